This is an optimization exercise on Yosys and OpenROAD, whose aim is small area, a short achievable clock period and few clock cycles per item, not a production implementation. RTL that was checked went through simulation tests only; none was proved equivalent to the original. The runs stand in the order in which they began. Some may have run side by side, so a run need not build on the results above it, and the first need not be the original design. The series may have gaps, and a smaller design here may also do less where the tests do not look. No functional check of the RTL was part of runs 3 to 5 and 14. Power and IR drop assume default switching activity.

==> design/flow/design.v <==
module MatrixMultiplication (
    input clk,
    input reset,
    input start,
    input [71:0] A_flat,   
    input [71:0] B_flat,   
    output reg [71:0] C_flat,  
    output reg done
);
    reg [7:0] A [2:0][2:0];
    reg [7:0] B [2:0][2:0];
    reg [7:0] C [2:0][2:0];
    reg [1:0] i, j, k;
    reg [15:0] sum;  
    reg [1:0] state;
    localparam IDLE = 0,
               MULT = 1,
               DONE = 2;
    integer m, n;
    always @(*) begin
        for (m = 0; m < 3; m = m + 1) begin
            for (n = 0; n < 3; n = n + 1) begin
                A[m][n] = A_flat[(m * 3 + n) * 8 +: 8];
                B[m][n] = B_flat[(m * 3 + n) * 8 +: 8];
            end
        end
    end
    always @(*) begin
        for (m = 0; m < 3; m = m + 1) begin
            for (n = 0; n < 3; n = n + 1) begin
                C_flat[(m * 3 + n) * 8 +: 8] = C[m][n];
            end
        end
    end
    always @(posedge clk or posedge reset) begin
        if (reset) begin
            state <= IDLE;
            done <= 0;
            i <= 0;
            j <= 0;
            k <= 0;
            sum <= 0;
            for (m = 0; m < 3; m = m + 1) begin
                for (n = 0; n < 3; n = n + 1) begin
                    C[m][n] <= 0;
                end
            end
        end else begin
            case (state)
                IDLE: begin
                    if (start) begin
                        state <= MULT;
                        i <= 0;
                        j <= 0;
                        k <= 0;
                        sum <= 0;
                        done <= 0;
                    end
                end
                MULT: begin
                    if (k == 0) begin
                        sum <= A[i][k] * B[k][j];
                        k <= k + 1;
                    end
                    else if (k < 3) begin
                        sum <= sum + (A[i][k] * B[k][j]);
                        k <= k + 1;
                    end else begin
                        C[i][j] <= sum[7:0];   
                        sum <= 0;
                        k <= 0;
                        if (j < 2) begin
                            j <= j + 1;
                        end else if (i < 2) begin
                            j <= 0;
                            i <= i + 1;
                        end else begin
                            state <= DONE;
                        end
                    end
                end
                DONE: begin
                    done <= 1;
                    state <= IDLE;
                end
            endcase
        end
    end
endmodule
==> design/flow/run.sh <==
#!/bin/bash
# synth_recipe.tcl (not shown) runs the flow's synth.tcl, then flattens the netlist and writes it again
# the make line also repeats each setting of config.mk as NAME=value (left out here)
make -C /OpenROAD-flow-scripts/flow DESIGN_CONFIG=/design/flow/config.mk WORK_HOME=/design/flow/orfs CLKGATE_MAP_FILE= SYNTH_SCRIPT=/design/flow/synth_recipe.tcl finish
==> design/flow/config.mk <==
export PLATFORM = sky130hd
export DESIGN_NAME = MatrixMultiplication
export DESIGN_NICKNAME = MatrixMultiplication
export VERILOG_FILES = /design/flow/design.v
export SDC_FILE = /design/flow/constraint.sdc
export NUM_CORES = 4
export LEC_CHECK = 0
export CAP_MARGIN = 20
export CORE_MARGIN = 2
export CORE_UTILIZATION = 40
export SLEW_MARGIN = 20
==> design/flow/constraint.sdc <==
create_clock -name core_clock -period 10.0 [get_ports {clk}]
set_input_delay 2.0000 -clock core_clock [delete_from_list [all_inputs] [get_ports {clk}]]
set_output_delay 2.0000 -clock core_clock [all_outputs]
set_load 0.01 [all_outputs]
==> results of run 1 <==
==> stage by stage <==
step           cells  worst slack [ps]  instance area [µm²]
3_5_place_dp    1165              1420                 9470
2_1_floorplan    750              2010                 7090
3_3_place_gp    1165              1690                 9470
4_1_cts         1181              1410                 9790
5_1_grt         1181               762                 9810
6_report        1181              1400                 9810
==> registers in the layout, summed over array words and instances, names as in the netlist <==
register and count:
k 2, C 72, done 1, j 2, sum 8, i 2
state 2
==> metal layers <==
metal / global-route usage / part of all wire / up-vias
met5: 0 / 0 / -
met4: 0.0584 / 0.023 / 0
met3: 0.0463 / 0.044 / 36
met2: 0.387 / 0.49 / 179
met1: 0.311 / 0.44 / 3033
li1: - / - / 3000
==> worst paths after layout <==
kind / depth (start not counted) / to / startpoint / slack [ps]
min reg2reg: 2 / C[6][5] / C[6][5] / 480
max in group asynchronous: 3 / C[3][2] / reset / 7240
min in group asynchronous: 2 / C[4][3] / reset / 1830
min: 2 / C[6][5] / C[6][5] / 480
max reg2reg: 30 / sum[7] / k[0] / 1400
max: 30 / sum[7] / k[0] / 1400
==> layout by cell type (no fill, tap or decap), types with 4 or more instances in the layout <==
cell and instances:
mux2_2 53, nand2b_1 5, a221oi_1 4, o22ai_1 11, a22oi_1 4, and2_1 14, xnor2_1 24, nor3_1 14
buf_4 6, clkbuf_16 9, clkdlybuf4s50_1 219, mux4_2 4, o21ai_0 64, o22a_1 4, a21oi_1 34, inv_1 72
dfrtp_1 89, a21o_1 7, nor2_1 26, fa_1 29, mux2i_1 16, nand3_1 17, ha_1 52, nand2_1 95
==> layout make-up <==
| type | count | area (µm²) | share of cell area |
|---|---|---|---|
| clock buffers | 10 | 229 | 0.0233 |
| inverters | 74 | 279 | 0.0284 |
| multi-input cells | 551 | 4460 | 0.454 |
| clock inverters | 6 | 91.3 | 0.00931 |
| well taps | 225 | 282 | 0.0287 |
| flip-flops and latches | 89 | 2230 | 0.227 |
| repair buffers | 226 | 2250 | 0.229 |
==> cell families after synthesis <==
group / after synthesis / share of synthesized area
simple gates: 195 / 0.129
flops: 89 / 0.314
xor+xnor: 35 / 0.0551
compound gates: 166 / 0.148
fa+ha+maj: 82 / 0.175
buf+inv: 110 / 0.0591
mux: 73 / 0.120
==> critical path: cells and delay by family, from the launching register on <==
family,cells,cell delay (ps)
flip-flops,1,550
XOR/XNOR,6,1330
AO/OA/AOI/OAI,6,1120
buffers and inverters,6,430
adder cells (fa/ha/maj),9,4180
AND/OR/NAND/NOR,3,850
==> summary.txt, run 1 <==
Clocking
  – CTS root buf: clkbuf_16
  – Reg clk slew, reported paths: 60 ps
  – H-tree Lvls: 3
  – Clock Latency Late Sink: 340 ps
  – CTS tree: yes
  – Sink Count: 89
  – Hold buffer count at cts: 0
  – Cts repair resizes: 0
  – Postcts setup bufs: 0
  – Clk buf depth: 2
  – Num CTS Buffers: 9

Detailed routing
  – Via Count: 6248
  – Routed vias/inst: 5.29
  – DR pass1 iterations: 5
  – Routed Antenna Nets: 0
  – WL final: 21000 µm
  – Initial DRC count: 403
  – Routed len/inst: 17.8 µm
  – Residual DRC: 0

Logic synthesis
  – Top cell type's share of synthesized area: 0.314
  – Sequential area share after synthesis: 0.314
  – Net Count, Synth: 978
  – Largest cells by area after synthesis: dfrtp_1 31%, ha_1 9.2%, mux2_2 8.4%
  – Top post-synthesis cells by count: 95 x nand2_1, 89 x dfrtp_1, 73 x inv_1, 64 x o21ai_0, 53 x mux2_2
  – Post-synth EDFFs: 0
  – Synth Cell Area: 7090 µm²
  – Synth warnings: 4
  – Synth cell types: 71
  – Most frequent cell after synthesis: nand2_1
  – Syn Inst Count: 750
  – Flops & latches, synth: 89
  – Top cell type by total area after synthesis: dfrtp_1
  – Async S/R FF share, synth: 1.00
  – Syn Area/Cell: 9.45 µm²
  – Post-synth top flop: dfrtp_1

Die
  – Initial core utilization: 0.410
  – Row Count: 48
  – Die height: 137 µm
  – Die area: 18800 µm²
  – Io pins: 220
  – Core ar.: 17300 µm²
  – Chip width: 137 µm

Place
  – GPL Wtd Cong: 0.941
  – IO buf count: 219
  – HPWL Detailed: 17200 µm

STA
  – Hold Vio Cnt, Final: 0
  – Final setup viols: 0
  – RSZ-0062 raised after global routing: no
  – Worst slew pin tran: 944 ps
  – Relative slew slack: 0.353
  – Fmax: 0.116 GHz
  – Setup TNS: 0 ps
  – Final min period: 8600 ps
  – Part of the cycle the worst path needs: 0.860
  – Hold slack: 478 ps
  – Skew final: 6.20 ps
  – Pins Over Slew Limit: 0

Worst setup path
  – CP Launch Type: register
  – Most used cell, CP: inv_1
  – Crit-path slowest cell: fa_1
  – Setup Crit Path Kind: register to register
  – Worst EP arrival: 8820 ps
  – Max Fanout on Critical Path: 25
  – Endpoint type of the worst setup path: register
  – Critical Path RT: 10220 ps
  – Crit-path max cell delay: 1110 ps

Status
  – Status: no timing/DRC/antenna violations

Job
  – Max cap viols: 0

Cells and area
  – Nets: 1179
  – Final core utilization: 0.567
  – Share of layout cells above drive strength 1: 0.0994
  – Antenna diode count: 0
  – Synth-to-Final Area Change: 38.5%
  – Filler Cell Count: 1519

Global route
  – Initial antenna violation count: 0
  – Grt total ovfl: 0
  – Vias in the first global route: 6542
  – Pin count of the biggest net entering global routing: 88
  – Global-route wire length before repair: 34100 µm
  – Aggregate global-route resource usage: 0.233

Worst hold path
  – Hold Crit Class: register to register
Testbench counts, summed over its fixed seeds: cycles 36,480, items 960.
Power of run 1 is left out: the tool's default activity adds up to more than one toggle a clock period on the data nets, which glitch-free logic cannot reach.
==> run 2, diff against run 1 <==
==> design/flow/design.v (replaced) <==
module MatrixMultiplication (
    input clk,
    input reset,
    input start,
    input [71:0] A_flat,   
    input [71:0] B_flat,   
    output [71:0] C_flat,  
    output reg done
);
    reg s1, s2;                   
    wire idle = ~s1 & ~s2;
    wire go = idle & start;       
    wire [7:0] As [0:2];
    wire [7:0] Bs [0:2];
    genvar g;
    generate
        for (g = 0; g < 3; g = g + 1) begin : sel
            assign As[g] = ({8{go}} & A_flat[(g*3+0)*8 +: 8])
                         | ({8{s1}} & A_flat[(g*3+1)*8 +: 8])
                         | ({8{s2}} & A_flat[(g*3+2)*8 +: 8]);
            assign Bs[g] = s1 ? B_flat[(3+g)*8 +: 8]
                         : s2 ? B_flat[(6+g)*8 +: 8]
                         : B_flat[g*8 +: 8];
        end
    endgenerate
    generate
        for (g = 0; g < 9; g = g + 1) begin : mac
            reg [7:0] c;
            always @(posedge clk)
                c <= (go ? 8'd0 : c) + As[g/3] * Bs[g%3];
            assign C_flat[g*8 +: 8] = c;
        end
    endgenerate
    always @(posedge clk or posedge reset) begin
        if (reset) begin
            s1 <= 1'b0;
            s2 <= 1'b0;
            done <= 1'b0;
        end else begin
            s1 <= go;
            s2 <= s1;
            if (go) done <= 1'b0;
            else if (s2) done <= 1'b1;
        end
    end
endmodule
==> run 2 against run 1 <==
- die area increased by 71%
- final area rose by 55%
- first-iteration DRC count increased by 65%
- count of clock-buffer cells in the layout grew 1
- register-to-register slack improved by 2200 ps
- global-route usage increased by 0.41 points
- cell count up 75%
- flip-flop and latch count is 14 lower
- via count grew 63%
- largest cell class unchanged
- highest routed layer is now met5
==> summary.txt, run 2 <==
Status
  – Status: no timing/DRC/antenna violations

Cells and area
  – Final core utilization: 0.501 (-0.0659)
  – Nets: 2123 (+80%)
  – Most frequent cells in the layout: 289 x inv_1, 270 x nand2_1, 219 x clkdlybuf4s50_1
  – Share of layout cells above drive strength 1: 0.0432 (-0.0562)
  – Synth-to-Final Area Change: 23.8%
  – Cell area after layout: 15300 µm² (+55%)
  – Commonest non-fill, non-tap cell in the layout: inv_1
  – Top reg by flops: mac.c
  – Max reg flops: 72 (unchanged)

Worst setup path
  – Levels on crit path: 17 (-43%)
  – Crit-path max cell delay: 730 ps (-380 ps)
  – Setup Crit Path Kind: input pin to register
  – RR Endpoint: mac[5].c[7]
  – CP Launch Type: input pin
  – CP delay by family, top: adder cells
  – RR Startpoint: s1
  – CP endpoint: mac[5].c[7]
  – CP Buf/Inv Count: 4 (-2)
  – CP Launch Point: start
  – Crit-path slowest cell: or3b_4
  – Reg2Reg Setup Slack: 3600 ps (+2200 ps)
  – Worst-case reg-to-reg path depth: 17 (-43%)
  – Worst EP arrival: 7770 ps (-1050 ps)
  – Most used cell, CP: fa_1
  – CP cell instances: clkdlybuf4s50_1 > or3b_4 > clkinv_4 > a21oi_2 > nor2_1 > fa_1 > fa_1 > ha_1 > inv_1 > fa_1 > inv_1 > ha_1 > a21o_1 > a21oi_1 > xnor2_1 > xnor2_1 > xnor3_1
  – Critical Path RT: 10240 ps (+20 ps)
  – Max Fanout on Critical Path: 45 (+80%)
  – Endpoint type of the worst setup path: register

STA
  – Setup TNS: 0 ps (unchanged)
  – Relative slew slack: 0.255 (-0.0971)
  – RSZ-0062 raised after global routing: no
  – Part of the cycle the worst path needs: 0.753 (-0.108)
  – Hold Vio Cnt, Final: 0 (unchanged)
  – Pins Over Slew Limit: 0 (unchanged)
  – Final min period: 7530 ps (-1080 ps)
  – Worst slew pin tran: 1120 ps (+173 ps)
  – Skew final: 11.5 ps (+5.28 ps)
  – Final setup viols: 0 (unchanged)
  – Fmax: 0.133 GHz (+14%)

Clocking
  – Postcts setup bufs: 0 (unchanged)
  – H-tree Lvls: 3 (unchanged)
  – Num CTS Buffers: 9 (unchanged)
  – Reg clk slew, reported paths: 70 ps (about the same)
  – Clock Latency Late Sink: 360 ps (+20 ps)
  – CTS tree: yes
  – Sink Count: 75 (-16%)
  – Hold buffer count at cts: 0 (unchanged)
  – Cts repair resizes: 0 (unchanged)
  – CTS root buf: clkbuf_16
  – Clk buf depth: 2 (unchanged)

Die
  – Initial core utilization: 0.405 (-0.00486)
  – Row Count: 64 (+33%)
  – Die height: 180 µm (+31%)
  – Core ar.: 30400 µm² (+76%)
  – Io pins: 220 (unchanged)
  – Chip width: 180 µm (+31%)
  – Die area: 32200 µm² (+71%)

Global route
  – Pin count of the biggest net entering global routing: 81 (-8.0%)
  – Global-route wire length before repair: 59200 µm (+74%)
  – Initial antenna violation count: 3 (+3)
  – Vias in the first global route: 10700 (+64%)
  – Grt total ovfl: 0 (unchanged)
  – Aggregate global-route resource usage: 0.237 (+0.00407)

Logic synthesis
  – Top cell type's share of synthesized area: 0.263 (-0.0510)
  – Top cell type by total area after synthesis: fa_1
  – Most frequent cell after synthesis: inv_1
  – Top post-synthesis cells by count: 289 x inv_1, 270 x nand2_1, 162 x fa_1, 153 x ha_1, 125 x xnor2_1
  – Post-synth EDFFs: 0 (unchanged)
  – Flops & latches, synth: 75 (-16%)
  – Post-synth top flop: dfxtp_1
  – Synth Cell Area: 12300 µm² (+74%)
  – Sequential area share after synthesis: 0.123 (-0.191)
  – Synth cell types: 37 (-48%)
  – Syn Inst Count: 1458 (+94%)
  – Net Count, Synth: 1920 (+96%)
  – Async S/R FF share, synth: 0.0400 (-0.960)
  – Synth warnings: 1 (-3)
  – Largest cells by area after synthesis: fa_1 26%, ha_1 16%, dfxtp_1 12%
  – Syn Area/Cell: 8.45 µm² (-11%)

Detailed routing
  – DR pass1 iterations: 5 (unchanged)
  – Via Count: 10200 (+63%)
  – Routed len/inst: 18.2 µm (+2.2%)
  – Initial DRC count: 664 (+65%)
  – Residual DRC: 0 (unchanged)
  – Routed vias/inst: 4.94 (-6.7%)
  – Routed Antenna Nets: 0 (unchanged)
  – WL final: 37500 µm (+79%)

Pwr
  – P_leak: 7.56 nW
  – Switch share: 0.450
  – VDD IR-drop max: 0.000118 V
  – Total power: 0.00457 W
  – Clock share of power: 0.076
  – Sequential share of power: 0.133
  – PD cells: 300 nW/µm²
  – NetSw: 0.00206 W
  – Gate power share: 0.791
  – P_int: 0.00251 W

Place
  – GPL Wtd Cong: 0.856 (-9.0%)
  – HPWL Detailed: 29200 µm (+70%)
  – Placed cell area: 15000 µm² (+58%)
  – IO buf count: 219 (unchanged)

Worst hold path
  – Hold Crit Class: register to register

Job
  – Max cap viols: 0 (unchanged)
-- run 2: cell types whose count changed after synthesis, sizes merged, moves of 93 or more --
cell   delta
nor2     +93
nand2   +175
ha      +101
inv     +216
fa      +133
xnor2    +99
-- run 2: kinds of logic (layout without fill, tap and decap cells) --
group	Yosys count	after routing	share of synthesized area
other	0	1	0
DFF	75	75	0.123
adders and majority gates	315	315	0.419
xor gates and xnor gates	153	153	0.119
AOI/OAI and AO/OA	112	112	0.0615
buffers and inverters	344	552	0.111
and+or+nand+nor	424	424	0.137
muxes	35	35	0.0295
-- run 2: worst min-delay path by stage --
stage | startpoint | end | depth (start not counted)
finish | done | done | 2
global route | done | done | 2
CTS | done | done | 2
detailed placement | done | done | 2
global placement | done | done | 2
floorplan | s1 | s2 | 0
-- run 2: stage by stage --
step                setup WS, ps  cells  hold slack (ps)
finish                      2470   2063              508
global route                2240   2062              570
CTS                         2550   2062              515
global placement            2280   2046              484
detailed placement          2170   2046              496
floorplan                   3410   1458              349
-- run 2: per-layer routing --
layer | GRT usage | vias to the layer above | wire, µm
met3 | 0.0334 | 54 | 2070
met5 | 0 | - | 13
li1 | - | 4813 | -
met4 | 0.0660 | 2 | 912
met2 | 0.412 | 313 | 18400
met1 | 0.307 | 5005 | 16200
-- run 2: area by class of cell --
type                       instances  area [µm²]
antenna                            1        2.50
fill                            2935       15200
tap                              396         495
timing repair buffer             246        2390
multi-input combinational       1039        9460
clock buffer                      11         233
clock inverter                     5        62.6
inverter                         290        1090
sequential                        75        1520
-- run 2: worst reg2reg max path, delay by kind of cell, from the launching register on --
family	cells	cell delay, ps
simple gates	2	920
flops	1	340
buf+inv	4	1110
fa+ha+maj	5	1990
xor+xnor	3	730
compound gates	3	1190
-- run 2: power groups by stage --
stage | sequential (W) | combinational, W | clock (W)
finish | 0.000610 | 0.00362 | 0.000347
detailed placement | 0.000616 | 0.00363 | 0
floorplan | 0.000658 | 0.00255 | 0
CTS | 0.000612 | 0.00366 | 0.000352
global route | 0.000627 | 0.00411 | 0.000362
global placement | 0.000621 | 0.00351 | 0
Testbench counts for the RTL of run 2, summed over its fixed seeds: cycles 2,880, items 960.
==> run 3, diff against run 2 <==
==> design/flow/design.v (replaced) <==
module MatrixMultiplication (
    input clk,
    input reset,
    input start,
    input [71:0] A_flat,   
    input [71:0] B_flat,   
    output [71:0] C_flat,  
    output reg done
);
    reg s1, s2;                   
    wire busy = s1 | s2;
    wire go = ~busy & start;      
    wire [7:0] As0 = ({8{go}} & A_flat[0 +: 8]) | ({8{s1}} & A_flat[8 +: 8]) | ({8{s2}} & A_flat[16 +: 8]);
    wire [7:0] As1 = ({8{go}} & A_flat[24 +: 8]) | ({8{s1}} & A_flat[32 +: 8]) | ({8{s2}} & A_flat[40 +: 8]);
    wire [7:0] As2 = ({8{go}} & A_flat[48 +: 8]) | ({8{s1}} & A_flat[56 +: 8]) | ({8{s2}} & A_flat[64 +: 8]);
    wire [7:0] Bs0 = s1 ? B_flat[24 +: 8] : s2 ? B_flat[48 +: 8] : B_flat[0 +: 8];
    wire [7:0] Bs1 = s1 ? B_flat[32 +: 8] : s2 ? B_flat[56 +: 8] : B_flat[8 +: 8];
    wire [7:0] Bs2 = s1 ? B_flat[40 +: 8] : s2 ? B_flat[64 +: 8] : B_flat[16 +: 8];
    reg [7:0] c0;
    wire [7:0] gs0 = {8{~go}} & c0;
    wire e0_s0 = gs0[5] ^ (As0[0] & Bs0[5]);
    wire e0_c0 = gs0[5] & (As0[0] & Bs0[5]);
    wire e0_s1 = gs0[6] ^ (As0[0] & Bs0[6]) ^ (As0[1] & Bs0[5]);
    wire e0_c1 = (gs0[6] & (As0[0] & Bs0[6])) | (gs0[6] & (As0[1] & Bs0[5])) | ((As0[0] & Bs0[6]) & (As0[1] & Bs0[5]));
    wire e0_s2 = (As0[2] & Bs0[4]) ^ (As0[3] & Bs0[3]);
    wire e0_c2 = (As0[2] & Bs0[4]) & (As0[3] & Bs0[3]);
    wire e0_s3 = gs0[7] ^ (As0[0] & Bs0[7]) ^ (As0[1] & Bs0[6]);
    wire e0_c3 = (gs0[7] & (As0[0] & Bs0[7])) | (gs0[7] & (As0[1] & Bs0[6])) | ((As0[0] & Bs0[7]) & (As0[1] & Bs0[6]));
    wire e0_s4 = (As0[2] & Bs0[5]) ^ (As0[3] & Bs0[4]) ^ (As0[4] & Bs0[3]);
    wire e0_c4 = ((As0[2] & Bs0[5]) & (As0[3] & Bs0[4])) | ((As0[2] & Bs0[5]) & (As0[4] & Bs0[3])) | ((As0[3] & Bs0[4]) & (As0[4] & Bs0[3]));
    wire e0_s5 = (As0[5] & Bs0[2]) ^ (As0[6] & Bs0[1]);
    wire e0_c5 = (As0[5] & Bs0[2]) & (As0[6] & Bs0[1]);
    wire e0_s6 = gs0[3] ^ (As0[0] & Bs0[3]);
    wire e0_c6 = gs0[3] & (As0[0] & Bs0[3]);
    wire e0_s7 = gs0[4] ^ (As0[0] & Bs0[4]) ^ (As0[1] & Bs0[3]);
    wire e0_c7 = (gs0[4] & (As0[0] & Bs0[4])) | (gs0[4] & (As0[1] & Bs0[3])) | ((As0[0] & Bs0[4]) & (As0[1] & Bs0[3]));
    wire e0_s8 = (As0[2] & Bs0[2]) ^ (As0[3] & Bs0[1]);
    wire e0_c8 = (As0[2] & Bs0[2]) & (As0[3] & Bs0[1]);
    wire e0_s9 = (As0[1] & Bs0[4]) ^ (As0[2] & Bs0[3]) ^ (As0[3] & Bs0[2]);
    wire e0_c9 = ((As0[1] & Bs0[4]) & (As0[2] & Bs0[3])) | ((As0[1] & Bs0[4]) & (As0[3] & Bs0[2])) | ((As0[2] & Bs0[3]) & (As0[3] & Bs0[2]));
    wire e0_s10 = (As0[4] & Bs0[1]) ^ (As0[5] & Bs0[0]) ^ e0_s0;
    wire e0_c10 = ((As0[4] & Bs0[1]) & (As0[5] & Bs0[0])) | ((As0[4] & Bs0[1]) & e0_s0) | ((As0[5] & Bs0[0]) & e0_s0);
    wire e0_s11 = (As0[4] & Bs0[2]) ^ (As0[5] & Bs0[1]) ^ (As0[6] & Bs0[0]);
    wire e0_c11 = ((As0[4] & Bs0[2]) & (As0[5] & Bs0[1])) | ((As0[4] & Bs0[2]) & (As0[6] & Bs0[0])) | ((As0[5] & Bs0[1]) & (As0[6] & Bs0[0]));
    wire e0_s12 = e0_c0 ^ e0_s2 ^ e0_s1;
    wire e0_c12 = (e0_c0 & e0_s2) | (e0_c0 & e0_s1) | (e0_s2 & e0_s1);
    wire e0_s13 = (As0[7] & Bs0[0]) ^ e0_c2 ^ e0_s5;
    wire e0_c13 = ((As0[7] & Bs0[0]) & e0_c2) | ((As0[7] & Bs0[0]) & e0_s5) | (e0_c2 & e0_s5);
    wire e0_s14 = e0_c1 ^ e0_s3 ^ e0_s4;
    wire e0_c14 = (e0_c1 & e0_s3) | (e0_c1 & e0_s4) | (e0_s3 & e0_s4);
    wire e0_s15 = gs0[2] ^ (As0[0] & Bs0[2]);
    wire e0_c15 = gs0[2] & (As0[0] & Bs0[2]);
    wire e0_s16 = (As0[1] & Bs0[2]) ^ (As0[2] & Bs0[1]) ^ (As0[3] & Bs0[0]);
    wire e0_c16 = ((As0[1] & Bs0[2]) & (As0[2] & Bs0[1])) | ((As0[1] & Bs0[2]) & (As0[3] & Bs0[0])) | ((As0[2] & Bs0[1]) & (As0[3] & Bs0[0]));
    wire e0_s17 = (As0[4] & Bs0[0]) ^ e0_c6 ^ e0_s8;
    wire e0_c17 = ((As0[4] & Bs0[0]) & e0_c6) | ((As0[4] & Bs0[0]) & e0_s8) | (e0_c6 & e0_s8);
    wire e0_s18 = e0_c8 ^ e0_c7 ^ e0_s9;
    wire e0_c18 = (e0_c8 & e0_c7) | (e0_c8 & e0_s9) | (e0_c7 & e0_s9);
    wire e0_s19 = e0_c9 ^ e0_s11 ^ e0_c10;
    wire e0_c19 = (e0_c9 & e0_s11) | (e0_c9 & e0_c10) | (e0_s11 & e0_c10);
    wire e0_s20 = e0_c11 ^ e0_s13 ^ e0_c12;
    wire e0_c20 = (e0_c11 & e0_s13) | (e0_c11 & e0_c12) | (e0_s13 & e0_c12);
    wire e0_s21 = gs0[1] ^ (As0[0] & Bs0[1]);
    wire e0_c21 = gs0[1] & (As0[0] & Bs0[1]);
    wire e0_s22 = (As0[1] & Bs0[1]) ^ (As0[2] & Bs0[0]) ^ e0_s15;
    wire e0_c22 = ((As0[1] & Bs0[1]) & (As0[2] & Bs0[0])) | ((As0[1] & Bs0[1]) & e0_s15) | ((As0[2] & Bs0[0]) & e0_s15);
    wire e0_s23 = e0_c15 ^ e0_s6 ^ e0_s16;
    wire e0_c23 = (e0_c15 & e0_s6) | (e0_c15 & e0_s16) | (e0_s6 & e0_s16);
    wire e0_s24 = e0_c16 ^ e0_s7 ^ e0_s17;
    wire e0_c24 = (e0_c16 & e0_s7) | (e0_c16 & e0_s17) | (e0_s7 & e0_s17);
    wire e0_s25 = e0_c17 ^ e0_s10 ^ e0_s18;
    wire e0_c25 = (e0_c17 & e0_s10) | (e0_c17 & e0_s18) | (e0_s10 & e0_s18);
    wire e0_s26 = e0_c18 ^ e0_s12 ^ e0_s19;
    wire e0_c26 = (e0_c18 & e0_s12) | (e0_c18 & e0_s19) | (e0_s12 & e0_s19);
    wire e0_s27 = e0_s14 ^ e0_c19 ^ e0_s20;
    wire e0_c27 = (e0_s14 & e0_c19) | (e0_s14 & e0_s20) | (e0_c19 & e0_s20);
    wire [7:0] n0 = {e0_s27, e0_s26, e0_s25, e0_s24, e0_s23, e0_s22, e0_s21, gs0[0]} + {e0_c26, e0_c25, e0_c24, e0_c23, e0_c22, e0_c21, (As0[1] & Bs0[0]), (As0[0] & Bs0[0])};
    always @(posedge clk)
        if (1'b1) c0 <= n0;
    assign C_flat[0 +: 8] = c0;
    reg [7:0] c1;
    wire [7:0] gs1 = {8{~go}} & c1;
    wire e1_s0 = gs1[5] ^ (As0[0] & Bs1[5]);
    wire e1_c0 = gs1[5] & (As0[0] & Bs1[5]);
    wire e1_s1 = gs1[6] ^ (As0[0] & Bs1[6]) ^ (As0[1] & Bs1[5]);
    wire e1_c1 = (gs1[6] & (As0[0] & Bs1[6])) | (gs1[6] & (As0[1] & Bs1[5])) | ((As0[0] & Bs1[6]) & (As0[1] & Bs1[5]));
    wire e1_s2 = (As0[2] & Bs1[4]) ^ (As0[3] & Bs1[3]);
    wire e1_c2 = (As0[2] & Bs1[4]) & (As0[3] & Bs1[3]);
    wire e1_s3 = gs1[7] ^ (As0[0] & Bs1[7]) ^ (As0[1] & Bs1[6]);
    wire e1_c3 = (gs1[7] & (As0[0] & Bs1[7])) | (gs1[7] & (As0[1] & Bs1[6])) | ((As0[0] & Bs1[7]) & (As0[1] & Bs1[6]));
    wire e1_s4 = (As0[2] & Bs1[5]) ^ (As0[3] & Bs1[4]) ^ (As0[4] & Bs1[3]);
    wire e1_c4 = ((As0[2] & Bs1[5]) & (As0[3] & Bs1[4])) | ((As0[2] & Bs1[5]) & (As0[4] & Bs1[3])) | ((As0[3] & Bs1[4]) & (As0[4] & Bs1[3]));
    wire e1_s5 = (As0[5] & Bs1[2]) ^ (As0[6] & Bs1[1]);
    wire e1_c5 = (As0[5] & Bs1[2]) & (As0[6] & Bs1[1]);
    wire e1_s6 = gs1[3] ^ (As0[0] & Bs1[3]);
    wire e1_c6 = gs1[3] & (As0[0] & Bs1[3]);
    wire e1_s7 = gs1[4] ^ (As0[0] & Bs1[4]) ^ (As0[1] & Bs1[3]);
    wire e1_c7 = (gs1[4] & (As0[0] & Bs1[4])) | (gs1[4] & (As0[1] & Bs1[3])) | ((As0[0] & Bs1[4]) & (As0[1] & Bs1[3]));
    wire e1_s8 = (As0[2] & Bs1[2]) ^ (As0[3] & Bs1[1]);
    wire e1_c8 = (As0[2] & Bs1[2]) & (As0[3] & Bs1[1]);
    wire e1_s9 = (As0[1] & Bs1[4]) ^ (As0[2] & Bs1[3]) ^ (As0[3] & Bs1[2]);
    wire e1_c9 = ((As0[1] & Bs1[4]) & (As0[2] & Bs1[3])) | ((As0[1] & Bs1[4]) & (As0[3] & Bs1[2])) | ((As0[2] & Bs1[3]) & (As0[3] & Bs1[2]));
    wire e1_s10 = (As0[4] & Bs1[1]) ^ (As0[5] & Bs1[0]) ^ e1_s0;
    wire e1_c10 = ((As0[4] & Bs1[1]) & (As0[5] & Bs1[0])) | ((As0[4] & Bs1[1]) & e1_s0) | ((As0[5] & Bs1[0]) & e1_s0);
    wire e1_s11 = (As0[4] & Bs1[2]) ^ (As0[5] & Bs1[1]) ^ (As0[6] & Bs1[0]);
    wire e1_c11 = ((As0[4] & Bs1[2]) & (As0[5] & Bs1[1])) | ((As0[4] & Bs1[2]) & (As0[6] & Bs1[0])) | ((As0[5] & Bs1[1]) & (As0[6] & Bs1[0]));
    wire e1_s12 = e1_c0 ^ e1_s2 ^ e1_s1;
    wire e1_c12 = (e1_c0 & e1_s2) | (e1_c0 & e1_s1) | (e1_s2 & e1_s1);
    wire e1_s13 = (As0[7] & Bs1[0]) ^ e1_c2 ^ e1_s5;
    wire e1_c13 = ((As0[7] & Bs1[0]) & e1_c2) | ((As0[7] & Bs1[0]) & e1_s5) | (e1_c2 & e1_s5);
    wire e1_s14 = e1_c1 ^ e1_s3 ^ e1_s4;
    wire e1_c14 = (e1_c1 & e1_s3) | (e1_c1 & e1_s4) | (e1_s3 & e1_s4);
    wire e1_s15 = gs1[2] ^ (As0[0] & Bs1[2]);
    wire e1_c15 = gs1[2] & (As0[0] & Bs1[2]);
    wire e1_s16 = (As0[1] & Bs1[2]) ^ (As0[2] & Bs1[1]) ^ (As0[3] & Bs1[0]);
    wire e1_c16 = ((As0[1] & Bs1[2]) & (As0[2] & Bs1[1])) | ((As0[1] & Bs1[2]) & (As0[3] & Bs1[0])) | ((As0[2] & Bs1[1]) & (As0[3] & Bs1[0]));
    wire e1_s17 = (As0[4] & Bs1[0]) ^ e1_c6 ^ e1_s8;
    wire e1_c17 = ((As0[4] & Bs1[0]) & e1_c6) | ((As0[4] & Bs1[0]) & e1_s8) | (e1_c6 & e1_s8);
    wire e1_s18 = e1_c8 ^ e1_c7 ^ e1_s9;
    wire e1_c18 = (e1_c8 & e1_c7) | (e1_c8 & e1_s9) | (e1_c7 & e1_s9);
    wire e1_s19 = e1_c9 ^ e1_s11 ^ e1_c10;
    wire e1_c19 = (e1_c9 & e1_s11) | (e1_c9 & e1_c10) | (e1_s11 & e1_c10);
    wire e1_s20 = e1_c11 ^ e1_s13 ^ e1_c12;
    wire e1_c20 = (e1_c11 & e1_s13) | (e1_c11 & e1_c12) | (e1_s13 & e1_c12);
    wire e1_s21 = gs1[1] ^ (As0[0] & Bs1[1]);
    wire e1_c21 = gs1[1] & (As0[0] & Bs1[1]);
    wire e1_s22 = (As0[1] & Bs1[1]) ^ (As0[2] & Bs1[0]) ^ e1_s15;
    wire e1_c22 = ((As0[1] & Bs1[1]) & (As0[2] & Bs1[0])) | ((As0[1] & Bs1[1]) & e1_s15) | ((As0[2] & Bs1[0]) & e1_s15);
    wire e1_s23 = e1_c15 ^ e1_s6 ^ e1_s16;
    wire e1_c23 = (e1_c15 & e1_s6) | (e1_c15 & e1_s16) | (e1_s6 & e1_s16);
    wire e1_s24 = e1_c16 ^ e1_s7 ^ e1_s17;
    wire e1_c24 = (e1_c16 & e1_s7) | (e1_c16 & e1_s17) | (e1_s7 & e1_s17);
    wire e1_s25 = e1_c17 ^ e1_s10 ^ e1_s18;
    wire e1_c25 = (e1_c17 & e1_s10) | (e1_c17 & e1_s18) | (e1_s10 & e1_s18);
    wire e1_s26 = e1_c18 ^ e1_s12 ^ e1_s19;
    wire e1_c26 = (e1_c18 & e1_s12) | (e1_c18 & e1_s19) | (e1_s12 & e1_s19);
    wire e1_s27 = e1_s14 ^ e1_c19 ^ e1_s20;
    wire e1_c27 = (e1_s14 & e1_c19) | (e1_s14 & e1_s20) | (e1_c19 & e1_s20);
    wire [7:0] n1 = {e1_s27, e1_s26, e1_s25, e1_s24, e1_s23, e1_s22, e1_s21, gs1[0]} + {e1_c26, e1_c25, e1_c24, e1_c23, e1_c22, e1_c21, (As0[1] & Bs1[0]), (As0[0] & Bs1[0])};
    always @(posedge clk)
        if (1'b1) c1 <= n1;
    assign C_flat[8 +: 8] = c1;
    reg [7:0] c2;
    wire [7:0] gs2 = {8{~go}} & c2;
    wire e2_s0 = gs2[5] ^ (As0[0] & Bs2[5]);
    wire e2_c0 = gs2[5] & (As0[0] & Bs2[5]);
    wire e2_s1 = gs2[6] ^ (As0[0] & Bs2[6]) ^ (As0[1] & Bs2[5]);
    wire e2_c1 = (gs2[6] & (As0[0] & Bs2[6])) | (gs2[6] & (As0[1] & Bs2[5])) | ((As0[0] & Bs2[6]) & (As0[1] & Bs2[5]));
    wire e2_s2 = (As0[2] & Bs2[4]) ^ (As0[3] & Bs2[3]);
    wire e2_c2 = (As0[2] & Bs2[4]) & (As0[3] & Bs2[3]);
    wire e2_s3 = gs2[7] ^ (As0[0] & Bs2[7]) ^ (As0[1] & Bs2[6]);
    wire e2_c3 = (gs2[7] & (As0[0] & Bs2[7])) | (gs2[7] & (As0[1] & Bs2[6])) | ((As0[0] & Bs2[7]) & (As0[1] & Bs2[6]));
    wire e2_s4 = (As0[2] & Bs2[5]) ^ (As0[3] & Bs2[4]) ^ (As0[4] & Bs2[3]);
    wire e2_c4 = ((As0[2] & Bs2[5]) & (As0[3] & Bs2[4])) | ((As0[2] & Bs2[5]) & (As0[4] & Bs2[3])) | ((As0[3] & Bs2[4]) & (As0[4] & Bs2[3]));
    wire e2_s5 = (As0[5] & Bs2[2]) ^ (As0[6] & Bs2[1]);
    wire e2_c5 = (As0[5] & Bs2[2]) & (As0[6] & Bs2[1]);
    wire e2_s6 = gs2[3] ^ (As0[0] & Bs2[3]);
    wire e2_c6 = gs2[3] & (As0[0] & Bs2[3]);
    wire e2_s7 = gs2[4] ^ (As0[0] & Bs2[4]) ^ (As0[1] & Bs2[3]);
    wire e2_c7 = (gs2[4] & (As0[0] & Bs2[4])) | (gs2[4] & (As0[1] & Bs2[3])) | ((As0[0] & Bs2[4]) & (As0[1] & Bs2[3]));
    wire e2_s8 = (As0[2] & Bs2[2]) ^ (As0[3] & Bs2[1]);
    wire e2_c8 = (As0[2] & Bs2[2]) & (As0[3] & Bs2[1]);
    wire e2_s9 = (As0[1] & Bs2[4]) ^ (As0[2] & Bs2[3]) ^ (As0[3] & Bs2[2]);
    wire e2_c9 = ((As0[1] & Bs2[4]) & (As0[2] & Bs2[3])) | ((As0[1] & Bs2[4]) & (As0[3] & Bs2[2])) | ((As0[2] & Bs2[3]) & (As0[3] & Bs2[2]));
    wire e2_s10 = (As0[4] & Bs2[1]) ^ (As0[5] & Bs2[0]) ^ e2_s0;
    wire e2_c10 = ((As0[4] & Bs2[1]) & (As0[5] & Bs2[0])) | ((As0[4] & Bs2[1]) & e2_s0) | ((As0[5] & Bs2[0]) & e2_s0);
    wire e2_s11 = (As0[4] & Bs2[2]) ^ (As0[5] & Bs2[1]) ^ (As0[6] & Bs2[0]);
    wire e2_c11 = ((As0[4] & Bs2[2]) & (As0[5] & Bs2[1])) | ((As0[4] & Bs2[2]) & (As0[6] & Bs2[0])) | ((As0[5] & Bs2[1]) & (As0[6] & Bs2[0]));
    wire e2_s12 = e2_c0 ^ e2_s2 ^ e2_s1;
    wire e2_c12 = (e2_c0 & e2_s2) | (e2_c0 & e2_s1) | (e2_s2 & e2_s1);
    wire e2_s13 = (As0[7] & Bs2[0]) ^ e2_c2 ^ e2_s5;
    wire e2_c13 = ((As0[7] & Bs2[0]) & e2_c2) | ((As0[7] & Bs2[0]) & e2_s5) | (e2_c2 & e2_s5);
    wire e2_s14 = e2_c1 ^ e2_s3 ^ e2_s4;
    wire e2_c14 = (e2_c1 & e2_s3) | (e2_c1 & e2_s4) | (e2_s3 & e2_s4);
    wire e2_s15 = gs2[2] ^ (As0[0] & Bs2[2]);
    wire e2_c15 = gs2[2] & (As0[0] & Bs2[2]);
    wire e2_s16 = (As0[1] & Bs2[2]) ^ (As0[2] & Bs2[1]) ^ (As0[3] & Bs2[0]);
    wire e2_c16 = ((As0[1] & Bs2[2]) & (As0[2] & Bs2[1])) | ((As0[1] & Bs2[2]) & (As0[3] & Bs2[0])) | ((As0[2] & Bs2[1]) & (As0[3] & Bs2[0]));
    wire e2_s17 = (As0[4] & Bs2[0]) ^ e2_c6 ^ e2_s8;
    wire e2_c17 = ((As0[4] & Bs2[0]) & e2_c6) | ((As0[4] & Bs2[0]) & e2_s8) | (e2_c6 & e2_s8);
    wire e2_s18 = e2_c8 ^ e2_c7 ^ e2_s9;
    wire e2_c18 = (e2_c8 & e2_c7) | (e2_c8 & e2_s9) | (e2_c7 & e2_s9);
    wire e2_s19 = e2_c9 ^ e2_s11 ^ e2_c10;
    wire e2_c19 = (e2_c9 & e2_s11) | (e2_c9 & e2_c10) | (e2_s11 & e2_c10);
    wire e2_s20 = e2_c11 ^ e2_s13 ^ e2_c12;
    wire e2_c20 = (e2_c11 & e2_s13) | (e2_c11 & e2_c12) | (e2_s13 & e2_c12);
    wire e2_s21 = gs2[1] ^ (As0[0] & Bs2[1]);
    wire e2_c21 = gs2[1] & (As0[0] & Bs2[1]);
    wire e2_s22 = (As0[1] & Bs2[1]) ^ (As0[2] & Bs2[0]) ^ e2_s15;
    wire e2_c22 = ((As0[1] & Bs2[1]) & (As0[2] & Bs2[0])) | ((As0[1] & Bs2[1]) & e2_s15) | ((As0[2] & Bs2[0]) & e2_s15);
    wire e2_s23 = e2_c15 ^ e2_s6 ^ e2_s16;
    wire e2_c23 = (e2_c15 & e2_s6) | (e2_c15 & e2_s16) | (e2_s6 & e2_s16);
    wire e2_s24 = e2_c16 ^ e2_s7 ^ e2_s17;
    wire e2_c24 = (e2_c16 & e2_s7) | (e2_c16 & e2_s17) | (e2_s7 & e2_s17);
    wire e2_s25 = e2_c17 ^ e2_s10 ^ e2_s18;
    wire e2_c25 = (e2_c17 & e2_s10) | (e2_c17 & e2_s18) | (e2_s10 & e2_s18);
    wire e2_s26 = e2_c18 ^ e2_s12 ^ e2_s19;
    wire e2_c26 = (e2_c18 & e2_s12) | (e2_c18 & e2_s19) | (e2_s12 & e2_s19);
    wire e2_s27 = e2_s14 ^ e2_c19 ^ e2_s20;
    wire e2_c27 = (e2_s14 & e2_c19) | (e2_s14 & e2_s20) | (e2_c19 & e2_s20);
    wire [7:0] n2 = {e2_s27, e2_s26, e2_s25, e2_s24, e2_s23, e2_s22, e2_s21, gs2[0]} + {e2_c26, e2_c25, e2_c24, e2_c23, e2_c22, e2_c21, (As0[1] & Bs2[0]), (As0[0] & Bs2[0])};
    always @(posedge clk)
        if (1'b1) c2 <= n2;
    assign C_flat[16 +: 8] = c2;
    reg [7:0] c3;
    wire [7:0] gs3 = {8{~go}} & c3;
    wire e3_s0 = gs3[5] ^ (As1[0] & Bs0[5]);
    wire e3_c0 = gs3[5] & (As1[0] & Bs0[5]);
    wire e3_s1 = gs3[6] ^ (As1[0] & Bs0[6]) ^ (As1[1] & Bs0[5]);
    wire e3_c1 = (gs3[6] & (As1[0] & Bs0[6])) | (gs3[6] & (As1[1] & Bs0[5])) | ((As1[0] & Bs0[6]) & (As1[1] & Bs0[5]));
    wire e3_s2 = (As1[2] & Bs0[4]) ^ (As1[3] & Bs0[3]);
    wire e3_c2 = (As1[2] & Bs0[4]) & (As1[3] & Bs0[3]);
    wire e3_s3 = gs3[7] ^ (As1[0] & Bs0[7]) ^ (As1[1] & Bs0[6]);
    wire e3_c3 = (gs3[7] & (As1[0] & Bs0[7])) | (gs3[7] & (As1[1] & Bs0[6])) | ((As1[0] & Bs0[7]) & (As1[1] & Bs0[6]));
    wire e3_s4 = (As1[2] & Bs0[5]) ^ (As1[3] & Bs0[4]) ^ (As1[4] & Bs0[3]);
    wire e3_c4 = ((As1[2] & Bs0[5]) & (As1[3] & Bs0[4])) | ((As1[2] & Bs0[5]) & (As1[4] & Bs0[3])) | ((As1[3] & Bs0[4]) & (As1[4] & Bs0[3]));
    wire e3_s5 = (As1[5] & Bs0[2]) ^ (As1[6] & Bs0[1]);
    wire e3_c5 = (As1[5] & Bs0[2]) & (As1[6] & Bs0[1]);
    wire e3_s6 = gs3[3] ^ (As1[0] & Bs0[3]);
    wire e3_c6 = gs3[3] & (As1[0] & Bs0[3]);
    wire e3_s7 = gs3[4] ^ (As1[0] & Bs0[4]) ^ (As1[1] & Bs0[3]);
    wire e3_c7 = (gs3[4] & (As1[0] & Bs0[4])) | (gs3[4] & (As1[1] & Bs0[3])) | ((As1[0] & Bs0[4]) & (As1[1] & Bs0[3]));
    wire e3_s8 = (As1[2] & Bs0[2]) ^ (As1[3] & Bs0[1]);
    wire e3_c8 = (As1[2] & Bs0[2]) & (As1[3] & Bs0[1]);
    wire e3_s9 = (As1[1] & Bs0[4]) ^ (As1[2] & Bs0[3]) ^ (As1[3] & Bs0[2]);
    wire e3_c9 = ((As1[1] & Bs0[4]) & (As1[2] & Bs0[3])) | ((As1[1] & Bs0[4]) & (As1[3] & Bs0[2])) | ((As1[2] & Bs0[3]) & (As1[3] & Bs0[2]));
    wire e3_s10 = (As1[4] & Bs0[1]) ^ (As1[5] & Bs0[0]) ^ e3_s0;
    wire e3_c10 = ((As1[4] & Bs0[1]) & (As1[5] & Bs0[0])) | ((As1[4] & Bs0[1]) & e3_s0) | ((As1[5] & Bs0[0]) & e3_s0);
    wire e3_s11 = (As1[4] & Bs0[2]) ^ (As1[5] & Bs0[1]) ^ (As1[6] & Bs0[0]);
    wire e3_c11 = ((As1[4] & Bs0[2]) & (As1[5] & Bs0[1])) | ((As1[4] & Bs0[2]) & (As1[6] & Bs0[0])) | ((As1[5] & Bs0[1]) & (As1[6] & Bs0[0]));
    wire e3_s12 = e3_c0 ^ e3_s2 ^ e3_s1;
    wire e3_c12 = (e3_c0 & e3_s2) | (e3_c0 & e3_s1) | (e3_s2 & e3_s1);
    wire e3_s13 = (As1[7] & Bs0[0]) ^ e3_c2 ^ e3_s5;
    wire e3_c13 = ((As1[7] & Bs0[0]) & e3_c2) | ((As1[7] & Bs0[0]) & e3_s5) | (e3_c2 & e3_s5);
    wire e3_s14 = e3_c1 ^ e3_s3 ^ e3_s4;
    wire e3_c14 = (e3_c1 & e3_s3) | (e3_c1 & e3_s4) | (e3_s3 & e3_s4);
    wire e3_s15 = gs3[2] ^ (As1[0] & Bs0[2]);
    wire e3_c15 = gs3[2] & (As1[0] & Bs0[2]);
    wire e3_s16 = (As1[1] & Bs0[2]) ^ (As1[2] & Bs0[1]) ^ (As1[3] & Bs0[0]);
    wire e3_c16 = ((As1[1] & Bs0[2]) & (As1[2] & Bs0[1])) | ((As1[1] & Bs0[2]) & (As1[3] & Bs0[0])) | ((As1[2] & Bs0[1]) & (As1[3] & Bs0[0]));
    wire e3_s17 = (As1[4] & Bs0[0]) ^ e3_c6 ^ e3_s8;
    wire e3_c17 = ((As1[4] & Bs0[0]) & e3_c6) | ((As1[4] & Bs0[0]) & e3_s8) | (e3_c6 & e3_s8);
    wire e3_s18 = e3_c8 ^ e3_c7 ^ e3_s9;
    wire e3_c18 = (e3_c8 & e3_c7) | (e3_c8 & e3_s9) | (e3_c7 & e3_s9);
    wire e3_s19 = e3_c9 ^ e3_s11 ^ e3_c10;
    wire e3_c19 = (e3_c9 & e3_s11) | (e3_c9 & e3_c10) | (e3_s11 & e3_c10);
    wire e3_s20 = e3_c11 ^ e3_s13 ^ e3_c12;
    wire e3_c20 = (e3_c11 & e3_s13) | (e3_c11 & e3_c12) | (e3_s13 & e3_c12);
    wire e3_s21 = gs3[1] ^ (As1[0] & Bs0[1]);
    wire e3_c21 = gs3[1] & (As1[0] & Bs0[1]);
    wire e3_s22 = (As1[1] & Bs0[1]) ^ (As1[2] & Bs0[0]) ^ e3_s15;
    wire e3_c22 = ((As1[1] & Bs0[1]) & (As1[2] & Bs0[0])) | ((As1[1] & Bs0[1]) & e3_s15) | ((As1[2] & Bs0[0]) & e3_s15);
    wire e3_s23 = e3_c15 ^ e3_s6 ^ e3_s16;
    wire e3_c23 = (e3_c15 & e3_s6) | (e3_c15 & e3_s16) | (e3_s6 & e3_s16);
    wire e3_s24 = e3_c16 ^ e3_s7 ^ e3_s17;
    wire e3_c24 = (e3_c16 & e3_s7) | (e3_c16 & e3_s17) | (e3_s7 & e3_s17);
    wire e3_s25 = e3_c17 ^ e3_s10 ^ e3_s18;
    wire e3_c25 = (e3_c17 & e3_s10) | (e3_c17 & e3_s18) | (e3_s10 & e3_s18);
    wire e3_s26 = e3_c18 ^ e3_s12 ^ e3_s19;
    wire e3_c26 = (e3_c18 & e3_s12) | (e3_c18 & e3_s19) | (e3_s12 & e3_s19);
    wire e3_s27 = e3_s14 ^ e3_c19 ^ e3_s20;
    wire e3_c27 = (e3_s14 & e3_c19) | (e3_s14 & e3_s20) | (e3_c19 & e3_s20);
    wire [7:0] n3 = {e3_s27, e3_s26, e3_s25, e3_s24, e3_s23, e3_s22, e3_s21, gs3[0]} + {e3_c26, e3_c25, e3_c24, e3_c23, e3_c22, e3_c21, (As1[1] & Bs0[0]), (As1[0] & Bs0[0])};
    always @(posedge clk)
        if (1'b1) c3 <= n3;
    assign C_flat[24 +: 8] = c3;
    reg [7:0] c4;
    wire [7:0] gs4 = {8{~go}} & c4;
    wire e4_s0 = gs4[5] ^ (As1[0] & Bs1[5]);
    wire e4_c0 = gs4[5] & (As1[0] & Bs1[5]);
    wire e4_s1 = gs4[6] ^ (As1[0] & Bs1[6]) ^ (As1[1] & Bs1[5]);
    wire e4_c1 = (gs4[6] & (As1[0] & Bs1[6])) | (gs4[6] & (As1[1] & Bs1[5])) | ((As1[0] & Bs1[6]) & (As1[1] & Bs1[5]));
    wire e4_s2 = (As1[2] & Bs1[4]) ^ (As1[3] & Bs1[3]);
    wire e4_c2 = (As1[2] & Bs1[4]) & (As1[3] & Bs1[3]);
    wire e4_s3 = gs4[7] ^ (As1[0] & Bs1[7]) ^ (As1[1] & Bs1[6]);
    wire e4_c3 = (gs4[7] & (As1[0] & Bs1[7])) | (gs4[7] & (As1[1] & Bs1[6])) | ((As1[0] & Bs1[7]) & (As1[1] & Bs1[6]));
    wire e4_s4 = (As1[2] & Bs1[5]) ^ (As1[3] & Bs1[4]) ^ (As1[4] & Bs1[3]);
    wire e4_c4 = ((As1[2] & Bs1[5]) & (As1[3] & Bs1[4])) | ((As1[2] & Bs1[5]) & (As1[4] & Bs1[3])) | ((As1[3] & Bs1[4]) & (As1[4] & Bs1[3]));
    wire e4_s5 = (As1[5] & Bs1[2]) ^ (As1[6] & Bs1[1]);
    wire e4_c5 = (As1[5] & Bs1[2]) & (As1[6] & Bs1[1]);
    wire e4_s6 = gs4[3] ^ (As1[0] & Bs1[3]);
    wire e4_c6 = gs4[3] & (As1[0] & Bs1[3]);
    wire e4_s7 = gs4[4] ^ (As1[0] & Bs1[4]) ^ (As1[1] & Bs1[3]);
    wire e4_c7 = (gs4[4] & (As1[0] & Bs1[4])) | (gs4[4] & (As1[1] & Bs1[3])) | ((As1[0] & Bs1[4]) & (As1[1] & Bs1[3]));
    wire e4_s8 = (As1[2] & Bs1[2]) ^ (As1[3] & Bs1[1]);
    wire e4_c8 = (As1[2] & Bs1[2]) & (As1[3] & Bs1[1]);
    wire e4_s9 = (As1[1] & Bs1[4]) ^ (As1[2] & Bs1[3]) ^ (As1[3] & Bs1[2]);
    wire e4_c9 = ((As1[1] & Bs1[4]) & (As1[2] & Bs1[3])) | ((As1[1] & Bs1[4]) & (As1[3] & Bs1[2])) | ((As1[2] & Bs1[3]) & (As1[3] & Bs1[2]));
    wire e4_s10 = (As1[4] & Bs1[1]) ^ (As1[5] & Bs1[0]) ^ e4_s0;
    wire e4_c10 = ((As1[4] & Bs1[1]) & (As1[5] & Bs1[0])) | ((As1[4] & Bs1[1]) & e4_s0) | ((As1[5] & Bs1[0]) & e4_s0);
    wire e4_s11 = (As1[4] & Bs1[2]) ^ (As1[5] & Bs1[1]) ^ (As1[6] & Bs1[0]);
    wire e4_c11 = ((As1[4] & Bs1[2]) & (As1[5] & Bs1[1])) | ((As1[4] & Bs1[2]) & (As1[6] & Bs1[0])) | ((As1[5] & Bs1[1]) & (As1[6] & Bs1[0]));
    wire e4_s12 = e4_c0 ^ e4_s2 ^ e4_s1;
    wire e4_c12 = (e4_c0 & e4_s2) | (e4_c0 & e4_s1) | (e4_s2 & e4_s1);
    wire e4_s13 = (As1[7] & Bs1[0]) ^ e4_c2 ^ e4_s5;
    wire e4_c13 = ((As1[7] & Bs1[0]) & e4_c2) | ((As1[7] & Bs1[0]) & e4_s5) | (e4_c2 & e4_s5);
    wire e4_s14 = e4_c1 ^ e4_s3 ^ e4_s4;
    wire e4_c14 = (e4_c1 & e4_s3) | (e4_c1 & e4_s4) | (e4_s3 & e4_s4);
    wire e4_s15 = gs4[2] ^ (As1[0] & Bs1[2]);
    wire e4_c15 = gs4[2] & (As1[0] & Bs1[2]);
    wire e4_s16 = (As1[1] & Bs1[2]) ^ (As1[2] & Bs1[1]) ^ (As1[3] & Bs1[0]);
    wire e4_c16 = ((As1[1] & Bs1[2]) & (As1[2] & Bs1[1])) | ((As1[1] & Bs1[2]) & (As1[3] & Bs1[0])) | ((As1[2] & Bs1[1]) & (As1[3] & Bs1[0]));
    wire e4_s17 = (As1[4] & Bs1[0]) ^ e4_c6 ^ e4_s8;
    wire e4_c17 = ((As1[4] & Bs1[0]) & e4_c6) | ((As1[4] & Bs1[0]) & e4_s8) | (e4_c6 & e4_s8);
    wire e4_s18 = e4_c8 ^ e4_c7 ^ e4_s9;
    wire e4_c18 = (e4_c8 & e4_c7) | (e4_c8 & e4_s9) | (e4_c7 & e4_s9);
    wire e4_s19 = e4_c9 ^ e4_s11 ^ e4_c10;
    wire e4_c19 = (e4_c9 & e4_s11) | (e4_c9 & e4_c10) | (e4_s11 & e4_c10);
    wire e4_s20 = e4_c11 ^ e4_s13 ^ e4_c12;
    wire e4_c20 = (e4_c11 & e4_s13) | (e4_c11 & e4_c12) | (e4_s13 & e4_c12);
    wire e4_s21 = gs4[1] ^ (As1[0] & Bs1[1]);
    wire e4_c21 = gs4[1] & (As1[0] & Bs1[1]);
    wire e4_s22 = (As1[1] & Bs1[1]) ^ (As1[2] & Bs1[0]) ^ e4_s15;
    wire e4_c22 = ((As1[1] & Bs1[1]) & (As1[2] & Bs1[0])) | ((As1[1] & Bs1[1]) & e4_s15) | ((As1[2] & Bs1[0]) & e4_s15);
    wire e4_s23 = e4_c15 ^ e4_s6 ^ e4_s16;
    wire e4_c23 = (e4_c15 & e4_s6) | (e4_c15 & e4_s16) | (e4_s6 & e4_s16);
    wire e4_s24 = e4_c16 ^ e4_s7 ^ e4_s17;
    wire e4_c24 = (e4_c16 & e4_s7) | (e4_c16 & e4_s17) | (e4_s7 & e4_s17);
    wire e4_s25 = e4_c17 ^ e4_s10 ^ e4_s18;
    wire e4_c25 = (e4_c17 & e4_s10) | (e4_c17 & e4_s18) | (e4_s10 & e4_s18);
    wire e4_s26 = e4_c18 ^ e4_s12 ^ e4_s19;
    wire e4_c26 = (e4_c18 & e4_s12) | (e4_c18 & e4_s19) | (e4_s12 & e4_s19);
    wire e4_s27 = e4_s14 ^ e4_c19 ^ e4_s20;
    wire e4_c27 = (e4_s14 & e4_c19) | (e4_s14 & e4_s20) | (e4_c19 & e4_s20);
    wire [7:0] n4 = {e4_s27, e4_s26, e4_s25, e4_s24, e4_s23, e4_s22, e4_s21, gs4[0]} + {e4_c26, e4_c25, e4_c24, e4_c23, e4_c22, e4_c21, (As1[1] & Bs1[0]), (As1[0] & Bs1[0])};
    always @(posedge clk)
        if (1'b1) c4 <= n4;
    assign C_flat[32 +: 8] = c4;
    reg [7:0] c5;
    wire [7:0] gs5 = {8{~go}} & c5;
    wire e5_s0 = gs5[5] ^ (As1[0] & Bs2[5]);
    wire e5_c0 = gs5[5] & (As1[0] & Bs2[5]);
    wire e5_s1 = gs5[6] ^ (As1[0] & Bs2[6]) ^ (As1[1] & Bs2[5]);
    wire e5_c1 = (gs5[6] & (As1[0] & Bs2[6])) | (gs5[6] & (As1[1] & Bs2[5])) | ((As1[0] & Bs2[6]) & (As1[1] & Bs2[5]));
    wire e5_s2 = (As1[2] & Bs2[4]) ^ (As1[3] & Bs2[3]);
    wire e5_c2 = (As1[2] & Bs2[4]) & (As1[3] & Bs2[3]);
    wire e5_s3 = gs5[7] ^ (As1[0] & Bs2[7]) ^ (As1[1] & Bs2[6]);
    wire e5_c3 = (gs5[7] & (As1[0] & Bs2[7])) | (gs5[7] & (As1[1] & Bs2[6])) | ((As1[0] & Bs2[7]) & (As1[1] & Bs2[6]));
    wire e5_s4 = (As1[2] & Bs2[5]) ^ (As1[3] & Bs2[4]) ^ (As1[4] & Bs2[3]);
    wire e5_c4 = ((As1[2] & Bs2[5]) & (As1[3] & Bs2[4])) | ((As1[2] & Bs2[5]) & (As1[4] & Bs2[3])) | ((As1[3] & Bs2[4]) & (As1[4] & Bs2[3]));
    wire e5_s5 = (As1[5] & Bs2[2]) ^ (As1[6] & Bs2[1]);
    wire e5_c5 = (As1[5] & Bs2[2]) & (As1[6] & Bs2[1]);
    wire e5_s6 = gs5[3] ^ (As1[0] & Bs2[3]);
    wire e5_c6 = gs5[3] & (As1[0] & Bs2[3]);
    wire e5_s7 = gs5[4] ^ (As1[0] & Bs2[4]) ^ (As1[1] & Bs2[3]);
    wire e5_c7 = (gs5[4] & (As1[0] & Bs2[4])) | (gs5[4] & (As1[1] & Bs2[3])) | ((As1[0] & Bs2[4]) & (As1[1] & Bs2[3]));
    wire e5_s8 = (As1[2] & Bs2[2]) ^ (As1[3] & Bs2[1]);
    wire e5_c8 = (As1[2] & Bs2[2]) & (As1[3] & Bs2[1]);
    wire e5_s9 = (As1[1] & Bs2[4]) ^ (As1[2] & Bs2[3]) ^ (As1[3] & Bs2[2]);
    wire e5_c9 = ((As1[1] & Bs2[4]) & (As1[2] & Bs2[3])) | ((As1[1] & Bs2[4]) & (As1[3] & Bs2[2])) | ((As1[2] & Bs2[3]) & (As1[3] & Bs2[2]));
    wire e5_s10 = (As1[4] & Bs2[1]) ^ (As1[5] & Bs2[0]) ^ e5_s0;
    wire e5_c10 = ((As1[4] & Bs2[1]) & (As1[5] & Bs2[0])) | ((As1[4] & Bs2[1]) & e5_s0) | ((As1[5] & Bs2[0]) & e5_s0);
    wire e5_s11 = (As1[4] & Bs2[2]) ^ (As1[5] & Bs2[1]) ^ (As1[6] & Bs2[0]);
    wire e5_c11 = ((As1[4] & Bs2[2]) & (As1[5] & Bs2[1])) | ((As1[4] & Bs2[2]) & (As1[6] & Bs2[0])) | ((As1[5] & Bs2[1]) & (As1[6] & Bs2[0]));
    wire e5_s12 = e5_c0 ^ e5_s2 ^ e5_s1;
    wire e5_c12 = (e5_c0 & e5_s2) | (e5_c0 & e5_s1) | (e5_s2 & e5_s1);
    wire e5_s13 = (As1[7] & Bs2[0]) ^ e5_c2 ^ e5_s5;
    wire e5_c13 = ((As1[7] & Bs2[0]) & e5_c2) | ((As1[7] & Bs2[0]) & e5_s5) | (e5_c2 & e5_s5);
    wire e5_s14 = e5_c1 ^ e5_s3 ^ e5_s4;
    wire e5_c14 = (e5_c1 & e5_s3) | (e5_c1 & e5_s4) | (e5_s3 & e5_s4);
    wire e5_s15 = gs5[2] ^ (As1[0] & Bs2[2]);
    wire e5_c15 = gs5[2] & (As1[0] & Bs2[2]);
    wire e5_s16 = (As1[1] & Bs2[2]) ^ (As1[2] & Bs2[1]) ^ (As1[3] & Bs2[0]);
    wire e5_c16 = ((As1[1] & Bs2[2]) & (As1[2] & Bs2[1])) | ((As1[1] & Bs2[2]) & (As1[3] & Bs2[0])) | ((As1[2] & Bs2[1]) & (As1[3] & Bs2[0]));
    wire e5_s17 = (As1[4] & Bs2[0]) ^ e5_c6 ^ e5_s8;
    wire e5_c17 = ((As1[4] & Bs2[0]) & e5_c6) | ((As1[4] & Bs2[0]) & e5_s8) | (e5_c6 & e5_s8);
    wire e5_s18 = e5_c8 ^ e5_c7 ^ e5_s9;
    wire e5_c18 = (e5_c8 & e5_c7) | (e5_c8 & e5_s9) | (e5_c7 & e5_s9);
    wire e5_s19 = e5_c9 ^ e5_s11 ^ e5_c10;
    wire e5_c19 = (e5_c9 & e5_s11) | (e5_c9 & e5_c10) | (e5_s11 & e5_c10);
    wire e5_s20 = e5_c11 ^ e5_s13 ^ e5_c12;
    wire e5_c20 = (e5_c11 & e5_s13) | (e5_c11 & e5_c12) | (e5_s13 & e5_c12);
    wire e5_s21 = gs5[1] ^ (As1[0] & Bs2[1]);
    wire e5_c21 = gs5[1] & (As1[0] & Bs2[1]);
    wire e5_s22 = (As1[1] & Bs2[1]) ^ (As1[2] & Bs2[0]) ^ e5_s15;
    wire e5_c22 = ((As1[1] & Bs2[1]) & (As1[2] & Bs2[0])) | ((As1[1] & Bs2[1]) & e5_s15) | ((As1[2] & Bs2[0]) & e5_s15);
    wire e5_s23 = e5_c15 ^ e5_s6 ^ e5_s16;
    wire e5_c23 = (e5_c15 & e5_s6) | (e5_c15 & e5_s16) | (e5_s6 & e5_s16);
    wire e5_s24 = e5_c16 ^ e5_s7 ^ e5_s17;
    wire e5_c24 = (e5_c16 & e5_s7) | (e5_c16 & e5_s17) | (e5_s7 & e5_s17);
    wire e5_s25 = e5_c17 ^ e5_s10 ^ e5_s18;
    wire e5_c25 = (e5_c17 & e5_s10) | (e5_c17 & e5_s18) | (e5_s10 & e5_s18);
    wire e5_s26 = e5_c18 ^ e5_s12 ^ e5_s19;
    wire e5_c26 = (e5_c18 & e5_s12) | (e5_c18 & e5_s19) | (e5_s12 & e5_s19);
    wire e5_s27 = e5_s14 ^ e5_c19 ^ e5_s20;
    wire e5_c27 = (e5_s14 & e5_c19) | (e5_s14 & e5_s20) | (e5_c19 & e5_s20);
    wire [7:0] n5 = {e5_s27, e5_s26, e5_s25, e5_s24, e5_s23, e5_s22, e5_s21, gs5[0]} + {e5_c26, e5_c25, e5_c24, e5_c23, e5_c22, e5_c21, (As1[1] & Bs2[0]), (As1[0] & Bs2[0])};
    always @(posedge clk)
        if (1'b1) c5 <= n5;
    assign C_flat[40 +: 8] = c5;
    reg [7:0] c6;
    wire [7:0] gs6 = {8{~go}} & c6;
    wire e6_s0 = gs6[5] ^ (As2[0] & Bs0[5]);
    wire e6_c0 = gs6[5] & (As2[0] & Bs0[5]);
    wire e6_s1 = gs6[6] ^ (As2[0] & Bs0[6]) ^ (As2[1] & Bs0[5]);
    wire e6_c1 = (gs6[6] & (As2[0] & Bs0[6])) | (gs6[6] & (As2[1] & Bs0[5])) | ((As2[0] & Bs0[6]) & (As2[1] & Bs0[5]));
    wire e6_s2 = (As2[2] & Bs0[4]) ^ (As2[3] & Bs0[3]);
    wire e6_c2 = (As2[2] & Bs0[4]) & (As2[3] & Bs0[3]);
    wire e6_s3 = gs6[7] ^ (As2[0] & Bs0[7]) ^ (As2[1] & Bs0[6]);
    wire e6_c3 = (gs6[7] & (As2[0] & Bs0[7])) | (gs6[7] & (As2[1] & Bs0[6])) | ((As2[0] & Bs0[7]) & (As2[1] & Bs0[6]));
    wire e6_s4 = (As2[2] & Bs0[5]) ^ (As2[3] & Bs0[4]) ^ (As2[4] & Bs0[3]);
    wire e6_c4 = ((As2[2] & Bs0[5]) & (As2[3] & Bs0[4])) | ((As2[2] & Bs0[5]) & (As2[4] & Bs0[3])) | ((As2[3] & Bs0[4]) & (As2[4] & Bs0[3]));
    wire e6_s5 = (As2[5] & Bs0[2]) ^ (As2[6] & Bs0[1]);
    wire e6_c5 = (As2[5] & Bs0[2]) & (As2[6] & Bs0[1]);
    wire e6_s6 = gs6[3] ^ (As2[0] & Bs0[3]);
    wire e6_c6 = gs6[3] & (As2[0] & Bs0[3]);
    wire e6_s7 = gs6[4] ^ (As2[0] & Bs0[4]) ^ (As2[1] & Bs0[3]);
    wire e6_c7 = (gs6[4] & (As2[0] & Bs0[4])) | (gs6[4] & (As2[1] & Bs0[3])) | ((As2[0] & Bs0[4]) & (As2[1] & Bs0[3]));
    wire e6_s8 = (As2[2] & Bs0[2]) ^ (As2[3] & Bs0[1]);
    wire e6_c8 = (As2[2] & Bs0[2]) & (As2[3] & Bs0[1]);
    wire e6_s9 = (As2[1] & Bs0[4]) ^ (As2[2] & Bs0[3]) ^ (As2[3] & Bs0[2]);
    wire e6_c9 = ((As2[1] & Bs0[4]) & (As2[2] & Bs0[3])) | ((As2[1] & Bs0[4]) & (As2[3] & Bs0[2])) | ((As2[2] & Bs0[3]) & (As2[3] & Bs0[2]));
    wire e6_s10 = (As2[4] & Bs0[1]) ^ (As2[5] & Bs0[0]) ^ e6_s0;
    wire e6_c10 = ((As2[4] & Bs0[1]) & (As2[5] & Bs0[0])) | ((As2[4] & Bs0[1]) & e6_s0) | ((As2[5] & Bs0[0]) & e6_s0);
    wire e6_s11 = (As2[4] & Bs0[2]) ^ (As2[5] & Bs0[1]) ^ (As2[6] & Bs0[0]);
    wire e6_c11 = ((As2[4] & Bs0[2]) & (As2[5] & Bs0[1])) | ((As2[4] & Bs0[2]) & (As2[6] & Bs0[0])) | ((As2[5] & Bs0[1]) & (As2[6] & Bs0[0]));
    wire e6_s12 = e6_c0 ^ e6_s2 ^ e6_s1;
    wire e6_c12 = (e6_c0 & e6_s2) | (e6_c0 & e6_s1) | (e6_s2 & e6_s1);
    wire e6_s13 = (As2[7] & Bs0[0]) ^ e6_c2 ^ e6_s5;
    wire e6_c13 = ((As2[7] & Bs0[0]) & e6_c2) | ((As2[7] & Bs0[0]) & e6_s5) | (e6_c2 & e6_s5);
    wire e6_s14 = e6_c1 ^ e6_s3 ^ e6_s4;
    wire e6_c14 = (e6_c1 & e6_s3) | (e6_c1 & e6_s4) | (e6_s3 & e6_s4);
    wire e6_s15 = gs6[2] ^ (As2[0] & Bs0[2]);
    wire e6_c15 = gs6[2] & (As2[0] & Bs0[2]);
    wire e6_s16 = (As2[1] & Bs0[2]) ^ (As2[2] & Bs0[1]) ^ (As2[3] & Bs0[0]);
    wire e6_c16 = ((As2[1] & Bs0[2]) & (As2[2] & Bs0[1])) | ((As2[1] & Bs0[2]) & (As2[3] & Bs0[0])) | ((As2[2] & Bs0[1]) & (As2[3] & Bs0[0]));
    wire e6_s17 = (As2[4] & Bs0[0]) ^ e6_c6 ^ e6_s8;
    wire e6_c17 = ((As2[4] & Bs0[0]) & e6_c6) | ((As2[4] & Bs0[0]) & e6_s8) | (e6_c6 & e6_s8);
    wire e6_s18 = e6_c8 ^ e6_c7 ^ e6_s9;
    wire e6_c18 = (e6_c8 & e6_c7) | (e6_c8 & e6_s9) | (e6_c7 & e6_s9);
    wire e6_s19 = e6_c9 ^ e6_s11 ^ e6_c10;
    wire e6_c19 = (e6_c9 & e6_s11) | (e6_c9 & e6_c10) | (e6_s11 & e6_c10);
    wire e6_s20 = e6_c11 ^ e6_s13 ^ e6_c12;
    wire e6_c20 = (e6_c11 & e6_s13) | (e6_c11 & e6_c12) | (e6_s13 & e6_c12);
    wire e6_s21 = gs6[1] ^ (As2[0] & Bs0[1]);
    wire e6_c21 = gs6[1] & (As2[0] & Bs0[1]);
    wire e6_s22 = (As2[1] & Bs0[1]) ^ (As2[2] & Bs0[0]) ^ e6_s15;
    wire e6_c22 = ((As2[1] & Bs0[1]) & (As2[2] & Bs0[0])) | ((As2[1] & Bs0[1]) & e6_s15) | ((As2[2] & Bs0[0]) & e6_s15);
    wire e6_s23 = e6_c15 ^ e6_s6 ^ e6_s16;
    wire e6_c23 = (e6_c15 & e6_s6) | (e6_c15 & e6_s16) | (e6_s6 & e6_s16);
    wire e6_s24 = e6_c16 ^ e6_s7 ^ e6_s17;
    wire e6_c24 = (e6_c16 & e6_s7) | (e6_c16 & e6_s17) | (e6_s7 & e6_s17);
    wire e6_s25 = e6_c17 ^ e6_s10 ^ e6_s18;
    wire e6_c25 = (e6_c17 & e6_s10) | (e6_c17 & e6_s18) | (e6_s10 & e6_s18);
    wire e6_s26 = e6_c18 ^ e6_s12 ^ e6_s19;
    wire e6_c26 = (e6_c18 & e6_s12) | (e6_c18 & e6_s19) | (e6_s12 & e6_s19);
    wire e6_s27 = e6_s14 ^ e6_c19 ^ e6_s20;
    wire e6_c27 = (e6_s14 & e6_c19) | (e6_s14 & e6_s20) | (e6_c19 & e6_s20);
    wire [7:0] n6 = {e6_s27, e6_s26, e6_s25, e6_s24, e6_s23, e6_s22, e6_s21, gs6[0]} + {e6_c26, e6_c25, e6_c24, e6_c23, e6_c22, e6_c21, (As2[1] & Bs0[0]), (As2[0] & Bs0[0])};
    always @(posedge clk)
        if (1'b1) c6 <= n6;
    assign C_flat[48 +: 8] = c6;
    reg [7:0] c7;
    wire [7:0] gs7 = {8{~go}} & c7;
    wire e7_s0 = gs7[5] ^ (As2[0] & Bs1[5]);
    wire e7_c0 = gs7[5] & (As2[0] & Bs1[5]);
    wire e7_s1 = gs7[6] ^ (As2[0] & Bs1[6]) ^ (As2[1] & Bs1[5]);
    wire e7_c1 = (gs7[6] & (As2[0] & Bs1[6])) | (gs7[6] & (As2[1] & Bs1[5])) | ((As2[0] & Bs1[6]) & (As2[1] & Bs1[5]));
    wire e7_s2 = (As2[2] & Bs1[4]) ^ (As2[3] & Bs1[3]);
    wire e7_c2 = (As2[2] & Bs1[4]) & (As2[3] & Bs1[3]);
    wire e7_s3 = gs7[7] ^ (As2[0] & Bs1[7]) ^ (As2[1] & Bs1[6]);
    wire e7_c3 = (gs7[7] & (As2[0] & Bs1[7])) | (gs7[7] & (As2[1] & Bs1[6])) | ((As2[0] & Bs1[7]) & (As2[1] & Bs1[6]));
    wire e7_s4 = (As2[2] & Bs1[5]) ^ (As2[3] & Bs1[4]) ^ (As2[4] & Bs1[3]);
    wire e7_c4 = ((As2[2] & Bs1[5]) & (As2[3] & Bs1[4])) | ((As2[2] & Bs1[5]) & (As2[4] & Bs1[3])) | ((As2[3] & Bs1[4]) & (As2[4] & Bs1[3]));
    wire e7_s5 = (As2[5] & Bs1[2]) ^ (As2[6] & Bs1[1]);
    wire e7_c5 = (As2[5] & Bs1[2]) & (As2[6] & Bs1[1]);
    wire e7_s6 = gs7[3] ^ (As2[0] & Bs1[3]);
    wire e7_c6 = gs7[3] & (As2[0] & Bs1[3]);
    wire e7_s7 = gs7[4] ^ (As2[0] & Bs1[4]) ^ (As2[1] & Bs1[3]);
    wire e7_c7 = (gs7[4] & (As2[0] & Bs1[4])) | (gs7[4] & (As2[1] & Bs1[3])) | ((As2[0] & Bs1[4]) & (As2[1] & Bs1[3]));
    wire e7_s8 = (As2[2] & Bs1[2]) ^ (As2[3] & Bs1[1]);
    wire e7_c8 = (As2[2] & Bs1[2]) & (As2[3] & Bs1[1]);
    wire e7_s9 = (As2[1] & Bs1[4]) ^ (As2[2] & Bs1[3]) ^ (As2[3] & Bs1[2]);
    wire e7_c9 = ((As2[1] & Bs1[4]) & (As2[2] & Bs1[3])) | ((As2[1] & Bs1[4]) & (As2[3] & Bs1[2])) | ((As2[2] & Bs1[3]) & (As2[3] & Bs1[2]));
    wire e7_s10 = (As2[4] & Bs1[1]) ^ (As2[5] & Bs1[0]) ^ e7_s0;
    wire e7_c10 = ((As2[4] & Bs1[1]) & (As2[5] & Bs1[0])) | ((As2[4] & Bs1[1]) & e7_s0) | ((As2[5] & Bs1[0]) & e7_s0);
    wire e7_s11 = (As2[4] & Bs1[2]) ^ (As2[5] & Bs1[1]) ^ (As2[6] & Bs1[0]);
    wire e7_c11 = ((As2[4] & Bs1[2]) & (As2[5] & Bs1[1])) | ((As2[4] & Bs1[2]) & (As2[6] & Bs1[0])) | ((As2[5] & Bs1[1]) & (As2[6] & Bs1[0]));
    wire e7_s12 = e7_c0 ^ e7_s2 ^ e7_s1;
    wire e7_c12 = (e7_c0 & e7_s2) | (e7_c0 & e7_s1) | (e7_s2 & e7_s1);
    wire e7_s13 = (As2[7] & Bs1[0]) ^ e7_c2 ^ e7_s5;
    wire e7_c13 = ((As2[7] & Bs1[0]) & e7_c2) | ((As2[7] & Bs1[0]) & e7_s5) | (e7_c2 & e7_s5);
    wire e7_s14 = e7_c1 ^ e7_s3 ^ e7_s4;
    wire e7_c14 = (e7_c1 & e7_s3) | (e7_c1 & e7_s4) | (e7_s3 & e7_s4);
    wire e7_s15 = gs7[2] ^ (As2[0] & Bs1[2]);
    wire e7_c15 = gs7[2] & (As2[0] & Bs1[2]);
    wire e7_s16 = (As2[1] & Bs1[2]) ^ (As2[2] & Bs1[1]) ^ (As2[3] & Bs1[0]);
    wire e7_c16 = ((As2[1] & Bs1[2]) & (As2[2] & Bs1[1])) | ((As2[1] & Bs1[2]) & (As2[3] & Bs1[0])) | ((As2[2] & Bs1[1]) & (As2[3] & Bs1[0]));
    wire e7_s17 = (As2[4] & Bs1[0]) ^ e7_c6 ^ e7_s8;
    wire e7_c17 = ((As2[4] & Bs1[0]) & e7_c6) | ((As2[4] & Bs1[0]) & e7_s8) | (e7_c6 & e7_s8);
    wire e7_s18 = e7_c8 ^ e7_c7 ^ e7_s9;
    wire e7_c18 = (e7_c8 & e7_c7) | (e7_c8 & e7_s9) | (e7_c7 & e7_s9);
    wire e7_s19 = e7_c9 ^ e7_s11 ^ e7_c10;
    wire e7_c19 = (e7_c9 & e7_s11) | (e7_c9 & e7_c10) | (e7_s11 & e7_c10);
    wire e7_s20 = e7_c11 ^ e7_s13 ^ e7_c12;
    wire e7_c20 = (e7_c11 & e7_s13) | (e7_c11 & e7_c12) | (e7_s13 & e7_c12);
    wire e7_s21 = gs7[1] ^ (As2[0] & Bs1[1]);
    wire e7_c21 = gs7[1] & (As2[0] & Bs1[1]);
    wire e7_s22 = (As2[1] & Bs1[1]) ^ (As2[2] & Bs1[0]) ^ e7_s15;
    wire e7_c22 = ((As2[1] & Bs1[1]) & (As2[2] & Bs1[0])) | ((As2[1] & Bs1[1]) & e7_s15) | ((As2[2] & Bs1[0]) & e7_s15);
    wire e7_s23 = e7_c15 ^ e7_s6 ^ e7_s16;
    wire e7_c23 = (e7_c15 & e7_s6) | (e7_c15 & e7_s16) | (e7_s6 & e7_s16);
    wire e7_s24 = e7_c16 ^ e7_s7 ^ e7_s17;
    wire e7_c24 = (e7_c16 & e7_s7) | (e7_c16 & e7_s17) | (e7_s7 & e7_s17);
    wire e7_s25 = e7_c17 ^ e7_s10 ^ e7_s18;
    wire e7_c25 = (e7_c17 & e7_s10) | (e7_c17 & e7_s18) | (e7_s10 & e7_s18);
    wire e7_s26 = e7_c18 ^ e7_s12 ^ e7_s19;
    wire e7_c26 = (e7_c18 & e7_s12) | (e7_c18 & e7_s19) | (e7_s12 & e7_s19);
    wire e7_s27 = e7_s14 ^ e7_c19 ^ e7_s20;
    wire e7_c27 = (e7_s14 & e7_c19) | (e7_s14 & e7_s20) | (e7_c19 & e7_s20);
    wire [7:0] n7 = {e7_s27, e7_s26, e7_s25, e7_s24, e7_s23, e7_s22, e7_s21, gs7[0]} + {e7_c26, e7_c25, e7_c24, e7_c23, e7_c22, e7_c21, (As2[1] & Bs1[0]), (As2[0] & Bs1[0])};
    always @(posedge clk)
        if (1'b1) c7 <= n7;
    assign C_flat[56 +: 8] = c7;
    reg [7:0] c8;
    wire [7:0] gs8 = {8{~go}} & c8;
    wire e8_s0 = gs8[5] ^ (As2[0] & Bs2[5]);
    wire e8_c0 = gs8[5] & (As2[0] & Bs2[5]);
    wire e8_s1 = gs8[6] ^ (As2[0] & Bs2[6]) ^ (As2[1] & Bs2[5]);
    wire e8_c1 = (gs8[6] & (As2[0] & Bs2[6])) | (gs8[6] & (As2[1] & Bs2[5])) | ((As2[0] & Bs2[6]) & (As2[1] & Bs2[5]));
    wire e8_s2 = (As2[2] & Bs2[4]) ^ (As2[3] & Bs2[3]);
    wire e8_c2 = (As2[2] & Bs2[4]) & (As2[3] & Bs2[3]);
    wire e8_s3 = gs8[7] ^ (As2[0] & Bs2[7]) ^ (As2[1] & Bs2[6]);
    wire e8_c3 = (gs8[7] & (As2[0] & Bs2[7])) | (gs8[7] & (As2[1] & Bs2[6])) | ((As2[0] & Bs2[7]) & (As2[1] & Bs2[6]));
    wire e8_s4 = (As2[2] & Bs2[5]) ^ (As2[3] & Bs2[4]) ^ (As2[4] & Bs2[3]);
    wire e8_c4 = ((As2[2] & Bs2[5]) & (As2[3] & Bs2[4])) | ((As2[2] & Bs2[5]) & (As2[4] & Bs2[3])) | ((As2[3] & Bs2[4]) & (As2[4] & Bs2[3]));
    wire e8_s5 = (As2[5] & Bs2[2]) ^ (As2[6] & Bs2[1]);
    wire e8_c5 = (As2[5] & Bs2[2]) & (As2[6] & Bs2[1]);
    wire e8_s6 = gs8[3] ^ (As2[0] & Bs2[3]);
    wire e8_c6 = gs8[3] & (As2[0] & Bs2[3]);
    wire e8_s7 = gs8[4] ^ (As2[0] & Bs2[4]) ^ (As2[1] & Bs2[3]);
    wire e8_c7 = (gs8[4] & (As2[0] & Bs2[4])) | (gs8[4] & (As2[1] & Bs2[3])) | ((As2[0] & Bs2[4]) & (As2[1] & Bs2[3]));
    wire e8_s8 = (As2[2] & Bs2[2]) ^ (As2[3] & Bs2[1]);
    wire e8_c8 = (As2[2] & Bs2[2]) & (As2[3] & Bs2[1]);
    wire e8_s9 = (As2[1] & Bs2[4]) ^ (As2[2] & Bs2[3]) ^ (As2[3] & Bs2[2]);
    wire e8_c9 = ((As2[1] & Bs2[4]) & (As2[2] & Bs2[3])) | ((As2[1] & Bs2[4]) & (As2[3] & Bs2[2])) | ((As2[2] & Bs2[3]) & (As2[3] & Bs2[2]));
    wire e8_s10 = (As2[4] & Bs2[1]) ^ (As2[5] & Bs2[0]) ^ e8_s0;
    wire e8_c10 = ((As2[4] & Bs2[1]) & (As2[5] & Bs2[0])) | ((As2[4] & Bs2[1]) & e8_s0) | ((As2[5] & Bs2[0]) & e8_s0);
    wire e8_s11 = (As2[4] & Bs2[2]) ^ (As2[5] & Bs2[1]) ^ (As2[6] & Bs2[0]);
    wire e8_c11 = ((As2[4] & Bs2[2]) & (As2[5] & Bs2[1])) | ((As2[4] & Bs2[2]) & (As2[6] & Bs2[0])) | ((As2[5] & Bs2[1]) & (As2[6] & Bs2[0]));
    wire e8_s12 = e8_c0 ^ e8_s2 ^ e8_s1;
    wire e8_c12 = (e8_c0 & e8_s2) | (e8_c0 & e8_s1) | (e8_s2 & e8_s1);
    wire e8_s13 = (As2[7] & Bs2[0]) ^ e8_c2 ^ e8_s5;
    wire e8_c13 = ((As2[7] & Bs2[0]) & e8_c2) | ((As2[7] & Bs2[0]) & e8_s5) | (e8_c2 & e8_s5);
    wire e8_s14 = e8_c1 ^ e8_s3 ^ e8_s4;
    wire e8_c14 = (e8_c1 & e8_s3) | (e8_c1 & e8_s4) | (e8_s3 & e8_s4);
    wire e8_s15 = gs8[2] ^ (As2[0] & Bs2[2]);
    wire e8_c15 = gs8[2] & (As2[0] & Bs2[2]);
    wire e8_s16 = (As2[1] & Bs2[2]) ^ (As2[2] & Bs2[1]) ^ (As2[3] & Bs2[0]);
    wire e8_c16 = ((As2[1] & Bs2[2]) & (As2[2] & Bs2[1])) | ((As2[1] & Bs2[2]) & (As2[3] & Bs2[0])) | ((As2[2] & Bs2[1]) & (As2[3] & Bs2[0]));
    wire e8_s17 = (As2[4] & Bs2[0]) ^ e8_c6 ^ e8_s8;
    wire e8_c17 = ((As2[4] & Bs2[0]) & e8_c6) | ((As2[4] & Bs2[0]) & e8_s8) | (e8_c6 & e8_s8);
    wire e8_s18 = e8_c8 ^ e8_c7 ^ e8_s9;
    wire e8_c18 = (e8_c8 & e8_c7) | (e8_c8 & e8_s9) | (e8_c7 & e8_s9);
    wire e8_s19 = e8_c9 ^ e8_s11 ^ e8_c10;
    wire e8_c19 = (e8_c9 & e8_s11) | (e8_c9 & e8_c10) | (e8_s11 & e8_c10);
    wire e8_s20 = e8_c11 ^ e8_s13 ^ e8_c12;
    wire e8_c20 = (e8_c11 & e8_s13) | (e8_c11 & e8_c12) | (e8_s13 & e8_c12);
    wire e8_s21 = gs8[1] ^ (As2[0] & Bs2[1]);
    wire e8_c21 = gs8[1] & (As2[0] & Bs2[1]);
    wire e8_s22 = (As2[1] & Bs2[1]) ^ (As2[2] & Bs2[0]) ^ e8_s15;
    wire e8_c22 = ((As2[1] & Bs2[1]) & (As2[2] & Bs2[0])) | ((As2[1] & Bs2[1]) & e8_s15) | ((As2[2] & Bs2[0]) & e8_s15);
    wire e8_s23 = e8_c15 ^ e8_s6 ^ e8_s16;
    wire e8_c23 = (e8_c15 & e8_s6) | (e8_c15 & e8_s16) | (e8_s6 & e8_s16);
    wire e8_s24 = e8_c16 ^ e8_s7 ^ e8_s17;
    wire e8_c24 = (e8_c16 & e8_s7) | (e8_c16 & e8_s17) | (e8_s7 & e8_s17);
    wire e8_s25 = e8_c17 ^ e8_s10 ^ e8_s18;
    wire e8_c25 = (e8_c17 & e8_s10) | (e8_c17 & e8_s18) | (e8_s10 & e8_s18);
    wire e8_s26 = e8_c18 ^ e8_s12 ^ e8_s19;
    wire e8_c26 = (e8_c18 & e8_s12) | (e8_c18 & e8_s19) | (e8_s12 & e8_s19);
    wire e8_s27 = e8_s14 ^ e8_c19 ^ e8_s20;
    wire e8_c27 = (e8_s14 & e8_c19) | (e8_s14 & e8_s20) | (e8_c19 & e8_s20);
    wire [7:0] n8 = {e8_s27, e8_s26, e8_s25, e8_s24, e8_s23, e8_s22, e8_s21, gs8[0]} + {e8_c26, e8_c25, e8_c24, e8_c23, e8_c22, e8_c21, (As2[1] & Bs2[0]), (As2[0] & Bs2[0])};
    always @(posedge clk)
        if (1'b1) c8 <= n8;
    assign C_flat[64 +: 8] = c8;
    always @(posedge clk or posedge reset) begin
        if (reset) begin
            s1 <= 1'b0;
            s2 <= 1'b0;
            done <= 1'b0;
        end else begin
            s1 <= go;
            s2 <= s1;
            if (go) done <= 1'b0;
            else if (s2) done <= 1'b1;
        end
    end
endmodule
==> design/flow/flow/run.sh (new file) <==
#!/bin/bash
# Standard layout, except that the port buffers are the smallest buffer cell
# instead of the cell buffer_ports picks by default (clkdlybuf4s50_1).
set -euo pipefail
export BUFFER_PORTS_ARGS="-buffer_cell sky130_fd_sc_hd__buf_1"
bash standard.sh finish > standard_make.log 2>&1
==> design/flow/standard.sh (new file) <==
#!/bin/bash
# synth_recipe.tcl (not shown) runs the flow's synth.tcl, then flattens the netlist and writes it again
# the make line also repeats each setting of config.mk as NAME=value (left out here)
make -C /OpenROAD-flow-scripts/flow DESIGN_CONFIG=/design/flow/config.mk WORK_HOME=/design/flow/orfs CLKGATE_MAP_FILE= SYNTH_SCRIPT=/design/flow/synth_recipe.tcl "${@:-finish}"
removed: design/flow/run.sh
==> run 3 against run 2 <==
- cell count decreased by 1.3%
- count of clock-buffer cells in the layout decreased by 1
- synthesized cell count decreased by 0.55%
- via count increased by 0.62%
- register-to-register slack improved by 870 ps
- total power decreased by 6.9%
- sequential power about the same
- largest cell class unchanged
- largest power group unchanged
- highest routed layer is now met4
==> summary.txt, run 3 <==
Detailed routing
  – Initial DRC count: 607 (-8.6%)
  – Routed Antenna Nets: 0 (unchanged)
  – Residual DRC: 0 (unchanged)
  – WL final: 37400 µm (-0.38%)
  – Routed vias/inst: 5.03 (+2.0%)
  – DR pass1 iterations: 7 (+2)
  – Routed len/inst: 18.4 µm (+0.94%)
  – Via Count: 10300 (+0.62%)

Die
  – Chip width: 178 µm (-0.72%)
  – Core ar.: 29800 µm² (-2.1%)
  – Row Count: 63 (-1.6%)
  – Die height: 178 µm (-0.72%)
  – Die area: 31800 µm² (-1.4%)
  – Initial core utilization: 0.407 (+0.00256)
  – Io pins: 220 (unchanged)

Pwr
  – NetSw: 0.00198 W (-4.0%)
  – VDD IR-drop max: 0.000148 V (+26%)
  – PD cells: 314 nW/µm² (+4.7%)
  – P_int: 0.00228 W (-9.3%)
  – P_leak: 6.55 nW (-13%)
  – Switch share: 0.465 (+0.0141)
  – Clock share of power: 0.078 (+0.002)
  – Gate power share: 0.779 (-0.012)
  – Sequential share of power: 0.143 (+0.010)

Logic synthesis
  – Largest family of logic cells by synthesized area: adder cells
  – Syn Inst Count: 1450 (-0.55%)
  – Synth Cell Area: 12100 µm² (-1.5%)
  – Synth cell types: 48 (+30%)
  – Multiplexer share of the synthesized area: 0.0213 (-0.00822)
  – Syn Area/Cell: 8.37 µm² (-0.92%)
  – Most frequent cell after synthesis: inv_1
  – Largest cells by area after synthesis: fa_1 24%, ha_1 12%, dfxtp_1 12%
  – Sequential area share after synthesis: 0.125 (+0.00183)
  – Adder-Cell Fraction of Synth Area: 0.358 (-0.0606)
  – Flops & latches, synth: 75 (unchanged)
  – Top post-synthesis cells by count: 234 x inv_1, 225 x nand2_1, 146 x nor2_1, 144 x fa_1, 117 x ha_1
  – Synth warnings: 1 (unchanged)
  – Post-synth EDFFs: 0 (unchanged)
  – Post-synth top flop: dfxtp_1
  – Top cell type's share of synthesized area: 0.237 (-0.0258)
  – Top cell type by total area after synthesis: fa_1
  – Async S/R FF share, synth: 0.0400 (unchanged)
  – Post-Synth XOR/XNOR Area: 0.137 (+0.0178)
  – Net Count, Synth: 1858 (-3.2%)
  – Simple-gate share of the synthesized area: 0.153 (+0.0154)
  – Synth Area in Compound Gates: 0.109 (+0.0476)

Worst setup path
  – CP cell instances: buf_1 > or3b_2 > buf_4 > o21ai_1 > nand2_1 > fa_1 > inv_1 > fa_1 > fa_1 > ha_1 > nor2b_1 > a311oi_1 > xnor3_1
  – Crit-path slowest cell: o21ai_1
  – Most used cell, CP: fa_1
  – RR Endpoint: c6[7]
  – RR Startpoint: s1
  – Critical Path RT: 10240 ps (about the same)
  – CP Launch Type: input pin
  – Setup Crit Path Kind: input pin to register
  – Endpoint type of the worst setup path: register
  – Max Fanout on Critical Path: 35 (-22%)
  – Crit-path max cell delay: 860 ps (+130 ps)
  – Worst-case reg-to-reg path depth: 12 (-5)
  – Worst EP arrival: 6950 ps (-820 ps)
  – Reg2Reg Setup Slack: 4470 ps (+870 ps)

Clocking
  – Hold buffer count at cts: 0 (unchanged)
  – Sink Count: 75 (unchanged)
  – Num CTS Buffers: 9 (unchanged)
  – Clk buf depth: 2 (unchanged)
  – H-tree Lvls: 3 (unchanged)
  – CTS root buf: clkbuf_16
  – Postcts setup bufs: 0 (unchanged)
  – Clock Latency Late Sink: 360 ps (about the same)
  – CTS tree: yes
  – Reg clk slew, reported paths: 70 ps (about the same)
  – Cts repair resizes: 0 (unchanged)

Global route
  – Met3 Use GR: 0.0332 (-0.000180)
  – Initial antenna violation count: 0 (-3)
  – Layer with the highest usage: met2
  – Grt total ovfl: 0 (unchanged)
  – Vias in the first global route: 10300 (-3.8%)
  – Met2 usage: 0.394 (-0.0180)
  – Global-route wire length before repair: 57300 µm (-3.2%)
  – Aggregate global-route resource usage: 0.240 (+0.00328)
  – Pin count of the biggest net entering global routing: 56 (-31%)
  – Met1 GRT Util: 0.327 (+0.0202)

Place
  – GPL Wtd Cong: 0.891 (+4.1%)
  – IO buf count: 219 (unchanged)
  – HPWL Detailed: 29100 µm (-0.42%)

Cells and area
  – Most frequent cells in the layout: 234 x inv_1, 225 x nand2_1, 219 x buf_1
  – Synth-to-Final Area Change: 11.7%
  – Share of layout cells above drive strength 1: 0.0383 (-0.00494)
  – Antenna diode count: 0 (-1)
  – Commonest non-fill, non-tap cell in the layout: inv_1
  – Nets: 2049 (-3.5%)

Worst hold path
  – Hold_sp: done
  – Hold EP: done
  – Hold Crit Class: register to register
  – Hold path cells: 2 (unchanged)

STA
  – Fmax: 0.149 GHz (+12%)
  – Relative slew slack: 0.228 (-0.0270)
  – Setup TNS: 0 ps (unchanged)
  – Pins Over Slew Limit: 0 (unchanged)
  – RSZ-0062 raised after global routing: no
  – Part of the cycle the worst path needs: 0.671 (-0.0816)
  – Skew final: 10.2 ps (-1.27 ps)
  – Hold Vio Cnt, Final: 0 (unchanged)
  – Hold slack: 507 ps (-1.76 ps)
  – Final setup viols: 0 (unchanged)
  – Final min period: 6710 ps (-816 ps)
  – Worst slew pin tran: 1160 ps (+40.6 ps)

Status
  – Status: no timing/DRC/antenna violations

Job
  – Max cap viols: 0 (unchanged)
## run 3: cell count changes in the layout (fill, tap and decap cells not counted), sizes merged, moves of 15 or more
cell / change
a21o: +15
buf: +208
fa: -18
xor2: +16
clkdlybuf4s50: -219
ha: -36
nor2: +27
and2: +23
inv: -55
nand2: -45
a21oi: +19
## run 3: power by group through the flow
| stage | Sequential, W | Combinational, W | Clock (W) |
|---|---|---|---|
| 2_1_floorplan | 0.000655 | 0.00255 | 0 |
| 3_3_place_gp | 0.000622 | 0.00324 | 0 |
| 3_5_place_dp | 0.000618 | 0.00331 | 0 |
| 4_1_cts | 0.000614 | 0.00334 | 0.000339 |
| 5_1_grt | 0.000632 | 0.00375 | 0.000350 |
| 6_report | 0.000610 | 0.00332 | 0.000332 |
## run 3: critical path, delay by kind of cell
family,cells,cell delay (ps)
adders and majority gates,4,1910
buffers and inverters,3,630
and+or+nand+nor,3,860
AOI/OAI and AO/OA,2,1100
xor gates and xnor gates,1,420
## run 3: layout make-up
type                    instances  area [µm²]
fillers                      3056       16200
flip-flops and latches         75        1520
well taps                     390         488
inverters                     235         885
repair buffers                235         942
clock buffers                  10         239
multi-input cells            1085        9450
clock inverters                 6        41.3
## run 3: cells by family after synthesis
kind of cell,Yosys count
buf+inv,290
xor+xnor,165
simple gates,444
compound gates,190
fa+ha+maj,261
mux,25
flops,75
## run 3: worst max path at each step
stage / slack, ps / start / cells past startpoint / end
floorplan: 3930 / start / 16 / c5[7]
global placement: 3090 / start / 13 / c5[7]
detailed placement: 2960 / start / 13 / c6[7]
CTS: 3320 / start / 13 / c6[7]
global route: 3090 / start / 13 / c6[7]
finish: 3290 / start / 13 / c6[7]
## run 3: routing by layer
metal,up-vias,part of all wire
li1,4893,-
met3,49,0.076
met2,359,0.47
met4,0,0.029
met5,-,0
met1,4949,0.43
## run 3: per-stage QoR
| step | instance area (µm²) | cells | utilization | power, W | setup slack [ps] |
|---|---|---|---|---|---|
| floorplan | 12100 | 1450 | - | 0.00320 | 3930 |
| global placement | 13300 | 2020 | 0.446 | 0.00387 | 3090 |
| detailed placement | 13300 | 2020 | 0.446 | 0.00392 | 2960 |
| CTS | 13600 | 2036 | 0.455 | 0.00429 | 3320 |
| global route | 13600 | 2036 | 0.455 | 0.00473 | 3090 |
| finish | 13600 | 2036 | 0.455 | 0.00426 | 3290 |
==> run 4, diff against run 3 <==
--- a/design/flow/design.v
+++ b/design/flow/design.v
@@ -10,14 +10,14 @@
     reg s1, s2;                   
     wire busy = s1 | s2;
     wire go = ~busy & start;      
-    wire [7:0] As0 = ({8{go}} & A_flat[0 +: 8]) | ({8{s1}} & A_flat[8 +: 8]) | ({8{s2}} & A_flat[16 +: 8]);
-    wire [7:0] As1 = ({8{go}} & A_flat[24 +: 8]) | ({8{s1}} & A_flat[32 +: 8]) | ({8{s2}} & A_flat[40 +: 8]);
-    wire [7:0] As2 = ({8{go}} & A_flat[48 +: 8]) | ({8{s1}} & A_flat[56 +: 8]) | ({8{s2}} & A_flat[64 +: 8]);
+    wire [7:0] As0 = s1 ? A_flat[8 +: 8] : s2 ? A_flat[16 +: 8] : A_flat[0 +: 8];
+    wire [7:0] As1 = s1 ? A_flat[32 +: 8] : s2 ? A_flat[40 +: 8] : A_flat[24 +: 8];
+    wire [7:0] As2 = s1 ? A_flat[56 +: 8] : s2 ? A_flat[64 +: 8] : A_flat[48 +: 8];
     wire [7:0] Bs0 = s1 ? B_flat[24 +: 8] : s2 ? B_flat[48 +: 8] : B_flat[0 +: 8];
     wire [7:0] Bs1 = s1 ? B_flat[32 +: 8] : s2 ? B_flat[56 +: 8] : B_flat[8 +: 8];
     wire [7:0] Bs2 = s1 ? B_flat[40 +: 8] : s2 ? B_flat[64 +: 8] : B_flat[16 +: 8];
     reg [7:0] c0;
-    wire [7:0] gs0 = {8{~go}} & c0;
+    wire [7:0] gs0 = {8{busy}} & c0;
     wire e0_s0 = gs0[5] ^ (As0[0] & Bs0[5]);
     wire e0_c0 = gs0[5] & (As0[0] & Bs0[5]);
     wire e0_s1 = gs0[6] ^ (As0[0] & Bs0[6]) ^ (As0[1] & Bs0[5]);
@@ -76,10 +76,10 @@
     wire e0_c27 = (e0_s14 & e0_c19) | (e0_s14 & e0_s20) | (e0_c19 & e0_s20);
     wire [7:0] n0 = {e0_s27, e0_s26, e0_s25, e0_s24, e0_s23, e0_s22, e0_s21, gs0[0]} + {e0_c26, e0_c25, e0_c24, e0_c23, e0_c22, e0_c21, (As0[1] & Bs0[0]), (As0[0] & Bs0[0])};
     always @(posedge clk)
-        if (1'b1) c0 <= n0;
+        if (go | busy) c0 <= n0;
     assign C_flat[0 +: 8] = c0;
     reg [7:0] c1;
-    wire [7:0] gs1 = {8{~go}} & c1;
+    wire [7:0] gs1 = {8{busy}} & c1;
     wire e1_s0 = gs1[5] ^ (As0[0] & Bs1[5]);
     wire e1_c0 = gs1[5] & (As0[0] & Bs1[5]);
     wire e1_s1 = gs1[6] ^ (As0[0] & Bs1[6]) ^ (As0[1] & Bs1[5]);
@@ -138,10 +138,10 @@
     wire e1_c27 = (e1_s14 & e1_c19) | (e1_s14 & e1_s20) | (e1_c19 & e1_s20);
     wire [7:0] n1 = {e1_s27, e1_s26, e1_s25, e1_s24, e1_s23, e1_s22, e1_s21, gs1[0]} + {e1_c26, e1_c25, e1_c24, e1_c23, e1_c22, e1_c21, (As0[1] & Bs1[0]), (As0[0] & Bs1[0])};
     always @(posedge clk)
-        if (1'b1) c1 <= n1;
+        if (go | busy) c1 <= n1;
     assign C_flat[8 +: 8] = c1;
     reg [7:0] c2;
-    wire [7:0] gs2 = {8{~go}} & c2;
+    wire [7:0] gs2 = {8{busy}} & c2;
     wire e2_s0 = gs2[5] ^ (As0[0] & Bs2[5]);
     wire e2_c0 = gs2[5] & (As0[0] & Bs2[5]);
     wire e2_s1 = gs2[6] ^ (As0[0] & Bs2[6]) ^ (As0[1] & Bs2[5]);
@@ -200,10 +200,10 @@
     wire e2_c27 = (e2_s14 & e2_c19) | (e2_s14 & e2_s20) | (e2_c19 & e2_s20);
     wire [7:0] n2 = {e2_s27, e2_s26, e2_s25, e2_s24, e2_s23, e2_s22, e2_s21, gs2[0]} + {e2_c26, e2_c25, e2_c24, e2_c23, e2_c22, e2_c21, (As0[1] & Bs2[0]), (As0[0] & Bs2[0])};
     always @(posedge clk)
-        if (1'b1) c2 <= n2;
+        if (go | busy) c2 <= n2;
     assign C_flat[16 +: 8] = c2;
     reg [7:0] c3;
-    wire [7:0] gs3 = {8{~go}} & c3;
+    wire [7:0] gs3 = {8{busy}} & c3;
     wire e3_s0 = gs3[5] ^ (As1[0] & Bs0[5]);
     wire e3_c0 = gs3[5] & (As1[0] & Bs0[5]);
     wire e3_s1 = gs3[6] ^ (As1[0] & Bs0[6]) ^ (As1[1] & Bs0[5]);
@@ -262,10 +262,10 @@
     wire e3_c27 = (e3_s14 & e3_c19) | (e3_s14 & e3_s20) | (e3_c19 & e3_s20);
     wire [7:0] n3 = {e3_s27, e3_s26, e3_s25, e3_s24, e3_s23, e3_s22, e3_s21, gs3[0]} + {e3_c26, e3_c25, e3_c24, e3_c23, e3_c22, e3_c21, (As1[1] & Bs0[0]), (As1[0] & Bs0[0])};
     always @(posedge clk)
-        if (1'b1) c3 <= n3;
+        if (go | busy) c3 <= n3;
     assign C_flat[24 +: 8] = c3;
     reg [7:0] c4;
-    wire [7:0] gs4 = {8{~go}} & c4;
+    wire [7:0] gs4 = {8{busy}} & c4;
     wire e4_s0 = gs4[5] ^ (As1[0] & Bs1[5]);
     wire e4_c0 = gs4[5] & (As1[0] & Bs1[5]);
     wire e4_s1 = gs4[6] ^ (As1[0] & Bs1[6]) ^ (As1[1] & Bs1[5]);
@@ -324,10 +324,10 @@
     wire e4_c27 = (e4_s14 & e4_c19) | (e4_s14 & e4_s20) | (e4_c19 & e4_s20);
     wire [7:0] n4 = {e4_s27, e4_s26, e4_s25, e4_s24, e4_s23, e4_s22, e4_s21, gs4[0]} + {e4_c26, e4_c25, e4_c24, e4_c23, e4_c22, e4_c21, (As1[1] & Bs1[0]), (As1[0] & Bs1[0])};
     always @(posedge clk)
-        if (1'b1) c4 <= n4;
+        if (go | busy) c4 <= n4;
     assign C_flat[32 +: 8] = c4;
     reg [7:0] c5;
-    wire [7:0] gs5 = {8{~go}} & c5;
+    wire [7:0] gs5 = {8{busy}} & c5;
     wire e5_s0 = gs5[5] ^ (As1[0] & Bs2[5]);
     wire e5_c0 = gs5[5] & (As1[0] & Bs2[5]);
     wire e5_s1 = gs5[6] ^ (As1[0] & Bs2[6]) ^ (As1[1] & Bs2[5]);
@@ -386,10 +386,10 @@
     wire e5_c27 = (e5_s14 & e5_c19) | (e5_s14 & e5_s20) | (e5_c19 & e5_s20);
     wire [7:0] n5 = {e5_s27, e5_s26, e5_s25, e5_s24, e5_s23, e5_s22, e5_s21, gs5[0]} + {e5_c26, e5_c25, e5_c24, e5_c23, e5_c22, e5_c21, (As1[1] & Bs2[0]), (As1[0] & Bs2[0])};
     always @(posedge clk)
-        if (1'b1) c5 <= n5;
+        if (go | busy) c5 <= n5;
     assign C_flat[40 +: 8] = c5;
     reg [7:0] c6;
-    wire [7:0] gs6 = {8{~go}} & c6;
+    wire [7:0] gs6 = {8{busy}} & c6;
     wire e6_s0 = gs6[5] ^ (As2[0] & Bs0[5]);
     wire e6_c0 = gs6[5] & (As2[0] & Bs0[5]);
     wire e6_s1 = gs6[6] ^ (As2[0] & Bs0[6]) ^ (As2[1] & Bs0[5]);
@@ -448,10 +448,10 @@
     wire e6_c27 = (e6_s14 & e6_c19) | (e6_s14 & e6_s20) | (e6_c19 & e6_s20);
     wire [7:0] n6 = {e6_s27, e6_s26, e6_s25, e6_s24, e6_s23, e6_s22, e6_s21, gs6[0]} + {e6_c26, e6_c25, e6_c24, e6_c23, e6_c22, e6_c21, (As2[1] & Bs0[0]), (As2[0] & Bs0[0])};
     always @(posedge clk)
-        if (1'b1) c6 <= n6;
+        if (go | busy) c6 <= n6;
     assign C_flat[48 +: 8] = c6;
     reg [7:0] c7;
-    wire [7:0] gs7 = {8{~go}} & c7;
+    wire [7:0] gs7 = {8{busy}} & c7;
     wire e7_s0 = gs7[5] ^ (As2[0] & Bs1[5]);
     wire e7_c0 = gs7[5] & (As2[0] & Bs1[5]);
     wire e7_s1 = gs7[6] ^ (As2[0] & Bs1[6]) ^ (As2[1] & Bs1[5]);
@@ -510,10 +510,10 @@
     wire e7_c27 = (e7_s14 & e7_c19) | (e7_s14 & e7_s20) | (e7_c19 & e7_s20);
     wire [7:0] n7 = {e7_s27, e7_s26, e7_s25, e7_s24, e7_s23, e7_s22, e7_s21, gs7[0]} + {e7_c26, e7_c25, e7_c24, e7_c23, e7_c22, e7_c21, (As2[1] & Bs1[0]), (As2[0] & Bs1[0])};
     always @(posedge clk)
-        if (1'b1) c7 <= n7;
+        if (go | busy) c7 <= n7;
     assign C_flat[56 +: 8] = c7;
     reg [7:0] c8;
-    wire [7:0] gs8 = {8{~go}} & c8;
+    wire [7:0] gs8 = {8{busy}} & c8;
     wire e8_s0 = gs8[5] ^ (As2[0] & Bs2[5]);
     wire e8_c0 = gs8[5] & (As2[0] & Bs2[5]);
     wire e8_s1 = gs8[6] ^ (As2[0] & Bs2[6]) ^ (As2[1] & Bs2[5]);
@@ -572,7 +572,7 @@
     wire e8_c27 = (e8_s14 & e8_c19) | (e8_s14 & e8_s20) | (e8_c19 & e8_s20);
     wire [7:0] n8 = {e8_s27, e8_s26, e8_s25, e8_s24, e8_s23, e8_s22, e8_s21, gs8[0]} + {e8_c26, e8_c25, e8_c24, e8_c23, e8_c22, e8_c21, (As2[1] & Bs2[0]), (As2[0] & Bs2[0])};
     always @(posedge clk)
-        if (1'b1) c8 <= n8;
+        if (go | busy) c8 <= n8;
     assign C_flat[64 +: 8] = c8;
     always @(posedge clk or posedge reset) begin
         if (reset) begin
==> run 4 against run 3 <==
- still clean
- count of clock-buffer cells in the layout unchanged
- synthesized cell count decreased by 0.21%
- flip-flop and latch count stayed put
- sequential power grew about 30%
- clock skew up 0.52 ps
- wire length is 0.59% lower
- via count up 0.71%
- die area is 8.7% higher
- critical path depth increased by 3
- fmax grew 11%
- global-route usage down 1.6 points
- clock power shrank 6.3%
- critical path type unchanged
- largest power group unchanged
- highest routed layer unchanged
==> summary.txt, run 4 <==
Detailed routing
  – Routed len/inst: 17.8 µm (-2.8%)
  – Via Count: 10300 (+0.71%)
  – DR pass1 iterations: 5 (-2)
  – Routed Antenna Nets: 0 (unchanged)
  – Routed vias/inst: 4.96 (-1.6%)
  – Initial DRC count: 556 (-8.4%)
  – Residual DRC: 0 (unchanged)
  – WL final: 37200 µm (-0.59%)

Cells and area
  – Commonest non-fill, non-tap cell in the layout: inv_1
  – Most frequent cells in the layout: 235 x inv_1, 219 x buf_1, 186 x nor2_1
  – Share of layout cells above drive strength 1: 0.0603 (+0.0221)
  – Antenna diode count: 0 (unchanged)
  – Cell Count, Final, Fillers Out: 2083 (+2.3%)
  – Nets: 2045 (-0.20%)
  – Synth-to-Final Area Change: 10.8%

Global route
  – Vias in the first global route: 10800 (+4.8%)
  – Aggregate global-route resource usage: 0.224 (-0.0164)
  – Initial antenna violation count: 0 (unchanged)
  – Global-route wire length before repair: 58400 µm (+1.9%)
  – Pin count of the biggest net entering global routing: 73 (+30%)
  – Grt total ovfl: 0 (unchanged)

Worst setup path
  – Worst EP arrival: 6160 ps (-790 ps)
  – Max Fanout on Critical Path: 24 (-31%)
  – Endpoint type of the worst setup path: register
  – Setup Crit Path Kind: input pin to register
  – Critical Path RT: 10100 ps (-140 ps)
  – CP Launch Type: input pin

Clocking
  – H-tree Lvls: 3 (unchanged)
  – Hold buffer count at cts: 0 (unchanged)
  – Num CTS Buffers: 9 (unchanged)
  – Clk buf depth: 2 (unchanged)
  – Clock Latency Late Sink: 360 ps (about the same)
  – Sink Count: 75 (unchanged)
  – CTS tree: yes
  – Reg clk slew, reported paths: 60 ps (about the same)
  – CTS root buf: clkbuf_16
  – Cts repair resizes: 0 (unchanged)
  – Postcts setup bufs: 0 (unchanged)

Logic synthesis
  – Flops & latches, synth: 75 (unchanged)
  – Top cell type by total area after synthesis: fa_1
  – Syn Inst Count: 1447 (-0.21%)
  – Syn Area/Cell: 9.14 µm² (+9.1%)
  – Async S/R FF share, synth: 0.0400 (unchanged)
  – Sequential area share after synthesis: 0.169 (+0.0443)
  – Net Count, Synth: 1855 (-0.16%)
  – Synth cell types: 37 (-23%)
  – Most frequent cell after synthesis: inv_1
  – Post-synth EDFFs: 72 (+72)
  – Synth warnings: 1 (unchanged)
  – Top cell type's share of synthesized area: 0.218 (-0.0194)
  – Synth Cell Area: 13200 µm² (+8.9%)
  – Post-synth top flop: edfxtp_1
  – Largest cells by area after synthesis: fa_1 22%, edfxtp_1 16%, ha_1 11%
  – Top post-synthesis cells by count: 235 x inv_1, 186 x nor2_1, 161 x nand2_1, 144 x fa_1, 117 x ha_1

Place
  – HPWL Detailed: 28200 µm (-3.2%)
  – Dpl cells: 2068 (+2.4%)
  – GPL Wtd Cong: 0.861 (-3.3%)
  – IO buf count: 219 (unchanged)

Pwr
  – PD cells: 309 nW/µm² (-1.6%)
  – VDD IR-drop max: 0.000144 V (-2.9%)
  – P_leak: 6.94 nW (+5.9%)

STA
  – Worst slew pin tran: 1090 ps (-64.8 ps)
  – Part of the cycle the worst path needs: 0.606 (-0.0655)
  – Setup TNS: 0 ps (unchanged)
  – Final setup viols: 0 (unchanged)
  – Fmax: 0.165 GHz (+11%)
  – Final min period: 6060 ps (-655 ps)
  – Hold Vio Cnt, Final: 0 (unchanged)
  – Skew final: 10.7 ps (+0.519 ps)
  – Relative slew slack: 0.272 (+0.0432)
  – Pins Over Slew Limit: 0 (unchanged)
  – RSZ-0062 raised after global routing: no

Die
  – Io pins: 220 (unchanged)
  – Initial core utilization: 0.406 (-0.00109)
  – Chip width: 186 µm (+4.3%)
  – Core ar.: 32500 µm² (+9.2%)
  – Die area: 34500 µm² (+8.7%)
  – Row Count: 66 (+4.8%)
  – Die height: 186 µm (+4.3%)

Status
  – Status: no timing/DRC/antenna violations

Job
  – Max cap viols: 0 (unchanged)

Worst hold path
  – Hold Crit Class: register to register
==> run 4: metrics by stage <==
stage	total power, W	hold slack [ps]	utilization	setup slack, ps	area [µm²]
floorplan	0.00348	355	-	4060	13200
global placement	0.00414	481	0.443	3710	14400
detailed placement	0.00421	499	0.443	3570	14400
CTS	0.00457	511	0.450	3950	14700
global route	0.00500	597	0.450	3750	14700
finish	0.00453	505	0.450	3940	14700
==> run 4: logic make-up (layout without fill, tap and decap cells) <==
| logic type | Yosys count | after routing | share of synthesized area |
|---|---|---|---|
| AND/OR/NAND/NOR | 432 | 432 | 0.138 |
| buffers and inverters | 295 | 489 | 0.0942 |
| adder cells (fa/ha/maj) | 261 | 261 | 0.329 |
| XOR/XNOR | 162 | 162 | 0.129 |
| AO/OA/AOI/OAI | 155 | 155 | 0.0781 |
| flip-flops | 75 | 75 | 0.169 |
| multiplexers | 67 | 67 | 0.0630 |
==> run 4: path summary, 6_finish.rpt <==
path	start	endpoint	slack [ps]	depth (start not counted)
max	A_flat[40]	c5[7]	3940	16
min	done	done	510	2
max reg2reg	s1	c5[7]	4210	16
min reg2reg	done	done	510	2
max in group asynchronous	reset	s2	8380	2
min in group asynchronous	reset	done	1470	2
==> run 4: where the power goes <==
part,switching (W),leakage (nW),internal [W]
clock,0.000147,0.125,0.000164
combinational,0.00180,6.04,0.00161
sequential,0.0000990,0.775,0.000697
total,0.00205,6.94,0.00247
==> run 4: area by class of cell <==
cell class              count  area [µm²]
fillers                  3282       17900
multi-input cells        1077        9750
flip-flops and latches     75        2240
repair buffers            239         972
inverters                 235         882
well taps                 442         553
clock buffers              10         229
clock inverters             5        21.3
==> run 4: routing by layer <==
layer | wire length (µm) | global-route usage | vias to the layer above
met5 | 0 | 0 | -
li1 | - | - | 4904
met1 | 15900 | 0.279 | 5062
met4 | 709 | 0.0595 | 0
met2 | 18700 | 0.410 | 312
met3 | 1860 | 0.0233 | 45
==> run 4: worst max-delay path: stages <==
cell and delay [ps]:
buf_1 70, mux2_2 280, mux2i_4 730, nor2_1 120, ha_1 320, inv_1 50, fa_1 410, inv_1 90
fa_1 430, fa_1 450, xor2_1 160, xnor2_1 180, xnor2_1 140, xnor3_1 450, xnor2_1 150, xnor2_1 120
==> run 5, diff against run 4 <==
--- a/design/flow/config.mk
+++ b/design/flow/config.mk
@@ -8,4 +8,5 @@
 export CAP_MARGIN = 20
 export CORE_MARGIN = 2
 export CORE_UTILIZATION = 40
+export SETUP_SLACK_MARGIN = 3
 export SLEW_MARGIN = 20
==> run 5 against run 4 <==
- critical path type unchanged
- area after synthesis unchanged
- clock skew unchanged
- fmax unchanged
- synthesized cell count unchanged
- critical endpoint unchanged
- highest routed layer unchanged
==> summary.txt, run 5 <==
Logic synthesis
  – Top cell type's share of synthesized area: 0.218 (unchanged)
  – Net Count, Synth: 1855 (unchanged)
  – Post-synth top flop: edfxtp_1
  – Flops & latches, synth: 75 (unchanged)
  – Syn Inst Count: 1447 (unchanged)
  – Top cell type by total area after synthesis: fa_1
  – Async S/R FF share, synth: 0.0400 (unchanged)
  – Top post-synthesis cells by count: 235 x inv_1, 186 x nor2_1, 161 x nand2_1, 144 x fa_1, 117 x ha_1
  – Most frequent cell after synthesis: inv_1
  – Synth Cell Area: 13200 µm² (unchanged)
  – Post-synth EDFFs: 72 (unchanged)
  – Synth cell types: 37 (unchanged)
  – Syn Area/Cell: 9.14 µm² (unchanged)
  – Sequential area share after synthesis: 0.169 (unchanged)
  – Largest cells by area after synthesis: fa_1 22%, edfxtp_1 16%, ha_1 11%
  – Synth warnings: 1 (unchanged)

STA
  – Skew final: 10.7 ps (unchanged)
  – Worst slew pin tran: 1090 ps (unchanged)
  – Part of the cycle the worst path needs: 0.606 (unchanged)
  – Pins Over Slew Limit: 0 (unchanged)
  – Fmax: 0.165 GHz (unchanged)
  – RSZ-0062 raised after global routing: no
  – Final min period: 6060 ps (unchanged)
  – Final setup viols: 0 (unchanged)
  – Hold Vio Cnt, Final: 0 (unchanged)
  – Relative slew slack: 0.272 (unchanged)
  – Setup TNS: 0 ps (unchanged)

Cells and area
  – Most frequent cells in the layout: 235 x inv_1, 219 x buf_1, 186 x nor2_1
  – Share of layout cells above drive strength 1: 0.0603 (unchanged)
  – Synth-to-Final Area Change: 10.8% (unchanged)
  – Nets: 2045 (unchanged)
  – Filler Cell Count: 3282 (unchanged)
  – Commonest non-fill, non-tap cell in the layout: inv_1
  – Antenna diode count: 0 (unchanged)

Pwr
  – Total power: 0.00453 W (unchanged)
  – PD cells: 309 nW/µm² (unchanged)
  – VDD IR-drop max: 0.000144 V (unchanged)
  – P_leak: 6.94 nW (unchanged)

Global route
  – Met1 GRT Util: 0.279 (unchanged)
  – Layer with the highest usage: met2
  – Grt total ovfl: 0 (unchanged)
  – Pin count of the biggest net entering global routing: 73 (unchanged)
  – Met3 Use GR: 0.0233 (unchanged)
  – Vias in the first global route: 10800 (unchanged)
  – Met2 usage: 0.410 (unchanged)
  – Initial antenna violation count: 0 (unchanged)
  – Global-route wire length before repair: 58400 µm (unchanged)
  – Aggregate global-route resource usage: 0.224 (unchanged)

Die
  – Die area: 34500 µm² (unchanged)
  – Io pins: 220 (unchanged)
  – Die height: 186 µm (unchanged)
  – Initial core utilization: 0.406 (unchanged)
  – Chip width: 186 µm (unchanged)
  – Row Count: 66 (unchanged)
  – Core ar.: 32500 µm² (unchanged)

Worst setup path
  – Worst EP arrival: 6160 ps (about the same)
  – Endpoint type of the worst setup path: register
  – CP Launch Type: input pin
  – Setup Crit Path Kind: input pin to register
  – Critical Path RT: 10100 ps (about the same)
  – Max Fanout on Critical Path: 24 (unchanged)

Detailed routing
  – WL final: 37200 µm (unchanged)
  – Residual DRC: 0 (unchanged)
  – DR pass1 iterations: 5 (unchanged)
  – Routed vias/inst: 4.96 (unchanged)
  – Via Count: 10300 (unchanged)
  – Routed Antenna Nets: 0 (unchanged)
  – Initial DRC count: 556 (unchanged)
  – Routed len/inst: 17.8 µm (unchanged)

Place
  – HPWL Detailed: 28200 µm (unchanged)
  – IO buf count: 219 (unchanged)
  – GPL Wtd Cong: 0.861 (unchanged)

Clocking
  – Sink Count: 75 (unchanged)
  – Hold buffer count at cts: 0 (unchanged)
  – CTS tree: yes
  – Reg clk slew, reported paths: 60 ps (about the same)
  – CTS root buf: clkbuf_16
  – Cts repair resizes: 0 (unchanged)
  – H-tree Lvls: 3 (unchanged)
  – Clk buf depth: 2 (unchanged)
  – Num CTS Buffers: 9 (unchanged)
  – Clock Latency Late Sink: 360 ps (about the same)
  – Postcts setup bufs: 0 (unchanged)

Worst hold path
  – Hold Crit Class: register to register

Status
  – Status: no timing/DRC/antenna violations

Job
  – Max cap viols: 0 (unchanged)
[run 5: cell counts in the layout (fill, tap and decap cells not counted)]
No cell type changed its count.
[run 5: routing by layer]
layer  wire, µm  share of wire
met5          0              0
met4        709          0.019
met3       1860          0.050
met2      18700           0.50
met1      15900           0.43
[run 5: kinds of logic after synthesis]
group,Yosys count,synth area share
buffers and inverters,295,0.0942
adders and majority gates,261,0.329
and+or+nand+nor,432,0.138
muxes,67,0.0630
AOI/OAI and AO/OA,155,0.0781
xor gates and xnor gates,162,0.129
DFF,75,0.169
[run 5: metrics by stage]
stage	setup WS, ps	std cells	cell area, µm²	utilization	hold slack, ps
4_1_cts	3950	2083	14700	0.450	511
3_3_place_gp	3710	2068	14400	0.443	481
2_1_floorplan	4060	1447	13200	-	355
5_1_grt	3750	2083	14700	0.450	597
6_report	3940	2083	14700	0.450	505
3_5_place_dp	3570	2068	14400	0.443	499
[run 5: power by group]
| group | leakage [nW] | switching [W] | total (W) | internal, W |
|---|---|---|---|---|
| clock network | 0.125 | 0.000147 | 0.000311 | 0.000164 |
| logic | 6.04 | 0.00180 | 0.00342 | 0.00161 |
| registers | 0.775 | 0.0000990 | 0.000796 | 0.000697 |
| total | 6.94 | 0.00205 | 0.00453 | 0.00247 |
[run 5: final cells by class]
type | count | area, µm² | area share
sequential | 75 | 2240 | 0.153
timing repair buffer | 239 | 972 | 0.0663
tap | 442 | 553 | 0.0377
clock inverter | 5 | 21.3 | 0.00145
multi-input combinational | 1077 | 9750 | 0.665
clock buffer | 10 | 229 | 0.0156
inverter | 235 | 882 | 0.0602
[run 5: critical path, cell delays in order]
cell and delay, ps:
buf_1 70, mux2_2 280, mux2i_4 730, nor2_1 120, ha_1 320, inv_1 50, fa_1 410, inv_1 90
fa_1 430, fa_1 450, xor2_1 160, xnor2_1 180, xnor2_1 140, xnor3_1 450, xnor2_1 150, xnor2_1 120
[run 5: path summary, 6_finish.rpt]
check,startpoint,to,slack [ps],depth (start not counted)
min in group asynchronous,reset,done,1470,2
setup reg to reg,s1,c5[7],4210,16
max in group asynchronous,reset,s2,8380,2
setup / recovery,A_flat[40],c5[7],3940,16
hold reg to reg,done,done,510,2
hold / removal,done,done,510,2
## Run 6: large edit since run 5, in outline
design/flow/design.v: 589 -> 855 lines; modules unchanged: 0
  MatrixMultiplication: edited, 589 -> 855 lines, shown in part
==> module MatrixMultiplication, changes in run 6, first 31 of 1403 lines <==
@@ -7,583 +7,849 @@
     output [71:0] C_flat,  
     output reg done
 );
-    reg s1, s2;                   
-    wire busy = s1 | s2;
-    wire go = ~busy & start;      
-    wire [7:0] As0 = s1 ? A_flat[8 +: 8] : s2 ? A_flat[16 +: 8] : A_flat[0 +: 8];
-    wire [7:0] As1 = s1 ? A_flat[32 +: 8] : s2 ? A_flat[40 +: 8] : A_flat[24 +: 8];
-    wire [7:0] As2 = s1 ? A_flat[56 +: 8] : s2 ? A_flat[64 +: 8] : A_flat[48 +: 8];
-    wire [7:0] Bs0 = s1 ? B_flat[24 +: 8] : s2 ? B_flat[48 +: 8] : B_flat[0 +: 8];
-    wire [7:0] Bs1 = s1 ? B_flat[32 +: 8] : s2 ? B_flat[56 +: 8] : B_flat[8 +: 8];
-    wire [7:0] Bs2 = s1 ? B_flat[40 +: 8] : s2 ? B_flat[64 +: 8] : B_flat[16 +: 8];
+    reg s1;
+    wire go = ~s1 & start;
+    wire [7:0] Ar0 = s1 ? A_flat[48 +: 8] : A_flat[0 +: 8];
+    wire [7:0] Bc0 = s1 ? B_flat[16 +: 8] : B_flat[0 +: 8];
+    wire [7:0] Ar1 = s1 ? A_flat[56 +: 8] : A_flat[8 +: 8];
+    wire [7:0] Bc1 = s1 ? B_flat[40 +: 8] : B_flat[24 +: 8];
+    wire [7:0] Ar2 = s1 ? A_flat[64 +: 8] : A_flat[16 +: 8];
+    wire [7:0] Bc2 = s1 ? B_flat[64 +: 8] : B_flat[48 +: 8];
+    wire [7:0] x0_0 = Ar0;
+    wire [7:0] y0_0 = B_flat[0 +: 8];
+    wire [7:0] x0_1 = Ar1;
+    wire [7:0] y0_1 = B_flat[24 +: 8];
+    wire [7:0] x0_2 = Ar2;
+    wire [7:0] y0_2 = B_flat[48 +: 8];
+    wire p0_s0 = (x0_0[0] & y0_0[6]) ^ (x0_0[1] & y0_0[5]) ^ (x0_0[2] & y0_0[4]);
+    wire p0_c0 = ((x0_0[0] & y0_0[6]) & (x0_0[1] & y0_0[5])) | ((x0_0[0] & y0_0[6]) & (x0_0[2] & y0_0[4])) | ((x0_0[1] & y0_0[5]) & (x0_0[2] & y0_0[4]));
+    wire p0_s1 = (x0_0[0] & y0_0[7]) ^ (x0_0[1] & y0_0[6]) ^ (x0_0[2] & y0_0[5]);
+    wire p0_c1 = ((x0_0[0] & y0_0[7]) & (x0_0[1] & y0_0[6])) | ((x0_0[0] & y0_0[7]) & (x0_0[2] & y0_0[5])) | ((x0_0[1] & y0_0[6]) & (x0_0[2] & y0_0[5]));
--- a/design/flow/config.mk
+++ b/design/flow/config.mk
@@ -8,5 +8,4 @@
 export CAP_MARGIN = 20
 export CORE_MARGIN = 2
 export CORE_UTILIZATION = 40
-export SETUP_SLACK_MARGIN = 3
 export SLEW_MARGIN = 20
==> run 6 against run 5 <==
- still clean on timing, DRC and antenna
- sequential power grew 12%
- hold slack lost 12 ps
- core utilization shrank 0.64 points
- area after synthesis grew 14%
- register-to-register slack lost 1200 ps
- critical path depth grew 3
- largest power group unchanged
- highest routed layer unchanged
==> summary.txt, run 6 <==
Cells and area
  – Multi-input gate area: 11700 µm² (+20%)
  – Cell area after layout: 16600 µm² (+13%)
  – Most frequent cells in the layout: 259 x nand2_1, 254 x fa_1, 231 x inv_1
  – Storage cell area: 2220 µm² (-1.3%)
  – Antenna diode count: 0 (unchanged)
  – Final core utilization: 0.444 (-0.00638)
  – Synth-to-Final Area Change: 10.3%
  – Filler Cell Count: 3675 (+12%)
  – Commonest non-fill, non-tap cell in the layout: nand2_1
  – Share of layout cells above drive strength 1: 0.0446 (-0.0158)
  – Nets: 2199 (+7.5%)

STA
  – Part of the cycle the worst path needs: 0.710 (+0.105)
  – RSZ-0062 raised after global routing: no
  – Hold Vio Cnt, Final: 0 (unchanged)
  – Worst slew pin tran: 984 ps (-109 ps)
  – Skew final: 21.9 ps (+11.2 ps)
  – Final setup viols: 0 (unchanged)
  – Pins Over Slew Limit: 0 (unchanged)
  – Relative slew slack: 0.344 (+0.0726)
  – Final min period: 7100 ps (+1050 ps)
  – Final WS setup: 2900 ps (-1050 ps)
  – Hold slack: 493 ps (-12.0 ps)
  – Fmax: 0.141 GHz (-15%)
  – Setup TNS: 0 ps (unchanged)

Die
  – Core ar.: 37400 µm² (+15%)
  – Chip width: 198 µm (+6.6%)
  – Die height: 198 µm (+6.6%)
  – Initial core utilization: 0.403 (-0.00384)
  – Die area: 39200 µm² (+14%)
  – Io pins: 220 (unchanged)
  – Row Count: 71 (+7.6%)

Global route
  – Pin count of the biggest net entering global routing: 63 (-14%)
  – Grt total ovfl: 0 (unchanged)
  – Initial antenna violation count: 0 (unchanged)
  – Global-route wire length before repair: 73600 µm (+26%)
  – Aggregate global-route resource usage: 0.259 (+0.0348)
  – Vias in the first global route: 12000 (+11%)

Clocking
  – CTS tree: yes
  – Clock Latency Late Sink: 380 ps (+20 ps)
  – Num CTS Buffers: 9 (unchanged)
  – Cts repair resizes: 0 (unchanged)
  – CTS root buf: clkbuf_16
  – H-tree Lvls: 3 (unchanged)
  – Reg clk slew, reported paths: 80 ps (+20 ps)
  – Postcts setup bufs: 0 (unchanged)
  – Sink Count: 74 (-1.3%)
  – Clk buf depth: 2 (unchanged)
  – Hold buffer count at cts: 0 (unchanged)

Logic synthesis
  – Flops & latches, synth: 74 (-1.3%)
  – Synth Cell Area: 15100 µm² (+14%)
  – Async S/R FF share, synth: 0.0270 (-0.0130)
  – Synth cell types: 41 (+11%)
  – Top post-synthesis cells by count: 259 x nand2_1, 254 x fa_1, 231 x inv_1, 192 x and2_1, 147 x xnor2_1
  – Synth warnings: 1 (unchanged)
  – Simple-gate share of the synthesized area: 0.168 (+0.0299)
  – Sequential area share after synthesis: 0.147 (-0.0223)
  – Adder-Cell Fraction of Synth Area: 0.400 (+0.0713)
  – Top cell type's share of synthesized area: 0.338 (+0.120)
  – Most frequent cell after synthesis: nand2_1
  – Net Count, Synth: 2012 (+8.5%)
  – Largest family of logic cells by synthesized area: adder cells
  – Multiplexer share of the synthesized area: 0.0362 (-0.0269)
  – Post-synth EDFFs: 72 (unchanged)
  – Post-Synth XOR/XNOR Area: 0.131 (+0.00251)
  – Syn Area/Cell: 9.80 µm² (+7.3%)
  – Top cell type by total area after synthesis: fa_1
  – Largest cells by area after synthesis: fa_1 34%, edfxtp_1 14%, xnor2_1 8.6%
  – Synth Area in Compound Gates: 0.0408 (-0.0373)
  – Syn Inst Count: 1536 (+6.2%)
  – Post-synth top flop: edfxtp_1

Place
  – GPL Wtd Cong: 0.984 (+14%)
  – Pre-CTS WS: 2580 ps (-998 ps)
  – Placed cell area: 16300 µm² (+13%)
  – IO buf count: 219 (unchanged)
  – HPWL Detailed: 38100 µm (+35%)

Worst setup path
  – Critical Path RT: 10120 ps (+20 ps)
  – Endpoint type of the worst setup path: register
  – Worst EP arrival: 7220 ps (+1060 ps)
  – CP Buf/Inv Count: 5 (+2)
  – Most used cell, CP: fa_1
  – CP cell instances: buf_1 > mux2i_1 > nor2b_1 > fa_1 > inv_1 > fa_1 > inv_1 > fa_1 > inv_1 > fa_1 > inv_1 > fa_1 > xor2_1 > xnor2_1 > xnor2_1 > xnor2_1 > xnor3_1 > xnor3_1 > xor2_1
  – CP delay by family, top: adder cells
  – RR Startpoint: s1
  – Crit-path max cell delay: 740 ps (about the same)
  – Setup Crit Path Kind: input pin to register
  – CP Launch Point: B_flat[17]
  – Crit-path slowest cell: mux2i_1
  – CP Launch Type: input pin
  – Max Fanout on Critical Path: 8 (-67%)

Detailed routing
  – DR pass1 iterations: 6 (+1)
  – Residual DRC: 0 (unchanged)
  – Routed vias/inst: 5.12 (+3.4%)
  – Via Count: 11500 (+11%)
  – Initial DRC count: 900 (+62%)
  – Routed len/inst: 21.7 µm (+21%)
  – Routed Antenna Nets: 0 (unchanged)
  – WL final: 48500 µm (+30%)

Worst hold path
  – Hold Crit Class: register to register
  – Hold_sp: done

Status
  – Status: no timing/DRC/antenna violations

Pwr
  – PD cells: 314 nW/µm² (+1.7%)
  – P_leak: 6.97 nW (+0.39%)
  – VDD IR-drop max: 0.000227 V (+58%)

Job
  – Max cap viols: 0 (unchanged)
[run 6: cell count changes after synthesis, sizes merged, moves of 15 or more]
cell	before	now
nor2	186	5
and2	54	193
fa	144	254
nand2	162	261
xnor2	94	147
ha	117	75
mux2i	48	6
o21ai	45	8
nor2b	0	35
a21o	36	9
mux2	19	42
o21a	20	0
buf	28	13
[run 6: layer usage]
metal | GRT usage | part of all wire
met1 | 0.351 | 0.43
met2 | 0.417 | 0.46
met3 | 0.0397 | 0.070
met4 | 0.102 | 0.038
met5 | 0 | 0
[run 6: logic make-up (layout without fill, tap and decap cells)]
family	Yosys count	in the layout
simple gates	508	508
compound gates	86	86
mux	48	48
flops	74	74
fa+ha+maj	329	329
xor+xnor	203	203
buf+inv	288	480
[run 6: cell type report]
cell class / count / area share
Inverter: 231 / 0.0522
Multi-Input combinational cell: 1174 / 0.704
Clock inverter: 6 / 0.00203
Sequential cell: 74 / 0.133
Tap cell: 511 / 0.0385
Timing Repair Buffer: 233 / 0.0558
Clock buffer: 10 / 0.0138
[run 6: path summary, 6_finish.rpt]
kind,endpoint,slack [ps],cells past startpoint
min in group asynchronous,s1,1430,2
worst min register to register,done,490,1
worst max register to register,c0[7],3060,19
max in group asynchronous,s1,8450,2
worst max-delay path,c5[7],2900,19
worst min-delay path,done,490,1
[run 6: stage by stage]
step / instances / power [W]
after floorplan: 1536 / 0.00401
after detailed placement: 2223 / 0.00489
after global placement: 2223 / 0.00481
after CTS: 2239 / 0.00525
final: 2239 / 0.00522
after global routing: 2239 / 0.00575
[run 6: report_power, final]
group          total (W)  switching [W]  internal, W  leakage, nW
Clock           0.000315       0.000149     0.000166        0.127
Combinational    0.00401        0.00206      0.00195         6.13
Sequential      0.000888      0.0000462     0.000842        0.714
Testbench counts for the RTL of run 6, summed over its fixed seeds: cycles 1,920, items 960.
==> run 7, diff against run 6 <==
==> design/flow/flow/run.sh (replaced) <==
#!/bin/bash
# Standard layout with two changes: Yosys's synth skips its early generic ABC pass
# (-noabc; the final ABC mapping still runs), so the full and half adders it finds
# keep their polarity, and the port buffers are the smallest buffer cell.
set -euo pipefail
export SYNTH_ARGS="-noabc"
export BUFFER_PORTS_ARGS="-buffer_cell sky130_fd_sc_hd__buf_1"
bash standard.sh finish > standard_make.log 2>&1
==> run 7 against run 6 <==
- die area is 1.5% lower
- hold slack worse by 6.6 ps
- wire length is 3.7% lower
==> summary.txt, run 7 <==
Global route
  – Grt total ovfl: 0 (unchanged)
  – Initial antenna violation count: 1 (+1)
  – Pin count of the biggest net entering global routing: 53 (-16%)
  – Met1 GRT Util: 0.351 (about the same)
  – Vias in the first global route: 11200 (-6.4%)
  – Global-route wire length before repair: 70600 µm (-4.1%)
  – Met3 Use GR: 0.0510 (+0.0113)
  – Layer with the highest usage: met2
  – Met2 usage: 0.388 (-0.0288)
  – Aggregate global-route resource usage: 0.251 (-0.00795)

Detailed routing
  – WL final: 46700 µm (-3.7%)
  – Initial DRC count: 807 (-10%)
  – Routed Antenna Nets: 0 (unchanged)
  – DR pass1 iterations: 5 (-1)
  – Routed len/inst: 23.5 µm (+8.5%)
  – Via Count: 10500 (-8.4%)
  – Routed vias/inst: 5.29 (+3.2%)
  – Residual DRC: 0 (unchanged)

Worst setup path
  – CP delay by family, top: adder cells
  – Crit-path max cell delay: 730 ps (about the same)
  – Worst-case reg-to-reg path depth: 16 (-3)
  – Worst EP arrival: 7140 ps (-80 ps)
  – Crit-path slowest cell: mux2i_1
  – RR Endpoint: c3[7]
  – CP Launch Type: input pin
  – Reg2Reg Setup Slack: 3200 ps (+140 ps)
  – Critical Path RT: 10090 ps (-30 ps)
  – CP Buf/Inv Count: 2 (-3)
  – Setup Crit Path Kind: input pin to register
  – RR Startpoint: s1
  – Max Fanout on Critical Path: 13 (+5)
  – Endpoint type of the worst setup path: register
  – CP cell instances: buf_1 > mux2i_1 > buf_4 > nor2b_1 > fa_1 > fa_1 > fa_1 > fa_1 > fa_1 > xnor2_1 > xnor2_1 > xnor2_1 > xnor2_1 > xnor3_1 > xnor3_1 > xnor2_1

Worst hold path
  – Hold path cells: 1 (unchanged)
  – Hold EP: done
  – Hold_sp: done
  – Hold Crit Class: register to register

Cells and area
  – Multi-input gate area: 12300 µm² (+5.2%)
  – Synth-to-Final Area Change: 10.9%
  – Most frequent cells in the layout: 325 x nor2b_1, 254 x fa_1, 219 x buf_1
  – Filler Cell Count: 3517 (-4.3%)
  – Commonest non-fill, non-tap cell in the layout: nor2b_1
  – Cell Count, Final, Fillers Out: 1988 (-11%)
  – Final core utilization: 0.450 (+0.00587)
  – Share of layout cells above drive strength 1: 0.0481 (+0.00350)
  – Nets: 1991 (-9.5%)
  – Storage cell area: 2220 µm² (unchanged)

Die
  – Die area: 38600 µm² (-1.5%)
  – Core ar.: 36500 µm² (-2.3%)
  – Initial core utilization: 0.406 (+0.00319)
  – Die height: 196 µm (-0.77%)
  – Chip width: 196 µm (-0.77%)
  – Io pins: 220 (unchanged)
  – Row Count: 70 (-1.4%)

Logic synthesis
  – Most frequent cell after synthesis: nor2b_1
  – Synth cell types: 40 (-2.4%)
  – Top cell type's share of synthesized area: 0.343 (+0.00539)
  – Largest cells by area after synthesis: fa_1 34%, edfxtp_1 15%, nor2b_1 14%
  – Top cell type by total area after synthesis: fa_1
  – Syn Inst Count: 1309 (-15%)
  – Synth warnings: 1 (unchanged)
  – Sequential area share after synthesis: 0.149 (+0.00234)
  – Post-Synth XOR/XNOR Area: 0.133 (+0.00210)
  – Largest family of logic cells by synthesized area: adder cells
  – Synth Area in Compound Gates: 0.0424 (+0.00158)
  – Flops & latches, synth: 74 (unchanged)
  – Adder-Cell Fraction of Synth Area: 0.406 (+0.00638)
  – Multiplexer share of the synthesized area: 0.0366 (+0.000408)
  – Net Count, Synth: 1785 (-11%)
  – Syn Area/Cell: 11.3 µm² (+15%)
  – Top post-synthesis cells by count: 325 x nor2b_1, 254 x fa_1, 164 x xnor2_1, 75 x ha_1, 72 x edfxtp_1
  – Simple-gate share of the synthesized area: 0.209 (+0.0414)
  – Post-synth top flop: edfxtp_1
  – Post-synth EDFFs: 72 (unchanged)
  – Synth Cell Area: 14800 µm² (-1.6%)
  – Async S/R FF share, synth: 0.0270 (unchanged)

Pwr
  – Gate power share: 0.771 (+0.002)
  – P_int: 0.00301 W (+1.9%)
  – VDD IR-drop max: 0.000207 V (-9.0%)
  – PD cells: 316 nW/µm² (+0.46%)
  – Switch share: 0.419 (-0.0144)
  – Sequential share of power: 0.171 (about the same)
  – P_leak: 6.69 nW (-4.0%)
  – Clock share of power: 0.058 (-0.002)
  – NetSw: 0.00217 W (-3.9%)

Clocking
  – CTS root buf: clkbuf_16
  – CTS tree: yes
  – Hold buffer count at cts: 0 (unchanged)
  – Clk buf depth: 2 (unchanged)
  – H-tree Lvls: 3 (unchanged)
  – Cts repair resizes: 0 (unchanged)
  – Num CTS Buffers: 9 (unchanged)
  – Sink Count: 74 (unchanged)
  – Reg clk slew, reported paths: 70 ps (about the same)
  – Clock Latency Late Sink: 370 ps (about the same)
  – Postcts setup bufs: 0 (unchanged)

Place
  – GPL Wtd Cong: 0.933 (-5.2%)
  – HPWL Detailed: 37400 µm (-1.9%)
  – IO buf count: 219 (unchanged)
  – Dpl cells: 1972 (-11%)

STA
  – RSZ-0062 raised after global routing: no
  – Skew final: 18.0 ps (-3.97 ps)
  – Part of the cycle the worst path needs: 0.704 (-0.00568)
  – Relative slew slack: 0.350 (+0.00578)
  – Fmax: 0.142 GHz (+0.81%)
  – Final min period: 7040 ps (-56.8 ps)
  – Pins Over Slew Limit: 0 (unchanged)
  – Setup TNS: 0 ps (unchanged)
  – Hold slack: 487 ps (-6.62 ps)
  – Worst slew pin tran: 948 ps (-35.8 ps)
  – Final setup viols: 0 (unchanged)
  – Hold Vio Cnt, Final: 0 (unchanged)

Job
  – Max cap viols: 0 (unchanged)

Status
  – Status: no timing/DRC/antenna violations
## run 7: cell types whose count changed after synthesis, sizes merged, moves of 5 or more
cell,before,now
nor2b,35,326
inv,231,13
nand2,261,50
and2,193,65
and2b,2,44
mux2,42,15
mux2i,6,33
xnor2,147,165
xor2,42,24
a22o,8,18
clkbuf,44,34
nand2b,5,11
a32oi,9,4
## run 7: metal layers
metal | routed length [µm] | up-vias
li1 | - | 4648
met1 | 20400 | 5312
met2 | 21200 | 474
met3 | 3820 | 73
met4 | 1290 | 0
met5 | 0 | -
## run 7: metrics by stage
stage               setup WS, ps  area [µm²]  power, W
detailed placement          2650       16200   0.00492
global route                2770       16400   0.00569
finish                      2960       16400   0.00519
CTS                         3040       16400   0.00525
global placement            2710       16200   0.00483
floorplan                   3090       14800   0.00399
## run 7: cell families after synthesis
family                     after synthesis
muxes                                   48
DFF                                     74
buffers and inverters                   62
xor gates and xnor gates               203
AOI/OAI and AO/OA                       86
adders and majority gates              329
and+or+nand+nor                        507
## run 7: final cells by class
class,count,share of cell area
Antenna cell,1,0.000152
Clock buffer,12,0.0144
Inverter,13,0.00297
Timing Repair Buffer,244,0.0622
Sequential cell,74,0.135
Multi-Input combinational cell,1173,0.749
Tap cell,468,0.0356
Clock inverter,3,0.00107
## run 7: how the worst max path moves through the flow
stage          cells past startpoint  startpoint     to
2_1_floorplan                     16  A_flat[49]  c0[7]
3_3_place_gp                      15  B_flat[16]  c3[7]
3_5_place_dp                      16  A_flat[58]  c0[7]
4_1_cts                           16  A_flat[58]  c6[7]
5_1_grt                           15  B_flat[16]  c3[7]
6_report                          16  A_flat[58]  c6[7]
## run 7: worst reg2reg max path: stages (launching register included)
cell     delay [ps]
dfrtp_4         930
buf_4           660
mux2i_1         740
nor2b_1         170
fa_1            460
ha_1            330
fa_1            470
fa_1            400
fa_1            490
fa_1            390
xnor2_1         140
xnor2_1         190
xnor2_1         150
xnor2_1         160
xnor3_1         330
xnor3_1         380
xnor2_1         150
## run 7: power groups by stage
stage | Combinational [W] | Clock (W) | Sequential, W
2_1_floorplan | 0.00304 | 0 | 0.000954
3_3_place_gp | 0.00393 | 0 | 0.000897
3_5_place_dp | 0.00402 | 0 | 0.000897
4_1_cts | 0.00404 | 0.000315 | 0.000891
5_1_grt | 0.00446 | 0.000324 | 0.000902
6_report | 0.00400 | 0.000302 | 0.000888
==> run 8, diff against run 7 <==
==> design/flow/flow/run.sh (replaced) <==
#!/bin/bash
# Standard layout, except that the port buffers are the smallest buffer cell
# instead of the cell buffer_ports picks by default (clkdlybuf4s50_1).
set -euo pipefail
export BUFFER_PORTS_ARGS="-buffer_cell sky130_fd_sc_hd__buf_1"
bash standard.sh finish > standard_make.log 2>&1
--- a/design/flow/config.mk
+++ b/design/flow/config.mk
@@ -8,4 +8,6 @@
 export CAP_MARGIN = 20
 export CORE_MARGIN = 2
 export CORE_UTILIZATION = 40
+export SETUP_SLACK_MARGIN = 5
 export SLEW_MARGIN = 20
+export TNS_END_PERCENT = 0
==> run 8 against run 7 <==
- still clean
- total power is 0.12% higher
- synthesized cell count is 17% higher
- global-route usage is 1.8 points higher
- via count is 12% higher
- worst setup slack better by 520 ps
- fmax is 8.1% higher
- core utilization is 0.97 points higher
- first-iteration DRC count is 18% higher
- clock power is 26% higher
- critical path depth is 1 lower
- combinational power is 2% lower
- critical endpoint is now c7[7]
- largest cell class unchanged
- largest power group unchanged
==> summary.txt, run 8 <==
Status
  – Status: no timing/DRC/antenna violations

Logic synthesis
  – Simple-gate share of the synthesized area: 0.168 (-0.0414)
  – Post-synth top flop: edfxtp_1
  – Multiplexer share of the synthesized area: 0.0362 (-0.000408)
  – Flops & latches, synth: 74 (unchanged)
  – Synth cell types: 41 (+2.5%)
  – Synth Cell Area: 15100 µm² (+1.6%)
  – Post-Synth XOR/XNOR Area: 0.131 (-0.00210)
  – Synth warnings: 1 (unchanged)
  – Largest family of logic cells by synthesized area: adder cells
  – Syn Inst Count: 1536 (+17%)
  – Net Count, Synth: 2012 (+13%)
  – Async S/R FF share, synth: 0.0270 (unchanged)
  – Top cell type's share of synthesized area: 0.338 (-0.00539)
  – Sequential area share after synthesis: 0.147 (-0.00234)
  – Syn Area/Cell: 9.80 µm² (-13%)
  – Top post-synthesis cells by count: 259 x nand2_1, 254 x fa_1, 231 x inv_1, 192 x and2_1, 147 x xnor2_1
  – Top cell type by total area after synthesis: fa_1
  – Largest cells by area after synthesis: fa_1 34%, edfxtp_1 14%, xnor2_1 8.6%
  – Synth Area in Compound Gates: 0.0408 (-0.00158)
  – Adder-Cell Fraction of Synth Area: 0.400 (-0.00638)
  – Most frequent cell after synthesis: nand2_1
  – Post-synth EDFFs: 72 (unchanged)

STA
  – Part of the cycle the worst path needs: 0.652 (-0.0525)
  – Pins Over Slew Limit: 0 (unchanged)
  – Setup TNS: 0 ps (unchanged)
  – Final min period: 6520 ps (-525 ps)
  – RSZ-0062 raised after global routing: yes
  – Final setup viols: 0 (unchanged)
  – Relative slew slack: 0.412 (+0.0619)
  – Worst slew pin tran: 882 ps (-65.7 ps)
  – Skew final: 25.8 ps (+7.84 ps)
  – Hold Vio Cnt, Final: 0 (unchanged)
  – Fmax: 0.153 GHz (+8.1%)

Global route
  – Global-route wire length before repair: 76200 µm (+7.9%)
  – Grt total ovfl: 0 (unchanged)
  – Vias in the first global route: 12600 (+12%)
  – Initial antenna violation count: 3 (+2)
  – Aggregate global-route resource usage: 0.268 (+0.0176)
  – Pin count of the biggest net entering global routing: 140 (+160%)

Cells and area
  – Filler Cell Count: 3650 (+3.8%)
  – Synth-to-Final Area Change: 14.2%
  – Share of layout cells above drive strength 1: 0.0897 (+0.0416)
  – Antenna diode count: 0 (-1)
  – Commonest non-fill, non-tap cell in the layout: nand2_1
  – Nets: 2233 (+12%)
  – Most frequent cells in the layout: 258 x nand2_1, 249 x fa_1, 226 x inv_1

Worst setup path
  – Critical Path RT: 10130 ps (+40 ps)
  – Reg2Reg Setup Slack: 3950 ps (+750 ps)
  – CP Launch Type: input pin
  – Max Fanout on Critical Path: 12 (-1)
  – Worst EP arrival: 6650 ps (-490 ps)
  – Setup Crit Path Kind: input pin to register
  – Endpoint type of the worst setup path: register

Die
  – Die height: 198 µm (+0.78%)
  – Die area: 39200 µm² (+1.6%)
  – Chip width: 198 µm (+0.78%)
  – Io pins: 220 (unchanged)
  – Initial core utilization: 0.403 (-0.00319)
  – Core ar.: 37400 µm² (+2.4%)
  – Row Count: 71 (+1.4%)

Detailed routing
  – Routed len/inst: 22.2 µm (-5.6%)
  – Max Used Layer: met4
  – Residual DRC: 0 (unchanged)
  – Via Count: 11800 (+12%)
  – Initial DRC count: 950 (+18%)
  – Routed Antenna Nets: 0 (unchanged)
  – DR pass1 iterations: 5 (unchanged)
  – Wire length on met1: 20600 µm (+1.0%)
  – Met3 wire length: 3970 µm (+3.9%)
  – Routed vias/inst: 5.18 (-2.0%)
  – WL final: 50400 µm (+8.0%)
  – Metal2 WL: 23200 µm (+9.3%)

Clocking
  – H-tree Lvls: 3 (unchanged)
  – CTS root buf: clkbuf_16
  – Num CTS Buffers: 9 (unchanged)
  – Clock Latency Late Sink: 380 ps (about the same)
  – Clk buf depth: 2 (unchanged)
  – Reg clk slew, reported paths: 90 ps (+20 ps)
  – Hold buffer count at cts: 0 (unchanged)
  – Sink Count: 74 (unchanged)
  – CTS tree: yes

Place
  – IO buf count: 219 (unchanged)
  – HPWL Detailed: 37900 µm (+1.3%)
  – GPL Wtd Cong: 0.916 (-1.9%)

Pwr
  – P_int: 0.00288 W (-4.4%)
  – PD cells: 302 nW/µm² (-4.3%)
  – NetSw: 0.00231 W (+6.4%)
  – Total power: 0.00519 W (+0.12%)
  – P_leak: 7.33 nW (+9.6%)
  – VDD IR-drop max: 0.000175 V (-15%)
  – Clock share of power: 0.073 (+0.015)
  – Gate power share: 0.757 (-0.014)
  – Switch share: 0.445 (+0.0265)
  – Sequential share of power: 0.170 (about the same)

Worst hold path
  – Hold Crit Class: register to register

Job
  – Max cap viols: 0 (unchanged)
[run 8: cell count changes after synthesis, sizes merged, moves of 27 or more]
cell and delta:
nor2b -291, inv +218, nand2 +211, and2 +128, and2b -42, mux2 +27
mux2i -27
[run 8: logic make-up (layout without fill, tap and decap cells)]
logic type                 count (synthesis)  in the layout
xor gates and xnor gates                 203            203
muxes                                     48             51
and+or+nand+nor                          508            508
DFF                                       74             74
adders and majority gates                329            329
AOI/OAI and AO/OA                         86             86
buffers and inverters                    288            511
[run 8: final timing paths]
path	cells past startpoint	end	startpoint
worst max-delay path	15	c7[7]	B_flat[34]
worst min-delay path	1	done	done
worst max register to register	19	c7[7]	s1
worst min register to register	1	done	done
max in group asynchronous	2	s1	reset
min in group asynchronous	2	s1	reset
[run 8: metal layers]
| layer | vias up | track usage |
|---|---|---|
| met5 | - | 0 |
| met2 | 568 | 0.436 |
| met1 | 5921 | 0.348 |
| met4 | 0 | 0.139 |
| met3 | 139 | 0.0404 |
| li1 | 5146 | - |
[run 8: timing repair]
| action | CTS | global route |
|---|---|---|
| setup endpoints to repair | 47 | 47 |
| setup buffers | 27 | 7 |
| pin swaps | 18 | 13 |
| gates resized for setup | 43 | 19 |
| cloned | 3 | 0 |
[run 8: power by group through the flow]
stage                     clock network (W)  logic (W)  registers, W
after global placement                    0    0.00377      0.000892
after floorplan                           0    0.00289      0.000954
after detailed placement                  0    0.00386      0.000893
after global routing               0.000404    0.00443      0.000897
after CTS                          0.000390    0.00395      0.000886
final                              0.000380    0.00393      0.000882
[run 8: cell type report]
cell class,instances,area [µm²],share of cell area
repair buffers,264,1260,0.0732
inverters,231,867,0.0504
well taps,511,639,0.0372
flip-flops and latches,74,2220,0.129
clock buffers,9,225,0.0131
multi-input cells,1177,11900,0.691
clock inverters,7,101,0.00590
[run 8: worst max-delay path: stages]
cell,delay (ps)
buf_1,640
nand2_1,210
fa_1,560
fa_1,470
fa_1,510
inv_1,50
fa_1,470
fa_2,370
xnor2_2,150
xnor2_1,140
xnor2_1,140
xnor2_1,210
xnor3_1,250
xnor3_2,280
xor2_1,190
[run 8: through the flow]
| stage | util | instances | hold WS, ps | worst slack (ps) | instance area [µm²] |
|---|---|---|---|---|---|
| after floorplan | - | 1536 | 518 | 3400 | 15100 |
| after global placement | 0.438 | 2220 | 462 | 2990 | 16400 |
| after detailed placement | 0.438 | 2220 | 472 | 2940 | 16400 |
| after CTS | 0.456 | 2266 | 499 | 3520 | 17100 |
| after global routing | 0.460 | 2273 | 510 | 3370 | 17200 |
| final | 0.460 | 2273 | 497 | 3480 | 17200 |
==> run 9, diff against run 8 <==
==> design/flow/flow/run.sh (replaced) <==
#!/bin/bash
# Standard layout with two changes: Yosys's synth skips its early generic ABC pass
# (-noabc; the final ABC mapping still runs), so the full and half adders it finds
# keep their polarity, and the port buffers are the smallest buffer cell.
set -euo pipefail
export SYNTH_ARGS="-noabc"
export BUFFER_PORTS_ARGS="-buffer_cell sky130_fd_sc_hd__buf_2"
bash standard.sh finish > standard_make.log 2>&1
==> run 9 against run 8 <==
- critical path depth is 2 higher
- highest routed layer unchanged
- global-route usage decreased by 1.4 points
- count of clock-buffer cells in the layout grew 1
- first-iteration DRC count shrank 9.7%
- largest power group unchanged
- cell count is 11% lower
- core utilization up 1.4 points
- area after synthesis decreased by 1.6%
- still clean
- flip-flop and latch count unchanged
- sequential power grew 0.5%
- final area grew 0.57%
==> summary.txt, run 9 <==
Status
  – Status: no timing/DRC/antenna violations

Die
  – Core ar.: 36500 µm² (-2.3%)
  – Initial core utilization: 0.406 (+0.00319)
  – Row Count: 70 (-1.4%)
  – Die height: 196 µm (-0.77%)
  – Io pins: 220 (unchanged)
  – Chip width: 196 µm (-0.77%)
  – Die area: 38600 µm² (-1.5%)

STA
  – Hold Vio Cnt, Final: 0 (unchanged)
  – Final setup viols: 0 (unchanged)
  – Final WS setup: 3560 ps (+81.8 ps)
  – Final min period: 6440 ps (-81.8 ps)
  – Setup TNS: 0 ps (unchanged)
  – Skew final: 11.2 ps (-14.6 ps)
  – Fmax: 0.155 GHz (+1.3%)
  – Pins Over Slew Limit: 0 (unchanged)
  – Relative slew slack: 0.239 (-0.173)
  – Part of the cycle the worst path needs: 0.644 (-0.00818)
  – RSZ-0062 raised after global routing: yes
  – Worst slew pin tran: 1120 ps (+237 ps)

Clocking
  – Clk buf depth: 2 (unchanged)
  – Hold buffer count at cts: 0 (unchanged)
  – CTS root buf: clkbuf_16
  – Reg clk slew, reported paths: 60 ps (-30 ps)
  – H-tree Lvls: 3 (unchanged)
  – CTS tree: yes
  – Sink Count: 74 (unchanged)
  – Num CTS Buffers: 9 (unchanged)
  – Clock Latency Late Sink: 370 ps (about the same)

Detailed routing
  – DR pass1 iterations: 7 (+2)
  – Routed Antenna Nets: 0 (unchanged)
  – Routed len/inst: 23.8 µm (+7.1%)
  – Residual DRC: 0 (unchanged)
  – Via Count: 10700 (-9.0%)
  – Routed vias/inst: 5.31 (+2.4%)
  – WL final: 48000 µm (-4.8%)
  – Initial DRC count: 858 (-9.7%)

Worst setup path
  – Critical Path RT: 10100 ps (-30 ps)
  – Worst EP arrival: 6540 ps (-110 ps)
  – Setup Crit Path Kind: input pin to register
  – Endpoint type of the worst setup path: register
  – CP Launch Type: input pin
  – Max Fanout on Critical Path: 5 (-7)

Logic synthesis
  – Synth cell types: 40 (-2.4%)
  – Net Count, Synth: 1785 (-11%)
  – Top cell type's share of synthesized area: 0.343 (+0.00539)
  – Synth warnings: 1 (unchanged)
  – Synth Cell Area: 14800 µm² (-1.6%)
  – Top cell type by total area after synthesis: fa_1
  – Async S/R FF share, synth: 0.0270 (unchanged)
  – Post-synth top flop: edfxtp_1
  – Syn Area/Cell: 11.3 µm² (+15%)
  – Largest cells by area after synthesis: fa_1 34%, edfxtp_1 15%, nor2b_1 14%
  – Sequential area share after synthesis: 0.149 (+0.00234)
  – Post-synth EDFFs: 72 (unchanged)
  – Most frequent cell after synthesis: nor2b_1
  – Syn Inst Count: 1309 (-15%)
  – Flops & latches, synth: 74 (unchanged)
  – Top post-synthesis cells by count: 325 x nor2b_1, 254 x fa_1, 164 x xnor2_1, 75 x ha_1, 72 x edfxtp_1

Cells and area
  – Share of layout cells above drive strength 1: 0.224 (+0.135)
  – Commonest non-fill, non-tap cell in the layout: nor2b_1
  – Synth-to-Final Area Change: 16.6%
  – Multi-input gate area: 12600 µm² (+5.7%)
  – Filler Cell Count: 3433 (-5.9%)
  – Most frequent cells in the layout: 324 x nor2b_1, 251 x fa_1, 219 x buf_2
  – Nets: 2022 (-9.4%)
  – Final core utilization: 0.473 (+0.0137)
  – Storage cell area: 2220 µm² (unchanged)

Place
  – IO buf count: 219 (unchanged)
  – GPL Wtd Cong: 0.926 (+1.1%)
  – HPWL Detailed: 37000 µm (-2.4%)
  – Pre-CTS WS: 2730 ps (-204 ps)

Pwr
  – PD cells: 305 nW/µm² (+1.1%)
  – VDD IR-drop max: 0.000234 V (+34%)
  – P_leak: 7.49 nW (+2.2%)

Global route
  – Grt total ovfl: 0 (unchanged)
  – Pin count of the biggest net entering global routing: 46 (-67%)
  – Global-route wire length before repair: 70800 µm (-7.1%)
  – Aggregate global-route resource usage: 0.254 (-0.0142)
  – Vias in the first global route: 11400 (-9.5%)
  – Initial antenna violation count: 2 (-1)

Job
  – Max cap viols: 0 (unchanged)

Worst hold path
  – Hold Crit Class: register to register
[run 9: final timing paths]
check                           cells after the start  slack [ps]       from  endpoint
worst min-delay path                                1         480       done      done
max in group asynchronous                           2        8410      reset        s1
min in group asynchronous                           2        1460      reset      done
worst max-delay path                               17        3560  A_flat[0]     c6[7]
worst min register to register                      1         480       done      done
worst max register to register                     17        3680         s1     c6[7]
[run 9: kinds of logic (layout without fill, tap and decap cells)]
kind of cell	after synthesis	after routing	share of synthesized area
simple gates	507	507	0.209
fa+ha+maj	329	329	0.406
xor+xnor	203	203	0.133
compound gates	86	86	0.0424
flops	74	74	0.149
buf+inv	62	303	0.0226
mux	48	49	0.0366
other cells	0	1	0
[run 9: metal layers]
metal	vias up	GRT usage	wire, µm	share of wire
met5	-	0	0	0
met4	0	0.0651	932	0.019
met3	58	0.0573	3950	0.082
met2	478	0.397	21800	0.45
met1	5470	0.358	21400	0.44
li1	4712	-	-	-
[run 9: worst max-delay path, stage by stage]
cell and delay (ps):
clkbuf_4 170, mux2i_4 330, buf_6 160, nor2b_1 60
fa_1 560, ha_4 210, fa_1 500, fa_2 360
fa_1 470, fa_2 400, xnor2_2 150, xnor2_1 200
xnor2_1 150, xnor2_1 140, xnor3_1 240, xnor3_2 280
xnor2_2 160
[run 9: metrics by stage]
| step | instances | hold WS (ps) | power, W | instance area (µm²) |
|---|---|---|---|---|
| CTS | 2006 | 490 | 0.00525 | 17100 |
| finish | 2020 | 482 | 0.00528 | 17300 |
| global placement | 1963 | 458 | 0.00481 | 16400 |
| detailed placement | 1963 | 474 | 0.00486 | 16400 |
| floorplan | 1309 | 518 | 0.00391 | 14900 |
| global route | 2020 | 521 | 0.00575 | 17300 |
[run 9: repair_timing]
item / in CTS / in global routing
gates resized for setup: 29 / 7
pin swaps: 1 / 10
setup buffers: 25 / 13
endpoints found under the setup margin: 50 / 50
gates cloned: 2 / 0
[run 9: cell type report]
cell class              instances  share of cell area
diodes                          1            0.000145
repair buffers                274              0.0929
multi-input cells            1174               0.727
flip-flops and latches         74               0.128
inverters                      13             0.00282
clock inverters                 6             0.00195
well taps                     468              0.0339
clock buffers                  10              0.0132
[run 9: report_power, final]
group | internal (W) | total [W] | switching (W)
clock network | 0.000166 | 0.000304 | 0.000138
registers | 0.000842 | 0.000886 | 0.0000446
logic | 0.00204 | 0.00409 | 0.00206
==> run 10, diff against run 9 <==
--- a/design/flow/flow/run.sh
+++ b/design/flow/flow/run.sh
@@ -4,5 +4,5 @@
 # keep their polarity, and the port buffers are the smallest buffer cell.
 set -euo pipefail
 export SYNTH_ARGS="-noabc"
-export BUFFER_PORTS_ARGS="-buffer_cell sky130_fd_sc_hd__buf_2"
+export BUFFER_PORTS_ARGS="-buffer_cell sky130_fd_sc_hd__buf_1"
 bash standard.sh finish > standard_make.log 2>&1
==> run 10 against run 9 <==
- non-clock buffer count down 4
- synthesized cell count unchanged
- via count up 0.17%
- fmax up 2.4%
- final area down 1.5%
- total power down 1.1%
- largest power group unchanged
- sequential power about the same
==> summary.txt, run 10 <==
Pwr
  – P_leak: 6.98 nW (-6.9%)
  – VDD IR-drop max: 0.000236 V (+0.78%)
  – PD cells: 307 nW/µm² (+0.45%)

Status
  – Status: no timing/DRC/antenna violations

Worst setup path
  – Reg2Reg Setup Slack: 3780 ps (+100 ps)
  – Most used cell, CP: fa_1
  – Crit-path slowest cell: fa_1
  – Endpoint type of the worst setup path: register
  – Crit-path max cell delay: 550 ps (about the same)
  – Max Fanout on Critical Path: 9 (+4)
  – CP Launch Type: input pin
  – RR Startpoint: s1
  – Worst-case reg-to-reg path depth: 16 (-1)
  – CP cell instances: buf_1 > mux2i_4 > nor2b_1 > fa_1 > fa_1 > fa_1 > fa_1 > fa_2 > xnor2_2 > xnor2_1 > xnor2_1 > xnor2_1 > xnor3_1 > xnor3_1 > xnor2_2
  – Critical Path RT: 10120 ps (+20 ps)
  – Setup Crit Path Kind: input pin to register
  – RR Endpoint: c5[7]
  – Worst EP arrival: 6400 ps (-140 ps)

Place
  – GPL Wtd Cong: 0.923 (-0.30%)
  – Dpl cells: 1970 (+0.36%)
  – IO buf count: 219 (unchanged)
  – HPWL Detailed: 36800 µm (-0.39%)
  – Pre-CTS WS: 2700 ps (-36.4 ps)

Clocking
  – CTS tree: yes
  – Num CTS Buffers: 9 (unchanged)
  – Sink Count: 74 (unchanged)
  – Clk buf depth: 2 (unchanged)
  – H-tree Lvls: 3 (unchanged)
  – CTS root buf: clkbuf_16
  – Reg clk slew, reported paths: 70 ps (about the same)
  – Clock Latency Late Sink: 370 ps (about the same)

STA
  – Skew final: 10.7 ps (-0.488 ps)
  – Part of the cycle the worst path needs: 0.629 (-0.0149)
  – Final min period: 6290 ps (-149 ps)
  – Hold Vio Cnt, Final: 0 (unchanged)
  – Worst slew pin tran: 1040 ps (-82.7 ps)
  – Final setup viols: 0 (unchanged)
  – Relative slew slack: 0.295 (+0.0562)
  – Setup TNS: 0 ps (unchanged)
  – RSZ-0062 raised after global routing: yes
  – Fmax: 0.159 GHz (+2.4%)
  – Pins Over Slew Limit: 0 (unchanged)
  – Final WS setup: 3710 ps (+149 ps)

Worst hold path
  – Hold path cells: 1 (unchanged)
  – Hold_sp: done
  – Hold Crit Class: register to register
  – Hold EP: done

Cells and area
  – Final core utilization: 0.466 (-0.00726)
  – Nets: 2018 (-0.20%)
  – Commonest non-fill, non-tap cell in the layout: nor2b_1
  – Synth-to-Final Area Change: 14.9%
  – Most frequent cells in the layout: 320 x nor2b_1, 250 x fa_1, 186 x buf_1
  – Share of layout cells above drive strength 1: 0.107 (-0.118)
  – Cell Count, Final, Fillers Out: 2015 (-0.25%)
  – Filler Cell Count: 3463 (+0.87%)
  – Antenna diode count: 0 (-1)

Global route
  – Met3 Use GR: 0.0650 (+0.00770)
  – Initial antenna violation count: 1 (-1)
  – Layer with the highest usage: met2
  – Met2 usage: 0.392 (-0.00486)
  – Met1 GRT Util: 0.355 (-0.00300)
  – Aggregate global-route resource usage: 0.256 (+0.00216)
  – Vias in the first global route: 11600 (+2.5%)
  – Pin count of the biggest net entering global routing: 45 (-2.2%)
  – Global-route wire length before repair: 71800 µm (+1.4%)
  – Grt total ovfl: 0 (unchanged)

Detailed routing
  – Via Count: 10700 (+0.17%)
  – Routed len/inst: 23.8 µm (about the same)
  – Residual DRC: 0 (unchanged)
  – WL final: 47900 µm (-0.30%)
  – Initial DRC count: 813 (-5.2%)
  – Routed Antenna Nets: 0 (unchanged)
  – Routed vias/inst: 5.33 (+0.42%)
  – DR pass1 iterations: 5 (-2)

Logic synthesis
  – Async S/R FF share, synth: 0.0270 (unchanged)
  – Top post-synthesis cells by count: 325 x nor2b_1, 254 x fa_1, 164 x xnor2_1, 75 x ha_1, 72 x edfxtp_1
  – Sequential area share after synthesis: 0.149 (unchanged)
  – Syn Area/Cell: 11.3 µm² (unchanged)
  – Post-synth top flop: edfxtp_1
  – Synth cell types: 40 (unchanged)
  – Net Count, Synth: 1785 (unchanged)
  – Post-synth EDFFs: 72 (unchanged)
  – Most frequent cell after synthesis: nor2b_1
  – Largest cells by area after synthesis: fa_1 34%, edfxtp_1 15%, nor2b_1 14%
  – Flops & latches, synth: 74 (unchanged)
  – Top cell type by total area after synthesis: fa_1
  – Synth Cell Area: 14800 µm² (unchanged)
  – Synth warnings: 1 (unchanged)
  – Top cell type's share of synthesized area: 0.343 (unchanged)
  – Syn Inst Count: 1309 (unchanged)

Die
  – Die area: 38600 µm² (unchanged)
  – Die height: 196 µm (unchanged)
  – Initial core utilization: 0.406 (unchanged)
  – Core ar.: 36500 µm² (unchanged)
  – Io pins: 220 (unchanged)
  – Row Count: 70 (unchanged)
  – Chip width: 196 µm (unchanged)

Job
  – Max cap viols: 0 (unchanged)
[run 10: cell type report]
cell class / instances / area, µm² / area share
clock buffer: 10 / 229 / 0.0135
clock inverter: 6 / 33.8 / 0.00198
inverter: 13 / 48.8 / 0.00287
multi-input combinational: 1174 / 12600 / 0.740
sequential: 74 / 2220 / 0.130
tap: 468 / 586 / 0.0344
timing repair buffer: 270 / 1310 / 0.0769
[run 10: timing repair]
item                       in CTS  in global routing
pin swaps                       4                  1
hold buffers                    0                  0
buffers inserted               25                  2
setup endpoints to repair      46                 53
gates cloned                    2                  0
resized for setup              70                 13
[run 10: worst max path at each step]
stage	from	end	slack, ps
after floorplan	A_flat[49]	c0[7]	3680
after global placement	A_flat[57]	c1[7]	2700
after detailed placement	A_flat[0]	c1[7]	2700
after CTS	A_flat[0]	c0[7]	3750
after global routing	A_flat[33]	c5[7]	3580
final	B_flat[16]	c5[7]	3710
[run 10: kinds of logic after synthesis]
logic type	Yosys count	share of synthesized area
compound gates	86	0.0424
flops	74	0.149
simple gates	507	0.209
xor+xnor	203	0.133
buf+inv	62	0.0226
mux	48	0.0366
fa+ha+maj	329	0.406
[run 10: through the flow]
step	hold WS [ps]	total power [W]	cell area [µm²]
after global placement	469	0.00479	16200
after detailed placement	481	0.00485	16200
after CTS	505	0.00522	17000
final	497	0.00522	17000
after global routing	533	0.00573	17000
after floorplan	518	0.00391	14900
[run 10: critical path, delay by kind of cell]
family / cells / cell delay (ps)
xor+xnor: 7 / 1260
fa+ha+maj: 5 / 2300
buf+inv: 1 / 410
mux: 1 / 240
simple gates: 1 / 190
[run 10: layer usage]
layer  wire (µm)  up-vias
met2       21400      499
met4        1300        2
met1       21100     5456
met5          11        -
li1            -     4705
met3        4040       74
[run 10: report_power, final]
group	switching (W)	internal, W	total, W
clock	0.000137	0.000166	0.000302
combinational	0.00208	0.00195	0.00403
sequential	0.0000450	0.000842	0.000887
total	0.00226	0.00296	0.00522
==> run 11, diff against run 10 <==
--- a/design/flow/config.mk
+++ b/design/flow/config.mk
@@ -7,7 +7,7 @@
 export LEC_CHECK = 0
 export CAP_MARGIN = 20
 export CORE_MARGIN = 2
-export CORE_UTILIZATION = 40
+export CORE_UTILIZATION = 65
 export SETUP_SLACK_MARGIN = 5
 export SLEW_MARGIN = 20
 export TNS_END_PERCENT = 0
==> run 11 against run 10 <==
- non-clock buffer count rose by 3
- count of clock-buffer cells in the layout fell by 1
- sequential power shrank 0.9%
- cell count is 8.9% lower
- die area down 38%
- still clean on timing, DRC and antenna
- final area is 1.2% lower
- area after synthesis is the same
- critical path depth rose by 1
- highest routed layer is now met4
- global-route usage rose by 13 points
==> summary.txt, run 11 <==
Worst setup path
  – CP cell instances: buf_1 > mux2i_2 > buf_4 > nor2b_1 > fa_1 > fa_1 > fa_1 > fa_1 > fa_2 > xnor2_2 > xnor2_1 > xnor2_1 > xnor2_1 > xnor3_1 > xnor3_2 > xnor2_1
  – CP delay by family, top: adder cells
  – Worst EP arrival: 6460 ps (+60 ps)
  – RR Endpoint: c6[7]
  – CP Launch Type: input pin
  – Reg2Reg Setup Slack: 3830 ps (+50 ps)
  – RR Startpoint: s1
  – Crit-path slowest cell: fa_1
  – Max Fanout on Critical Path: 24 (+15)
  – Worst-case reg-to-reg path depth: 16 (unchanged)
  – Setup Crit Path Kind: input pin to register
  – Crit-path max cell delay: 540 ps (about the same)
  – Critical Path RT: 10090 ps (-30 ps)
  – Endpoint type of the worst setup path: register
  – CP Buf/Inv Count: 2 (+1)

Cells and area
  – Most frequent cells in the layout: 323 x nor2b_1, 252 x fa_1, 192 x buf_1
  – Cell Count, Final, Fillers Out: 1835 (-8.9%)
  – Synth-to-Final Area Change: 13.5%
  – Final core utilization: 0.747 (+0.281)
  – Multi-input gate area: 12500 µm² (-0.43%)
  – Share of layout cells above drive strength 1: 0.100 (-0.00659)
  – Commonest non-fill, non-tap cell in the layout: nor2b_1
  – Storage cell area: 2220 µm² (unchanged)
  – Nets: 2021 (+0.15%)
  – Filler Cell Count: 1598 (-54%)

Detailed routing
  – Routed len/inst: 24.3 µm (+2.5%)
  – DR pass1 iterations: 7 (+2)
  – Initial DRC count: 943 (+16%)
  – WL final: 44700 µm (-6.7%)
  – Routed vias/inst: 6.10 (+14%)
  – Routed Antenna Nets: 0 (unchanged)
  – Via Count: 11200 (+4.2%)
  – Residual DRC: 0 (unchanged)

Pwr
  – P_leak: 6.97 nW (about the same)
  – PD cells: 311 nW/µm² (+1.3%)
  – VDD IR-drop max: 0.000487 V (+110%)

Clocking
  – Num CTS Buffers: 9 (unchanged)
  – CTS root buf: clkbuf_16
  – Clk buf depth: 2 (unchanged)
  – Clock Latency Late Sink: 350 ps (-20 ps)
  – Hold buffer count at cts: 0 (unchanged)
  – Sink Count: 74 (unchanged)
  – H-tree Lvls: 3 (unchanged)
  – Reg clk slew, reported paths: 70 ps (about the same)
  – CTS tree: yes

Logic synthesis
  – Net Count, Synth: 1785 (unchanged)
  – Sequential area share after synthesis: 0.149 (unchanged)
  – Synth Cell Area: 14800 µm² (unchanged)
  – Largest cells by area after synthesis: fa_1 34%, edfxtp_1 15%, nor2b_1 14%
  – Flops & latches, synth: 74 (unchanged)
  – Top cell type by total area after synthesis: fa_1
  – Syn Inst Count: 1309 (unchanged)
  – Post-synth EDFFs: 72 (unchanged)
  – Synth cell types: 40 (unchanged)
  – Syn Area/Cell: 11.3 µm² (unchanged)
  – Async S/R FF share, synth: 0.0270 (unchanged)
  – Top cell type's share of synthesized area: 0.343 (unchanged)
  – Most frequent cell after synthesis: nor2b_1
  – Synth warnings: 1 (unchanged)
  – Top post-synthesis cells by count: 325 x nor2b_1, 254 x fa_1, 164 x xnor2_1, 75 x ha_1, 72 x edfxtp_1
  – Post-synth top flop: edfxtp_1

Die
  – Initial core utilization: 0.659 (+0.253)
  – Die area: 24000 µm² (-38%)
  – Io pins: 220 (unchanged)
  – Row Count: 55 (-21%)
  – Core ar.: 22500 µm² (-38%)
  – Die height: 155 µm (-21%)
  – Chip width: 155 µm (-21%)

Place
  – Dpl cells: 1783 (-9.5%)
  – GPL Wtd Cong: 0.984 (+6.6%)
  – HPWL Detailed: 33400 µm (-9.3%)
  – IO buf count: 219 (unchanged)

Global route
  – Grt total ovfl: 0 (unchanged)
  – Met2 usage: 0.617 (+0.225)
  – Met1 GRT Util: 0.528 (+0.173)
  – Layer with the highest usage: met2
  – Aggregate global-route resource usage: 0.389 (+0.133)
  – Vias in the first global route: 12200 (+4.4%)
  – Initial antenna violation count: 0 (-1)
  – Pin count of the biggest net entering global routing: 75 (+67%)
  – Global-route wire length before repair: 69100 µm (-3.8%)
  – Met3 Use GR: 0.0972 (+0.0322)

STA
  – Final min period: 6370 ps (+81.2 ps)
  – Hold Vio Cnt, Final: 0 (unchanged)
  – Final setup viols: 0 (unchanged)
  – RSZ-0062 raised after global routing: yes
  – Skew final: 12.4 ps (+1.67 ps)
  – Pins Over Slew Limit: 0 (unchanged)
  – Relative slew slack: 0.290 (-0.00468)
  – Part of the cycle the worst path needs: 0.637 (+0.00812)
  – Hold slack: 494 ps (-3.44 ps)
  – Fmax: 0.157 GHz (-1.3%)
  – Setup TNS: 0 ps (unchanged)
  – Worst slew pin tran: 1040 ps (+6.88 ps)

Worst hold path
  – Hold_sp: done
  – Hold Crit Class: register to register
  – Hold path cells: 1 (unchanged)
  – Hold EP: done

Status
  – Status: no timing/DRC/antenna violations

Job
  – Max cap viols: 0 (unchanged)
-- run 11: cell counts after synthesis --
Identical to the previous run, type by type.
-- run 11: worst register-to-register path, cell delays in order (launching register included) --
cell,delay [ps]
dfrtp_4,780
buf_6,580
mux2i_2,300
buf_4,400
nor2b_1,140
fa_1,530
fa_1,450
fa_1,540
fa_1,450
fa_2,430
xnor2_2,150
xnor2_1,180
xnor2_1,160
xnor2_1,150
xnor3_1,250
xnor3_2,270
xnor2_1,160
-- run 11: metrics by stage --
step | worst slack (ps) | power (W) | cell area (µm²)
2_1_floorplan | 3680 | 0.00391 | 14900
3_3_place_gp | 2930 | 0.00462 | 15900
6_report | 3630 | 0.00523 | 16800
3_5_place_dp | 2830 | 0.00475 | 15900
4_1_cts | 3720 | 0.00521 | 16800
5_1_grt | 3490 | 0.00567 | 16800
-- run 11: kinds of logic (layout without fill, tap and decap cells) --
kind of cell | after synthesis | count (layout) | synth area share
simple gates | 507 | 507 | 0.209
flops | 74 | 74 | 0.149
buf+inv | 62 | 301 | 0.0226
mux | 48 | 49 | 0.0366
fa+ha+maj | 329 | 329 | 0.406
compound gates | 86 | 86 | 0.0424
other cells | 0 | 1 | 0
xor+xnor | 203 | 203 | 0.133
-- run 11: how the worst max path moves through the flow --
stage,start,endpoint,cells after the start,slack [ps]
final,A_flat[64],c6[7],16,3630
after global routing,A_flat[1],c0[7],17,3490
after CTS,A_flat[1],c0[7],17,3720
after detailed placement,A_flat[0],c7[7],14,2830
after global placement,A_flat[0],c1[7],14,2930
after floorplan,A_flat[49],c0[7],16,3680
-- run 11: cell type report --
type	instances	share of cell area
Antenna cell	1	0.000149
Inverter	13	0.00290
Sequential cell	74	0.132
Timing Repair Buffer	273	0.0792
Clock inverter	6	0.00536
Tap cell	285	0.0212
Clock buffer	9	0.0134
Multi-Input combinational cell	1174	0.746
-- run 11: per-layer routing --
layer  vias to the layer above  wire [µm]
met5                         -          0
met4                         0       1520
met3                       117       5140
met2                       755      20600
met1                      5605      17400
li1                       4710          -
-- run 11: power breakdown --
part | internal, W | leakage (nW) | switching [W]
clock | 0.000218 | 0.152 | 0.000139
sequential | 0.000841 | 0.714 | 0.0000387
combinational | 0.00197 | 6.11 | 0.00202
total | 0.00303 | 6.97 | 0.00219
-- run 11: repair_timing --
action / in CTS / in global routing
pin swaps: 2 / 2
setup buffers: 34 / 0
gates resized for setup: 55 / 5
setup endpoints to repair: 46 / 51
gates cloned: 2 / 0
==> run 12, diff against run 11 <==
==> design/flow/design.v (replaced) <==
module MatrixMultiplication (
    input clk,
    input reset,
    input start,
    input [71:0] A_flat,   
    input [71:0] B_flat,   
    output [71:0] C_flat,  
    output reg done
);
    reg s1;
    wire go = ~s1 & start;
    wire [7:0] Ar0 = s1 ? A_flat[48 +: 8] : A_flat[0 +: 8];
    wire [7:0] Bc0 = s1 ? B_flat[16 +: 8] : B_flat[0 +: 8];
    wire [7:0] Ar1 = s1 ? A_flat[56 +: 8] : A_flat[8 +: 8];
    wire [7:0] Bc1 = s1 ? B_flat[40 +: 8] : B_flat[24 +: 8];
    wire [7:0] Ar2 = s1 ? A_flat[64 +: 8] : A_flat[16 +: 8];
    wire [7:0] Bc2 = s1 ? B_flat[64 +: 8] : B_flat[48 +: 8];
    wire [7:0] x0_0 = Ar0;
    wire [7:0] y0_0 = B_flat[0 +: 8];
    wire [7:0] x0_1 = Ar1;
    wire [7:0] y0_1 = B_flat[24 +: 8];
    wire [7:0] x0_2 = Ar2;
    wire [7:0] y0_2 = B_flat[48 +: 8];
    wire p0_s0 = (x0_0[0] & y0_0[6]) ^ (x0_0[1] & y0_0[5]) ^ (x0_0[2] & y0_0[4]);
    wire p0_c0 = ((x0_0[0] & y0_0[6]) & (x0_0[1] & y0_0[5])) | ((x0_0[0] & y0_0[6]) & (x0_0[2] & y0_0[4])) | ((x0_0[1] & y0_0[5]) & (x0_0[2] & y0_0[4]));
    wire p0_s1 = (x0_0[0] & y0_0[4]) ^ (x0_0[1] & y0_0[3]) ^ (x0_0[2] & y0_0[2]);
    wire p0_c1 = ((x0_0[0] & y0_0[4]) & (x0_0[1] & y0_0[3])) | ((x0_0[0] & y0_0[4]) & (x0_0[2] & y0_0[2])) | ((x0_0[1] & y0_0[3]) & (x0_0[2] & y0_0[2]));
    wire p0_s2 = (x0_0[0] & y0_0[5]) ^ (x0_0[1] & y0_0[4]) ^ (x0_0[2] & y0_0[3]);
    wire p0_c2 = ((x0_0[0] & y0_0[5]) & (x0_0[1] & y0_0[4])) | ((x0_0[0] & y0_0[5]) & (x0_0[2] & y0_0[3])) | ((x0_0[1] & y0_0[4]) & (x0_0[2] & y0_0[3]));
    wire p0_s3 = (x0_0[3] & y0_0[2]) ^ (x0_0[4] & y0_0[1]) ^ (x0_0[5] & y0_0[0]);
    wire p0_c3 = ((x0_0[3] & y0_0[2]) & (x0_0[4] & y0_0[1])) | ((x0_0[3] & y0_0[2]) & (x0_0[5] & y0_0[0])) | ((x0_0[4] & y0_0[1]) & (x0_0[5] & y0_0[0]));
    wire p0_s4 = (x0_1[0] & y0_1[5]) ^ (x0_1[1] & y0_1[4]) ^ (x0_1[2] & y0_1[3]);
    wire p0_c4 = ((x0_1[0] & y0_1[5]) & (x0_1[1] & y0_1[4])) | ((x0_1[0] & y0_1[5]) & (x0_1[2] & y0_1[3])) | ((x0_1[1] & y0_1[4]) & (x0_1[2] & y0_1[3]));
    wire p0_s5 = (x0_0[3] & y0_0[3]) ^ (x0_0[4] & y0_0[2]) ^ (x0_0[5] & y0_0[1]);
    wire p0_c5 = ((x0_0[3] & y0_0[3]) & (x0_0[4] & y0_0[2])) | ((x0_0[3] & y0_0[3]) & (x0_0[5] & y0_0[1])) | ((x0_0[4] & y0_0[2]) & (x0_0[5] & y0_0[1]));
    wire p0_s6 = (x0_0[6] & y0_0[0]) ^ (x0_1[0] & y0_1[6]) ^ (x0_1[1] & y0_1[5]);
    wire p0_c6 = ((x0_0[6] & y0_0[0]) & (x0_1[0] & y0_1[6])) | ((x0_0[6] & y0_0[0]) & (x0_1[1] & y0_1[5])) | ((x0_1[0] & y0_1[6]) & (x0_1[1] & y0_1[5]));
    wire p0_s7 = (x0_1[2] & y0_1[4]) ^ (x0_1[3] & y0_1[3]) ^ (x0_1[4] & y0_1[2]);
    wire p0_c7 = ((x0_1[2] & y0_1[4]) & (x0_1[3] & y0_1[3])) | ((x0_1[2] & y0_1[4]) & (x0_1[4] & y0_1[2])) | ((x0_1[3] & y0_1[3]) & (x0_1[4] & y0_1[2]));
    wire p0_s8 = (x0_1[5] & y0_1[1]) ^ (x0_1[6] & y0_1[0]) ^ (x0_2[0] & y0_2[6]);
    wire p0_c8 = ((x0_1[5] & y0_1[1]) & (x0_1[6] & y0_1[0])) | ((x0_1[5] & y0_1[1]) & (x0_2[0] & y0_2[6])) | ((x0_1[6] & y0_1[0]) & (x0_2[0] & y0_2[6]));
    wire p0_s9 = (x0_2[1] & y0_2[5]) ^ (x0_2[2] & y0_2[4]);
    wire p0_c9 = (x0_2[1] & y0_2[5]) & (x0_2[2] & y0_2[4]);
    wire p0_s10 = (x0_0[0] & y0_0[3]) ^ (x0_0[1] & y0_0[2]) ^ (x0_0[2] & y0_0[1]);
    wire p0_c10 = ((x0_0[0] & y0_0[3]) & (x0_0[1] & y0_0[2])) | ((x0_0[0] & y0_0[3]) & (x0_0[2] & y0_0[1])) | ((x0_0[1] & y0_0[2]) & (x0_0[2] & y0_0[1]));
    wire p0_s11 = (x0_0[3] & y0_0[0]) ^ (x0_1[0] & y0_1[3]);
    wire p0_c11 = (x0_0[3] & y0_0[0]) & (x0_1[0] & y0_1[3]);
    wire p0_s12 = (x0_0[3] & y0_0[1]) ^ (x0_0[4] & y0_0[0]) ^ (x0_1[0] & y0_1[4]);
    wire p0_c12 = ((x0_0[3] & y0_0[1]) & (x0_0[4] & y0_0[0])) | ((x0_0[3] & y0_0[1]) & (x0_1[0] & y0_1[4])) | ((x0_0[4] & y0_0[0]) & (x0_1[0] & y0_1[4]));
    wire p0_s13 = (x0_1[1] & y0_1[3]) ^ (x0_1[2] & y0_1[2]) ^ (x0_1[3] & y0_1[1]);
    wire p0_c13 = ((x0_1[1] & y0_1[3]) & (x0_1[2] & y0_1[2])) | ((x0_1[1] & y0_1[3]) & (x0_1[3] & y0_1[1])) | ((x0_1[2] & y0_1[2]) & (x0_1[3] & y0_1[1]));
    wire p0_s14 = (x0_1[4] & y0_1[0]) ^ (x0_2[0] & y0_2[4]) ^ (x0_2[1] & y0_2[3]);
    wire p0_c14 = ((x0_1[4] & y0_1[0]) & (x0_2[0] & y0_2[4])) | ((x0_1[4] & y0_1[0]) & (x0_2[1] & y0_2[3])) | ((x0_2[0] & y0_2[4]) & (x0_2[1] & y0_2[3]));
    wire p0_s15 = (x0_1[3] & y0_1[2]) ^ (x0_1[4] & y0_1[1]) ^ (x0_1[5] & y0_1[0]);
    wire p0_c15 = ((x0_1[3] & y0_1[2]) & (x0_1[4] & y0_1[1])) | ((x0_1[3] & y0_1[2]) & (x0_1[5] & y0_1[0])) | ((x0_1[4] & y0_1[1]) & (x0_1[5] & y0_1[0]));
    wire p0_s16 = (x0_2[0] & y0_2[5]) ^ (x0_2[1] & y0_2[4]) ^ (x0_2[2] & y0_2[3]);
    wire p0_c16 = ((x0_2[0] & y0_2[5]) & (x0_2[1] & y0_2[4])) | ((x0_2[0] & y0_2[5]) & (x0_2[2] & y0_2[3])) | ((x0_2[1] & y0_2[4]) & (x0_2[2] & y0_2[3]));
    wire p0_s17 = (x0_2[3] & y0_2[2]) ^ (x0_2[4] & y0_2[1]) ^ (x0_2[5] & y0_2[0]);
    wire p0_c17 = ((x0_2[3] & y0_2[2]) & (x0_2[4] & y0_2[1])) | ((x0_2[3] & y0_2[2]) & (x0_2[5] & y0_2[0])) | ((x0_2[4] & y0_2[1]) & (x0_2[5] & y0_2[0]));
    wire p0_s18 = p0_c1 ^ p0_s2;
    wire p0_c18 = p0_c1 & p0_s2;
    wire p0_s19 = (x0_2[3] & y0_2[3]) ^ (x0_2[4] & y0_2[2]) ^ (x0_2[5] & y0_2[1]);
    wire p0_c19 = ((x0_2[3] & y0_2[3]) & (x0_2[4] & y0_2[2])) | ((x0_2[3] & y0_2[3]) & (x0_2[5] & y0_2[1])) | ((x0_2[4] & y0_2[2]) & (x0_2[5] & y0_2[1]));
    wire p0_s20 = (x0_2[6] & y0_2[0]) ^ p0_s9 ^ p0_c2;
    wire p0_c20 = ((x0_2[6] & y0_2[0]) & p0_s9) | ((x0_2[6] & y0_2[0]) & p0_c2) | (p0_s9 & p0_c2);
    wire p0_s21 = p0_c3 ^ p0_c4 ^ p0_s0;
    wire p0_c21 = (p0_c3 & p0_c4) | (p0_c3 & p0_s0) | (p0_c4 & p0_s0);
    wire p0_s22 = p0_s5 ^ p0_s6 ^ p0_s7;
    wire p0_c22 = (p0_s5 & p0_s6) | (p0_s5 & p0_s7) | (p0_s6 & p0_s7);
    wire p0_s23 = (x0_0[0] & y0_0[2]) ^ (x0_0[1] & y0_0[1]) ^ (x0_0[2] & y0_0[0]);
    wire p0_c23 = ((x0_0[0] & y0_0[2]) & (x0_0[1] & y0_0[1])) | ((x0_0[0] & y0_0[2]) & (x0_0[2] & y0_0[0])) | ((x0_0[1] & y0_0[1]) & (x0_0[2] & y0_0[0]));
    wire p0_s24 = (x0_1[0] & y0_1[2]) ^ (x0_1[1] & y0_1[1]);
    wire p0_c24 = (x0_1[0] & y0_1[2]) & (x0_1[1] & y0_1[1]);
    wire p0_s25 = (x0_1[1] & y0_1[2]) ^ (x0_1[2] & y0_1[1]) ^ (x0_1[3] & y0_1[0]);
    wire p0_c25 = ((x0_1[1] & y0_1[2]) & (x0_1[2] & y0_1[1])) | ((x0_1[1] & y0_1[2]) & (x0_1[3] & y0_1[0])) | ((x0_1[2] & y0_1[1]) & (x0_1[3] & y0_1[0]));
    wire p0_s26 = (x0_2[0] & y0_2[3]) ^ (x0_2[1] & y0_2[2]) ^ (x0_2[2] & y0_2[1]);
    wire p0_c26 = ((x0_2[0] & y0_2[3]) & (x0_2[1] & y0_2[2])) | ((x0_2[0] & y0_2[3]) & (x0_2[2] & y0_2[1])) | ((x0_2[1] & y0_2[2]) & (x0_2[2] & y0_2[1]));
    wire p0_s27 = (x0_2[3] & y0_2[0]) ^ p0_s11;
    wire p0_c27 = (x0_2[3] & y0_2[0]) & p0_s11;
    wire p0_s28 = (x0_2[2] & y0_2[2]) ^ (x0_2[3] & y0_2[1]) ^ (x0_2[4] & y0_2[0]);
    wire p0_c28 = ((x0_2[2] & y0_2[2]) & (x0_2[3] & y0_2[1])) | ((x0_2[2] & y0_2[2]) & (x0_2[4] & y0_2[0])) | ((x0_2[3] & y0_2[1]) & (x0_2[4] & y0_2[0]));
    wire p0_s29 = p0_c11 ^ p0_c10 ^ p0_s1;
    wire p0_c29 = (p0_c11 & p0_c10) | (p0_c11 & p0_s1) | (p0_c10 & p0_s1);
    wire p0_s30 = p0_s12 ^ p0_s13 ^ p0_s14;
    wire p0_c30 = (p0_s12 & p0_s13) | (p0_s12 & p0_s14) | (p0_s13 & p0_s14);
    wire p0_s31 = p0_c12 ^ p0_c13 ^ p0_c14;
    wire p0_c31 = (p0_c12 & p0_c13) | (p0_c12 & p0_c14) | (p0_c13 & p0_c14);
    wire p0_s32 = p0_s15 ^ p0_s16 ^ p0_s17;
    wire p0_c32 = (p0_s15 & p0_s16) | (p0_s15 & p0_s17) | (p0_s16 & p0_s17);
    wire p0_s33 = p0_s3 ^ p0_s4 ^ p0_s18;
    wire p0_c33 = (p0_s3 & p0_s4) | (p0_s3 & p0_s18) | (p0_s4 & p0_s18);
    wire p0_s34 = p0_c15 ^ p0_c16 ^ p0_c17;
    wire p0_c34 = (p0_c15 & p0_c16) | (p0_c15 & p0_c17) | (p0_c16 & p0_c17);
    wire p0_s35 = p0_s19 ^ p0_s8 ^ p0_c18;
    wire p0_c35 = (p0_s19 & p0_s8) | (p0_s19 & p0_c18) | (p0_s8 & p0_c18);
    wire p0_s36 = p0_s20 ^ p0_s21 ^ p0_s22;
    wire p0_c36 = (p0_s20 & p0_s21) | (p0_s20 & p0_s22) | (p0_s21 & p0_s22);
    wire p0_s37 = (x0_0[0] & y0_0[1]) ^ (x0_0[1] & y0_0[0]) ^ (x0_1[0] & y0_1[1]);
    wire p0_c37 = ((x0_0[0] & y0_0[1]) & (x0_0[1] & y0_0[0])) | ((x0_0[0] & y0_0[1]) & (x0_1[0] & y0_1[1])) | ((x0_0[1] & y0_0[0]) & (x0_1[0] & y0_1[1]));
    wire p0_s38 = (x0_1[2] & y0_1[0]) ^ (x0_2[0] & y0_2[2]) ^ (x0_2[1] & y0_2[1]);
    wire p0_c38 = ((x0_1[2] & y0_1[0]) & (x0_2[0] & y0_2[2])) | ((x0_1[2] & y0_1[0]) & (x0_2[1] & y0_2[1])) | ((x0_2[0] & y0_2[2]) & (x0_2[1] & y0_2[1]));
    wire p0_s39 = (x0_2[2] & y0_2[0]) ^ p0_s24;
    wire p0_c39 = (x0_2[2] & y0_2[0]) & p0_s24;
    wire p0_s40 = p0_c24 ^ p0_c23 ^ p0_s10;
    wire p0_c40 = (p0_c24 & p0_c23) | (p0_c24 & p0_s10) | (p0_c23 & p0_s10);
    wire p0_s41 = p0_s25 ^ p0_s26 ^ p0_s27;
    wire p0_c41 = (p0_s25 & p0_s26) | (p0_s25 & p0_s27) | (p0_s26 & p0_s27);
    wire p0_s42 = p0_c25 ^ p0_c26 ^ p0_c27;
    wire p0_c42 = (p0_c25 & p0_c26) | (p0_c25 & p0_c27) | (p0_c26 & p0_c27);
    wire p0_s43 = p0_s28 ^ p0_s29 ^ p0_s30;
    wire p0_c43 = (p0_s28 & p0_s29) | (p0_s28 & p0_s30) | (p0_s29 & p0_s30);
    wire p0_s44 = p0_c28 ^ p0_c29 ^ p0_c30;
    wire p0_c44 = (p0_c28 & p0_c29) | (p0_c28 & p0_c30) | (p0_c29 & p0_c30);
    wire p0_s45 = p0_s31 ^ p0_s32 ^ p0_s33;
    wire p0_c45 = (p0_s31 & p0_s32) | (p0_s31 & p0_s33) | (p0_s32 & p0_s33);
    wire p0_s46 = p0_c31 ^ p0_c32 ^ p0_s34;
    wire p0_c46 = (p0_c31 & p0_c32) | (p0_c31 & p0_s34) | (p0_c32 & p0_s34);
    wire p0_s47 = p0_c33 ^ p0_s35 ^ p0_s36;
    wire p0_c47 = (p0_c33 & p0_s35) | (p0_c33 & p0_s36) | (p0_s35 & p0_s36);
    wire p0_s48 = (x0_1[1] & y0_1[0]) ^ (x0_2[0] & y0_2[1]);
    wire p0_c48 = (x0_1[1] & y0_1[0]) & (x0_2[0] & y0_2[1]);
    wire p0_s49 = p0_c37 ^ p0_s23 ^ p0_s38;
    wire p0_c49 = (p0_c37 & p0_s23) | (p0_c37 & p0_s38) | (p0_s23 & p0_s38);
    wire p0_s50 = p0_c38 ^ p0_c39 ^ p0_s40;
    wire p0_c50 = (p0_c38 & p0_c39) | (p0_c38 & p0_s40) | (p0_c39 & p0_s40);
    wire p0_s51 = p0_c40 ^ p0_c41 ^ p0_s42;
    wire p0_c51 = (p0_c40 & p0_c41) | (p0_c40 & p0_s42) | (p0_c41 & p0_s42);
    wire p0_s52 = p0_c42 ^ p0_s44 ^ p0_c43;
    wire p0_c52 = (p0_c42 & p0_s44) | (p0_c42 & p0_c43) | (p0_s44 & p0_c43);
    wire p0_s53 = p0_c44 ^ p0_s46 ^ p0_c45;
    wire p0_c53 = (p0_c44 & p0_s46) | (p0_c44 & p0_c45) | (p0_s46 & p0_c45);
    wire p0_s54 = (x0_0[0] & y0_0[0]) ^ (x0_1[0] & y0_1[0]);
    wire p0_c54 = (x0_0[0] & y0_0[0]) & (x0_1[0] & y0_1[0]);
    wire p0_s55 = (x0_2[1] & y0_2[0]) ^ p0_s48 ^ p0_s37;
    wire p0_c55 = ((x0_2[1] & y0_2[0]) & p0_s48) | ((x0_2[1] & y0_2[0]) & p0_s37) | (p0_s48 & p0_s37);
    wire p0_s56 = p0_c48 ^ p0_s39 ^ p0_s49;
    wire p0_c56 = (p0_c48 & p0_s39) | (p0_c48 & p0_s49) | (p0_s39 & p0_s49);
    wire p0_s57 = p0_c49 ^ p0_s41 ^ p0_s50;
    wire p0_c57 = (p0_c49 & p0_s41) | (p0_c49 & p0_s50) | (p0_s41 & p0_s50);
    wire p0_s58 = p0_c50 ^ p0_s51 ^ p0_s43;
    wire p0_c58 = (p0_c50 & p0_s51) | (p0_c50 & p0_s43) | (p0_s51 & p0_s43);
    wire p0_s59 = p0_c51 ^ p0_s45 ^ p0_s52;
    wire p0_c59 = (p0_c51 & p0_s45) | (p0_c51 & p0_s52) | (p0_s45 & p0_s52);
    wire p0_s60 = p0_c52 ^ p0_s47 ^ p0_s53;
    wire p0_c60 = (p0_c52 & p0_s47) | (p0_c52 & p0_s53) | (p0_s47 & p0_s53);
    wire p0_x61 = (x0_0[0] & y0_0[7]) ^ (x0_0[1] & y0_0[6]);
    wire p0_x62 = (x0_0[2] & y0_0[5]) ^ (x0_0[3] & y0_0[4]);
    wire p0_x63 = (x0_0[4] & y0_0[3]) ^ (x0_0[5] & y0_0[2]);
    wire p0_x64 = (x0_0[6] & y0_0[1]) ^ (x0_0[7] & y0_0[0]);
    wire p0_x65 = (x0_1[0] & y0_1[7]) ^ (x0_1[1] & y0_1[6]);
    wire p0_x66 = (x0_1[2] & y0_1[5]) ^ (x0_1[3] & y0_1[4]);
    wire p0_x67 = (x0_1[4] & y0_1[3]) ^ (x0_1[5] & y0_1[2]);
    wire p0_x68 = (x0_1[6] & y0_1[1]) ^ (x0_1[7] & y0_1[0]);
    wire p0_x69 = (x0_2[0] & y0_2[7]) ^ (x0_2[1] & y0_2[6]);
    wire p0_x70 = (x0_2[2] & y0_2[5]) ^ (x0_2[3] & y0_2[4]);
    wire p0_x71 = (x0_2[4] & y0_2[3]) ^ (x0_2[5] & y0_2[2]);
    wire p0_x72 = (x0_2[6] & y0_2[1]) ^ (x0_2[7] & y0_2[0]);
    wire p0_x73 = p0_c9 ^ p0_x61;
    wire p0_x74 = p0_x62 ^ p0_x63;
    wire p0_x75 = p0_x64 ^ p0_x65;
    wire p0_x76 = p0_x66 ^ p0_x67;
    wire p0_x77 = p0_x68 ^ p0_x69;
    wire p0_x78 = p0_x70 ^ p0_x71;
    wire p0_x79 = p0_x72 ^ p0_c0;
    wire p0_x80 = p0_c19 ^ p0_c5;
    wire p0_x81 = p0_c6 ^ p0_c7;
    wire p0_x82 = p0_c8 ^ p0_x73;
    wire p0_x83 = p0_x74 ^ p0_x75;
    wire p0_x84 = p0_x76 ^ p0_x77;
    wire p0_x85 = p0_x78 ^ p0_x79;
    wire p0_x86 = p0_x80 ^ p0_x81;
    wire p0_x87 = p0_x82 ^ p0_x83;
    wire p0_x88 = p0_x84 ^ p0_c20;
    wire p0_x89 = p0_c34 ^ p0_x85;
    wire p0_x90 = p0_x86 ^ p0_x87;
    wire p0_x91 = p0_c21 ^ p0_c22;
    wire p0_x92 = p0_x88 ^ p0_x89;
    wire p0_x93 = p0_x90 ^ p0_c35;
    wire p0_x94 = p0_x91 ^ p0_x92;
    wire p0_x95 = p0_x93 ^ p0_c46;
    wire p0_x96 = p0_c36 ^ p0_x94;
    wire p0_x97 = p0_x95 ^ p0_x96;
    wire p0_x98 = p0_x97 ^ p0_c47;
    wire p0_x99 = p0_c53 ^ p0_x98;
    wire [7:0] d0 = {p0_c60, p0_s60, p0_s59, p0_s58, p0_s57, p0_s56, p0_s55, p0_s54} + {p0_x99, p0_c59, p0_c58, p0_c57, p0_c56, p0_c55, p0_c54, (x0_2[0] & y0_2[0])};
    wire [7:0] x1_0 = Ar0;
    wire [7:0] y1_0 = B_flat[8 +: 8];
    wire [7:0] x1_1 = Ar1;
    wire [7:0] y1_1 = B_flat[32 +: 8];
    wire [7:0] x1_2 = Ar2;
    wire [7:0] y1_2 = B_flat[56 +: 8];
    wire p1_s0 = (x1_0[0] & y1_0[6]) ^ (x1_0[1] & y1_0[5]) ^ (x1_0[2] & y1_0[4]);
    wire p1_c0 = ((x1_0[0] & y1_0[6]) & (x1_0[1] & y1_0[5])) | ((x1_0[0] & y1_0[6]) & (x1_0[2] & y1_0[4])) | ((x1_0[1] & y1_0[5]) & (x1_0[2] & y1_0[4]));
    wire p1_s1 = (x1_0[0] & y1_0[4]) ^ (x1_0[1] & y1_0[3]) ^ (x1_0[2] & y1_0[2]);
    wire p1_c1 = ((x1_0[0] & y1_0[4]) & (x1_0[1] & y1_0[3])) | ((x1_0[0] & y1_0[4]) & (x1_0[2] & y1_0[2])) | ((x1_0[1] & y1_0[3]) & (x1_0[2] & y1_0[2]));
    wire p1_s2 = (x1_0[0] & y1_0[5]) ^ (x1_0[1] & y1_0[4]) ^ (x1_0[2] & y1_0[3]);
    wire p1_c2 = ((x1_0[0] & y1_0[5]) & (x1_0[1] & y1_0[4])) | ((x1_0[0] & y1_0[5]) & (x1_0[2] & y1_0[3])) | ((x1_0[1] & y1_0[4]) & (x1_0[2] & y1_0[3]));
    wire p1_s3 = (x1_0[3] & y1_0[2]) ^ (x1_0[4] & y1_0[1]) ^ (x1_0[5] & y1_0[0]);
    wire p1_c3 = ((x1_0[3] & y1_0[2]) & (x1_0[4] & y1_0[1])) | ((x1_0[3] & y1_0[2]) & (x1_0[5] & y1_0[0])) | ((x1_0[4] & y1_0[1]) & (x1_0[5] & y1_0[0]));
    wire p1_s4 = (x1_1[0] & y1_1[5]) ^ (x1_1[1] & y1_1[4]) ^ (x1_1[2] & y1_1[3]);
    wire p1_c4 = ((x1_1[0] & y1_1[5]) & (x1_1[1] & y1_1[4])) | ((x1_1[0] & y1_1[5]) & (x1_1[2] & y1_1[3])) | ((x1_1[1] & y1_1[4]) & (x1_1[2] & y1_1[3]));
    wire p1_s5 = (x1_0[3] & y1_0[3]) ^ (x1_0[4] & y1_0[2]) ^ (x1_0[5] & y1_0[1]);
    wire p1_c5 = ((x1_0[3] & y1_0[3]) & (x1_0[4] & y1_0[2])) | ((x1_0[3] & y1_0[3]) & (x1_0[5] & y1_0[1])) | ((x1_0[4] & y1_0[2]) & (x1_0[5] & y1_0[1]));
    wire p1_s6 = (x1_0[6] & y1_0[0]) ^ (x1_1[0] & y1_1[6]) ^ (x1_1[1] & y1_1[5]);
    wire p1_c6 = ((x1_0[6] & y1_0[0]) & (x1_1[0] & y1_1[6])) | ((x1_0[6] & y1_0[0]) & (x1_1[1] & y1_1[5])) | ((x1_1[0] & y1_1[6]) & (x1_1[1] & y1_1[5]));
    wire p1_s7 = (x1_1[2] & y1_1[4]) ^ (x1_1[3] & y1_1[3]) ^ (x1_1[4] & y1_1[2]);
    wire p1_c7 = ((x1_1[2] & y1_1[4]) & (x1_1[3] & y1_1[3])) | ((x1_1[2] & y1_1[4]) & (x1_1[4] & y1_1[2])) | ((x1_1[3] & y1_1[3]) & (x1_1[4] & y1_1[2]));
    wire p1_s8 = (x1_1[5] & y1_1[1]) ^ (x1_1[6] & y1_1[0]) ^ (x1_2[0] & y1_2[6]);
    wire p1_c8 = ((x1_1[5] & y1_1[1]) & (x1_1[6] & y1_1[0])) | ((x1_1[5] & y1_1[1]) & (x1_2[0] & y1_2[6])) | ((x1_1[6] & y1_1[0]) & (x1_2[0] & y1_2[6]));
    wire p1_s9 = (x1_2[1] & y1_2[5]) ^ (x1_2[2] & y1_2[4]);
    wire p1_c9 = (x1_2[1] & y1_2[5]) & (x1_2[2] & y1_2[4]);
    wire p1_s10 = (x1_0[0] & y1_0[3]) ^ (x1_0[1] & y1_0[2]) ^ (x1_0[2] & y1_0[1]);
    wire p1_c10 = ((x1_0[0] & y1_0[3]) & (x1_0[1] & y1_0[2])) | ((x1_0[0] & y1_0[3]) & (x1_0[2] & y1_0[1])) | ((x1_0[1] & y1_0[2]) & (x1_0[2] & y1_0[1]));
    wire p1_s11 = (x1_0[3] & y1_0[0]) ^ (x1_1[0] & y1_1[3]);
    wire p1_c11 = (x1_0[3] & y1_0[0]) & (x1_1[0] & y1_1[3]);
    wire p1_s12 = (x1_0[3] & y1_0[1]) ^ (x1_0[4] & y1_0[0]) ^ (x1_1[0] & y1_1[4]);
    wire p1_c12 = ((x1_0[3] & y1_0[1]) & (x1_0[4] & y1_0[0])) | ((x1_0[3] & y1_0[1]) & (x1_1[0] & y1_1[4])) | ((x1_0[4] & y1_0[0]) & (x1_1[0] & y1_1[4]));
    wire p1_s13 = (x1_1[1] & y1_1[3]) ^ (x1_1[2] & y1_1[2]) ^ (x1_1[3] & y1_1[1]);
    wire p1_c13 = ((x1_1[1] & y1_1[3]) & (x1_1[2] & y1_1[2])) | ((x1_1[1] & y1_1[3]) & (x1_1[3] & y1_1[1])) | ((x1_1[2] & y1_1[2]) & (x1_1[3] & y1_1[1]));
    wire p1_s14 = (x1_1[4] & y1_1[0]) ^ (x1_2[0] & y1_2[4]) ^ (x1_2[1] & y1_2[3]);
    wire p1_c14 = ((x1_1[4] & y1_1[0]) & (x1_2[0] & y1_2[4])) | ((x1_1[4] & y1_1[0]) & (x1_2[1] & y1_2[3])) | ((x1_2[0] & y1_2[4]) & (x1_2[1] & y1_2[3]));
    wire p1_s15 = (x1_1[3] & y1_1[2]) ^ (x1_1[4] & y1_1[1]) ^ (x1_1[5] & y1_1[0]);
    wire p1_c15 = ((x1_1[3] & y1_1[2]) & (x1_1[4] & y1_1[1])) | ((x1_1[3] & y1_1[2]) & (x1_1[5] & y1_1[0])) | ((x1_1[4] & y1_1[1]) & (x1_1[5] & y1_1[0]));
    wire p1_s16 = (x1_2[0] & y1_2[5]) ^ (x1_2[1] & y1_2[4]) ^ (x1_2[2] & y1_2[3]);
    wire p1_c16 = ((x1_2[0] & y1_2[5]) & (x1_2[1] & y1_2[4])) | ((x1_2[0] & y1_2[5]) & (x1_2[2] & y1_2[3])) | ((x1_2[1] & y1_2[4]) & (x1_2[2] & y1_2[3]));
    wire p1_s17 = (x1_2[3] & y1_2[2]) ^ (x1_2[4] & y1_2[1]) ^ (x1_2[5] & y1_2[0]);
    wire p1_c17 = ((x1_2[3] & y1_2[2]) & (x1_2[4] & y1_2[1])) | ((x1_2[3] & y1_2[2]) & (x1_2[5] & y1_2[0])) | ((x1_2[4] & y1_2[1]) & (x1_2[5] & y1_2[0]));
    wire p1_s18 = p1_c1 ^ p1_s2;
    wire p1_c18 = p1_c1 & p1_s2;
    wire p1_s19 = (x1_2[3] & y1_2[3]) ^ (x1_2[4] & y1_2[2]) ^ (x1_2[5] & y1_2[1]);
    wire p1_c19 = ((x1_2[3] & y1_2[3]) & (x1_2[4] & y1_2[2])) | ((x1_2[3] & y1_2[3]) & (x1_2[5] & y1_2[1])) | ((x1_2[4] & y1_2[2]) & (x1_2[5] & y1_2[1]));
    wire p1_s20 = (x1_2[6] & y1_2[0]) ^ p1_s9 ^ p1_c2;
    wire p1_c20 = ((x1_2[6] & y1_2[0]) & p1_s9) | ((x1_2[6] & y1_2[0]) & p1_c2) | (p1_s9 & p1_c2);
    wire p1_s21 = p1_c3 ^ p1_c4 ^ p1_s0;
    wire p1_c21 = (p1_c3 & p1_c4) | (p1_c3 & p1_s0) | (p1_c4 & p1_s0);
    wire p1_s22 = p1_s5 ^ p1_s6 ^ p1_s7;
    wire p1_c22 = (p1_s5 & p1_s6) | (p1_s5 & p1_s7) | (p1_s6 & p1_s7);
    wire p1_s23 = (x1_0[0] & y1_0[2]) ^ (x1_0[1] & y1_0[1]) ^ (x1_0[2] & y1_0[0]);
    wire p1_c23 = ((x1_0[0] & y1_0[2]) & (x1_0[1] & y1_0[1])) | ((x1_0[0] & y1_0[2]) & (x1_0[2] & y1_0[0])) | ((x1_0[1] & y1_0[1]) & (x1_0[2] & y1_0[0]));
    wire p1_s24 = (x1_1[0] & y1_1[2]) ^ (x1_1[1] & y1_1[1]);
    wire p1_c24 = (x1_1[0] & y1_1[2]) & (x1_1[1] & y1_1[1]);
    wire p1_s25 = (x1_1[1] & y1_1[2]) ^ (x1_1[2] & y1_1[1]) ^ (x1_1[3] & y1_1[0]);
    wire p1_c25 = ((x1_1[1] & y1_1[2]) & (x1_1[2] & y1_1[1])) | ((x1_1[1] & y1_1[2]) & (x1_1[3] & y1_1[0])) | ((x1_1[2] & y1_1[1]) & (x1_1[3] & y1_1[0]));
    wire p1_s26 = (x1_2[0] & y1_2[3]) ^ (x1_2[1] & y1_2[2]) ^ (x1_2[2] & y1_2[1]);
    wire p1_c26 = ((x1_2[0] & y1_2[3]) & (x1_2[1] & y1_2[2])) | ((x1_2[0] & y1_2[3]) & (x1_2[2] & y1_2[1])) | ((x1_2[1] & y1_2[2]) & (x1_2[2] & y1_2[1]));
    wire p1_s27 = (x1_2[3] & y1_2[0]) ^ p1_s11;
    wire p1_c27 = (x1_2[3] & y1_2[0]) & p1_s11;
    wire p1_s28 = (x1_2[2] & y1_2[2]) ^ (x1_2[3] & y1_2[1]) ^ (x1_2[4] & y1_2[0]);
    wire p1_c28 = ((x1_2[2] & y1_2[2]) & (x1_2[3] & y1_2[1])) | ((x1_2[2] & y1_2[2]) & (x1_2[4] & y1_2[0])) | ((x1_2[3] & y1_2[1]) & (x1_2[4] & y1_2[0]));
    wire p1_s29 = p1_c11 ^ p1_c10 ^ p1_s1;
    wire p1_c29 = (p1_c11 & p1_c10) | (p1_c11 & p1_s1) | (p1_c10 & p1_s1);
    wire p1_s30 = p1_s12 ^ p1_s13 ^ p1_s14;
    wire p1_c30 = (p1_s12 & p1_s13) | (p1_s12 & p1_s14) | (p1_s13 & p1_s14);
    wire p1_s31 = p1_c12 ^ p1_c13 ^ p1_c14;
    wire p1_c31 = (p1_c12 & p1_c13) | (p1_c12 & p1_c14) | (p1_c13 & p1_c14);
    wire p1_s32 = p1_s15 ^ p1_s16 ^ p1_s17;
    wire p1_c32 = (p1_s15 & p1_s16) | (p1_s15 & p1_s17) | (p1_s16 & p1_s17);
    wire p1_s33 = p1_s3 ^ p1_s4 ^ p1_s18;
    wire p1_c33 = (p1_s3 & p1_s4) | (p1_s3 & p1_s18) | (p1_s4 & p1_s18);
    wire p1_s34 = p1_c15 ^ p1_c16 ^ p1_c17;
    wire p1_c34 = (p1_c15 & p1_c16) | (p1_c15 & p1_c17) | (p1_c16 & p1_c17);
    wire p1_s35 = p1_s19 ^ p1_s8 ^ p1_c18;
    wire p1_c35 = (p1_s19 & p1_s8) | (p1_s19 & p1_c18) | (p1_s8 & p1_c18);
    wire p1_s36 = p1_s20 ^ p1_s21 ^ p1_s22;
    wire p1_c36 = (p1_s20 & p1_s21) | (p1_s20 & p1_s22) | (p1_s21 & p1_s22);
    wire p1_s37 = (x1_0[0] & y1_0[1]) ^ (x1_0[1] & y1_0[0]) ^ (x1_1[0] & y1_1[1]);
    wire p1_c37 = ((x1_0[0] & y1_0[1]) & (x1_0[1] & y1_0[0])) | ((x1_0[0] & y1_0[1]) & (x1_1[0] & y1_1[1])) | ((x1_0[1] & y1_0[0]) & (x1_1[0] & y1_1[1]));
    wire p1_s38 = (x1_1[2] & y1_1[0]) ^ (x1_2[0] & y1_2[2]) ^ (x1_2[1] & y1_2[1]);
    wire p1_c38 = ((x1_1[2] & y1_1[0]) & (x1_2[0] & y1_2[2])) | ((x1_1[2] & y1_1[0]) & (x1_2[1] & y1_2[1])) | ((x1_2[0] & y1_2[2]) & (x1_2[1] & y1_2[1]));
    wire p1_s39 = (x1_2[2] & y1_2[0]) ^ p1_s24;
    wire p1_c39 = (x1_2[2] & y1_2[0]) & p1_s24;
    wire p1_s40 = p1_c24 ^ p1_c23 ^ p1_s10;
    wire p1_c40 = (p1_c24 & p1_c23) | (p1_c24 & p1_s10) | (p1_c23 & p1_s10);
    wire p1_s41 = p1_s25 ^ p1_s26 ^ p1_s27;
    wire p1_c41 = (p1_s25 & p1_s26) | (p1_s25 & p1_s27) | (p1_s26 & p1_s27);
    wire p1_s42 = p1_c25 ^ p1_c26 ^ p1_c27;
    wire p1_c42 = (p1_c25 & p1_c26) | (p1_c25 & p1_c27) | (p1_c26 & p1_c27);
    wire p1_s43 = p1_s28 ^ p1_s29 ^ p1_s30;
    wire p1_c43 = (p1_s28 & p1_s29) | (p1_s28 & p1_s30) | (p1_s29 & p1_s30);
    wire p1_s44 = p1_c28 ^ p1_c29 ^ p1_c30;
    wire p1_c44 = (p1_c28 & p1_c29) | (p1_c28 & p1_c30) | (p1_c29 & p1_c30);
    wire p1_s45 = p1_s31 ^ p1_s32 ^ p1_s33;
    wire p1_c45 = (p1_s31 & p1_s32) | (p1_s31 & p1_s33) | (p1_s32 & p1_s33);
    wire p1_s46 = p1_c31 ^ p1_c32 ^ p1_s34;
    wire p1_c46 = (p1_c31 & p1_c32) | (p1_c31 & p1_s34) | (p1_c32 & p1_s34);
    wire p1_s47 = p1_c33 ^ p1_s35 ^ p1_s36;
    wire p1_c47 = (p1_c33 & p1_s35) | (p1_c33 & p1_s36) | (p1_s35 & p1_s36);
    wire p1_s48 = (x1_1[1] & y1_1[0]) ^ (x1_2[0] & y1_2[1]);
    wire p1_c48 = (x1_1[1] & y1_1[0]) & (x1_2[0] & y1_2[1]);
    wire p1_s49 = p1_c37 ^ p1_s23 ^ p1_s38;
    wire p1_c49 = (p1_c37 & p1_s23) | (p1_c37 & p1_s38) | (p1_s23 & p1_s38);
    wire p1_s50 = p1_c38 ^ p1_c39 ^ p1_s40;
    wire p1_c50 = (p1_c38 & p1_c39) | (p1_c38 & p1_s40) | (p1_c39 & p1_s40);
    wire p1_s51 = p1_c40 ^ p1_c41 ^ p1_s42;
    wire p1_c51 = (p1_c40 & p1_c41) | (p1_c40 & p1_s42) | (p1_c41 & p1_s42);
    wire p1_s52 = p1_c42 ^ p1_s44 ^ p1_c43;
    wire p1_c52 = (p1_c42 & p1_s44) | (p1_c42 & p1_c43) | (p1_s44 & p1_c43);
    wire p1_s53 = p1_c44 ^ p1_s46 ^ p1_c45;
    wire p1_c53 = (p1_c44 & p1_s46) | (p1_c44 & p1_c45) | (p1_s46 & p1_c45);
    wire p1_s54 = (x1_0[0] & y1_0[0]) ^ (x1_1[0] & y1_1[0]);
    wire p1_c54 = (x1_0[0] & y1_0[0]) & (x1_1[0] & y1_1[0]);
    wire p1_s55 = (x1_2[1] & y1_2[0]) ^ p1_s48 ^ p1_s37;
    wire p1_c55 = ((x1_2[1] & y1_2[0]) & p1_s48) | ((x1_2[1] & y1_2[0]) & p1_s37) | (p1_s48 & p1_s37);
    wire p1_s56 = p1_c48 ^ p1_s39 ^ p1_s49;
    wire p1_c56 = (p1_c48 & p1_s39) | (p1_c48 & p1_s49) | (p1_s39 & p1_s49);
    wire p1_s57 = p1_c49 ^ p1_s41 ^ p1_s50;
    wire p1_c57 = (p1_c49 & p1_s41) | (p1_c49 & p1_s50) | (p1_s41 & p1_s50);
    wire p1_s58 = p1_c50 ^ p1_s51 ^ p1_s43;
    wire p1_c58 = (p1_c50 & p1_s51) | (p1_c50 & p1_s43) | (p1_s51 & p1_s43);
    wire p1_s59 = p1_c51 ^ p1_s45 ^ p1_s52;
    wire p1_c59 = (p1_c51 & p1_s45) | (p1_c51 & p1_s52) | (p1_s45 & p1_s52);
    wire p1_s60 = p1_c52 ^ p1_s47 ^ p1_s53;
    wire p1_c60 = (p1_c52 & p1_s47) | (p1_c52 & p1_s53) | (p1_s47 & p1_s53);
    wire p1_x61 = (x1_0[0] & y1_0[7]) ^ (x1_0[1] & y1_0[6]);
    wire p1_x62 = (x1_0[2] & y1_0[5]) ^ (x1_0[3] & y1_0[4]);
    wire p1_x63 = (x1_0[4] & y1_0[3]) ^ (x1_0[5] & y1_0[2]);
    wire p1_x64 = (x1_0[6] & y1_0[1]) ^ (x1_0[7] & y1_0[0]);
    wire p1_x65 = (x1_1[0] & y1_1[7]) ^ (x1_1[1] & y1_1[6]);
    wire p1_x66 = (x1_1[2] & y1_1[5]) ^ (x1_1[3] & y1_1[4]);
    wire p1_x67 = (x1_1[4] & y1_1[3]) ^ (x1_1[5] & y1_1[2]);
    wire p1_x68 = (x1_1[6] & y1_1[1]) ^ (x1_1[7] & y1_1[0]);
    wire p1_x69 = (x1_2[0] & y1_2[7]) ^ (x1_2[1] & y1_2[6]);
    wire p1_x70 = (x1_2[2] & y1_2[5]) ^ (x1_2[3] & y1_2[4]);
    wire p1_x71 = (x1_2[4] & y1_2[3]) ^ (x1_2[5] & y1_2[2]);
    wire p1_x72 = (x1_2[6] & y1_2[1]) ^ (x1_2[7] & y1_2[0]);
    wire p1_x73 = p1_c9 ^ p1_x61;
    wire p1_x74 = p1_x62 ^ p1_x63;
    wire p1_x75 = p1_x64 ^ p1_x65;
    wire p1_x76 = p1_x66 ^ p1_x67;
    wire p1_x77 = p1_x68 ^ p1_x69;
    wire p1_x78 = p1_x70 ^ p1_x71;
    wire p1_x79 = p1_x72 ^ p1_c0;
    wire p1_x80 = p1_c19 ^ p1_c5;
    wire p1_x81 = p1_c6 ^ p1_c7;
    wire p1_x82 = p1_c8 ^ p1_x73;
    wire p1_x83 = p1_x74 ^ p1_x75;
    wire p1_x84 = p1_x76 ^ p1_x77;
    wire p1_x85 = p1_x78 ^ p1_x79;
    wire p1_x86 = p1_x80 ^ p1_x81;
    wire p1_x87 = p1_x82 ^ p1_x83;
    wire p1_x88 = p1_x84 ^ p1_c20;
    wire p1_x89 = p1_c34 ^ p1_x85;
    wire p1_x90 = p1_x86 ^ p1_x87;
    wire p1_x91 = p1_c21 ^ p1_c22;
    wire p1_x92 = p1_x88 ^ p1_x89;
    wire p1_x93 = p1_x90 ^ p1_c35;
    wire p1_x94 = p1_x91 ^ p1_x92;
    wire p1_x95 = p1_x93 ^ p1_c46;
    wire p1_x96 = p1_c36 ^ p1_x94;
    wire p1_x97 = p1_x95 ^ p1_x96;
    wire p1_x98 = p1_x97 ^ p1_c47;
    wire p1_x99 = p1_c53 ^ p1_x98;
    wire [7:0] d1 = {p1_c60, p1_s60, p1_s59, p1_s58, p1_s57, p1_s56, p1_s55, p1_s54} + {p1_x99, p1_c59, p1_c58, p1_c57, p1_c56, p1_c55, p1_c54, (x1_2[0] & y1_2[0])};
    wire [7:0] x2_0 = Ar0;
    wire [7:0] y2_0 = B_flat[16 +: 8];
    wire [7:0] x2_1 = Ar1;
    wire [7:0] y2_1 = B_flat[40 +: 8];
    wire [7:0] x2_2 = Ar2;
    wire [7:0] y2_2 = B_flat[64 +: 8];
    wire p2_s0 = (x2_0[0] & y2_0[6]) ^ (x2_0[1] & y2_0[5]) ^ (x2_0[2] & y2_0[4]);
    wire p2_c0 = ((x2_0[0] & y2_0[6]) & (x2_0[1] & y2_0[5])) | ((x2_0[0] & y2_0[6]) & (x2_0[2] & y2_0[4])) | ((x2_0[1] & y2_0[5]) & (x2_0[2] & y2_0[4]));
    wire p2_s1 = (x2_0[0] & y2_0[4]) ^ (x2_0[1] & y2_0[3]) ^ (x2_0[2] & y2_0[2]);
    wire p2_c1 = ((x2_0[0] & y2_0[4]) & (x2_0[1] & y2_0[3])) | ((x2_0[0] & y2_0[4]) & (x2_0[2] & y2_0[2])) | ((x2_0[1] & y2_0[3]) & (x2_0[2] & y2_0[2]));
    wire p2_s2 = (x2_0[0] & y2_0[5]) ^ (x2_0[1] & y2_0[4]) ^ (x2_0[2] & y2_0[3]);
    wire p2_c2 = ((x2_0[0] & y2_0[5]) & (x2_0[1] & y2_0[4])) | ((x2_0[0] & y2_0[5]) & (x2_0[2] & y2_0[3])) | ((x2_0[1] & y2_0[4]) & (x2_0[2] & y2_0[3]));
    wire p2_s3 = (x2_0[3] & y2_0[2]) ^ (x2_0[4] & y2_0[1]) ^ (x2_0[5] & y2_0[0]);
    wire p2_c3 = ((x2_0[3] & y2_0[2]) & (x2_0[4] & y2_0[1])) | ((x2_0[3] & y2_0[2]) & (x2_0[5] & y2_0[0])) | ((x2_0[4] & y2_0[1]) & (x2_0[5] & y2_0[0]));
    wire p2_s4 = (x2_1[0] & y2_1[5]) ^ (x2_1[1] & y2_1[4]) ^ (x2_1[2] & y2_1[3]);
    wire p2_c4 = ((x2_1[0] & y2_1[5]) & (x2_1[1] & y2_1[4])) | ((x2_1[0] & y2_1[5]) & (x2_1[2] & y2_1[3])) | ((x2_1[1] & y2_1[4]) & (x2_1[2] & y2_1[3]));
    wire p2_s5 = (x2_0[3] & y2_0[3]) ^ (x2_0[4] & y2_0[2]) ^ (x2_0[5] & y2_0[1]);
    wire p2_c5 = ((x2_0[3] & y2_0[3]) & (x2_0[4] & y2_0[2])) | ((x2_0[3] & y2_0[3]) & (x2_0[5] & y2_0[1])) | ((x2_0[4] & y2_0[2]) & (x2_0[5] & y2_0[1]));
    wire p2_s6 = (x2_0[6] & y2_0[0]) ^ (x2_1[0] & y2_1[6]) ^ (x2_1[1] & y2_1[5]);
    wire p2_c6 = ((x2_0[6] & y2_0[0]) & (x2_1[0] & y2_1[6])) | ((x2_0[6] & y2_0[0]) & (x2_1[1] & y2_1[5])) | ((x2_1[0] & y2_1[6]) & (x2_1[1] & y2_1[5]));
    wire p2_s7 = (x2_1[2] & y2_1[4]) ^ (x2_1[3] & y2_1[3]) ^ (x2_1[4] & y2_1[2]);
    wire p2_c7 = ((x2_1[2] & y2_1[4]) & (x2_1[3] & y2_1[3])) | ((x2_1[2] & y2_1[4]) & (x2_1[4] & y2_1[2])) | ((x2_1[3] & y2_1[3]) & (x2_1[4] & y2_1[2]));
    wire p2_s8 = (x2_1[5] & y2_1[1]) ^ (x2_1[6] & y2_1[0]) ^ (x2_2[0] & y2_2[6]);
    wire p2_c8 = ((x2_1[5] & y2_1[1]) & (x2_1[6] & y2_1[0])) | ((x2_1[5] & y2_1[1]) & (x2_2[0] & y2_2[6])) | ((x2_1[6] & y2_1[0]) & (x2_2[0] & y2_2[6]));
    wire p2_s9 = (x2_2[1] & y2_2[5]) ^ (x2_2[2] & y2_2[4]);
    wire p2_c9 = (x2_2[1] & y2_2[5]) & (x2_2[2] & y2_2[4]);
    wire p2_s10 = (x2_0[0] & y2_0[3]) ^ (x2_0[1] & y2_0[2]) ^ (x2_0[2] & y2_0[1]);
    wire p2_c10 = ((x2_0[0] & y2_0[3]) & (x2_0[1] & y2_0[2])) | ((x2_0[0] & y2_0[3]) & (x2_0[2] & y2_0[1])) | ((x2_0[1] & y2_0[2]) & (x2_0[2] & y2_0[1]));
    wire p2_s11 = (x2_0[3] & y2_0[0]) ^ (x2_1[0] & y2_1[3]);
    wire p2_c11 = (x2_0[3] & y2_0[0]) & (x2_1[0] & y2_1[3]);
    wire p2_s12 = (x2_0[3] & y2_0[1]) ^ (x2_0[4] & y2_0[0]) ^ (x2_1[0] & y2_1[4]);
    wire p2_c12 = ((x2_0[3] & y2_0[1]) & (x2_0[4] & y2_0[0])) | ((x2_0[3] & y2_0[1]) & (x2_1[0] & y2_1[4])) | ((x2_0[4] & y2_0[0]) & (x2_1[0] & y2_1[4]));
    wire p2_s13 = (x2_1[1] & y2_1[3]) ^ (x2_1[2] & y2_1[2]) ^ (x2_1[3] & y2_1[1]);
    wire p2_c13 = ((x2_1[1] & y2_1[3]) & (x2_1[2] & y2_1[2])) | ((x2_1[1] & y2_1[3]) & (x2_1[3] & y2_1[1])) | ((x2_1[2] & y2_1[2]) & (x2_1[3] & y2_1[1]));
    wire p2_s14 = (x2_1[4] & y2_1[0]) ^ (x2_2[0] & y2_2[4]) ^ (x2_2[1] & y2_2[3]);
    wire p2_c14 = ((x2_1[4] & y2_1[0]) & (x2_2[0] & y2_2[4])) | ((x2_1[4] & y2_1[0]) & (x2_2[1] & y2_2[3])) | ((x2_2[0] & y2_2[4]) & (x2_2[1] & y2_2[3]));
    wire p2_s15 = (x2_1[3] & y2_1[2]) ^ (x2_1[4] & y2_1[1]) ^ (x2_1[5] & y2_1[0]);
    wire p2_c15 = ((x2_1[3] & y2_1[2]) & (x2_1[4] & y2_1[1])) | ((x2_1[3] & y2_1[2]) & (x2_1[5] & y2_1[0])) | ((x2_1[4] & y2_1[1]) & (x2_1[5] & y2_1[0]));
    wire p2_s16 = (x2_2[0] & y2_2[5]) ^ (x2_2[1] & y2_2[4]) ^ (x2_2[2] & y2_2[3]);
    wire p2_c16 = ((x2_2[0] & y2_2[5]) & (x2_2[1] & y2_2[4])) | ((x2_2[0] & y2_2[5]) & (x2_2[2] & y2_2[3])) | ((x2_2[1] & y2_2[4]) & (x2_2[2] & y2_2[3]));
    wire p2_s17 = (x2_2[3] & y2_2[2]) ^ (x2_2[4] & y2_2[1]) ^ (x2_2[5] & y2_2[0]);
    wire p2_c17 = ((x2_2[3] & y2_2[2]) & (x2_2[4] & y2_2[1])) | ((x2_2[3] & y2_2[2]) & (x2_2[5] & y2_2[0])) | ((x2_2[4] & y2_2[1]) & (x2_2[5] & y2_2[0]));
    wire p2_s18 = p2_c1 ^ p2_s2;
    wire p2_c18 = p2_c1 & p2_s2;
    wire p2_s19 = (x2_2[3] & y2_2[3]) ^ (x2_2[4] & y2_2[2]) ^ (x2_2[5] & y2_2[1]);
    wire p2_c19 = ((x2_2[3] & y2_2[3]) & (x2_2[4] & y2_2[2])) | ((x2_2[3] & y2_2[3]) & (x2_2[5] & y2_2[1])) | ((x2_2[4] & y2_2[2]) & (x2_2[5] & y2_2[1]));
    wire p2_s20 = (x2_2[6] & y2_2[0]) ^ p2_s9 ^ p2_c2;
    wire p2_c20 = ((x2_2[6] & y2_2[0]) & p2_s9) | ((x2_2[6] & y2_2[0]) & p2_c2) | (p2_s9 & p2_c2);
    wire p2_s21 = p2_c3 ^ p2_c4 ^ p2_s0;
    wire p2_c21 = (p2_c3 & p2_c4) | (p2_c3 & p2_s0) | (p2_c4 & p2_s0);
    wire p2_s22 = p2_s5 ^ p2_s6 ^ p2_s7;
    wire p2_c22 = (p2_s5 & p2_s6) | (p2_s5 & p2_s7) | (p2_s6 & p2_s7);
    wire p2_s23 = (x2_0[0] & y2_0[2]) ^ (x2_0[1] & y2_0[1]) ^ (x2_0[2] & y2_0[0]);
    wire p2_c23 = ((x2_0[0] & y2_0[2]) & (x2_0[1] & y2_0[1])) | ((x2_0[0] & y2_0[2]) & (x2_0[2] & y2_0[0])) | ((x2_0[1] & y2_0[1]) & (x2_0[2] & y2_0[0]));
    wire p2_s24 = (x2_1[0] & y2_1[2]) ^ (x2_1[1] & y2_1[1]);
    wire p2_c24 = (x2_1[0] & y2_1[2]) & (x2_1[1] & y2_1[1]);
    wire p2_s25 = (x2_1[1] & y2_1[2]) ^ (x2_1[2] & y2_1[1]) ^ (x2_1[3] & y2_1[0]);
    wire p2_c25 = ((x2_1[1] & y2_1[2]) & (x2_1[2] & y2_1[1])) | ((x2_1[1] & y2_1[2]) & (x2_1[3] & y2_1[0])) | ((x2_1[2] & y2_1[1]) & (x2_1[3] & y2_1[0]));
    wire p2_s26 = (x2_2[0] & y2_2[3]) ^ (x2_2[1] & y2_2[2]) ^ (x2_2[2] & y2_2[1]);
    wire p2_c26 = ((x2_2[0] & y2_2[3]) & (x2_2[1] & y2_2[2])) | ((x2_2[0] & y2_2[3]) & (x2_2[2] & y2_2[1])) | ((x2_2[1] & y2_2[2]) & (x2_2[2] & y2_2[1]));
    wire p2_s27 = (x2_2[3] & y2_2[0]) ^ p2_s11;
    wire p2_c27 = (x2_2[3] & y2_2[0]) & p2_s11;
    wire p2_s28 = (x2_2[2] & y2_2[2]) ^ (x2_2[3] & y2_2[1]) ^ (x2_2[4] & y2_2[0]);
    wire p2_c28 = ((x2_2[2] & y2_2[2]) & (x2_2[3] & y2_2[1])) | ((x2_2[2] & y2_2[2]) & (x2_2[4] & y2_2[0])) | ((x2_2[3] & y2_2[1]) & (x2_2[4] & y2_2[0]));
    wire p2_s29 = p2_c11 ^ p2_c10 ^ p2_s1;
    wire p2_c29 = (p2_c11 & p2_c10) | (p2_c11 & p2_s1) | (p2_c10 & p2_s1);
    wire p2_s30 = p2_s12 ^ p2_s13 ^ p2_s14;
    wire p2_c30 = (p2_s12 & p2_s13) | (p2_s12 & p2_s14) | (p2_s13 & p2_s14);
    wire p2_s31 = p2_c12 ^ p2_c13 ^ p2_c14;
    wire p2_c31 = (p2_c12 & p2_c13) | (p2_c12 & p2_c14) | (p2_c13 & p2_c14);
    wire p2_s32 = p2_s15 ^ p2_s16 ^ p2_s17;
    wire p2_c32 = (p2_s15 & p2_s16) | (p2_s15 & p2_s17) | (p2_s16 & p2_s17);
    wire p2_s33 = p2_s3 ^ p2_s4 ^ p2_s18;
    wire p2_c33 = (p2_s3 & p2_s4) | (p2_s3 & p2_s18) | (p2_s4 & p2_s18);
    wire p2_s34 = p2_c15 ^ p2_c16 ^ p2_c17;
    wire p2_c34 = (p2_c15 & p2_c16) | (p2_c15 & p2_c17) | (p2_c16 & p2_c17);
    wire p2_s35 = p2_s19 ^ p2_s8 ^ p2_c18;
    wire p2_c35 = (p2_s19 & p2_s8) | (p2_s19 & p2_c18) | (p2_s8 & p2_c18);
    wire p2_s36 = p2_s20 ^ p2_s21 ^ p2_s22;
    wire p2_c36 = (p2_s20 & p2_s21) | (p2_s20 & p2_s22) | (p2_s21 & p2_s22);
    wire p2_s37 = (x2_0[0] & y2_0[1]) ^ (x2_0[1] & y2_0[0]) ^ (x2_1[0] & y2_1[1]);
    wire p2_c37 = ((x2_0[0] & y2_0[1]) & (x2_0[1] & y2_0[0])) | ((x2_0[0] & y2_0[1]) & (x2_1[0] & y2_1[1])) | ((x2_0[1] & y2_0[0]) & (x2_1[0] & y2_1[1]));
    wire p2_s38 = (x2_1[2] & y2_1[0]) ^ (x2_2[0] & y2_2[2]) ^ (x2_2[1] & y2_2[1]);
    wire p2_c38 = ((x2_1[2] & y2_1[0]) & (x2_2[0] & y2_2[2])) | ((x2_1[2] & y2_1[0]) & (x2_2[1] & y2_2[1])) | ((x2_2[0] & y2_2[2]) & (x2_2[1] & y2_2[1]));
    wire p2_s39 = (x2_2[2] & y2_2[0]) ^ p2_s24;
    wire p2_c39 = (x2_2[2] & y2_2[0]) & p2_s24;
    wire p2_s40 = p2_c24 ^ p2_c23 ^ p2_s10;
    wire p2_c40 = (p2_c24 & p2_c23) | (p2_c24 & p2_s10) | (p2_c23 & p2_s10);
    wire p2_s41 = p2_s25 ^ p2_s26 ^ p2_s27;
    wire p2_c41 = (p2_s25 & p2_s26) | (p2_s25 & p2_s27) | (p2_s26 & p2_s27);
    wire p2_s42 = p2_c25 ^ p2_c26 ^ p2_c27;
    wire p2_c42 = (p2_c25 & p2_c26) | (p2_c25 & p2_c27) | (p2_c26 & p2_c27);
    wire p2_s43 = p2_s28 ^ p2_s29 ^ p2_s30;
    wire p2_c43 = (p2_s28 & p2_s29) | (p2_s28 & p2_s30) | (p2_s29 & p2_s30);
    wire p2_s44 = p2_c28 ^ p2_c29 ^ p2_c30;
    wire p2_c44 = (p2_c28 & p2_c29) | (p2_c28 & p2_c30) | (p2_c29 & p2_c30);
    wire p2_s45 = p2_s31 ^ p2_s32 ^ p2_s33;
    wire p2_c45 = (p2_s31 & p2_s32) | (p2_s31 & p2_s33) | (p2_s32 & p2_s33);
    wire p2_s46 = p2_c31 ^ p2_c32 ^ p2_s34;
    wire p2_c46 = (p2_c31 & p2_c32) | (p2_c31 & p2_s34) | (p2_c32 & p2_s34);
    wire p2_s47 = p2_c33 ^ p2_s35 ^ p2_s36;
    wire p2_c47 = (p2_c33 & p2_s35) | (p2_c33 & p2_s36) | (p2_s35 & p2_s36);
    wire p2_s48 = (x2_1[1] & y2_1[0]) ^ (x2_2[0] & y2_2[1]);
    wire p2_c48 = (x2_1[1] & y2_1[0]) & (x2_2[0] & y2_2[1]);
    wire p2_s49 = p2_c37 ^ p2_s23 ^ p2_s38;
    wire p2_c49 = (p2_c37 & p2_s23) | (p2_c37 & p2_s38) | (p2_s23 & p2_s38);
    wire p2_s50 = p2_c38 ^ p2_c39 ^ p2_s40;
    wire p2_c50 = (p2_c38 & p2_c39) | (p2_c38 & p2_s40) | (p2_c39 & p2_s40);
    wire p2_s51 = p2_c40 ^ p2_c41 ^ p2_s42;
    wire p2_c51 = (p2_c40 & p2_c41) | (p2_c40 & p2_s42) | (p2_c41 & p2_s42);
    wire p2_s52 = p2_c42 ^ p2_s44 ^ p2_c43;
    wire p2_c52 = (p2_c42 & p2_s44) | (p2_c42 & p2_c43) | (p2_s44 & p2_c43);
    wire p2_s53 = p2_c44 ^ p2_s46 ^ p2_c45;
    wire p2_c53 = (p2_c44 & p2_s46) | (p2_c44 & p2_c45) | (p2_s46 & p2_c45);
    wire p2_s54 = (x2_0[0] & y2_0[0]) ^ (x2_1[0] & y2_1[0]);
    wire p2_c54 = (x2_0[0] & y2_0[0]) & (x2_1[0] & y2_1[0]);
    wire p2_s55 = (x2_2[1] & y2_2[0]) ^ p2_s48 ^ p2_s37;
    wire p2_c55 = ((x2_2[1] & y2_2[0]) & p2_s48) | ((x2_2[1] & y2_2[0]) & p2_s37) | (p2_s48 & p2_s37);
    wire p2_s56 = p2_c48 ^ p2_s39 ^ p2_s49;
    wire p2_c56 = (p2_c48 & p2_s39) | (p2_c48 & p2_s49) | (p2_s39 & p2_s49);
    wire p2_s57 = p2_c49 ^ p2_s41 ^ p2_s50;
    wire p2_c57 = (p2_c49 & p2_s41) | (p2_c49 & p2_s50) | (p2_s41 & p2_s50);
    wire p2_s58 = p2_c50 ^ p2_s51 ^ p2_s43;
    wire p2_c58 = (p2_c50 & p2_s51) | (p2_c50 & p2_s43) | (p2_s51 & p2_s43);
    wire p2_s59 = p2_c51 ^ p2_s45 ^ p2_s52;
    wire p2_c59 = (p2_c51 & p2_s45) | (p2_c51 & p2_s52) | (p2_s45 & p2_s52);
    wire p2_s60 = p2_c52 ^ p2_s47 ^ p2_s53;
    wire p2_c60 = (p2_c52 & p2_s47) | (p2_c52 & p2_s53) | (p2_s47 & p2_s53);
    wire p2_x61 = (x2_0[0] & y2_0[7]) ^ (x2_0[1] & y2_0[6]);
    wire p2_x62 = (x2_0[2] & y2_0[5]) ^ (x2_0[3] & y2_0[4]);
    wire p2_x63 = (x2_0[4] & y2_0[3]) ^ (x2_0[5] & y2_0[2]);
    wire p2_x64 = (x2_0[6] & y2_0[1]) ^ (x2_0[7] & y2_0[0]);
    wire p2_x65 = (x2_1[0] & y2_1[7]) ^ (x2_1[1] & y2_1[6]);
    wire p2_x66 = (x2_1[2] & y2_1[5]) ^ (x2_1[3] & y2_1[4]);
    wire p2_x67 = (x2_1[4] & y2_1[3]) ^ (x2_1[5] & y2_1[2]);
    wire p2_x68 = (x2_1[6] & y2_1[1]) ^ (x2_1[7] & y2_1[0]);
    wire p2_x69 = (x2_2[0] & y2_2[7]) ^ (x2_2[1] & y2_2[6]);
    wire p2_x70 = (x2_2[2] & y2_2[5]) ^ (x2_2[3] & y2_2[4]);
    wire p2_x71 = (x2_2[4] & y2_2[3]) ^ (x2_2[5] & y2_2[2]);
    wire p2_x72 = (x2_2[6] & y2_2[1]) ^ (x2_2[7] & y2_2[0]);
    wire p2_x73 = p2_c9 ^ p2_x61;
    wire p2_x74 = p2_x62 ^ p2_x63;
    wire p2_x75 = p2_x64 ^ p2_x65;
    wire p2_x76 = p2_x66 ^ p2_x67;
    wire p2_x77 = p2_x68 ^ p2_x69;
    wire p2_x78 = p2_x70 ^ p2_x71;
    wire p2_x79 = p2_x72 ^ p2_c0;
    wire p2_x80 = p2_c19 ^ p2_c5;
    wire p2_x81 = p2_c6 ^ p2_c7;
    wire p2_x82 = p2_c8 ^ p2_x73;
    wire p2_x83 = p2_x74 ^ p2_x75;
    wire p2_x84 = p2_x76 ^ p2_x77;
    wire p2_x85 = p2_x78 ^ p2_x79;
    wire p2_x86 = p2_x80 ^ p2_x81;
    wire p2_x87 = p2_x82 ^ p2_x83;
    wire p2_x88 = p2_x84 ^ p2_c20;
    wire p2_x89 = p2_c34 ^ p2_x85;
    wire p2_x90 = p2_x86 ^ p2_x87;
    wire p2_x91 = p2_c21 ^ p2_c22;
    wire p2_x92 = p2_x88 ^ p2_x89;
    wire p2_x93 = p2_x90 ^ p2_c35;
    wire p2_x94 = p2_x91 ^ p2_x92;
    wire p2_x95 = p2_x93 ^ p2_c46;
    wire p2_x96 = p2_c36 ^ p2_x94;
    wire p2_x97 = p2_x95 ^ p2_x96;
    wire p2_x98 = p2_x97 ^ p2_c47;
    wire p2_x99 = p2_c53 ^ p2_x98;
    wire [7:0] d2 = {p2_c60, p2_s60, p2_s59, p2_s58, p2_s57, p2_s56, p2_s55, p2_s54} + {p2_x99, p2_c59, p2_c58, p2_c57, p2_c56, p2_c55, p2_c54, (x2_2[0] & y2_2[0])};
    wire [7:0] x3_0 = A_flat[24 +: 8];
    wire [7:0] y3_0 = Bc0;
    wire [7:0] x3_1 = A_flat[32 +: 8];
    wire [7:0] y3_1 = Bc1;
    wire [7:0] x3_2 = A_flat[40 +: 8];
    wire [7:0] y3_2 = Bc2;
    wire p3_s0 = (x3_0[0] & y3_0[6]) ^ (x3_0[1] & y3_0[5]) ^ (x3_0[2] & y3_0[4]);
    wire p3_c0 = ((x3_0[0] & y3_0[6]) & (x3_0[1] & y3_0[5])) | ((x3_0[0] & y3_0[6]) & (x3_0[2] & y3_0[4])) | ((x3_0[1] & y3_0[5]) & (x3_0[2] & y3_0[4]));
    wire p3_s1 = (x3_0[0] & y3_0[4]) ^ (x3_0[1] & y3_0[3]) ^ (x3_0[2] & y3_0[2]);
    wire p3_c1 = ((x3_0[0] & y3_0[4]) & (x3_0[1] & y3_0[3])) | ((x3_0[0] & y3_0[4]) & (x3_0[2] & y3_0[2])) | ((x3_0[1] & y3_0[3]) & (x3_0[2] & y3_0[2]));
    wire p3_s2 = (x3_0[0] & y3_0[5]) ^ (x3_0[1] & y3_0[4]) ^ (x3_0[2] & y3_0[3]);
    wire p3_c2 = ((x3_0[0] & y3_0[5]) & (x3_0[1] & y3_0[4])) | ((x3_0[0] & y3_0[5]) & (x3_0[2] & y3_0[3])) | ((x3_0[1] & y3_0[4]) & (x3_0[2] & y3_0[3]));
    wire p3_s3 = (x3_0[3] & y3_0[2]) ^ (x3_0[4] & y3_0[1]) ^ (x3_0[5] & y3_0[0]);
    wire p3_c3 = ((x3_0[3] & y3_0[2]) & (x3_0[4] & y3_0[1])) | ((x3_0[3] & y3_0[2]) & (x3_0[5] & y3_0[0])) | ((x3_0[4] & y3_0[1]) & (x3_0[5] & y3_0[0]));
    wire p3_s4 = (x3_1[0] & y3_1[5]) ^ (x3_1[1] & y3_1[4]) ^ (x3_1[2] & y3_1[3]);
    wire p3_c4 = ((x3_1[0] & y3_1[5]) & (x3_1[1] & y3_1[4])) | ((x3_1[0] & y3_1[5]) & (x3_1[2] & y3_1[3])) | ((x3_1[1] & y3_1[4]) & (x3_1[2] & y3_1[3]));
    wire p3_s5 = (x3_0[3] & y3_0[3]) ^ (x3_0[4] & y3_0[2]) ^ (x3_0[5] & y3_0[1]);
    wire p3_c5 = ((x3_0[3] & y3_0[3]) & (x3_0[4] & y3_0[2])) | ((x3_0[3] & y3_0[3]) & (x3_0[5] & y3_0[1])) | ((x3_0[4] & y3_0[2]) & (x3_0[5] & y3_0[1]));
    wire p3_s6 = (x3_0[6] & y3_0[0]) ^ (x3_1[0] & y3_1[6]) ^ (x3_1[1] & y3_1[5]);
    wire p3_c6 = ((x3_0[6] & y3_0[0]) & (x3_1[0] & y3_1[6])) | ((x3_0[6] & y3_0[0]) & (x3_1[1] & y3_1[5])) | ((x3_1[0] & y3_1[6]) & (x3_1[1] & y3_1[5]));
    wire p3_s7 = (x3_1[2] & y3_1[4]) ^ (x3_1[3] & y3_1[3]) ^ (x3_1[4] & y3_1[2]);
    wire p3_c7 = ((x3_1[2] & y3_1[4]) & (x3_1[3] & y3_1[3])) | ((x3_1[2] & y3_1[4]) & (x3_1[4] & y3_1[2])) | ((x3_1[3] & y3_1[3]) & (x3_1[4] & y3_1[2]));
    wire p3_s8 = (x3_1[5] & y3_1[1]) ^ (x3_1[6] & y3_1[0]) ^ (x3_2[0] & y3_2[6]);
    wire p3_c8 = ((x3_1[5] & y3_1[1]) & (x3_1[6] & y3_1[0])) | ((x3_1[5] & y3_1[1]) & (x3_2[0] & y3_2[6])) | ((x3_1[6] & y3_1[0]) & (x3_2[0] & y3_2[6]));
    wire p3_s9 = (x3_2[1] & y3_2[5]) ^ (x3_2[2] & y3_2[4]);
    wire p3_c9 = (x3_2[1] & y3_2[5]) & (x3_2[2] & y3_2[4]);
    wire p3_s10 = (x3_0[0] & y3_0[3]) ^ (x3_0[1] & y3_0[2]) ^ (x3_0[2] & y3_0[1]);
    wire p3_c10 = ((x3_0[0] & y3_0[3]) & (x3_0[1] & y3_0[2])) | ((x3_0[0] & y3_0[3]) & (x3_0[2] & y3_0[1])) | ((x3_0[1] & y3_0[2]) & (x3_0[2] & y3_0[1]));
    wire p3_s11 = (x3_0[3] & y3_0[0]) ^ (x3_1[0] & y3_1[3]);
    wire p3_c11 = (x3_0[3] & y3_0[0]) & (x3_1[0] & y3_1[3]);
    wire p3_s12 = (x3_0[3] & y3_0[1]) ^ (x3_0[4] & y3_0[0]) ^ (x3_1[0] & y3_1[4]);
    wire p3_c12 = ((x3_0[3] & y3_0[1]) & (x3_0[4] & y3_0[0])) | ((x3_0[3] & y3_0[1]) & (x3_1[0] & y3_1[4])) | ((x3_0[4] & y3_0[0]) & (x3_1[0] & y3_1[4]));
    wire p3_s13 = (x3_1[1] & y3_1[3]) ^ (x3_1[2] & y3_1[2]) ^ (x3_1[3] & y3_1[1]);
    wire p3_c13 = ((x3_1[1] & y3_1[3]) & (x3_1[2] & y3_1[2])) | ((x3_1[1] & y3_1[3]) & (x3_1[3] & y3_1[1])) | ((x3_1[2] & y3_1[2]) & (x3_1[3] & y3_1[1]));
    wire p3_s14 = (x3_1[4] & y3_1[0]) ^ (x3_2[0] & y3_2[4]) ^ (x3_2[1] & y3_2[3]);
    wire p3_c14 = ((x3_1[4] & y3_1[0]) & (x3_2[0] & y3_2[4])) | ((x3_1[4] & y3_1[0]) & (x3_2[1] & y3_2[3])) | ((x3_2[0] & y3_2[4]) & (x3_2[1] & y3_2[3]));
    wire p3_s15 = (x3_1[3] & y3_1[2]) ^ (x3_1[4] & y3_1[1]) ^ (x3_1[5] & y3_1[0]);
    wire p3_c15 = ((x3_1[3] & y3_1[2]) & (x3_1[4] & y3_1[1])) | ((x3_1[3] & y3_1[2]) & (x3_1[5] & y3_1[0])) | ((x3_1[4] & y3_1[1]) & (x3_1[5] & y3_1[0]));
    wire p3_s16 = (x3_2[0] & y3_2[5]) ^ (x3_2[1] & y3_2[4]) ^ (x3_2[2] & y3_2[3]);
    wire p3_c16 = ((x3_2[0] & y3_2[5]) & (x3_2[1] & y3_2[4])) | ((x3_2[0] & y3_2[5]) & (x3_2[2] & y3_2[3])) | ((x3_2[1] & y3_2[4]) & (x3_2[2] & y3_2[3]));
    wire p3_s17 = (x3_2[3] & y3_2[2]) ^ (x3_2[4] & y3_2[1]) ^ (x3_2[5] & y3_2[0]);
    wire p3_c17 = ((x3_2[3] & y3_2[2]) & (x3_2[4] & y3_2[1])) | ((x3_2[3] & y3_2[2]) & (x3_2[5] & y3_2[0])) | ((x3_2[4] & y3_2[1]) & (x3_2[5] & y3_2[0]));
    wire p3_s18 = p3_c1 ^ p3_s2;
    wire p3_c18 = p3_c1 & p3_s2;
    wire p3_s19 = (x3_2[3] & y3_2[3]) ^ (x3_2[4] & y3_2[2]) ^ (x3_2[5] & y3_2[1]);
    wire p3_c19 = ((x3_2[3] & y3_2[3]) & (x3_2[4] & y3_2[2])) | ((x3_2[3] & y3_2[3]) & (x3_2[5] & y3_2[1])) | ((x3_2[4] & y3_2[2]) & (x3_2[5] & y3_2[1]));
    wire p3_s20 = (x3_2[6] & y3_2[0]) ^ p3_s9 ^ p3_c2;
    wire p3_c20 = ((x3_2[6] & y3_2[0]) & p3_s9) | ((x3_2[6] & y3_2[0]) & p3_c2) | (p3_s9 & p3_c2);
    wire p3_s21 = p3_c3 ^ p3_c4 ^ p3_s0;
    wire p3_c21 = (p3_c3 & p3_c4) | (p3_c3 & p3_s0) | (p3_c4 & p3_s0);
    wire p3_s22 = p3_s5 ^ p3_s6 ^ p3_s7;
    wire p3_c22 = (p3_s5 & p3_s6) | (p3_s5 & p3_s7) | (p3_s6 & p3_s7);
    wire p3_s23 = (x3_0[0] & y3_0[2]) ^ (x3_0[1] & y3_0[1]) ^ (x3_0[2] & y3_0[0]);
    wire p3_c23 = ((x3_0[0] & y3_0[2]) & (x3_0[1] & y3_0[1])) | ((x3_0[0] & y3_0[2]) & (x3_0[2] & y3_0[0])) | ((x3_0[1] & y3_0[1]) & (x3_0[2] & y3_0[0]));
    wire p3_s24 = (x3_1[0] & y3_1[2]) ^ (x3_1[1] & y3_1[1]);
    wire p3_c24 = (x3_1[0] & y3_1[2]) & (x3_1[1] & y3_1[1]);
    wire p3_s25 = (x3_1[1] & y3_1[2]) ^ (x3_1[2] & y3_1[1]) ^ (x3_1[3] & y3_1[0]);
    wire p3_c25 = ((x3_1[1] & y3_1[2]) & (x3_1[2] & y3_1[1])) | ((x3_1[1] & y3_1[2]) & (x3_1[3] & y3_1[0])) | ((x3_1[2] & y3_1[1]) & (x3_1[3] & y3_1[0]));
    wire p3_s26 = (x3_2[0] & y3_2[3]) ^ (x3_2[1] & y3_2[2]) ^ (x3_2[2] & y3_2[1]);
    wire p3_c26 = ((x3_2[0] & y3_2[3]) & (x3_2[1] & y3_2[2])) | ((x3_2[0] & y3_2[3]) & (x3_2[2] & y3_2[1])) | ((x3_2[1] & y3_2[2]) & (x3_2[2] & y3_2[1]));
    wire p3_s27 = (x3_2[3] & y3_2[0]) ^ p3_s11;
    wire p3_c27 = (x3_2[3] & y3_2[0]) & p3_s11;
    wire p3_s28 = (x3_2[2] & y3_2[2]) ^ (x3_2[3] & y3_2[1]) ^ (x3_2[4] & y3_2[0]);
    wire p3_c28 = ((x3_2[2] & y3_2[2]) & (x3_2[3] & y3_2[1])) | ((x3_2[2] & y3_2[2]) & (x3_2[4] & y3_2[0])) | ((x3_2[3] & y3_2[1]) & (x3_2[4] & y3_2[0]));
    wire p3_s29 = p3_c11 ^ p3_c10 ^ p3_s1;
    wire p3_c29 = (p3_c11 & p3_c10) | (p3_c11 & p3_s1) | (p3_c10 & p3_s1);
    wire p3_s30 = p3_s12 ^ p3_s13 ^ p3_s14;
    wire p3_c30 = (p3_s12 & p3_s13) | (p3_s12 & p3_s14) | (p3_s13 & p3_s14);
    wire p3_s31 = p3_c12 ^ p3_c13 ^ p3_c14;
    wire p3_c31 = (p3_c12 & p3_c13) | (p3_c12 & p3_c14) | (p3_c13 & p3_c14);
    wire p3_s32 = p3_s15 ^ p3_s16 ^ p3_s17;
    wire p3_c32 = (p3_s15 & p3_s16) | (p3_s15 & p3_s17) | (p3_s16 & p3_s17);
    wire p3_s33 = p3_s3 ^ p3_s4 ^ p3_s18;
    wire p3_c33 = (p3_s3 & p3_s4) | (p3_s3 & p3_s18) | (p3_s4 & p3_s18);
    wire p3_s34 = p3_c15 ^ p3_c16 ^ p3_c17;
    wire p3_c34 = (p3_c15 & p3_c16) | (p3_c15 & p3_c17) | (p3_c16 & p3_c17);
    wire p3_s35 = p3_s19 ^ p3_s8 ^ p3_c18;
    wire p3_c35 = (p3_s19 & p3_s8) | (p3_s19 & p3_c18) | (p3_s8 & p3_c18);
    wire p3_s36 = p3_s20 ^ p3_s21 ^ p3_s22;
    wire p3_c36 = (p3_s20 & p3_s21) | (p3_s20 & p3_s22) | (p3_s21 & p3_s22);
    wire p3_s37 = (x3_0[0] & y3_0[1]) ^ (x3_0[1] & y3_0[0]) ^ (x3_1[0] & y3_1[1]);
    wire p3_c37 = ((x3_0[0] & y3_0[1]) & (x3_0[1] & y3_0[0])) | ((x3_0[0] & y3_0[1]) & (x3_1[0] & y3_1[1])) | ((x3_0[1] & y3_0[0]) & (x3_1[0] & y3_1[1]));
    wire p3_s38 = (x3_1[2] & y3_1[0]) ^ (x3_2[0] & y3_2[2]) ^ (x3_2[1] & y3_2[1]);
    wire p3_c38 = ((x3_1[2] & y3_1[0]) & (x3_2[0] & y3_2[2])) | ((x3_1[2] & y3_1[0]) & (x3_2[1] & y3_2[1])) | ((x3_2[0] & y3_2[2]) & (x3_2[1] & y3_2[1]));
    wire p3_s39 = (x3_2[2] & y3_2[0]) ^ p3_s24;
    wire p3_c39 = (x3_2[2] & y3_2[0]) & p3_s24;
    wire p3_s40 = p3_c24 ^ p3_c23 ^ p3_s10;
    wire p3_c40 = (p3_c24 & p3_c23) | (p3_c24 & p3_s10) | (p3_c23 & p3_s10);
    wire p3_s41 = p3_s25 ^ p3_s26 ^ p3_s27;
    wire p3_c41 = (p3_s25 & p3_s26) | (p3_s25 & p3_s27) | (p3_s26 & p3_s27);
    wire p3_s42 = p3_c25 ^ p3_c26 ^ p3_c27;
    wire p3_c42 = (p3_c25 & p3_c26) | (p3_c25 & p3_c27) | (p3_c26 & p3_c27);
    wire p3_s43 = p3_s28 ^ p3_s29 ^ p3_s30;
    wire p3_c43 = (p3_s28 & p3_s29) | (p3_s28 & p3_s30) | (p3_s29 & p3_s30);
    wire p3_s44 = p3_c28 ^ p3_c29 ^ p3_c30;
    wire p3_c44 = (p3_c28 & p3_c29) | (p3_c28 & p3_c30) | (p3_c29 & p3_c30);
    wire p3_s45 = p3_s31 ^ p3_s32 ^ p3_s33;
    wire p3_c45 = (p3_s31 & p3_s32) | (p3_s31 & p3_s33) | (p3_s32 & p3_s33);
    wire p3_s46 = p3_c31 ^ p3_c32 ^ p3_s34;
    wire p3_c46 = (p3_c31 & p3_c32) | (p3_c31 & p3_s34) | (p3_c32 & p3_s34);
    wire p3_s47 = p3_c33 ^ p3_s35 ^ p3_s36;
    wire p3_c47 = (p3_c33 & p3_s35) | (p3_c33 & p3_s36) | (p3_s35 & p3_s36);
    wire p3_s48 = (x3_1[1] & y3_1[0]) ^ (x3_2[0] & y3_2[1]);
    wire p3_c48 = (x3_1[1] & y3_1[0]) & (x3_2[0] & y3_2[1]);
    wire p3_s49 = p3_c37 ^ p3_s23 ^ p3_s38;
    wire p3_c49 = (p3_c37 & p3_s23) | (p3_c37 & p3_s38) | (p3_s23 & p3_s38);
    wire p3_s50 = p3_c38 ^ p3_c39 ^ p3_s40;
    wire p3_c50 = (p3_c38 & p3_c39) | (p3_c38 & p3_s40) | (p3_c39 & p3_s40);
    wire p3_s51 = p3_c40 ^ p3_c41 ^ p3_s42;
    wire p3_c51 = (p3_c40 & p3_c41) | (p3_c40 & p3_s42) | (p3_c41 & p3_s42);
    wire p3_s52 = p3_c42 ^ p3_s44 ^ p3_c43;
    wire p3_c52 = (p3_c42 & p3_s44) | (p3_c42 & p3_c43) | (p3_s44 & p3_c43);
    wire p3_s53 = p3_c44 ^ p3_s46 ^ p3_c45;
    wire p3_c53 = (p3_c44 & p3_s46) | (p3_c44 & p3_c45) | (p3_s46 & p3_c45);
    wire p3_s54 = (x3_0[0] & y3_0[0]) ^ (x3_1[0] & y3_1[0]);
    wire p3_c54 = (x3_0[0] & y3_0[0]) & (x3_1[0] & y3_1[0]);
    wire p3_s55 = (x3_2[1] & y3_2[0]) ^ p3_s48 ^ p3_s37;
    wire p3_c55 = ((x3_2[1] & y3_2[0]) & p3_s48) | ((x3_2[1] & y3_2[0]) & p3_s37) | (p3_s48 & p3_s37);
    wire p3_s56 = p3_c48 ^ p3_s39 ^ p3_s49;
    wire p3_c56 = (p3_c48 & p3_s39) | (p3_c48 & p3_s49) | (p3_s39 & p3_s49);
    wire p3_s57 = p3_c49 ^ p3_s41 ^ p3_s50;
    wire p3_c57 = (p3_c49 & p3_s41) | (p3_c49 & p3_s50) | (p3_s41 & p3_s50);
    wire p3_s58 = p3_c50 ^ p3_s51 ^ p3_s43;
    wire p3_c58 = (p3_c50 & p3_s51) | (p3_c50 & p3_s43) | (p3_s51 & p3_s43);
    wire p3_s59 = p3_c51 ^ p3_s45 ^ p3_s52;
    wire p3_c59 = (p3_c51 & p3_s45) | (p3_c51 & p3_s52) | (p3_s45 & p3_s52);
    wire p3_s60 = p3_c52 ^ p3_s47 ^ p3_s53;
    wire p3_c60 = (p3_c52 & p3_s47) | (p3_c52 & p3_s53) | (p3_s47 & p3_s53);
    wire p3_x61 = (x3_0[0] & y3_0[7]) ^ (x3_0[1] & y3_0[6]);
    wire p3_x62 = (x3_0[2] & y3_0[5]) ^ (x3_0[3] & y3_0[4]);
    wire p3_x63 = (x3_0[4] & y3_0[3]) ^ (x3_0[5] & y3_0[2]);
    wire p3_x64 = (x3_0[6] & y3_0[1]) ^ (x3_0[7] & y3_0[0]);
    wire p3_x65 = (x3_1[0] & y3_1[7]) ^ (x3_1[1] & y3_1[6]);
    wire p3_x66 = (x3_1[2] & y3_1[5]) ^ (x3_1[3] & y3_1[4]);
    wire p3_x67 = (x3_1[4] & y3_1[3]) ^ (x3_1[5] & y3_1[2]);
    wire p3_x68 = (x3_1[6] & y3_1[1]) ^ (x3_1[7] & y3_1[0]);
    wire p3_x69 = (x3_2[0] & y3_2[7]) ^ (x3_2[1] & y3_2[6]);
    wire p3_x70 = (x3_2[2] & y3_2[5]) ^ (x3_2[3] & y3_2[4]);
    wire p3_x71 = (x3_2[4] & y3_2[3]) ^ (x3_2[5] & y3_2[2]);
    wire p3_x72 = (x3_2[6] & y3_2[1]) ^ (x3_2[7] & y3_2[0]);
    wire p3_x73 = p3_c9 ^ p3_x61;
    wire p3_x74 = p3_x62 ^ p3_x63;
    wire p3_x75 = p3_x64 ^ p3_x65;
    wire p3_x76 = p3_x66 ^ p3_x67;
    wire p3_x77 = p3_x68 ^ p3_x69;
    wire p3_x78 = p3_x70 ^ p3_x71;
    wire p3_x79 = p3_x72 ^ p3_c0;
    wire p3_x80 = p3_c19 ^ p3_c5;
    wire p3_x81 = p3_c6 ^ p3_c7;
    wire p3_x82 = p3_c8 ^ p3_x73;
    wire p3_x83 = p3_x74 ^ p3_x75;
    wire p3_x84 = p3_x76 ^ p3_x77;
    wire p3_x85 = p3_x78 ^ p3_x79;
    wire p3_x86 = p3_x80 ^ p3_x81;
    wire p3_x87 = p3_x82 ^ p3_x83;
    wire p3_x88 = p3_x84 ^ p3_c20;
    wire p3_x89 = p3_c34 ^ p3_x85;
    wire p3_x90 = p3_x86 ^ p3_x87;
    wire p3_x91 = p3_c21 ^ p3_c22;
    wire p3_x92 = p3_x88 ^ p3_x89;
    wire p3_x93 = p3_x90 ^ p3_c35;
    wire p3_x94 = p3_x91 ^ p3_x92;
    wire p3_x95 = p3_x93 ^ p3_c46;
    wire p3_x96 = p3_c36 ^ p3_x94;
    wire p3_x97 = p3_x95 ^ p3_x96;
    wire p3_x98 = p3_x97 ^ p3_c47;
    wire p3_x99 = p3_c53 ^ p3_x98;
    wire [7:0] d3 = {p3_c60, p3_s60, p3_s59, p3_s58, p3_s57, p3_s56, p3_s55, p3_s54} + {p3_x99, p3_c59, p3_c58, p3_c57, p3_c56, p3_c55, p3_c54, (x3_2[0] & y3_2[0])};
    wire [7:0] x4_0 = s1 ? A_flat[40 +: 8] : A_flat[24 +: 8];
    wire [7:0] y4_0 = s1 ? B_flat[56 +: 8] : B_flat[8 +: 8];
    wire [7:0] x4_1 = {8{~s1}} & A_flat[32 +: 8];
    wire [7:0] y4_1 = B_flat[32 +: 8];
    reg [7:0] c4;
    wire [7:0] g4 = {8{s1}} & c4;
    wire p4_s0 = g4[6] ^ (x4_0[0] & y4_0[6]) ^ (x4_0[1] & y4_0[5]);
    wire p4_c0 = (g4[6] & (x4_0[0] & y4_0[6])) | (g4[6] & (x4_0[1] & y4_0[5])) | ((x4_0[0] & y4_0[6]) & (x4_0[1] & y4_0[5]));
    wire p4_s1 = g4[4] ^ (x4_0[0] & y4_0[4]) ^ (x4_0[1] & y4_0[3]);
    wire p4_c1 = (g4[4] & (x4_0[0] & y4_0[4])) | (g4[4] & (x4_0[1] & y4_0[3])) | ((x4_0[0] & y4_0[4]) & (x4_0[1] & y4_0[3]));
    wire p4_s2 = g4[5] ^ (x4_0[0] & y4_0[5]) ^ (x4_0[1] & y4_0[4]);
    wire p4_c2 = (g4[5] & (x4_0[0] & y4_0[5])) | (g4[5] & (x4_0[1] & y4_0[4])) | ((x4_0[0] & y4_0[5]) & (x4_0[1] & y4_0[4]));
    wire p4_s3 = (x4_0[2] & y4_0[3]) ^ (x4_0[3] & y4_0[2]) ^ (x4_0[4] & y4_0[1]);
    wire p4_c3 = ((x4_0[2] & y4_0[3]) & (x4_0[3] & y4_0[2])) | ((x4_0[2] & y4_0[3]) & (x4_0[4] & y4_0[1])) | ((x4_0[3] & y4_0[2]) & (x4_0[4] & y4_0[1]));
    wire p4_s4 = (x4_0[5] & y4_0[0]) ^ (x4_1[0] & y4_1[5]);
    wire p4_c4 = (x4_0[5] & y4_0[0]) & (x4_1[0] & y4_1[5]);
    wire p4_s5 = (x4_0[2] & y4_0[4]) ^ (x4_0[3] & y4_0[3]) ^ (x4_0[4] & y4_0[2]);
    wire p4_c5 = ((x4_0[2] & y4_0[4]) & (x4_0[3] & y4_0[3])) | ((x4_0[2] & y4_0[4]) & (x4_0[4] & y4_0[2])) | ((x4_0[3] & y4_0[3]) & (x4_0[4] & y4_0[2]));
    wire p4_s6 = (x4_0[5] & y4_0[1]) ^ (x4_0[6] & y4_0[0]) ^ (x4_1[0] & y4_1[6]);
    wire p4_c6 = ((x4_0[5] & y4_0[1]) & (x4_0[6] & y4_0[0])) | ((x4_0[5] & y4_0[1]) & (x4_1[0] & y4_1[6])) | ((x4_0[6] & y4_0[0]) & (x4_1[0] & y4_1[6]));
    wire p4_s7 = (x4_1[1] & y4_1[5]) ^ (x4_1[2] & y4_1[4]) ^ (x4_1[3] & y4_1[3]);
    wire p4_c7 = ((x4_1[1] & y4_1[5]) & (x4_1[2] & y4_1[4])) | ((x4_1[1] & y4_1[5]) & (x4_1[3] & y4_1[3])) | ((x4_1[2] & y4_1[4]) & (x4_1[3] & y4_1[3]));
    wire p4_s8 = (x4_1[4] & y4_1[2]) ^ (x4_1[5] & y4_1[1]);
    wire p4_c8 = (x4_1[4] & y4_1[2]) & (x4_1[5] & y4_1[1]);
    wire p4_s9 = g4[2] ^ (x4_0[0] & y4_0[2]);
    wire p4_c9 = g4[2] & (x4_0[0] & y4_0[2]);
    wire p4_s10 = g4[3] ^ (x4_0[0] & y4_0[3]) ^ (x4_0[1] & y4_0[2]);
    wire p4_c10 = (g4[3] & (x4_0[0] & y4_0[3])) | (g4[3] & (x4_0[1] & y4_0[2])) | ((x4_0[0] & y4_0[3]) & (x4_0[1] & y4_0[2]));
    wire p4_s11 = (x4_0[2] & y4_0[1]) ^ (x4_0[3] & y4_0[0]) ^ (x4_1[0] & y4_1[3]);
    wire p4_c11 = ((x4_0[2] & y4_0[1]) & (x4_0[3] & y4_0[0])) | ((x4_0[2] & y4_0[1]) & (x4_1[0] & y4_1[3])) | ((x4_0[3] & y4_0[0]) & (x4_1[0] & y4_1[3]));
    wire p4_s12 = (x4_0[2] & y4_0[2]) ^ (x4_0[3] & y4_0[1]) ^ (x4_0[4] & y4_0[0]);
    wire p4_c12 = ((x4_0[2] & y4_0[2]) & (x4_0[3] & y4_0[1])) | ((x4_0[2] & y4_0[2]) & (x4_0[4] & y4_0[0])) | ((x4_0[3] & y4_0[1]) & (x4_0[4] & y4_0[0]));
    wire p4_s13 = (x4_1[0] & y4_1[4]) ^ (x4_1[1] & y4_1[3]) ^ (x4_1[2] & y4_1[2]);
    wire p4_c13 = ((x4_1[0] & y4_1[4]) & (x4_1[1] & y4_1[3])) | ((x4_1[0] & y4_1[4]) & (x4_1[2] & y4_1[2])) | ((x4_1[1] & y4_1[3]) & (x4_1[2] & y4_1[2]));
    wire p4_s14 = (x4_1[3] & y4_1[1]) ^ (x4_1[4] & y4_1[0]);
    wire p4_c14 = (x4_1[3] & y4_1[1]) & (x4_1[4] & y4_1[0]);
    wire p4_s15 = (x4_1[1] & y4_1[4]) ^ (x4_1[2] & y4_1[3]) ^ (x4_1[3] & y4_1[2]);
    wire p4_c15 = ((x4_1[1] & y4_1[4]) & (x4_1[2] & y4_1[3])) | ((x4_1[1] & y4_1[4]) & (x4_1[3] & y4_1[2])) | ((x4_1[2] & y4_1[3]) & (x4_1[3] & y4_1[2]));
    wire p4_s16 = (x4_1[4] & y4_1[1]) ^ (x4_1[5] & y4_1[0]) ^ p4_s4;
    wire p4_c16 = ((x4_1[4] & y4_1[1]) & (x4_1[5] & y4_1[0])) | ((x4_1[4] & y4_1[1]) & p4_s4) | ((x4_1[5] & y4_1[0]) & p4_s4);
    wire p4_s17 = p4_c1 ^ p4_s2 ^ p4_s3;
    wire p4_c17 = (p4_c1 & p4_s2) | (p4_c1 & p4_s3) | (p4_s2 & p4_s3);
    wire p4_s18 = (x4_1[6] & y4_1[0]) ^ p4_c4 ^ p4_s8;
    wire p4_c18 = ((x4_1[6] & y4_1[0]) & p4_c4) | ((x4_1[6] & y4_1[0]) & p4_s8) | (p4_c4 & p4_s8);
    wire p4_s19 = p4_c2 ^ p4_c3 ^ p4_s0;
    wire p4_c19 = (p4_c2 & p4_c3) | (p4_c2 & p4_s0) | (p4_c3 & p4_s0);
    wire p4_s20 = p4_s5 ^ p4_s6 ^ p4_s7;
    wire p4_c20 = (p4_s5 & p4_s6) | (p4_s5 & p4_s7) | (p4_s6 & p4_s7);
    wire p4_s21 = g4[1] ^ (x4_0[0] & y4_0[1]);
    wire p4_c21 = g4[1] & (x4_0[0] & y4_0[1]);
    wire p4_s22 = (x4_0[1] & y4_0[1]) ^ (x4_0[2] & y4_0[0]) ^ (x4_1[0] & y4_1[2]);
    wire p4_c22 = ((x4_0[1] & y4_0[1]) & (x4_0[2] & y4_0[0])) | ((x4_0[1] & y4_0[1]) & (x4_1[0] & y4_1[2])) | ((x4_0[2] & y4_0[0]) & (x4_1[0] & y4_1[2]));
    wire p4_s23 = (x4_1[1] & y4_1[1]) ^ (x4_1[2] & y4_1[0]);
    wire p4_c23 = (x4_1[1] & y4_1[1]) & (x4_1[2] & y4_1[0]);
    wire p4_s24 = (x4_1[1] & y4_1[2]) ^ (x4_1[2] & y4_1[1]) ^ (x4_1[3] & y4_1[0]);
    wire p4_c24 = ((x4_1[1] & y4_1[2]) & (x4_1[2] & y4_1[1])) | ((x4_1[1] & y4_1[2]) & (x4_1[3] & y4_1[0])) | ((x4_1[2] & y4_1[1]) & (x4_1[3] & y4_1[0]));
    wire p4_s25 = p4_c9 ^ p4_s10 ^ p4_s11;
    wire p4_c25 = (p4_c9 & p4_s10) | (p4_c9 & p4_s11) | (p4_s10 & p4_s11);
    wire p4_s26 = p4_s14 ^ p4_c10 ^ p4_c11;
    wire p4_c26 = (p4_s14 & p4_c10) | (p4_s14 & p4_c11) | (p4_c10 & p4_c11);
    wire p4_s27 = p4_s1 ^ p4_s12 ^ p4_s13;
    wire p4_c27 = (p4_s1 & p4_s12) | (p4_s1 & p4_s13) | (p4_s12 & p4_s13);
    wire p4_s28 = p4_c14 ^ p4_c12 ^ p4_c13;
    wire p4_c28 = (p4_c14 & p4_c12) | (p4_c14 & p4_c13) | (p4_c12 & p4_c13);
    wire p4_s29 = p4_s15 ^ p4_s16 ^ p4_s17;
    wire p4_c29 = (p4_s15 & p4_s16) | (p4_s15 & p4_s17) | (p4_s16 & p4_s17);
    wire p4_s30 = p4_c15 ^ p4_c16 ^ p4_s18;
    wire p4_c30 = (p4_c15 & p4_c16) | (p4_c15 & p4_s18) | (p4_c16 & p4_s18);
    wire p4_s31 = p4_c17 ^ p4_s19 ^ p4_s20;
    wire p4_c31 = (p4_c17 & p4_s19) | (p4_c17 & p4_s20) | (p4_s19 & p4_s20);
    wire p4_s32 = (x4_0[1] & y4_0[0]) ^ (x4_1[0] & y4_1[1]);
    wire p4_c32 = (x4_0[1] & y4_0[0]) & (x4_1[0] & y4_1[1]);
    wire p4_s33 = p4_c21 ^ p4_s23 ^ p4_s9;
    wire p4_c33 = (p4_c21 & p4_s23) | (p4_c21 & p4_s9) | (p4_s23 & p4_s9);
    wire p4_s34 = p4_c23 ^ p4_c22 ^ p4_s24;
    wire p4_c34 = (p4_c23 & p4_c22) | (p4_c23 & p4_s24) | (p4_c22 & p4_s24);
    wire p4_s35 = p4_c24 ^ p4_c25 ^ p4_s26;
    wire p4_c35 = (p4_c24 & p4_c25) | (p4_c24 & p4_s26) | (p4_c25 & p4_s26);
    wire p4_s36 = p4_c26 ^ p4_c27 ^ p4_s28;
    wire p4_c36 = (p4_c26 & p4_c27) | (p4_c26 & p4_s28) | (p4_c27 & p4_s28);
    wire p4_s37 = p4_c28 ^ p4_s30 ^ p4_c29;
    wire p4_c37 = (p4_c28 & p4_s30) | (p4_c28 & p4_c29) | (p4_s30 & p4_c29);
    wire p4_s38 = g4[0] ^ (x4_0[0] & y4_0[0]);
    wire p4_c38 = g4[0] & (x4_0[0] & y4_0[0]);
    wire p4_s39 = (x4_1[1] & y4_1[0]) ^ p4_s21 ^ p4_s32;
    wire p4_c39 = ((x4_1[1] & y4_1[0]) & p4_s21) | ((x4_1[1] & y4_1[0]) & p4_s32) | (p4_s21 & p4_s32);
    wire p4_s40 = p4_c32 ^ p4_s22 ^ p4_s33;
    wire p4_c40 = (p4_c32 & p4_s22) | (p4_c32 & p4_s33) | (p4_s22 & p4_s33);
    wire p4_s41 = p4_c33 ^ p4_s25 ^ p4_s34;
    wire p4_c41 = (p4_c33 & p4_s25) | (p4_c33 & p4_s34) | (p4_s25 & p4_s34);
    wire p4_s42 = p4_c34 ^ p4_s27 ^ p4_s35;
    wire p4_c42 = (p4_c34 & p4_s27) | (p4_c34 & p4_s35) | (p4_s27 & p4_s35);
    wire p4_s43 = p4_c35 ^ p4_s36 ^ p4_s29;
    wire p4_c43 = (p4_c35 & p4_s36) | (p4_c35 & p4_s29) | (p4_s36 & p4_s29);
    wire p4_s44 = p4_c36 ^ p4_s31 ^ p4_s37;
    wire p4_c44 = (p4_c36 & p4_s31) | (p4_c36 & p4_s37) | (p4_s31 & p4_s37);
    wire p4_x45 = g4[7] ^ (x4_0[0] & y4_0[7]);
    wire p4_x46 = (x4_0[1] & y4_0[6]) ^ (x4_0[2] & y4_0[5]);
    wire p4_x47 = (x4_0[3] & y4_0[4]) ^ (x4_0[4] & y4_0[3]);
    wire p4_x48 = (x4_0[5] & y4_0[2]) ^ (x4_0[6] & y4_0[1]);
    wire p4_x49 = (x4_0[7] & y4_0[0]) ^ (x4_1[0] & y4_1[7]);
    wire p4_x50 = (x4_1[1] & y4_1[6]) ^ (x4_1[2] & y4_1[5]);
    wire p4_x51 = (x4_1[3] & y4_1[4]) ^ (x4_1[4] & y4_1[3]);
    wire p4_x52 = (x4_1[5] & y4_1[2]) ^ (x4_1[6] & y4_1[1]);
    wire p4_x53 = (x4_1[7] & y4_1[0]) ^ p4_c8;
    wire p4_x54 = p4_x45 ^ p4_x46;
    wire p4_x55 = p4_x47 ^ p4_x48;
    wire p4_x56 = p4_x49 ^ p4_x50;
    wire p4_x57 = p4_x51 ^ p4_x52;
    wire p4_x58 = p4_x53 ^ p4_c0;
    wire p4_x59 = p4_c5 ^ p4_c6;
    wire p4_x60 = p4_c7 ^ p4_x54;
    wire p4_x61 = p4_x55 ^ p4_x56;
    wire p4_x62 = p4_x57 ^ p4_x58;
    wire p4_x63 = p4_x59 ^ p4_x60;
    wire p4_x64 = p4_x61 ^ p4_c18;
    wire p4_x65 = p4_x62 ^ p4_x63;
    wire p4_x66 = p4_x64 ^ p4_c19;
    wire p4_x67 = p4_c20 ^ p4_x65;
    wire p4_x68 = p4_x66 ^ p4_c30;
    wire p4_x69 = p4_x67 ^ p4_x68;
    wire p4_x70 = p4_c31 ^ p4_x69;
    wire p4_x71 = p4_x70 ^ p4_c37;
    wire [7:0] d4 = {p4_c44, p4_s44, p4_s43, p4_s42, p4_s41, p4_s40, p4_s39, p4_s38} + {p4_x71, p4_c43, p4_c42, p4_c41, p4_c40, p4_c39, p4_c38, (x4_1[0] & y4_1[0])};
    always @(posedge clk) if (go | s1) c4 <= d4;
    reg [7:0] c0;
    always @(posedge clk) if (go) c0 <= d0;
    assign C_flat[0 +: 8] = c0;
    reg [7:0] c1;
    always @(posedge clk) if (go) c1 <= d1;
    assign C_flat[8 +: 8] = c1;
    reg [7:0] c2;
    always @(posedge clk) if (go) c2 <= d2;
    assign C_flat[16 +: 8] = c2;
    reg [7:0] c3;
    always @(posedge clk) if (go) c3 <= d3;
    assign C_flat[24 +: 8] = c3;
    assign C_flat[32 +: 8] = c4;
    reg [7:0] c5;
    always @(posedge clk) if (s1) c5 <= d3;
    assign C_flat[40 +: 8] = c5;
    reg [7:0] c6;
    always @(posedge clk) if (s1) c6 <= d0;
    assign C_flat[48 +: 8] = c6;
    reg [7:0] c7;
    always @(posedge clk) if (s1) c7 <= d1;
    assign C_flat[56 +: 8] = c7;
    reg [7:0] c8;
    always @(posedge clk) if (s1) c8 <= d2;
    assign C_flat[64 +: 8] = c8;
    always @(posedge clk or posedge reset) begin
        if (reset) begin
            s1 <= 1'b0;
            done <= 1'b0;
        end else begin
            s1 <= go;
            if (go) done <= 1'b0;
            else if (s1) done <= 1'b1;
        end
    end
endmodule
==> design/flow/flow/run.sh (replaced) <==
#!/bin/bash
# The standard layout (standard.sh) with three changes:
#  - Yosys's synth skips its early generic ABC pass (-noabc), so the full and
#    half adders that extract_fa finds keep the polarity the RTL gives them;
#  - the final ABC mapping runs flow/abc.script, an area-oriented mapping;
#  - the port buffers are the smallest buffer cell (buf_1) instead of the cell
#    buffer_ports picks by default (clkdlybuf4s50_1).
# Synthesis is otherwise synth_recipe.tcl unchanged (synth -nofsm -noshare,
# flatten, renames), so the registers and their names are the standard ones.
set -euo pipefail
here=$(pwd)
export SYNTH_ARGS="-noabc"
export BUFFER_PORTS_ARGS="-buffer_cell sky130_fd_sc_hd__buf_1"
{
  head -n 1 synth_recipe.tcl
  sed "s|@ABC_SCRIPT@|$here/flow/abc.script|" flow/abc_override.tcl
  tail -n +2 synth_recipe.tcl
} > my_synth.tcl
sed "s|SYNTH_SCRIPT=[^ ]*|SYNTH_SCRIPT=$here/my_synth.tcl|" standard.sh > my_standard.sh
grep -q "SYNTH_SCRIPT=$here/my_synth.tcl" my_standard.sh
bash my_standard.sh finish > standard_make.log 2>&1
==> design/flow/flow/abc.script (new file) <==
strash
dch -f
map -a
topo
stime -c
buffer -c
upsize -c
dnsize -c
==> design/flow/flow/abc_override.tcl (new file) <==
# Map with flow/abc.script (area-oriented mapping) in place of the script
# synth_preamble.tcl picks; everything else about the abc call stays as is.
proc abc {args} {
  set i [lsearch -exact $args -script]
  if { $i >= 0 } {
    lset args [expr { $i + 1 }] {@ABC_SCRIPT@}
  }
  yosys abc {*}$args
}
--- a/design/flow/config.mk
+++ b/design/flow/config.mk
@@ -7,7 +7,8 @@
 export LEC_CHECK = 0
 export CAP_MARGIN = 20
 export CORE_MARGIN = 2
-export CORE_UTILIZATION = 65
+export CORE_UTILIZATION = 40
+export CTS_BUF_LIST = sky130_fd_sc_hd__clkbuf_8
 export SETUP_SLACK_MARGIN = 5
 export SLEW_MARGIN = 20
 export TNS_END_PERCENT = 0
==> run 12 against run 11 <==
- still clean
- critical path type unchanged
- clock power shrank 38%
- critical endpoint is now c3[7]
- count of clock-buffer cells in the layout is the same
- hold slack lost 19 ps
- highest routed layer unchanged
==> summary.txt, run 12 <==
STA
  – Part of the cycle the worst path needs: 0.605 (-0.0320)
  – Worst slew pin tran: 681 ps (-363 ps)
  – Relative slew slack: 0.546 (+0.256)
  – Final WS setup: 3950 ps (+320 ps)
  – Final setup viols: 0 (unchanged)
  – Skew final: 24.4 ps (+12.1 ps)
  – RSZ-0062 raised after global routing: yes
  – Final min period: 6050 ps (-320 ps)
  – Setup TNS: 0 ps (unchanged)
  – Hold Vio Cnt, Final: 0 (unchanged)
  – Pins Over Slew Limit: 0 (unchanged)
  – Fmax: 0.165 GHz (+5.3%)

Pwr
  – PD cells: 308 nW/µm² (-0.76%)
  – P_int: 0.00266 W (-12%)
  – P_leak: 7.41 nW (+6.2%)
  – NetSw: 0.00241 W (+9.6%)
  – VDD IR-drop max: 0.000205 V (-58%)
  – Clock share of power: 0.044 (-0.024)
  – Gate power share: 0.772 (+0.009)
  – Switch share: 0.475 (+0.0549)
  – Total power: 0.00507 W (-3.1%)
  – Sequential share of power: 0.184 (+0.016)

Detailed routing
  – DR pass1 iterations: 6 (-1)
  – Via Count: 11800 (+5.4%)
  – Residual DRC: 0 (unchanged)
  – Routed len/inst: 21.2 µm (-13%)
  – Initial DRC count: 1040 (+10%)
  – Routed Antenna Nets: 0 (unchanged)
  – Routed vias/inst: 5.20 (-15%)
  – WL final: 48000 µm (+7.5%)

Clocking
  – H-tree Lvls: 3 (unchanged)
  – CTS tree: yes
  – Hold buffer count at cts: 0 (unchanged)
  – Reg clk slew, reported paths: 90 ps (+20 ps)
  – Num CTS Buffers: 9 (unchanged)
  – Sink Count: 74 (unchanged)
  – CTS root buf: clkbuf_8
  – Clk buf depth: 2 (unchanged)
  – Clock Latency Late Sink: 410 ps (+60 ps)

Cells and area
  – Nets: 2282 (+13%)
  – Storage cell area: 2220 µm² (unchanged)
  – Cell Count, Final, Fillers Out: 2267 (+24%)
  – Synth-to-Final Area Change: 18.1%
  – Multi-input gate area: 11400 µm² (-8.9%)
  – Filler Cell Count: 3386 (+110%)
  – Share of layout cells above drive strength 1: 0.134 (+0.0341)
  – Most frequent cells in the layout: 455 x nor2_1, 244 x fa_1, 192 x buf_1
  – Commonest non-fill, non-tap cell in the layout: nor2_1

Logic synthesis
  – Post-synth EDFFs: 72 (unchanged)
  – Most frequent cell after synthesis: nor2_1
  – Net Count, Synth: 2033 (+14%)
  – Top post-synthesis cells by count: 495 x nor2_1, 254 x fa_1, 156 x inv_1, 148 x nand2_1, 135 x xor2_1
  – Top cell type's share of synthesized area: 0.366 (+0.0224)
  – Synth warnings: 1 (unchanged)
  – Top cell type by total area after synthesis: fa_1
  – Async S/R FF share, synth: 0.0270 (unchanged)
  – Sequential area share after synthesis: 0.159 (+0.00976)
  – Syn Area/Cell: 8.93 µm² (-21%)
  – Synth cell types: 32 (-20%)
  – Largest cells by area after synthesis: fa_1 37%, edfxtp_1 16%, nor2_1 13%
  – Post-synth top flop: edfxtp_1
  – Synth Cell Area: 13900 µm² (-6.1%)
  – Syn Inst Count: 1557 (+19%)
  – Flops & latches, synth: 74 (unchanged)

Worst setup path
  – Setup Crit Path Kind: input pin to register
  – Crit-path max cell delay: 570 ps (+30 ps)
  – Worst-case reg-to-reg path depth: 16 (unchanged)
  – Worst EP arrival: 6190 ps (-270 ps)
  – CP cell instances: buf_2 > nor2_2 > a21oi_4 > inv_2 > nor2_1 > fa_1 > fa_1 > fa_1 > fa_1 > fa_2 > xor2_1 > xor2_1 > xor2_1 > xor2_1 > xor2_1 > xor2_1
  – CP Launch Type: input pin
  – Most used cell, CP: xor2_1
  – Max Fanout on Critical Path: 6 (-75%)
  – Crit-path slowest cell: fa_1
  – Critical Path RT: 10150 ps (+60 ps)
  – Endpoint type of the worst setup path: register

Global route
  – Initial antenna violation count: 1 (+1)
  – Vias in the first global route: 12300 (+1.2%)
  – Pin count of the biggest net entering global routing: 102 (+36%)
  – Grt total ovfl: 0 (unchanged)
  – Aggregate global-route resource usage: 0.272 (-0.117)
  – Global-route wire length before repair: 71900 µm (+4.1%)

Die
  – Initial core utilization: 0.405 (-0.254)
  – Io pins: 220 (unchanged)
  – Die height: 190 µm (+23%)
  – Core ar.: 34400 µm² (+53%)
  – Die area: 36300 µm² (+51%)
  – Chip width: 190 µm (+23%)
  – Row Count: 68 (+24%)

Place
  – HPWL Detailed: 38600 µm (+16%)
  – IO buf count: 219 (unchanged)
  – Dpl cells: 2204 (+24%)
  – GPL Wtd Cong: 0.945 (-4.0%)
  – Pre-CTS WS: 2850 ps (+23.2 ps)

Worst hold path
  – Hold path cells: 2 (+1)
  – Hold Crit Class: register to register

Job
  – Max cap viols: 0 (unchanged)

Status
  – Status: no timing/DRC/antenna violations
==> run 12: changes by cell type after synthesis, moves of 18 or more <==
cell,previous run,this run
a22o_1,18,0
and2_1,64,0
and2b_1,44,0
inv_1,13,156
mux2i_1,26,1
nand2_1,50,148
nor2_1,7,495
nor2b_1,325,0
o21ai_0,7,25
xnor2_1,164,81
xor2_1,24,135
==> run 12: critical path, delay by kind of cell <==
family | cells | cell delay [ps]
compound gates | 1 | 190
xor+xnor | 6 | 1160
fa+ha+maj | 5 | 2380
buf+inv | 2 | 230
simple gates | 2 | 210
==> run 12: layout make-up <==
cell class	count	area share
repair inverters	4	0.00152
clock buffers	9	0.00754
flip-flops and latches	74	0.135
inverters	168	0.0444
clock inverters	7	0.00282
well taps	455	0.0347
multi-input cells	1283	0.695
repair buffers	266	0.0786
diodes	1	0.000152
==> run 12: layer usage <==
layer,vias up,GRT usage,wire length [µm]
met5,-,0,0
met4,0,0.114,1950
met3,113,0.0692,4430
met2,596,0.426,22100
met1,5844,0.360,19500
li1,5241,-,-
==> run 12: power by group through the flow <==
| stage | sequential (W) | combinational, W | clock, W |
|---|---|---|---|
| floorplan | 0.00100 | 0.00286 | 0 |
| global placement | 0.000938 | 0.00373 | 0 |
| detailed placement | 0.000941 | 0.00382 | 0 |
| CTS | 0.000936 | 0.00391 | 0.000231 |
| global route | 0.000946 | 0.00439 | 0.000240 |
| finish | 0.000933 | 0.00391 | 0.000222 |
==> run 12: metrics by stage <==
stage                util  hold WS, ps  area, µm²
floorplan               -          507      14000
finish              0.478          475      16400
detailed placement  0.443          459      15200
global route        0.478          490      16400
CTS                 0.471          478      16200
global placement    0.443          452      15200
==> run 12: final timing paths <==
path | startpoint | endpoint | slack, ps
worst max register to register | s1 | c3[7] | 4170
max in group asynchronous | reset | s1 | 8460
worst max-delay path | B_flat[26] | c3[7] | 3950
min in group asynchronous | reset | s1 | 1420
worst min-delay path | done | done | 480
worst min register to register | done | done | 480
==> run 12: cell families after synthesis <==
kind of cell / Yosys count / share of synthesized area
AND/OR/NAND/NOR: 659 / 0.180
adder cells (fa/ha/maj): 329 / 0.433
XOR/XNOR: 217 / 0.137
buffers and inverters: 200 / 0.0594
AO/OA/AOI/OAI: 77 / 0.0308
flip-flops: 74 / 0.159
multiplexers: 1 / 0.000720
==> run 12: repair_timing <==
item,in CTS,in global routing
resized for setup,196,50
buffers inserted,34,8
pin swaps,26,21
cloned,4,0
endpoints found under the setup margin,51,45
Testbench counts for the RTL of run 12, summed over its fixed seeds: cycles 1,920, items 960.
==> run 13, diff against run 12 <==
--- a/design/flow/config.mk
+++ b/design/flow/config.mk
@@ -8,7 +8,4 @@
 export CAP_MARGIN = 20
 export CORE_MARGIN = 2
 export CORE_UTILIZATION = 40
-export CTS_BUF_LIST = sky130_fd_sc_hd__clkbuf_8
-export SETUP_SLACK_MARGIN = 5
 export SLEW_MARGIN = 20
-export TNS_END_PERCENT = 0
==> run 13 against run 12 <==
- die area unchanged
- clock skew down 7.4 ps
- flip-flop and latch count is the same
- sequential share of layout area up 0.81 points
- via count is 2.9% lower
- final area down 5.7%
- non-clock buffer count down 40
- wire length is 2.3% lower
- area after synthesis did not move
- fmax shrank 14%
- count of clock-buffer cells in the layout unchanged
- cell count fell by 2.1%
- highest routed layer unchanged
==> summary.txt, run 13 <==
Cells and area
  – Share of layout cells above drive strength 1: 0.0193 (-0.115)
  – Synth-to-Final Area Change: 11.4%
  – Most frequent cells in the layout: 494 x nor2_1, 254 x fa_1, 219 x buf_1
  – Filler Cell Count: 3512 (+3.7%)
  – Antenna diode count: 0 (-1)
  – Nets: 2238 (-1.9%)
  – Cell Count, Final, Fillers Out: 2220 (-2.1%)
  – Commonest non-fill, non-tap cell in the layout: nor2_1

Clocking
  – Clk buf depth: 2 (unchanged)
  – Cts repair resizes: 0 (-100%)
  – H-tree Lvls: 3 (unchanged)
  – Reg clk slew, reported paths: 70 ps (-20 ps)
  – Sink Count: 74 (unchanged)
  – Postcts setup bufs: 0 (-100%)
  – Num CTS Buffers: 9 (unchanged)
  – Clock Latency Late Sink: 370 ps (-40 ps)
  – Hold buffer count at cts: 0 (unchanged)
  – CTS tree: yes
  – CTS root buf: clkbuf_16

Place
  – HPWL Detailed: 39200 µm (+1.6%)
  – IO buf count: 219 (unchanged)
  – Dpl cells: 2206 (+0.091%)
  – Pre-CTS WS: 2660 ps (-196 ps)
  – GPL Wtd Cong: 0.974 (+3.1%)

Status
  – Status: no timing/DRC/antenna violations

Worst setup path
  – CP Launch Type: input pin
  – Critical Path RT: 10210 ps (+60 ps)
  – Crit-path slowest cell: clkinv_1
  – Setup Crit Path Kind: input pin to register
  – Max Fanout on Critical Path: 18 (+12)
  – Crit-path max cell delay: 850 ps (+280 ps)
  – Endpoint type of the worst setup path: register
  – Worst-case reg-to-reg path depth: 15 (-1)
  – Worst EP arrival: 7260 ps (+1070 ps)
  – CP cell instances: buf_1 > nor2_1 > nor2_1 > clkinv_1 > nor2_1 > fa_1 > fa_1 > fa_1 > fa_1 > fa_1 > ha_1 > a21oi_1 > xor2_1 > xor2_1
  – Most used cell, CP: fa_1
  – RR Startpoint: s1
  – Reg2Reg Setup Slack: 3390 ps (-780 ps)
  – RR Endpoint: c6[7]

Detailed routing
  – Metal2 WL: 21400 µm (-3.2%)
  – Initial DRC count: 836 (-20%)
  – Routed len/inst: 21.1 µm (-0.26%)
  – Max Used Layer: met4
  – Residual DRC: 0 (unchanged)
  – Via Count: 11500 (-2.9%)
  – Routed vias/inst: 5.16 (-0.83%)
  – Wire length on met1: 19800 µm (+1.3%)
  – Met3 wire length: 3960 µm (-10%)
  – DR pass1 iterations: 5 (-1)
  – Routed Antenna Nets: 0 (unchanged)
  – WL final: 46900 µm (-2.3%)

Die
  – Initial core utilization: 0.405 (unchanged)
  – Io pins: 220 (unchanged)
  – Chip width: 190 µm (unchanged)
  – Row Count: 68 (unchanged)
  – Core ar.: 34400 µm² (unchanged)
  – Die height: 190 µm (unchanged)
  – Die area: 36300 µm² (unchanged)

Global route
  – Vias in the first global route: 12300 (-0.38%)
  – Aggregate global-route resource usage: 0.270 (-0.00215)
  – Global-route wire length before repair: 71400 µm (-0.66%)
  – Pin count of the biggest net entering global routing: 74 (-27%)
  – Grt total ovfl: 0 (unchanged)
  – Initial antenna violation count: 0 (-1)

STA
  – Relative slew slack: 0.322 (-0.224)
  – Final setup viols: 0 (unchanged)
  – Fmax: 0.142 GHz (-14%)
  – Setup TNS: 0 ps (unchanged)
  – Skew final: 17.0 ps (-7.44 ps)
  – Pins Over Slew Limit: 0 (unchanged)
  – Hold slack: 466 ps (-9.68 ps)
  – Hold Vio Cnt, Final: 0 (unchanged)
  – RSZ-0062 raised after global routing: no
  – Final WS setup: 2950 ps (-1000 ps)
  – Part of the cycle the worst path needs: 0.705 (+0.100)
  – Final min period: 7050 ps (+1000 ps)
  – Worst slew pin tran: 1020 ps (+335 ps)

Logic synthesis
  – Largest cells by area after synthesis: fa_1 37%, edfxtp_1 16%, nor2_1 13%
  – Top post-synthesis cells by count: 495 x nor2_1, 254 x fa_1, 156 x inv_1, 148 x nand2_1, 135 x xor2_1
  – Synth warnings: 1 (unchanged)
  – Sequential area share after synthesis: 0.159 (unchanged)
  – Net Count, Synth: 2033 (unchanged)
  – Async S/R FF share, synth: 0.0270 (unchanged)
  – Flops & latches, synth: 74 (unchanged)
  – Top cell type's share of synthesized area: 0.366 (unchanged)
  – Most frequent cell after synthesis: nor2_1
  – Synth Cell Area: 13900 µm² (unchanged)
  – Syn Inst Count: 1557 (unchanged)
  – Synth cell types: 32 (unchanged)
  – Syn Area/Cell: 8.93 µm² (unchanged)
  – Top cell type by total area after synthesis: fa_1
  – Post-synth EDFFs: 72 (unchanged)
  – Post-synth top flop: edfxtp_1

Worst hold path
  – Hold_sp: done
  – Hold path cells: 2 (unchanged)
  – Hold Crit Class: register to register
  – Hold EP: done

Pwr
  – VDD IR-drop max: 0.000238 V (+16%)
  – P_leak: 7.15 nW (-3.4%)
  – PD cells: 317 nW/µm² (+2.8%)

Job
  – Max cap viols: 0 (unchanged)
==> run 13: cell counts after synthesis <==
No cell type changed its count.
==> run 13: worst max-delay path by stage <==
stage / from / to / slack [ps] / depth (start not counted)
4_1_cts: A_flat[49] / c6[7] / 3040 / 15
2_1_floorplan: A_flat[49] / c2[7] / 3650 / 15
3_5_place_dp: A_flat[49] / c6[7] / 2660 / 15
6_report: A_flat[9] / c6[7] / 2950 / 14
3_3_place_gp: A_flat[49] / c0[7] / 2680 / 15
5_1_grt: A_flat[49] / c8[7] / 2780 / 15
==> run 13: power breakdown <==
part	internal, W	switching, W
clock	0.000216	0.000139
sequential	0.000887	0.0000495
combinational	0.00152	0.00210
==> run 13: critical path, delay by kind of cell <==
family,cells,cell delay [ps]
compound gates,1,230
buf+inv,2,920
simple gates,3,890
fa+ha+maj,6,2830
xor+xnor,2,380
==> run 13: layout make-up <==
| class | count | area, µm² | area share |
|---|---|---|---|
| well taps | 455 | 569 | 0.0367 |
| multi-input cells | 1283 | 10900 | 0.702 |
| clock inverters | 5 | 81.3 | 0.00525 |
| inverters | 168 | 633 | 0.0409 |
| flip-flops and latches | 74 | 2220 | 0.143 |
| repair buffers | 226 | 887 | 0.0573 |
| clock buffers | 9 | 225 | 0.0145 |
==> run 13: through the flow <==
stage	power, W	utilization	instance area [µm²]
3_5_place_dp	0.00457	0.442	15200
3_3_place_gp	0.00448	0.441	15200
2_1_floorplan	0.00369	-	13900
6_report	0.00491	0.451	15500
4_1_cts	0.00495	0.451	15500
5_1_grt	0.00544	0.451	15500
==> run 13: metal layers <==
metal / vias to the layer above / track usage
met4: 0 / 0.106
met5: - / 0
met3: 94 / 0.0510
met1: 5668 / 0.368
li1: 5138 / -
met2: 554 / 0.426
==> run 13: cells by family (layout without fill, tap and decap cells) <==
logic type / count (synthesis) / after routing / synth area share
AO/OA/AOI/OAI: 77 / 77 / 0.0308
adder cells (fa/ha/maj): 329 / 329 / 0.433
XOR/XNOR: 217 / 217 / 0.137
buffers and inverters: 200 / 408 / 0.0594
flip-flops: 74 / 74 / 0.159
multiplexers: 1 / 1 / 0.000720
AND/OR/NAND/NOR: 659 / 659 / 0.180
==> run 14, diff against run 13 <==
--- a/design/flow/design.v
+++ b/design/flow/design.v
@@ -9,6 +9,9 @@
 );
     reg s1;
     wire go = ~s1 & start;
+    wire [7:0] A1_0 = A_flat[24 +: 8];
+    wire [7:0] A1_1 = A_flat[32 +: 8];
+    wire [7:0] A1_2 = A_flat[40 +: 8];
     wire [7:0] Ar0 = s1 ? A_flat[48 +: 8] : A_flat[0 +: 8];
     wire [7:0] Bc0 = s1 ? B_flat[16 +: 8] : B_flat[0 +: 8];
     wire [7:0] Ar1 = s1 ? A_flat[56 +: 8] : A_flat[8 +: 8];
@@ -115,18 +118,18 @@
     wire p0_c45 = (p0_s31 & p0_s32) | (p0_s31 & p0_s33) | (p0_s32 & p0_s33);
     wire p0_s46 = p0_c31 ^ p0_c32 ^ p0_s34;
     wire p0_c46 = (p0_c31 & p0_c32) | (p0_c31 & p0_s34) | (p0_c32 & p0_s34);
-    wire p0_s47 = p0_c33 ^ p0_s35 ^ p0_s36;
-    wire p0_c47 = (p0_c33 & p0_s35) | (p0_c33 & p0_s36) | (p0_s35 & p0_s36);
+    wire p0_s47 = p0_s35 ^ p0_c33 ^ p0_s36;
+    wire p0_c47 = (p0_s35 & p0_c33) | (p0_s35 & p0_s36) | (p0_c33 & p0_s36);
     wire p0_s48 = (x0_1[1] & y0_1[0]) ^ (x0_2[0] & y0_2[1]);
     wire p0_c48 = (x0_1[1] & y0_1[0]) & (x0_2[0] & y0_2[1]);
     wire p0_s49 = p0_c37 ^ p0_s23 ^ p0_s38;
     wire p0_c49 = (p0_c37 & p0_s23) | (p0_c37 & p0_s38) | (p0_s23 & p0_s38);
     wire p0_s50 = p0_c38 ^ p0_c39 ^ p0_s40;
     wire p0_c50 = (p0_c38 & p0_c39) | (p0_c38 & p0_s40) | (p0_c39 & p0_s40);
-    wire p0_s51 = p0_c40 ^ p0_c41 ^ p0_s42;
-    wire p0_c51 = (p0_c40 & p0_c41) | (p0_c40 & p0_s42) | (p0_c41 & p0_s42);
-    wire p0_s52 = p0_c42 ^ p0_s44 ^ p0_c43;
-    wire p0_c52 = (p0_c42 & p0_s44) | (p0_c42 & p0_c43) | (p0_s44 & p0_c43);
+    wire p0_s51 = p0_c40 ^ p0_s42 ^ p0_c41;
+    wire p0_c51 = (p0_c40 & p0_s42) | (p0_c40 & p0_c41) | (p0_s42 & p0_c41);
+    wire p0_s52 = p0_c42 ^ p0_c43 ^ p0_s44;
+    wire p0_c52 = (p0_c42 & p0_c43) | (p0_c42 & p0_s44) | (p0_c43 & p0_s44);
     wire p0_s53 = p0_c44 ^ p0_s46 ^ p0_c45;
     wire p0_c53 = (p0_c44 & p0_s46) | (p0_c44 & p0_c45) | (p0_s46 & p0_c45);
     wire p0_s54 = (x0_0[0] & y0_0[0]) ^ (x0_1[0] & y0_1[0]);
@@ -137,8 +140,8 @@
     wire p0_c56 = (p0_c48 & p0_s39) | (p0_c48 & p0_s49) | (p0_s39 & p0_s49);
     wire p0_s57 = p0_c49 ^ p0_s41 ^ p0_s50;
     wire p0_c57 = (p0_c49 & p0_s41) | (p0_c49 & p0_s50) | (p0_s41 & p0_s50);
-    wire p0_s58 = p0_c50 ^ p0_s51 ^ p0_s43;
-    wire p0_c58 = (p0_c50 & p0_s51) | (p0_c50 & p0_s43) | (p0_s51 & p0_s43);
+    wire p0_s58 = p0_c50 ^ p0_s43 ^ p0_s51;
+    wire p0_c58 = (p0_c50 & p0_s43) | (p0_c50 & p0_s51) | (p0_s43 & p0_s51);
     wire p0_s59 = p0_c51 ^ p0_s45 ^ p0_s52;
     wire p0_c59 = (p0_c51 & p0_s45) | (p0_c51 & p0_s52) | (p0_s45 & p0_s52);
     wire p0_s60 = p0_c52 ^ p0_s47 ^ p0_s53;
@@ -161,18 +164,18 @@
     wire p0_x76 = p0_x66 ^ p0_x67;
     wire p0_x77 = p0_x68 ^ p0_x69;
     wire p0_x78 = p0_x70 ^ p0_x71;
-    wire p0_x79 = p0_x72 ^ p0_c0;
-    wire p0_x80 = p0_c19 ^ p0_c5;
-    wire p0_x81 = p0_c6 ^ p0_c7;
-    wire p0_x82 = p0_c8 ^ p0_x73;
-    wire p0_x83 = p0_x74 ^ p0_x75;
-    wire p0_x84 = p0_x76 ^ p0_x77;
-    wire p0_x85 = p0_x78 ^ p0_x79;
+    wire p0_x79 = p0_x72 ^ p0_x73;
+    wire p0_x80 = p0_x74 ^ p0_x75;
+    wire p0_x81 = p0_x76 ^ p0_x77;
+    wire p0_x82 = p0_x78 ^ p0_c0;
+    wire p0_x83 = p0_c19 ^ p0_c5;
+    wire p0_x84 = p0_c6 ^ p0_c7;
+    wire p0_x85 = p0_c8 ^ p0_x79;
     wire p0_x86 = p0_x80 ^ p0_x81;
     wire p0_x87 = p0_x82 ^ p0_x83;
-    wire p0_x88 = p0_x84 ^ p0_c20;
-    wire p0_x89 = p0_c34 ^ p0_x85;
-    wire p0_x90 = p0_x86 ^ p0_x87;
+    wire p0_x88 = p0_x84 ^ p0_x85;
+    wire p0_x89 = p0_x86 ^ p0_x87;
+    wire p0_x90 = p0_c20 ^ p0_c34;
     wire p0_x91 = p0_c21 ^ p0_c22;
     wire p0_x92 = p0_x88 ^ p0_x89;
     wire p0_x93 = p0_x90 ^ p0_c35;
@@ -181,7 +184,7 @@
     wire p0_x96 = p0_c36 ^ p0_x94;
     wire p0_x97 = p0_x95 ^ p0_x96;
     wire p0_x98 = p0_x97 ^ p0_c47;
-    wire p0_x99 = p0_c53 ^ p0_x98;
+    wire p0_x99 = p0_x98 ^ p0_c53;
     wire [7:0] d0 = {p0_c60, p0_s60, p0_s59, p0_s58, p0_s57, p0_s56, p0_s55, p0_s54} + {p0_x99, p0_c59, p0_c58, p0_c57, p0_c56, p0_c55, p0_c54, (x0_2[0] & y0_2[0])};
     wire [7:0] x1_0 = Ar0;
     wire [7:0] y1_0 = B_flat[8 +: 8];
@@ -283,18 +286,18 @@
     wire p1_c45 = (p1_s31 & p1_s32) | (p1_s31 & p1_s33) | (p1_s32 & p1_s33);
     wire p1_s46 = p1_c31 ^ p1_c32 ^ p1_s34;
     wire p1_c46 = (p1_c31 & p1_c32) | (p1_c31 & p1_s34) | (p1_c32 & p1_s34);
-    wire p1_s47 = p1_c33 ^ p1_s35 ^ p1_s36;
-    wire p1_c47 = (p1_c33 & p1_s35) | (p1_c33 & p1_s36) | (p1_s35 & p1_s36);
+    wire p1_s47 = p1_s35 ^ p1_c33 ^ p1_s36;
+    wire p1_c47 = (p1_s35 & p1_c33) | (p1_s35 & p1_s36) | (p1_c33 & p1_s36);
     wire p1_s48 = (x1_1[1] & y1_1[0]) ^ (x1_2[0] & y1_2[1]);
     wire p1_c48 = (x1_1[1] & y1_1[0]) & (x1_2[0] & y1_2[1]);
     wire p1_s49 = p1_c37 ^ p1_s23 ^ p1_s38;
     wire p1_c49 = (p1_c37 & p1_s23) | (p1_c37 & p1_s38) | (p1_s23 & p1_s38);
     wire p1_s50 = p1_c38 ^ p1_c39 ^ p1_s40;
     wire p1_c50 = (p1_c38 & p1_c39) | (p1_c38 & p1_s40) | (p1_c39 & p1_s40);
-    wire p1_s51 = p1_c40 ^ p1_c41 ^ p1_s42;
-    wire p1_c51 = (p1_c40 & p1_c41) | (p1_c40 & p1_s42) | (p1_c41 & p1_s42);
-    wire p1_s52 = p1_c42 ^ p1_s44 ^ p1_c43;
-    wire p1_c52 = (p1_c42 & p1_s44) | (p1_c42 & p1_c43) | (p1_s44 & p1_c43);
+    wire p1_s51 = p1_c40 ^ p1_s42 ^ p1_c41;
+    wire p1_c51 = (p1_c40 & p1_s42) | (p1_c40 & p1_c41) | (p1_s42 & p1_c41);
+    wire p1_s52 = p1_c42 ^ p1_c43 ^ p1_s44;
+    wire p1_c52 = (p1_c42 & p1_c43) | (p1_c42 & p1_s44) | (p1_c43 & p1_s44);
     wire p1_s53 = p1_c44 ^ p1_s46 ^ p1_c45;
     wire p1_c53 = (p1_c44 & p1_s46) | (p1_c44 & p1_c45) | (p1_s46 & p1_c45);
     wire p1_s54 = (x1_0[0] & y1_0[0]) ^ (x1_1[0] & y1_1[0]);
@@ -305,8 +308,8 @@
     wire p1_c56 = (p1_c48 & p1_s39) | (p1_c48 & p1_s49) | (p1_s39 & p1_s49);
     wire p1_s57 = p1_c49 ^ p1_s41 ^ p1_s50;
     wire p1_c57 = (p1_c49 & p1_s41) | (p1_c49 & p1_s50) | (p1_s41 & p1_s50);
-    wire p1_s58 = p1_c50 ^ p1_s51 ^ p1_s43;
-    wire p1_c58 = (p1_c50 & p1_s51) | (p1_c50 & p1_s43) | (p1_s51 & p1_s43);
+    wire p1_s58 = p1_c50 ^ p1_s43 ^ p1_s51;
+    wire p1_c58 = (p1_c50 & p1_s43) | (p1_c50 & p1_s51) | (p1_s43 & p1_s51);
     wire p1_s59 = p1_c51 ^ p1_s45 ^ p1_s52;
     wire p1_c59 = (p1_c51 & p1_s45) | (p1_c51 & p1_s52) | (p1_s45 & p1_s52);
     wire p1_s60 = p1_c52 ^ p1_s47 ^ p1_s53;
@@ -329,18 +332,18 @@
     wire p1_x76 = p1_x66 ^ p1_x67;
     wire p1_x77 = p1_x68 ^ p1_x69;
     wire p1_x78 = p1_x70 ^ p1_x71;
-    wire p1_x79 = p1_x72 ^ p1_c0;
-    wire p1_x80 = p1_c19 ^ p1_c5;
-    wire p1_x81 = p1_c6 ^ p1_c7;
-    wire p1_x82 = p1_c8 ^ p1_x73;
-    wire p1_x83 = p1_x74 ^ p1_x75;
-    wire p1_x84 = p1_x76 ^ p1_x77;
-    wire p1_x85 = p1_x78 ^ p1_x79;
+    wire p1_x79 = p1_x72 ^ p1_x73;
+    wire p1_x80 = p1_x74 ^ p1_x75;
+    wire p1_x81 = p1_x76 ^ p1_x77;
+    wire p1_x82 = p1_x78 ^ p1_c0;
+    wire p1_x83 = p1_c19 ^ p1_c5;
+    wire p1_x84 = p1_c6 ^ p1_c7;
+    wire p1_x85 = p1_c8 ^ p1_x79;
     wire p1_x86 = p1_x80 ^ p1_x81;
     wire p1_x87 = p1_x82 ^ p1_x83;
-    wire p1_x88 = p1_x84 ^ p1_c20;
-    wire p1_x89 = p1_c34 ^ p1_x85;
-    wire p1_x90 = p1_x86 ^ p1_x87;
+    wire p1_x88 = p1_x84 ^ p1_x85;
+    wire p1_x89 = p1_x86 ^ p1_x87;
+    wire p1_x90 = p1_c20 ^ p1_c34;
     wire p1_x91 = p1_c21 ^ p1_c22;
     wire p1_x92 = p1_x88 ^ p1_x89;
     wire p1_x93 = p1_x90 ^ p1_c35;
@@ -349,7 +352,7 @@
     wire p1_x96 = p1_c36 ^ p1_x94;
     wire p1_x97 = p1_x95 ^ p1_x96;
     wire p1_x98 = p1_x97 ^ p1_c47;
-    wire p1_x99 = p1_c53 ^ p1_x98;
+    wire p1_x99 = p1_x98 ^ p1_c53;
     wire [7:0] d1 = {p1_c60, p1_s60, p1_s59, p1_s58, p1_s57, p1_s56, p1_s55, p1_s54} + {p1_x99, p1_c59, p1_c58, p1_c57, p1_c56, p1_c55, p1_c54, (x1_2[0] & y1_2[0])};
     wire [7:0] x2_0 = Ar0;
     wire [7:0] y2_0 = B_flat[16 +: 8];
@@ -451,18 +454,18 @@
     wire p2_c45 = (p2_s31 & p2_s32) | (p2_s31 & p2_s33) | (p2_s32 & p2_s33);
     wire p2_s46 = p2_c31 ^ p2_c32 ^ p2_s34;
     wire p2_c46 = (p2_c31 & p2_c32) | (p2_c31 & p2_s34) | (p2_c32 & p2_s34);
-    wire p2_s47 = p2_c33 ^ p2_s35 ^ p2_s36;
-    wire p2_c47 = (p2_c33 & p2_s35) | (p2_c33 & p2_s36) | (p2_s35 & p2_s36);
+    wire p2_s47 = p2_s35 ^ p2_c33 ^ p2_s36;
+    wire p2_c47 = (p2_s35 & p2_c33) | (p2_s35 & p2_s36) | (p2_c33 & p2_s36);
     wire p2_s48 = (x2_1[1] & y2_1[0]) ^ (x2_2[0] & y2_2[1]);
     wire p2_c48 = (x2_1[1] & y2_1[0]) & (x2_2[0] & y2_2[1]);
     wire p2_s49 = p2_c37 ^ p2_s23 ^ p2_s38;
     wire p2_c49 = (p2_c37 & p2_s23) | (p2_c37 & p2_s38) | (p2_s23 & p2_s38);
     wire p2_s50 = p2_c38 ^ p2_c39 ^ p2_s40;
     wire p2_c50 = (p2_c38 & p2_c39) | (p2_c38 & p2_s40) | (p2_c39 & p2_s40);
-    wire p2_s51 = p2_c40 ^ p2_c41 ^ p2_s42;
-    wire p2_c51 = (p2_c40 & p2_c41) | (p2_c40 & p2_s42) | (p2_c41 & p2_s42);
-    wire p2_s52 = p2_c42 ^ p2_s44 ^ p2_c43;
-    wire p2_c52 = (p2_c42 & p2_s44) | (p2_c42 & p2_c43) | (p2_s44 & p2_c43);
+    wire p2_s51 = p2_c40 ^ p2_s42 ^ p2_c41;
+    wire p2_c51 = (p2_c40 & p2_s42) | (p2_c40 & p2_c41) | (p2_s42 & p2_c41);
+    wire p2_s52 = p2_c42 ^ p2_c43 ^ p2_s44;
+    wire p2_c52 = (p2_c42 & p2_c43) | (p2_c42 & p2_s44) | (p2_c43 & p2_s44);
     wire p2_s53 = p2_c44 ^ p2_s46 ^ p2_c45;
     wire p2_c53 = (p2_c44 & p2_s46) | (p2_c44 & p2_c45) | (p2_s46 & p2_c45);
     wire p2_s54 = (x2_0[0] & y2_0[0]) ^ (x2_1[0] & y2_1[0]);
@@ -473,8 +476,8 @@
     wire p2_c56 = (p2_c48 & p2_s39) | (p2_c48 & p2_s49) | (p2_s39 & p2_s49);
     wire p2_s57 = p2_c49 ^ p2_s41 ^ p2_s50;
     wire p2_c57 = (p2_c49 & p2_s41) | (p2_c49 & p2_s50) | (p2_s41 & p2_s50);
-    wire p2_s58 = p2_c50 ^ p2_s51 ^ p2_s43;
-    wire p2_c58 = (p2_c50 & p2_s51) | (p2_c50 & p2_s43) | (p2_s51 & p2_s43);
+    wire p2_s58 = p2_c50 ^ p2_s43 ^ p2_s51;
+    wire p2_c58 = (p2_c50 & p2_s43) | (p2_c50 & p2_s51) | (p2_s43 & p2_s51);
     wire p2_s59 = p2_c51 ^ p2_s45 ^ p2_s52;
     wire p2_c59 = (p2_c51 & p2_s45) | (p2_c51 & p2_s52) | (p2_s45 & p2_s52);
     wire p2_s60 = p2_c52 ^ p2_s47 ^ p2_s53;
@@ -497,18 +500,18 @@
     wire p2_x76 = p2_x66 ^ p2_x67;
     wire p2_x77 = p2_x68 ^ p2_x69;
     wire p2_x78 = p2_x70 ^ p2_x71;
-    wire p2_x79 = p2_x72 ^ p2_c0;
-    wire p2_x80 = p2_c19 ^ p2_c5;
-    wire p2_x81 = p2_c6 ^ p2_c7;
-    wire p2_x82 = p2_c8 ^ p2_x73;
-    wire p2_x83 = p2_x74 ^ p2_x75;
-    wire p2_x84 = p2_x76 ^ p2_x77;
-    wire p2_x85 = p2_x78 ^ p2_x79;
+    wire p2_x79 = p2_x72 ^ p2_x73;
+    wire p2_x80 = p2_x74 ^ p2_x75;
+    wire p2_x81 = p2_x76 ^ p2_x77;
+    wire p2_x82 = p2_x78 ^ p2_c0;
+    wire p2_x83 = p2_c19 ^ p2_c5;
+    wire p2_x84 = p2_c6 ^ p2_c7;
+    wire p2_x85 = p2_c8 ^ p2_x79;
     wire p2_x86 = p2_x80 ^ p2_x81;
     wire p2_x87 = p2_x82 ^ p2_x83;
-    wire p2_x88 = p2_x84 ^ p2_c20;
-    wire p2_x89 = p2_c34 ^ p2_x85;
-    wire p2_x90 = p2_x86 ^ p2_x87;
+    wire p2_x88 = p2_x84 ^ p2_x85;
+    wire p2_x89 = p2_x86 ^ p2_x87;
+    wire p2_x90 = p2_c20 ^ p2_c34;
     wire p2_x91 = p2_c21 ^ p2_c22;
     wire p2_x92 = p2_x88 ^ p2_x89;
     wire p2_x93 = p2_x90 ^ p2_c35;
@@ -517,7 +520,7 @@
     wire p2_x96 = p2_c36 ^ p2_x94;
     wire p2_x97 = p2_x95 ^ p2_x96;
     wire p2_x98 = p2_x97 ^ p2_c47;
-    wire p2_x99 = p2_c53 ^ p2_x98;
+    wire p2_x99 = p2_x98 ^ p2_c53;
     wire [7:0] d2 = {p2_c60, p2_s60, p2_s59, p2_s58, p2_s57, p2_s56, p2_s55, p2_s54} + {p2_x99, p2_c59, p2_c58, p2_c57, p2_c56, p2_c55, p2_c54, (x2_2[0] & y2_2[0])};
     wire [7:0] x3_0 = A_flat[24 +: 8];
     wire [7:0] y3_0 = Bc0;
@@ -619,18 +622,18 @@
     wire p3_c45 = (p3_s31 & p3_s32) | (p3_s31 & p3_s33) | (p3_s32 & p3_s33);
     wire p3_s46 = p3_c31 ^ p3_c32 ^ p3_s34;
     wire p3_c46 = (p3_c31 & p3_c32) | (p3_c31 & p3_s34) | (p3_c32 & p3_s34);
-    wire p3_s47 = p3_c33 ^ p3_s35 ^ p3_s36;
-    wire p3_c47 = (p3_c33 & p3_s35) | (p3_c33 & p3_s36) | (p3_s35 & p3_s36);
+    wire p3_s47 = p3_s35 ^ p3_c33 ^ p3_s36;
+    wire p3_c47 = (p3_s35 & p3_c33) | (p3_s35 & p3_s36) | (p3_c33 & p3_s36);
     wire p3_s48 = (x3_1[1] & y3_1[0]) ^ (x3_2[0] & y3_2[1]);
     wire p3_c48 = (x3_1[1] & y3_1[0]) & (x3_2[0] & y3_2[1]);
     wire p3_s49 = p3_c37 ^ p3_s23 ^ p3_s38;
     wire p3_c49 = (p3_c37 & p3_s23) | (p3_c37 & p3_s38) | (p3_s23 & p3_s38);
     wire p3_s50 = p3_c38 ^ p3_c39 ^ p3_s40;
     wire p3_c50 = (p3_c38 & p3_c39) | (p3_c38 & p3_s40) | (p3_c39 & p3_s40);
-    wire p3_s51 = p3_c40 ^ p3_c41 ^ p3_s42;
-    wire p3_c51 = (p3_c40 & p3_c41) | (p3_c40 & p3_s42) | (p3_c41 & p3_s42);
-    wire p3_s52 = p3_c42 ^ p3_s44 ^ p3_c43;
-    wire p3_c52 = (p3_c42 & p3_s44) | (p3_c42 & p3_c43) | (p3_s44 & p3_c43);
+    wire p3_s51 = p3_c40 ^ p3_s42 ^ p3_c41;
+    wire p3_c51 = (p3_c40 & p3_s42) | (p3_c40 & p3_c41) | (p3_s42 & p3_c41);
+    wire p3_s52 = p3_c42 ^ p3_c43 ^ p3_s44;
+    wire p3_c52 = (p3_c42 & p3_c43) | (p3_c42 & p3_s44) | (p3_c43 & p3_s44);
     wire p3_s53 = p3_c44 ^ p3_s46 ^ p3_c45;
     wire p3_c53 = (p3_c44 & p3_s46) | (p3_c44 & p3_c45) | (p3_s46 & p3_c45);
     wire p3_s54 = (x3_0[0] & y3_0[0]) ^ (x3_1[0] & y3_1[0]);
@@ -641,8 +644,8 @@
     wire p3_c56 = (p3_c48 & p3_s39) | (p3_c48 & p3_s49) | (p3_s39 & p3_s49);
     wire p3_s57 = p3_c49 ^ p3_s41 ^ p3_s50;
     wire p3_c57 = (p3_c49 & p3_s41) | (p3_c49 & p3_s50) | (p3_s41 & p3_s50);
-    wire p3_s58 = p3_c50 ^ p3_s51 ^ p3_s43;
-    wire p3_c58 = (p3_c50 & p3_s51) | (p3_c50 & p3_s43) | (p3_s51 & p3_s43);
+    wire p3_s58 = p3_c50 ^ p3_s43 ^ p3_s51;
+    wire p3_c58 = (p3_c50 & p3_s43) | (p3_c50 & p3_s51) | (p3_s43 & p3_s51);
     wire p3_s59 = p3_c51 ^ p3_s45 ^ p3_s52;
     wire p3_c59 = (p3_c51 & p3_s45) | (p3_c51 & p3_s52) | (p3_s45 & p3_s52);
     wire p3_s60 = p3_c52 ^ p3_s47 ^ p3_s53;
@@ -665,18 +668,18 @@
     wire p3_x76 = p3_x66 ^ p3_x67;
     wire p3_x77 = p3_x68 ^ p3_x69;
     wire p3_x78 = p3_x70 ^ p3_x71;
-    wire p3_x79 = p3_x72 ^ p3_c0;
-    wire p3_x80 = p3_c19 ^ p3_c5;
-    wire p3_x81 = p3_c6 ^ p3_c7;
-    wire p3_x82 = p3_c8 ^ p3_x73;
-    wire p3_x83 = p3_x74 ^ p3_x75;
-    wire p3_x84 = p3_x76 ^ p3_x77;
-    wire p3_x85 = p3_x78 ^ p3_x79;
+    wire p3_x79 = p3_x72 ^ p3_x73;
+    wire p3_x80 = p3_x74 ^ p3_x75;
+    wire p3_x81 = p3_x76 ^ p3_x77;
+    wire p3_x82 = p3_x78 ^ p3_c0;
+    wire p3_x83 = p3_c19 ^ p3_c5;
+    wire p3_x84 = p3_c6 ^ p3_c7;
+    wire p3_x85 = p3_c8 ^ p3_x79;
     wire p3_x86 = p3_x80 ^ p3_x81;
     wire p3_x87 = p3_x82 ^ p3_x83;
-    wire p3_x88 = p3_x84 ^ p3_c20;
-    wire p3_x89 = p3_c34 ^ p3_x85;
-    wire p3_x90 = p3_x86 ^ p3_x87;
+    wire p3_x88 = p3_x84 ^ p3_x85;
+    wire p3_x89 = p3_x86 ^ p3_x87;
+    wire p3_x90 = p3_c20 ^ p3_c34;
     wire p3_x91 = p3_c21 ^ p3_c22;
     wire p3_x92 = p3_x88 ^ p3_x89;
     wire p3_x93 = p3_x90 ^ p3_c35;
@@ -685,133 +688,176 @@
     wire p3_x96 = p3_c36 ^ p3_x94;
     wire p3_x97 = p3_x95 ^ p3_x96;
     wire p3_x98 = p3_x97 ^ p3_c47;
-    wire p3_x99 = p3_c53 ^ p3_x98;
+    wire p3_x99 = p3_x98 ^ p3_c53;
     wire [7:0] d3 = {p3_c60, p3_s60, p3_s59, p3_s58, p3_s57, p3_s56, p3_s55, p3_s54} + {p3_x99, p3_c59, p3_c58, p3_c57, p3_c56, p3_c55, p3_c54, (x3_2[0] & y3_2[0])};
-    wire [7:0] x4_0 = s1 ? A_flat[40 +: 8] : A_flat[24 +: 8];
-    wire [7:0] y4_0 = s1 ? B_flat[56 +: 8] : B_flat[8 +: 8];
-    wire [7:0] x4_1 = {8{~s1}} & A_flat[32 +: 8];
+    wire [7:0] x4_0 = A_flat[24 +: 8];
+    wire [7:0] y4_0 = B_flat[8 +: 8];
+    wire [7:0] x4_1 = A_flat[32 +: 8];
     wire [7:0] y4_1 = B_flat[32 +: 8];
-    reg [7:0] c4;
-    wire [7:0] g4 = {8{s1}} & c4;
-    wire p4_s0 = g4[6] ^ (x4_0[0] & y4_0[6]) ^ (x4_0[1] & y4_0[5]);
-    wire p4_c0 = (g4[6] & (x4_0[0] & y4_0[6])) | (g4[6] & (x4_0[1] & y4_0[5])) | ((x4_0[0] & y4_0[6]) & (x4_0[1] & y4_0[5]));
-    wire p4_s1 = g4[4] ^ (x4_0[0] & y4_0[4]) ^ (x4_0[1] & y4_0[3]);
-    wire p4_c1 = (g4[4] & (x4_0[0] & y4_0[4])) | (g4[4] & (x4_0[1] & y4_0[3])) | ((x4_0[0] & y4_0[4]) & (x4_0[1] & y4_0[3]));
-    wire p4_s2 = g4[5] ^ (x4_0[0] & y4_0[5]) ^ (x4_0[1] & y4_0[4]);
-    wire p4_c2 = (g4[5] & (x4_0[0] & y4_0[5])) | (g4[5] & (x4_0[1] & y4_0[4])) | ((x4_0[0] & y4_0[5]) & (x4_0[1] & y4_0[4]));
-    wire p4_s3 = (x4_0[2] & y4_0[3]) ^ (x4_0[3] & y4_0[2]) ^ (x4_0[4] & y4_0[1]);
-    wire p4_c3 = ((x4_0[2] & y4_0[3]) & (x4_0[3] & y4_0[2])) | ((x4_0[2] & y4_0[3]) & (x4_0[4] & y4_0[1])) | ((x4_0[3] & y4_0[2]) & (x4_0[4] & y4_0[1]));
-    wire p4_s4 = (x4_0[5] & y4_0[0]) ^ (x4_1[0] & y4_1[5]);
-    wire p4_c4 = (x4_0[5] & y4_0[0]) & (x4_1[0] & y4_1[5]);
-    wire p4_s5 = (x4_0[2] & y4_0[4]) ^ (x4_0[3] & y4_0[3]) ^ (x4_0[4] & y4_0[2]);
-    wire p4_c5 = ((x4_0[2] & y4_0[4]) & (x4_0[3] & y4_0[3])) | ((x4_0[2] & y4_0[4]) & (x4_0[4] & y4_0[2])) | ((x4_0[3] & y4_0[3]) & (x4_0[4] & y4_0[2]));
-    wire p4_s6 = (x4_0[5] & y4_0[1]) ^ (x4_0[6] & y4_0[0]) ^ (x4_1[0] & y4_1[6]);
-    wire p4_c6 = ((x4_0[5] & y4_0[1]) & (x4_0[6] & y4_0[0])) | ((x4_0[5] & y4_0[1]) & (x4_1[0] & y4_1[6])) | ((x4_0[6] & y4_0[0]) & (x4_1[0] & y4_1[6]));
-    wire p4_s7 = (x4_1[1] & y4_1[5]) ^ (x4_1[2] & y4_1[4]) ^ (x4_1[3] & y4_1[3]);
-    wire p4_c7 = ((x4_1[1] & y4_1[5]) & (x4_1[2] & y4_1[4])) | ((x4_1[1] & y4_1[5]) & (x4_1[3] & y4_1[3])) | ((x4_1[2] & y4_1[4]) & (x4_1[3] & y4_1[3]));
-    wire p4_s8 = (x4_1[4] & y4_1[2]) ^ (x4_1[5] & y4_1[1]);
-    wire p4_c8 = (x4_1[4] & y4_1[2]) & (x4_1[5] & y4_1[1]);
-    wire p4_s9 = g4[2] ^ (x4_0[0] & y4_0[2]);
-    wire p4_c9 = g4[2] & (x4_0[0] & y4_0[2]);
-    wire p4_s10 = g4[3] ^ (x4_0[0] & y4_0[3]) ^ (x4_0[1] & y4_0[2]);
-    wire p4_c10 = (g4[3] & (x4_0[0] & y4_0[3])) | (g4[3] & (x4_0[1] & y4_0[2])) | ((x4_0[0] & y4_0[3]) & (x4_0[1] & y4_0[2]));
-    wire p4_s11 = (x4_0[2] & y4_0[1]) ^ (x4_0[3] & y4_0[0]) ^ (x4_1[0] & y4_1[3]);
-    wire p4_c11 = ((x4_0[2] & y4_0[1]) & (x4_0[3] & y4_0[0])) | ((x4_0[2] & y4_0[1]) & (x4_1[0] & y4_1[3])) | ((x4_0[3] & y4_0[0]) & (x4_1[0] & y4_1[3]));
-    wire p4_s12 = (x4_0[2] & y4_0[2]) ^ (x4_0[3] & y4_0[1]) ^ (x4_0[4] & y4_0[0]);
-    wire p4_c12 = ((x4_0[2] & y4_0[2]) & (x4_0[3] & y4_0[1])) | ((x4_0[2] & y4_0[2]) & (x4_0[4] & y4_0[0])) | ((x4_0[3] & y4_0[1]) & (x4_0[4] & y4_0[0]));
-    wire p4_s13 = (x4_1[0] & y4_1[4]) ^ (x4_1[1] & y4_1[3]) ^ (x4_1[2] & y4_1[2]);
-    wire p4_c13 = ((x4_1[0] & y4_1[4]) & (x4_1[1] & y4_1[3])) | ((x4_1[0] & y4_1[4]) & (x4_1[2] & y4_1[2])) | ((x4_1[1] & y4_1[3]) & (x4_1[2] & y4_1[2]));
-    wire p4_s14 = (x4_1[3] & y4_1[1]) ^ (x4_1[4] & y4_1[0]);
-    wire p4_c14 = (x4_1[3] & y4_1[1]) & (x4_1[4] & y4_1[0]);
-    wire p4_s15 = (x4_1[1] & y4_1[4]) ^ (x4_1[2] & y4_1[3]) ^ (x4_1[3] & y4_1[2]);
-    wire p4_c15 = ((x4_1[1] & y4_1[4]) & (x4_1[2] & y4_1[3])) | ((x4_1[1] & y4_1[4]) & (x4_1[3] & y4_1[2])) | ((x4_1[2] & y4_1[3]) & (x4_1[3] & y4_1[2]));
-    wire p4_s16 = (x4_1[4] & y4_1[1]) ^ (x4_1[5] & y4_1[0]) ^ p4_s4;
-    wire p4_c16 = ((x4_1[4] & y4_1[1]) & (x4_1[5] & y4_1[0])) | ((x4_1[4] & y4_1[1]) & p4_s4) | ((x4_1[5] & y4_1[0]) & p4_s4);
-    wire p4_s17 = p4_c1 ^ p4_s2 ^ p4_s3;
-    wire p4_c17 = (p4_c1 & p4_s2) | (p4_c1 & p4_s3) | (p4_s2 & p4_s3);
-    wire p4_s18 = (x4_1[6] & y4_1[0]) ^ p4_c4 ^ p4_s8;
-    wire p4_c18 = ((x4_1[6] & y4_1[0]) & p4_c4) | ((x4_1[6] & y4_1[0]) & p4_s8) | (p4_c4 & p4_s8);
-    wire p4_s19 = p4_c2 ^ p4_c3 ^ p4_s0;
-    wire p4_c19 = (p4_c2 & p4_c3) | (p4_c2 & p4_s0) | (p4_c3 & p4_s0);
-    wire p4_s20 = p4_s5 ^ p4_s6 ^ p4_s7;
-    wire p4_c20 = (p4_s5 & p4_s6) | (p4_s5 & p4_s7) | (p4_s6 & p4_s7);
-    wire p4_s21 = g4[1] ^ (x4_0[0] & y4_0[1]);
-    wire p4_c21 = g4[1] & (x4_0[0] & y4_0[1]);
-    wire p4_s22 = (x4_0[1] & y4_0[1]) ^ (x4_0[2] & y4_0[0]) ^ (x4_1[0] & y4_1[2]);
-    wire p4_c22 = ((x4_0[1] & y4_0[1]) & (x4_0[2] & y4_0[0])) | ((x4_0[1] & y4_0[1]) & (x4_1[0] & y4_1[2])) | ((x4_0[2] & y4_0[0]) & (x4_1[0] & y4_1[2]));
-    wire p4_s23 = (x4_1[1] & y4_1[1]) ^ (x4_1[2] & y4_1[0]);
-    wire p4_c23 = (x4_1[1] & y4_1[1]) & (x4_1[2] & y4_1[0]);
-    wire p4_s24 = (x4_1[1] & y4_1[2]) ^ (x4_1[2] & y4_1[1]) ^ (x4_1[3] & y4_1[0]);
-    wire p4_c24 = ((x4_1[1] & y4_1[2]) & (x4_1[2] & y4_1[1])) | ((x4_1[1] & y4_1[2]) & (x4_1[3] & y4_1[0])) | ((x4_1[2] & y4_1[1]) & (x4_1[3] & y4_1[0]));
-    wire p4_s25 = p4_c9 ^ p4_s10 ^ p4_s11;
-    wire p4_c25 = (p4_c9 & p4_s10) | (p4_c9 & p4_s11) | (p4_s10 & p4_s11);
-    wire p4_s26 = p4_s14 ^ p4_c10 ^ p4_c11;
-    wire p4_c26 = (p4_s14 & p4_c10) | (p4_s14 & p4_c11) | (p4_c10 & p4_c11);
-    wire p4_s27 = p4_s1 ^ p4_s12 ^ p4_s13;
-    wire p4_c27 = (p4_s1 & p4_s12) | (p4_s1 & p4_s13) | (p4_s12 & p4_s13);
-    wire p4_s28 = p4_c14 ^ p4_c12 ^ p4_c13;
-    wire p4_c28 = (p4_c14 & p4_c12) | (p4_c14 & p4_c13) | (p4_c12 & p4_c13);
-    wire p4_s29 = p4_s15 ^ p4_s16 ^ p4_s17;
-    wire p4_c29 = (p4_s15 & p4_s16) | (p4_s15 & p4_s17) | (p4_s16 & p4_s17);
-    wire p4_s30 = p4_c15 ^ p4_c16 ^ p4_s18;
-    wire p4_c30 = (p4_c15 & p4_c16) | (p4_c15 & p4_s18) | (p4_c16 & p4_s18);
-    wire p4_s31 = p4_c17 ^ p4_s19 ^ p4_s20;
-    wire p4_c31 = (p4_c17 & p4_s19) | (p4_c17 & p4_s20) | (p4_s19 & p4_s20);
-    wire p4_s32 = (x4_0[1] & y4_0[0]) ^ (x4_1[0] & y4_1[1]);
-    wire p4_c32 = (x4_0[1] & y4_0[0]) & (x4_1[0] & y4_1[1]);
-    wire p4_s33 = p4_c21 ^ p4_s23 ^ p4_s9;
-    wire p4_c33 = (p4_c21 & p4_s23) | (p4_c21 & p4_s9) | (p4_s23 & p4_s9);
-    wire p4_s34 = p4_c23 ^ p4_c22 ^ p4_s24;
-    wire p4_c34 = (p4_c23 & p4_c22) | (p4_c23 & p4_s24) | (p4_c22 & p4_s24);
-    wire p4_s35 = p4_c24 ^ p4_c25 ^ p4_s26;
-    wire p4_c35 = (p4_c24 & p4_c25) | (p4_c24 & p4_s26) | (p4_c25 & p4_s26);
-    wire p4_s36 = p4_c26 ^ p4_c27 ^ p4_s28;
-    wire p4_c36 = (p4_c26 & p4_c27) | (p4_c26 & p4_s28) | (p4_c27 & p4_s28);
-    wire p4_s37 = p4_c28 ^ p4_s30 ^ p4_c29;
-    wire p4_c37 = (p4_c28 & p4_s30) | (p4_c28 & p4_c29) | (p4_s30 & p4_c29);
-    wire p4_s38 = g4[0] ^ (x4_0[0] & y4_0[0]);
-    wire p4_c38 = g4[0] & (x4_0[0] & y4_0[0]);
-    wire p4_s39 = (x4_1[1] & y4_1[0]) ^ p4_s21 ^ p4_s32;
-    wire p4_c39 = ((x4_1[1] & y4_1[0]) & p4_s21) | ((x4_1[1] & y4_1[0]) & p4_s32) | (p4_s21 & p4_s32);
-    wire p4_s40 = p4_c32 ^ p4_s22 ^ p4_s33;
-    wire p4_c40 = (p4_c32 & p4_s22) | (p4_c32 & p4_s33) | (p4_s22 & p4_s33);
-    wire p4_s41 = p4_c33 ^ p4_s25 ^ p4_s34;
-    wire p4_c41 = (p4_c33 & p4_s25) | (p4_c33 & p4_s34) | (p4_s25 & p4_s34);
-    wire p4_s42 = p4_c34 ^ p4_s27 ^ p4_s35;
-    wire p4_c42 = (p4_c34 & p4_s27) | (p4_c34 & p4_s35) | (p4_s27 & p4_s35);
-    wire p4_s43 = p4_c35 ^ p4_s36 ^ p4_s29;
-    wire p4_c43 = (p4_c35 & p4_s36) | (p4_c35 & p4_s29) | (p4_s36 & p4_s29);
-    wire p4_s44 = p4_c36 ^ p4_s31 ^ p4_s37;
-    wire p4_c44 = (p4_c36 & p4_s31) | (p4_c36 & p4_s37) | (p4_s31 & p4_s37);
-    wire p4_x45 = g4[7] ^ (x4_0[0] & y4_0[7]);
-    wire p4_x46 = (x4_0[1] & y4_0[6]) ^ (x4_0[2] & y4_0[5]);
-    wire p4_x47 = (x4_0[3] & y4_0[4]) ^ (x4_0[4] & y4_0[3]);
-    wire p4_x48 = (x4_0[5] & y4_0[2]) ^ (x4_0[6] & y4_0[1]);
-    wire p4_x49 = (x4_0[7] & y4_0[0]) ^ (x4_1[0] & y4_1[7]);
-    wire p4_x50 = (x4_1[1] & y4_1[6]) ^ (x4_1[2] & y4_1[5]);
-    wire p4_x51 = (x4_1[3] & y4_1[4]) ^ (x4_1[4] & y4_1[3]);
-    wire p4_x52 = (x4_1[5] & y4_1[2]) ^ (x4_1[6] & y4_1[1]);
-    wire p4_x53 = (x4_1[7] & y4_1[0]) ^ p4_c8;
-    wire p4_x54 = p4_x45 ^ p4_x46;
-    wire p4_x55 = p4_x47 ^ p4_x48;
-    wire p4_x56 = p4_x49 ^ p4_x50;
-    wire p4_x57 = p4_x51 ^ p4_x52;
-    wire p4_x58 = p4_x53 ^ p4_c0;
-    wire p4_x59 = p4_c5 ^ p4_c6;
-    wire p4_x60 = p4_c7 ^ p4_x54;
-    wire p4_x61 = p4_x55 ^ p4_x56;
-    wire p4_x62 = p4_x57 ^ p4_x58;
-    wire p4_x63 = p4_x59 ^ p4_x60;
-    wire p4_x64 = p4_x61 ^ p4_c18;
-    wire p4_x65 = p4_x62 ^ p4_x63;
-    wire p4_x66 = p4_x64 ^ p4_c19;
-    wire p4_x67 = p4_c20 ^ p4_x65;
-    wire p4_x68 = p4_x66 ^ p4_c30;
-    wire p4_x69 = p4_x67 ^ p4_x68;
-    wire p4_x70 = p4_c31 ^ p4_x69;
-    wire p4_x71 = p4_x70 ^ p4_c37;
-    wire [7:0] d4 = {p4_c44, p4_s44, p4_s43, p4_s42, p4_s41, p4_s40, p4_s39, p4_s38} + {p4_x71, p4_c43, p4_c42, p4_c41, p4_c40, p4_c39, p4_c38, (x4_1[0] & y4_1[0])};
-    always @(posedge clk) if (go | s1) c4 <= d4;
+    wire [7:0] x4_2 = A_flat[40 +: 8];
+    wire [7:0] y4_2 = B_flat[56 +: 8];
+    wire p4_s0 = (x4_0[0] & y4_0[6]) ^ (x4_0[1] & y4_0[5]) ^ (x4_0[2] & y4_0[4]);
+    wire p4_c0 = ((x4_0[0] & y4_0[6]) & (x4_0[1] & y4_0[5])) | ((x4_0[0] & y4_0[6]) & (x4_0[2] & y4_0[4])) | ((x4_0[1] & y4_0[5]) & (x4_0[2] & y4_0[4]));
+    wire p4_s1 = (x4_0[0] & y4_0[4]) ^ (x4_0[1] & y4_0[3]) ^ (x4_0[2] & y4_0[2]);
+    wire p4_c1 = ((x4_0[0] & y4_0[4]) & (x4_0[1] & y4_0[3])) | ((x4_0[0] & y4_0[4]) & (x4_0[2] & y4_0[2])) | ((x4_0[1] & y4_0[3]) & (x4_0[2] & y4_0[2]));
+    wire p4_s2 = (x4_0[0] & y4_0[5]) ^ (x4_0[1] & y4_0[4]) ^ (x4_0[2] & y4_0[3]);
+    wire p4_c2 = ((x4_0[0] & y4_0[5]) & (x4_0[1] & y4_0[4])) | ((x4_0[0] & y4_0[5]) & (x4_0[2] & y4_0[3])) | ((x4_0[1] & y4_0[4]) & (x4_0[2] & y4_0[3]));
+    wire p4_s3 = (x4_0[3] & y4_0[2]) ^ (x4_0[4] & y4_0[1]) ^ (x4_0[5] & y4_0[0]);
+    wire p4_c3 = ((x4_0[3] & y4_0[2]) & (x4_0[4] & y4_0[1])) | ((x4_0[3] & y4_0[2]) & (x4_0[5] & y4_0[0])) | ((x4_0[4] & y4_0[1]) & (x4_0[5] & y4_0[0]));
+    wire p4_s4 = (x4_1[0] & y4_1[5]) ^ (x4_1[1] & y4_1[4]) ^ (x4_1[2] & y4_1[3]);
+    wire p4_c4 = ((x4_1[0] & y4_1[5]) & (x4_1[1] & y4_1[4])) | ((x4_1[0] & y4_1[5]) & (x4_1[2] & y4_1[3])) | ((x4_1[1] & y4_1[4]) & (x4_1[2] & y4_1[3]));
+    wire p4_s5 = (x4_0[3] & y4_0[3]) ^ (x4_0[4] & y4_0[2]) ^ (x4_0[5] & y4_0[1]);
+    wire p4_c5 = ((x4_0[3] & y4_0[3]) & (x4_0[4] & y4_0[2])) | ((x4_0[3] & y4_0[3]) & (x4_0[5] & y4_0[1])) | ((x4_0[4] & y4_0[2]) & (x4_0[5] & y4_0[1]));
+    wire p4_s6 = (x4_0[6] & y4_0[0]) ^ (x4_1[0] & y4_1[6]) ^ (x4_1[1] & y4_1[5]);
+    wire p4_c6 = ((x4_0[6] & y4_0[0]) & (x4_1[0] & y4_1[6])) | ((x4_0[6] & y4_0[0]) & (x4_1[1] & y4_1[5])) | ((x4_1[0] & y4_1[6]) & (x4_1[1] & y4_1[5]));
+    wire p4_s7 = (x4_1[2] & y4_1[4]) ^ (x4_1[3] & y4_1[3]) ^ (x4_1[4] & y4_1[2]);
+    wire p4_c7 = ((x4_1[2] & y4_1[4]) & (x4_1[3] & y4_1[3])) | ((x4_1[2] & y4_1[4]) & (x4_1[4] & y4_1[2])) | ((x4_1[3] & y4_1[3]) & (x4_1[4] & y4_1[2]));
+    wire p4_s8 = (x4_1[5] & y4_1[1]) ^ (x4_1[6] & y4_1[0]) ^ (x4_2[0] & y4_2[6]);
+    wire p4_c8 = ((x4_1[5] & y4_1[1]) & (x4_1[6] & y4_1[0])) | ((x4_1[5] & y4_1[1]) & (x4_2[0] & y4_2[6])) | ((x4_1[6] & y4_1[0]) & (x4_2[0] & y4_2[6]));
+    wire p4_s9 = (x4_2[1] & y4_2[5]) ^ (x4_2[2] & y4_2[4]);
+    wire p4_c9 = (x4_2[1] & y4_2[5]) & (x4_2[2] & y4_2[4]);
+    wire p4_s10 = (x4_0[0] & y4_0[3]) ^ (x4_0[1] & y4_0[2]) ^ (x4_0[2] & y4_0[1]);
+    wire p4_c10 = ((x4_0[0] & y4_0[3]) & (x4_0[1] & y4_0[2])) | ((x4_0[0] & y4_0[3]) & (x4_0[2] & y4_0[1])) | ((x4_0[1] & y4_0[2]) & (x4_0[2] & y4_0[1]));
+    wire p4_s11 = (x4_0[3] & y4_0[0]) ^ (x4_1[0] & y4_1[3]);
+    wire p4_c11 = (x4_0[3] & y4_0[0]) & (x4_1[0] & y4_1[3]);
+    wire p4_s12 = (x4_0[3] & y4_0[1]) ^ (x4_0[4] & y4_0[0]) ^ (x4_1[0] & y4_1[4]);
+    wire p4_c12 = ((x4_0[3] & y4_0[1]) & (x4_0[4] & y4_0[0])) | ((x4_0[3] & y4_0[1]) & (x4_1[0] & y4_1[4])) | ((x4_0[4] & y4_0[0]) & (x4_1[0] & y4_1[4]));
+    wire p4_s13 = (x4_1[1] & y4_1[3]) ^ (x4_1[2] & y4_1[2]) ^ (x4_1[3] & y4_1[1]);
+    wire p4_c13 = ((x4_1[1] & y4_1[3]) & (x4_1[2] & y4_1[2])) | ((x4_1[1] & y4_1[3]) & (x4_1[3] & y4_1[1])) | ((x4_1[2] & y4_1[2]) & (x4_1[3] & y4_1[1]));
+    wire p4_s14 = (x4_1[4] & y4_1[0]) ^ (x4_2[0] & y4_2[4]) ^ (x4_2[1] & y4_2[3]);
+    wire p4_c14 = ((x4_1[4] & y4_1[0]) & (x4_2[0] & y4_2[4])) | ((x4_1[4] & y4_1[0]) & (x4_2[1] & y4_2[3])) | ((x4_2[0] & y4_2[4]) & (x4_2[1] & y4_2[3]));
+    wire p4_s15 = (x4_1[3] & y4_1[2]) ^ (x4_1[4] & y4_1[1]) ^ (x4_1[5] & y4_1[0]);
+    wire p4_c15 = ((x4_1[3] & y4_1[2]) & (x4_1[4] & y4_1[1])) | ((x4_1[3] & y4_1[2]) & (x4_1[5] & y4_1[0])) | ((x4_1[4] & y4_1[1]) & (x4_1[5] & y4_1[0]));
+    wire p4_s16 = (x4_2[0] & y4_2[5]) ^ (x4_2[1] & y4_2[4]) ^ (x4_2[2] & y4_2[3]);
+    wire p4_c16 = ((x4_2[0] & y4_2[5]) & (x4_2[1] & y4_2[4])) | ((x4_2[0] & y4_2[5]) & (x4_2[2] & y4_2[3])) | ((x4_2[1] & y4_2[4]) & (x4_2[2] & y4_2[3]));
+    wire p4_s17 = (x4_2[3] & y4_2[2]) ^ (x4_2[4] & y4_2[1]) ^ (x4_2[5] & y4_2[0]);
+    wire p4_c17 = ((x4_2[3] & y4_2[2]) & (x4_2[4] & y4_2[1])) | ((x4_2[3] & y4_2[2]) & (x4_2[5] & y4_2[0])) | ((x4_2[4] & y4_2[1]) & (x4_2[5] & y4_2[0]));
+    wire p4_s18 = p4_c1 ^ p4_s2;
+    wire p4_c18 = p4_c1 & p4_s2;
+    wire p4_s19 = (x4_2[3] & y4_2[3]) ^ (x4_2[4] & y4_2[2]) ^ (x4_2[5] & y4_2[1]);
+    wire p4_c19 = ((x4_2[3] & y4_2[3]) & (x4_2[4] & y4_2[2])) | ((x4_2[3] & y4_2[3]) & (x4_2[5] & y4_2[1])) | ((x4_2[4] & y4_2[2]) & (x4_2[5] & y4_2[1]));
+    wire p4_s20 = (x4_2[6] & y4_2[0]) ^ p4_s9 ^ p4_c2;
+    wire p4_c20 = ((x4_2[6] & y4_2[0]) & p4_s9) | ((x4_2[6] & y4_2[0]) & p4_c2) | (p4_s9 & p4_c2);
+    wire p4_s21 = p4_c3 ^ p4_c4 ^ p4_s0;
+    wire p4_c21 = (p4_c3 & p4_c4) | (p4_c3 & p4_s0) | (p4_c4 & p4_s0);
+    wire p4_s22 = p4_s5 ^ p4_s6 ^ p4_s7;
+    wire p4_c22 = (p4_s5 & p4_s6) | (p4_s5 & p4_s7) | (p4_s6 & p4_s7);
+    wire p4_s23 = (x4_0[0] & y4_0[2]) ^ (x4_0[1] & y4_0[1]) ^ (x4_0[2] & y4_0[0]);
+    wire p4_c23 = ((x4_0[0] & y4_0[2]) & (x4_0[1] & y4_0[1])) | ((x4_0[0] & y4_0[2]) & (x4_0[2] & y4_0[0])) | ((x4_0[1] & y4_0[1]) & (x4_0[2] & y4_0[0]));
+    wire p4_s24 = (x4_1[0] & y4_1[2]) ^ (x4_1[1] & y4_1[1]);
+    wire p4_c24 = (x4_1[0] & y4_1[2]) & (x4_1[1] & y4_1[1]);
+    wire p4_s25 = (x4_1[1] & y4_1[2]) ^ (x4_1[2] & y4_1[1]) ^ (x4_1[3] & y4_1[0]);
+    wire p4_c25 = ((x4_1[1] & y4_1[2]) & (x4_1[2] & y4_1[1])) | ((x4_1[1] & y4_1[2]) & (x4_1[3] & y4_1[0])) | ((x4_1[2] & y4_1[1]) & (x4_1[3] & y4_1[0]));
+    wire p4_s26 = (x4_2[0] & y4_2[3]) ^ (x4_2[1] & y4_2[2]) ^ (x4_2[2] & y4_2[1]);
+    wire p4_c26 = ((x4_2[0] & y4_2[3]) & (x4_2[1] & y4_2[2])) | ((x4_2[0] & y4_2[3]) & (x4_2[2] & y4_2[1])) | ((x4_2[1] & y4_2[2]) & (x4_2[2] & y4_2[1]));
+    wire p4_s27 = (x4_2[3] & y4_2[0]) ^ p4_s11;
+    wire p4_c27 = (x4_2[3] & y4_2[0]) & p4_s11;
+    wire p4_s28 = (x4_2[2] & y4_2[2]) ^ (x4_2[3] & y4_2[1]) ^ (x4_2[4] & y4_2[0]);
+    wire p4_c28 = ((x4_2[2] & y4_2[2]) & (x4_2[3] & y4_2[1])) | ((x4_2[2] & y4_2[2]) & (x4_2[4] & y4_2[0])) | ((x4_2[3] & y4_2[1]) & (x4_2[4] & y4_2[0]));
+    wire p4_s29 = p4_c11 ^ p4_c10 ^ p4_s1;
+    wire p4_c29 = (p4_c11 & p4_c10) | (p4_c11 & p4_s1) | (p4_c10 & p4_s1);
+    wire p4_s30 = p4_s12 ^ p4_s13 ^ p4_s14;
+    wire p4_c30 = (p4_s12 & p4_s13) | (p4_s12 & p4_s14) | (p4_s13 & p4_s14);
+    wire p4_s31 = p4_c12 ^ p4_c13 ^ p4_c14;
+    wire p4_c31 = (p4_c12 & p4_c13) | (p4_c12 & p4_c14) | (p4_c13 & p4_c14);
+    wire p4_s32 = p4_s15 ^ p4_s16 ^ p4_s17;
+    wire p4_c32 = (p4_s15 & p4_s16) | (p4_s15 & p4_s17) | (p4_s16 & p4_s17);
+    wire p4_s33 = p4_s3 ^ p4_s4 ^ p4_s18;
+    wire p4_c33 = (p4_s3 & p4_s4) | (p4_s3 & p4_s18) | (p4_s4 & p4_s18);
+    wire p4_s34 = p4_c15 ^ p4_c16 ^ p4_c17;
+    wire p4_c34 = (p4_c15 & p4_c16) | (p4_c15 & p4_c17) | (p4_c16 & p4_c17);
+    wire p4_s35 = p4_s19 ^ p4_s8 ^ p4_c18;
+    wire p4_c35 = (p4_s19 & p4_s8) | (p4_s19 & p4_c18) | (p4_s8 & p4_c18);
+    wire p4_s36 = p4_s20 ^ p4_s21 ^ p4_s22;
+    wire p4_c36 = (p4_s20 & p4_s21) | (p4_s20 & p4_s22) | (p4_s21 & p4_s22);
+    wire p4_s37 = (x4_0[0] & y4_0[1]) ^ (x4_0[1] & y4_0[0]) ^ (x4_1[0] & y4_1[1]);
+    wire p4_c37 = ((x4_0[0] & y4_0[1]) & (x4_0[1] & y4_0[0])) | ((x4_0[0] & y4_0[1]) & (x4_1[0] & y4_1[1])) | ((x4_0[1] & y4_0[0]) & (x4_1[0] & y4_1[1]));
+    wire p4_s38 = (x4_1[2] & y4_1[0]) ^ (x4_2[0] & y4_2[2]) ^ (x4_2[1] & y4_2[1]);
+    wire p4_c38 = ((x4_1[2] & y4_1[0]) & (x4_2[0] & y4_2[2])) | ((x4_1[2] & y4_1[0]) & (x4_2[1] & y4_2[1])) | ((x4_2[0] & y4_2[2]) & (x4_2[1] & y4_2[1]));
+    wire p4_s39 = (x4_2[2] & y4_2[0]) ^ p4_s24;
+    wire p4_c39 = (x4_2[2] & y4_2[0]) & p4_s24;
+    wire p4_s40 = p4_c24 ^ p4_c23 ^ p4_s10;
+    wire p4_c40 = (p4_c24 & p4_c23) | (p4_c24 & p4_s10) | (p4_c23 & p4_s10);
+    wire p4_s41 = p4_s25 ^ p4_s26 ^ p4_s27;
+    wire p4_c41 = (p4_s25 & p4_s26) | (p4_s25 & p4_s27) | (p4_s26 & p4_s27);
+    wire p4_s42 = p4_c25 ^ p4_c26 ^ p4_c27;
+    wire p4_c42 = (p4_c25 & p4_c26) | (p4_c25 & p4_c27) | (p4_c26 & p4_c27);
+    wire p4_s43 = p4_s28 ^ p4_s29 ^ p4_s30;
+    wire p4_c43 = (p4_s28 & p4_s29) | (p4_s28 & p4_s30) | (p4_s29 & p4_s30);
+    wire p4_s44 = p4_c28 ^ p4_c29 ^ p4_c30;
+    wire p4_c44 = (p4_c28 & p4_c29) | (p4_c28 & p4_c30) | (p4_c29 & p4_c30);
+    wire p4_s45 = p4_s31 ^ p4_s32 ^ p4_s33;
+    wire p4_c45 = (p4_s31 & p4_s32) | (p4_s31 & p4_s33) | (p4_s32 & p4_s33);
+    wire p4_s46 = p4_c31 ^ p4_c32 ^ p4_s34;
+    wire p4_c46 = (p4_c31 & p4_c32) | (p4_c31 & p4_s34) | (p4_c32 & p4_s34);
+    wire p4_s47 = p4_s35 ^ p4_c33 ^ p4_s36;
+    wire p4_c47 = (p4_s35 & p4_c33) | (p4_s35 & p4_s36) | (p4_c33 & p4_s36);
+    wire p4_s48 = (x4_1[1] & y4_1[0]) ^ (x4_2[0] & y4_2[1]);
+    wire p4_c48 = (x4_1[1] & y4_1[0]) & (x4_2[0] & y4_2[1]);
+    wire p4_s49 = p4_c37 ^ p4_s23 ^ p4_s38;
+    wire p4_c49 = (p4_c37 & p4_s23) | (p4_c37 & p4_s38) | (p4_s23 & p4_s38);
+    wire p4_s50 = p4_c38 ^ p4_c39 ^ p4_s40;
+    wire p4_c50 = (p4_c38 & p4_c39) | (p4_c38 & p4_s40) | (p4_c39 & p4_s40);
+    wire p4_s51 = p4_c40 ^ p4_s42 ^ p4_c41;
+    wire p4_c51 = (p4_c40 & p4_s42) | (p4_c40 & p4_c41) | (p4_s42 & p4_c41);
+    wire p4_s52 = p4_c42 ^ p4_c43 ^ p4_s44;
+    wire p4_c52 = (p4_c42 & p4_c43) | (p4_c42 & p4_s44) | (p4_c43 & p4_s44);
+    wire p4_s53 = p4_c44 ^ p4_s46 ^ p4_c45;
+    wire p4_c53 = (p4_c44 & p4_s46) | (p4_c44 & p4_c45) | (p4_s46 & p4_c45);
+    wire p4_s54 = (x4_0[0] & y4_0[0]) ^ (x4_1[0] & y4_1[0]);
+    wire p4_c54 = (x4_0[0] & y4_0[0]) & (x4_1[0] & y4_1[0]);
+    wire p4_s55 = (x4_2[1] & y4_2[0]) ^ p4_s48 ^ p4_s37;
+    wire p4_c55 = ((x4_2[1] & y4_2[0]) & p4_s48) | ((x4_2[1] & y4_2[0]) & p4_s37) | (p4_s48 & p4_s37);
+    wire p4_s56 = p4_c48 ^ p4_s39 ^ p4_s49;
+    wire p4_c56 = (p4_c48 & p4_s39) | (p4_c48 & p4_s49) | (p4_s39 & p4_s49);
+    wire p4_s57 = p4_c49 ^ p4_s41 ^ p4_s50;
+    wire p4_c57 = (p4_c49 & p4_s41) | (p4_c49 & p4_s50) | (p4_s41 & p4_s50);
+    wire p4_s58 = p4_c50 ^ p4_s43 ^ p4_s51;
+    wire p4_c58 = (p4_c50 & p4_s43) | (p4_c50 & p4_s51) | (p4_s43 & p4_s51);
+    wire p4_s59 = p4_c51 ^ p4_s45 ^ p4_s52;
+    wire p4_c59 = (p4_c51 & p4_s45) | (p4_c51 & p4_s52) | (p4_s45 & p4_s52);
+    wire p4_s60 = p4_c52 ^ p4_s47 ^ p4_s53;
+    wire p4_c60 = (p4_c52 & p4_s47) | (p4_c52 & p4_s53) | (p4_s47 & p4_s53);
+    wire p4_x61 = (x4_0[0] & y4_0[7]) ^ (x4_0[1] & y4_0[6]);
+    wire p4_x62 = (x4_0[2] & y4_0[5]) ^ (x4_0[3] & y4_0[4]);
+    wire p4_x63 = (x4_0[4] & y4_0[3]) ^ (x4_0[5] & y4_0[2]);
+    wire p4_x64 = (x4_0[6] & y4_0[1]) ^ (x4_0[7] & y4_0[0]);
+    wire p4_x65 = (x4_1[0] & y4_1[7]) ^ (x4_1[1] & y4_1[6]);
+    wire p4_x66 = (x4_1[2] & y4_1[5]) ^ (x4_1[3] & y4_1[4]);
+    wire p4_x67 = (x4_1[4] & y4_1[3]) ^ (x4_1[5] & y4_1[2]);
+    wire p4_x68 = (x4_1[6] & y4_1[1]) ^ (x4_1[7] & y4_1[0]);
+    wire p4_x69 = (x4_2[0] & y4_2[7]) ^ (x4_2[1] & y4_2[6]);
+    wire p4_x70 = (x4_2[2] & y4_2[5]) ^ (x4_2[3] & y4_2[4]);
+    wire p4_x71 = (x4_2[4] & y4_2[3]) ^ (x4_2[5] & y4_2[2]);
+    wire p4_x72 = (x4_2[6] & y4_2[1]) ^ (x4_2[7] & y4_2[0]);
+    wire p4_x73 = p4_c9 ^ p4_x61;
+    wire p4_x74 = p4_x62 ^ p4_x63;
+    wire p4_x75 = p4_x64 ^ p4_x65;
+    wire p4_x76 = p4_x66 ^ p4_x67;
+    wire p4_x77 = p4_x68 ^ p4_x69;
+    wire p4_x78 = p4_x70 ^ p4_x71;
+    wire p4_x79 = p4_x72 ^ p4_x73;
+    wire p4_x80 = p4_x74 ^ p4_x75;
+    wire p4_x81 = p4_x76 ^ p4_x77;
+    wire p4_x82 = p4_x78 ^ p4_c0;
+    wire p4_x83 = p4_c19 ^ p4_c5;
+    wire p4_x84 = p4_c6 ^ p4_c7;
+    wire p4_x85 = p4_c8 ^ p4_x79;
+    wire p4_x86 = p4_x80 ^ p4_x81;
+    wire p4_x87 = p4_x82 ^ p4_x83;
+    wire p4_x88 = p4_x84 ^ p4_x85;
+    wire p4_x89 = p4_x86 ^ p4_x87;
+    wire p4_x90 = p4_c20 ^ p4_c34;
+    wire p4_x91 = p4_c21 ^ p4_c22;
+    wire p4_x92 = p4_x88 ^ p4_x89;
+    wire p4_x93 = p4_x90 ^ p4_c35;
+    wire p4_x94 = p4_x91 ^ p4_x92;
+    wire p4_x95 = p4_x93 ^ p4_c46;
+    wire p4_x96 = p4_c36 ^ p4_x94;
+    wire p4_x97 = p4_x95 ^ p4_x96;
+    wire p4_x98 = p4_x97 ^ p4_c47;
+    wire p4_x99 = p4_x98 ^ p4_c53;
+    wire [7:0] d4 = {p4_c60, p4_s60, p4_s59, p4_s58, p4_s57, p4_s56, p4_s55, p4_s54} + {p4_x99, p4_c59, p4_c58, p4_c57, p4_c56, p4_c55, p4_c54, (x4_2[0] & y4_2[0])};
     reg [7:0] c0;
     always @(posedge clk) if (go) c0 <= d0;
     assign C_flat[0 +: 8] = c0;
@@ -824,6 +870,8 @@
     reg [7:0] c3;
     always @(posedge clk) if (go) c3 <= d3;
     assign C_flat[24 +: 8] = c3;
+    reg [7:0] c4;
+    always @(posedge clk) if (go) c4 <= d4;
     assign C_flat[32 +: 8] = c4;
     reg [7:0] c5;
     always @(posedge clk) if (s1) c5 <= d3;
--- a/design/flow/config.mk
+++ b/design/flow/config.mk
@@ -8,4 +8,7 @@
 export CAP_MARGIN = 20
 export CORE_MARGIN = 2
 export CORE_UTILIZATION = 40
+export CTS_BUF_LIST = sky130_fd_sc_hd__clkbuf_8
+export SETUP_SLACK_MARGIN = 5
 export SLEW_MARGIN = 20
+export TNS_END_PERCENT = 0
==> run 14 against run 13 <==
- worst setup slack improved by 1100 ps
- core utilization rose by 2.5 points
- clock power fell by 23%
- combinational power rose by 7.7%
- first-iteration DRC count rose by 24%
- sequential power fell by 1%
- fmax rose by 18%
- synthesized cell count fell by 0.39%
- non-clock buffer count rose by 72
==> summary.txt, run 14 <==
Status
  – Status: no timing/DRC/antenna violations

Die
  – Chip width: 193 µm (+1.4%)
  – Row Count: 69 (+1.5%)
  – Io pins: 220 (unchanged)
  – Core ar.: 35400 µm² (+3.0%)
  – Die height: 193 µm (+1.4%)
  – Initial core utilization: 0.404 (-0.000637)
  – Die area: 37300 µm² (+2.8%)

Detailed routing
  – Initial DRC count: 1033 (+24%)
  – Routed vias/inst: 5.19 (+0.56%)
  – DR pass1 iterations: 6 (+1)
  – Routed len/inst: 20.9 µm (-1.2%)
  – Via Count: 11900 (+3.9%)
  – Residual DRC: 0 (unchanged)
  – Routed Antenna Nets: 0 (unchanged)
  – WL final: 47800 µm (+2.0%)

Logic synthesis
  – Post-synth EDFFs: 72 (unchanged)
  – Synth cell types: 28 (-13%)
  – Async S/R FF share, synth: 0.0270 (unchanged)
  – Net Count, Synth: 2043 (+0.49%)
  – Largest family of logic cells by synthesized area: adder cells
  – Post-synth top flop: edfxtp_1
  – Flops & latches, synth: 74 (unchanged)
  – Simple-gate share of the synthesized area: 0.162 (-0.0183)
  – Adder-Cell Fraction of Synth Area: 0.444 (+0.0105)
  – Largest cells by area after synthesis: fa_1 38%, edfxtp_1 15%, nor2_1 11%
  – Multiplexer share of the synthesized area: 0.00262 (+0.00191)
  – Post-Synth XOR/XNOR Area: 0.141 (+0.00421)
  – Synth Area in Compound Gates: 0.0384 (+0.00764)
  – Most frequent cell after synthesis: nor2_1
  – Syn Area/Cell: 9.22 µm² (+3.2%)
  – Top post-synthesis cells by count: 429 x nor2_1, 270 x fa_1, 175 x nand2_1, 154 x inv_1, 118 x xnor2_1
  – Sequential area share after synthesis: 0.155 (-0.00436)
  – Top cell type's share of synthesized area: 0.378 (+0.0124)
  – Synth warnings: 1 (unchanged)
  – Syn Inst Count: 1551 (-0.39%)
  – Synth Cell Area: 14300 µm² (+2.8%)
  – Top cell type by total area after synthesis: fa_1

Pwr
  – VDD IR-drop max: 0.000256 V (+7.5%)
  – PD cells: 303 nW/µm² (-4.5%)
  – P_leak: 7.48 nW (+4.6%)

Clocking
  – Clk buf depth: 2 (unchanged)
  – Hold buffer count at cts: 0 (unchanged)
  – Reg clk slew, reported paths: 80 ps (about the same)
  – CTS root buf: clkbuf_8
  – CTS tree: yes
  – Num CTS Buffers: 9 (unchanged)
  – Sink Count: 74 (unchanged)
  – H-tree Lvls: 3 (unchanged)
  – Clock Latency Late Sink: 390 ps (+20 ps)

Worst setup path
  – Critical Path RT: 10220 ps (about the same)
  – CP Launch Point: A_flat[48]
  – Setup Crit Path Kind: input pin to register
  – Max Fanout on Critical Path: 4 (-14)
  – Worst EP arrival: 6200 ps (-1060 ps)
  – CP Launch Type: input pin
  – Reg2Reg Setup Slack: 4220 ps (+830 ps)
  – Worst-case reg-to-reg path depth: 18 (+3)
  – RR Endpoint: c7[7]
  – Most used cell, CP: fa_1
  – Endpoint type of the worst setup path: register
  – RR Startpoint: s1
  – Crit-path slowest cell: fa_1
  – Crit-path max cell delay: 580 ps (-270 ps)
  – CP cell instances: buf_1 > inv_1 > nand2_1 > o21a_4 > clkinvlp_4 > buf_4 > nor2_2 > fa_1 > fa_1 > fa_1 > fa_1 > fa_1 > ha_4 > a21oi_2 > xor2_1 > xor2_1 > xor2_1

Worst hold path
  – Hold Crit Class: register to register
  – Hold_sp: done
  – Hold EP: done
  – Hold path cells: 2 (unchanged)

Global route
  – Vias in the first global route: 12500 (+1.7%)
  – Met2 usage: 0.425 (-0.00115)
  – Layer with the highest usage: met2
  – Met3 Use GR: 0.0588 (+0.00785)
  – Aggregate global-route resource usage: 0.266 (-0.00370)
  – Initial antenna violation count: 1 (+1)
  – Global-route wire length before repair: 72200 µm (+1.1%)
  – Pin count of the biggest net entering global routing: 67 (-9.5%)
  – Met1 GRT Util: 0.347 (-0.0210)
  – Grt total ovfl: 0 (unchanged)

STA
  – Hold Vio Cnt, Final: 0 (unchanged)
  – Fmax: 0.167 GHz (+18%)
  – Part of the cycle the worst path needs: 0.598 (-0.107)
  – Relative slew slack: 0.441 (+0.120)
  – Final setup viols: 0 (unchanged)
  – Skew final: 15.4 ps (-1.58 ps)
  – Worst slew pin tran: 838 ps (-178 ps)
  – RSZ-0062 raised after global routing: yes
  – Setup TNS: 0 ps (unchanged)
  – Pins Over Slew Limit: 0 (unchanged)
  – Final min period: 5980 ps (-1070 ps)

Cells and area
  – Nets: 2318 (+3.6%)
  – Final core utilization: 0.476 (+0.0249)
  – Most frequent cells in the layout: 406 x nor2_1, 264 x fa_1, 205 x buf_1
  – Filler Cell Count: 3446 (-1.9%)
  – Synth-to-Final Area Change: 17.7%
  – Commonest non-fill, non-tap cell in the layout: nor2_1
  – Share of layout cells above drive strength 1: 0.125 (+0.105)

Place
  – IO buf count: 219 (unchanged)
  – HPWL Detailed: 37600 µm (-4.1%)
  – GPL Wtd Cong: 0.991 (+1.8%)

Job
  – Max cap viols: 0 (unchanged)
run 14: final cells by class:
class	count	area (µm²)	area share
Tap cell	461	577	0.0343
Clock inverter	7	101	0.00602
Multi-Input combinational cell	1273	11500	0.684
Antenna cell	1	2.50	0.000149
Timing Repair Buffer	298	1490	0.0888
Sequential cell	74	2220	0.132
Timing Repair inverter	4	27.5	0.00164
Inverter	166	776	0.0461
Clock buffer	9	124	0.00736
run 14: repair_timing:
item                                   CTS  global route
resized for setup                      119            20
endpoints found under the hold margin    0             0
pin swaps                               12             5
setup endpoints to repair               51            47
setup buffers                           70             6
cloned                                   4             0
run 14: cell families (layout without fill, tap and decap cells):
logic type | after synthesis | count (layout)
AND/OR/NAND/NOR | 612 | 612
adder cells (fa/ha/maj) | 345 | 345
XOR/XNOR | 230 | 230
buffers and inverters | 204 | 484
AO/OA/AOI/OAI | 83 | 83
flip-flops | 74 | 74
multiplexers | 3 | 3
other | 0 | 1
run 14: routing by layer:
metal	share of wire	up-vias	wire (µm)
met5	0	-	0
met2	0.46	677	22100
li1	-	5266	-
met1	0.39	5835	18900
met4	0.047	0	2250
met3	0.097	119	4630
run 14: worst max path at each step:
stage,to,depth (start not counted),slack (ps)
6_report,c7[7],17,4020
5_1_grt,c1[7],17,3850
3_3_place_gp,c1[7],18,3090
2_1_floorplan,c1[7],17,3830
4_1_cts,c2[7],18,4060
3_5_place_dp,c1[7],18,2970
run 14: where the power goes:
part / internal [W] / switching [W]
clock network: 0.000143 / 0.000132
logic: 0.00171 / 0.00219
registers: 0.000891 / 0.0000358
run 14: through the flow:
stage	setup WS, ps	total power (W)	hold WS (ps)	cell area (µm²)	cells
5_1_grt	3850	0.00563	562	16800	2292
3_3_place_gp	3090	0.00462	489	15600	2196
6_report	4020	0.00510	514	16800	2293
3_5_place_dp	2970	0.00469	501	15600	2196
2_1_floorplan	3830	0.00384	546	14400	1551
4_1_cts	4060	0.00514	520	16700	2286
run 14: critical path, delay by kind of cell:
kind / cells / cell delay, ps
fa+ha+maj: 6 / 2730
xor+xnor: 3 / 560
buf+inv: 4 / 400
compound gates: 2 / 320
simple gates: 2 / 170
==> run 15, diff against run 14 <==
==> design/flow/design.v: back to that of run 12 <==
==> design/flow/flow/run.sh (replaced) <==
#!/bin/bash
# Standard layout with two changes: Yosys's synth skips its early generic ABC pass
# (-noabc; the final ABC mapping still runs), so the full and half adders it finds
# keep their polarity, and the port buffers are the smallest buffer cell.
set -euo pipefail
export SYNTH_ARGS="-noabc"
export BUFFER_PORTS_ARGS="-buffer_cell sky130_fd_sc_hd__buf_1"
bash standard.sh finish > standard_make.log 2>&1
--- a/design/flow/config.mk
+++ b/design/flow/config.mk
@@ -8,7 +8,6 @@
 export CAP_MARGIN = 20
 export CORE_MARGIN = 2
 export CORE_UTILIZATION = 40
-export CTS_BUF_LIST = sky130_fd_sc_hd__clkbuf_8
 export SETUP_SLACK_MARGIN = 5
 export SLEW_MARGIN = 20
 export TNS_END_PERCENT = 0
removed: design/flow/flow/abc.script
removed: design/flow/flow/abc_override.tcl
==> run 15 against run 14 <==
- clock skew shrank 9.1 ps
- critical endpoint is now c6[7]
- largest cell class unchanged
- sequential power shrank 4.2%
- register-to-register slack lost 190 ps
- critical path type unchanged
==> summary.txt, run 15 <==
STA
  – Final min period: 6140 ps (+159 ps)
  – Hold Vio Cnt, Final: 0 (unchanged)
  – Part of the cycle the worst path needs: 0.614 (+0.0159)
  – Setup TNS: 0 ps (unchanged)
  – Worst slew pin tran: 746 ps (-92.4 ps)
  – Relative slew slack: 0.503 (+0.0616)
  – Skew final: 6.37 ps (-9.06 ps)
  – RSZ-0062 raised after global routing: yes
  – Final setup viols: 0 (unchanged)
  – Fmax: 0.163 GHz (-2.6%)
  – Pins Over Slew Limit: 0 (unchanged)

Cells and area
  – Most frequent cells in the layout: 342 x nor2b_1, 244 x fa_1, 173 x buf_1
  – Nets: 2035 (-12%)
  – Commonest non-fill, non-tap cell in the layout: nor2b_1
  – Antenna diode count: 0 (-1)
  – Share of layout cells above drive strength 1: 0.129 (+0.00399)
  – Synth-to-Final Area Change: 17.6% (about the same)
  – Filler Cell Count: 3423 (-0.67%)
  – Cell Count, Final, Fillers Out: 2032 (-11%)

Die
  – Chip width: 196 µm (+1.7%)
  – Die area: 38600 µm² (+3.4%)
  – Initial core utilization: 0.405 (+0.00118)
  – Die height: 196 µm (+1.7%)
  – Core ar.: 36500 µm² (+3.2%)
  – Io pins: 220 (unchanged)
  – Row Count: 70 (+1.4%)

Logic synthesis
  – Net Count, Synth: 1793 (-12%)
  – Top cell type's share of synthesized area: 0.344 (-0.0344)
  – Most frequent cell after synthesis: nor2b_1
  – Flops & latches, synth: 74 (unchanged)
  – Post-synth top flop: edfxtp_1
  – Synth Cell Area: 14800 µm² (+3.5%)
  – Synth warnings: 1 (unchanged)
  – Post-synth EDFFs: 72 (unchanged)
  – Synth cell types: 41 (+46%)
  – Syn Area/Cell: 11.2 µm² (+22%)
  – Syn Inst Count: 1317 (-15%)
  – Top cell type by total area after synthesis: fa_1
  – Async S/R FF share, synth: 0.0270 (unchanged)
  – Sequential area share after synthesis: 0.149 (-0.00520)
  – Top post-synthesis cells by count: 350 x nor2b_1, 254 x fa_1, 165 x xnor2_1, 75 x ha_1, 72 x edfxtp_1
  – Largest cells by area after synthesis: fa_1 34%, nor2b_1 15%, edfxtp_1 15%

Worst setup path
  – CP cell instances: buf_1 > mux2_4 > and2_1 > fa_1 > fa_1 > fa_1 > fa_1 > fa_2 > xnor2_2 > xnor2_1 > xnor3_1 > xnor3_2 > xnor2_2
  – RR Startpoint: s1
  – Most used cell, CP: fa_1
  – Endpoint type of the worst setup path: register
  – Critical Path RT: 10110 ps (-110 ps)
  – CP Launch Point: A_flat[5]
  – Worst EP arrival: 6260 ps (+60 ps)
  – CP Launch Type: input pin
  – Max Fanout on Critical Path: 9 (+5)
  – Crit-path slowest cell: fa_1
  – Setup Crit Path Kind: input pin to register
  – Crit-path max cell delay: 570 ps (about the same)

Global route
  – Global-route wire length before repair: 71600 µm (-0.96%)
  – Vias in the first global route: 11800 (-5.0%)
  – Initial antenna violation count: 1 (unchanged)
  – Grt total ovfl: 0 (unchanged)
  – Aggregate global-route resource usage: 0.253 (-0.0135)
  – Pin count of the biggest net entering global routing: 34 (-49%)

Worst hold path
  – Hold Crit Class: register to register
  – Hold_sp: done

Clocking
  – CTS tree: yes
  – Num CTS Buffers: 9 (unchanged)
  – Clk buf depth: 2 (unchanged)
  – Reg clk slew, reported paths: 70 ps (about the same)
  – CTS root buf: clkbuf_16
  – H-tree Lvls: 3 (unchanged)
  – Clock Latency Late Sink: 370 ps (-20 ps)
  – Hold buffer count at cts: 0 (unchanged)
  – Sink Count: 74 (unchanged)

Pwr
  – Clock share of power: 0.068 (+0.014)
  – Gate power share: 0.763 (about the same)
  – NetSw: 0.00221 W (-6.3%)
  – Switch share: 0.422 (-0.0410)
  – VDD IR-drop max: 0.000184 V (-28%)
  – P_leak: 7.05 nW (-5.8%)
  – Sequential share of power: 0.169 (-0.013)
  – PD cells: 301 nW/µm² (-0.58%)
  – P_int: 0.00303 W (+11%)

Place
  – IO buf count: 219 (unchanged)
  – HPWL Detailed: 36000 µm (-4.2%)
  – Dpl cells: 1976 (-10%)
  – GPL Wtd Cong: 0.896 (-9.6%)

Detailed routing
  – Routed Antenna Nets: 0 (unchanged)
  – Routed vias/inst: 5.34 (+3.0%)
  – WL final: 47900 µm (about the same)
  – Initial DRC count: 708 (-31%)
  – DR pass1 iterations: 7 (+1)
  – Via Count: 10900 (-8.8%)
  – Residual DRC: 0 (unchanged)
  – Routed len/inst: 23.6 µm (+13%)

Status
  – Status: no timing/DRC/antenna violations

Job
  – Max cap viols: 0 (unchanged)
-- run 15: cell types whose count changed after synthesis, moves of 13 or more --
cell      change
xnor3_1      +13
and2_1       +63
a22o_1       +21
xnor2_1      +47
nand2b_1     +15
fa_1         -16
o21a_1       -35
and2b_1      +14
nor2_1      -419
inv_1       -141
xor2_1       -86
nor2b_1     +350
mux2i_1      +25
nand2_1     -124
-- run 15: logic make-up (layout without fill, tap and decap cells) --
group                    after synthesis  count (layout)  share of synthesized area
AND/OR/NAND/NOR                      515             515                      0.209
adder cells (fa/ha/maj)              329             329                      0.407
XOR/XNOR                             204             204                      0.133
AO/OA/AOI/OAI                         85              85                     0.0405
flip-flops                            74              74                      0.149
buffers and inverters                 62             309                     0.0212
multiplexers                          48              48                     0.0394
-- run 15: power groups by stage --
stage	Clock [W]	Combinational [W]	Sequential [W]
final	0.000356	0.00400	0.000887
after global routing	0.000375	0.00445	0.000901
after CTS	0.000367	0.00391	0.000890
after detailed placement	0	0.00382	0.000896
after global placement	0	0.00375	0.000895
after floorplan	0	0.00289	0.000954
-- run 15: area by class of cell --
type | instances | area [µm²] | area share
multi-input cells | 1181 | 12600 | 0.725
flip-flops and latches | 74 | 2220 | 0.127
repair buffers | 280 | 1630 | 0.0937
well taps | 468 | 586 | 0.0336
clock buffers | 9 | 225 | 0.0129
clock inverters | 7 | 83.8 | 0.00482
inverters | 13 | 48.8 | 0.00280
-- run 15: path summary, 6_finish.rpt --
| path | endpoint | cells past startpoint | slack, ps |
|---|---|---|---|
| max in group asynchronous | s1 | 2 | 8420 |
| max reg2reg | c5[7] | 16 | 4030 |
| min | done | 1 | 480 |
| max | c6[7] | 13 | 3860 |
| min in group asynchronous | done | 2 | 1450 |
| min reg2reg | done | 1 | 480 |
-- run 15: through the flow --
step           area (µm²)  utilization  hold WS, ps  worst slack, ps  power (W)
6_report            17400        0.477          484             3860    0.00524
3_3_place_gp        16200        0.444          462             3180    0.00465
2_1_floorplan       14900            -          518             3870    0.00385
5_1_grt             17400        0.477          519             3770    0.00572
3_5_place_dp        16200        0.444          474             3130    0.00471
4_1_cts             17200        0.471          489             3900    0.00516
-- run 15: timing repair --
action / in CTS / in global routing
setup buffers: 31 / 7
pin swaps: 16 / 17
resized for setup: 101 / 28
setup endpoints to repair: 44 / 44
gates cloned: 0 / 2
-- run 15: metal layers --
| layer | share of wire | global-route usage | up-vias |
|---|---|---|---|
| met5 | 0 | 0 | - |
| li1 | - | - | 4743 |
| met4 | 0.026 | 0.0802 | 0 |
| met3 | 0.059 | 0.0317 | 75 |
| met1 | 0.43 | 0.341 | 5606 |
| met2 | 0.48 | 0.426 | 430 |
-- run 15: critical path, delay by kind of cell --
family / cells / cell delay (ps)
buf+inv: 1 / 70
fa+ha+maj: 5 / 2450
mux: 1 / 360
simple gates: 1 / 200
xor+xnor: 5 / 1180
Testbench counts for the RTL of run 15, summed over its fixed seeds: cycles 1,920, items 960.
==> run 16, diff against run 15 <==
==> design/flow/design.v: back to that of run 6 <==
==> design/flow/flow/run.sh (replaced) <==
#!/bin/bash
# The standard layout (standard.sh) with three changes:
#  - Yosys's synth skips its early generic ABC pass (-noabc), so the full and
#    half adders that extract_fa finds keep the polarity the RTL gives them;
#  - the final ABC mapping runs flow/abc.script, an area-oriented mapping (map -a, no choice computation);
#  - the port buffers are the smallest buffer cell (buf_1) instead of the cell
#    buffer_ports picks by default (clkdlybuf4s50_1).
# Synthesis is otherwise synth_recipe.tcl unchanged (synth -nofsm -noshare,
# flatten, renames), so the registers and their names are the standard ones.
set -euo pipefail
here=$(pwd)
export SYNTH_ARGS="-noabc"
export BUFFER_PORTS_ARGS="-buffer_cell sky130_fd_sc_hd__buf_1"
{
  head -n 1 synth_recipe.tcl
  sed "s|@ABC_SCRIPT@|$here/flow/abc.script|" flow/abc_override.tcl
  tail -n +2 synth_recipe.tcl
} > my_synth.tcl
sed "s|SYNTH_SCRIPT=[^ ]*|SYNTH_SCRIPT=$here/my_synth.tcl|" standard.sh > my_standard.sh
grep -q "SYNTH_SCRIPT=$here/my_synth.tcl" my_standard.sh
bash my_standard.sh finish > standard_make.log 2>&1
==> design/flow/flow/abc.script (new file) <==
strash
map -a
topo
stime -c
buffer -c
upsize -c
dnsize -c
==> design/flow/flow/abc_override.tcl (new file) <==
# Map with flow/abc.script (area-oriented mapping) in place of the script
# synth_preamble.tcl picks; everything else about the abc call stays as is.
proc abc {args} {
  set i [lsearch -exact $args -script]
  if { $i >= 0 } {
    lset args [expr { $i + 1 }] {@ABC_SCRIPT@}
  }
  yosys abc {*}$args
}
==> run 16 against run 15 <==
- die area decreased by 4.6%
- clock power decreased by 16%
- synthesized cell count increased by 19%
- critical path depth increased by 3
- via count increased by 10%
- clock skew increased by 8.3 ps
- global-route usage increased by 2.0 points
- hold slack improved by 45 ps
- worst setup slack improved by 200 ps
- total power increased by 3.1%
- cell count increased by 13%
- first-iteration DRC count increased by 43%
==> summary.txt, run 16 <==
Logic synthesis
  – Synth warnings: 1 (unchanged)
  – Synth Cell Area: 14100 µm² (-4.7%)
  – Top cell type by total area after synthesis: fa_1
  – Top post-synthesis cells by count: 457 x nor2_1, 254 x fa_1, 163 x nand2_1, 145 x inv_1, 129 x xor2_1
  – Post-synth EDFFs: 72 (unchanged)
  – Flops & latches, synth: 74 (unchanged)
  – Synth cell types: 31 (-24%)
  – Syn Inst Count: 1561 (+19%)
  – Async S/R FF share, synth: 0.0270 (unchanged)
  – Largest cells by area after synthesis: fa_1 36%, edfxtp_1 15%, nor2_1 12%
  – Top cell type's share of synthesized area: 0.360 (+0.0169)
  – Post-synth top flop: edfxtp_1
  – Net Count, Synth: 2037 (+14%)
  – Sequential area share after synthesis: 0.157 (+0.00735)
  – Most frequent cell after synthesis: nor2_1
  – Syn Area/Cell: 9.04 µm² (-20%)

Cells and area
  – Nets: 2304 (+13%)
  – Cell area after layout: 16900 µm² (-3.0%)
  – Cell Count, Final, Fillers Out: 2291 (+13%)
  – Synth-to-Final Area Change: 19.7%
  – Share of layout cells above drive strength 1: 0.142 (+0.0133)
  – Commonest non-fill, non-tap cell in the layout: nor2_1
  – Most frequent cells in the layout: 435 x nor2_1, 248 x fa_1, 210 x buf_1

STA
  – Setup TNS: 0 ps (unchanged)
  – Fmax: 0.168 GHz (+3.4%)
  – Final min period: 5940 ps (-201 ps)
  – Part of the cycle the worst path needs: 0.594 (-0.0201)
  – Pins Over Slew Limit: 0 (unchanged)
  – Final setup viols: 0 (unchanged)
  – Hold slack: 529 ps (+44.9 ps)
  – RSZ-0062 raised after global routing: yes
  – Relative slew slack: 0.506 (+0.00268)
  – Hold Vio Cnt, Final: 0 (unchanged)
  – Skew final: 14.6 ps (+8.27 ps)
  – Worst slew pin tran: 742 ps (-4.02 ps)

Detailed routing
  – WL final: 48000 µm (+0.31%)
  – Routed vias/inst: 5.23 (-2.1%)
  – DR pass1 iterations: 6 (-1)
  – Residual DRC: 0 (unchanged)
  – Via Count: 12000 (+10%)
  – Routed len/inst: 21.0 µm (-11%)
  – Routed Antenna Nets: 0 (unchanged)
  – Initial DRC count: 1012 (+43%)

Worst setup path
  – Reg2Reg Setup Slack: 4210 ps (+180 ps)
  – Endpoint type of the worst setup path: register
  – CP Launch Type: input pin
  – Critical Path RT: 10120 ps (about the same)
  – Setup Crit Path Kind: input pin to register
  – Max Fanout on Critical Path: 5 (-4)
  – Worst EP arrival: 6060 ps (-200 ps)

Clocking
  – Sink Count: 74 (unchanged)
  – Hold buffer count at cts: 0 (unchanged)
  – CTS tree: yes
  – Reg clk slew, reported paths: 70 ps (about the same)
  – Clk buf depth: 2 (unchanged)
  – Clock Latency Late Sink: 380 ps (about the same)
  – Num CTS Buffers: 9 (unchanged)
  – CTS root buf: clkbuf_16
  – H-tree Lvls: 3 (unchanged)

Die
  – Chip width: 192 µm (-2.3%)
  – Initial core utilization: 0.407 (+0.00215)
  – Core ar.: 34600 µm² (-5.2%)
  – Die area: 36800 µm² (-4.6%)
  – Io pins: 220 (unchanged)
  – Die height: 192 µm (-2.3%)
  – Row Count: 68 (-2.9%)

Global route
  – Global-route wire length before repair: 73200 µm (+2.3%)
  – Grt total ovfl: 0 (unchanged)
  – Vias in the first global route: 12600 (+6.5%)
  – Pin count of the biggest net entering global routing: 80 (+140%)
  – Aggregate global-route resource usage: 0.273 (+0.0199)
  – Initial antenna violation count: 3 (+2)

Place
  – HPWL Detailed: 38500 µm (+6.8%)
  – GPL Wtd Cong: 1.00 (+12%)
  – Placed cell area: 15500 µm² (-4.4%)
  – IO buf count: 219 (unchanged)
  – Dpl cells: 2206 (+12%)

Pwr
  – PD cells: 320 nW/µm² (+6.3%)
  – P_leak: 7.55 nW (+7.2%)
  – VDD IR-drop max: 0.000275 V (+50%)

Status
  – Status: no timing/DRC/antenna violations

Job
  – Max cap viols: 0 (unchanged)

Worst hold path
  – Hold Crit Class: register to register
run 16: layout make-up:
cell class,instances,area (µm²)
antenna,3,7.51
clock buffer,10,229
clock inverter,6,33.8
fill,3362,17700
inverter,156,689
multi-input combinational,1297,11700
sequential,74,2220
tap,455,569
timing repair buffer,286,1430
timing repair inverter,4,27.5
run 16: per-stage QoR:
| step | total power [W] | util | setup slack (ps) |
|---|---|---|---|
| 2_1_floorplan | 0.00379 | - | 4040 |
| 3_3_place_gp | 0.00456 | 0.448 | 3260 |
| 3_5_place_dp | 0.00465 | 0.448 | 3170 |
| 4_1_cts | 0.00534 | 0.485 | 4160 |
| 5_1_grt | 0.00596 | 0.487 | 3950 |
| 6_report | 0.00541 | 0.488 | 4060 |
run 16: where the power goes:
group | leakage, nW | switching (W) | internal [W] | total (W)
registers | 0.714 | 0.0000400 | 0.000824 | 0.000864
clock network | 0.126 | 0.000133 | 0.000165 | 0.000299
logic | 6.71 | 0.00239 | 0.00185 | 0.00424
run 16: repair_timing:
| item | CTS | global route |
|---|---|---|
| endpoints found under the setup margin | 53 | 49 |
| gates cloned | 4 | 0 |
| pin swaps | 52 | 6 |
| gates resized for setup | 168 | 15 |
| buffers inserted | 61 | 0 |
run 16: kinds of logic (layout without fill, tap and decap cells):
| family | after synthesis | in the layout | share of synthesized area |
|---|---|---|---|
| compound gates | 81 | 81 | 0.0339 |
| xor+xnor | 218 | 218 | 0.139 |
| fa+ha+maj | 329 | 329 | 0.427 |
| buf+inv | 190 | 462 | 0.0563 |
| flops | 74 | 74 | 0.157 |
| mux | 6 | 6 | 0.00514 |
| other cells | 0 | 3 | 0 |
| simple gates | 663 | 663 | 0.182 |
run 16: path summary, 6_finish.rpt:
| path | from | end | depth (start not counted) |
|---|---|---|---|
| max reg2reg | s1 | c1[7] | 17 |
| max in group asynchronous | reset | s1 | 2 |
| min reg2reg | done | done | 2 |
| min in group asynchronous | reset | done | 2 |
| max | B_flat[27] | c5[7] | 16 |
| min | done | done | 2 |
run 16: metal layers:
| metal | track usage | vias to the layer above | part of all wire |
|---|---|---|---|
| li1 | - | 5357 | - |
| met1 | 0.370 | 5914 | 0.42 |
| met2 | 0.418 | 645 | 0.44 |
| met3 | 0.0786 | 57 | 0.10 |
| met4 | 0.0888 | 2 | 0.027 |
| met5 | 0.0192 | - | 0.0019 |
run 16: critical path: stages:
cell and delay [ps]:
buf_1 130, inv_2 120, o21ai_4 200, inv_1 130, nor2_1 150, fa_1 470
fa_1 570, fa_1 450, fa_1 470, fa_1 620, ha_4 240, inv_4 70
nor3_2 40, nand2_1 100, o311ai_4 110, xor2_2 170
Testbench counts for the RTL of run 16, summed over its fixed seeds: cycles 1,920, items 960.

## separate check: timing with driven ports
In the flow no input, the clock included, has a driving cell. The finished layouts below were timed again as built, in two steps.
Step 1 (the two cells are an assumption about what drives the block):
set clk [get_ports {clk}]
set_driving_cell -lib_cell sky130_fd_sc_hd__clkbuf_16 $clk
set_driving_cell -lib_cell sky130_fd_sc_hd__buf_2 [delete_from_list [all_inputs] $clk]
Step 2 also shifts input and output timing later by t, the mid clock arrival at the registers, as if the neighbouring blocks saw the same clock.
Three values: ideal ports, drivers, drivers and shift; two values: the first two.
run	t, ns	setup slack, ns	clock arrival spread, ns	cell pins on the clock port's net
run 1	0.374	1.399 / 1.399 / 1.399	0.007 / 0.007	1
run 2	0.405	2.475 / 2.501 / 2.096	0.013 / 0.014	1
run 3	0.406	3.290 / 3.302 / 2.896	0.013 / 0.013	1
run 4	0.405	3.945 / 3.967 / 3.562	0.014 / 0.014	1
run 5	0.405	3.945 / 3.967 / 3.562	0.014 / 0.014	1
run 6	0.425	2.900 / 2.932 / 2.507	0.028 / 0.028	1
run 7	0.418	2.956 / 2.990 / 2.571	0.020 / 0.019	1
run 8	0.425	3.481 / 3.507 / 3.082	0.033 / 0.033	1
run 9	0.420	3.563 / 3.593 / 3.173	0.015 / 0.014	1
run 10	0.419	3.712 / 3.720 / 3.300	0.013 / 0.013	1
run 11	0.396	3.631 / 3.649 / 3.254	0.013 / 0.013	1
run 12	0.446	3.951 / 3.910 / 3.465	0.025 / 0.025	1
run 13	0.411	2.948 / 2.978 / 2.566	0.019 / 0.019	1
run 14	0.417	4.017 / 4.035 / 3.617	0.021 / 0.021	1
run 15	0.417	3.857 / 3.891 / 3.474	0.010 / 0.010	1
run 16	0.421	4.058 / 4.068 / 3.647	0.017 / 0.018	1
After both steps setup and hold are still met in every run listed. For run 12, which loses most, drivers alone change the setup slack by -0.041 ns; drivers and shift together by -0.486 ns.
